What follows belongs to an exercise in optimizing a design on an open flow for small area and a short achievable clock period; a production flow would make more cautious choices. Where RTL was checked, it was by simulation tests only, not by an equivalence proof against the original. The runs stand in the order in which they began. Some may have run side by side, so a run need not build on the results above it, and the first need not be the original design. Not every run is shown, and edits may drop behaviour that the tests do not exercise. Function not checked in runs 2 to 8, 10, 11, 13, 18, 21, 22, 25, 26 and 34: the RTL went through the layout flow alone. Power and IR drop assume default switching activity.

File: flow/run.sh
#!/bin/bash
# synth_recipe.tcl (not shown) runs the flow's synth.tcl, then flattens the netlist and writes it again
# the make line also repeats each setting of config.mk as NAME=value (left out here)
make -C /OpenROAD-flow-scripts/flow DESIGN_CONFIG=/design/flow/config.mk WORK_HOME=/design/flow/orfs CLKGATE_MAP_FILE= SYNTH_SCRIPT=/design/flow/synth_recipe.tcl finish
File: flow/config.mk
export PLATFORM = sky130hd
export DESIGN_NAME = mult32x32
export DESIGN_NICKNAME = mult32x32
export VERILOG_FILES = /design/flow/design.v
export SDC_FILE = /design/flow/constraint.sdc
export NUM_CORES = 4
export LEC_CHECK = 0
export CAP_MARGIN = 20
export CORE_MARGIN = 2
export CORE_UTILIZATION = 40
export SLEW_MARGIN = 20
File: flow/constraint.sdc
create_clock -name core_clock -period 4.0 [get_ports {i_clk}]
set_input_delay 0.8000 -clock core_clock [delete_from_list [all_inputs] [get_ports {i_clk}]]
set_output_delay 0.8000 -clock core_clock [all_outputs]
set_load 0.01 [all_outputs]
File: flow/design.v
`timescale 1ns/1ps
module full_adder(
	input   wire a,
	input   wire b,
	input   wire ci,
	output  wire s,
	output  wire co
);
assign s  = a ^ b ^ ci;
assign co = (a & b) | (a & ci) | (b & ci);
endmodule
`timescale 1ns/1ps
module half_adder(
	input   wire a,
	input   wire b,
	output  wire s,
	output  wire co
);
	assign s  = a ^ b;
	assign co = a & b;
endmodule
`timescale 1ns/1ps
module booth_r4_32x32 
(
	input  wire        i_multa_ns,  
	input  wire        i_multb_ns,  
	input  wire [31:0] i_multa   ,  
	input  wire [31:0] i_multb   ,  
	output wire [33:0] o_pp1     ,  
	output wire [33:0] o_pp2     ,
	output wire [33:0] o_pp3     ,
	output wire [33:0] o_pp4     ,
	output wire [33:0] o_pp5     ,
	output wire [33:0] o_pp6     ,
	output wire [33:0] o_pp7     ,
	output wire [33:0] o_pp8     ,
	output wire [33:0] o_pp9 	   ,
	output wire [33:0] o_pp10	   ,
	output wire [33:0] o_pp11	   ,
	output wire [33:0] o_pp12	   ,
	output wire [33:0] o_pp13	   ,
	output wire [33:0] o_pp14	   ,
	output wire [33:0] o_pp15	   ,
	output wire [33:0] o_pp16	   ,
	output wire [33:0] o_pp17	   
);
wire [1:0] sig_exta = ~i_multa_ns ? 2'b00 : {2{i_multa[31]}};
wire [1:0] sig_extb = ~i_multb_ns ? 2'b00 : {2{i_multb[31]}};
wire [33:0] x     =  {sig_exta, i_multa};
wire [33:0] x_c   = ~x + 1;     
wire [33:0] xm2   =  x << 1;    
wire [33:0] x_cm2 =  x_c << 1;  
wire [34:0] y     =  {sig_extb, i_multb, 1'b0};
wire [33:0] pp[16:0];
generate
  genvar i;
  for(i=0; i<34; i=i+2) begin : GEN_PP
    assign pp[i/2] = (y[i+2:i] == 3'b001 || y[i+2:i] == 3'b010) ? x     :
                     (y[i+2:i] == 3'b101 || y[i+2:i] == 3'b110) ? x_c   :
        	     	 (y[i+2:i] == 3'b011                      ) ? xm2   :
        	     	 (y[i+2:i] == 3'b100                      ) ? x_cm2 : 
					 34'b0;
  end
endgenerate
assign o_pp1   = pp[ 0];
assign o_pp2   = pp[ 1];
assign o_pp3   = pp[ 2];
assign o_pp4   = pp[ 3];
assign o_pp5   = pp[ 4];
assign o_pp6   = pp[ 5];
assign o_pp7   = pp[ 6];
assign o_pp8   = pp[ 7];
assign o_pp9   = pp[ 8];
assign o_pp10  = pp[ 9];
assign o_pp11  = pp[10];
assign o_pp12  = pp[11];
assign o_pp13  = pp[12];
assign o_pp14  = pp[13];
assign o_pp15  = pp[14];
assign o_pp16  = pp[15];
assign o_pp17  = pp[16];
endmodule
`timescale 1ns/1ps
module wtree_3to2_32x32(
	input    wire        clk    ,
	input    wire        rstn   ,
	input    wire [33:0] pp1    , 
	input    wire [33:0] pp2    , 
	input    wire [33:0] pp3    , 
	input    wire [33:0] pp4    , 
	input    wire [33:0] pp5    , 
	input    wire [33:0] pp6    , 
	input    wire [33:0] pp7    , 
	input    wire [33:0] pp8    , 
	input    wire [33:0] pp9    , 
	input    wire [33:0] pp10   , 
	input    wire [33:0] pp11   , 
	input    wire [33:0] pp12   , 
	input    wire [33:0] pp13   , 
	input    wire [33:0] pp14   , 
	input    wire [33:0] pp15   , 
	input    wire [33:0] pp16   , 
	input    wire [33:0] pp17   , 
	output   wire [63:0] final_p
);
wire [33:0] pp1_w;
wire [33:0] pp2_w;
wire [33:0] pp3_w;
wire [33:0] pp4_w;
wire [33:0] pp5_w;
wire [33:0] pp6_w;
wire [33:0] pp7_w;
wire [33:0] pp8_w;
wire [33:0] pp9_w; 
wire [33:0] pp10_w;
wire [33:0] pp11_w;
wire [33:0] pp12_w;
wire [33:0] pp13_w;
wire [33:0] pp14_w;
wire [33:0] pp15_w;
wire [33:0] pp16_w; 
wire [31:0] pp17_w;
reg  [33:0] pp1_ff;
reg  [33:0] pp2_ff;
reg  [33:0] pp3_ff;
reg  [33:0] pp4_ff;
reg  [33:0] pp5_ff;
reg  [33:0] pp6_ff;
reg  [33:0] pp7_ff;
reg  [33:0] pp8_ff;
reg  [33:0] pp9_ff; 
reg  [33:0] pp10_ff; 
reg  [33:0] pp11_ff;
reg  [33:0] pp12_ff;
reg  [33:0] pp13_ff;
reg  [33:0] pp14_ff;
reg  [33:0] pp15_ff;
reg  [33:0] pp16_ff; 
reg  [31:0] pp17_ff;
always @(posedge clk or negedge rstn) begin
  if(~rstn) begin
    pp1_ff  <= 34'b0;
    pp2_ff  <= 34'b0;
    pp3_ff  <= 34'b0;
    pp4_ff  <= 34'b0;
    pp5_ff  <= 34'b0;
    pp6_ff  <= 34'b0;
    pp7_ff  <= 34'b0;
    pp8_ff  <= 34'b0;
    pp9_ff  <= 34'b0;
    pp10_ff <= 34'b0;
    pp11_ff <= 34'b0;
    pp12_ff <= 34'b0;
    pp13_ff <= 34'b0;
    pp14_ff <= 34'b0;
    pp15_ff <= 34'b0;
    pp16_ff <= 34'b0;
    pp17_ff <= 32'b0;
  end
  else begin
    pp1_ff  <= pp1       ;
    pp2_ff  <= pp2       ;
    pp3_ff  <= pp3       ;
    pp4_ff  <= pp4       ;
    pp5_ff  <= pp5       ;
    pp6_ff  <= pp6       ;
    pp7_ff  <= pp7       ;
    pp8_ff  <= pp8       ;
    pp9_ff  <= pp9       ;
    pp10_ff <= pp10      ;
    pp11_ff <= pp11      ;
    pp12_ff <= pp12      ;
    pp13_ff <= pp13      ;
    pp14_ff <= pp14      ;
    pp15_ff <= pp15      ;
    pp16_ff <= pp16[33:0];
    pp17_ff <= pp17[31:0];
  end
end
assign pp1_w  = pp1_ff ;
assign pp2_w  = pp2_ff ;
assign pp3_w  = pp3_ff ;
assign pp4_w  = pp4_ff ;
assign pp5_w  = pp5_ff ;
assign pp6_w  = pp6_ff ;
assign pp7_w  = pp7_ff ;
assign pp8_w  = pp8_ff ;
assign pp9_w  = pp9_ff ;
assign pp10_w = pp10_ff;
assign pp11_w = pp11_ff;
assign pp12_w = pp12_ff;
assign pp13_w = pp13_ff;
assign pp14_w = pp14_ff;
assign pp15_w = pp15_ff;
assign pp16_w = pp16_ff;
assign pp17_w = pp17_ff;
wire [37:0] stg1_s1, stg1_c1;
wire [37:0] stg1_s2, stg1_c2;
wire [37:0] stg1_s3, stg1_c3;
wire [37:0] stg1_s4, stg1_c4;
wire [37:0] stg1_s5, stg1_c5;
assign stg1_s1[1:0]   = pp1_w[1:0];
assign stg1_c1[1:0]   = 2'b0;
half_adder u_a11_2 (.a(pp1_w[ 2]), .b(pp2_w[ 0]),                 .s(stg1_s1[ 2]), .co(stg1_c1[ 2]));
half_adder u_a11_3 (.a(pp1_w[ 3]), .b(pp2_w[ 1]),                 .s(stg1_s1[ 3]), .co(stg1_c1[ 3]));
full_adder u_a11_4 (.a(pp1_w[ 4]), .b(pp2_w[ 2]), .ci(pp3_w[ 0]), .s(stg1_s1[ 4]), .co(stg1_c1[ 4]));
full_adder u_a11_5 (.a(pp1_w[ 5]), .b(pp2_w[ 3]), .ci(pp3_w[ 1]), .s(stg1_s1[ 5]), .co(stg1_c1[ 5]));
full_adder u_a11_6 (.a(pp1_w[ 6]), .b(pp2_w[ 4]), .ci(pp3_w[ 2]), .s(stg1_s1[ 6]), .co(stg1_c1[ 6]));
full_adder u_a11_7 (.a(pp1_w[ 7]), .b(pp2_w[ 5]), .ci(pp3_w[ 3]), .s(stg1_s1[ 7]), .co(stg1_c1[ 7]));
full_adder u_a11_8 (.a(pp1_w[ 8]), .b(pp2_w[ 6]), .ci(pp3_w[ 4]), .s(stg1_s1[ 8]), .co(stg1_c1[ 8]));
full_adder u_a11_9 (.a(pp1_w[ 9]), .b(pp2_w[ 7]), .ci(pp3_w[ 5]), .s(stg1_s1[ 9]), .co(stg1_c1[ 9]));
full_adder u_a11_10(.a(pp1_w[10]), .b(pp2_w[ 8]), .ci(pp3_w[ 6]), .s(stg1_s1[10]), .co(stg1_c1[10]));
full_adder u_a11_11(.a(pp1_w[11]), .b(pp2_w[ 9]), .ci(pp3_w[ 7]), .s(stg1_s1[11]), .co(stg1_c1[11]));
full_adder u_a11_12(.a(pp1_w[12]), .b(pp2_w[10]), .ci(pp3_w[ 8]), .s(stg1_s1[12]), .co(stg1_c1[12]));
full_adder u_a11_13(.a(pp1_w[13]), .b(pp2_w[11]), .ci(pp3_w[ 9]), .s(stg1_s1[13]), .co(stg1_c1[13]));
full_adder u_a11_14(.a(pp1_w[14]), .b(pp2_w[12]), .ci(pp3_w[10]), .s(stg1_s1[14]), .co(stg1_c1[14]));
full_adder u_a11_15(.a(pp1_w[15]), .b(pp2_w[13]), .ci(pp3_w[11]), .s(stg1_s1[15]), .co(stg1_c1[15]));
full_adder u_a11_16(.a(pp1_w[16]), .b(pp2_w[14]), .ci(pp3_w[12]), .s(stg1_s1[16]), .co(stg1_c1[16]));
full_adder u_a11_17(.a(pp1_w[17]), .b(pp2_w[15]), .ci(pp3_w[13]), .s(stg1_s1[17]), .co(stg1_c1[17]));
full_adder u_a11_18(.a(pp1_w[18]), .b(pp2_w[16]), .ci(pp3_w[14]), .s(stg1_s1[18]), .co(stg1_c1[18]));
full_adder u_a11_19(.a(pp1_w[19]), .b(pp2_w[17]), .ci(pp3_w[15]), .s(stg1_s1[19]), .co(stg1_c1[19]));
full_adder u_a11_20(.a(pp1_w[20]), .b(pp2_w[18]), .ci(pp3_w[16]), .s(stg1_s1[20]), .co(stg1_c1[20]));
full_adder u_a11_21(.a(pp1_w[21]), .b(pp2_w[19]), .ci(pp3_w[17]), .s(stg1_s1[21]), .co(stg1_c1[21]));
full_adder u_a11_22(.a(pp1_w[22]), .b(pp2_w[20]), .ci(pp3_w[18]), .s(stg1_s1[22]), .co(stg1_c1[22]));
full_adder u_a11_23(.a(pp1_w[23]), .b(pp2_w[21]), .ci(pp3_w[19]), .s(stg1_s1[23]), .co(stg1_c1[23]));
full_adder u_a11_24(.a(pp1_w[24]), .b(pp2_w[22]), .ci(pp3_w[20]), .s(stg1_s1[24]), .co(stg1_c1[24]));
full_adder u_a11_25(.a(pp1_w[25]), .b(pp2_w[23]), .ci(pp3_w[21]), .s(stg1_s1[25]), .co(stg1_c1[25]));
full_adder u_a11_26(.a(pp1_w[26]), .b(pp2_w[24]), .ci(pp3_w[22]), .s(stg1_s1[26]), .co(stg1_c1[26]));
full_adder u_a11_27(.a(pp1_w[27]), .b(pp2_w[25]), .ci(pp3_w[23]), .s(stg1_s1[27]), .co(stg1_c1[27]));
full_adder u_a11_28(.a(pp1_w[28]), .b(pp2_w[26]), .ci(pp3_w[24]), .s(stg1_s1[28]), .co(stg1_c1[28]));
full_adder u_a11_29(.a(pp1_w[29]), .b(pp2_w[27]), .ci(pp3_w[25]), .s(stg1_s1[29]), .co(stg1_c1[29]));
full_adder u_a11_30(.a(pp1_w[30]), .b(pp2_w[28]), .ci(pp3_w[26]), .s(stg1_s1[30]), .co(stg1_c1[30]));
full_adder u_a11_31(.a(pp1_w[31]), .b(pp2_w[29]), .ci(pp3_w[27]), .s(stg1_s1[31]), .co(stg1_c1[31]));
full_adder u_a11_32(.a(pp1_w[32]), .b(pp2_w[30]), .ci(pp3_w[28]), .s(stg1_s1[32]), .co(stg1_c1[32]));
full_adder u_a11_33(.a(pp1_w[33]), .b(pp2_w[31]), .ci(pp3_w[29]), .s(stg1_s1[33]), .co(stg1_c1[33]));
full_adder u_a11_34(.a(pp1_w[33]), .b(pp2_w[32]), .ci(pp3_w[30]), .s(stg1_s1[34]), .co(stg1_c1[34]));
full_adder u_a11_35(.a(pp1_w[33]), .b(pp2_w[33]), .ci(pp3_w[31]), .s(stg1_s1[35]), .co(stg1_c1[35]));
full_adder u_a11_36(.a(pp1_w[33]), .b(pp2_w[33]), .ci(pp3_w[32]), .s(stg1_s1[36]), .co(stg1_c1[36]));
full_adder u_a11_37(.a(pp1_w[33]), .b(pp2_w[33]), .ci(pp3_w[33]), .s(stg1_s1[37]), .co(stg1_c1[37]));
assign stg1_s2[1:0]   = pp4_w[1:0];
assign stg1_c2[1:0]   = 2'b0;
half_adder u_a12_2 (.a(pp4_w[ 2]), .b(pp5_w[ 0]),                 .s(stg1_s2[ 2]), .co(stg1_c2[ 2]));
half_adder u_a12_3 (.a(pp4_w[ 3]), .b(pp5_w[ 1]),                 .s(stg1_s2[ 3]), .co(stg1_c2[ 3]));
full_adder u_a12_4 (.a(pp4_w[ 4]), .b(pp5_w[ 2]), .ci(pp6_w[ 0]), .s(stg1_s2[ 4]), .co(stg1_c2[ 4]));
full_adder u_a12_5 (.a(pp4_w[ 5]), .b(pp5_w[ 3]), .ci(pp6_w[ 1]), .s(stg1_s2[ 5]), .co(stg1_c2[ 5]));
full_adder u_a12_6 (.a(pp4_w[ 6]), .b(pp5_w[ 4]), .ci(pp6_w[ 2]), .s(stg1_s2[ 6]), .co(stg1_c2[ 6]));
full_adder u_a12_7 (.a(pp4_w[ 7]), .b(pp5_w[ 5]), .ci(pp6_w[ 3]), .s(stg1_s2[ 7]), .co(stg1_c2[ 7]));
full_adder u_a12_8 (.a(pp4_w[ 8]), .b(pp5_w[ 6]), .ci(pp6_w[ 4]), .s(stg1_s2[ 8]), .co(stg1_c2[ 8]));
full_adder u_a12_9 (.a(pp4_w[ 9]), .b(pp5_w[ 7]), .ci(pp6_w[ 5]), .s(stg1_s2[ 9]), .co(stg1_c2[ 9]));
full_adder u_a12_10(.a(pp4_w[10]), .b(pp5_w[ 8]), .ci(pp6_w[ 6]), .s(stg1_s2[10]), .co(stg1_c2[10]));
full_adder u_a12_11(.a(pp4_w[11]), .b(pp5_w[ 9]), .ci(pp6_w[ 7]), .s(stg1_s2[11]), .co(stg1_c2[11]));
full_adder u_a12_12(.a(pp4_w[12]), .b(pp5_w[10]), .ci(pp6_w[ 8]), .s(stg1_s2[12]), .co(stg1_c2[12]));
full_adder u_a12_13(.a(pp4_w[13]), .b(pp5_w[11]), .ci(pp6_w[ 9]), .s(stg1_s2[13]), .co(stg1_c2[13]));
full_adder u_a12_14(.a(pp4_w[14]), .b(pp5_w[12]), .ci(pp6_w[10]), .s(stg1_s2[14]), .co(stg1_c2[14]));
full_adder u_a12_15(.a(pp4_w[15]), .b(pp5_w[13]), .ci(pp6_w[11]), .s(stg1_s2[15]), .co(stg1_c2[15]));
full_adder u_a12_16(.a(pp4_w[16]), .b(pp5_w[14]), .ci(pp6_w[12]), .s(stg1_s2[16]), .co(stg1_c2[16]));
full_adder u_a12_17(.a(pp4_w[17]), .b(pp5_w[15]), .ci(pp6_w[13]), .s(stg1_s2[17]), .co(stg1_c2[17]));
full_adder u_a12_18(.a(pp4_w[18]), .b(pp5_w[16]), .ci(pp6_w[14]), .s(stg1_s2[18]), .co(stg1_c2[18]));
full_adder u_a12_19(.a(pp4_w[19]), .b(pp5_w[17]), .ci(pp6_w[15]), .s(stg1_s2[19]), .co(stg1_c2[19]));
full_adder u_a12_20(.a(pp4_w[20]), .b(pp5_w[18]), .ci(pp6_w[16]), .s(stg1_s2[20]), .co(stg1_c2[20]));
full_adder u_a12_21(.a(pp4_w[21]), .b(pp5_w[19]), .ci(pp6_w[17]), .s(stg1_s2[21]), .co(stg1_c2[21]));
full_adder u_a12_22(.a(pp4_w[22]), .b(pp5_w[20]), .ci(pp6_w[18]), .s(stg1_s2[22]), .co(stg1_c2[22]));
full_adder u_a12_23(.a(pp4_w[23]), .b(pp5_w[21]), .ci(pp6_w[19]), .s(stg1_s2[23]), .co(stg1_c2[23]));
full_adder u_a12_24(.a(pp4_w[24]), .b(pp5_w[22]), .ci(pp6_w[20]), .s(stg1_s2[24]), .co(stg1_c2[24]));
full_adder u_a12_25(.a(pp4_w[25]), .b(pp5_w[23]), .ci(pp6_w[21]), .s(stg1_s2[25]), .co(stg1_c2[25]));
full_adder u_a12_26(.a(pp4_w[26]), .b(pp5_w[24]), .ci(pp6_w[22]), .s(stg1_s2[26]), .co(stg1_c2[26]));
full_adder u_a12_27(.a(pp4_w[27]), .b(pp5_w[25]), .ci(pp6_w[23]), .s(stg1_s2[27]), .co(stg1_c2[27]));
full_adder u_a12_28(.a(pp4_w[28]), .b(pp5_w[26]), .ci(pp6_w[24]), .s(stg1_s2[28]), .co(stg1_c2[28]));
full_adder u_a12_29(.a(pp4_w[29]), .b(pp5_w[27]), .ci(pp6_w[25]), .s(stg1_s2[29]), .co(stg1_c2[29]));
full_adder u_a12_30(.a(pp4_w[30]), .b(pp5_w[28]), .ci(pp6_w[26]), .s(stg1_s2[30]), .co(stg1_c2[30]));
full_adder u_a12_31(.a(pp4_w[31]), .b(pp5_w[29]), .ci(pp6_w[27]), .s(stg1_s2[31]), .co(stg1_c2[31]));
full_adder u_a12_32(.a(pp4_w[32]), .b(pp5_w[30]), .ci(pp6_w[28]), .s(stg1_s2[32]), .co(stg1_c2[32]));
full_adder u_a12_33(.a(pp4_w[33]), .b(pp5_w[31]), .ci(pp6_w[29]), .s(stg1_s2[33]), .co(stg1_c2[33]));
full_adder u_a12_34(.a(pp4_w[33]), .b(pp5_w[32]), .ci(pp6_w[30]), .s(stg1_s2[34]), .co(stg1_c2[34]));
full_adder u_a12_35(.a(pp4_w[33]), .b(pp5_w[33]), .ci(pp6_w[31]), .s(stg1_s2[35]), .co(stg1_c2[35]));
full_adder u_a12_36(.a(pp4_w[33]), .b(pp5_w[33]), .ci(pp6_w[32]), .s(stg1_s2[36]), .co(stg1_c2[36]));
full_adder u_a12_37(.a(pp4_w[33]), .b(pp5_w[33]), .ci(pp6_w[33]), .s(stg1_s2[37]), .co(stg1_c2[37]));
assign stg1_s3[1:0]   = pp7_w[1:0];
assign stg1_c3[1:0]   = 2'b0;
half_adder u_a13_2 (.a(pp7_w[ 2]), .b(pp8_w[ 0]),                 .s(stg1_s3[ 2]), .co(stg1_c3[ 2]));
half_adder u_a13_3 (.a(pp7_w[ 3]), .b(pp8_w[ 1]),                 .s(stg1_s3[ 3]), .co(stg1_c3[ 3]));
full_adder u_a13_4 (.a(pp7_w[ 4]), .b(pp8_w[ 2]), .ci(pp9_w[ 0]), .s(stg1_s3[ 4]), .co(stg1_c3[ 4]));
full_adder u_a13_5 (.a(pp7_w[ 5]), .b(pp8_w[ 3]), .ci(pp9_w[ 1]), .s(stg1_s3[ 5]), .co(stg1_c3[ 5]));
full_adder u_a13_6 (.a(pp7_w[ 6]), .b(pp8_w[ 4]), .ci(pp9_w[ 2]), .s(stg1_s3[ 6]), .co(stg1_c3[ 6]));
full_adder u_a13_7 (.a(pp7_w[ 7]), .b(pp8_w[ 5]), .ci(pp9_w[ 3]), .s(stg1_s3[ 7]), .co(stg1_c3[ 7]));
full_adder u_a13_8 (.a(pp7_w[ 8]), .b(pp8_w[ 6]), .ci(pp9_w[ 4]), .s(stg1_s3[ 8]), .co(stg1_c3[ 8]));
full_adder u_a13_9 (.a(pp7_w[ 9]), .b(pp8_w[ 7]), .ci(pp9_w[ 5]), .s(stg1_s3[ 9]), .co(stg1_c3[ 9]));
full_adder u_a13_10(.a(pp7_w[10]), .b(pp8_w[ 8]), .ci(pp9_w[ 6]), .s(stg1_s3[10]), .co(stg1_c3[10]));
full_adder u_a13_11(.a(pp7_w[11]), .b(pp8_w[ 9]), .ci(pp9_w[ 7]), .s(stg1_s3[11]), .co(stg1_c3[11]));
full_adder u_a13_12(.a(pp7_w[12]), .b(pp8_w[10]), .ci(pp9_w[ 8]), .s(stg1_s3[12]), .co(stg1_c3[12]));
full_adder u_a13_13(.a(pp7_w[13]), .b(pp8_w[11]), .ci(pp9_w[ 9]), .s(stg1_s3[13]), .co(stg1_c3[13]));
full_adder u_a13_14(.a(pp7_w[14]), .b(pp8_w[12]), .ci(pp9_w[10]), .s(stg1_s3[14]), .co(stg1_c3[14]));
full_adder u_a13_15(.a(pp7_w[15]), .b(pp8_w[13]), .ci(pp9_w[11]), .s(stg1_s3[15]), .co(stg1_c3[15]));
full_adder u_a13_16(.a(pp7_w[16]), .b(pp8_w[14]), .ci(pp9_w[12]), .s(stg1_s3[16]), .co(stg1_c3[16]));
full_adder u_a13_17(.a(pp7_w[17]), .b(pp8_w[15]), .ci(pp9_w[13]), .s(stg1_s3[17]), .co(stg1_c3[17]));
full_adder u_a13_18(.a(pp7_w[18]), .b(pp8_w[16]), .ci(pp9_w[14]), .s(stg1_s3[18]), .co(stg1_c3[18]));
full_adder u_a13_19(.a(pp7_w[19]), .b(pp8_w[17]), .ci(pp9_w[15]), .s(stg1_s3[19]), .co(stg1_c3[19]));
full_adder u_a13_20(.a(pp7_w[20]), .b(pp8_w[18]), .ci(pp9_w[16]), .s(stg1_s3[20]), .co(stg1_c3[20]));
full_adder u_a13_21(.a(pp7_w[21]), .b(pp8_w[19]), .ci(pp9_w[17]), .s(stg1_s3[21]), .co(stg1_c3[21]));
full_adder u_a13_22(.a(pp7_w[22]), .b(pp8_w[20]), .ci(pp9_w[18]), .s(stg1_s3[22]), .co(stg1_c3[22]));
full_adder u_a13_23(.a(pp7_w[23]), .b(pp8_w[21]), .ci(pp9_w[19]), .s(stg1_s3[23]), .co(stg1_c3[23]));
full_adder u_a13_24(.a(pp7_w[24]), .b(pp8_w[22]), .ci(pp9_w[20]), .s(stg1_s3[24]), .co(stg1_c3[24]));
full_adder u_a13_25(.a(pp7_w[25]), .b(pp8_w[23]), .ci(pp9_w[21]), .s(stg1_s3[25]), .co(stg1_c3[25]));
full_adder u_a13_26(.a(pp7_w[26]), .b(pp8_w[24]), .ci(pp9_w[22]), .s(stg1_s3[26]), .co(stg1_c3[26]));
full_adder u_a13_27(.a(pp7_w[27]), .b(pp8_w[25]), .ci(pp9_w[23]), .s(stg1_s3[27]), .co(stg1_c3[27]));
full_adder u_a13_28(.a(pp7_w[28]), .b(pp8_w[26]), .ci(pp9_w[24]), .s(stg1_s3[28]), .co(stg1_c3[28]));
full_adder u_a13_29(.a(pp7_w[29]), .b(pp8_w[27]), .ci(pp9_w[25]), .s(stg1_s3[29]), .co(stg1_c3[29]));
full_adder u_a13_30(.a(pp7_w[30]), .b(pp8_w[28]), .ci(pp9_w[26]), .s(stg1_s3[30]), .co(stg1_c3[30]));
full_adder u_a13_31(.a(pp7_w[31]), .b(pp8_w[29]), .ci(pp9_w[27]), .s(stg1_s3[31]), .co(stg1_c3[31]));
full_adder u_a13_32(.a(pp7_w[32]), .b(pp8_w[30]), .ci(pp9_w[28]), .s(stg1_s3[32]), .co(stg1_c3[32]));
full_adder u_a13_33(.a(pp7_w[33]), .b(pp8_w[31]), .ci(pp9_w[29]), .s(stg1_s3[33]), .co(stg1_c3[33]));
full_adder u_a13_34(.a(pp7_w[33]), .b(pp8_w[32]), .ci(pp9_w[30]), .s(stg1_s3[34]), .co(stg1_c3[34]));
full_adder u_a13_35(.a(pp7_w[33]), .b(pp8_w[33]), .ci(pp9_w[31]), .s(stg1_s3[35]), .co(stg1_c3[35]));
full_adder u_a13_36(.a(pp7_w[33]), .b(pp8_w[33]), .ci(pp9_w[32]), .s(stg1_s3[36]), .co(stg1_c3[36]));
full_adder u_a13_37(.a(pp7_w[33]), .b(pp8_w[33]), .ci(pp9_w[33]), .s(stg1_s3[37]), .co(stg1_c3[37]));
assign stg1_s4[1:0]   = pp10_w[1:0];
assign stg1_c4[1:0]   = 2'b0;
half_adder u_a14_2  (.a(pp10_w[ 2]), .b(pp11_w[ 0]),                  .s(stg1_s4[ 2]), .co(stg1_c4[ 2]));
half_adder u_a14_3  (.a(pp10_w[ 3]), .b(pp11_w[ 1]),                  .s(stg1_s4[ 3]), .co(stg1_c4[ 3]));
full_adder u_a14_4  (.a(pp10_w[ 4]), .b(pp11_w[ 2]), .ci(pp12_w[ 0]), .s(stg1_s4[ 4]), .co(stg1_c4[ 4]));
full_adder u_a14_5  (.a(pp10_w[ 5]), .b(pp11_w[ 3]), .ci(pp12_w[ 1]), .s(stg1_s4[ 5]), .co(stg1_c4[ 5]));
full_adder u_a14_6  (.a(pp10_w[ 6]), .b(pp11_w[ 4]), .ci(pp12_w[ 2]), .s(stg1_s4[ 6]), .co(stg1_c4[ 6]));
full_adder u_a14_7  (.a(pp10_w[ 7]), .b(pp11_w[ 5]), .ci(pp12_w[ 3]), .s(stg1_s4[ 7]), .co(stg1_c4[ 7]));
full_adder u_a14_8  (.a(pp10_w[ 8]), .b(pp11_w[ 6]), .ci(pp12_w[ 4]), .s(stg1_s4[ 8]), .co(stg1_c4[ 8]));
full_adder u_a14_9  (.a(pp10_w[ 9]), .b(pp11_w[ 7]), .ci(pp12_w[ 5]), .s(stg1_s4[ 9]), .co(stg1_c4[ 9]));
full_adder u_a14_10 (.a(pp10_w[10]), .b(pp11_w[ 8]), .ci(pp12_w[ 6]), .s(stg1_s4[10]), .co(stg1_c4[10]));
full_adder u_a14_11 (.a(pp10_w[11]), .b(pp11_w[ 9]), .ci(pp12_w[ 7]), .s(stg1_s4[11]), .co(stg1_c4[11]));
full_adder u_a14_12 (.a(pp10_w[12]), .b(pp11_w[10]), .ci(pp12_w[ 8]), .s(stg1_s4[12]), .co(stg1_c4[12]));
full_adder u_a14_13 (.a(pp10_w[13]), .b(pp11_w[11]), .ci(pp12_w[ 9]), .s(stg1_s4[13]), .co(stg1_c4[13]));
full_adder u_a14_14 (.a(pp10_w[14]), .b(pp11_w[12]), .ci(pp12_w[10]), .s(stg1_s4[14]), .co(stg1_c4[14]));
full_adder u_a14_15 (.a(pp10_w[15]), .b(pp11_w[13]), .ci(pp12_w[11]), .s(stg1_s4[15]), .co(stg1_c4[15]));
full_adder u_a14_16 (.a(pp10_w[16]), .b(pp11_w[14]), .ci(pp12_w[12]), .s(stg1_s4[16]), .co(stg1_c4[16]));
full_adder u_a14_17 (.a(pp10_w[17]), .b(pp11_w[15]), .ci(pp12_w[13]), .s(stg1_s4[17]), .co(stg1_c4[17]));
full_adder u_a14_18 (.a(pp10_w[18]), .b(pp11_w[16]), .ci(pp12_w[14]), .s(stg1_s4[18]), .co(stg1_c4[18]));
full_adder u_a14_19 (.a(pp10_w[19]), .b(pp11_w[17]), .ci(pp12_w[15]), .s(stg1_s4[19]), .co(stg1_c4[19]));
full_adder u_a14_20 (.a(pp10_w[20]), .b(pp11_w[18]), .ci(pp12_w[16]), .s(stg1_s4[20]), .co(stg1_c4[20]));
full_adder u_a14_21 (.a(pp10_w[21]), .b(pp11_w[19]), .ci(pp12_w[17]), .s(stg1_s4[21]), .co(stg1_c4[21]));
full_adder u_a14_22 (.a(pp10_w[22]), .b(pp11_w[20]), .ci(pp12_w[18]), .s(stg1_s4[22]), .co(stg1_c4[22]));
full_adder u_a14_23 (.a(pp10_w[23]), .b(pp11_w[21]), .ci(pp12_w[19]), .s(stg1_s4[23]), .co(stg1_c4[23]));
full_adder u_a14_24 (.a(pp10_w[24]), .b(pp11_w[22]), .ci(pp12_w[20]), .s(stg1_s4[24]), .co(stg1_c4[24]));
full_adder u_a14_25 (.a(pp10_w[25]), .b(pp11_w[23]), .ci(pp12_w[21]), .s(stg1_s4[25]), .co(stg1_c4[25]));
full_adder u_a14_26 (.a(pp10_w[26]), .b(pp11_w[24]), .ci(pp12_w[22]), .s(stg1_s4[26]), .co(stg1_c4[26]));
full_adder u_a14_27 (.a(pp10_w[27]), .b(pp11_w[25]), .ci(pp12_w[23]), .s(stg1_s4[27]), .co(stg1_c4[27]));
full_adder u_a14_28 (.a(pp10_w[28]), .b(pp11_w[26]), .ci(pp12_w[24]), .s(stg1_s4[28]), .co(stg1_c4[28]));
full_adder u_a14_29 (.a(pp10_w[29]), .b(pp11_w[27]), .ci(pp12_w[25]), .s(stg1_s4[29]), .co(stg1_c4[29]));
full_adder u_a14_30 (.a(pp10_w[30]), .b(pp11_w[28]), .ci(pp12_w[26]), .s(stg1_s4[30]), .co(stg1_c4[30]));
full_adder u_a14_31 (.a(pp10_w[31]), .b(pp11_w[29]), .ci(pp12_w[27]), .s(stg1_s4[31]), .co(stg1_c4[31]));
full_adder u_a14_32 (.a(pp10_w[32]), .b(pp11_w[30]), .ci(pp12_w[28]), .s(stg1_s4[32]), .co(stg1_c4[32]));
full_adder u_a14_33 (.a(pp10_w[33]), .b(pp11_w[31]), .ci(pp12_w[29]), .s(stg1_s4[33]), .co(stg1_c4[33]));
full_adder u_a14_34 (.a(pp10_w[33]), .b(pp11_w[32]), .ci(pp12_w[30]), .s(stg1_s4[34]), .co(stg1_c4[34]));
full_adder u_a14_35 (.a(pp10_w[33]), .b(pp11_w[33]), .ci(pp12_w[31]), .s(stg1_s4[35]), .co(stg1_c4[35]));
full_adder u_a14_36 (.a(pp10_w[33]), .b(pp11_w[33]), .ci(pp12_w[32]), .s(stg1_s4[36]), .co(stg1_c4[36]));
full_adder u_a14_37 (.a(pp10_w[33]), .b(pp11_w[33]), .ci(pp12_w[33]), .s(stg1_s4[37]), .co(stg1_c4[37]));
assign stg1_s5[1:0]   = pp13_w[1:0];
assign stg1_c5[1:0]   = 2'b0;
half_adder u_a15_2  (.a(pp13_w[  2]), .b(pp14_w[  0]),                   .s(stg1_s5[  2]), .co(stg1_c5[  2]));
half_adder u_a15_3  (.a(pp13_w[  3]), .b(pp14_w[  1]),                   .s(stg1_s5[  3]), .co(stg1_c5[  3]));
full_adder u_a15_4  (.a(pp13_w[  4]), .b(pp14_w[  2]), .ci(pp15_w[  0]), .s(stg1_s5[  4]), .co(stg1_c5[  4]));
full_adder u_a15_5  (.a(pp13_w[  5]), .b(pp14_w[  3]), .ci(pp15_w[  1]), .s(stg1_s5[  5]), .co(stg1_c5[  5]));
full_adder u_a15_6  (.a(pp13_w[  6]), .b(pp14_w[  4]), .ci(pp15_w[  2]), .s(stg1_s5[  6]), .co(stg1_c5[  6]));
full_adder u_a15_7  (.a(pp13_w[  7]), .b(pp14_w[  5]), .ci(pp15_w[  3]), .s(stg1_s5[  7]), .co(stg1_c5[  7]));
full_adder u_a15_8  (.a(pp13_w[  8]), .b(pp14_w[  6]), .ci(pp15_w[  4]), .s(stg1_s5[  8]), .co(stg1_c5[  8]));
full_adder u_a15_9  (.a(pp13_w[  9]), .b(pp14_w[  7]), .ci(pp15_w[  5]), .s(stg1_s5[  9]), .co(stg1_c5[  9]));
full_adder u_a15_10 (.a(pp13_w[ 10]), .b(pp14_w[  8]), .ci(pp15_w[  6]), .s(stg1_s5[ 10]), .co(stg1_c5[ 10]));
full_adder u_a15_11 (.a(pp13_w[ 11]), .b(pp14_w[  9]), .ci(pp15_w[  7]), .s(stg1_s5[ 11]), .co(stg1_c5[ 11]));
full_adder u_a15_12 (.a(pp13_w[ 12]), .b(pp14_w[ 10]), .ci(pp15_w[  8]), .s(stg1_s5[ 12]), .co(stg1_c5[ 12]));
full_adder u_a15_13 (.a(pp13_w[ 13]), .b(pp14_w[ 11]), .ci(pp15_w[  9]), .s(stg1_s5[ 13]), .co(stg1_c5[ 13]));
full_adder u_a15_14 (.a(pp13_w[ 14]), .b(pp14_w[ 12]), .ci(pp15_w[ 10]), .s(stg1_s5[ 14]), .co(stg1_c5[ 14]));
full_adder u_a15_15 (.a(pp13_w[ 15]), .b(pp14_w[ 13]), .ci(pp15_w[ 11]), .s(stg1_s5[ 15]), .co(stg1_c5[ 15]));
full_adder u_a15_16 (.a(pp13_w[ 16]), .b(pp14_w[ 14]), .ci(pp15_w[ 12]), .s(stg1_s5[ 16]), .co(stg1_c5[ 16]));
full_adder u_a15_17 (.a(pp13_w[ 17]), .b(pp14_w[ 15]), .ci(pp15_w[ 13]), .s(stg1_s5[ 17]), .co(stg1_c5[ 17]));
full_adder u_a15_18 (.a(pp13_w[ 18]), .b(pp14_w[ 16]), .ci(pp15_w[ 14]), .s(stg1_s5[ 18]), .co(stg1_c5[ 18]));
full_adder u_a15_19 (.a(pp13_w[ 19]), .b(pp14_w[ 17]), .ci(pp15_w[ 15]), .s(stg1_s5[ 19]), .co(stg1_c5[ 19]));
full_adder u_a15_20 (.a(pp13_w[ 20]), .b(pp14_w[ 18]), .ci(pp15_w[ 16]), .s(stg1_s5[ 20]), .co(stg1_c5[ 20]));
full_adder u_a15_21 (.a(pp13_w[ 21]), .b(pp14_w[ 19]), .ci(pp15_w[ 17]), .s(stg1_s5[ 21]), .co(stg1_c5[ 21]));
full_adder u_a15_22 (.a(pp13_w[ 22]), .b(pp14_w[ 20]), .ci(pp15_w[ 18]), .s(stg1_s5[ 22]), .co(stg1_c5[ 22]));
full_adder u_a15_23 (.a(pp13_w[ 23]), .b(pp14_w[ 21]), .ci(pp15_w[ 19]), .s(stg1_s5[ 23]), .co(stg1_c5[ 23]));
full_adder u_a15_24 (.a(pp13_w[ 24]), .b(pp14_w[ 22]), .ci(pp15_w[ 20]), .s(stg1_s5[ 24]), .co(stg1_c5[ 24]));
full_adder u_a15_25 (.a(pp13_w[ 25]), .b(pp14_w[ 23]), .ci(pp15_w[ 21]), .s(stg1_s5[ 25]), .co(stg1_c5[ 25]));
full_adder u_a15_26 (.a(pp13_w[ 26]), .b(pp14_w[ 24]), .ci(pp15_w[ 22]), .s(stg1_s5[ 26]), .co(stg1_c5[ 26]));
full_adder u_a15_27 (.a(pp13_w[ 27]), .b(pp14_w[ 25]), .ci(pp15_w[ 23]), .s(stg1_s5[ 27]), .co(stg1_c5[ 27]));
full_adder u_a15_28 (.a(pp13_w[ 28]), .b(pp14_w[ 26]), .ci(pp15_w[ 24]), .s(stg1_s5[ 28]), .co(stg1_c5[ 28]));
full_adder u_a15_29 (.a(pp13_w[ 29]), .b(pp14_w[ 27]), .ci(pp15_w[ 25]), .s(stg1_s5[ 29]), .co(stg1_c5[ 29]));
full_adder u_a15_30 (.a(pp13_w[ 30]), .b(pp14_w[ 28]), .ci(pp15_w[ 26]), .s(stg1_s5[ 30]), .co(stg1_c5[ 30]));
full_adder u_a15_31 (.a(pp13_w[ 31]), .b(pp14_w[ 29]), .ci(pp15_w[ 27]), .s(stg1_s5[ 31]), .co(stg1_c5[ 31]));
full_adder u_a15_32 (.a(pp13_w[ 32]), .b(pp14_w[ 30]), .ci(pp15_w[ 28]), .s(stg1_s5[ 32]), .co(stg1_c5[ 32]));
full_adder u_a15_33 (.a(pp13_w[ 33]), .b(pp14_w[ 31]), .ci(pp15_w[ 29]), .s(stg1_s5[ 33]), .co(stg1_c5[ 33]));
full_adder u_a15_34 (.a(pp13_w[ 33]), .b(pp14_w[ 32]), .ci(pp15_w[ 30]), .s(stg1_s5[ 34]), .co(stg1_c5[ 34]));
full_adder u_a15_35 (.a(pp13_w[ 33]), .b(pp14_w[ 33]), .ci(pp15_w[ 31]), .s(stg1_s5[ 35]), .co(stg1_c5[ 35]));
full_adder u_a15_36 (.a(pp13_w[ 33]), .b(pp14_w[ 33]), .ci(pp15_w[ 32]), .s(stg1_s5[ 36]), .co(stg1_c5[ 36]));
full_adder u_a15_37 (.a(pp13_w[ 33]), .b(pp14_w[ 33]), .ci(pp15_w[ 33]), .s(stg1_s5[ 37]), .co(stg1_c5[ 37]));
wire [37:0] stg1_s1_w, stg1_c1_w;
wire [37:0] stg1_s2_w, stg1_c2_w;
wire [37:0] stg1_s3_w, stg1_c3_w;
wire [37:0] stg1_s4_w, stg1_c4_w;
wire [37:0] stg1_s5_w, stg1_c5_w;
wire [33:0] pp16_w2;
wire [31:0] pp17_w2;
reg [37:0] stg1_s1_ff, stg1_c1_ff;
reg [37:0] stg1_s2_ff, stg1_c2_ff;
reg [37:0] stg1_s3_ff, stg1_c3_ff;
reg [37:0] stg1_s4_ff, stg1_c4_ff;
reg [37:0] stg1_s5_ff, stg1_c5_ff;
reg [33:0] pp16_ff2;
reg [31:0] pp17_ff2;
always @(posedge clk or negedge rstn) begin
  if(~rstn) begin
    stg1_s1_ff <= 38'b0;
    stg1_c1_ff <= 38'b0;
    stg1_s2_ff <= 38'b0;
    stg1_c2_ff <= 38'b0;
    stg1_s3_ff <= 38'b0;
    stg1_c3_ff <= 38'b0;
    stg1_s4_ff <= 38'b0;
    stg1_c4_ff <= 38'b0;
    stg1_s5_ff <= 38'b0;
    stg1_c5_ff <= 38'b0;
    pp16_ff2 <= 34'b0;
    pp17_ff2 <= 32'b0;
  end
  else begin
    stg1_s1_ff <= stg1_s1;
    stg1_c1_ff <= stg1_c1;
    stg1_s2_ff <= stg1_s2;
    stg1_c2_ff <= stg1_c2;
    stg1_s3_ff <= stg1_s3;
    stg1_c3_ff <= stg1_c3;
    stg1_s4_ff <= stg1_s4;
    stg1_c4_ff <= stg1_c4;
    stg1_s5_ff <= stg1_s5;
    stg1_c5_ff <= stg1_c5;
    pp16_ff2   <= pp16_w[33:0];
    pp17_ff2   <= pp17_w[31:0];
  end
end
assign stg1_s1_w = stg1_s1_ff;
assign stg1_c1_w = stg1_c1_ff;
assign stg1_s2_w = stg1_s2_ff;
assign stg1_c2_w = stg1_c2_ff;
assign stg1_s3_w = stg1_s3_ff;
assign stg1_c3_w = stg1_c3_ff;
assign stg1_s4_w = stg1_s4_ff;
assign stg1_c4_w = stg1_c4_ff;
assign stg1_s5_w = stg1_s5_ff;
assign stg1_c5_w = stg1_c5_ff;
assign pp16_w2   = pp16_ff2;
assign pp17_w2   = pp17_ff2;
wire [43:0] stg2_s1, stg2_c1;
wire [43:0] stg2_s2, stg2_c2;
wire [43:0] stg2_s3, stg2_c3;
wire [38:0] stg2_s4, stg2_c4;
assign stg2_s1[0] = stg1_s1_w[0];
assign stg2_c1[0] = 1'b0; 
half_adder u_a21_1 (.a(stg1_s1_w[ 1]), .b(stg1_c1_w[ 0]),                     .s(stg2_s1[ 1]), .co(stg2_c1[ 1]));
half_adder u_a21_2 (.a(stg1_s1_w[ 2]), .b(stg1_c1_w[ 1]),                     .s(stg2_s1[ 2]), .co(stg2_c1[ 2]));
half_adder u_a21_3 (.a(stg1_s1_w[ 3]), .b(stg1_c1_w[ 2]),                     .s(stg2_s1[ 3]), .co(stg2_c1[ 3]));
half_adder u_a21_4 (.a(stg1_s1_w[ 4]), .b(stg1_c1_w[ 3]),                     .s(stg2_s1[ 4]), .co(stg2_c1[ 4]));
half_adder u_a21_5 (.a(stg1_s1_w[ 5]), .b(stg1_c1_w[ 4]),                     .s(stg2_s1[ 5]), .co(stg2_c1[ 5]));
full_adder u_a21_6 (.a(stg1_s1_w[ 6]), .b(stg1_c1_w[ 5]), .ci(stg1_s2_w[ 0]), .s(stg2_s1[ 6]), .co(stg2_c1[ 6]));
full_adder u_a21_7 (.a(stg1_s1_w[ 7]), .b(stg1_c1_w[ 6]), .ci(stg1_s2_w[ 1]), .s(stg2_s1[ 7]), .co(stg2_c1[ 7]));
full_adder u_a21_8 (.a(stg1_s1_w[ 8]), .b(stg1_c1_w[ 7]), .ci(stg1_s2_w[ 2]), .s(stg2_s1[ 8]), .co(stg2_c1[ 8]));
full_adder u_a21_9 (.a(stg1_s1_w[ 9]), .b(stg1_c1_w[ 8]), .ci(stg1_s2_w[ 3]), .s(stg2_s1[ 9]), .co(stg2_c1[ 9]));
full_adder u_a21_10(.a(stg1_s1_w[10]), .b(stg1_c1_w[ 9]), .ci(stg1_s2_w[ 4]), .s(stg2_s1[10]), .co(stg2_c1[10]));
full_adder u_a21_11(.a(stg1_s1_w[11]), .b(stg1_c1_w[10]), .ci(stg1_s2_w[ 5]), .s(stg2_s1[11]), .co(stg2_c1[11]));
full_adder u_a21_12(.a(stg1_s1_w[12]), .b(stg1_c1_w[11]), .ci(stg1_s2_w[ 6]), .s(stg2_s1[12]), .co(stg2_c1[12]));
full_adder u_a21_13(.a(stg1_s1_w[13]), .b(stg1_c1_w[12]), .ci(stg1_s2_w[ 7]), .s(stg2_s1[13]), .co(stg2_c1[13]));
full_adder u_a21_14(.a(stg1_s1_w[14]), .b(stg1_c1_w[13]), .ci(stg1_s2_w[ 8]), .s(stg2_s1[14]), .co(stg2_c1[14]));
full_adder u_a21_15(.a(stg1_s1_w[15]), .b(stg1_c1_w[14]), .ci(stg1_s2_w[ 9]), .s(stg2_s1[15]), .co(stg2_c1[15]));
full_adder u_a21_16(.a(stg1_s1_w[16]), .b(stg1_c1_w[15]), .ci(stg1_s2_w[10]), .s(stg2_s1[16]), .co(stg2_c1[16]));
full_adder u_a21_17(.a(stg1_s1_w[17]), .b(stg1_c1_w[16]), .ci(stg1_s2_w[11]), .s(stg2_s1[17]), .co(stg2_c1[17]));
full_adder u_a21_18(.a(stg1_s1_w[18]), .b(stg1_c1_w[17]), .ci(stg1_s2_w[12]), .s(stg2_s1[18]), .co(stg2_c1[18]));
full_adder u_a21_19(.a(stg1_s1_w[19]), .b(stg1_c1_w[18]), .ci(stg1_s2_w[13]), .s(stg2_s1[19]), .co(stg2_c1[19]));
full_adder u_a21_20(.a(stg1_s1_w[20]), .b(stg1_c1_w[19]), .ci(stg1_s2_w[14]), .s(stg2_s1[20]), .co(stg2_c1[20]));
full_adder u_a21_21(.a(stg1_s1_w[21]), .b(stg1_c1_w[20]), .ci(stg1_s2_w[15]), .s(stg2_s1[21]), .co(stg2_c1[21]));
full_adder u_a21_22(.a(stg1_s1_w[22]), .b(stg1_c1_w[21]), .ci(stg1_s2_w[16]), .s(stg2_s1[22]), .co(stg2_c1[22]));
full_adder u_a21_23(.a(stg1_s1_w[23]), .b(stg1_c1_w[22]), .ci(stg1_s2_w[17]), .s(stg2_s1[23]), .co(stg2_c1[23]));
full_adder u_a21_24(.a(stg1_s1_w[24]), .b(stg1_c1_w[23]), .ci(stg1_s2_w[18]), .s(stg2_s1[24]), .co(stg2_c1[24]));
full_adder u_a21_25(.a(stg1_s1_w[25]), .b(stg1_c1_w[24]), .ci(stg1_s2_w[19]), .s(stg2_s1[25]), .co(stg2_c1[25]));
full_adder u_a21_26(.a(stg1_s1_w[26]), .b(stg1_c1_w[25]), .ci(stg1_s2_w[20]), .s(stg2_s1[26]), .co(stg2_c1[26]));
full_adder u_a21_27(.a(stg1_s1_w[27]), .b(stg1_c1_w[26]), .ci(stg1_s2_w[21]), .s(stg2_s1[27]), .co(stg2_c1[27]));
full_adder u_a21_28(.a(stg1_s1_w[28]), .b(stg1_c1_w[27]), .ci(stg1_s2_w[22]), .s(stg2_s1[28]), .co(stg2_c1[28]));
full_adder u_a21_29(.a(stg1_s1_w[29]), .b(stg1_c1_w[28]), .ci(stg1_s2_w[23]), .s(stg2_s1[29]), .co(stg2_c1[29]));
full_adder u_a21_30(.a(stg1_s1_w[30]), .b(stg1_c1_w[29]), .ci(stg1_s2_w[24]), .s(stg2_s1[30]), .co(stg2_c1[30]));
full_adder u_a21_31(.a(stg1_s1_w[31]), .b(stg1_c1_w[30]), .ci(stg1_s2_w[25]), .s(stg2_s1[31]), .co(stg2_c1[31]));
full_adder u_a21_32(.a(stg1_s1_w[32]), .b(stg1_c1_w[31]), .ci(stg1_s2_w[26]), .s(stg2_s1[32]), .co(stg2_c1[32]));
full_adder u_a21_33(.a(stg1_s1_w[33]), .b(stg1_c1_w[32]), .ci(stg1_s2_w[27]), .s(stg2_s1[33]), .co(stg2_c1[33]));
full_adder u_a21_34(.a(stg1_s1_w[34]), .b(stg1_c1_w[33]), .ci(stg1_s2_w[28]), .s(stg2_s1[34]), .co(stg2_c1[34]));
full_adder u_a21_35(.a(stg1_s1_w[35]), .b(stg1_c1_w[34]), .ci(stg1_s2_w[29]), .s(stg2_s1[35]), .co(stg2_c1[35]));
full_adder u_a21_36(.a(stg1_s1_w[36]), .b(stg1_c1_w[35]), .ci(stg1_s2_w[30]), .s(stg2_s1[36]), .co(stg2_c1[36]));
full_adder u_a21_37(.a(stg1_s1_w[37]), .b(stg1_c1_w[36]), .ci(stg1_s2_w[31]), .s(stg2_s1[37]), .co(stg2_c1[37]));
full_adder u_a21_38(.a(stg1_s1_w[37]), .b(stg1_c1_w[37]), .ci(stg1_s2_w[32]), .s(stg2_s1[38]), .co(stg2_c1[38]));
full_adder u_a21_39(.a(stg1_s1_w[37]), .b(stg1_c1_w[37]), .ci(stg1_s2_w[33]), .s(stg2_s1[39]), .co(stg2_c1[39]));
full_adder u_a21_40(.a(stg1_s1_w[37]), .b(stg1_c1_w[37]), .ci(stg1_s2_w[34]), .s(stg2_s1[40]), .co(stg2_c1[40]));
full_adder u_a21_41(.a(stg1_s1_w[37]), .b(stg1_c1_w[37]), .ci(stg1_s2_w[35]), .s(stg2_s1[41]), .co(stg2_c1[41]));
full_adder u_a21_42(.a(stg1_s1_w[37]), .b(stg1_c1_w[37]), .ci(stg1_s2_w[36]), .s(stg2_s1[42]), .co(stg2_c1[42]));
full_adder u_a21_43(.a(stg1_s1_w[37]), .b(stg1_c1_w[37]), .ci(stg1_s2_w[37]), .s(stg2_s1[43]), .co(stg2_c1[43]));
assign stg2_s2[4:0] = stg1_c2_w[4:0];
assign stg2_c2[4:0] = 5'b0; 
half_adder u_a22_5 (.a(stg1_c2_w[ 5]), .b(stg1_s3_w[ 0]),                     .s(stg2_s2[ 5]), .co(stg2_c2[ 5]));
full_adder u_a22_6 (.a(stg1_c2_w[ 6]), .b(stg1_s3_w[ 1]), .ci(stg1_c3_w[ 0]), .s(stg2_s2[ 6]), .co(stg2_c2[ 6]));
full_adder u_a22_7 (.a(stg1_c2_w[ 7]), .b(stg1_s3_w[ 2]), .ci(stg1_c3_w[ 1]), .s(stg2_s2[ 7]), .co(stg2_c2[ 7]));
full_adder u_a22_8 (.a(stg1_c2_w[ 8]), .b(stg1_s3_w[ 3]), .ci(stg1_c3_w[ 2]), .s(stg2_s2[ 8]), .co(stg2_c2[ 8]));
full_adder u_a22_9 (.a(stg1_c2_w[ 9]), .b(stg1_s3_w[ 4]), .ci(stg1_c3_w[ 3]), .s(stg2_s2[ 9]), .co(stg2_c2[ 9]));
full_adder u_a22_10(.a(stg1_c2_w[10]), .b(stg1_s3_w[ 5]), .ci(stg1_c3_w[ 4]), .s(stg2_s2[10]), .co(stg2_c2[10]));
full_adder u_a22_11(.a(stg1_c2_w[11]), .b(stg1_s3_w[ 6]), .ci(stg1_c3_w[ 5]), .s(stg2_s2[11]), .co(stg2_c2[11]));
full_adder u_a22_12(.a(stg1_c2_w[12]), .b(stg1_s3_w[ 7]), .ci(stg1_c3_w[ 6]), .s(stg2_s2[12]), .co(stg2_c2[12]));
full_adder u_a22_13(.a(stg1_c2_w[13]), .b(stg1_s3_w[ 8]), .ci(stg1_c3_w[ 7]), .s(stg2_s2[13]), .co(stg2_c2[13]));
full_adder u_a22_14(.a(stg1_c2_w[14]), .b(stg1_s3_w[ 9]), .ci(stg1_c3_w[ 8]), .s(stg2_s2[14]), .co(stg2_c2[14]));
full_adder u_a22_15(.a(stg1_c2_w[15]), .b(stg1_s3_w[10]), .ci(stg1_c3_w[ 9]), .s(stg2_s2[15]), .co(stg2_c2[15]));
full_adder u_a22_16(.a(stg1_c2_w[16]), .b(stg1_s3_w[11]), .ci(stg1_c3_w[10]), .s(stg2_s2[16]), .co(stg2_c2[16]));
full_adder u_a22_17(.a(stg1_c2_w[17]), .b(stg1_s3_w[12]), .ci(stg1_c3_w[11]), .s(stg2_s2[17]), .co(stg2_c2[17]));
full_adder u_a22_18(.a(stg1_c2_w[18]), .b(stg1_s3_w[13]), .ci(stg1_c3_w[12]), .s(stg2_s2[18]), .co(stg2_c2[18]));
full_adder u_a22_19(.a(stg1_c2_w[19]), .b(stg1_s3_w[14]), .ci(stg1_c3_w[13]), .s(stg2_s2[19]), .co(stg2_c2[19]));
full_adder u_a22_20(.a(stg1_c2_w[20]), .b(stg1_s3_w[15]), .ci(stg1_c3_w[14]), .s(stg2_s2[20]), .co(stg2_c2[20]));
full_adder u_a22_21(.a(stg1_c2_w[21]), .b(stg1_s3_w[16]), .ci(stg1_c3_w[15]), .s(stg2_s2[21]), .co(stg2_c2[21]));
full_adder u_a22_22(.a(stg1_c2_w[22]), .b(stg1_s3_w[17]), .ci(stg1_c3_w[16]), .s(stg2_s2[22]), .co(stg2_c2[22]));
full_adder u_a22_23(.a(stg1_c2_w[23]), .b(stg1_s3_w[18]), .ci(stg1_c3_w[17]), .s(stg2_s2[23]), .co(stg2_c2[23]));
full_adder u_a22_24(.a(stg1_c2_w[24]), .b(stg1_s3_w[19]), .ci(stg1_c3_w[18]), .s(stg2_s2[24]), .co(stg2_c2[24]));
full_adder u_a22_25(.a(stg1_c2_w[25]), .b(stg1_s3_w[20]), .ci(stg1_c3_w[19]), .s(stg2_s2[25]), .co(stg2_c2[25]));
full_adder u_a22_26(.a(stg1_c2_w[26]), .b(stg1_s3_w[21]), .ci(stg1_c3_w[20]), .s(stg2_s2[26]), .co(stg2_c2[26]));
full_adder u_a22_27(.a(stg1_c2_w[27]), .b(stg1_s3_w[22]), .ci(stg1_c3_w[21]), .s(stg2_s2[27]), .co(stg2_c2[27]));
full_adder u_a22_28(.a(stg1_c2_w[28]), .b(stg1_s3_w[23]), .ci(stg1_c3_w[22]), .s(stg2_s2[28]), .co(stg2_c2[28]));
full_adder u_a22_29(.a(stg1_c2_w[29]), .b(stg1_s3_w[24]), .ci(stg1_c3_w[23]), .s(stg2_s2[29]), .co(stg2_c2[29]));
full_adder u_a22_30(.a(stg1_c2_w[30]), .b(stg1_s3_w[25]), .ci(stg1_c3_w[24]), .s(stg2_s2[30]), .co(stg2_c2[30]));
full_adder u_a22_31(.a(stg1_c2_w[31]), .b(stg1_s3_w[26]), .ci(stg1_c3_w[25]), .s(stg2_s2[31]), .co(stg2_c2[31]));
full_adder u_a22_32(.a(stg1_c2_w[32]), .b(stg1_s3_w[27]), .ci(stg1_c3_w[26]), .s(stg2_s2[32]), .co(stg2_c2[32]));
full_adder u_a22_33(.a(stg1_c2_w[33]), .b(stg1_s3_w[28]), .ci(stg1_c3_w[27]), .s(stg2_s2[33]), .co(stg2_c2[33]));
full_adder u_a22_34(.a(stg1_c2_w[34]), .b(stg1_s3_w[29]), .ci(stg1_c3_w[28]), .s(stg2_s2[34]), .co(stg2_c2[34]));
full_adder u_a22_35(.a(stg1_c2_w[35]), .b(stg1_s3_w[30]), .ci(stg1_c3_w[29]), .s(stg2_s2[35]), .co(stg2_c2[35]));
full_adder u_a22_36(.a(stg1_c2_w[36]), .b(stg1_s3_w[31]), .ci(stg1_c3_w[30]), .s(stg2_s2[36]), .co(stg2_c2[36]));
full_adder u_a22_37(.a(stg1_c2_w[37]), .b(stg1_s3_w[32]), .ci(stg1_c3_w[31]), .s(stg2_s2[37]), .co(stg2_c2[37]));
full_adder u_a22_38(.a(stg1_c2_w[37]), .b(stg1_s3_w[33]), .ci(stg1_c3_w[32]), .s(stg2_s2[38]), .co(stg2_c2[38]));
full_adder u_a22_39(.a(stg1_c2_w[37]), .b(stg1_s3_w[34]), .ci(stg1_c3_w[33]), .s(stg2_s2[39]), .co(stg2_c2[39]));
full_adder u_a22_40(.a(stg1_c2_w[37]), .b(stg1_s3_w[35]), .ci(stg1_c3_w[34]), .s(stg2_s2[40]), .co(stg2_c2[40]));
full_adder u_a22_41(.a(stg1_c2_w[37]), .b(stg1_s3_w[36]), .ci(stg1_c3_w[35]), .s(stg2_s2[41]), .co(stg2_c2[41]));
full_adder u_a22_42(.a(stg1_c2_w[37]), .b(stg1_s3_w[37]), .ci(stg1_c3_w[36]), .s(stg2_s2[42]), .co(stg2_c2[42]));
full_adder u_a22_43(.a(stg1_c2_w[37]), .b(stg1_s3_w[37]), .ci(stg1_c3_w[37]), .s(stg2_s2[43]), .co(stg2_c2[43]));
assign stg2_s3[0] = stg1_s4_w[0];
assign stg2_c3[0] = 1'b0; 
half_adder u_a23_1  (.a(stg1_s4_w[ 1]), .b(stg1_c4_w[ 0]),                     .s(stg2_s3[ 1]), .co(stg2_c3[ 1]));
half_adder u_a23_2  (.a(stg1_s4_w[ 2]), .b(stg1_c4_w[ 1]),                     .s(stg2_s3[ 2]), .co(stg2_c3[ 2]));
half_adder u_a23_3  (.a(stg1_s4_w[ 3]), .b(stg1_c4_w[ 2]),                     .s(stg2_s3[ 3]), .co(stg2_c3[ 3]));
half_adder u_a23_4  (.a(stg1_s4_w[ 4]), .b(stg1_c4_w[ 3]),                     .s(stg2_s3[ 4]), .co(stg2_c3[ 4]));
half_adder u_a23_5  (.a(stg1_s4_w[ 5]), .b(stg1_c4_w[ 4]),                     .s(stg2_s3[ 5]), .co(stg2_c3[ 5]));
full_adder u_a23_6  (.a(stg1_s4_w[ 6]), .b(stg1_c4_w[ 5]), .ci(stg1_s5_w[ 0]), .s(stg2_s3[ 6]), .co(stg2_c3[ 6]));
full_adder u_a23_7  (.a(stg1_s4_w[ 7]), .b(stg1_c4_w[ 6]), .ci(stg1_s5_w[ 1]), .s(stg2_s3[ 7]), .co(stg2_c3[ 7]));
full_adder u_a23_8  (.a(stg1_s4_w[ 8]), .b(stg1_c4_w[ 7]), .ci(stg1_s5_w[ 2]), .s(stg2_s3[ 8]), .co(stg2_c3[ 8]));
full_adder u_a23_9  (.a(stg1_s4_w[ 9]), .b(stg1_c4_w[ 8]), .ci(stg1_s5_w[ 3]), .s(stg2_s3[ 9]), .co(stg2_c3[ 9]));
full_adder u_a23_10 (.a(stg1_s4_w[10]), .b(stg1_c4_w[ 9]), .ci(stg1_s5_w[ 4]), .s(stg2_s3[10]), .co(stg2_c3[10]));
full_adder u_a23_11 (.a(stg1_s4_w[11]), .b(stg1_c4_w[10]), .ci(stg1_s5_w[ 5]), .s(stg2_s3[11]), .co(stg2_c3[11]));
full_adder u_a23_12 (.a(stg1_s4_w[12]), .b(stg1_c4_w[11]), .ci(stg1_s5_w[ 6]), .s(stg2_s3[12]), .co(stg2_c3[12]));
full_adder u_a23_13 (.a(stg1_s4_w[13]), .b(stg1_c4_w[12]), .ci(stg1_s5_w[ 7]), .s(stg2_s3[13]), .co(stg2_c3[13]));
full_adder u_a23_14 (.a(stg1_s4_w[14]), .b(stg1_c4_w[13]), .ci(stg1_s5_w[ 8]), .s(stg2_s3[14]), .co(stg2_c3[14]));
full_adder u_a23_15 (.a(stg1_s4_w[15]), .b(stg1_c4_w[14]), .ci(stg1_s5_w[ 9]), .s(stg2_s3[15]), .co(stg2_c3[15]));
full_adder u_a23_16 (.a(stg1_s4_w[16]), .b(stg1_c4_w[15]), .ci(stg1_s5_w[10]), .s(stg2_s3[16]), .co(stg2_c3[16]));
full_adder u_a23_17 (.a(stg1_s4_w[17]), .b(stg1_c4_w[16]), .ci(stg1_s5_w[11]), .s(stg2_s3[17]), .co(stg2_c3[17]));
full_adder u_a23_18 (.a(stg1_s4_w[18]), .b(stg1_c4_w[17]), .ci(stg1_s5_w[12]), .s(stg2_s3[18]), .co(stg2_c3[18]));
full_adder u_a23_19 (.a(stg1_s4_w[19]), .b(stg1_c4_w[18]), .ci(stg1_s5_w[13]), .s(stg2_s3[19]), .co(stg2_c3[19]));
full_adder u_a23_20 (.a(stg1_s4_w[20]), .b(stg1_c4_w[19]), .ci(stg1_s5_w[14]), .s(stg2_s3[20]), .co(stg2_c3[20]));
full_adder u_a23_21 (.a(stg1_s4_w[21]), .b(stg1_c4_w[20]), .ci(stg1_s5_w[15]), .s(stg2_s3[21]), .co(stg2_c3[21]));
full_adder u_a23_22 (.a(stg1_s4_w[22]), .b(stg1_c4_w[21]), .ci(stg1_s5_w[16]), .s(stg2_s3[22]), .co(stg2_c3[22]));
full_adder u_a23_23 (.a(stg1_s4_w[23]), .b(stg1_c4_w[22]), .ci(stg1_s5_w[17]), .s(stg2_s3[23]), .co(stg2_c3[23]));
full_adder u_a23_24 (.a(stg1_s4_w[24]), .b(stg1_c4_w[23]), .ci(stg1_s5_w[18]), .s(stg2_s3[24]), .co(stg2_c3[24]));
full_adder u_a23_25 (.a(stg1_s4_w[25]), .b(stg1_c4_w[24]), .ci(stg1_s5_w[19]), .s(stg2_s3[25]), .co(stg2_c3[25]));
full_adder u_a23_26 (.a(stg1_s4_w[26]), .b(stg1_c4_w[25]), .ci(stg1_s5_w[20]), .s(stg2_s3[26]), .co(stg2_c3[26]));
full_adder u_a23_27 (.a(stg1_s4_w[27]), .b(stg1_c4_w[26]), .ci(stg1_s5_w[21]), .s(stg2_s3[27]), .co(stg2_c3[27]));
full_adder u_a23_28 (.a(stg1_s4_w[28]), .b(stg1_c4_w[27]), .ci(stg1_s5_w[22]), .s(stg2_s3[28]), .co(stg2_c3[28]));
full_adder u_a23_29 (.a(stg1_s4_w[29]), .b(stg1_c4_w[28]), .ci(stg1_s5_w[23]), .s(stg2_s3[29]), .co(stg2_c3[29]));
full_adder u_a23_30 (.a(stg1_s4_w[30]), .b(stg1_c4_w[29]), .ci(stg1_s5_w[24]), .s(stg2_s3[30]), .co(stg2_c3[30]));
full_adder u_a23_31 (.a(stg1_s4_w[31]), .b(stg1_c4_w[30]), .ci(stg1_s5_w[25]), .s(stg2_s3[31]), .co(stg2_c3[31]));
full_adder u_a23_32 (.a(stg1_s4_w[32]), .b(stg1_c4_w[31]), .ci(stg1_s5_w[26]), .s(stg2_s3[32]), .co(stg2_c3[32]));
full_adder u_a23_33 (.a(stg1_s4_w[33]), .b(stg1_c4_w[32]), .ci(stg1_s5_w[27]), .s(stg2_s3[33]), .co(stg2_c3[33]));
full_adder u_a23_34 (.a(stg1_s4_w[34]), .b(stg1_c4_w[33]), .ci(stg1_s5_w[28]), .s(stg2_s3[34]), .co(stg2_c3[34]));
full_adder u_a23_35 (.a(stg1_s4_w[35]), .b(stg1_c4_w[34]), .ci(stg1_s5_w[29]), .s(stg2_s3[35]), .co(stg2_c3[35]));
full_adder u_a23_36 (.a(stg1_s4_w[36]), .b(stg1_c4_w[35]), .ci(stg1_s5_w[30]), .s(stg2_s3[36]), .co(stg2_c3[36]));
full_adder u_a23_37 (.a(stg1_s4_w[37]), .b(stg1_c4_w[36]), .ci(stg1_s5_w[31]), .s(stg2_s3[37]), .co(stg2_c3[37]));
full_adder u_a23_38 (.a(stg1_s4_w[37]), .b(stg1_c4_w[37]), .ci(stg1_s5_w[32]), .s(stg2_s3[38]), .co(stg2_c3[38]));
full_adder u_a23_39 (.a(stg1_s4_w[37]), .b(stg1_c4_w[37]), .ci(stg1_s5_w[33]), .s(stg2_s3[39]), .co(stg2_c3[39]));
full_adder u_a23_40 (.a(stg1_s4_w[37]), .b(stg1_c4_w[37]), .ci(stg1_s5_w[34]), .s(stg2_s3[40]), .co(stg2_c3[40]));
full_adder u_a23_41 (.a(stg1_s4_w[37]), .b(stg1_c4_w[37]), .ci(stg1_s5_w[35]), .s(stg2_s3[41]), .co(stg2_c3[41]));
full_adder u_a23_42 (.a(stg1_s4_w[37]), .b(stg1_c4_w[37]), .ci(stg1_s5_w[36]), .s(stg2_s3[42]), .co(stg2_c3[42]));
full_adder u_a23_43 (.a(stg1_s4_w[37]), .b(stg1_c4_w[37]), .ci(stg1_s5_w[37]), .s(stg2_s3[43]), .co(stg2_c3[43]));
assign stg2_s4[4:0] = stg1_c5_w[4:0];
assign stg2_c4[4:0] = 5'b0; 
half_adder u_a24_5  (.a(stg1_c5_w[ 5]), .b(pp16_w2[ 0]),                   .s(stg2_s4[ 5]), .co(stg2_c4[ 5]));
half_adder u_a24_6  (.a(stg1_c5_w[ 6]), .b(pp16_w2[ 1]),                   .s(stg2_s4[ 6]), .co(stg2_c4[ 6]));
full_adder u_a24_7  (.a(stg1_c5_w[ 7]), .b(pp16_w2[ 2]), .ci(pp17_w2[ 0]), .s(stg2_s4[ 7]), .co(stg2_c4[ 7]));
full_adder u_a24_8  (.a(stg1_c5_w[ 8]), .b(pp16_w2[ 3]), .ci(pp17_w2[ 1]), .s(stg2_s4[ 8]), .co(stg2_c4[ 8]));
full_adder u_a24_9  (.a(stg1_c5_w[ 9]), .b(pp16_w2[ 4]), .ci(pp17_w2[ 2]), .s(stg2_s4[ 9]), .co(stg2_c4[ 9]));
full_adder u_a24_10 (.a(stg1_c5_w[10]), .b(pp16_w2[ 5]), .ci(pp17_w2[ 3]), .s(stg2_s4[10]), .co(stg2_c4[10]));
full_adder u_a24_11 (.a(stg1_c5_w[11]), .b(pp16_w2[ 6]), .ci(pp17_w2[ 4]), .s(stg2_s4[11]), .co(stg2_c4[11]));
full_adder u_a24_12 (.a(stg1_c5_w[12]), .b(pp16_w2[ 7]), .ci(pp17_w2[ 5]), .s(stg2_s4[12]), .co(stg2_c4[12]));
full_adder u_a24_13 (.a(stg1_c5_w[13]), .b(pp16_w2[ 8]), .ci(pp17_w2[ 6]), .s(stg2_s4[13]), .co(stg2_c4[13]));
full_adder u_a24_14 (.a(stg1_c5_w[14]), .b(pp16_w2[ 9]), .ci(pp17_w2[ 7]), .s(stg2_s4[14]), .co(stg2_c4[14]));
full_adder u_a24_15 (.a(stg1_c5_w[15]), .b(pp16_w2[10]), .ci(pp17_w2[ 8]), .s(stg2_s4[15]), .co(stg2_c4[15]));
full_adder u_a24_16 (.a(stg1_c5_w[16]), .b(pp16_w2[11]), .ci(pp17_w2[ 9]), .s(stg2_s4[16]), .co(stg2_c4[16]));
full_adder u_a24_17 (.a(stg1_c5_w[17]), .b(pp16_w2[12]), .ci(pp17_w2[10]), .s(stg2_s4[17]), .co(stg2_c4[17]));
full_adder u_a24_18 (.a(stg1_c5_w[18]), .b(pp16_w2[13]), .ci(pp17_w2[11]), .s(stg2_s4[18]), .co(stg2_c4[18]));
full_adder u_a24_19 (.a(stg1_c5_w[19]), .b(pp16_w2[14]), .ci(pp17_w2[12]), .s(stg2_s4[19]), .co(stg2_c4[19]));
full_adder u_a24_20 (.a(stg1_c5_w[20]), .b(pp16_w2[15]), .ci(pp17_w2[13]), .s(stg2_s4[20]), .co(stg2_c4[20]));
full_adder u_a24_21 (.a(stg1_c5_w[21]), .b(pp16_w2[16]), .ci(pp17_w2[14]), .s(stg2_s4[21]), .co(stg2_c4[21]));
full_adder u_a24_22 (.a(stg1_c5_w[22]), .b(pp16_w2[17]), .ci(pp17_w2[15]), .s(stg2_s4[22]), .co(stg2_c4[22]));
full_adder u_a24_23 (.a(stg1_c5_w[23]), .b(pp16_w2[18]), .ci(pp17_w2[16]), .s(stg2_s4[23]), .co(stg2_c4[23]));
full_adder u_a24_24 (.a(stg1_c5_w[24]), .b(pp16_w2[19]), .ci(pp17_w2[17]), .s(stg2_s4[24]), .co(stg2_c4[24]));
full_adder u_a24_25 (.a(stg1_c5_w[25]), .b(pp16_w2[20]), .ci(pp17_w2[18]), .s(stg2_s4[25]), .co(stg2_c4[25]));
full_adder u_a24_26 (.a(stg1_c5_w[26]), .b(pp16_w2[21]), .ci(pp17_w2[19]), .s(stg2_s4[26]), .co(stg2_c4[26]));
full_adder u_a24_27 (.a(stg1_c5_w[27]), .b(pp16_w2[22]), .ci(pp17_w2[20]), .s(stg2_s4[27]), .co(stg2_c4[27]));
full_adder u_a24_28 (.a(stg1_c5_w[28]), .b(pp16_w2[23]), .ci(pp17_w2[21]), .s(stg2_s4[28]), .co(stg2_c4[28]));
full_adder u_a24_29 (.a(stg1_c5_w[29]), .b(pp16_w2[24]), .ci(pp17_w2[22]), .s(stg2_s4[29]), .co(stg2_c4[29]));
full_adder u_a24_30 (.a(stg1_c5_w[30]), .b(pp16_w2[25]), .ci(pp17_w2[23]), .s(stg2_s4[30]), .co(stg2_c4[30]));
full_adder u_a24_31 (.a(stg1_c5_w[31]), .b(pp16_w2[26]), .ci(pp17_w2[24]), .s(stg2_s4[31]), .co(stg2_c4[31]));
full_adder u_a24_32 (.a(stg1_c5_w[32]), .b(pp16_w2[27]), .ci(pp17_w2[25]), .s(stg2_s4[32]), .co(stg2_c4[32]));
full_adder u_a24_33 (.a(stg1_c5_w[33]), .b(pp16_w2[28]), .ci(pp17_w2[26]), .s(stg2_s4[33]), .co(stg2_c4[33]));
full_adder u_a24_34 (.a(stg1_c5_w[34]), .b(pp16_w2[29]), .ci(pp17_w2[27]), .s(stg2_s4[34]), .co(stg2_c4[34]));
full_adder u_a24_35 (.a(stg1_c5_w[35]), .b(pp16_w2[30]), .ci(pp17_w2[28]), .s(stg2_s4[35]), .co(stg2_c4[35]));
full_adder u_a24_36 (.a(stg1_c5_w[36]), .b(pp16_w2[31]), .ci(pp17_w2[29]), .s(stg2_s4[36]), .co(stg2_c4[36]));
full_adder u_a24_37 (.a(stg1_c5_w[37]), .b(pp16_w2[32]), .ci(pp17_w2[30]), .s(stg2_s4[37]), .co(stg2_c4[37]));
full_adder u_a24_38 (.a(stg1_c5_w[37]), .b(pp16_w2[33]), .ci(pp17_w2[31]), .s(stg2_s4[38]), .co(stg2_c4[38]));
wire [43:0] stg2_s1_w, stg2_c1_w;
wire [43:0] stg2_s2_w, stg2_c2_w;
wire [43:0] stg2_s3_w, stg2_c3_w;
wire [38:0] stg2_s4_w, stg2_c4_w;
reg [43:0] stg2_s1_ff, stg2_c1_ff;
reg [43:0] stg2_s2_ff, stg2_c2_ff;
reg [43:0] stg2_s3_ff, stg2_c3_ff;
reg [38:0] stg2_s4_ff, stg2_c4_ff;
always @(posedge clk or negedge rstn) begin
  if(~rstn) begin
    stg2_s1_ff <= 44'b0;
    stg2_c1_ff <= 44'b0;
    stg2_s2_ff <= 44'b0;
    stg2_c2_ff <= 44'b0;
    stg2_s3_ff <= 44'b0;
    stg2_c3_ff <= 44'b0;
    stg2_s4_ff <= 39'b0;
    stg2_c4_ff <= 39'b0;
  end
  else begin
    stg2_s1_ff <= stg2_s1;
    stg2_c1_ff <= stg2_c1;
    stg2_s2_ff <= stg2_s2;
    stg2_c2_ff <= stg2_c2;
    stg2_s3_ff <= stg2_s3;
    stg2_c3_ff <= stg2_c3;
    stg2_s4_ff <= stg2_s4;
    stg2_c4_ff <= stg2_c4;
  end
end
assign stg2_s1_w = stg2_s1_ff;
assign stg2_c1_w = stg2_c1_ff;
assign stg2_s2_w = stg2_s2_ff;
assign stg2_c2_w = stg2_c2_ff;
assign stg2_s3_w = stg2_s3_ff;
assign stg2_c3_w = stg2_c3_ff;
assign stg2_s4_w = stg2_s4_ff;
assign stg2_c4_w = stg2_c4_ff;
wire [50:0] stg3_s1, stg3_c1;
wire [54:0] stg3_s2, stg3_c2;
assign stg3_s1[0] = stg2_s1_w[0];
assign stg3_c1[0] = 1'b0;
half_adder u_a31_1 (.a(stg2_s1_w[ 1]), .b(stg2_c1_w[ 0]),                     .s(stg3_s1[ 1]), .co(stg3_c1[ 1]));
half_adder u_a31_2 (.a(stg2_s1_w[ 2]), .b(stg2_c1_w[ 1]),                     .s(stg3_s1[ 2]), .co(stg3_c1[ 2]));
half_adder u_a31_3 (.a(stg2_s1_w[ 3]), .b(stg2_c1_w[ 2]),                     .s(stg3_s1[ 3]), .co(stg3_c1[ 3]));
half_adder u_a31_4 (.a(stg2_s1_w[ 4]), .b(stg2_c1_w[ 3]),                     .s(stg3_s1[ 4]), .co(stg3_c1[ 4]));
half_adder u_a31_5 (.a(stg2_s1_w[ 5]), .b(stg2_c1_w[ 4]),                     .s(stg3_s1[ 5]), .co(stg3_c1[ 5]));
half_adder u_a31_6 (.a(stg2_s1_w[ 6]), .b(stg2_c1_w[ 5]),                     .s(stg3_s1[ 6]), .co(stg3_c1[ 6]));
full_adder u_a31_7 (.a(stg2_s1_w[ 7]), .b(stg2_c1_w[ 6]), .ci(stg2_s2_w[ 0]), .s(stg3_s1[ 7]), .co(stg3_c1[ 7]));
full_adder u_a31_8 (.a(stg2_s1_w[ 8]), .b(stg2_c1_w[ 7]), .ci(stg2_s2_w[ 1]), .s(stg3_s1[ 8]), .co(stg3_c1[ 8]));
full_adder u_a31_9 (.a(stg2_s1_w[ 9]), .b(stg2_c1_w[ 8]), .ci(stg2_s2_w[ 2]), .s(stg3_s1[ 9]), .co(stg3_c1[ 9]));
full_adder u_a31_10(.a(stg2_s1_w[10]), .b(stg2_c1_w[ 9]), .ci(stg2_s2_w[ 3]), .s(stg3_s1[10]), .co(stg3_c1[10]));
full_adder u_a31_11(.a(stg2_s1_w[11]), .b(stg2_c1_w[10]), .ci(stg2_s2_w[ 4]), .s(stg3_s1[11]), .co(stg3_c1[11]));
full_adder u_a31_12(.a(stg2_s1_w[12]), .b(stg2_c1_w[11]), .ci(stg2_s2_w[ 5]), .s(stg3_s1[12]), .co(stg3_c1[12]));
full_adder u_a31_13(.a(stg2_s1_w[13]), .b(stg2_c1_w[12]), .ci(stg2_s2_w[ 6]), .s(stg3_s1[13]), .co(stg3_c1[13]));
full_adder u_a31_14(.a(stg2_s1_w[14]), .b(stg2_c1_w[13]), .ci(stg2_s2_w[ 7]), .s(stg3_s1[14]), .co(stg3_c1[14]));
full_adder u_a31_15(.a(stg2_s1_w[15]), .b(stg2_c1_w[14]), .ci(stg2_s2_w[ 8]), .s(stg3_s1[15]), .co(stg3_c1[15]));
full_adder u_a31_16(.a(stg2_s1_w[16]), .b(stg2_c1_w[15]), .ci(stg2_s2_w[ 9]), .s(stg3_s1[16]), .co(stg3_c1[16]));
full_adder u_a31_17(.a(stg2_s1_w[17]), .b(stg2_c1_w[16]), .ci(stg2_s2_w[10]), .s(stg3_s1[17]), .co(stg3_c1[17]));
full_adder u_a31_18(.a(stg2_s1_w[18]), .b(stg2_c1_w[17]), .ci(stg2_s2_w[11]), .s(stg3_s1[18]), .co(stg3_c1[18]));
full_adder u_a31_19(.a(stg2_s1_w[19]), .b(stg2_c1_w[18]), .ci(stg2_s2_w[12]), .s(stg3_s1[19]), .co(stg3_c1[19]));
full_adder u_a31_20(.a(stg2_s1_w[20]), .b(stg2_c1_w[19]), .ci(stg2_s2_w[13]), .s(stg3_s1[20]), .co(stg3_c1[20]));
full_adder u_a31_21(.a(stg2_s1_w[21]), .b(stg2_c1_w[20]), .ci(stg2_s2_w[14]), .s(stg3_s1[21]), .co(stg3_c1[21]));
full_adder u_a31_22(.a(stg2_s1_w[22]), .b(stg2_c1_w[21]), .ci(stg2_s2_w[15]), .s(stg3_s1[22]), .co(stg3_c1[22]));
full_adder u_a31_23(.a(stg2_s1_w[23]), .b(stg2_c1_w[22]), .ci(stg2_s2_w[16]), .s(stg3_s1[23]), .co(stg3_c1[23]));
full_adder u_a31_24(.a(stg2_s1_w[24]), .b(stg2_c1_w[23]), .ci(stg2_s2_w[17]), .s(stg3_s1[24]), .co(stg3_c1[24]));
full_adder u_a31_25(.a(stg2_s1_w[25]), .b(stg2_c1_w[24]), .ci(stg2_s2_w[18]), .s(stg3_s1[25]), .co(stg3_c1[25]));
full_adder u_a31_26(.a(stg2_s1_w[26]), .b(stg2_c1_w[25]), .ci(stg2_s2_w[19]), .s(stg3_s1[26]), .co(stg3_c1[26]));
full_adder u_a31_27(.a(stg2_s1_w[27]), .b(stg2_c1_w[26]), .ci(stg2_s2_w[20]), .s(stg3_s1[27]), .co(stg3_c1[27]));
full_adder u_a31_28(.a(stg2_s1_w[28]), .b(stg2_c1_w[27]), .ci(stg2_s2_w[21]), .s(stg3_s1[28]), .co(stg3_c1[28]));
full_adder u_a31_29(.a(stg2_s1_w[29]), .b(stg2_c1_w[28]), .ci(stg2_s2_w[22]), .s(stg3_s1[29]), .co(stg3_c1[29]));
full_adder u_a31_30(.a(stg2_s1_w[30]), .b(stg2_c1_w[29]), .ci(stg2_s2_w[23]), .s(stg3_s1[30]), .co(stg3_c1[30]));
full_adder u_a31_31(.a(stg2_s1_w[31]), .b(stg2_c1_w[30]), .ci(stg2_s2_w[24]), .s(stg3_s1[31]), .co(stg3_c1[31]));
full_adder u_a31_32(.a(stg2_s1_w[32]), .b(stg2_c1_w[31]), .ci(stg2_s2_w[25]), .s(stg3_s1[32]), .co(stg3_c1[32]));
full_adder u_a31_33(.a(stg2_s1_w[33]), .b(stg2_c1_w[32]), .ci(stg2_s2_w[26]), .s(stg3_s1[33]), .co(stg3_c1[33]));
full_adder u_a31_34(.a(stg2_s1_w[34]), .b(stg2_c1_w[33]), .ci(stg2_s2_w[27]), .s(stg3_s1[34]), .co(stg3_c1[34]));
full_adder u_a31_35(.a(stg2_s1_w[35]), .b(stg2_c1_w[34]), .ci(stg2_s2_w[28]), .s(stg3_s1[35]), .co(stg3_c1[35]));
full_adder u_a31_36(.a(stg2_s1_w[36]), .b(stg2_c1_w[35]), .ci(stg2_s2_w[29]), .s(stg3_s1[36]), .co(stg3_c1[36]));
full_adder u_a31_37(.a(stg2_s1_w[37]), .b(stg2_c1_w[36]), .ci(stg2_s2_w[30]), .s(stg3_s1[37]), .co(stg3_c1[37]));
full_adder u_a31_38(.a(stg2_s1_w[38]), .b(stg2_c1_w[37]), .ci(stg2_s2_w[31]), .s(stg3_s1[38]), .co(stg3_c1[38]));
full_adder u_a31_39(.a(stg2_s1_w[39]), .b(stg2_c1_w[38]), .ci(stg2_s2_w[32]), .s(stg3_s1[39]), .co(stg3_c1[39]));
full_adder u_a31_40(.a(stg2_s1_w[40]), .b(stg2_c1_w[39]), .ci(stg2_s2_w[33]), .s(stg3_s1[40]), .co(stg3_c1[40]));
full_adder u_a31_41(.a(stg2_s1_w[41]), .b(stg2_c1_w[40]), .ci(stg2_s2_w[34]), .s(stg3_s1[41]), .co(stg3_c1[41]));
full_adder u_a31_42(.a(stg2_s1_w[42]), .b(stg2_c1_w[41]), .ci(stg2_s2_w[35]), .s(stg3_s1[42]), .co(stg3_c1[42]));
full_adder u_a31_43(.a(stg2_s1_w[43]), .b(stg2_c1_w[42]), .ci(stg2_s2_w[36]), .s(stg3_s1[43]), .co(stg3_c1[43]));
full_adder u_a31_44(.a(stg2_s1_w[43]), .b(stg2_c1_w[43]), .ci(stg2_s2_w[37]), .s(stg3_s1[44]), .co(stg3_c1[44]));
full_adder u_a31_45(.a(stg2_s1_w[43]), .b(stg2_c1_w[43]), .ci(stg2_s2_w[38]), .s(stg3_s1[45]), .co(stg3_c1[45]));
full_adder u_a31_46(.a(stg2_s1_w[43]), .b(stg2_c1_w[43]), .ci(stg2_s2_w[39]), .s(stg3_s1[46]), .co(stg3_c1[46]));
full_adder u_a31_47(.a(stg2_s1_w[43]), .b(stg2_c1_w[43]), .ci(stg2_s2_w[40]), .s(stg3_s1[47]), .co(stg3_c1[47]));
full_adder u_a31_48(.a(stg2_s1_w[43]), .b(stg2_c1_w[43]), .ci(stg2_s2_w[41]), .s(stg3_s1[48]), .co(stg3_c1[48]));
full_adder u_a31_49(.a(stg2_s1_w[43]), .b(stg2_c1_w[43]), .ci(stg2_s2_w[42]), .s(stg3_s1[49]), .co(stg3_c1[49]));
full_adder u_a31_50(.a(stg2_s1_w[43]), .b(stg2_c1_w[43]), .ci(stg2_s2_w[43]), .s(stg3_s1[50]), .co(stg3_c1[50]));
assign stg3_s2[9:0] = stg2_c2_w[9:0];
assign stg3_c2[9:0] = 10'b0;
half_adder u_a32_10 (.a(stg2_c2_w[10]), .b(stg2_s3_w[ 0]),                     .s(stg3_s2[10]), .co(stg3_c2[10]));
full_adder u_a32_11 (.a(stg2_c2_w[11]), .b(stg2_s3_w[ 1]), .ci(stg2_c3_w[ 0]), .s(stg3_s2[11]), .co(stg3_c2[11]));
full_adder u_a32_12 (.a(stg2_c2_w[12]), .b(stg2_s3_w[ 2]), .ci(stg2_c3_w[ 1]), .s(stg3_s2[12]), .co(stg3_c2[12]));
full_adder u_a32_13 (.a(stg2_c2_w[13]), .b(stg2_s3_w[ 3]), .ci(stg2_c3_w[ 2]), .s(stg3_s2[13]), .co(stg3_c2[13]));
full_adder u_a32_14 (.a(stg2_c2_w[14]), .b(stg2_s3_w[ 4]), .ci(stg2_c3_w[ 3]), .s(stg3_s2[14]), .co(stg3_c2[14]));
full_adder u_a32_15 (.a(stg2_c2_w[15]), .b(stg2_s3_w[ 5]), .ci(stg2_c3_w[ 4]), .s(stg3_s2[15]), .co(stg3_c2[15]));
full_adder u_a32_16 (.a(stg2_c2_w[16]), .b(stg2_s3_w[ 6]), .ci(stg2_c3_w[ 5]), .s(stg3_s2[16]), .co(stg3_c2[16]));
full_adder u_a32_17 (.a(stg2_c2_w[17]), .b(stg2_s3_w[ 7]), .ci(stg2_c3_w[ 6]), .s(stg3_s2[17]), .co(stg3_c2[17]));
full_adder u_a32_18 (.a(stg2_c2_w[18]), .b(stg2_s3_w[ 8]), .ci(stg2_c3_w[ 7]), .s(stg3_s2[18]), .co(stg3_c2[18]));
full_adder u_a32_19 (.a(stg2_c2_w[19]), .b(stg2_s3_w[ 9]), .ci(stg2_c3_w[ 8]), .s(stg3_s2[19]), .co(stg3_c2[19]));
full_adder u_a32_20 (.a(stg2_c2_w[20]), .b(stg2_s3_w[10]), .ci(stg2_c3_w[ 9]), .s(stg3_s2[20]), .co(stg3_c2[20]));
full_adder u_a32_21 (.a(stg2_c2_w[21]), .b(stg2_s3_w[11]), .ci(stg2_c3_w[10]), .s(stg3_s2[21]), .co(stg3_c2[21]));
full_adder u_a32_22 (.a(stg2_c2_w[22]), .b(stg2_s3_w[12]), .ci(stg2_c3_w[11]), .s(stg3_s2[22]), .co(stg3_c2[22]));
full_adder u_a32_23 (.a(stg2_c2_w[23]), .b(stg2_s3_w[13]), .ci(stg2_c3_w[12]), .s(stg3_s2[23]), .co(stg3_c2[23]));
full_adder u_a32_24 (.a(stg2_c2_w[24]), .b(stg2_s3_w[14]), .ci(stg2_c3_w[13]), .s(stg3_s2[24]), .co(stg3_c2[24]));
full_adder u_a32_25 (.a(stg2_c2_w[25]), .b(stg2_s3_w[15]), .ci(stg2_c3_w[14]), .s(stg3_s2[25]), .co(stg3_c2[25]));
full_adder u_a32_26 (.a(stg2_c2_w[26]), .b(stg2_s3_w[16]), .ci(stg2_c3_w[15]), .s(stg3_s2[26]), .co(stg3_c2[26]));
full_adder u_a32_27 (.a(stg2_c2_w[27]), .b(stg2_s3_w[17]), .ci(stg2_c3_w[16]), .s(stg3_s2[27]), .co(stg3_c2[27]));
full_adder u_a32_28 (.a(stg2_c2_w[28]), .b(stg2_s3_w[18]), .ci(stg2_c3_w[17]), .s(stg3_s2[28]), .co(stg3_c2[28]));
full_adder u_a32_29 (.a(stg2_c2_w[29]), .b(stg2_s3_w[19]), .ci(stg2_c3_w[18]), .s(stg3_s2[29]), .co(stg3_c2[29]));
full_adder u_a32_30 (.a(stg2_c2_w[30]), .b(stg2_s3_w[20]), .ci(stg2_c3_w[19]), .s(stg3_s2[30]), .co(stg3_c2[30]));
full_adder u_a32_31 (.a(stg2_c2_w[31]), .b(stg2_s3_w[21]), .ci(stg2_c3_w[20]), .s(stg3_s2[31]), .co(stg3_c2[31]));
full_adder u_a32_32 (.a(stg2_c2_w[32]), .b(stg2_s3_w[22]), .ci(stg2_c3_w[21]), .s(stg3_s2[32]), .co(stg3_c2[32]));
full_adder u_a32_33 (.a(stg2_c2_w[33]), .b(stg2_s3_w[23]), .ci(stg2_c3_w[22]), .s(stg3_s2[33]), .co(stg3_c2[33]));
full_adder u_a32_34 (.a(stg2_c2_w[34]), .b(stg2_s3_w[24]), .ci(stg2_c3_w[23]), .s(stg3_s2[34]), .co(stg3_c2[34]));
full_adder u_a32_35 (.a(stg2_c2_w[35]), .b(stg2_s3_w[25]), .ci(stg2_c3_w[24]), .s(stg3_s2[35]), .co(stg3_c2[35]));
full_adder u_a32_36 (.a(stg2_c2_w[36]), .b(stg2_s3_w[26]), .ci(stg2_c3_w[25]), .s(stg3_s2[36]), .co(stg3_c2[36]));
full_adder u_a32_37 (.a(stg2_c2_w[37]), .b(stg2_s3_w[27]), .ci(stg2_c3_w[26]), .s(stg3_s2[37]), .co(stg3_c2[37]));
full_adder u_a32_38 (.a(stg2_c2_w[38]), .b(stg2_s3_w[28]), .ci(stg2_c3_w[27]), .s(stg3_s2[38]), .co(stg3_c2[38]));
full_adder u_a32_39 (.a(stg2_c2_w[39]), .b(stg2_s3_w[29]), .ci(stg2_c3_w[28]), .s(stg3_s2[39]), .co(stg3_c2[39]));
full_adder u_a32_40 (.a(stg2_c2_w[40]), .b(stg2_s3_w[30]), .ci(stg2_c3_w[29]), .s(stg3_s2[40]), .co(stg3_c2[40]));
full_adder u_a32_41 (.a(stg2_c2_w[41]), .b(stg2_s3_w[31]), .ci(stg2_c3_w[30]), .s(stg3_s2[41]), .co(stg3_c2[41]));
full_adder u_a32_42 (.a(stg2_c2_w[42]), .b(stg2_s3_w[32]), .ci(stg2_c3_w[31]), .s(stg3_s2[42]), .co(stg3_c2[42]));
full_adder u_a32_43 (.a(stg2_c2_w[43]), .b(stg2_s3_w[33]), .ci(stg2_c3_w[32]), .s(stg3_s2[43]), .co(stg3_c2[43]));
full_adder u_a32_44 (.a(stg2_c2_w[43]), .b(stg2_s3_w[34]), .ci(stg2_c3_w[33]), .s(stg3_s2[44]), .co(stg3_c2[44]));
full_adder u_a32_45 (.a(stg2_c2_w[43]), .b(stg2_s3_w[35]), .ci(stg2_c3_w[34]), .s(stg3_s2[45]), .co(stg3_c2[45]));
full_adder u_a32_46 (.a(stg2_c2_w[43]), .b(stg2_s3_w[36]), .ci(stg2_c3_w[35]), .s(stg3_s2[46]), .co(stg3_c2[46]));
full_adder u_a32_47 (.a(stg2_c2_w[43]), .b(stg2_s3_w[37]), .ci(stg2_c3_w[36]), .s(stg3_s2[47]), .co(stg3_c2[47]));
full_adder u_a32_48 (.a(stg2_c2_w[43]), .b(stg2_s3_w[38]), .ci(stg2_c3_w[37]), .s(stg3_s2[48]), .co(stg3_c2[48]));
full_adder u_a32_49 (.a(stg2_c2_w[43]), .b(stg2_s3_w[39]), .ci(stg2_c3_w[38]), .s(stg3_s2[49]), .co(stg3_c2[49]));
full_adder u_a32_50 (.a(stg2_c2_w[43]), .b(stg2_s3_w[40]), .ci(stg2_c3_w[39]), .s(stg3_s2[50]), .co(stg3_c2[50]));
full_adder u_a32_51 (.a(stg2_c2_w[43]), .b(stg2_s3_w[41]), .ci(stg2_c3_w[40]), .s(stg3_s2[51]), .co(stg3_c2[51]));
full_adder u_a32_52 (.a(stg2_c2_w[43]), .b(stg2_s3_w[42]), .ci(stg2_c3_w[41]), .s(stg3_s2[52]), .co(stg3_c2[52]));
full_adder u_a32_53 (.a(stg2_c2_w[43]), .b(stg2_s3_w[43]), .ci(stg2_c3_w[42]), .s(stg3_s2[53]), .co(stg3_c2[53]));
full_adder u_a32_54 (.a(stg2_c2_w[43]), .b(stg2_s3_w[43]), .ci(stg2_c3_w[43]), .s(stg3_s2[54]), .co(stg3_c2[54]));
wire [50:0] stg3_s1_w, stg3_c1_w;
wire [54:0] stg3_s2_w, stg3_c2_w;
wire [38:0] stg2_s4_w2;
wire [37:0] stg2_c4_w2;
reg [50:0] stg3_s1_ff, stg3_c1_ff;
reg [54:0] stg3_s2_ff, stg3_c2_ff;
reg [38:0] stg2_s4_ff2;
reg [37:0] stg2_c4_ff2;
always @(posedge clk or negedge rstn) begin
  if(~rstn) begin
    stg3_s1_ff  <= 51'b0;
    stg3_c1_ff  <= 51'b0;
    stg3_s2_ff  <= 55'b0;
    stg3_c2_ff  <= 55'b0;
    stg2_s4_ff2 <= 39'b0;
    stg2_c4_ff2 <= 38'b0;
  end
  else begin
    stg3_s1_ff  <= stg3_s1         ;
    stg3_c1_ff  <= stg3_c1         ;
    stg3_s2_ff  <= stg3_s2         ;
    stg3_c2_ff  <= stg3_c2         ;
    stg2_s4_ff2 <= stg2_s4_w[38:0] ;
    stg2_c4_ff2 <= stg2_c4_w[37:0] ;
  end
end
assign stg3_s1_w  = stg3_s1_ff ;
assign stg3_c1_w  = stg3_c1_ff ;
assign stg3_s2_w  = stg3_s2_ff ;
assign stg3_c2_w  = stg3_c2_ff ;
assign stg2_s4_w2 = stg2_s4_ff2;
assign stg2_c4_w2 = stg2_c4_ff2;
wire [62:0] stg4_s1, stg4_c1;
wire [54:0] stg4_s2, stg4_c2;
assign stg4_s1[0] = stg3_s1_w[0];
assign stg4_c1[0] = 1'b0;
half_adder u_a41_1  (.a(stg3_s1_w[ 1]), .b(stg3_c1_w[ 0]),                     .s(stg4_s1[ 1]), .co(stg4_c1[ 1]));
half_adder u_a41_2  (.a(stg3_s1_w[ 2]), .b(stg3_c1_w[ 1]),                     .s(stg4_s1[ 2]), .co(stg4_c1[ 2]));
half_adder u_a41_3  (.a(stg3_s1_w[ 3]), .b(stg3_c1_w[ 2]),                     .s(stg4_s1[ 3]), .co(stg4_c1[ 3]));
half_adder u_a41_4  (.a(stg3_s1_w[ 4]), .b(stg3_c1_w[ 3]),                     .s(stg4_s1[ 4]), .co(stg4_c1[ 4]));
half_adder u_a41_5  (.a(stg3_s1_w[ 5]), .b(stg3_c1_w[ 4]),                     .s(stg4_s1[ 5]), .co(stg4_c1[ 5]));
half_adder u_a41_6  (.a(stg3_s1_w[ 6]), .b(stg3_c1_w[ 5]),                     .s(stg4_s1[ 6]), .co(stg4_c1[ 6]));
half_adder u_a41_7  (.a(stg3_s1_w[ 7]), .b(stg3_c1_w[ 6]),                     .s(stg4_s1[ 7]), .co(stg4_c1[ 7]));
full_adder u_a41_8  (.a(stg3_s1_w[ 8]), .b(stg3_c1_w[ 7]), .ci(stg3_s2_w[ 0]), .s(stg4_s1[ 8]), .co(stg4_c1[ 8]));
full_adder u_a41_9  (.a(stg3_s1_w[ 9]), .b(stg3_c1_w[ 8]), .ci(stg3_s2_w[ 1]), .s(stg4_s1[ 9]), .co(stg4_c1[ 9]));
full_adder u_a41_10 (.a(stg3_s1_w[10]), .b(stg3_c1_w[ 9]), .ci(stg3_s2_w[ 2]), .s(stg4_s1[10]), .co(stg4_c1[10]));
full_adder u_a41_11 (.a(stg3_s1_w[11]), .b(stg3_c1_w[10]), .ci(stg3_s2_w[ 3]), .s(stg4_s1[11]), .co(stg4_c1[11]));
full_adder u_a41_12 (.a(stg3_s1_w[12]), .b(stg3_c1_w[11]), .ci(stg3_s2_w[ 4]), .s(stg4_s1[12]), .co(stg4_c1[12]));
full_adder u_a41_13 (.a(stg3_s1_w[13]), .b(stg3_c1_w[12]), .ci(stg3_s2_w[ 5]), .s(stg4_s1[13]), .co(stg4_c1[13]));
full_adder u_a41_14 (.a(stg3_s1_w[14]), .b(stg3_c1_w[13]), .ci(stg3_s2_w[ 6]), .s(stg4_s1[14]), .co(stg4_c1[14]));
full_adder u_a41_15 (.a(stg3_s1_w[15]), .b(stg3_c1_w[14]), .ci(stg3_s2_w[ 7]), .s(stg4_s1[15]), .co(stg4_c1[15]));
full_adder u_a41_16 (.a(stg3_s1_w[16]), .b(stg3_c1_w[15]), .ci(stg3_s2_w[ 8]), .s(stg4_s1[16]), .co(stg4_c1[16]));
full_adder u_a41_17 (.a(stg3_s1_w[17]), .b(stg3_c1_w[16]), .ci(stg3_s2_w[9]), .s(stg4_s1[17]), .co(stg4_c1[17]));
full_adder u_a41_18 (.a(stg3_s1_w[18]), .b(stg3_c1_w[17]), .ci(stg3_s2_w[10]), .s(stg4_s1[18]), .co(stg4_c1[18]));
full_adder u_a41_19 (.a(stg3_s1_w[19]), .b(stg3_c1_w[18]), .ci(stg3_s2_w[11]), .s(stg4_s1[19]), .co(stg4_c1[19]));
full_adder u_a41_20 (.a(stg3_s1_w[20]), .b(stg3_c1_w[19]), .ci(stg3_s2_w[12]), .s(stg4_s1[20]), .co(stg4_c1[20]));
full_adder u_a41_21 (.a(stg3_s1_w[21]), .b(stg3_c1_w[20]), .ci(stg3_s2_w[13]), .s(stg4_s1[21]), .co(stg4_c1[21]));
full_adder u_a41_22 (.a(stg3_s1_w[22]), .b(stg3_c1_w[21]), .ci(stg3_s2_w[14]), .s(stg4_s1[22]), .co(stg4_c1[22]));
full_adder u_a41_23 (.a(stg3_s1_w[23]), .b(stg3_c1_w[22]), .ci(stg3_s2_w[15]), .s(stg4_s1[23]), .co(stg4_c1[23]));
full_adder u_a41_24 (.a(stg3_s1_w[24]), .b(stg3_c1_w[23]), .ci(stg3_s2_w[16]), .s(stg4_s1[24]), .co(stg4_c1[24]));
full_adder u_a41_25 (.a(stg3_s1_w[25]), .b(stg3_c1_w[24]), .ci(stg3_s2_w[17]), .s(stg4_s1[25]), .co(stg4_c1[25]));
full_adder u_a41_26 (.a(stg3_s1_w[26]), .b(stg3_c1_w[25]), .ci(stg3_s2_w[18]), .s(stg4_s1[26]), .co(stg4_c1[26]));
full_adder u_a41_27 (.a(stg3_s1_w[27]), .b(stg3_c1_w[26]), .ci(stg3_s2_w[19]), .s(stg4_s1[27]), .co(stg4_c1[27]));
full_adder u_a41_28 (.a(stg3_s1_w[28]), .b(stg3_c1_w[27]), .ci(stg3_s2_w[20]), .s(stg4_s1[28]), .co(stg4_c1[28]));
full_adder u_a41_29 (.a(stg3_s1_w[29]), .b(stg3_c1_w[28]), .ci(stg3_s2_w[21]), .s(stg4_s1[29]), .co(stg4_c1[29]));
full_adder u_a41_30 (.a(stg3_s1_w[30]), .b(stg3_c1_w[29]), .ci(stg3_s2_w[22]), .s(stg4_s1[30]), .co(stg4_c1[30]));
full_adder u_a41_31 (.a(stg3_s1_w[31]), .b(stg3_c1_w[30]), .ci(stg3_s2_w[23]), .s(stg4_s1[31]), .co(stg4_c1[31]));
full_adder u_a41_32 (.a(stg3_s1_w[32]), .b(stg3_c1_w[31]), .ci(stg3_s2_w[24]), .s(stg4_s1[32]), .co(stg4_c1[32]));
full_adder u_a41_33 (.a(stg3_s1_w[33]), .b(stg3_c1_w[32]), .ci(stg3_s2_w[25]), .s(stg4_s1[33]), .co(stg4_c1[33]));
full_adder u_a41_34 (.a(stg3_s1_w[34]), .b(stg3_c1_w[33]), .ci(stg3_s2_w[26]), .s(stg4_s1[34]), .co(stg4_c1[34]));
full_adder u_a41_35 (.a(stg3_s1_w[35]), .b(stg3_c1_w[34]), .ci(stg3_s2_w[27]), .s(stg4_s1[35]), .co(stg4_c1[35]));
full_adder u_a41_36 (.a(stg3_s1_w[36]), .b(stg3_c1_w[35]), .ci(stg3_s2_w[28]), .s(stg4_s1[36]), .co(stg4_c1[36]));
full_adder u_a41_37 (.a(stg3_s1_w[37]), .b(stg3_c1_w[36]), .ci(stg3_s2_w[29]), .s(stg4_s1[37]), .co(stg4_c1[37]));
full_adder u_a41_38 (.a(stg3_s1_w[38]), .b(stg3_c1_w[37]), .ci(stg3_s2_w[30]), .s(stg4_s1[38]), .co(stg4_c1[38]));
full_adder u_a41_39 (.a(stg3_s1_w[39]), .b(stg3_c1_w[38]), .ci(stg3_s2_w[31]), .s(stg4_s1[39]), .co(stg4_c1[39]));
full_adder u_a41_40 (.a(stg3_s1_w[40]), .b(stg3_c1_w[39]), .ci(stg3_s2_w[32]), .s(stg4_s1[40]), .co(stg4_c1[40]));
full_adder u_a41_41 (.a(stg3_s1_w[41]), .b(stg3_c1_w[40]), .ci(stg3_s2_w[33]), .s(stg4_s1[41]), .co(stg4_c1[41]));
full_adder u_a41_42 (.a(stg3_s1_w[42]), .b(stg3_c1_w[41]), .ci(stg3_s2_w[34]), .s(stg4_s1[42]), .co(stg4_c1[42]));
full_adder u_a41_43 (.a(stg3_s1_w[43]), .b(stg3_c1_w[42]), .ci(stg3_s2_w[35]), .s(stg4_s1[43]), .co(stg4_c1[43]));
full_adder u_a41_44 (.a(stg3_s1_w[44]), .b(stg3_c1_w[43]), .ci(stg3_s2_w[36]), .s(stg4_s1[44]), .co(stg4_c1[44]));
full_adder u_a41_45 (.a(stg3_s1_w[45]), .b(stg3_c1_w[44]), .ci(stg3_s2_w[37]), .s(stg4_s1[45]), .co(stg4_c1[45]));
full_adder u_a41_46 (.a(stg3_s1_w[46]), .b(stg3_c1_w[45]), .ci(stg3_s2_w[38]), .s(stg4_s1[46]), .co(stg4_c1[46]));
full_adder u_a41_47 (.a(stg3_s1_w[47]), .b(stg3_c1_w[46]), .ci(stg3_s2_w[39]), .s(stg4_s1[47]), .co(stg4_c1[47]));
full_adder u_a41_48 (.a(stg3_s1_w[48]), .b(stg3_c1_w[47]), .ci(stg3_s2_w[40]), .s(stg4_s1[48]), .co(stg4_c1[48]));
full_adder u_a41_49 (.a(stg3_s1_w[49]), .b(stg3_c1_w[48]), .ci(stg3_s2_w[41]), .s(stg4_s1[49]), .co(stg4_c1[49]));
full_adder u_a41_50 (.a(stg3_s1_w[50]), .b(stg3_c1_w[49]), .ci(stg3_s2_w[42]), .s(stg4_s1[50]), .co(stg4_c1[50]));
full_adder u_a41_51 (.a(stg3_s1_w[50]), .b(stg3_c1_w[50]), .ci(stg3_s2_w[43]), .s(stg4_s1[51]), .co(stg4_c1[51]));
full_adder u_a41_52 (.a(stg3_s1_w[50]), .b(stg3_c1_w[50]), .ci(stg3_s2_w[44]), .s(stg4_s1[52]), .co(stg4_c1[52]));
full_adder u_a41_53 (.a(stg3_s1_w[50]), .b(stg3_c1_w[50]), .ci(stg3_s2_w[45]), .s(stg4_s1[53]), .co(stg4_c1[53]));
full_adder u_a41_54 (.a(stg3_s1_w[50]), .b(stg3_c1_w[50]), .ci(stg3_s2_w[46]), .s(stg4_s1[54]), .co(stg4_c1[54]));
full_adder u_a41_55 (.a(stg3_s1_w[50]), .b(stg3_c1_w[50]), .ci(stg3_s2_w[47]), .s(stg4_s1[55]), .co(stg4_c1[55]));
full_adder u_a41_56 (.a(stg3_s1_w[50]), .b(stg3_c1_w[50]), .ci(stg3_s2_w[48]), .s(stg4_s1[56]), .co(stg4_c1[56]));
full_adder u_a41_57 (.a(stg3_s1_w[50]), .b(stg3_c1_w[50]), .ci(stg3_s2_w[49]), .s(stg4_s1[57]), .co(stg4_c1[57]));
full_adder u_a41_58 (.a(stg3_s1_w[50]), .b(stg3_c1_w[50]), .ci(stg3_s2_w[50]), .s(stg4_s1[58]), .co(stg4_c1[58]));
full_adder u_a41_59 (.a(stg3_s1_w[50]), .b(stg3_c1_w[50]), .ci(stg3_s2_w[51]), .s(stg4_s1[59]), .co(stg4_c1[59]));
full_adder u_a41_60 (.a(stg3_s1_w[50]), .b(stg3_c1_w[50]), .ci(stg3_s2_w[52]), .s(stg4_s1[60]), .co(stg4_c1[60]));
full_adder u_a41_61 (.a(stg3_s1_w[50]), .b(stg3_c1_w[50]), .ci(stg3_s2_w[53]), .s(stg4_s1[61]), .co(stg4_c1[61]));
full_adder u_a41_62 (.a(stg3_s1_w[50]), .b(stg3_c1_w[50]), .ci(stg3_s2_w[54]), .s(stg4_s1[62]), .co(stg4_c1[62]));
assign stg4_s2[15:0] = stg3_c2_w[15:0];
assign stg4_c2[15:0] = 16'b0;
half_adder u_a42_16 (.a(stg3_c2_w[16]), .b(stg2_s4_w2[ 0]),                      .s(stg4_s2[16]), .co(stg4_c2[16]));
full_adder u_a42_17 (.a(stg3_c2_w[17]), .b(stg2_s4_w2[ 1]), .ci(stg2_c4_w2[ 0]), .s(stg4_s2[17]), .co(stg4_c2[17]));
full_adder u_a42_18 (.a(stg3_c2_w[18]), .b(stg2_s4_w2[ 2]), .ci(stg2_c4_w2[ 1]), .s(stg4_s2[18]), .co(stg4_c2[18]));
full_adder u_a42_19 (.a(stg3_c2_w[19]), .b(stg2_s4_w2[ 3]), .ci(stg2_c4_w2[ 2]), .s(stg4_s2[19]), .co(stg4_c2[19]));
full_adder u_a42_20 (.a(stg3_c2_w[20]), .b(stg2_s4_w2[ 4]), .ci(stg2_c4_w2[ 3]), .s(stg4_s2[20]), .co(stg4_c2[20]));
full_adder u_a42_21 (.a(stg3_c2_w[21]), .b(stg2_s4_w2[ 5]), .ci(stg2_c4_w2[ 4]), .s(stg4_s2[21]), .co(stg4_c2[21]));
full_adder u_a42_22 (.a(stg3_c2_w[22]), .b(stg2_s4_w2[ 6]), .ci(stg2_c4_w2[ 5]), .s(stg4_s2[22]), .co(stg4_c2[22]));
full_adder u_a42_23 (.a(stg3_c2_w[23]), .b(stg2_s4_w2[ 7]), .ci(stg2_c4_w2[ 6]), .s(stg4_s2[23]), .co(stg4_c2[23]));
full_adder u_a42_24 (.a(stg3_c2_w[24]), .b(stg2_s4_w2[ 8]), .ci(stg2_c4_w2[ 7]), .s(stg4_s2[24]), .co(stg4_c2[24]));
full_adder u_a42_25 (.a(stg3_c2_w[25]), .b(stg2_s4_w2[ 9]), .ci(stg2_c4_w2[ 8]), .s(stg4_s2[25]), .co(stg4_c2[25]));
full_adder u_a42_26 (.a(stg3_c2_w[26]), .b(stg2_s4_w2[10]), .ci(stg2_c4_w2[ 9]), .s(stg4_s2[26]), .co(stg4_c2[26]));
full_adder u_a42_27 (.a(stg3_c2_w[27]), .b(stg2_s4_w2[11]), .ci(stg2_c4_w2[10]), .s(stg4_s2[27]), .co(stg4_c2[27]));
full_adder u_a42_28 (.a(stg3_c2_w[28]), .b(stg2_s4_w2[12]), .ci(stg2_c4_w2[11]), .s(stg4_s2[28]), .co(stg4_c2[28]));
full_adder u_a42_29 (.a(stg3_c2_w[29]), .b(stg2_s4_w2[13]), .ci(stg2_c4_w2[12]), .s(stg4_s2[29]), .co(stg4_c2[29]));
full_adder u_a42_30 (.a(stg3_c2_w[30]), .b(stg2_s4_w2[14]), .ci(stg2_c4_w2[13]), .s(stg4_s2[30]), .co(stg4_c2[30]));
full_adder u_a42_31 (.a(stg3_c2_w[31]), .b(stg2_s4_w2[15]), .ci(stg2_c4_w2[14]), .s(stg4_s2[31]), .co(stg4_c2[31]));
full_adder u_a42_32 (.a(stg3_c2_w[32]), .b(stg2_s4_w2[16]), .ci(stg2_c4_w2[15]), .s(stg4_s2[32]), .co(stg4_c2[32]));
full_adder u_a42_33 (.a(stg3_c2_w[33]), .b(stg2_s4_w2[17]), .ci(stg2_c4_w2[16]), .s(stg4_s2[33]), .co(stg4_c2[33]));
full_adder u_a42_34 (.a(stg3_c2_w[34]), .b(stg2_s4_w2[18]), .ci(stg2_c4_w2[17]), .s(stg4_s2[34]), .co(stg4_c2[34]));
full_adder u_a42_35 (.a(stg3_c2_w[35]), .b(stg2_s4_w2[19]), .ci(stg2_c4_w2[18]), .s(stg4_s2[35]), .co(stg4_c2[35]));
full_adder u_a42_36 (.a(stg3_c2_w[36]), .b(stg2_s4_w2[20]), .ci(stg2_c4_w2[19]), .s(stg4_s2[36]), .co(stg4_c2[36]));
full_adder u_a42_37 (.a(stg3_c2_w[37]), .b(stg2_s4_w2[21]), .ci(stg2_c4_w2[20]), .s(stg4_s2[37]), .co(stg4_c2[37]));
full_adder u_a42_38 (.a(stg3_c2_w[38]), .b(stg2_s4_w2[22]), .ci(stg2_c4_w2[21]), .s(stg4_s2[38]), .co(stg4_c2[38]));
full_adder u_a42_39 (.a(stg3_c2_w[39]), .b(stg2_s4_w2[23]), .ci(stg2_c4_w2[22]), .s(stg4_s2[39]), .co(stg4_c2[39]));
full_adder u_a42_40 (.a(stg3_c2_w[40]), .b(stg2_s4_w2[24]), .ci(stg2_c4_w2[23]), .s(stg4_s2[40]), .co(stg4_c2[40]));
full_adder u_a42_41 (.a(stg3_c2_w[41]), .b(stg2_s4_w2[25]), .ci(stg2_c4_w2[24]), .s(stg4_s2[41]), .co(stg4_c2[41]));
full_adder u_a42_42 (.a(stg3_c2_w[42]), .b(stg2_s4_w2[26]), .ci(stg2_c4_w2[25]), .s(stg4_s2[42]), .co(stg4_c2[42]));
full_adder u_a42_43 (.a(stg3_c2_w[43]), .b(stg2_s4_w2[27]), .ci(stg2_c4_w2[26]), .s(stg4_s2[43]), .co(stg4_c2[43]));
full_adder u_a42_44 (.a(stg3_c2_w[44]), .b(stg2_s4_w2[28]), .ci(stg2_c4_w2[27]), .s(stg4_s2[44]), .co(stg4_c2[44]));
full_adder u_a42_45 (.a(stg3_c2_w[45]), .b(stg2_s4_w2[29]), .ci(stg2_c4_w2[28]), .s(stg4_s2[45]), .co(stg4_c2[45]));
full_adder u_a42_46 (.a(stg3_c2_w[46]), .b(stg2_s4_w2[30]), .ci(stg2_c4_w2[29]), .s(stg4_s2[46]), .co(stg4_c2[46]));
full_adder u_a42_47 (.a(stg3_c2_w[47]), .b(stg2_s4_w2[31]), .ci(stg2_c4_w2[30]), .s(stg4_s2[47]), .co(stg4_c2[47]));
full_adder u_a42_48 (.a(stg3_c2_w[48]), .b(stg2_s4_w2[32]), .ci(stg2_c4_w2[31]), .s(stg4_s2[48]), .co(stg4_c2[48]));
full_adder u_a42_49 (.a(stg3_c2_w[49]), .b(stg2_s4_w2[33]), .ci(stg2_c4_w2[32]), .s(stg4_s2[49]), .co(stg4_c2[49]));
full_adder u_a42_50 (.a(stg3_c2_w[50]), .b(stg2_s4_w2[34]), .ci(stg2_c4_w2[33]), .s(stg4_s2[50]), .co(stg4_c2[50]));
full_adder u_a42_51 (.a(stg3_c2_w[51]), .b(stg2_s4_w2[35]), .ci(stg2_c4_w2[34]), .s(stg4_s2[51]), .co(stg4_c2[51]));
full_adder u_a42_52 (.a(stg3_c2_w[52]), .b(stg2_s4_w2[36]), .ci(stg2_c4_w2[35]), .s(stg4_s2[52]), .co(stg4_c2[52]));
full_adder u_a42_53 (.a(stg3_c2_w[53]), .b(stg2_s4_w2[37]), .ci(stg2_c4_w2[36]), .s(stg4_s2[53]), .co(stg4_c2[53]));
full_adder u_a42_54 (.a(stg3_c2_w[54]), .b(stg2_s4_w2[38]), .ci(stg2_c4_w2[37]), .s(stg4_s2[54]), .co(stg4_c2[54]));
wire [62:0] stg4_s1_w, stg4_c1_w;
wire [54:0] stg4_s2_w, stg4_c2_w;
reg [62:0] stg4_s1_ff, stg4_c1_ff;
reg [54:0] stg4_s2_ff, stg4_c2_ff;
always @(posedge clk or negedge rstn) begin
  if(~rstn) begin
    stg4_s1_ff <= 63'b0;
    stg4_c1_ff <= 63'b0;
	  stg4_s2_ff <= 55'b0;
    stg4_c2_ff <= 55'b0;
  end
  else begin
    stg4_s1_ff <= stg4_s1;
    stg4_c1_ff <= stg4_c1;
    stg4_s2_ff <= stg4_s2;
    stg4_c2_ff <= stg4_c2;
  end
end
assign stg4_s1_w = stg4_s1_ff;
assign stg4_c1_w = stg4_c1_ff;
assign stg4_s2_w = stg4_s2_ff;
assign stg4_c2_w = stg4_c2_ff;
wire [63:0] stg5_s1, stg5_c1;
assign stg5_s1[0] = stg4_s1_w[0];
assign stg5_c1[0] = 1'b0;
half_adder u_a51_1  (.a(stg4_s1_w[ 1]), .b(stg4_c1_w[ 0]),                     .s(stg5_s1[ 1]), .co(stg5_c1[ 1]));
half_adder u_a51_2  (.a(stg4_s1_w[ 2]), .b(stg4_c1_w[ 1]),                     .s(stg5_s1[ 2]), .co(stg5_c1[ 2]));
half_adder u_a51_3  (.a(stg4_s1_w[ 3]), .b(stg4_c1_w[ 2]),                     .s(stg5_s1[ 3]), .co(stg5_c1[ 3]));
half_adder u_a51_4  (.a(stg4_s1_w[ 4]), .b(stg4_c1_w[ 3]),                     .s(stg5_s1[ 4]), .co(stg5_c1[ 4]));
half_adder u_a51_5  (.a(stg4_s1_w[ 5]), .b(stg4_c1_w[ 4]),                     .s(stg5_s1[ 5]), .co(stg5_c1[ 5]));
half_adder u_a51_6  (.a(stg4_s1_w[ 6]), .b(stg4_c1_w[ 5]),                     .s(stg5_s1[ 6]), .co(stg5_c1[ 6]));
half_adder u_a51_7  (.a(stg4_s1_w[ 7]), .b(stg4_c1_w[ 6]),                     .s(stg5_s1[ 7]), .co(stg5_c1[ 7]));
half_adder u_a51_8  (.a(stg4_s1_w[ 8]), .b(stg4_c1_w[ 7]),                     .s(stg5_s1[ 8]), .co(stg5_c1[ 8]));
full_adder u_a51_9  (.a(stg4_s1_w[ 9]), .b(stg4_c1_w[ 8]), .ci(stg4_s2_w[ 0]), .s(stg5_s1[ 9]), .co(stg5_c1[ 9]));
full_adder u_a51_10 (.a(stg4_s1_w[10]), .b(stg4_c1_w[ 9]), .ci(stg4_s2_w[ 1]), .s(stg5_s1[10]), .co(stg5_c1[10]));
full_adder u_a51_11 (.a(stg4_s1_w[11]), .b(stg4_c1_w[10]), .ci(stg4_s2_w[ 2]), .s(stg5_s1[11]), .co(stg5_c1[11]));
full_adder u_a51_12 (.a(stg4_s1_w[12]), .b(stg4_c1_w[11]), .ci(stg4_s2_w[ 3]), .s(stg5_s1[12]), .co(stg5_c1[12]));
full_adder u_a51_13 (.a(stg4_s1_w[13]), .b(stg4_c1_w[12]), .ci(stg4_s2_w[ 4]), .s(stg5_s1[13]), .co(stg5_c1[13]));
full_adder u_a51_14 (.a(stg4_s1_w[14]), .b(stg4_c1_w[13]), .ci(stg4_s2_w[ 5]), .s(stg5_s1[14]), .co(stg5_c1[14]));
full_adder u_a51_15 (.a(stg4_s1_w[15]), .b(stg4_c1_w[14]), .ci(stg4_s2_w[ 6]), .s(stg5_s1[15]), .co(stg5_c1[15]));
full_adder u_a51_16 (.a(stg4_s1_w[16]), .b(stg4_c1_w[15]), .ci(stg4_s2_w[ 7]), .s(stg5_s1[16]), .co(stg5_c1[16]));
full_adder u_a51_17 (.a(stg4_s1_w[17]), .b(stg4_c1_w[16]), .ci(stg4_s2_w[ 8]), .s(stg5_s1[17]), .co(stg5_c1[17]));
full_adder u_a51_18 (.a(stg4_s1_w[18]), .b(stg4_c1_w[17]), .ci(stg4_s2_w[ 9]), .s(stg5_s1[18]), .co(stg5_c1[18]));
full_adder u_a51_19 (.a(stg4_s1_w[19]), .b(stg4_c1_w[18]), .ci(stg4_s2_w[10]), .s(stg5_s1[19]), .co(stg5_c1[19]));
full_adder u_a51_20 (.a(stg4_s1_w[20]), .b(stg4_c1_w[19]), .ci(stg4_s2_w[11]), .s(stg5_s1[20]), .co(stg5_c1[20]));
full_adder u_a51_21 (.a(stg4_s1_w[21]), .b(stg4_c1_w[20]), .ci(stg4_s2_w[12]), .s(stg5_s1[21]), .co(stg5_c1[21]));
full_adder u_a51_22 (.a(stg4_s1_w[22]), .b(stg4_c1_w[21]), .ci(stg4_s2_w[13]), .s(stg5_s1[22]), .co(stg5_c1[22]));
full_adder u_a51_23 (.a(stg4_s1_w[23]), .b(stg4_c1_w[22]), .ci(stg4_s2_w[14]), .s(stg5_s1[23]), .co(stg5_c1[23]));
full_adder u_a51_24 (.a(stg4_s1_w[24]), .b(stg4_c1_w[23]), .ci(stg4_s2_w[15]), .s(stg5_s1[24]), .co(stg5_c1[24]));
full_adder u_a51_25 (.a(stg4_s1_w[25]), .b(stg4_c1_w[24]), .ci(stg4_s2_w[16]), .s(stg5_s1[25]), .co(stg5_c1[25]));
full_adder u_a51_26 (.a(stg4_s1_w[26]), .b(stg4_c1_w[25]), .ci(stg4_s2_w[17]), .s(stg5_s1[26]), .co(stg5_c1[26]));
full_adder u_a51_27 (.a(stg4_s1_w[27]), .b(stg4_c1_w[26]), .ci(stg4_s2_w[18]), .s(stg5_s1[27]), .co(stg5_c1[27]));
full_adder u_a51_28 (.a(stg4_s1_w[28]), .b(stg4_c1_w[27]), .ci(stg4_s2_w[19]), .s(stg5_s1[28]), .co(stg5_c1[28]));
full_adder u_a51_29 (.a(stg4_s1_w[29]), .b(stg4_c1_w[28]), .ci(stg4_s2_w[20]), .s(stg5_s1[29]), .co(stg5_c1[29]));
full_adder u_a51_30 (.a(stg4_s1_w[30]), .b(stg4_c1_w[29]), .ci(stg4_s2_w[21]), .s(stg5_s1[30]), .co(stg5_c1[30]));
full_adder u_a51_31 (.a(stg4_s1_w[31]), .b(stg4_c1_w[30]), .ci(stg4_s2_w[22]), .s(stg5_s1[31]), .co(stg5_c1[31]));
full_adder u_a51_32 (.a(stg4_s1_w[32]), .b(stg4_c1_w[31]), .ci(stg4_s2_w[23]), .s(stg5_s1[32]), .co(stg5_c1[32]));
full_adder u_a51_33 (.a(stg4_s1_w[33]), .b(stg4_c1_w[32]), .ci(stg4_s2_w[24]), .s(stg5_s1[33]), .co(stg5_c1[33]));
full_adder u_a51_34 (.a(stg4_s1_w[34]), .b(stg4_c1_w[33]), .ci(stg4_s2_w[25]), .s(stg5_s1[34]), .co(stg5_c1[34]));
full_adder u_a51_35 (.a(stg4_s1_w[35]), .b(stg4_c1_w[34]), .ci(stg4_s2_w[26]), .s(stg5_s1[35]), .co(stg5_c1[35]));
full_adder u_a51_36 (.a(stg4_s1_w[36]), .b(stg4_c1_w[35]), .ci(stg4_s2_w[27]), .s(stg5_s1[36]), .co(stg5_c1[36]));
full_adder u_a51_37 (.a(stg4_s1_w[37]), .b(stg4_c1_w[36]), .ci(stg4_s2_w[28]), .s(stg5_s1[37]), .co(stg5_c1[37]));
full_adder u_a51_38 (.a(stg4_s1_w[38]), .b(stg4_c1_w[37]), .ci(stg4_s2_w[29]), .s(stg5_s1[38]), .co(stg5_c1[38]));
full_adder u_a51_39 (.a(stg4_s1_w[39]), .b(stg4_c1_w[38]), .ci(stg4_s2_w[30]), .s(stg5_s1[39]), .co(stg5_c1[39]));
full_adder u_a51_40 (.a(stg4_s1_w[40]), .b(stg4_c1_w[39]), .ci(stg4_s2_w[31]), .s(stg5_s1[40]), .co(stg5_c1[40]));
full_adder u_a51_41 (.a(stg4_s1_w[41]), .b(stg4_c1_w[40]), .ci(stg4_s2_w[32]), .s(stg5_s1[41]), .co(stg5_c1[41]));
full_adder u_a51_42 (.a(stg4_s1_w[42]), .b(stg4_c1_w[41]), .ci(stg4_s2_w[33]), .s(stg5_s1[42]), .co(stg5_c1[42]));
full_adder u_a51_43 (.a(stg4_s1_w[43]), .b(stg4_c1_w[42]), .ci(stg4_s2_w[34]), .s(stg5_s1[43]), .co(stg5_c1[43]));
full_adder u_a51_44 (.a(stg4_s1_w[44]), .b(stg4_c1_w[43]), .ci(stg4_s2_w[35]), .s(stg5_s1[44]), .co(stg5_c1[44]));
full_adder u_a51_45 (.a(stg4_s1_w[45]), .b(stg4_c1_w[44]), .ci(stg4_s2_w[36]), .s(stg5_s1[45]), .co(stg5_c1[45]));
full_adder u_a51_46 (.a(stg4_s1_w[46]), .b(stg4_c1_w[45]), .ci(stg4_s2_w[37]), .s(stg5_s1[46]), .co(stg5_c1[46]));
full_adder u_a51_47 (.a(stg4_s1_w[47]), .b(stg4_c1_w[46]), .ci(stg4_s2_w[38]), .s(stg5_s1[47]), .co(stg5_c1[47]));
full_adder u_a51_48 (.a(stg4_s1_w[48]), .b(stg4_c1_w[47]), .ci(stg4_s2_w[39]), .s(stg5_s1[48]), .co(stg5_c1[48]));
full_adder u_a51_49 (.a(stg4_s1_w[49]), .b(stg4_c1_w[48]), .ci(stg4_s2_w[40]), .s(stg5_s1[49]), .co(stg5_c1[49]));
full_adder u_a51_50 (.a(stg4_s1_w[50]), .b(stg4_c1_w[49]), .ci(stg4_s2_w[41]), .s(stg5_s1[50]), .co(stg5_c1[50]));
full_adder u_a51_51 (.a(stg4_s1_w[51]), .b(stg4_c1_w[50]), .ci(stg4_s2_w[42]), .s(stg5_s1[51]), .co(stg5_c1[51]));
full_adder u_a51_52 (.a(stg4_s1_w[52]), .b(stg4_c1_w[51]), .ci(stg4_s2_w[43]), .s(stg5_s1[52]), .co(stg5_c1[52]));
full_adder u_a51_53 (.a(stg4_s1_w[53]), .b(stg4_c1_w[52]), .ci(stg4_s2_w[44]), .s(stg5_s1[53]), .co(stg5_c1[53]));
full_adder u_a51_54 (.a(stg4_s1_w[54]), .b(stg4_c1_w[53]), .ci(stg4_s2_w[45]), .s(stg5_s1[54]), .co(stg5_c1[54]));
full_adder u_a51_55 (.a(stg4_s1_w[55]), .b(stg4_c1_w[54]), .ci(stg4_s2_w[46]), .s(stg5_s1[55]), .co(stg5_c1[55]));
full_adder u_a51_56 (.a(stg4_s1_w[56]), .b(stg4_c1_w[55]), .ci(stg4_s2_w[47]), .s(stg5_s1[56]), .co(stg5_c1[56]));
full_adder u_a51_57 (.a(stg4_s1_w[57]), .b(stg4_c1_w[56]), .ci(stg4_s2_w[48]), .s(stg5_s1[57]), .co(stg5_c1[57]));
full_adder u_a51_58 (.a(stg4_s1_w[58]), .b(stg4_c1_w[57]), .ci(stg4_s2_w[49]), .s(stg5_s1[58]), .co(stg5_c1[58]));
full_adder u_a51_59 (.a(stg4_s1_w[59]), .b(stg4_c1_w[58]), .ci(stg4_s2_w[50]), .s(stg5_s1[59]), .co(stg5_c1[59]));
full_adder u_a51_60 (.a(stg4_s1_w[60]), .b(stg4_c1_w[59]), .ci(stg4_s2_w[51]), .s(stg5_s1[60]), .co(stg5_c1[60]));
full_adder u_a51_61 (.a(stg4_s1_w[61]), .b(stg4_c1_w[60]), .ci(stg4_s2_w[52]), .s(stg5_s1[61]), .co(stg5_c1[61]));
full_adder u_a51_62 (.a(stg4_s1_w[62]), .b(stg4_c1_w[61]), .ci(stg4_s2_w[53]), .s(stg5_s1[62]), .co(stg5_c1[62]));
full_adder u_a51_63 (.a(stg4_s1_w[62]), .b(stg4_c1_w[62]), .ci(stg4_s2_w[54]), .s(stg5_s1[63]), .co(stg5_c1[63]));
wire [63:0] stg5_s1_w, stg5_c1_w;
wire [53:0] stg4_c2_w2;
reg [63:0] stg5_s1_ff, stg5_c1_ff;
reg [53:0] stg4_c2_ff2;
always @(posedge clk or negedge rstn) begin
  if(~rstn) begin
    stg5_s1_ff  <= 64'b0;
    stg5_c1_ff  <= 64'b0;
    stg4_c2_ff2 <= 54'b0;
  end
  else begin
    stg5_s1_ff  <= stg5_s1;
    stg5_c1_ff  <= stg5_c1;
    stg4_c2_ff2 <= stg4_c2_w[53:0] ;
  end
end
assign stg5_s1_w = stg5_s1_ff;
assign stg5_c1_w = stg5_c1_ff;
assign stg4_c2_w2 = stg4_c2_ff2;
wire [63:0] stg6_s1, stg6_c1;
assign stg6_s1[0] = stg5_s1_w[0];
assign stg6_c1[0] = 1'b0;
half_adder u_a61_1  (.a(stg5_s1_w[ 1]), .b(stg5_c1_w[ 0]),                      .s(stg6_s1[ 1]), .co(stg6_c1[ 1]));
half_adder u_a61_2  (.a(stg5_s1_w[ 2]), .b(stg5_c1_w[ 1]),                      .s(stg6_s1[ 2]), .co(stg6_c1[ 2]));
half_adder u_a61_3  (.a(stg5_s1_w[ 3]), .b(stg5_c1_w[ 2]),                      .s(stg6_s1[ 3]), .co(stg6_c1[ 3]));
half_adder u_a61_4  (.a(stg5_s1_w[ 4]), .b(stg5_c1_w[ 3]),                      .s(stg6_s1[ 4]), .co(stg6_c1[ 4]));
half_adder u_a61_5  (.a(stg5_s1_w[ 5]), .b(stg5_c1_w[ 4]),                      .s(stg6_s1[ 5]), .co(stg6_c1[ 5]));
half_adder u_a61_6  (.a(stg5_s1_w[ 6]), .b(stg5_c1_w[ 5]),                      .s(stg6_s1[ 6]), .co(stg6_c1[ 6]));
half_adder u_a61_7  (.a(stg5_s1_w[ 7]), .b(stg5_c1_w[ 6]),                      .s(stg6_s1[ 7]), .co(stg6_c1[ 7]));
half_adder u_a61_8  (.a(stg5_s1_w[ 8]), .b(stg5_c1_w[ 7]),                      .s(stg6_s1[ 8]), .co(stg6_c1[ 8]));
half_adder u_a61_9  (.a(stg5_s1_w[ 9]), .b(stg5_c1_w[ 8]),                      .s(stg6_s1[ 9]), .co(stg6_c1[ 9]));
full_adder u_a61_10 (.a(stg5_s1_w[10]), .b(stg5_c1_w[ 9]), .ci(stg4_c2_w2[ 0]), .s(stg6_s1[10]), .co(stg6_c1[10]));
full_adder u_a61_11 (.a(stg5_s1_w[11]), .b(stg5_c1_w[10]), .ci(stg4_c2_w2[ 1]), .s(stg6_s1[11]), .co(stg6_c1[11]));
full_adder u_a61_12 (.a(stg5_s1_w[12]), .b(stg5_c1_w[11]), .ci(stg4_c2_w2[ 2]), .s(stg6_s1[12]), .co(stg6_c1[12]));
full_adder u_a61_13 (.a(stg5_s1_w[13]), .b(stg5_c1_w[12]), .ci(stg4_c2_w2[ 3]), .s(stg6_s1[13]), .co(stg6_c1[13]));
full_adder u_a61_14 (.a(stg5_s1_w[14]), .b(stg5_c1_w[13]), .ci(stg4_c2_w2[ 4]), .s(stg6_s1[14]), .co(stg6_c1[14]));
full_adder u_a61_15 (.a(stg5_s1_w[15]), .b(stg5_c1_w[14]), .ci(stg4_c2_w2[ 5]), .s(stg6_s1[15]), .co(stg6_c1[15]));
full_adder u_a61_16 (.a(stg5_s1_w[16]), .b(stg5_c1_w[15]), .ci(stg4_c2_w2[ 6]), .s(stg6_s1[16]), .co(stg6_c1[16]));
full_adder u_a61_17 (.a(stg5_s1_w[17]), .b(stg5_c1_w[16]), .ci(stg4_c2_w2[ 7]), .s(stg6_s1[17]), .co(stg6_c1[17]));
full_adder u_a61_18 (.a(stg5_s1_w[18]), .b(stg5_c1_w[17]), .ci(stg4_c2_w2[ 8]), .s(stg6_s1[18]), .co(stg6_c1[18]));
full_adder u_a61_19 (.a(stg5_s1_w[19]), .b(stg5_c1_w[18]), .ci(stg4_c2_w2[ 9]), .s(stg6_s1[19]), .co(stg6_c1[19]));
full_adder u_a61_20 (.a(stg5_s1_w[20]), .b(stg5_c1_w[19]), .ci(stg4_c2_w2[10]), .s(stg6_s1[20]), .co(stg6_c1[20]));
full_adder u_a61_21 (.a(stg5_s1_w[21]), .b(stg5_c1_w[20]), .ci(stg4_c2_w2[11]), .s(stg6_s1[21]), .co(stg6_c1[21]));
full_adder u_a61_22 (.a(stg5_s1_w[22]), .b(stg5_c1_w[21]), .ci(stg4_c2_w2[12]), .s(stg6_s1[22]), .co(stg6_c1[22]));
full_adder u_a61_23 (.a(stg5_s1_w[23]), .b(stg5_c1_w[22]), .ci(stg4_c2_w2[13]), .s(stg6_s1[23]), .co(stg6_c1[23]));
full_adder u_a61_24 (.a(stg5_s1_w[24]), .b(stg5_c1_w[23]), .ci(stg4_c2_w2[14]), .s(stg6_s1[24]), .co(stg6_c1[24]));
full_adder u_a61_25 (.a(stg5_s1_w[25]), .b(stg5_c1_w[24]), .ci(stg4_c2_w2[15]), .s(stg6_s1[25]), .co(stg6_c1[25]));
full_adder u_a61_26 (.a(stg5_s1_w[26]), .b(stg5_c1_w[25]), .ci(stg4_c2_w2[16]), .s(stg6_s1[26]), .co(stg6_c1[26]));
full_adder u_a61_27 (.a(stg5_s1_w[27]), .b(stg5_c1_w[26]), .ci(stg4_c2_w2[17]), .s(stg6_s1[27]), .co(stg6_c1[27]));
full_adder u_a61_28 (.a(stg5_s1_w[28]), .b(stg5_c1_w[27]), .ci(stg4_c2_w2[18]), .s(stg6_s1[28]), .co(stg6_c1[28]));
full_adder u_a61_29 (.a(stg5_s1_w[29]), .b(stg5_c1_w[28]), .ci(stg4_c2_w2[19]), .s(stg6_s1[29]), .co(stg6_c1[29]));
full_adder u_a61_30 (.a(stg5_s1_w[30]), .b(stg5_c1_w[29]), .ci(stg4_c2_w2[20]), .s(stg6_s1[30]), .co(stg6_c1[30]));
full_adder u_a61_31 (.a(stg5_s1_w[31]), .b(stg5_c1_w[30]), .ci(stg4_c2_w2[21]), .s(stg6_s1[31]), .co(stg6_c1[31]));
full_adder u_a61_32 (.a(stg5_s1_w[32]), .b(stg5_c1_w[31]), .ci(stg4_c2_w2[22]), .s(stg6_s1[32]), .co(stg6_c1[32]));
full_adder u_a61_33 (.a(stg5_s1_w[33]), .b(stg5_c1_w[32]), .ci(stg4_c2_w2[23]), .s(stg6_s1[33]), .co(stg6_c1[33]));
full_adder u_a61_34 (.a(stg5_s1_w[34]), .b(stg5_c1_w[33]), .ci(stg4_c2_w2[24]), .s(stg6_s1[34]), .co(stg6_c1[34]));
full_adder u_a61_35 (.a(stg5_s1_w[35]), .b(stg5_c1_w[34]), .ci(stg4_c2_w2[25]), .s(stg6_s1[35]), .co(stg6_c1[35]));
full_adder u_a61_36 (.a(stg5_s1_w[36]), .b(stg5_c1_w[35]), .ci(stg4_c2_w2[26]), .s(stg6_s1[36]), .co(stg6_c1[36]));
full_adder u_a61_37 (.a(stg5_s1_w[37]), .b(stg5_c1_w[36]), .ci(stg4_c2_w2[27]), .s(stg6_s1[37]), .co(stg6_c1[37]));
full_adder u_a61_38 (.a(stg5_s1_w[38]), .b(stg5_c1_w[37]), .ci(stg4_c2_w2[28]), .s(stg6_s1[38]), .co(stg6_c1[38]));
full_adder u_a61_39 (.a(stg5_s1_w[39]), .b(stg5_c1_w[38]), .ci(stg4_c2_w2[29]), .s(stg6_s1[39]), .co(stg6_c1[39]));
full_adder u_a61_40 (.a(stg5_s1_w[40]), .b(stg5_c1_w[39]), .ci(stg4_c2_w2[30]), .s(stg6_s1[40]), .co(stg6_c1[40]));
full_adder u_a61_41 (.a(stg5_s1_w[41]), .b(stg5_c1_w[40]), .ci(stg4_c2_w2[31]), .s(stg6_s1[41]), .co(stg6_c1[41]));
full_adder u_a61_42 (.a(stg5_s1_w[42]), .b(stg5_c1_w[41]), .ci(stg4_c2_w2[32]), .s(stg6_s1[42]), .co(stg6_c1[42]));
full_adder u_a61_43 (.a(stg5_s1_w[43]), .b(stg5_c1_w[42]), .ci(stg4_c2_w2[33]), .s(stg6_s1[43]), .co(stg6_c1[43]));
full_adder u_a61_44 (.a(stg5_s1_w[44]), .b(stg5_c1_w[43]), .ci(stg4_c2_w2[34]), .s(stg6_s1[44]), .co(stg6_c1[44]));
full_adder u_a61_45 (.a(stg5_s1_w[45]), .b(stg5_c1_w[44]), .ci(stg4_c2_w2[35]), .s(stg6_s1[45]), .co(stg6_c1[45]));
full_adder u_a61_46 (.a(stg5_s1_w[46]), .b(stg5_c1_w[45]), .ci(stg4_c2_w2[36]), .s(stg6_s1[46]), .co(stg6_c1[46]));
full_adder u_a61_47 (.a(stg5_s1_w[47]), .b(stg5_c1_w[46]), .ci(stg4_c2_w2[37]), .s(stg6_s1[47]), .co(stg6_c1[47]));
full_adder u_a61_48 (.a(stg5_s1_w[48]), .b(stg5_c1_w[47]), .ci(stg4_c2_w2[38]), .s(stg6_s1[48]), .co(stg6_c1[48]));
full_adder u_a61_49 (.a(stg5_s1_w[49]), .b(stg5_c1_w[48]), .ci(stg4_c2_w2[39]), .s(stg6_s1[49]), .co(stg6_c1[49]));
full_adder u_a61_50 (.a(stg5_s1_w[50]), .b(stg5_c1_w[49]), .ci(stg4_c2_w2[40]), .s(stg6_s1[50]), .co(stg6_c1[50]));
full_adder u_a61_51 (.a(stg5_s1_w[51]), .b(stg5_c1_w[50]), .ci(stg4_c2_w2[41]), .s(stg6_s1[51]), .co(stg6_c1[51]));
full_adder u_a61_52 (.a(stg5_s1_w[52]), .b(stg5_c1_w[51]), .ci(stg4_c2_w2[42]), .s(stg6_s1[52]), .co(stg6_c1[52]));
full_adder u_a61_53 (.a(stg5_s1_w[53]), .b(stg5_c1_w[52]), .ci(stg4_c2_w2[43]), .s(stg6_s1[53]), .co(stg6_c1[53]));
full_adder u_a61_54 (.a(stg5_s1_w[54]), .b(stg5_c1_w[53]), .ci(stg4_c2_w2[44]), .s(stg6_s1[54]), .co(stg6_c1[54]));
full_adder u_a61_55 (.a(stg5_s1_w[55]), .b(stg5_c1_w[54]), .ci(stg4_c2_w2[45]), .s(stg6_s1[55]), .co(stg6_c1[55]));
full_adder u_a61_56 (.a(stg5_s1_w[56]), .b(stg5_c1_w[55]), .ci(stg4_c2_w2[46]), .s(stg6_s1[56]), .co(stg6_c1[56]));
full_adder u_a61_57 (.a(stg5_s1_w[57]), .b(stg5_c1_w[56]), .ci(stg4_c2_w2[47]), .s(stg6_s1[57]), .co(stg6_c1[57]));
full_adder u_a61_58 (.a(stg5_s1_w[58]), .b(stg5_c1_w[57]), .ci(stg4_c2_w2[48]), .s(stg6_s1[58]), .co(stg6_c1[58]));
full_adder u_a61_59 (.a(stg5_s1_w[59]), .b(stg5_c1_w[58]), .ci(stg4_c2_w2[49]), .s(stg6_s1[59]), .co(stg6_c1[59]));
full_adder u_a61_60 (.a(stg5_s1_w[60]), .b(stg5_c1_w[59]), .ci(stg4_c2_w2[50]), .s(stg6_s1[60]), .co(stg6_c1[60]));
full_adder u_a61_61 (.a(stg5_s1_w[61]), .b(stg5_c1_w[60]), .ci(stg4_c2_w2[51]), .s(stg6_s1[61]), .co(stg6_c1[61]));
full_adder u_a61_62 (.a(stg5_s1_w[62]), .b(stg5_c1_w[61]), .ci(stg4_c2_w2[52]), .s(stg6_s1[62]), .co(stg6_c1[62]));
full_adder u_a61_63 (.a(stg5_s1_w[63]), .b(stg5_c1_w[62]), .ci(stg4_c2_w2[53]), .s(stg6_s1[63]), .co(stg6_c1[63]));
wire [63:0] stg6_s1_w, stg6_c1_w;
reg [63:0] stg6_s1_ff, stg6_c1_ff;
always @(posedge clk or negedge rstn) begin
  if(~rstn) begin
    stg6_s1_ff <= 64'b0;
    stg6_c1_ff <= 64'b0;
  end
  else begin
    stg6_s1_ff <= stg6_s1;
    stg6_c1_ff <= stg6_c1;
  end
end
assign stg6_s1_w = stg6_s1_ff;
assign stg6_c1_w = stg6_c1_ff;
wire [63:0] stg7_s;
assign stg7_s = stg6_s1_w + {stg6_c1_w[62:0], 1'b0};  
reg [63:0] stg7_s_ff;
always @(posedge clk or negedge rstn) begin
  if(~rstn)
    stg7_s_ff <= 64'b0;
  else
    stg7_s_ff <= stg7_s;
end
assign final_p = stg7_s_ff;                    
endmodule
`timescale 1ns/1ps
module mult32x32 (
	input              i_clk     ,
	input              i_rstn    ,
	input  wire        i_multa_ns,      
	input  wire        i_multb_ns,      
	input  wire [31:0] i_multa   ,      
	input  wire [31:0] i_multb   ,      
	output wire [63:0] o_product
);
wire [33:0] pp1, pp2, pp3, pp4, pp5, pp6, pp7, pp8, pp9, pp10, pp11, pp12, pp13, pp14, pp15, pp16, pp17;
wire [63:0] final_p;
booth_r4_32x32 U_BOOTH_R4_32X32(
  .i_multa_ns  (i_multa_ns),
  .i_multb_ns  (i_multb_ns),
  .i_multa     (i_multa   ),
  .i_multb     (i_multb   ),
  .o_pp1       (pp1       ),
  .o_pp2       (pp2       ),
  .o_pp3       (pp3       ),
  .o_pp4       (pp4       ),
  .o_pp5       (pp5       ),
  .o_pp6       (pp6       ),
  .o_pp7       (pp7       ),
  .o_pp8       (pp8       ),
  .o_pp9       (pp9       ),
  .o_pp10      (pp10      ),
  .o_pp11      (pp11      ),
  .o_pp12      (pp12      ),
  .o_pp13      (pp13      ),
  .o_pp14      (pp14      ),
  .o_pp15      (pp15      ),
  .o_pp16      (pp16      ),
  .o_pp17      (pp17      )
);
wtree_3to2_32x32 U_WALLACE_TREE(
  .clk         (i_clk      ),
  .rstn        (i_rstn     ),
  .pp1         (pp1        ),
  .pp2         (pp2        ),
  .pp3         (pp3        ),
  .pp4         (pp4        ),
  .pp5         (pp5        ),
  .pp6         (pp6        ),
  .pp7         (pp7        ),
  .pp8         (pp8        ),
  .pp9         (pp9        ),
  .pp10        (pp10       ),
  .pp11        (pp11       ),
  .pp12        (pp12       ),
  .pp13        (pp13       ),
  .pp14        (pp14       ),
  .pp15        (pp15       ),
  .pp16        (pp16       ),
  .pp17        (pp17       ),
  .final_p     (final_p    )
);
assign o_product = final_p[63:0];
endmodule
==> results of run 1 <==
[power by group through the flow]
stage	combinational [mW]	sequential [mW]	clock [mW]
after CTS	17.9	32.1	22.5
after global placement	17.4	32.3	0
after global routing	19.7	32.7	23.4
after floorplan	8.42	31.5	0
final	17.9	32.0	22.1
after detailed placement	17.7	32.5	0
[worst max-delay path: cells and delay by family (launching register included)]
family	cells	cell delay [ns]
AND/OR/NAND/NOR	1	0.17
AO/OA/AOI/OAI	8	2.67
adder cells (fa/ha/maj)	1	0.37
flip-flops	1	0.37
[flip-flops by register name, indices dropped and copies added (netlist names), 38 cells and up]
register / count
U_WALLACE_TREE.stg1_s1_ff: 38
U_WALLACE_TREE.stg1_s2_ff: 38
U_WALLACE_TREE.stg1_s3_ff: 38
U_WALLACE_TREE.stg1_s4_ff: 38
U_WALLACE_TREE.stg1_s5_ff: 38
U_WALLACE_TREE.stg2_c1_ff: 41
U_WALLACE_TREE.stg2_c2_ff: 39
U_WALLACE_TREE.stg2_c3_ff: 41
U_WALLACE_TREE.stg2_s1_ff: 44
U_WALLACE_TREE.stg2_s2_ff: 42
U_WALLACE_TREE.stg2_s3_ff: 44
U_WALLACE_TREE.stg3_c1_ff: 47
U_WALLACE_TREE.stg3_c2_ff: 45
U_WALLACE_TREE.stg3_s1_ff: 51
U_WALLACE_TREE.stg3_s2_ff: 50
U_WALLACE_TREE.stg4_c1_ff: 58
U_WALLACE_TREE.stg4_s1_ff: 63
U_WALLACE_TREE.stg4_s2_ff: 45
U_WALLACE_TREE.stg5_c1_ff: 57
U_WALLACE_TREE.stg5_s1_ff: 64
U_WALLACE_TREE.stg6_c1_ff: 56
U_WALLACE_TREE.stg6_s1_ff: 64
U_WALLACE_TREE.stg7_s_ff: 64
[cells in the final DEF (no fill, tap or decap), types with 47 or more instances in the layout]
cell and count:
clkdlybuf4s50_1 90, nor2_1 439, a22oi_1 115, buf_12 77, fa_1 558, xor2_1 142, nand2b_1 68, inv_1 48
nand2_1 555, ha_1 132, dfrtp_1 2139, clkbuf_16 222, and2_1 47, xnor2_1 156, a31oi_1 59, a22o_1 53
a221oi_1 204, clkbuf_8 47, o21ai_0 599, o221ai_1 84, buf_4 605, a21oi_1 590, a21o_1 71
[per-layer routing]
layer,vias up,share of wire (%)
li1,25660,-
met1,33340,42
met2,4306,40
met3,1055,12
met4,70,5.8
met5,-,0.13
[path summary, 6_finish.rpt]
check | start | endpoint | slack, ns | cells past startpoint
worst max-delay path | U_WALLACE_TREE.stg6_c1_ff[11] | U_WALLACE_TREE.stg7_s_ff[61] | 0.30 | 10
worst min-delay path | i_multb[19] | U_WALLACE_TREE.pp11_ff[13] | 0.21 | 2
worst max register to register | U_WALLACE_TREE.stg6_c1_ff[11] | U_WALLACE_TREE.stg7_s_ff[61] | 0.30 | 10
worst min register to register | U_WALLACE_TREE.stg2_s4_ff[7] | U_WALLACE_TREE.stg2_s4_ff2[7] | 0.33 | 0
max in group asynchronous | i_rstn | U_WALLACE_TREE.stg2_s4_ff[37] | 2.18 | 4
min in group asynchronous | i_rstn | U_WALLACE_TREE.stg4_s1_ff[9] | 0.45 | 2
[repair_timing]
action	in CTS	in global routing
hold buffers	1	0
gates resized for setup	1	1
buffers inserted	0	0
endpoints found under the hold margin	21	0
cloned	0	0
endpoints found under the setup margin	3	2
[metrics by stage]
step	cell area [µm²]	instances	setup slack (ns)	hold slack [ns]	utilization [%]
2_1_floorplan	90390	7150	0.4242	0.3312	-
3_3_place_gp	99200	10370	-0.2038	0.3320	44.15
3_5_place_dp	99210	10370	-0.2051	0.3347	44.16
4_1_cts	107200	10780	0.09050	0.1541	47.72
5_1_grt	107200	10790	0.05721	0.2016	47.72
6_report	107300	10810	0.3043	0.2096	47.75
[kinds of logic after synthesis]
kind of cell               count (synthesis)
DFF                                     2139
AOI/OAI and AO/OA                       2049
and+or+nand+nor                         1289
adders and majority gates                690
buffers and inverters                    647
xor gates and xnor gates                 310
muxes                                     26
[layout make-up]
type / count / area [µm²]
diodes: 26 / 65.06
repair buffers: 813 / 7217
well taps: 2992 / 3744
fillers: 19670 / 117400
clock buffers: 302 / 6326
multi-input cells: 4364 / 34520
flip-flops and latches: 2139 / 53530
inverters: 58 / 217.7
clock inverters: 116 / 1662
==> impl_metrics.sql, run 1 <==
INSERT INTO impl_metrics (metric_group, metric, value, unit) VALUES
('status', 'run_status', 'finished clean', ''),
('placement', 'detailedPlacementHpwl', '272.5', 'mm'),
('synthesis', 'synthXorXnorAreaFrac', '3.004', '%'),
('global_route', 'global_route.usage.met3', '11.61', '%'),
('synthesis', 'post_synth_most_frequent_cells', 'dfrtp_1, o21ai_0, a21oi_1', ''),
('global_route', 'grt_pass1_wl', '519.9', 'mm'),
('critical_path', 'timing.critical_path.to_type', 'flip-flop', ''),
('layout', 'layout-drive-gt1-share', '15.00', '%'),
('job', 'cap_violations', '0', ''),
('die', 'dieArea', '229800', 'µm²'),
('synthesis', 'synth-edff-count', '0', ''),
('synthesis', 'synth_cell_type_count', '78', ''),
('sta', 'worst-slew-pin-transition', '1.314', 'ns'),
('synthesis', 'synth.yosys.warnings', '2', ''),
('sta', 'layout_min_cycle_time', '3.696', 'ns'),
('die', 'top_level_ports', '132', ''),
('global_route', 'vias_in_the_first_global_route', '63690', ''),
('global_route', 'track_usage', '32.64', '%'),
('critical_path', 'worst_ep_arrival_time', '4.47', 'ns'),
('detailed_routing', 'vias', '64430', ''),
('power', 'irDropWorstVdd', '0.4648', 'mV'),
('detailed_routing', 'vias_per_cell', '5.961', ''),
('cts', 'h-tree-depth', '4', ''),
('sta', 'totalNegativeSetupSlack', '0', 'ns'),
('synthesis', 'synth_area', '90390', 'µm²'),
('sta', 'clock.fmax', '270.6', 'MHz'),
('cts', 'root_buffer', 'clkbuf_16', ''),
('power', 'leakage_power_total', '48.15', 'nW'),
('placement', 'place.port_buffers', '131', ''),
('sta', 'timing_max_transition_violations_final', '0', ''),
('cts', 'cts_buffer_depth', '3', ''),
('cts', 'tritoncts_num_sinks', '2139', ''),
('synthesis', 'post-synth-top-area-cell', 'dfrtp_1', ''),
('worst_hold_path', 'worst_hold_path_type', 'in -> reg', ''),
('global_route', 'gr-usage-met1', '46.80', '%'),
('synthesis', 'synth_async_sr_flop_share', '100.0', '%'),
('power', 'power_density', '671.4', 'nW/µm²'),
('sta', 'clock-skew-final', '0.1100', 'ns'),
('critical_path', 'worst-endpoint-required', '4.78', 'ns'),
('synthesis', 'synth_sequential_area_ratio', '59.22', '%'),
('sta', 'finalHoldViolCount', '0', ''),
('synthesis', 'main_combinational_cell_family_by_area_after_synthesis', 'compound AO/OA/AOI/OAI gates', ''),
('die', 'floorplan.die.height', '479.4', 'µm'),
('layout', 'area_growth_syn_to_layout', '18.69', '%'),
('detailed_routing', 'detail_route.first_pass.iterations', '6', ''),
('detailed_routing', 'postRouteAntennaNets', '0', ''),
('cts', 'tritoncts', 'done', ''),
('detailed_routing', 'wl_per_cell', '34.64', 'µm'),
('critical_path', 'cp_cell_sequence', 'ha_1, a21o_1, a31o_2, o21ai_1, o31a_1, o21a_1, o31ai_2, a21oi_1, nor2_1, o311a_1', ''),
('synthesis', 'synthAdderAreaFrac', '14.19', '%'),
('power', 'seq_power_share', '44.4', '%'),
('critical_path', 'critical_path.slowest_cell', 'a21oi_1', ''),
('die', 'die_width', '479.4', 'µm'),
('synthesis', 'yosys.area_share.simple', '6.197', '%'),
('synthesis', 'dominantRegCellSynth', 'dfrtp_1', ''),
('synthesis', 'leading_cell_type_by_number_of_instances_after_synthesis', 'dfrtp_1', ''),
('synthesis', 'synthTopCellsByArea', 'dfrtp_1, fa_1, o21ai_0', ''),
('detailed_routing', 'overall_routed_net_length', '374.4', 'mm'),
('critical_path', 'worst-setup-path-type', 'reg -> reg', ''),
('detailed_routing', 'detail_route.iter0.violations', '9030', ''),
('layout', 'finalNetCount', '8354', ''),
('sta', 'final_min_period_over_clock_period', '92.39', '%'),
('global_route', 'largest_net_degree_at_the_start_of_global_routing', '149', ''),
('synthesis', 'avgSynthCellArea', '12.64', 'µm²'),
('critical_path', 'critical_path.startpoint_type', 'flip-flop', ''),
('critical_path', 'crit_path_max_fanout', '5', ''),
('sta', 'setup_viol_count_final', '0', ''),
('critical_path', 'critPathMaxStageDelay', '0.55', 'ns'),
('synthesis', 'compound_cell_area_share_of_the_yosys_netlist', '14.36', '%'),
('cts', 'cts_made_buffers', '220', ''),
('synthesis', 'post_synth_mux_area_share', '0.2879', '%');
--- run 2: outline of the changes from run 1 ---
flow/design.v: 1153 -> 3712 lines; modules unchanged: 0
  mult32x32: edited, 58 -> 3711 lines, shown in part
  removed: full_adder, half_adder, booth_r4_32x32, wtree_3to2_32x32
  code outside the modules changed too, not shown
==> module mult32x32, changes in run 2, first 57 of 3767 lines <==
@@ -1,58 +1,3711 @@
 module mult32x32 (
-	input              i_clk     ,
-	input              i_rstn    ,
-	input  wire        i_multa_ns,      
-	input  wire        i_multb_ns,      
-	input  wire [31:0] i_multa   ,      
-	input  wire [31:0] i_multb   ,      
-	output wire [63:0] o_product
+  input              i_clk     ,
+  input              i_rstn    ,
+  input  wire        i_multa_ns,
+  input  wire        i_multb_ns,
+  input  wire [31:0] i_multa   ,
+  input  wire [31:0] i_multb   ,
+  output wire [63:0] o_product
 );
-wire [33:0] pp1, pp2, pp3, pp4, pp5, pp6, pp7, pp8, pp9, pp10, pp11, pp12, pp13, pp14, pp15, pp16, pp17;
-wire [63:0] final_p;
-booth_r4_32x32 U_BOOTH_R4_32X32(
-  .i_multa_ns  (i_multa_ns),
-  .i_multb_ns  (i_multb_ns),
-  .i_multa     (i_multa   ),
-  .i_multb     (i_multb   ),
-  .o_pp1       (pp1       ),
-  .o_pp2       (pp2       ),
-  .o_pp3       (pp3       ),
-  .o_pp4       (pp4       ),
-  .o_pp5       (pp5       ),
-  .o_pp6       (pp6       ),
-  .o_pp7       (pp7       ),
-  .o_pp8       (pp8       ),
-  .o_pp9       (pp9       ),
-  .o_pp10      (pp10      ),
-  .o_pp11      (pp11      ),
-  .o_pp12      (pp12      ),
-  .o_pp13      (pp13      ),
-  .o_pp14      (pp14      ),
-  .o_pp15      (pp15      ),
-  .o_pp16      (pp16      ),
-  .o_pp17      (pp17      )
-);
-wtree_3to2_32x32 U_WALLACE_TREE(
-  .clk         (i_clk      ),
-  .rstn        (i_rstn     ),
-  .pp1         (pp1        ),
-  .pp2         (pp2        ),
-  .pp3         (pp3        ),
-  .pp4         (pp4        ),
-  .pp5         (pp5        ),
-  .pp6         (pp6        ),
-  .pp7         (pp7        ),
-  .pp8         (pp8        ),
-  .pp9         (pp9        ),
-  .pp10        (pp10       ),
-  .pp11        (pp11       ),
-  .pp12        (pp12       ),
==> run 2 against run 1 <==
Against the previous run: highest routed layer unchanged; die area is 47% lower; routed wire length fell by 66%; still clean; worst setup slack gained 0.70 ns; synthesized cell count shrank 42%; power shrank 38%; first-iteration DRC count decreased by 68%; maximum frequency is 23% higher; global-route usage fell by 12 points; critical path depth down 3; core utilization is 1.3 points lower; largest power group unchanged; sequential power shrank 46%; largest cell class is now multi-input gates; sequential cell count down 1086.
==> impl_metrics.sql, run 2 <==
INSERT INTO impl_metrics (metric_group, metric, value, unit) VALUES
('global_route', 'vias_in_the_first_global_route', '30710', ''),
('die', 'die_width', '349.2', 'µm'),
('worst_hold_path', 'worst_hold_path_type', 'in -> async', ''),
('layout', 'commonest_non_fill_non_tap_cells_in_the_layout', 'dfxtp_1, inv_1, xnor2_1, fa_1, a22oi_1', ''),
('critical_path', 'worst-endpoint-required', '4.58', 'ns'),
('sta', 'finalHoldViolCount', '0', ''),
('cts', 'root_buffer', 'clkbuf_16', ''),
('detailed_routing', 'wl_per_cell', '21.78', 'µm'),
('layout', 'layout-drive-gt1-share', '8.234', '%'),
('layout', 'area_used_by_multi_input_combinational_logic', '22960', 'µm²'),
('detailed_routing', 'postRouteAntennaNets', '0', ''),
('power', 'leakage_power_total', '23.14', 'nW'),
('global_route', 'track_usage', '20.88', '%'),
('placement', 'detailedPlace.worstSlack', '0.2911', 'ns'),
('critical_path', 'crit_path_max_fanout', '17', ''),
('job', 'cap_violations', '0', ''),
('critical_path', 'worst-setup-path-type', 'in -> reg', ''),
('placement', 'place.port_buffers', '131', ''),
('die', 'floorplan.die.height', '349.2', 'µm'),
('synthesis', 'synth.yosys.warnings', '1', ''),
('synthesis', 'synth-edff-count', '0', ''),
('layout', 'largestRegisters', 'prod_q (64), vld (7)', ''),
('power', 'irDropWorstVdd', '0.5775', 'mV'),
('sta', 'final_min_period_over_clock_period', '74.92', '%'),
('sta', 'clock.fmax', '333.7', 'MHz'),
('critical_path', 'timing.critical_path.to_type', 'flip-flop', ''),
('layout', 'post-route-util', '46.46', '%'),
('synthesis', 'main_combinational_cell_family_by_area_after_synthesis', 'adder cells', ''),
('synthesis', 'synth_async_sr_flop_share', '6.743', '%'),
('synthesis', 'synth_cell_type_count', '66', ''),
('synthesis', 'compound_cell_area_share_of_the_yosys_netlist', '10.27', '%'),
('detailed_routing', 'detail_route.first_pass.iterations', '6', ''),
('placement', 'placed_cells_incl_taps', '5612', ''),
('status', 'run_status', 'finished clean', '');
-- run 2: cell types whose count changed after synthesis, sizes merged, moves of 174 or more --
| cell | before | now |
|---|---|---|
| dfrtp | 2139 | 71 |
| dfxtp | 0 | 982 |
| a21oi | 595 | 23 |
| o21ai | 605 | 71 |
| inv | 50 | 533 |
| nand2 | 555 | 116 |
| nor2 | 443 | 44 |
| a22oi | 115 | 465 |
| xnor2 | 165 | 502 |
| a221oi | 204 | 2 |
| clkbuf | 495 | 321 |
-- run 2: cells by family after synthesis --
family	Yosys count
DFF	1053
buffers and inverters	878
AOI/OAI and AO/OA	673
xor gates and xnor gates	599
adders and majority gates	581
and+or+nand+nor	352
other	2
muxes	2
-- run 2: worst paths after layout --
kind | end | slack [ns] | cells after the start | start
setup / recovery | s1_1244 | 1.00 | 7 | i_multb[2]
hold / removal | prod_q[7] | 0.13 | 1 | i_rstn
setup reg to reg | s5_2547 | 1.11 | 7 | s4_2424
max in group asynchronous | prod_q[48] | 3.04 | 2 | i_rstn
hold reg to reg | s4_2426 | 0.31 | 0 | s3_2343
min in group core_clock | s4_2426 | 0.31 | 0 | s3_2343
-- run 2: layer usage --
layer  routed length [µm]  share of wire (%)  vias to the layer above  track usage, %
li1                     -                  -                    13210               -
met1                54020                 43                    14860           28.13
met2                58650                 46                     1247           33.73
met5                   13              0.010                        -               0
met4                 3833                3.0                        2           7.424
met3                10080                8.0                      245           3.726
-- run 2: cell type report --
type	count	area share [%]
clock buffer	148	5.583
sequential	1053	39.08
timing repair buffer	267	4.890
tap	1536	3.503
antenna	3	0.01368
clock inverter	51	1.337
inverter	547	3.743
multi-input combinational	2209	41.85
-- run 2: metrics by stage --
stage / power [mW] / cell area [µm²]
6_report: 44.95 / 54860
5_1_grt: 48.46 / 54860
4_1_cts: 45.41 / 54850
3_5_place_dp: 34.67 / 51060
3_3_place_gp: 34.14 / 51060
2_1_floorplan: 27.85 / 47660
-- run 2: worst max-delay path, cell delays in order --
cell and delay, ns:
clkdlybuf4s50_1 0.52, nand2b_1 0.21, o21ai_2 0.82, buf_4 0.29, o21ai_0 0.10, xnor2_1 0.35
fa_1 0.47
-- run 2: power breakdown --
group	switching (mW)	internal (mW)	total [mW]	leakage [nW]
Clock	4.32	6.29	10.6	1.86
Combinational	9.71	7.27	17.0	12.1
Sequential	1.91	15.5	17.4	9.18
==> run 3: too many edits to list; what changed since run 2 <==
flow/design.v: 3712 -> 4297 lines; modules unchanged: 0
  mult32x32: edited, 3711 -> 4296 lines, shown in part
==> module mult32x32, changes in run 3, first 8 of 1776 lines <==
@@ -1694,11 +1694,632 @@
 wire [63:0] row1 = {s3_2391, 1'b0, s3_2388, 1'b0, s3_2385, 1'b0, s3_2382, 1'b0, s3_2379, 1'b0, s3_2376, 1'b0, s3_2373, 1'b0, s3_2370, 1'b0, s3_2367, 1'b0, s3_2364, 1'b0, s3_2361, 1'b0, s3_2358, 1'b0, s3_2355, 1'b0, s3_2352, 1'b0, s3_2349, 1'b0, s3_2346, s3_2344, s3_2342, s3_2340, s3_2338, s3_2336, s3_2334, s3_2332, s3_2330, s3_2328, s3_2326, s3_2324, s3_2322, s3_2320, s3_2318, s3_2316, s3_2314, s3_2312, s3_2310, s3_2308, s3_2306, s3_2304, s3_2302, s3_2300, 1'b0, 1'b0, 1'b0, 1'b0, 1'b0, 1'b0, 1'b0, 1'b0, 1'b0, s3_2289};
 wire [63:0] rowa = row0;
 wire [63:0] rowb = row1;
-wire [33:0] plo = row0[31:0] + row1[31:0];
-wire [31:0] row0_hi = {s4_2457, s4_2456, s4_2455, s4_2454, s4_2453, s4_2452, s4_2451, s4_2450, s4_2449, s4_2448, s4_2447, s4_2446, s4_2445, s4_2444, s4_2443, s4_2442, s4_2441, s4_2440, s4_2439, s4_2438, s4_2437, s4_2436, s4_2435, s4_2434, s4_2433, s4_2432, s4_2431, s4_2430, s4_2429, s4_2428, s4_2427, s4_2426};
-wire [31:0] row1_hi = {s4_2489, s4_2488, s4_2487, s4_2486, s4_2485, s4_2484, s4_2483, s4_2482, s4_2481, s4_2480, s4_2479, s4_2478, s4_2477, s4_2476, s4_2475, s4_2474, s4_2473, s4_2472, s4_2471, s4_2470, s4_2469, s4_2468, s4_2467, s4_2466, s4_2465, s4_2464, s4_2463, s4_2462, s4_2461, s4_2460, s4_2459, s4_2458};
-wire [31:0] phi = row0_hi + row1_hi + s4_2424;
--- a/flow/config.mk
+++ b/flow/config.mk
@@ -8,4 +8,6 @@
 export CAP_MARGIN = 20
 export CORE_MARGIN = 2
 export CORE_UTILIZATION = 40
+export SETUP_SLACK_MARGIN = 1.9
 export SLEW_MARGIN = 20
+export TNS_END_PERCENT = 100
==> run 3 against run 2 <==
Against the previous run: global-route usage rose by 3.2 points; register-to-register slack improved by 0.41 ns; synthesized area fell by 0.78%; clock power barely moved; combinational power rose by 9%; critical path depth rose by 2; still clean on timing, DRC and antenna; sequential cell count fell by 2; non-clock buffer count rose by 113; highest routed layer unchanged.
==> impl_metrics.sql, run 3 <==
INSERT INTO impl_metrics (metric_group, metric, value, unit) VALUES
('status', 'run_status', 'finished clean', ''),
('synthesis', 'post-synth-top-area-cell', 'dfxtp_1', ''),
('critical_path', 'worst-endpoint-required', '4.60', 'ns'),
('global_route', 'grt_pass1_wl', '215.3', 'mm'),
('die', 'dieArea', '121000', 'µm²'),
('layout', 'largest_register', 'prod_q', ''),
('sta', 'totalNegativeSetupSlack', '0', 'ns'),
('layout', 'area_used_by_multi_input_combinational_logic', '26580', 'µm²'),
('detailed_routing', 'met2_length', '66.22', 'mm'),
('sta', 'setup_viol_count_final', '0', ''),
('detailed_routing', 'detail_route.iter0.violations', '2239', ''),
('placement', 'detailedPlacementHpwl', '92.54', 'mm'),
('synthesis', 'synth-edff-count', '0', ''),
('synthesis', 'synth.yosys.warnings', '1', ''),
('critical_path', 'cp_cell_sequence', 'ha_4, nand4_1, or4_4, a2111oi_4, buf_4, o211ai_4, o21ai_4, a41oi_2, xnor2_1', ''),
('layout', 'post_layout_nonfiller_instances', '5931', ''),
('sta', 'final_min_period_over_clock_period', '61.96', '%'),
('global_route', 'largest_net_degree_at_the_start_of_global_routing', '64', ''),
('layout', 'largestRegisters', 'prod_q (64), vld (7)', ''),
('layout', 'layout-drive-gt1-share', '30.62', '%'),
('placement', 'place.port_buffers', '131', ''),
('layout', 'flip_flop_count_of_the_largest_register_all_copies_and_words_added', '64', ''),
('synthesis', 'avgSynthCellArea', '11.48', 'µm²'),
('synthesis', 'synth_async_sr_flop_share', '6.755', '%'),
('layout', 'area_growth_syn_to_layout', '26.88', '%'),
('synthesis', 'leading_cell_type_by_number_of_instances_after_synthesis', 'dfxtp_1', ''),
('critical_path', 'crit_path_max_fanout', '4', ''),
('critical_path', 'critPathMaxStageDelay', '0.58', 'ns'),
('sta', 'finalHoldViolCount', '0', ''),
('layout', 'finalNetCount', '4940', ''),
('critical_path', 'critical_path.startpoint_type', 'flip-flop', ''),
('placement', 'placement.cell_area', '53590', 'µm²'),
('synthesis', 'synth_cell_type_count', '60', ''),
('layout', 'postLayoutCellArea', '60000', 'µm²');
run 3: cell types whose count changed after synthesis, moves of 8 or more:
cell / delta
nand3_1: +21
nand2b_1: -8
xnor2_1: +8
o31ai_1: -22
nand2_1: +20
o21ai_0: +21
xor2_1: -35
clkbuf_2: -16
buf_1: +18
a21oi_1: +9
run 3: cells by family (layout without fill, tap and decap cells):
| kind of cell | after synthesis | after routing | synth area share (%) |
|---|---|---|---|
| flip-flops | 1051 | 1051 | 45.25 |
| buffers and inverters | 870 | 1140 | 6.906 |
| AO/OA/AOI/OAI | 662 | 662 | 10.01 |
| XOR/XNOR | 572 | 572 | 10.59 |
| other | 2 | 8 | 0.01588 |
| AND/OR/NAND/NOR | 376 | 376 | 4.006 |
| adder cells (fa/ha/maj) | 582 | 582 | 23.13 |
| multiplexers | 4 | 4 | 0.08732 |
run 3: cell type report:
type	instances	share of cell area, %
flip-flops and latches	1051	35.69
clock inverters	58	1.055
repair buffers	380	6.821
multi-input cells	2198	44.30
inverters	548	3.514
clock buffers	154	5.387
well taps	1536	3.203
diodes	6	0.02502
run 3: report_power, final:
part	switching (mW)	leakage [nW]	internal (mW)
Clock	4.46	1.89	6.20
Combinational	10.4	13.7	8.23
Sequential	1.88	9.17	15.4
run 3: path summary, 6_finish.rpt:
| kind | cells past startpoint | to | from | slack, ns |
|---|---|---|---|---|
| hold reg to reg | 0 | s5_3098 | s4_2733 | 0.32 |
| min in group core_clock | 0 | s5_3098 | s4_2733 | 0.32 |
| setup reg to reg | 9 | s4_2765 | s3_2289 | 1.52 |
| setup / recovery | 9 | s4_2765 | s3_2289 | 1.52 |
| max in group asynchronous | 2 | prod_q[10] | i_rstn | 3.29 |
| hold / removal | 1 | prod_q[13] | i_rstn | 0.11 |
run 3: worst reg2reg max path, cell delays in order, from the launching register on:
cell	delay (ns)
dfxtp_2	0.35
ha_4	0.15
nand4_1	0.19
or4_4	0.58
a2111oi_4	0.30
buf_4	0.21
o211ai_4	0.12
o21ai_4	0.21
a41oi_2	0.13
xnor2_1	0.15
run 3: what timing repair did:
| action | 4_1_cts | 5_1_grt |
|---|---|---|
| endpoints found under the setup margin | 482 | 197 |
| gates cloned | 16 | 3 |
| setup buffers | 80 | 19 |
| endpoints found under the hold margin | 0 | 0 |
| pin swaps | 76 | 61 |
| gates resized for setup | 483 | 145 |
run 3: layer usage:
layer  up-vias  global-route usage, %
met4        10                  10.60
met2      1168                  38.39
met5         -                      0
met1     15850                  31.83
li1      13410                      -
met3       382                  4.702
==> run 4, diff against run 3 <==
--- a/flow/config.mk
+++ b/flow/config.mk
@@ -8,6 +8,6 @@
 export CAP_MARGIN = 20
 export CORE_MARGIN = 2
 export CORE_UTILIZATION = 40
-export SETUP_SLACK_MARGIN = 1.9
+export SETUP_SLACK_MARGIN = 1.6
 export SLEW_MARGIN = 20
 export TNS_END_PERCENT = 100
==> run 4 against run 3 <==
Against the previous run: largest cell class unchanged; sequential power is essentially flat; combinational power down 5%; clock skew is 0.027 ns higher; cell area decreased by 7.7%; synthesized area stayed put; sequential cell count unchanged; clock-buffer cell count fell by 6; global-route usage decreased by 3.0 points; sequential share of layout area grew 3.0 points; critical endpoint unchanged; critical path depth down 1.
==> impl_metrics.sql, run 4 <==
INSERT INTO impl_metrics (metric_group, metric, value, unit) VALUES
('status', 'run_status', 'finished clean', ''),
('synthesis', 'synthXorXnorAreaFrac', '10.59', '%'),
('layout', 'layout_commonest_cell', 'dfxtp_1', ''),
('critical_path', 'critPathLaunch', 's3_2300', ''),
('critical_path', 'worst-endpoint-required', '4.57', 'ns'),
('power', 'power_density', '813.2', 'nW/µm²'),
('placement', 'place.port_buffers', '131', ''),
('layout', 'finalNetCount', '4848', ''),
('synthesis', 'synth_area', '47290', 'µm²'),
('layout', 'layout-drive-gt1-share', '10.25', '%'),
('cts', 'cts_buffer_depth', '3', ''),
('synthesis', 'synthTopCellsByArea', 'dfxtp_1, fa_1, xnor2_1', ''),
('synthesis', 'post-synth-top-area-cell', 'dfxtp_1', ''),
('cts', 'tritoncts', 'done', ''),
('critical_path', 'timing.critical_path.to_type', 'flip-flop', ''),
('critical_path', 'worstRegToRegCells', '8', ''),
('placement', 'placement.cell_area', '50770', 'µm²'),
('synthesis', 'synthAdderAreaFrac', '23.13', '%'),
('critical_path', 'worst_ep_arrival_time', '3.09', 'ns'),
('sta', 'clock-skew-final', '0.05887', 'ns'),
('layout', 'largestRegisters', 'prod_q (64), vld (7)', ''),
('synthesis', 'synth_cell_type_count', '60', ''),
('synthesis', 'yosys.area_share.simple', '4.006', '%'),
('synthesis', 'synth_sequential_area_ratio', '45.25', '%'),
('detailed_routing', 'detail_route.iter0.violations', '2837', ''),
('synthesis', 'main_combinational_cell_family_by_area_after_synthesis', 'adder cells', ''),
('die', 'dieArea', '121000', 'µm²'),
('critical_path', 'critical_path.startpoint_type', 'flip-flop', ''),
('sta', 'clock.fmax', '397.5', 'MHz'),
('layout', 'postLayoutCellArea', '55350', 'µm²'),
('synthesis', 'dominantRegCellSynth', 'dfxtp_1', ''),
('sta', 'timing_max_transition_violations_final', '0', ''),
('cts', 'cts_made_buffers', '104', ''),
('synthesis', 'post_synth_mux_area_share', '0.08732', '%');
==> run 4: changes by cell type in the layout (fill, tap and decap cells not counted), sizes merged, moves of 7 or more <==
cell           previous run  this run
dlygate4sd2              11        37
clkdlybuf4s15             7         0
clkbuf                  166       149
dlymetal6s2s              2        18
clkinv                   49        39
clkinvlp                 13         6
buf                     337       164
bufbuf                    9         1
clkdlybuf4s50             2        74
==> run 4: kinds of logic (layout without fill, tap and decap cells) <==
group,Yosys count,after routing
compound gates,662,662
buf+inv,870,1033
mux,4,4
xor+xnor,572,572
simple gates,376,376
other cells,2,7
flops,1051,1051
fa+ha+maj,582,582
==> run 4: how the worst max path moves through the flow <==
stage / cells after the start / slack (ns) / to
final: 8 / 1.48 / s4_2765
after global routing: 8 / 1.40 / s4_2765
after CTS: 8 / 1.45 / s4_2765
after detailed placement: 7 / 0.57 / s1_1131
after global placement: 8 / 0.63 / s1_1409
after floorplan: 8 / 1.56 / s1_1237
==> run 4: final cells by class <==
| class | count | area, µm² |
|---|---|---|
| well taps | 1536 | 1922 |
| fillers | 10640 | 62260 |
| inverters | 548 | 2068 |
| diodes | 5 | 12.51 |
| clock inverters | 42 | 619.3 |
| clock buffers | 148 | 2989 |
| multi-input cells | 2198 | 23190 |
| flip-flops and latches | 1051 | 21400 |
| repair buffers | 295 | 3143 |
==> run 4: report_power, final <==
group,switching (mW),total (mW),internal (mW)
clock network,4.24,10.1,5.84
logic,10.1,17.6,7.47
registers,1.91,17.3,15.4
==> run 4: routing by layer <==
layer / global-route usage (%) / part of all wire [%]
met3: 4.435 / 9.3
met5: 0 / 0.027
met1: 30.02 / 44
met2: 31.66 / 44
met4: 7.554 / 2.9
==> run 4: timing repair <==
action | 4_1_cts | 5_1_grt
endpoints found under the setup margin | 344 | 157
gates resized for setup | 107 | 68
cloned | 1 | 1
pin swaps | 20 | 9
buffers inserted | 18 | 12
==> run 4: stage by stage <==
stage | cells | hold WS, ns | util [%] | power [mW]
floorplan | 4119 | 0.3096 | - | 27.56
global placement | 5596 | 0.3096 | 43.17 | 34.19
detailed placement | 5596 | 0.3121 | 43.17 | 34.67
CTS | 5805 | 0.03899 | 46.67 | 45.10
global route | 5821 | 0.06960 | 47.06 | 48.48
finish | 5823 | 0.06620 | 47.06 | 45.01
==> run 4: worst max-delay path: cells and delay by family (launching register included) <==
kind / cells / cell delay (ns)
compound gates: 4 / 0.95
xor+xnor: 1 / 0.15
fa+ha+maj: 1 / 0.26
flops: 1 / 0.33
simple gates: 2 / 0.70
## Run 5: large edit since run 4, in outline
flow/design.v: 4297 -> 4324 lines; modules unchanged: 0
  mult32x32: edited, 4296 -> 4323 lines, shown in part
==> module mult32x32 as of run 5, first 34 of 4323 lines <==
module mult32x32 (
  input              i_clk     ,
  input              i_rstn    ,
  input  wire        i_multa_ns,
  input  wire        i_multb_ns,
  input  wire [31:0] i_multa   ,
  input  wire [31:0] i_multb   ,
  output wire [63:0] o_product
);
wire n1 = i_multa_ns & i_multa[31];
wire n2 = i_multb_ns & i_multb[31];
wire one3 = i_multb[0] ^ 1'b0;
wire two4 = (i_multb[1] & ~i_multb[0] & ~1'b0) | (~i_multb[1] & i_multb[0] & 1'b0);
wire neg5 = i_multb[1] & ~(i_multb[0] & 1'b0);
wire pp6 = ((one3 & i_multa[0]) | (two4 & 1'b0)) ^ neg5;
wire pp7 = ((one3 & i_multa[1]) | (two4 & i_multa[0])) ^ neg5;
wire pp8 = ((one3 & i_multa[2]) | (two4 & i_multa[1])) ^ neg5;
wire pp9 = ((one3 & i_multa[3]) | (two4 & i_multa[2])) ^ neg5;
wire pp10 = ((one3 & i_multa[4]) | (two4 & i_multa[3])) ^ neg5;
wire pp11 = ((one3 & i_multa[5]) | (two4 & i_multa[4])) ^ neg5;
wire pp12 = ((one3 & i_multa[6]) | (two4 & i_multa[5])) ^ neg5;
wire pp13 = ((one3 & i_multa[7]) | (two4 & i_multa[6])) ^ neg5;
wire pp14 = ((one3 & i_multa[8]) | (two4 & i_multa[7])) ^ neg5;
wire pp15 = ((one3 & i_multa[9]) | (two4 & i_multa[8])) ^ neg5;
wire pp16 = ((one3 & i_multa[10]) | (two4 & i_multa[9])) ^ neg5;
wire pp17 = ((one3 & i_multa[11]) | (two4 & i_multa[10])) ^ neg5;
wire pp18 = ((one3 & i_multa[12]) | (two4 & i_multa[11])) ^ neg5;
wire pp19 = ((one3 & i_multa[13]) | (two4 & i_multa[12])) ^ neg5;
wire pp20 = ((one3 & i_multa[14]) | (two4 & i_multa[13])) ^ neg5;
wire pp21 = ((one3 & i_multa[15]) | (two4 & i_multa[14])) ^ neg5;
wire pp22 = ((one3 & i_multa[16]) | (two4 & i_multa[15])) ^ neg5;
wire pp23 = ((one3 & i_multa[17]) | (two4 & i_multa[16])) ^ neg5;
wire pp24 = ((one3 & i_multa[18]) | (two4 & i_multa[17])) ^ neg5;
wire pp25 = ((one3 & i_multa[19]) | (two4 & i_multa[18])) ^ neg5;
--- a/flow/config.mk
+++ b/flow/config.mk
@@ -7,7 +7,8 @@
 export LEC_CHECK = 0
 export CAP_MARGIN = 20
 export CORE_MARGIN = 2
-export CORE_UTILIZATION = 40
-export SETUP_SLACK_MARGIN = 1.6
+export CORE_UTILIZATION = 60
+export PLACE_DENSITY = 0.75
+export SETUP_SLACK_MARGIN = 1.9
 export SLEW_MARGIN = 20
 export TNS_END_PERCENT = 100
==> run 5 against run 4 <==
Against the previous run: first-iteration DRC count up 11%; largest cell class unchanged; die area down 32%; core utilization up 28 points; sequential power up 3%; clock skew down 0.030 ns; register-to-register slack better by 0.37 ns; clock-buffer cell count down 10; worst setup slack better by 0.37 ns.
==> impl_metrics.sql, run 5 <==
INSERT INTO impl_metrics (metric_group, metric, value, unit) VALUES
('layout', 'layout_commonest_cell', 'dfxtp_1', ''),
('detailed_routing', 'postRouteAntennaNets', '0', ''),
('placement', 'detailedPlacementHpwl', '81.96', 'mm'),
('synthesis', 'synth_area', '48330', 'µm²'),
('die', 'die_width', '287.8', 'µm'),
('critical_path', 'worstRegToRegCells', '8', ''),
('critical_path', 'crit_path_max_fanout', '5', ''),
('global_route', 'vias_in_the_first_global_route', '33670', ''),
('sta', 'final_min_period_over_clock_period', '53.65', '%'),
('critical_path', 'worst-endpoint-required', '4.60', 'ns'),
('layout', 'flip_flop_count_of_the_largest_register_all_copies_and_words_added', '64', ''),
('cts', 'cts_made_buffers', '107', ''),
('detailed_routing', 'detail_route.iter0.violations', '3139', ''),
('power', 'switchingPower', '16.41', 'mW'),
('die', 'dieArea', '82840', 'µm²'),
('power', 'leakage_power_total', '25.34', 'nW'),
('global_route', 'largest_net_degree_at_the_start_of_global_routing', '68', ''),
('sta', 'totalNegativeSetupSlack', '0', 'ns'),
('sta', 'setup_viol_count_final', '0', ''),
('job', 'cap_violations', '0', ''),
('detailed_routing', 'detail_route.first_pass.iterations', '6', ''),
('sta', 'clock.fmax', '466.0', 'MHz'),
('status', 'run_status', 'finished clean', ''),
('synthesis', 'synth.yosys.warnings', '1', ''),
('layout', 'area_growth_syn_to_layout', '25.29', '%'),
('die', 'floorplan.die.height', '287.8', 'µm'),
('sta', 'clock-skew-final', '0.02850', 'ns'),
('detailed_routing', 'vias_per_cell', '5.875', ''),
('power', 'seq_power_share', '38.1', '%'),
('critical_path', 'regToRegSetupSlack', '1.85', 'ns'),
('critical_path', 'r2r-end', 's5_2938', ''),
('synthesis', 'dominantRegCellSynth', 'dfxtp_1', ''),
('synthesis', 'post_synth_most_frequent_cells', 'dfxtp_1, inv_1, xnor2_1', ''),
('critical_path', 'worst-setup-path-type', 'reg -> reg', '');
==> run 5: cell count changes in the layout (fill, tap and decap cells not counted), sizes merged, moves of 12 or more <==
cell	before	now
dlymetal6s2s	18	1
buf	164	309
clkbuf	149	175
clkdlybuf4s50	74	9
inv	536	523
clkdlybuf4s15	0	27
dfxtp	980	1022
dlygate4sd2	37	9
ha	95	107
==> run 5: kinds of logic (layout without fill, tap and decap cells) <==
logic type,Yosys count,count (layout),synth area share (%)
simple gates,408,409,4.194
compound gates,671,671,9.946
fa+ha+maj,589,589,22.74
xor+xnor,566,566,10.26
flops,1093,1093,46.01
buf+inv,859,1133,6.801
mux,2,2,0.04142
other cells,2,6,0.01554
==> run 5: critical path, cell delays in order, from the launching register on <==
cell and delay [ns]:
dfxtp_1 0.30, ha_1 0.37, a21oi_1 0.14, o21ai_2 0.25, a2111oi_4 0.08, buf_4 0.18, o41ai_4 0.44, buf_4 0.18
xor2_1 0.13
==> run 5: how the worst max path moves through the flow <==
stage	end	slack [ns]
after floorplan	s1_1188	1.75
after global placement	s1_1277	0.07
final	s5_2938	1.85
after detailed placement	s1_1277	0.06
after global routing	s5_2938	1.79
after CTS	s1_1277	1.83
==> run 5: area by class of cell <==
class / count / area, µm²
Sequential cell: 1093 / 22250
Antenna cell: 4 / 10.01
Tap cell: 1060 / 1326
Multi-Input combinational cell: 2239 / 26390
Fill cell: 5044 / 19610
Inverter: 534 / 2063
Timing Repair inverter: 3 / 48.80
Clock inverter: 63 / 892.1
Clock buffer: 138 / 2987
Timing Repair Buffer: 395 / 4587
==> run 5: timing repair <==
item	4_1_cts	5_1_grt
setup buffers	97	22
cloned	19	7
setup endpoints to repair	467	227
pin swaps	75	40
hold buffers	0	0
resized for setup	362	166
==> run 5: through the flow <==
step | area, µm² | power, mW | utilization, % | hold slack, ns
floorplan | 52530 | 28.85 | - | 0.3096
CTS | 59840 | 46.35 | 74.66 | 0.1905
global route | 60550 | 49.98 | 75.54 | 0.2338
detailed placement | 53550 | 34.61 | 66.81 | 0.3121
global placement | 53550 | 33.99 | 66.81 | 0.3103
finish | 60550 | 46.75 | 75.54 | 0.1711
==> run 5: power by group through the flow <==
stage	Sequential (mW)	Combinational, mW	Clock [mW]
floorplan	17.5	11.4	0
finish	17.8	18.0	10.9
global placement	17.8	16.1	0
CTS	17.8	17.5	11.0
detailed placement	18.0	16.6	0
global route	18.2	20.3	11.5
==> run 5: metal layers <==
layer	part of all wire, %	routed length (µm)	vias to the layer above	global-route usage [%]
met4	5.7	7929	12	16.09
met3	12	16510	515	9.485
met2	46	64310	1972	53.82
li1	-	-	13670	-
met1	37	51120	16310	42.85
met5	0.090	126	-	0
==> run 6, diff against run 5 <==
--- a/flow/config.mk
+++ b/flow/config.mk
@@ -7,8 +7,7 @@
 export LEC_CHECK = 0
 export CAP_MARGIN = 20
 export CORE_MARGIN = 2
-export CORE_UTILIZATION = 60
-export PLACE_DENSITY = 0.75
+export CORE_UTILIZATION = 40
 export SETUP_SLACK_MARGIN = 1.9
 export SLEW_MARGIN = 20
 export TNS_END_PERCENT = 100
==> run 6 against run 5 <==
Against the previous run: still clean on timing, DRC and antenna; critical path depth decreased by 1; final cell count increased by 9.6%; combinational power decreased by 3%; die area increased by 49%; synthesized cell count unchanged; clock skew increased by 0.038 ns; critical path type unchanged; largest cell class unchanged.
==> impl_metrics.sql, run 6 <==
INSERT INTO impl_metrics (metric_group, metric, value, unit) VALUES
('cts', 'cts_buffer_depth', '3', ''),
('critical_path', 'cp_cell_sequence', 'ha_2, nand2_1, o21ai_1, a41oi_2, o41ai_4, a21oi_2, xnor2_1', ''),
('die', 'floorplan.die.height', '351.6', 'µm'),
('power', 'leakage_power_total', '25.26', 'nW'),
('placement', 'detailedPlacementHpwl', '89.82', 'mm'),
('synthesis', 'synth_async_sr_flop_share', '6.496', '%'),
('global_route', 'track_usage', '23.59', '%'),
('synthesis', 'synthTopCellsByArea', 'dfxtp_1, fa_1, xnor2_1', ''),
('die', 'dieArea', '123600', 'µm²'),
('detailed_routing', 'wl_per_cell', '23.62', 'µm'),
('placement', 'place.port_buffers', '131', ''),
('synthesis', 'compound_cell_area_share_of_the_yosys_netlist', '9.946', '%'),
('sta', 'timing_max_transition_violations_final', '0', ''),
('cts', 'cts_made_buffers', '115', ''),
('detailed_routing', 'detail_route.iter0.violations', '2346', ''),
('placement', 'placed_cells_incl_taps', '5736', ''),
('synthesis', 'synthAdderAreaFrac', '22.74', '%'),
('layout', 'area_growth_syn_to_layout', '26.19', '%'),
('die', 'top_level_ports', '132', ''),
('power', 'seq_power_share', '38.3', '%'),
('synthesis', 'yosys.area_share.simple', '4.194', '%'),
('power', 'irDropWorstVdd', '0.3912', 'mV'),
('power', 'p_sw_share', '35.09', '%'),
('power', 'intPower', '30.04', 'mW'),
('synthesis', 'synth.yosys.warnings', '1', ''),
('status', 'run_status', 'finished clean', ''),
('worst_hold_path', 'worst_hold_path_type', 'in -> async', ''),
('layout', 'layout_commonest_cell', 'dfxtp_1', ''),
('critical_path', 'worstRegToRegCells', '7', ''),
('layout', 'largest_register', 'prod_q', ''),
('layout', 'area_used_by_multi_input_combinational_logic', '26410', 'µm²'),
('synthesis', 'synth_cell_type_count', '66', ''),
('layout', 'layout-drive-gt1-share', '27.67', '%'),
('power', 'pwr-share-comb', '37.9', '%');
==> run 6: routing by layer <==
metal | routed length [µm] | track usage (%)
met4 | 6869 | 10.86
met2 | 66980 | 38.35
met5 | 73 | 0
met3 | 11440 | 4.668
met1 | 57740 | 30.32
==> run 6: logic make-up (layout without fill, tap and decap cells) <==
logic type | count (synthesis) | count (layout)
DFF | 1093 | 1093
buffers and inverters | 859 | 1113
AOI/OAI and AO/OA | 671 | 672
adders and majority gates | 589 | 589
xor gates and xnor gates | 566 | 566
and+or+nand+nor | 408 | 408
other | 2 | 4
muxes | 2 | 2
==> run 6: cell type report <==
class	instances	share of cell area [%]
inverters	534	3.383
flip-flops and latches	1093	36.49
repair buffers	361	6.990
clock inverters	43	0.9376
diodes	2	0.008206
well taps	1612	3.307
multi-input cells	2239	43.30
clock buffers	174	5.560
repair inverters	1	0.02667
==> run 6: what timing repair did <==
item,4_1_cts,5_1_grt
setup buffers,80,2
hold buffers,0,0
pin swaps,80,36
cloned,21,1
setup endpoints to repair,463,176
gates resized for setup,469,95
==> run 6: per-stage QoR <==
step / total power [mW] / setup slack [ns] / util, % / hold WS, ns / cell area, µm²
2_1_floorplan: 28.85 / 1.752 / - / 0.3096 / 52530
3_3_place_gp: 34.53 / 0.4415 / 45.41 / 0.3098 / 54470
3_5_place_dp: 34.94 / 0.4370 / 45.41 / 0.3121 / 54470
4_1_cts: 46.78 / 1.812 / 50.57 / 0.1093 / 60670
5_1_grt: 50.01 / 1.797 / 50.83 / 0.1561 / 60980
6_report: 46.28 / 1.873 / 50.83 / 0.09549 / 60990
==> run 6: worst paths after layout <==
path / from / end
min reg2reg: s4_2610 / s5_2919
min in group core_clock: s4_2610 / s5_2919
min: i_rstn / prod_q[4]
max reg2reg: s4_2667 / s5_2942
max: s4_2667 / s5_2942
max in group asynchronous: i_rstn / prod_q[60]
==> run 6: power by group through the flow <==
| stage | registers [mW] | logic, mW | clock network [mW] |
|---|---|---|---|
| 6_report | 17.7 | 17.5 | 11.0 |
| 5_1_grt | 18.2 | 20.1 | 11.7 |
| 4_1_cts | 17.8 | 17.7 | 11.3 |
| 3_5_place_dp | 18.0 | 17.0 | 0 |
| 3_3_place_gp | 17.9 | 16.6 | 0 |
| 2_1_floorplan | 17.5 | 11.4 | 0 |
==> run 6: critical path, delay by kind of cell (launching register included) <==
| family | cells | cell delay [ns] |
|---|---|---|
| DFF | 1 | 0.30 |
| AOI/OAI and AO/OA | 4 | 1.04 |
| xor gates and xnor gates | 1 | 0.14 |
| adders and majority gates | 1 | 0.44 |
| and+or+nand+nor | 1 | 0.08 |
==> run 7: too many edits to list; what changed since run 6 <==
flow/design.v: 4324 -> 3845 lines; modules unchanged: 0
  mult32x32: edited, 4323 -> 3844 lines, shown in part
==> module mult32x32 as of run 7, first 51 of 3844 lines <==
module mult32x32 (
  input              i_clk     ,
  input              i_rstn    ,
  input  wire        i_multa_ns,
  input  wire        i_multb_ns,
  input  wire [31:0] i_multa   ,
  input  wire [31:0] i_multb   ,
  output wire [63:0] o_product
);
wire n1 = i_multa_ns & i_multa[31];
wire n2 = i_multb_ns & i_multb[31];
wire g3 = i_multa[1] & i_multa[0];
wire p4 = i_multa[1] ^ i_multa[0];
wire g5 = i_multa[2] & i_multa[1];
wire p6 = i_multa[2] ^ i_multa[1];
wire g7 = i_multa[3] & i_multa[2];
wire p8 = i_multa[3] ^ i_multa[2];
wire g9 = i_multa[4] & i_multa[3];
wire p10 = i_multa[4] ^ i_multa[3];
wire g11 = i_multa[5] & i_multa[4];
wire p12 = i_multa[5] ^ i_multa[4];
wire g13 = i_multa[6] & i_multa[5];
wire p14 = i_multa[6] ^ i_multa[5];
wire g15 = i_multa[7] & i_multa[6];
wire p16 = i_multa[7] ^ i_multa[6];
wire g17 = i_multa[8] & i_multa[7];
wire p18 = i_multa[8] ^ i_multa[7];
wire g19 = i_multa[9] & i_multa[8];
wire p20 = i_multa[9] ^ i_multa[8];
wire g21 = i_multa[10] & i_multa[9];
wire p22 = i_multa[10] ^ i_multa[9];
wire g23 = i_multa[11] & i_multa[10];
wire p24 = i_multa[11] ^ i_multa[10];
wire g25 = i_multa[12] & i_multa[11];
wire p26 = i_multa[12] ^ i_multa[11];
wire g27 = i_multa[13] & i_multa[12];
wire p28 = i_multa[13] ^ i_multa[12];
wire g29 = i_multa[14] & i_multa[13];
wire p30 = i_multa[14] ^ i_multa[13];
wire g31 = i_multa[15] & i_multa[14];
wire p32 = i_multa[15] ^ i_multa[14];
wire g33 = i_multa[16] & i_multa[15];
wire p34 = i_multa[16] ^ i_multa[15];
wire g35 = i_multa[17] & i_multa[16];
wire p36 = i_multa[17] ^ i_multa[16];
wire g37 = i_multa[18] & i_multa[17];
wire p38 = i_multa[18] ^ i_multa[17];
wire g39 = i_multa[19] & i_multa[18];
wire p40 = i_multa[19] ^ i_multa[18];
wire g41 = i_multa[20] & i_multa[19];
wire p42 = i_multa[20] ^ i_multa[19];
==> run 7 against run 6 <==
Against the previous run: final cell count shrank 11%; sequential share of layout area grew 1.8 points; clock skew grew 0.0067 ns; die area shrank 9.9%; clock power shrank 11%; global-route usage shrank 1.3 points; sequential cell count shrank 141; largest cell class unchanged; highest routed layer unchanged.
==> impl_metrics.sql, run 7 <==
INSERT INTO impl_metrics (metric_group, metric, value, unit) VALUES
('critical_path', 'critical_path.startpoint_type', 'flip-flop', ''),
('layout', 'post_layout_nonfiller_instances', '5406', ''),
('cts', 'h-tree-depth', '3', ''),
('critical_path', 'critPathLaunch', 's1_451', ''),
('layout', 'area_growth_syn_to_layout', '18.16', '%'),
('power', 'power_density', '777.6', 'nW/µm²'),
('layout', 'largest_register', 'prod_q', ''),
('critical_path', 'r2r-end', 's2_1377', ''),
('power', 'leakage_power_total', '21.45', 'nW'),
('placement', 'detailedPlacementHpwl', '84.17', 'mm'),
('critical_path', 'crit_path_max_fanout', '11', ''),
('layout', 'finalNetCount', '4429', ''),
('power', 'seq_power_share', '40.8', '%'),
('synthesis', 'synth_cell_type_count', '61', ''),
('critical_path', 'worst-setup-path-type', 'reg -> reg', ''),
('global_route', 'busiest_layer_in_global_routing', 'met2', ''),
('detailed_routing', 'overall_routed_net_length', '126.4', 'mm'),
('power', 'p_sw_share', '34.73', '%'),
('power', 'pwr-share-comb', '34.7', '%'),
('synthesis', 'synth.yosys.warnings', '1', ''),
('status', 'run_status', 'finished clean', ''),
('detailed_routing', 'vias_per_cell', '5.602', ''),
('synthesis', 'avgSynthCellArea', '11.18', 'µm²'),
('worst_hold_path', 'worstHoldPathCells', '1', ''),
('cts', 'root_buffer', 'clkbuf_16', ''),
('sta', 'worst-slew-pin-transition', '0.9710', 'ns'),
('synthesis', 'synth_sequential_area_ratio', '44.63', '%'),
('detailed_routing', 'vias', '30290', ''),
('global_route', 'gr-usage-met2', '32.83', '%'),
('die', 'dieArea', '111400', 'µm²'),
('detailed_routing', 'detail_route.first_pass.iterations', '6', ''),
('cts', 'tritoncts_num_sinks', '952', ''),
('power', 'power', '39.96', 'mW'),
('power', 'intPower', '26.08', 'mW');
[run 7: cells by family after synthesis]
kind of cell	synth area share (%)
DFF	44.63
AOI/OAI and AO/OA	17.65
buffers and inverters	6.628
xor gates and xnor gates	9.665
adders and majority gates	17.77
and+or+nand+nor	3.596
muxes	0.04890
other	0.008621
[run 7: power groups by stage]
stage	Sequential [mW]	Clock [mW]	Combinational, mW
finish	16.3	9.77	13.9
CTS	16.2	10.1	13.5
global placement	16.3	0	13.1
detailed placement	16.4	0	13.2
floorplan	15.1	0	9.07
global route	16.7	10.4	15.9
[run 7: final cells by class]
type                       count  area [µm²]
timing repair buffer         307        2535
inverter                     389        1460
sequential                   952       19700
antenna                        1       2.502
clock inverter                55       809.5
multi-input combinational   2171       22370
clock buffer                 128        2759
fill                        9655       56110
tap                         1403        1755
[run 7: repair_timing]
item / 4_1_cts / 5_1_grt
resized for setup: 526 / 129
endpoints found under the setup margin: 332 / 117
cloned: 0 / 0
pin swaps: 48 / 41
endpoints found under the hold margin: 6 / 0
hold buffers: 1 / 0
setup buffers: 33 / 26
[run 7: worst max-delay path by stage]
stage | end | cells after the start | slack [ns]
after floorplan | s1_456 | 8 | 1.39
after global placement | s1_456 | 10 | 0.49
after detailed placement | s1_456 | 10 | 0.49
after CTS | s7_2932 | 9 | 1.82
after global routing | s1_456 | 10 | 1.75
final | s2_1377 | 4 | 1.80
[run 7: per-stage QoR]
step	hold slack [ns]	area (µm²)
after floorplan	0.3096	43800
final	0.2026	51390
after global placement	0.3099	46370
after global routing	0.1816	51390
after CTS	0.1561	50580
after detailed placement	0.3121	46370
[run 7: worst max-delay path, stage by stage, from the launching register on]
cell      delay [ns]
dfxtp_1         0.95
a22o_1          0.24
a221oi_1        0.06
xnor2_1         0.19
fa_1            0.55
[run 7: metal layers]
metal / part of all wire [%] / vias up
met4: 5.4 / 8
li1: - / 13450
met2: 42 / 1725
met5: 0.044 / -
met3: 12 / 419
met1: 41 / 14690
## Run 8: large edit since run 7, in outline
flow/design.v: 3845 -> 3866 lines; modules unchanged: 0
  full_adder: new, 10 lines
  half_adder: new, 9 lines
  mult32x32: edited, 3844 -> 3844 lines, shown in part
  code outside the modules changed too, not shown
==> module full_adder as of run 8 <==
module full_adder(
	input   wire a,
	input   wire b,
	input   wire ci,
	output  wire s,
	output  wire co
);
assign s  = a ^ b ^ ci;
assign co = (a & b) | (a & ci) | (b & ci);
endmodule
==> module half_adder as of run 8 <==
module half_adder(
	input   wire a,
	input   wire b,
	output  wire s,
	output  wire co
);
	assign s  = a ^ b;
	assign co = a & b;
endmodule
==> module mult32x32, changes in run 8, first 29 of 1325 lines <==
@@ -837,686 +837,686 @@
 wire pp951 = ((s1_915 & s1_423) | (s1_916 & s1_422) | (s1_917 & s1_456) | (s1_918 & s1_421)) ^ s1_919;
 wire pp952 = ((s1_915 & s1_424) | (s1_916 & s1_423) | (s1_917 & s1_457) | (s1_918 & s1_422)) ^ s1_919;
 wire pp953 = ((s1_915 & s1_424) | (s1_916 & s1_424) | (s1_917 & s1_458) | (s1_918 & s1_423)) ^ s1_919;
-wire s954 = s1_514 ^ pp473 ^ pp515;
-wire c955 = (s1_514 & pp473) | (s1_514 & pp515) | (pp473 & pp515);
-wire s956 = s1_559 ^ pp476 ^ pp518;
-wire c957 = (s1_559 & pp476) | (s1_559 & pp518) | (pp476 & pp518);
-wire s958 = pp477 ^ pp519 ^ pp561;
-wire c959 = (pp477 & pp519) | (pp477 & pp561) | (pp519 & pp561);
-wire s960 = pp478 ^ pp520 ^ pp562;
-wire c961 = (pp478 & pp520) | (pp478 & pp562) | (pp520 & pp562);
-wire s962 = s1_604 ^ pp479 ^ pp521;
-wire c963 = (s1_604 & pp479) | (s1_604 & pp521) | (pp479 & pp521);
-wire s964 = pp480 ^ pp522 ^ pp564;
-wire c965 = (pp480 & pp522) | (pp480 & pp564) | (pp522 & pp564);
-wire s966 = pp481 ^ pp523 ^ pp565;
-wire c967 = (pp481 & pp523) | (pp481 & pp565) | (pp523 & pp565);
-wire s968 = s1_649 ^ pp482 ^ pp524;
-wire c969 = (s1_649 & pp482) | (s1_649 & pp524) | (pp482 & pp524);
-wire s970 = pp566 ^ pp608 ^ pp650;
-wire c971 = (pp566 & pp608) | (pp566 & pp650) | (pp608 & pp650);
-wire s972 = pp483 ^ pp525 ^ pp567;
-wire c973 = (pp483 & pp525) | (pp483 & pp567) | (pp525 & pp567);
-wire s974 = pp484 ^ pp526 ^ pp568;
-wire c975 = (pp484 & pp526) | (pp484 & pp568) | (pp526 & pp568);
-wire s976 = s1_694 ^ pp485 ^ pp527;
-wire c977 = (s1_694 & pp485) | (s1_694 & pp527) | (pp485 & pp527);
-wire s978 = pp569 ^ pp611 ^ pp653;
--- a/flow/config.mk
+++ b/flow/config.mk
@@ -10,4 +10,5 @@
 export CORE_UTILIZATION = 40
 export SETUP_SLACK_MARGIN = 1.9
 export SLEW_MARGIN = 20
+export SYNTH_HIERARCHICAL = 1
 export TNS_END_PERCENT = 100
==> run 8 against run 7 <==
Against the previous run: still clean; power down 2.5%; routed wire length up 1.1%; combinational power down 8%; clock-buffer cell count up 11; worst hold slack worse by 0.021 ns; via count down 2.8%; maximum frequency down 6.4%; cell area down 2.4%; sequential cell count unchanged; final cell count down 6.2%; critical endpoint is now s1_458; largest cell class unchanged; largest power group unchanged; highest routed layer unchanged.
==> impl_metrics.sql, run 8 <==
INSERT INTO impl_metrics (metric_group, metric, value, unit) VALUES
('detailed_routing', 'postRouteAntennaNets', '0', ''),
('critical_path', 'r2r-end', 's2_1406', ''),
('detailed_routing', 'vias_per_cell', '5.803', ''),
('placement', 'placement.cell_area', '45090', 'µm²'),
('cts', 'root_buffer', 'clkbuf_16', ''),
('critical_path', 'critical_path.startpoint_type', 'primary input', ''),
('layout', 'layout-drive-gt1-share', '18.13', '%'),
('critical_path', 'critPathLaunch', 'i_multa[1]', ''),
('critical_path', 'cp_capture_point', 's1_458', ''),
('synthesis', 'synthTopCellsByArea', 'dfxtp_1, fa_1, xnor2_1', ''),
('critical_path', 'critPathMaxStageDelay', '0.39', 'ns'),
('synthesis', 'avgSynthCellArea', '11.85', 'µm²'),
('critical_path', 'crit_path_max_fanout', '3', ''),
('synthesis', 'leading_cell_type_by_number_of_instances_after_synthesis', 'dfxtp_1', ''),
('layout', 'post_layout_nonfiller_instances', '5070', ''),
('status', 'run_status', 'finished clean', ''),
('layout', 'commonest_non_fill_non_tap_cells_in_the_layout', 'dfxtp_1, xnor2_1, a22o_1, a221oi_1, fa_1', ''),
('critical_path', 'worst-setup-path-type', 'in -> reg', ''),
('sta', 'final_min_period_over_clock_period', '58.88', '%'),
('critical_path', 'regToRegSetupSlack', '1.78', 'ns'),
('die', 'floorplan.die.height', '330.0', 'µm'),
('critical_path', 'cp.buffers_inverters', '1', ''),
('sta', 'clock.fmax', '424.6', 'MHz'),
('critical_path', 'cpLargestDelayFamily', 'compound AO/OA/AOI/OAI gates', ''),
('layout', 'area_growth_syn_to_layout', '17.98', '%'),
('critical_path', 'worstRegToRegCells', '6', ''),
('placement', 'detailedPlacementHpwl', '82.27', 'mm'),
('critical_path', 'worst-endpoint-required', '4.58', 'ns'),
('synthesis', 'post_synth_most_frequent_cells', 'dfxtp_1, xnor2_1, a221oi_1, a22o_1, clkbuf_1', ''),
('global_route', 'grt_pass1_wl', '187.8', 'mm'),
('power', 'leakage_power_total', '19.68', 'nW'),
('cts', 'h-tree-depth', '3', ''),
('sta', 'worst-slew-pin-transition', '0.8619', 'ns'),
('detailed_routing', 'vias', '29420', '');
## run 8: Yosys stat by module, one instance, submodules excluded
module | cells | flip-flops and latches
mult32x32 | 3267 | 952
full_adder | 1 | 0
half_adder | 1 | 0
## run 8: timing repair
action,CTS,global route
hold buffers,0,0
setup endpoints to repair,311,119
resized for setup,484,137
buffers inserted,26,27
pin swaps,51,66
cloned,0,2
## run 8: metrics by stage
step,setup slack [ns],hold slack [ns]
CTS,1.632,0.1619
global placement,0.3712,0.3099
finish,1.645,0.1816
floorplan,1.264,0.3096
global route,1.648,0.1639
detailed placement,0.3192,0.3121
## run 8: power breakdown
group          switching, mW  internal [mW]
sequential              2.70           13.8
combinational           6.64           6.16
clock                   3.90           5.72
## run 8: metal layers
layer	up-vias	track usage, %	part of all wire (%)
met2	1789	32.85	41
met3	454	8.546	13
met1	14330	30.39	41
met5	-	0	0.087
li1	12830	-	-
met4	18	11.58	5.1
## run 8: worst min-delay path by stage
stage,start,end
after floorplan,s2_1210,s3_1782
after global placement,s5_2407,s6_2701
after detailed placement,s3_1920,s4_2161
after CTS,i_multa[0],s1_425
after global routing,i_multa[0],s1_425
final,i_rstn,prod_q[22]
## run 8: area by class of cell
type                            instances  area [µm²]
Clock inverter                         43       583.1
Sequential cell                       952       19690
Inverter                               68       255.2
Antenna cell                           11       27.53
Timing Repair Buffer                  273        2359
Clock buffer                          139        2914
Tap cell                             1391        1740
Multi-Input combinational cell       2193       22570
Fill cell                            9446       55130
## run 8: cell families after synthesis
family / Yosys count / share of synthesized area (%)
xor gates and xnor gates: 479 / 9.872
buffers and inverters: 441 / 4.007
and+or+nand+nor: 314 / 3.733
DFF: 952 / 45.68
adders and majority gates: 443 / 18.24
other: 1 / 0.008824
AOI/OAI and AO/OA: 955 / 18.44
muxes: 1 / 0.02355
==> run 9: too many edits to list; what changed since run 8 <==
flow/design.v: 3866 -> 3864 lines; modules unchanged: 2
  mult32x32: edited, 3844 -> 3842 lines, shown in part
==> module mult32x32, changes in run 9, first 35 of 1337 lines <==
@@ -837,686 +837,686 @@
 wire pp951 = ((s1_915 & s1_423) | (s1_916 & s1_422) | (s1_917 & s1_456) | (s1_918 & s1_421)) ^ s1_919;
 wire pp952 = ((s1_915 & s1_424) | (s1_916 & s1_423) | (s1_917 & s1_457) | (s1_918 & s1_422)) ^ s1_919;
 wire pp953 = ((s1_915 & s1_424) | (s1_916 & s1_424) | (s1_917 & s1_458) | (s1_918 & s1_423)) ^ s1_919;
-wire s954, c955;
-full_adder u_s954 (.a(s1_514), .b(pp473), .ci(pp515), .s(s954), .co(c955));
-wire s956, c957;
-full_adder u_s956 (.a(s1_559), .b(pp476), .ci(pp518), .s(s956), .co(c957));
-wire s958, c959;
-full_adder u_s958 (.a(pp477), .b(pp519), .ci(pp561), .s(s958), .co(c959));
-wire s960, c961;
-full_adder u_s960 (.a(pp478), .b(pp520), .ci(pp562), .s(s960), .co(c961));
-wire s962, c963;
-full_adder u_s962 (.a(s1_604), .b(pp479), .ci(pp521), .s(s962), .co(c963));
-wire s964, c965;
-full_adder u_s964 (.a(pp480), .b(pp522), .ci(pp564), .s(s964), .co(c965));
-wire s966, c967;
-full_adder u_s966 (.a(pp481), .b(pp523), .ci(pp565), .s(s966), .co(c967));
-wire s968, c969;
-full_adder u_s968 (.a(s1_649), .b(pp482), .ci(pp524), .s(s968), .co(c969));
-wire s970, c971;
-full_adder u_s970 (.a(pp566), .b(pp608), .ci(pp650), .s(s970), .co(c971));
-wire s972, c973;
-full_adder u_s972 (.a(pp483), .b(pp525), .ci(pp567), .s(s972), .co(c973));
-wire s974, c975;
-full_adder u_s974 (.a(pp484), .b(pp526), .ci(pp568), .s(s974), .co(c975));
-wire s976, c977;
-full_adder u_s976 (.a(s1_694), .b(pp485), .ci(pp527), .s(s976), .co(c977));
-wire s978, c979;
-full_adder u_s978 (.a(pp569), .b(pp611), .ci(pp653), .s(s978), .co(c979));
-wire s980, c981;
-full_adder u_s980 (.a(pp486), .b(pp528), .ci(pp570), .s(s980), .co(c981));
-wire s982, c983;
-full_adder u_s982 (.a(pp612), .b(pp654), .ci(pp696), .s(s982), .co(c983));
-wire s984, c985;
--- a/flow/config.mk
+++ b/flow/config.mk
@@ -10,5 +10,4 @@
 export CORE_UTILIZATION = 40
 export SETUP_SLACK_MARGIN = 1.9
 export SLEW_MARGIN = 20
-export SYNTH_HIERARCHICAL = 1
 export TNS_END_PERCENT = 100
==> run 9 against run 8 <==
Against the previous run: combinational power rose by 11%; clock skew fell by 0.017 ns; synthesized cell count rose by 9.3%; synthesized area rose by 1.9%; worst setup slack improved by 0.090 ns; sequential cell count did not move; cell area rose by 2.2%; routed wire length rose by 2.7%; critical path depth did not move; critical path type unchanged; highest routed layer unchanged.
==> impl_metrics.sql, run 9 <==
INSERT INTO impl_metrics (metric_group, metric, value, unit) VALUES
('placement', 'placed_cells_incl_taps', '5148', ''),
('job', 'cap_violations', '0', ''),
('layout', 'layout_commonest_cell', 'dfxtp_1', ''),
('cts', 'root_buffer', 'clkbuf_16', ''),
('layout', 'flip_flop_count_of_the_largest_register_all_copies_and_words_added', '64', ''),
('power', 'pwr-share-comb', '35.9', '%'),
('critical_path', 'timing.critical_path.to_type', 'flip-flop', ''),
('synthesis', 'synth_async_sr_flop_share', '0.7353', '%'),
('placement', 'detailedPlace.worstSlack', '0.2972', 'ns'),
('detailed_routing', 'wl_per_cell', '24.30', 'µm'),
('sta', 'finalHoldViolCount', '0', ''),
('die', 'top_level_ports', '132', ''),
('status', 'run_status', 'finished clean', ''),
('die', 'dieArea', '110900', 'µm²'),
('layout', 'layout-drive-gt1-share', '15.98', '%'),
('placement', 'placement.cell_area', '45840', 'µm²'),
('power', 'leakage_power_total', '21.22', 'nW'),
('layout', 'area_growth_syn_to_layout', '18.36', '%'),
('layout', 'post-route-util', '47.82', '%'),
('synthesis', 'leading_cell_type_by_number_of_instances_after_synthesis', 'dfxtp_1', ''),
('critical_path', 'crit_path_max_fanout', '4', ''),
('cts', 'tritoncts_num_sinks', '952', ''),
('synthesis', 'dominantRegCellSynth', 'dfxtp_1', ''),
('power', 'p_sw_share', '35.42', '%'),
('die', 'die_width', '333.1', 'µm'),
('synthesis', 'post-synth-top-area-cell', 'dfxtp_1', ''),
('critical_path', 'worst_ep_arrival_time', '2.84', 'ns'),
('synthesis', 'synthTopCellsByArea', 'dfxtp_1, fa_1, xnor2_1', ''),
('layout', 'largestRegisters', 'prod_q (64), vld (7)', ''),
('synthesis', 'synth.yosys.warnings', '1', ''),
('sta', 'timing.final.ws_setup', '1.735', 'ns'),
('power', 'power_density', '773.0', 'nW/µm²'),
('sta', 'whs', '0.2068', 'ns'),
('sta', 'setup_viol_count_final', '0', '');
==> run 9: cell types whose count changed after synthesis, moves of 8 or more <==
cell and delta:
dfxtp_1 +64, dfrtp_1 -64, clkbuf_1 +36, buf_1 -14, and2_1 -62, nand3_1 +11, xor2_1 -8, and3_1 +64
inv_1 +317
==> run 9: power by group through the flow <==
stage	clock (mW)	sequential (mW)	combinational [mW]
2_1_floorplan	0	15.0	9.06
3_3_place_gp	0	16.2	13.1
3_5_place_dp	0	16.3	13.3
4_1_cts	9.46	16.1	13.9
5_1_grt	9.85	16.6	16.1
6_report	9.20	16.2	14.2
==> run 9: worst paths after layout <==
| check | cells past startpoint | start | slack (ns) | endpoint |
|---|---|---|---|---|
| max | 10 | i_multa[1] | 1.74 | s1_458 |
| max reg2reg | 9 | s4_2065 | 1.74 | s5_2369 |
| min in group asynchronous | 2 | i_rstn | 0.59 | vld[0] |
| min reg2reg | 0 | s6_2647 | 0.30 | s7_2876 |
| min | 1 | i_multa[0] | 0.21 | s1_425 |
| max in group asynchronous | 2 | i_rstn | 3.25 | vld[6] |
==> run 9: what timing repair did <==
| item | 4_1_cts | 5_1_grt |
|---|---|---|
| buffers inserted | 28 | 40 |
| gates resized for setup | 385 | 147 |
| cloned | 0 | 3 |
| setup endpoints to repair | 327 | 142 |
| pin swaps | 58 | 58 |
| endpoints found under the hold margin | 0 | 0 |
==> run 9: kinds of logic after synthesis <==
| family | Yosys count | share of synthesized area [%] |
|---|---|---|
| buffers and inverters | 777 | 6.743 |
| flip-flops | 952 | 44.08 |
| AO/OA/AOI/OAI | 936 | 17.71 |
| multiplexers | 3 | 0.07222 |
| AND/OR/NAND/NOR | 331 | 3.874 |
| XOR/XNOR | 478 | 9.666 |
| adder cells (fa/ha/maj) | 442 | 17.85 |
| other | 1 | 0.008658 |
==> run 9: critical path: stages <==
cell	delay, ns
buf_12	0.11
ha_4	0.16
fa_2	0.36
a21oi_2	0.17
nor2_2	0.09
o2111ai_2	0.23
nand3_4	0.15
o311ai_4	0.36
a21oi_1	0.13
o31a_1	0.28
==> run 9: area by class of cell <==
type,instances,area [µm²]
tap,1403,1755
fill,9746,55940
multi-input combinational,2191,22500
clock inverter,41,486.7
clock buffer,135,2813
sequential,952,19380
inverter,385,1445
antenna,7,17.52
timing repair buffer,288,2863
==> run 9: routing by layer <==
| layer | wire [µm] | vias to the layer above | GRT usage, % |
|---|---|---|---|
| met1 | 53020 | 14900 | 29.61 |
| met3 | 15320 | 566 | 7.954 |
| met5 | 87 | - | 0.1737 |
| met4 | 8300 | 10 | 11.96 |
| met2 | 54550 | 1880 | 33.47 |
| li1 | - | 13530 | - |
==> run 10: too many edits to list; what changed since run 9 <==
flow/design.v: 3864 -> 4172 lines; modules unchanged: 2
  mult32x32: edited, 3842 -> 4147 lines, not shown
  mul_ao21: new, 3 lines
==> module mul_ao21 as of run 10 <==
module mul_ao21 (input wire a, input wire b, input wire c, output wire y);
assign y = (a & b) | c;
endmodule
--- a/flow/config.mk
+++ b/flow/config.mk
@@ -10,4 +10,5 @@
 export CORE_UTILIZATION = 40
 export SETUP_SLACK_MARGIN = 1.9
 export SLEW_MARGIN = 20
+export SYNTH_HIERARCHICAL = 1
 export TNS_END_PERCENT = 100
==> run 10 against run 9 <==
Against the previous run: largest power group unchanged; routed wire length grew 4.4%; clock power barely moved; synthesized cell count fell by 1.5%; synthesized area increased by 8.7%; first-iteration DRC count is 27% lower; die area is 8.6% higher; sequential cell count rose by 1; final cell count is 2.2% higher; global-route usage is 0.60 points lower.
==> impl_metrics.sql, run 10 <==
INSERT INTO impl_metrics (metric_group, metric, value, unit) VALUES
('sta', 'clock-skew-final', '0.05645', 'ns'),
('power', 'irDropWorstVdd', '0.3598', 'mV'),
('placement', 'placement.cell_area', '49470', 'µm²'),
('power', 'pwr-share-comb', '35.4', '%'),
('synthesis', 'post-synth-top-area-cell', 'dfxtp_1', ''),
('sta', 'timing_max_transition_violations_final', '0', ''),
('placement', 'placed_cells_incl_taps', '5300', ''),
('synthesis', 'post_synth_mux_area_share', '0', '%'),
('synthesis', 'avgSynthCellArea', '12.19', 'µm²'),
('synthesis', 'compound_cell_area_share_of_the_yosys_netlist', '22.99', '%'),
('placement', 'detailedPlace.worstSlack', '0.9444', 'ns'),
('status', 'run_status', 'finished clean', ''),
('synthesis', 'yosys.area_share.simple', '4.634', '%'),
('critical_path', 'crit_path_max_fanout', '33', ''),
('global_route', 'track_usage', '22.24', '%'),
('layout', 'post_layout_nonfiller_instances', '5519', ''),
('worst_hold_path', 'worst_hold_path_type', 'reg -> reg', ''),
('die', 'top_level_ports', '132', ''),
('layout', 'area_used_by_multi_input_combinational_logic', '25450', 'µm²'),
('placement', 'place.port_buffers', '131', ''),
('detailed_routing', 'overall_routed_net_length', '137.0', 'mm'),
('cts', 'tritoncts', 'done', ''),
('placement', 'detailedPlacementHpwl', '98.12', 'mm'),
('layout', 'flip_flop_count_of_the_largest_register_all_copies_and_words_added', '64', ''),
('synthesis', 'synthXorXnorAreaFrac', '9.062', '%'),
('global_route', 'grt_pass1_wl', '202.8', 'mm'),
('layout', 'layout-drive-gt1-share', '21.70', '%'),
('cts', 'cts_made_buffers', '101', ''),
('layout', 'largestRegisters', 'prod_q (64), vld (7)', ''),
('critical_path', 'critical_path.startpoint_type', 'flip-flop', ''),
('synthesis', 'main_combinational_cell_family_by_area_after_synthesis', 'compound AO/OA/AOI/OAI gates', ''),
('sta', 'timing.final.ws_setup', '1.839', 'ns'),
('layout', 'postLayoutCellArea', '53550', 'µm²'),
('die', 'floorplan.die.height', '347.0', 'µm');
## run 10: changes by cell type after synthesis, sizes merged, moves of 15 or more
cell    previous run  this run
a21o              20       296
and2              16        86
xnor2            414       358
xor2              64       129
a21oi             74        20
clkbuf           358        60
inv              385       142
nand4              8        23
o21ai             53        22
buf               34       309
## run 10: critical path: stages (launching register included)
cell and delay [ns]:
dfxtp_1 0.31, buf_8 0.17, a22o_1 0.22, a221oi_2 0.20
xor2_1 0.33, ha_2 0.26, inv_1 0.06, fa_1 0.42
## run 10: final timing paths
check                      startpoint  endpoint  slack, ns  cells after the start
setup reg to reg               s1_648   s2_1430       1.84                      7
max in group asynchronous      i_rstn    vld[6]       3.11                      2
min in group asynchronous      i_rstn    vld[5]       0.68                      2
hold reg to reg               s6_2666   s7_2895       0.32                      0
setup / recovery               s1_648   s2_1430       1.84                      7
hold / removal                s6_2666   s7_2895       0.32                      0
## run 10: Yosys stat by module, one instance, submodules excluded
module	area, µm²	flip-flops and latches	cells inside	times used
mult32x32	38670	953	3246	1
full_adder	20.02	0	1	291
half_adder	12.51	0	1	28
mul_ao21	7.507	0	1	296
## run 10: area by class of cell
class / count / area share, %
Sequential cell: 953 / 36.27
Inverter: 142 / 0.9954
Multi-Input combinational cell: 2402 / 47.53
Timing Repair Buffer: 315 / 5.452
Tap cell: 1524 / 3.561
Clock inverter: 46 / 0.8272
Clock buffer: 137 / 5.370
## run 10: cell families (layout without fill, tap and decap cells)
kind of cell	count (synthesis)	after routing
adder cells (fa/ha/maj)	440	440
flip-flops	953	953
buffers and inverters	511	640
other	2	7
AO/OA/AOI/OAI	1052	1052
AND/OR/NAND/NOR	416	416
XOR/XNOR	487	487
## run 10: routing by layer
layer,global-route usage (%),up-vias,wire [µm]
met4,7.578,6,4202
met1,31.32,15040,62920
met5,0,-,34
met2,33.27,1227,58770
met3,5.336,222,11070
li1,-,13880,-
## run 10: power by group through the flow
stage | sequential, mW | clock [mW] | combinational (mW)
2_1_floorplan | 15.2 | 0 | 9.77
3_3_place_gp | 16.7 | 0 | 13.9
5_1_grt | 17.0 | 9.89 | 15.9
3_5_place_dp | 16.8 | 0 | 14.1
6_report | 16.6 | 9.23 | 14.2
4_1_cts | 16.6 | 9.52 | 14.1
## run 10: what timing repair did
item | 4_1_cts | 5_1_grt
setup buffers | 13 | 22
endpoints found under the setup margin | 290 | 82
cloned | 0 | 1
pin swaps | 6 | 12
gates resized for setup | 229 | 53
==> run 11: too many edits to list; what changed since run 10 <==
flow/design.v: 4172 -> 3751 lines; modules unchanged: 3
  mult32x32: edited, 4147 -> 3726 lines, shown in part
==> module mult32x32, changes in run 11, first 53 of 7245 lines <==
@@ -79,2417 +79,2115 @@
 wire p70 = n1 ^ n1;
 wire pp_71 = p4 & i_multa[0];
 wire gg72;
-mul_ao21 u_gg72 (.a(p6), .b(g3), .c(g5), .y(gg72));
-wire pp_73 = p6 & p4;
+mul_ao21 u_gg72 (.a(p8), .b(g5), .c(g7), .y(gg72));
+wire pp_73 = p8 & p6;
 wire gg74;
-mul_ao21 u_gg74 (.a(p8), .b(g5), .c(g7), .y(gg74));
-wire pp_75 = p8 & p6;
+mul_ao21 u_gg74 (.a(p12), .b(g9), .c(g11), .y(gg74));
+wire pp_75 = p12 & p10;
 wire gg76;
-mul_ao21 u_gg76 (.a(p10), .b(g7), .c(g9), .y(gg76));
-wire pp_77 = p10 & p8;
+mul_ao21 u_gg76 (.a(p16), .b(g13), .c(g15), .y(gg76));
+wire pp_77 = p16 & p14;
 wire gg78;
-mul_ao21 u_gg78 (.a(p12), .b(g9), .c(g11), .y(gg78));
-wire pp_79 = p12 & p10;
+mul_ao21 u_gg78 (.a(p20), .b(g17), .c(g19), .y(gg78));
+wire pp_79 = p20 & p18;
 wire gg80;
-mul_ao21 u_gg80 (.a(p14), .b(g11), .c(g13), .y(gg80));
-wire pp_81 = p14 & p12;
+mul_ao21 u_gg80 (.a(p24), .b(g21), .c(g23), .y(gg80));
+wire pp_81 = p24 & p22;
 wire gg82;
-mul_ao21 u_gg82 (.a(p16), .b(g13), .c(g15), .y(gg82));
-wire pp_83 = p16 & p14;
+mul_ao21 u_gg82 (.a(p28), .b(g25), .c(g27), .y(gg82));
+wire pp_83 = p28 & p26;
 wire gg84;
-mul_ao21 u_gg84 (.a(p18), .b(g15), .c(g17), .y(gg84));
-wire pp_85 = p18 & p16;
+mul_ao21 u_gg84 (.a(p32), .b(g29), .c(g31), .y(gg84));
+wire pp_85 = p32 & p30;
 wire gg86;
-mul_ao21 u_gg86 (.a(p20), .b(g17), .c(g19), .y(gg86));
-wire pp_87 = p20 & p18;
+mul_ao21 u_gg86 (.a(p36), .b(g33), .c(g35), .y(gg86));
+wire pp_87 = p36 & p34;
 wire gg88;
-mul_ao21 u_gg88 (.a(p22), .b(g19), .c(g21), .y(gg88));
-wire pp_89 = p22 & p20;
+mul_ao21 u_gg88 (.a(p40), .b(g37), .c(g39), .y(gg88));
+wire pp_89 = p40 & p38;
 wire gg90;
-mul_ao21 u_gg90 (.a(p24), .b(g21), .c(g23), .y(gg90));
-wire pp_91 = p24 & p22;
+mul_ao21 u_gg90 (.a(p44), .b(g41), .c(g43), .y(gg90));
+wire pp_91 = p44 & p42;
==> run 11 against run 10 <==
Against the previous run: die area shrank 3.8%; largest power group unchanged; synthesized cell count shrank 8.6%; maximum frequency grew 1.4%; sequential share of layout area grew 1.0 points; final cell count shrank 6.4%; still clean on timing, DRC and antenna.
==> impl_metrics.sql, run 11 <==
INSERT INTO impl_metrics (metric_group, metric, value, unit) VALUES
('status', 'run_status', 'finished clean', ''),
('global_route', 'largest_net_degree_at_the_start_of_global_routing', '65', ''),
('global_route', 'track_usage', '20.74', '%'),
('layout', 'layout-drive-gt1-share', '23.38', '%'),
('sta', 'setup_viol_count_final', '0', ''),
('synthesis', 'synth_sequential_area_ratio', '42.24', '%'),
('sta', 'worst-slew-pin-transition', '0.9005', 'ns'),
('synthesis', 'synthTopCellsByArea', 'dfxtp_1, fa_1, a221oi_2', ''),
('synthesis', 'synth_cell_type_count', '31', ''),
('power', 'share_clk_of_total_power', '24.1', '%'),
('power', 'power_density', '730.2', 'nW/µm²'),
('synthesis', 'leading_cell_type_by_number_of_instances_after_synthesis', 'dfxtp_1', ''),
('power', 'irDropWorstVdd', '0.3763', 'mV'),
('cts', 'post_cts_buffers', '2', ''),
('synthesis', 'avgSynthCellArea', '12.82', 'µm²'),
('synthesis', 'synth.yosys.warnings', '7', ''),
('layout', 'largest_register', 'prod_q', ''),
('detailed_routing', 'postRouteAntennaNets', '0', ''),
('cts', 'tritoncts', 'done', ''),
('synthesis', 'synth_async_sr_flop_share', '0.7345', '%'),
('sta', 'layout_min_cycle_time', '2.132', 'ns'),
('detailed_routing', 'vias_per_cell', '5.486', ''),
('critical_path', 'crit_path_max_fanout', '8', ''),
('layout', 'largestRegisters', 'prod_q (64), vld (7)', ''),
('die', 'top_level_ports', '132', ''),
('synthesis', 'synth-edff-count', '0', ''),
('die', 'floorplan.die.height', '340.4', 'µm'),
('power', 'power', '37.92', 'mW'),
('layout', 'finalNetCount', '4093', ''),
('global_route', 'grt_pass1_wl', '184.2', 'mm'),
('die', 'die_width', '340.4', 'µm'),
('power', 'pwr-share-comb', '33.1', '%'),
('detailed_routing', 'overall_routed_net_length', '125.2', 'mm'),
('power', 'intPower', '25.15', 'mW');
==> run 11: area by class of cell <==
| class | count | area, µm² |
|---|---|---|
| Tap cell | 1500 | 1877 |
| Clock inverter | 47 | 569.3 |
| Fill cell | 10180 | 60410 |
| Multi-Input combinational cell | 2142 | 24010 |
| Inverter | 66 | 247.7 |
| Timing Repair Buffer | 321 | 3138 |
| Clock buffer | 136 | 2735 |
| Sequential cell | 953 | 19350 |
==> run 11: Yosys stat by module, one instance, submodules excluded <==
module	cells	copies in the design	area (µm²)
full_adder	1	291	20.02
mul_ao21	1	172	7.507
half_adder	1	28	12.51
mult32x32	3039	1	37790
==> run 11: through the flow <==
step / hold WS, ns / std cells / setup WS [ns] / instance area (µm²)
global placement: 0.3099 / 4915 / 0.7799 / 47090
floorplan: 0.3096 / 3531 / 1.616 / 45350
global route: 0.2838 / 5165 / 1.829 / 51930
finish: 0.3070 / 5165 / 1.868 / 51930
detailed placement: 0.3121 / 4915 / 0.7343 / 47090
CTS: 0.3184 / 5102 / 1.901 / 50940
==> run 11: power groups by stage <==
stage / Clock, mW / Combinational [mW] / Sequential (mW)
global placement: 0 / 12.2 / 16.3
finish: 9.13 / 12.5 / 16.2
detailed placement: 0 / 12.3 / 16.4
floorplan: 0 / 8.70 / 15.2
global route: 9.82 / 14.1 / 16.6
CTS: 9.43 / 12.4 / 16.2
==> run 11: cell families (layout without fill, tap and decap cells) <==
| kind of cell | after synthesis | count (layout) | synth area share, % |
|---|---|---|---|
| and+or+nand+nor | 281 | 281 | 3.520 |
| xor gates and xnor gates | 484 | 484 | 9.367 |
| other | 2 | 3 | 0.01659 |
| adders and majority gates | 444 | 444 | 17.10 |
| DFF | 953 | 953 | 42.24 |
| AOI/OAI and AO/OA | 928 | 930 | 21.77 |
| buffers and inverters | 438 | 570 | 5.991 |
==> run 11: layer usage <==
layer	part of all wire [%]	routed length [µm]	track usage (%)
met2	43	53720	30.79
met5	0.018	23	0
met3	8.8	11000	5.044
met1	45	56830	29.46
met4	2.9	3646	6.975
==> run 11: final timing paths <==
check,start,end,slack (ns),cells past startpoint
max reg2reg,s1_303,s2_1260,1.87,7
max,s1_303,s2_1260,1.87,7
min reg2reg,s3_1796,s4_2038,0.31,0
min,i_multa[11],s1_284,0.31,1
min in group asynchronous,i_rstn,vld[5],0.65,2
max in group asynchronous,i_rstn,vld[6],3.01,2
==> run 11: worst max-delay path, stage by stage (launching register included) <==
cell	delay (ns)
dfxtp_4	0.39
buf_8	0.15
buf_4	0.14
a221oi_2	0.27
xor2_1	0.22
ha_2	0.21
inv_2	0.05
fa_1	0.53
--- run 12: outline of the changes from run 11 ---
flow/design.v: 3751 -> 3759 lines; modules unchanged: 3
  mult32x32: edited, 3726 -> 3734 lines, shown in part
==> module mult32x32, changes in run 12, first 36 of 3211 lines <==
@@ -924,574 +924,570 @@
 full_adder u_s953 (.a(pp510), .b(pp552), .ci(pp594), .s(s953), .co(c954));
 wire s955, c956;
 full_adder u_s955 (.a(pp636), .b(pp678), .ci(pp720), .s(s955), .co(c956));
-wire s957 = ~(pp385 ^ pp427);
-wire c958 = pp385 | pp427;
+wire s957, c958;
+full_adder u_s957 (.a(pp385), .b(pp427), .ci(pp469), .s(s957), .co(c958));
 wire s959, c960;
-full_adder u_s959 (.a(pp469), .b(pp511), .ci(pp553), .s(s959), .co(c960));
+full_adder u_s959 (.a(pp511), .b(pp553), .ci(pp595), .s(s959), .co(c960));
 wire s961, c962;
-full_adder u_s961 (.a(pp595), .b(pp637), .ci(pp679), .s(s961), .co(c962));
+full_adder u_s961 (.a(pp637), .b(pp679), .ci(pp721), .s(s961), .co(c962));
 wire s963, c964;
-full_adder u_s963 (.a(pp721), .b(pp763), .ci(pp805), .s(s963), .co(c964));
-wire s965 = ~(pp428 ^ pp470);
-wire c966 = pp428 | pp470;
+full_adder u_s963 (.a(pp428), .b(pp470), .ci(pp512), .s(s963), .co(c964));
+wire s965, c966;
+full_adder u_s965 (.a(pp554), .b(pp596), .ci(pp638), .s(s965), .co(c966));
 wire s967, c968;
-full_adder u_s967 (.a(pp512), .b(pp554), .ci(pp596), .s(s967), .co(c968));
+full_adder u_s967 (.a(pp680), .b(pp722), .ci(pp764), .s(s967), .co(c968));
 wire s969, c970;
-full_adder u_s969 (.a(pp638), .b(pp680), .ci(pp722), .s(s969), .co(c970));
+full_adder u_s969 (.a(pp429), .b(pp471), .ci(pp513), .s(s969), .co(c970));
 wire s971, c972;
-full_adder u_s971 (.a(pp764), .b(pp806), .ci(c958), .s(s971), .co(c972));
-wire s973 = ~(pp429 ^ pp471);
-wire c974 = pp429 | pp471;
+full_adder u_s971 (.a(pp555), .b(pp597), .ci(pp639), .s(s971), .co(c972));
+wire s973, c974;
+full_adder u_s973 (.a(pp681), .b(pp723), .ci(pp765), .s(s973), .co(c974));
 wire s975, c976;
-full_adder u_s975 (.a(pp513), .b(pp555), .ci(pp597), .s(s975), .co(c976));
==> run 12 against run 11 <==
Against the previous run: still clean; maximum frequency is 1.3% higher; routed wire length rose by 2.5%; register-to-register slack better by 0.03 ns; synthesized cell count is 1.1% higher; sequential cell count up 4; combinational power barely moved; sequential share of layout area increased by 0.35 points; global-route usage up 0.69 points; first-iteration DRC count increased by 30%; synthesized area increased by 0.33%.
==> impl_metrics.sql, run 12 <==
INSERT INTO impl_metrics (metric_group, metric, value, unit) VALUES
('sta', 'timing_max_transition_violations_final', '0', ''),
('synthesis', 'synth_sequential_area_ratio', '42.27', '%'),
('die', 'top_level_ports', '132', ''),
('placement', 'detailedPlacementHpwl', '83.94', 'mm'),
('layout', 'post-route-util', '45.95', '%'),
('detailed_routing', 'detail_route.iter0.violations', '2752', ''),
('global_route', 'largest_net_degree_at_the_start_of_global_routing', '47', ''),
('critical_path', 'worst-endpoint-required', '4.55', 'ns'),
('layout', 'layout-drive-gt1-share', '22.59', '%'),
('synthesis', 'avgSynthCellArea', '12.72', 'µm²'),
('cts', 'cts_made_buffers', '97', ''),
('layout', 'postLayoutCellArea', '51700', 'µm²'),
('detailed_routing', 'postRouteAntennaNets', '0', ''),
('synthesis', 'post_synth_most_frequent_cells', 'dfxtp_1, xnor2_1, a221oi_2, a22o_1, fa_1', ''),
('global_route', 'global_route.usage.met3', '6.350', '%'),
('placement', 'place.port_buffers', '131', ''),
('synthesis', 'post_synth_mux_area_share', '0', '%'),
('critical_path', 'crit_path_max_fanout', '16', ''),
('status', 'run_status', 'finished clean', ''),
('detailed_routing', 'wl_per_cell', '24.90', 'µm'),
('sta', 'layout_min_cycle_time', '2.104', 'ns'),
('critical_path', 'critical_path.startpoint_type', 'flip-flop', ''),
('synthesis', 'post-synth-top-area-cell', 'dfxtp_1', ''),
('synthesis', 'synthTopCellsByArea', 'dfxtp_1, fa_1, a221oi_2', ''),
('cts', 'tritoncts_num_sinks', '957', ''),
('die', 'die_width', '340.9', 'µm'),
('placement', 'placement.cell_area', '47350', 'µm²'),
('synthesis', 'synthAdderAreaFrac', '17.05', '%'),
('worst_hold_path', 'worst_hold_path_type', 'in -> reg', ''),
('global_route', 'gr-usage-met2', '30.28', '%'),
('layout', 'finalNetCount', '4083', ''),
('power', 'power_density', '744.9', 'nW/µm²'),
('power', 'irDropWorstVdd', '0.4558', 'mV'),
('sta', 'totalNegativeSetupSlack', '0', 'ns');
==> run 12: changes by cell type in the layout (fill, tap and decap cells not counted), moves of 18 or more <==
| cell | previous run | this run |
|---|---|---|
| clkbuf_1 | 24 | 6 |
| o21ai_1 | 0 | 22 |
| inv_1 | 62 | 102 |
| clkdlybuf4s15_1 | 47 | 22 |
| o21ai_0 | 22 | 0 |
| xnor2_1 | 352 | 374 |
| dlygate4sd2_1 | 27 | 47 |
| buf_4 | 137 | 102 |
==> run 12: power by group <==
group	internal, mW	total [mW]	switching, mW
Clock	5.73	9.67	3.94
Sequential	13.8	16.4	2.60
Combinational	6.00	12.5	6.45
==> run 12: cells by family (layout without fill, tap and decap cells) <==
family                     Yosys count  in the layout
other                                2              5
and+or+nand+nor                    282            282
adders and majority gates          444            444
buffers and inverters              473            552
AOI/OAI and AO/OA                  928            930
DFF                                957            957
xor gates and xnor gates           484            484
==> run 12: through the flow <==
| stage | power, mW | setup WS, ns | hold WS [ns] |
|---|---|---|---|
| global route | 41.32 | 1.887 | 0.3016 |
| finish | 38.51 | 1.896 | 0.2987 |
| floorplan | 23.99 | 1.616 | 0.3096 |
| CTS | 38.75 | 1.900 | 0.3083 |
| global placement | 28.66 | 0.6021 | 0.3100 |
| detailed placement | 28.92 | 0.5811 | 0.3121 |
==> run 12: worst max-delay path, cell delays in order (launching register included) <==
cell and delay [ns]:
dfxtp_2 0.54, buf_4 0.39, a221oi_2 0.14, xnor2_1 0.17, fa_1 0.69
==> run 12: worst paths after layout <==
kind	from	endpoint	depth (start not counted)
min in group asynchronous	i_rstn	vld[0]	2
max reg2reg	s1_571	s2_1273	4
max in group asynchronous	i_rstn	vld[6]	2
max	s1_571	s2_1273	4
min reg2reg	s4_1993	s5_2250	0
min	i_multa[11]	s1_284	1
==> run 12: area by class of cell <==
type	count	area [µm²]	share of cell area [%]
multi-input combinational	2143	23930	46.28
sequential	957	19450	37.62
timing repair buffer	268	2557	4.947
clock inverter	58	773.2	1.496
inverter	104	390.4	0.7551
clock buffer	122	2723	5.266
tap	1500	1877	3.630
antenna	2	5.005	0.009681
==> run 12: per-layer routing <==
metal  part of all wire (%)  up-vias
met5                  0.037        -
met4                    4.1        8
met3                     11      348
met2                     40     1418
met1                     45    14190
li1                       -    12730
==> run 12: what timing repair did <==
item                       4_1_cts  5_1_grt
setup endpoints to repair      305       84
resized for setup              270       62
pin swaps                        5        8
hold buffers                     0        0
buffers inserted                 3       16
gates cloned                     1        1
==> run 13, diff against run 12 <==
==> flow/design.v: back to that of run 11 <==
--- a/flow/config.mk
+++ b/flow/config.mk
@@ -7,7 +7,8 @@
 export LEC_CHECK = 0
 export CAP_MARGIN = 20
 export CORE_MARGIN = 2
-export CORE_UTILIZATION = 40
+export CORE_UTILIZATION = 50
+export CTS_CLUSTER_SIZE = 30
 export SETUP_SLACK_MARGIN = 1.9
 export SLEW_MARGIN = 20
 export SYNTH_HIERARCHICAL = 1
==> run 13 against run 12 <==
Against the previous run: core utilization is 11 points higher; routed wire length is 4.8% higher; die area is 20% lower; critical path type unchanged.
==> impl_metrics.sql, run 13 <==
INSERT INTO impl_metrics (metric_group, metric, value, unit) VALUES
('critical_path', 'critical_path.startpoint_type', 'flip-flop', ''),
('sta', 'clock-skew-final', '0.03588', 'ns'),
('synthesis', 'post_synth_most_frequent_cells', 'dfxtp_1, xnor2_1, a22o_1', ''),
('detailed_routing', 'vias', '29450', ''),
('critical_path', 'r2r_start', 's1_349', ''),
('worst_hold_path', 'worstHoldPathCells', '1', ''),
('detailed_routing', 'postRouteAntennaNets', '0', ''),
('sta', 'totalNegativeSetupSlack', '0', 'ns'),
('synthesis', 'synthAdderAreaFrac', '17.10', '%'),
('placement', 'detailedPlacementHpwl', '87.87', 'mm'),
('critical_path', 'critPathLaunch', 's1_349', ''),
('detailed_routing', 'wl_per_cell', '27.83', 'µm'),
('sta', 'finalHoldViolCount', '0', ''),
('sta', 'timing.final.ws_setup', '1.800', 'ns'),
('synthesis', 'synthTopCellsByArea', 'dfxtp_1, fa_1, a221oi_2', ''),
('worst_hold_path', 'worst_hold_path_type', 'in -> reg', ''),
('cts', 'h-tree-depth', '3', ''),
('layout', 'finalNetCount', '4089', ''),
('synthesis', 'post-synth-top-area-cell', 'dfxtp_1', ''),
('sta', 'final_min_period_over_clock_period', '55.01', '%'),
('die', 'die_width', '304.8', 'µm'),
('synthesis', 'leading_cell_type_by_number_of_instances_after_synthesis', 'dfxtp_1', ''),
('detailed_routing', 'detail_route.iter0.violations', '3175', ''),
('placement', 'detailedPlace.worstSlack', '0.8345', 'ns'),
('synthesis', 'main_combinational_cell_family_by_area_after_synthesis', 'compound AO/OA/AOI/OAI gates', ''),
('synthesis', 'synth_cell_type_count', '31', ''),
('critical_path', 'worst_ep_arrival_time', '2.72', 'ns'),
('power', 'irDropWorstVdd', '0.4469', 'mV'),
('critical_path', 'worst-endpoint-required', '4.52', 'ns'),
('sta', 'worst-slew-pin-transition', '0.8878', 'ns'),
('critical_path', 'cp_capture_point', 's2_1178', ''),
('global_route', 'largest_net_degree_at_the_start_of_global_routing', '66', ''),
('power', 'power_density', '744.7', 'nW/µm²'),
('status', 'run_status', 'finished clean', '');
-- run 13: worst min-delay path by stage --
stage	startpoint	slack (ns)	to
floorplan	s2_1091	0.31	s3_1663
global placement	s6_2431	0.31	s7_2610
detailed placement	s2_1110	0.31	s3_1676
CTS	s6_2420	0.32	s7_2599
global route	i_multa[10]	0.30	s1_283
finish	i_multa[9]	0.31	s1_282
-- run 13: metal layers --
metal | vias to the layer above | global-route usage (%) | wire length (µm)
li1 | 12740 | - | -
met1 | 14700 | 40.46 | 60110
met2 | 1663 | 40.28 | 54990
met3 | 347 | 7.385 | 14310
met4 | 6 | 9.222 | 5019
met5 | - | 0 | 31
-- run 13: where the power goes --
group	switching (mW)	internal, mW
Combinational	6.72	6.08
Clock	3.70	5.45
Sequential	2.63	13.8
Total	13.0	25.3
-- run 13: logic make-up (layout without fill, tap and decap cells) --
family | Yosys count | after routing
flops | 953 | 953
buf+inv | 438 | 558
simple gates | 281 | 281
xor+xnor | 484 | 484
fa+ha+maj | 444 | 444
compound gates | 928 | 929
other cells | 2 | 6
-- run 13: worst register-to-register path: stages, from the launching register on --
cell	delay [ns]
dfxtp_2	0.62
a22o_1	0.25
a221oi_2	0.04
xnor2_1	0.55
fa_1	0.58
-- run 13: repair_timing --
item                       in CTS  in global routing
gates resized for setup       264                 82
cloned                          2                  1
pin swaps                       8                 15
buffers inserted               15                 44
setup endpoints to repair     316                 92
-- run 13: layout make-up --
type / instances / area (µm²) / area share, %
Antenna cell: 3 / 7.507 / 0.01458
Multi-Input combinational cell: 2141 / 23970 / 46.53
Timing Repair Buffer: 321 / 3162 / 6.139
Tap cell: 1176 / 1471 / 2.857
Clock buffer: 133 / 2740 / 5.320
Clock inverter: 38 / 536.8 / 1.042
Inverter: 66 / 247.7 / 0.4810
Sequential cell: 953 / 19370 / 37.61
-- run 13: modules after synthesis (local to each module, per instance) --
module / cell area (µm²) / flip-flops and latches
half_adder: 12.51 / 0
full_adder: 20.02 / 0
mul_ao21: 7.507 / 0
mult32x32: 37790 / 953
-- run 13: stage by stage --
stage / util [%] / cell area, µm² / power, mW / hold slack (ns) / std cells
after floorplan: - / 45350 / 23.91 / 0.3096 / 3531
after global placement: 52.05 / 46780 / 28.72 / 0.3099 / 4595
after detailed placement: 52.06 / 46780 / 29.06 / 0.3121 / 4595
after CTS: 56.50 / 50780 / 38.42 / 0.3215 / 4783
after global routing: 57.30 / 51500 / 40.90 / 0.3032 / 4828
final: 57.31 / 51510 / 38.36 / 0.3110 / 4831
==> run 14, diff against run 13 <==
==> flow/design.v: back to that of run 12 <==
--- a/flow/config.mk
+++ b/flow/config.mk
@@ -7,9 +7,8 @@
 export LEC_CHECK = 0
 export CAP_MARGIN = 20
 export CORE_MARGIN = 2
-export CORE_UTILIZATION = 50
-export CTS_CLUSTER_SIZE = 30
-export SETUP_SLACK_MARGIN = 1.9
+export CORE_UTILIZATION = 40
+export SETUP_SLACK_MARGIN = 1.8
 export SLEW_MARGIN = 20
 export SYNTH_HIERARCHICAL = 1
 export TNS_END_PERCENT = 100
==> run 14 against run 13 <==
Against the previous run: register-to-register slack worse by 0.095 ns; core utilization shrank 12 points; final cell count rose by 6.0%; critical endpoint is now s2_1135; largest power group unchanged; highest routed layer unchanged.
==> impl_metrics.sql, run 14 <==
INSERT INTO impl_metrics (metric_group, metric, value, unit) VALUES
('critical_path', 'worstRegToRegCells', '4', ''),
('power', 'intPower', '25.14', 'mW'),
('detailed_routing', 'detail_route.iter0.violations', '2730', ''),
('job', 'cap_violations', '0', ''),
('power', 'pwr-share-comb', '32.4', '%'),
('layout', 'post_layout_nonfiller_instances', '5121', ''),
('die', 'die_width', '340.9', 'µm'),
('critical_path', 'worst-endpoint-required', '4.55', 'ns'),
('critical_path', 'critical_path.slowest_cell', 'dfxtp_1', ''),
('critical_path', 'crit_path_max_fanout', '11', ''),
('power', 'share_clk_of_total_power', '24.5', '%'),
('critical_path', 'timing.critical_path.to_type', 'flip-flop', ''),
('placement', 'place.port_buffers', '131', ''),
('detailed_routing', 'route.layer.met1.wl', '56.36', 'mm'),
('sta', 'finalHoldViolCount', '0', ''),
('layout', 'fillers', '10060', ''),
('global_route', 'gr-usage-met1', '29.85', '%'),
('layout', 'finalNetCount', '4050', ''),
('placement', 'placed_cells_incl_taps', '4937', ''),
('sta', 'clock-skew-final', '0.04586', 'ns'),
('status', 'run_status', 'finished clean', ''),
('synthesis', 'post_synth_most_frequent_cells', 'dfxtp_1, xnor2_1, a221oi_2, a22o_1, fa_1', ''),
('layout', 'area_growth_syn_to_layout', '12.50', '%'),
('synthesis', 'synth_cell_type_count', '31', ''),
('detailed_routing', 'met2_length', '51.34', 'mm'),
('synthesis', 'compound_cell_area_share_of_the_yosys_netlist', '21.78', '%'),
('detailed_routing', 'topRoutingLayerUsed', 'met5', ''),
('critical_path', 'worst-setup-path-type', 'reg -> reg', ''),
('power', 'seq_power_share', '43.1', '%'),
('cts', 'cts_made_buffers', '98', ''),
('cts', 'cts_hold_buffers', '0', ''),
('critical_path', 'cp.buffers_inverters', '0', ''),
('global_route', 'global_route.usage.met3', '7.002', '%'),
('synthesis', 'synth.yosys.warnings', '7', '');
==> run 14: cell count changes in the layout (fill, tap and decap cells not counted), sizes merged, moves of 2 or more <==
| cell | previous run | this run |
|---|---|---|
| buf | 187 | 105 |
| inv | 72 | 110 |
| diode | 3 | 1 |
| dlygate4sd2 | 65 | 86 |
| xor2 | 126 | 108 |
| clkdlybuf4s15 | 18 | 2 |
| xnor2 | 358 | 376 |
| clkdlybuf4s50 | 36 | 38 |
| bufinv | 10 | 8 |
| clkbuf | 143 | 127 |
| clkinvlp | 2 | 9 |
| dfxtp | 946 | 950 |
| clkinv | 20 | 32 |
==> run 14: final cells by class <==
cell class | count | area, µm² | share of cell area [%]
Inverter | 104 | 390.4 | 0.7643
Tap cell | 1500 | 1877 | 3.674
Clock buffer | 127 | 2753 | 5.389
Timing Repair Buffer | 235 | 2155 | 4.218
Clock inverter | 55 | 639.4 | 1.252
Multi-Input combinational cell | 2142 | 23860 | 46.72
Sequential cell | 957 | 19400 | 37.98
Antenna cell | 1 | 2.502 | 0.004899
==> run 14: per-stage QoR <==
step / utilization, % / power (mW) / hold slack [ns]
after global placement: 42.05 / 28.67 / 0.3105
after CTS: 45.25 / 38.40 / 0.3196
after floorplan: - / 23.99 / 0.3096
after global routing: 45.40 / 40.86 / 0.3210
final: 45.40 / 38.08 / 0.3169
after detailed placement: 42.05 / 28.92 / 0.3121
==> run 14: power by group through the flow <==
stage	Combinational [mW]	Clock, mW	Sequential, mW
finish	12.3	9.34	16.4
detailed placement	12.3	0	16.6
CTS	12.4	9.63	16.4
global route	14.1	10.0	16.8
floorplan	8.80	0	15.2
global placement	12.2	0	16.5
==> run 14: worst paths after layout <==
check,start,end
max,s1_323,s2_1135
min,s4_1994,s5_2209
max reg2reg,s1_323,s2_1135
min reg2reg,s4_1994,s5_2209
max in group asynchronous,i_rstn,vld[6]
min in group asynchronous,i_rstn,vld[6]
==> run 14: modules after synthesis (local to each module, per instance) <==
module / cells / flip-flops and latches
mult32x32: 3079 / 957
full_adder: 1 / 0
half_adder: 1 / 0
mul_ao21: 1 / 0
==> run 14: cells by family (layout without fill, tap and decap cells) <==
kind of cell,count (synthesis),in the layout
other cells,2,4
flops,957,957
simple gates,282,282
fa+ha+maj,444,444
buf+inv,473,521
compound gates,928,929
xor+xnor,484,484
==> run 14: repair_timing <==
| item | in CTS | in global routing |
|---|---|---|
| pin swaps | 3 | 1 |
| endpoints found under the setup margin | 263 | 79 |
| cloned | 0 | 1 |
| gates resized for setup | 164 | 45 |
==> run 15, diff against run 14 <==
--- a/flow/config.mk
+++ b/flow/config.mk
@@ -8,7 +8,7 @@
 export CAP_MARGIN = 20
 export CORE_MARGIN = 2
 export CORE_UTILIZATION = 40
-export SETUP_SLACK_MARGIN = 1.8
+export SETUP_SLACK_MARGIN = 2.0
 export SLEW_MARGIN = 20
 export SYNTH_HIERARCHICAL = 1
 export TNS_END_PERCENT = 100
==> run 15 against run 14 <==
Against the previous run: critical path depth is the same; sequential cell count unchanged; sequential share of layout area is 0.32 points lower; clock skew is 0.0063 ns higher; global-route usage fell by 0.10 points; synthesized area unchanged; register-to-register slack improved by 0.26 ns.
==> impl_metrics.sql, run 15 <==
INSERT INTO impl_metrics (metric_group, metric, value, unit) VALUES
('layout', 'commonest_non_fill_non_tap_cells_in_the_layout', 'dfxtp_1, xnor2_1, a22o_1, a221oi_2, fa_1', ''),
('critical_path', 'worst-setup-path-type', 'reg -> reg', ''),
('sta', 'timing_max_transition_violations_final', '0', ''),
('placement', 'placement.cell_area', '47340', 'µm²'),
('layout', 'area_growth_syn_to_layout', '13.96', '%'),
('synthesis', 'synth_sequential_area_ratio', '42.27', '%'),
('critical_path', 'crit_path_max_fanout', '11', ''),
('layout', 'layout_commonest_cell', 'dfxtp_1', ''),
('detailed_routing', 'vias_per_cell', '5.549', ''),
('synthesis', 'synth-edff-count', '0', ''),
('critical_path', 'cp_capture_point', 's2_1160', ''),
('die', 'floorplan.die.height', '340.9', 'µm'),
('detailed_routing', 'overall_routed_net_length', '128.8', 'mm'),
('status', 'run_status', 'finished clean', ''),
('job', 'cap_violations', '0', ''),
('power', 'leakage_power_total', '21.69', 'nW'),
('critical_path', 'r2r_start', 's1_333', ''),
('critical_path', 'timing.critical_path.to_type', 'flip-flop', ''),
('sta', 'whs', '0.2888', 'ns'),
('layout', 'finalNetCount', '4109', ''),
('critical_path', 'critical_path.startpoint_type', 'flip-flop', ''),
('global_route', 'track_usage', '21.36', '%'),
('cts', 'tritoncts', 'done', ''),
('synthesis', 'synthTopCellsByArea', 'dfxtp_1, fa_1, a221oi_2', ''),
('critical_path', 'regToRegSetupSlack', '1.97', 'ns'),
('synthesis', 'post_synth_most_frequent_cells', 'dfxtp_1, xnor2_1, a221oi_2, a22o_1, fa_1', ''),
('critical_path', 'worstRegToRegCells', '4', ''),
('sta', 'setup_viol_count_final', '0', ''),
('synthesis', 'dominantRegCellSynth', 'dfxtp_1', ''),
('sta', 'layout_min_cycle_time', '2.031', 'ns'),
('detailed_routing', 'detail_route.first_pass.iterations', '8', ''),
('synthesis', 'avgSynthCellArea', '12.72', 'µm²'),
('global_route', 'grt_pass1_wl', '188.9', 'mm'),
('power', 'power', '38.32', 'mW');
-- run 15: cell counts after synthesis --
Identical to the previous run, type by type.
-- run 15: how the worst min path moves through the flow --
stage	from	endpoint	slack, ns	cells past startpoint
5_1_grt	i_multa[1]	s1_274	0.27	1
4_1_cts	i_multa[8]	s1_281	0.29	1
3_5_place_dp	s2_1054	s3_1656	0.31	0
2_1_floorplan	s2_1053	s3_1655	0.31	0
6_report	i_multa[1]	s1_274	0.29	1
3_3_place_gp	s4_2049	s5_2271	0.31	0
-- run 15: layer usage --
layer | GRT usage [%] | vias to the layer above | wire [µm]
met5 | 0 | - | 76
met4 | 8.746 | 12 | 5592
met3 | 6.256 | 337 | 13680
met2 | 30.01 | 1428 | 52100
met1 | 30.50 | 14170 | 57370
li1 | - | 12780 | -
-- run 15: critical path: stages (launching register included) --
cell and delay, ns:
dfxtp_1 0.63, a22o_1 0.22, a221oi_2 0.05, xnor2_1 0.52
fa_1 0.53
-- run 15: what timing repair did --
action                                  CTS  global route
cloned                                    2             1
pin swaps                                15            23
gates resized for setup                 469            97
setup buffers                            13            35
endpoints found under the setup margin  322           101
-- run 15: Yosys stat by module (local to each module, per instance) --
module	copies in the design	area, µm²	flip-flops and latches	cells inside
full_adder	291	20.02	0	1
mul_ao21	172	7.507	0	1
half_adder	28	12.51	0	1
mult32x32	1	37940	957	3079
-- run 15: kinds of logic (layout without fill, tap and decap cells) --
| logic type | after synthesis | after routing | synth area share (%) |
|---|---|---|---|
| and+or+nand+nor | 282 | 282 | 3.519 |
| xor gates and xnor gates | 484 | 484 | 9.336 |
| buffers and inverters | 473 | 574 | 6.032 |
| other | 2 | 4 | 0.01654 |
| adders and majority gates | 444 | 444 | 17.05 |
| AOI/OAI and AO/OA | 928 | 931 | 21.78 |
| DFF | 957 | 957 | 42.27 |
-- run 15: power breakdown --
group          internal, mW  leakage, nW  switching, mW  total, mW
Clock                  5.35         1.62           3.83       9.18
Sequential             13.8         8.11           2.60       16.4
Combinational          6.17         12.0           6.58       12.7
Total                  25.3         21.7           13.0       38.3
-- run 15: final cells by class --
type | instances | area, µm²
timing repair buffer | 291 | 2572
sequential | 957 | 19490
multi-input combinational | 2144 | 24090
clock buffer | 142 | 2870
fill | 10100 | 60760
tap | 1500 | 1877
clock inverter | 37 | 454.2
antenna | 1 | 2.502
inverter | 104 | 390.4
-- run 15: stage by stage --
| stage | setup slack [ns] | cells |
|---|---|---|
| global placement | 0.6411 | 4945 |
| detailed placement | 0.6298 | 4945 |
| global route | 1.919 | 5175 |
| floorplan | 1.617 | 3571 |
| CTS | 1.954 | 5139 |
| finish | 1.969 | 5176 |
==> run 16, diff against run 15 <==
--- a/flow/config.mk
+++ b/flow/config.mk
@@ -8,7 +8,7 @@
 export CAP_MARGIN = 20
 export CORE_MARGIN = 2
 export CORE_UTILIZATION = 40
-export SETUP_SLACK_MARGIN = 2.0
+export SETUP_SLACK_MARGIN = 2.2
 export SLEW_MARGIN = 20
 export SYNTH_HIERARCHICAL = 1
 export TNS_END_PERCENT = 100
==> run 16 against run 15 <==
Against the previous run: sequential power about the same; non-clock buffer count is 314 higher; synthesized area unchanged; combinational power rose by 17%; global-route usage grew 4.5 points; via count grew 13%; worst hold slack lost 0.071 ns; largest power group unchanged; highest routed layer unchanged.
==> impl_metrics.sql, run 16 <==
INSERT INTO impl_metrics (metric_group, metric, value, unit) VALUES
('die', 'dieArea', '116200', 'µm²'),
('sta', 'totalNegativeSetupSlack', '0', 'ns'),
('cts', 'tritoncts', 'done', ''),
('sta', 'timing.final.ws_setup', '1.953', 'ns'),
('global_route', 'vias_in_the_first_global_route', '31530', ''),
('die', 'top_level_ports', '132', ''),
('placement', 'place.port_buffers', '131', ''),
('layout', 'layout_commonest_cell', 'dfxtp_1', ''),
('layout', 'area_growth_syn_to_layout', '28.48', '%'),
('sta', 'clock.fmax', '488.6', 'MHz'),
('placement', 'detailedPlace.worstSlack', '0.5650', 'ns'),
('worst_hold_path', 'worstHoldPathCells', '1', ''),
('job', 'cap_violations', '0', ''),
('placement', 'placement.cell_area', '47230', 'µm²'),
('layout', 'area_used_by_multi_input_combinational_logic', '25320', 'µm²'),
('detailed_routing', 'detail_route.first_pass.iterations', '13', ''),
('cts', 'tritoncts_num_sinks', '957', ''),
('layout', 'fillers', '9314', ''),
('critical_path', 'crit_path_max_fanout', '7', ''),
('synthesis', 'synth_area', '45400', 'µm²'),
('cts', 'root_buffer', 'clkbuf_16', ''),
('cts', 'cts_buffer_depth', '3', ''),
('power', 'leakage_power_total', '24.52', 'nW'),
('cts', 'cts_made_buffers', '98', ''),
('worst_hold_path', 'worst_hold_path_type', 'in -> reg', ''),
('status', 'run_status', 'finished clean', ''),
('synthesis', 'dominantRegCellSynth', 'dfxtp_1', ''),
('detailed_routing', 'overall_routed_net_length', '157.3', 'mm'),
('synthesis', 'synth_async_sr_flop_share', '0.7315', '%'),
('placement', 'detailedPlacementHpwl', '83.02', 'mm'),
('die', 'die_width', '340.9', 'µm'),
('sta', 'setup_viol_count_final', '0', ''),
('layout', 'postLayoutCellArea', '58340', 'µm²'),
('layout', 'post_layout_nonfiller_instances', '5497', '');
## run 16: cell counts after synthesis
No cell type changed its count.
## run 16: timing repair
item / 4_1_cts / 5_1_grt
pin swaps: 294 / 282
hold endpoints to repair: 0 / 0
endpoints found under the setup margin: 372 / 304
buffers inserted: 243 / 81
hold buffers: 0 / 0
resized for setup: 903 / 246
cloned: 39 / 11
## run 16: critical path, delay by kind of cell (launching register included)
kind                       cells  cell delay [ns]
buffers and inverters          2             0.30
adders and majority gates      1             0.56
DFF                            1             0.37
xor gates and xnor gates       1             0.19
AOI/OAI and AO/OA              2             0.44
## run 16: area by class of cell
class	instances	share of cell area, %
Antenna cell	6	0.02574
Clock buffer	124	4.560
Clock inverter	57	1.362
Inverter	104	0.6692
Multi-Input combinational cell	2144	43.40
Sequential cell	957	33.62
Tap cell	1500	3.217
Timing Repair Buffer	605	13.14
## run 16: cell families after synthesis
group	share of synthesized area, %
fa+ha+maj	17.05
simple gates	3.519
other cells	0.01654
buf+inv	6.032
flops	42.27
xor+xnor	9.336
compound gates	21.78
## run 16: worst max-delay path by stage
stage / from / to / slack, ns
after global placement: i_multa[3] / s1_339 / 0.60
final: s1_438 / s2_1214 / 1.95
after detailed placement: i_multa[3] / s1_339 / 0.57
after floorplan: i_multa[2] / s1_339 / 1.62
after CTS: s6_2469 / s7_2646 / 1.95
after global routing: s1_438 / s2_1214 / 1.95
## run 16: layer usage
metal	vias up	wire length (µm)	GRT usage [%]
met5	-	393	0.5310
met4	40	11800	15.04
met3	837	23570	12.57
met2	2365	60750	35.39
met1	15660	60810	32.80
li1	13450	-	-
## run 16: where the power goes
group / internal, mW / total (mW) / leakage (nW) / switching, mW
Sequential: 13.8 / 16.3 / 8.13 / 2.50
Combinational: 7.34 / 14.8 / 14.7 / 7.51
Clock: 5.57 / 9.55 / 1.66 / 3.97
## run 16: per-module statistics from Yosys (local to each module, per instance)
module | flip-flops and latches | copies in the design | cells inside
mult32x32 | 957 | 1 | 3079
full_adder | 0 | 291 | 1
half_adder | 0 | 28 | 1
mul_ao21 | 0 | 172 | 1
==> run 17, diff against run 16 <==
--- a/flow/config.mk
+++ b/flow/config.mk
@@ -8,7 +8,8 @@
 export CAP_MARGIN = 20
 export CORE_MARGIN = 2
 export CORE_UTILIZATION = 40
-export SETUP_SLACK_MARGIN = 2.2
+export CTS_BUF_LIST = sky130_fd_sc_hd__clkbuf_8
+export SETUP_SLACK_MARGIN = 2.0
 export SLEW_MARGIN = 20
 export SYNTH_HIERARCHICAL = 1
 export TNS_END_PERCENT = 100
==> run 17 against run 16 <==
Against the previous run: still clean; sequential power barely moved; first-iteration DRC count fell by 35%; register-to-register slack got worse by 0.05 ns; synthesized cell count did not move; worst hold slack got worse by 0.054 ns; clock power fell by 6.9%; sequential cell count did not move; combinational power fell by 13%; cell area fell by 10%; routed wire length fell by 17%; largest cell class unchanged.
==> impl_metrics.sql, run 17 <==
INSERT INTO impl_metrics (metric_group, metric, value, unit) VALUES
('synthesis', 'synthTopCellsByArea', 'dfxtp_1, fa_1, a221oi_2', ''),
('global_route', 'busiest_layer_in_global_routing', 'met1', ''),
('critical_path', 'cp_cell_sequence', 'buf_12, a221oi_2, xnor2_1, fa_1', ''),
('layout', 'finalNetCount', '4188', ''),
('sta', 'whs', '0.1644', 'ns'),
('critical_path', 'critPathMaxStageDelay', '0.63', 'ns'),
('sta', 'totalNegativeSetupSlack', '0', 'ns'),
('synthesis', 'synth_sequential_area_ratio', '42.27', '%'),
('critical_path', 'critical_path.slowest_cell', 'dfxtp_2', ''),
('synthesis', 'synth_area', '45400', 'µm²'),
('status', 'run_status', 'finished clean', ''),
('sta', 'finalHoldViolCount', '0', ''),
('cts', 'cts_hold_buffers', '0', ''),
('sta', 'layout_min_cycle_time', '2.100', 'ns'),
('detailed_routing', 'postRouteAntennaNets', '0', ''),
('detailed_routing', 'overall_routed_net_length', '131.2', 'mm'),
('sta', 'clock-skew-final', '0.05373', 'ns'),
('placement', 'place.port_buffers', '131', ''),
('synthesis', 'leading_cell_type_by_number_of_instances_after_synthesis', 'dfxtp_1', ''),
('synthesis', 'synth_cell_type_count', '31', ''),
('synthesis', 'post-synth-top-area-cell', 'dfxtp_1', ''),
('layout', 'postLayoutCellArea', '52300', 'µm²'),
('detailed_routing', 'vias', '29240', ''),
('die', 'die_width', '340.9', 'µm'),
('critical_path', 'worst-endpoint-required', '4.69', 'ns'),
('layout', 'layout_commonest_cell', 'dfxtp_1', ''),
('power', 'irDropWorstVdd', '0.3200', 'mV'),
('cts', 'h-tree-depth', '4', ''),
('sta', 'timing_max_transition_violations_final', '0', ''),
('placement', 'placed_cells_incl_taps', '4945', ''),
('global_route', 'global_route.usage.met3', '6.601', '%'),
('critical_path', 'critical_path.startpoint_type', 'flip-flop', ''),
('power', 'leakage_power_total', '22.14', 'nW'),
('critical_path', 'cp.buffers_inverters', '1', '');
-- run 17: cell count changes in the layout (fill, tap and decap cells not counted), sizes merged, moves of 4 or more --
cell / before / now
inv: 114 / 151
clkdlybuf4s50: 34 / 38
dlygate4sd2: 3 / 20
clkbuf: 135 / 195
buf: 540 / 247
diode: 6 / 2
clkinv: 25 / 17
bufbuf: 13 / 0
-- run 17: power by group --
group	total, mW	internal, mW	leakage, nW	switching [mW]
combinational	12.9	6.28	12.2	6.63
sequential	16.4	13.8	8.12	2.61
clock	8.89	5.07	1.85	3.83
total	38.2	25.2	22.1	13.1
-- run 17: final timing paths --
check | startpoint | slack (ns) | cells after the start | to
worst max-delay path | s1_296 | 1.90 | 4 | s2_1140
worst min-delay path | i_multa[8] | 0.16 | 1 | s1_281
worst max register to register | s1_296 | 1.90 | 4 | s2_1140
worst min register to register | s2_1067 | 0.31 | 0 | s3_1666
max in group asynchronous | i_rstn | 3.18 | 2 | vld[6]
min in group asynchronous | i_rstn | 0.47 | 2 | vld[5]
-- run 17: metal layers --
metal  vias to the layer above  share of wire, %
met5                         -             0.020
met4                         4               4.7
met3                       372                11
met2                      1568                40
met1                     14340                44
li1                      12960                 -
-- run 17: what timing repair did --
| item | 4_1_cts | 5_1_grt |
|---|---|---|
| cloned | 1 | 1 |
| pin swaps | 10 | 19 |
| gates resized for setup | 477 | 105 |
| buffers inserted | 13 | 58 |
| setup endpoints to repair | 321 | 179 |
-- run 17: cell families (layout without fill, tap and decap cells) --
| family | count (synthesis) | in the layout | share of synthesized area (%) |
|---|---|---|---|
| fa+ha+maj | 444 | 444 | 17.05 |
| compound gates | 928 | 929 | 21.78 |
| xor+xnor | 484 | 484 | 9.336 |
| flops | 957 | 957 | 42.27 |
| buf+inv | 473 | 692 | 6.032 |
| simple gates | 282 | 282 | 3.519 |
| other cells | 2 | 5 | 0.01654 |
-- run 17: per-module statistics from Yosys (local to each module, per instance) --
| module | copies in the design | flops+latches |
|---|---|---|
| mult32x32 | 1 | 957 |
| mul_ao21 | 172 | 0 |
| half_adder | 28 | 0 |
| full_adder | 291 | 0 |
-- run 17: through the flow --
stage	power (mW)	util, %	setup slack [ns]
after floorplan	23.99	-	1.617
after global placement	28.67	42.08	0.6411
after detailed placement	28.96	42.08	0.6298
after CTS	38.18	45.51	1.834
after global routing	41.07	46.49	1.867
final	38.23	46.49	1.900
-- run 17: area by class of cell --
type	instances	area [µm²]
fillers	10060	60200
multi-input cells	2142	24030
flip-flops and latches	957	19530
repair buffers	315	3129
clock buffers	189	2601
well taps	1500	1877
clock inverters	84	737.0
inverters	104	390.4
diodes	2	5.005
--- run 18: outline of the changes from run 17 ---
flow/design.v: 3759 -> 3761 lines; modules unchanged: 3
  mult32x32: edited, 3734 -> 3736 lines, shown in part
==> module mult32x32, changes in run 18, first 50 of 1273 lines <==
@@ -1512,440 +1512,448 @@
 wire p2075 = s4_1980 ^ s4_1981;
 wire g2076 = s4_1982 & s4_1983;
 wire p2077 = s4_1982 ^ s4_1983;
-wire gg2078 = s4_1951 & g2052;
-wire pp_2079 = s4_1951 & p2053;
-wire pp_2080 = s4_1953 & s4_1952;
-wire pp_2081 = s4_1955 & s4_1954;
-wire pp_2082 = s4_1957 & s4_1956;
-wire pp_2083 = s4_1959 & s4_1958;
-wire gg2084;
-mul_ao21 u_gg2084 (.a(p2057), .b(g2054), .c(g2056), .y(gg2084));
-wire pp_2085 = p2057 & p2055;
-wire gg2086;
-mul_ao21 u_gg2086 (.a(p2061), .b(g2058), .c(g2060), .y(gg2086));
-wire pp_2087 = p2061 & p2059;
-wire gg2088;
-mul_ao21 u_gg2088 (.a(p2065), .b(g2062), .c(g2064), .y(gg2088));
-wire pp_2089 = p2065 & p2063;
+wire g2078 = s4_1984 & s4_1985;
+wire p2079 = s4_1984 ^ s4_1985;
+wire g2080 = s4_1986 & s4_1987;
+wire p2081 = s4_1986 ^ s4_1987;
+wire g2082 = s4_1988 & s4_1989;
+wire p2083 = s4_1988 ^ s4_1989;
+wire gg2084 = s4_1951 & g2052;
+wire pp_2085 = s4_1951 & p2053;
+wire pp_2086 = s4_1953 & s4_1952;
+wire pp_2087 = s4_1955 & s4_1954;
+wire pp_2088 = s4_1957 & s4_1956;
+wire pp_2089 = s4_1959 & s4_1958;
 wire gg2090;
-mul_ao21 u_gg2090 (.a(p2069), .b(g2066), .c(g2068), .y(gg2090));
-wire pp_2091 = p2069 & p2067;
+mul_ao21 u_gg2090 (.a(p2057), .b(g2054), .c(g2056), .y(gg2090));
+wire pp_2091 = p2057 & p2055;
 wire gg2092;
-mul_ao21 u_gg2092 (.a(p2073), .b(g2070), .c(g2072), .y(gg2092));
-wire pp_2093 = p2073 & p2071;
+mul_ao21 u_gg2092 (.a(p2061), .b(g2058), .c(g2060), .y(gg2092));
+wire pp_2093 = p2061 & p2059;
 wire gg2094;
-mul_ao21 u_gg2094 (.a(p2077), .b(g2074), .c(g2076), .y(gg2094));
-wire pp_2095 = p2077 & p2075;
-wire gg2096 = s4_1952 & gg2078;
-wire pp_2097 = s4_1952 & pp_2079;
-wire gg2098 = pp_2080 & gg2078;
-wire pp_2099 = pp_2080 & pp_2079;
-wire pp_2100 = s4_1956 & pp_2081;
-wire pp_2101 = pp_2082 & pp_2081;
--- a/flow/config.mk
+++ b/flow/config.mk
@@ -8,7 +8,6 @@
 export CAP_MARGIN = 20
 export CORE_MARGIN = 2
 export CORE_UTILIZATION = 40
-export CTS_BUF_LIST = sky130_fd_sc_hd__clkbuf_8
 export SETUP_SLACK_MARGIN = 2.0
 export SLEW_MARGIN = 20
 export SYNTH_HIERARCHICAL = 1
==> run 18 against run 17 <==
Against the previous run: still clean; non-clock buffer count fell by 9; sequential power about the same; synthesized area is 0.12% higher; die area increased by 0.12%; clock-buffer cell count is 63 lower; sequential cell count shrank 3; final cell count decreased by 1.9%; clock power grew 12%; first-iteration DRC count increased by 5.6%; register-to-register slack improved by 0.05 ns; critical path depth grew 3; sequential share of layout area is 0.34 points lower; largest cell class unchanged.
==> impl_metrics.sql, run 18 <==
INSERT INTO impl_metrics (metric_group, metric, value, unit) VALUES
('detailed_routing', 'vias_per_cell', '5.639', ''),
('die', 'top_level_ports', '132', ''),
('synthesis', 'synth_async_sr_flop_share', '0.7338', '%'),
('global_route', 'vias_in_the_first_global_route', '29220', ''),
('critical_path', 'critPathMostFrequentCell', 'a21o_4', ''),
('sta', 'layout_min_cycle_time', '2.046', 'ns'),
('status', 'run_status', 'finished clean', ''),
('detailed_routing', 'overall_routed_net_length', '133.6', 'mm'),
('synthesis', 'synth_cell_type_count', '33', ''),
('critical_path', 'timing.critical_path.to_type', 'flip-flop', ''),
('global_route', 'grt_pass1_wl', '192.8', 'mm'),
('worst_hold_path', 'worst_hold_path_type', 'in -> reg', ''),
('detailed_routing', 'detail_route.iter0.violations', '2660', ''),
('sta', 'finalHoldViolCount', '0', ''),
('synthesis', 'synth_sequential_area_ratio', '42.09', '%'),
('layout', 'post-route-util', '46.61', '%'),
('critical_path', 'worst_ep_arrival_time', '2.61', 'ns'),
('cts', 'cts_hold_buffers', '0', ''),
('power', 'share_clk_of_total_power', '25.1', '%'),
('layout', 'layout-drive-gt1-share', '26.39', '%'),
('sta', 'clock-skew-final', '0.03989', 'ns'),
('power', 'power_density', '753.1', 'nW/µm²'),
('sta', 'final_min_period_over_clock_period', '51.15', '%'),
('layout', 'largestRegisters', 'prod_q (64), vld (7)', ''),
('synthesis', 'leading_cell_type_by_number_of_instances_after_synthesis', 'dfxtp_1', ''),
('power', 'p_sw_share', '33.84', '%'),
('layout', 'flip_flop_count_of_the_largest_register_all_copies_and_words_added', '64', ''),
('power', 'pwr-share-comb', '33.5', '%'),
('power', 'leakage_power_total', '22.01', 'nW'),
('power', 'switchingPower', '13.38', 'mW'),
('detailed_routing', 'detail_route.first_pass.iterations', '5', ''),
('power', 'irDropWorstVdd', '0.3925', 'mV'),
('global_route', 'gr-usage-met2', '30.79', '%'),
('placement', 'detailedPlacementHpwl', '84.31', 'mm');
-- run 18: changes by cell type after synthesis, sizes merged --
cell / change
dfxtp: -3
and3: -3
nand3: -1
and4: +1
a21o: +2
buf: +2
clkbuf: -2
and2: +3
-- run 18: worst paths after layout --
path                                  start      end  slack (ns)  cells past startpoint
max in group asynchronous            i_rstn   vld[6]        3.01                      2
worst max-delay path                s6_2472  s7_2649        1.95                      7
min in group asynchronous            i_rstn   vld[6]        0.69                      2
worst max register to register      s6_2472  s7_2649        1.95                      7
worst min register to register      s6_2436  s7_2615        0.32                      0
worst min-delay path            i_multa[10]   s1_283        0.28                      1
-- run 18: through the flow --
step / total power [mW] / worst slack (ns) / std cells / area, µm²
floorplan: 23.99 / 1.617 / 3570 / 45570
global placement: 28.82 / 0.7941 / 4935 / 47250
detailed placement: 29.04 / 0.7507 / 4935 / 47250
CTS: 39.32 / 1.946 / 5142 / 51510
global route: 42.26 / 1.904 / 5194 / 52510
finish: 39.54 / 1.954 / 5194 / 52510
-- run 18: cells by family after synthesis --
family,after synthesis,share of synthesized area [%]
buffers and inverters,473,6.237
XOR/XNOR,484,9.325
flip-flops,954,42.09
AO/OA/AOI/OAI,930,21.78
other,2,0.01652
AND/OR/NAND/NOR,282,3.523
adder cells (fa/ha/maj),444,17.03
-- run 18: final cells by class --
class,instances,area share (%)
Clock buffer,126,5.257
Inverter,104,0.7435
Timing Repair Buffer,306,5.469
Multi-Input combinational cell,2147,46.34
Sequential cell,954,37.01
Tap cell,1500,3.574
Clock inverter,57,1.606
-- run 18: power groups by stage --
stage | sequential (mW) | clock [mW] | combinational, mW
after floorplan | 15.1 | 0 | 8.85
after global placement | 16.5 | 0 | 12.4
after detailed placement | 16.6 | 0 | 12.5
after CTS | 16.3 | 10.2 | 12.8
after global routing | 16.7 | 10.6 | 14.9
final | 16.3 | 9.93 | 13.3
-- run 18: what timing repair did --
action,in CTS,in global routing
setup endpoints to repair,325,103
pin swaps,17,43
buffers inserted,22,50
gates cloned,2,2
resized for setup,466,120
-- run 18: Yosys stat by module (local to each module, per instance) --
module      flip-flops and latches  copies in the design  cell area (µm²)  cells inside
half_adder                       0                    28            12.51             1
mul_ao21                         0                   174            7.507             1
mult32x32                      954                     1            37980          3076
full_adder                       0                   291            20.02             1
-- run 18: metal layers --
| layer | up-vias | share of wire [%] |
|---|---|---|
| li1 | 12820 | - |
| met4 | 10 | 3.9 |
| met1 | 14520 | 44 |
| met3 | 348 | 11 |
| met2 | 1586 | 41 |
| met5 | - | 0.055 |
==> run 19, diff against run 18 <==
==> flow/design.v: back to that of run 12 <==
--- a/flow/config.mk
+++ b/flow/config.mk
@@ -8,6 +8,8 @@
 export CAP_MARGIN = 20
 export CORE_MARGIN = 2
 export CORE_UTILIZATION = 40
+export CTS_CLUSTER_DIAMETER = 40
+export CTS_CLUSTER_SIZE = 10
 export SETUP_SLACK_MARGIN = 2.0
 export SLEW_MARGIN = 20
 export SYNTH_HIERARCHICAL = 1
==> run 19 against run 18 <==
Against the previous run: global-route usage decreased by 0.33 points; critical path depth decreased by 3; clock-buffer cell count increased by 41; clock skew decreased by 0.0086 ns; critical path type unchanged; largest cell class unchanged.
==> impl_metrics.sql, run 19 <==
INSERT INTO impl_metrics (metric_group, metric, value, unit) VALUES
('die', 'floorplan.die.height', '340.9', 'µm'),
('status', 'run_status', 'finished clean', ''),
('layout', 'flip_flop_count_of_the_largest_register_all_copies_and_words_added', '64', ''),
('critical_path', 'timing.critical_path.to_type', 'flip-flop', ''),
('placement', 'placement.cell_area', '47340', 'µm²'),
('power', 'seq_power_share', '40.0', '%'),
('critical_path', 'r2r_start', 's1_333', ''),
('layout', 'fillers', '9913', ''),
('job', 'cap_violations', '0', ''),
('detailed_routing', 'detail_route.first_pass.iterations', '7', ''),
('layout', 'antenna_cells_inserted', '0', ''),
('cts', 'cts_made_buffers', '143', ''),
('synthesis', 'leading_cell_type_by_number_of_instances_after_synthesis', 'dfxtp_1', ''),
('die', 'die_width', '340.9', 'µm'),
('worst_hold_path', 'worst_hold_path_type', 'in -> reg', ''),
('critical_path', 'cp.buffers_inverters', '0', ''),
('synthesis', 'synth-edff-count', '0', ''),
('critical_path', 'critPathMaxStageDelay', '0.64', 'ns'),
('critical_path', 'worst_ep_arrival_time', '2.66', 'ns'),
('synthesis', 'post-synth-top-area-cell', 'dfxtp_1', ''),
('die', 'top_level_ports', '132', ''),
('power', 'power_density', '772.2', 'nW/µm²'),
('critical_path', 'cp_cell_sequence', 'a22o_1, a221oi_2, xnor2_1, fa_1', ''),
('cts', 'tritoncts', 'done', ''),
('layout', 'layout-drive-gt1-share', '26.84', '%'),
('worst_hold_path', 'holdCritStartpoint', 'i_multa[1]', ''),
('cts', 'cts_hold_buffers', '0', ''),
('layout', 'ff_latch_area', '19530', 'µm²'),
('sta', 'finalHoldViolCount', '0', ''),
('detailed_routing', 'overall_routed_net_length', '130.6', 'mm'),
('sta', 'final_min_period_over_clock_period', '51.85', '%'),
('power', 'intPower', '27.56', 'mW'),
('detailed_routing', 'vias', '29210', ''),
('sta', 'clock.fmax', '482.2', 'MHz');
## run 19: logic make-up (layout without fill, tap and decap cells)
family | after synthesis | after routing | share of synthesized area, %
AND/OR/NAND/NOR | 282 | 282 | 3.519
XOR/XNOR | 484 | 484 | 9.336
other | 2 | 3 | 0.01654
buffers and inverters | 473 | 618 | 6.032
AO/OA/AOI/OAI | 928 | 931 | 21.78
adder cells (fa/ha/maj) | 444 | 444 | 17.05
flip-flops | 957 | 957 | 42.27
## run 19: final timing paths
check / cells after the start / endpoint
max in group asynchronous: 2 / vld[6]
min reg2reg: 0 / s5_2238
min: 1 / s1_274
max reg2reg: 4 / s2_1160
max: 4 / s2_1160
min in group asynchronous: 2 / vld[0]
## run 19: repair_timing
item,in CTS,in global routing
cloned,2,2
pin swaps,11,23
setup endpoints to repair,320,163
setup buffers,9,33
gates resized for setup,492,122
## run 19: through the flow
stage / setup WS (ns) / cells / total power [mW] / util (%)
2_1_floorplan: 1.617 / 3571 / 23.99 / -
3_3_place_gp: 0.6411 / 4945 / 28.67 / 42.08
3_5_place_dp: 0.6298 / 4945 / 28.96 / 42.08
4_1_cts: 1.953 / 5184 / 41.18 / 46.60
5_1_grt: 1.927 / 5219 / 44.00 / 47.40
6_report: 1.926 / 5219 / 41.18 / 47.40
## run 19: Yosys stat by module (local to each module, per instance)
module      cells inside  times used
full_adder             1         291
half_adder             1          28
mul_ao21               1         172
mult32x32           3079           1
## run 19: power by group through the flow
stage	combinational [mW]	clock (mW)	sequential, mW
floorplan	8.81	0	15.2
global placement	12.2	0	16.5
detailed placement	12.3	0	16.6
CTS	12.5	12.2	16.4
global route	14.6	12.6	16.8
finish	12.8	11.9	16.5
## run 19: cell type report
class	instances	area share (%)
tap	1500	3.519
inverter	104	0.7320
sequential	957	36.62
clock buffer	167	7.189
timing repair buffer	286	5.284
clock inverter	61	1.441
multi-input combinational	2144	45.22
## run 19: worst reg2reg max path, cell delays in order (launching register included)
cell and delay, ns:
dfxtp_1 0.64, a22o_1 0.23, a221oi_2 0.05, xnor2_1 0.51, fa_1 0.53
## run 19: per-layer routing
metal,vias up,share of wire [%],track usage (%)
li1,12880,-,-
met1,14400,44,30.29
met2,1558,41,30.47
met3,359,11,6.835
met4,8,4.4,9.068
met5,-,0.041,0
==> run 20, diff against run 19 <==
--- a/flow/config.mk
+++ b/flow/config.mk
@@ -8,8 +8,8 @@
 export CAP_MARGIN = 20
 export CORE_MARGIN = 2
 export CORE_UTILIZATION = 40
-export CTS_CLUSTER_DIAMETER = 40
-export CTS_CLUSTER_SIZE = 10
+export CTS_CLUSTER_DIAMETER = 60
+export CTS_CLUSTER_SIZE = 25
 export SETUP_SLACK_MARGIN = 2.0
 export SLEW_MARGIN = 20
 export SYNTH_HIERARCHICAL = 1
==> run 20 against run 19 <==
Against the previous run: synthesized cell count unchanged; non-clock buffer count increased by 17; worst setup slack improved by 0.0029 ns; maximum frequency increased by 0.14%; critical path type unchanged; largest power group unchanged.
==> impl_metrics.sql, run 20 <==
INSERT INTO impl_metrics (metric_group, metric, value, unit) VALUES
('status', 'run_status', 'finished clean', ''),
('power', 'power_density', '728.2', 'nW/µm²'),
('synthesis', 'synth_cell_type_count', '31', ''),
('cts', 'root_buffer', 'clkbuf_16', ''),
('critical_path', 'critPathMaxStageDelay', '0.63', 'ns'),
('synthesis', 'post_synth_most_frequent_cells', 'dfxtp_1, xnor2_1, a221oi_2, a22o_1, fa_1', ''),
('die', 'die_width', '340.9', 'µm'),
('placement', 'place.port_buffers', '131', ''),
('die', 'dieArea', '116200', 'µm²'),
('detailed_routing', 'route.layer.met1.wl', '56.87', 'mm'),
('layout', 'flip_flop_count_of_the_largest_register_all_copies_and_words_added', '64', ''),
('detailed_routing', 'postRouteAntennaNets', '0', ''),
('cts', 'cts_hold_buffers', '0', ''),
('critical_path', 'worst-setup-path-type', 'reg -> reg', ''),
('detailed_routing', 'wl_per_cell', '25.03', 'µm'),
('critical_path', 'worst_ep_arrival_time', '2.63', 'ns'),
('die', 'top_level_ports', '132', ''),
('synthesis', 'post-synth-top-area-cell', 'dfxtp_1', ''),
('synthesis', 'avgSynthCellArea', '12.72', 'µm²'),
('die', 'floorplan.die.height', '340.9', 'µm'),
('detailed_routing', 'routed-wl-met3', '14.13', 'mm'),
('synthesis', 'dominantRegCellSynth', 'dfxtp_1', ''),
('global_route', 'grt_pass1_wl', '188.2', 'mm'),
('critical_path', 'timing.critical_path.to_type', 'flip-flop', ''),
('synthesis', 'synth_area', '45400', 'µm²'),
('layout', 'post_layout_nonfiller_instances', '5153', ''),
('detailed_routing', 'vias', '28670', ''),
('critical_path', 'cp.buffers_inverters', '1', ''),
('layout', 'largestRegisters', 'prod_q (64), vld (7)', ''),
('synthesis', 'synthTopCellsByArea', 'dfxtp_1, fa_1, a221oi_2', ''),
('layout', 'finalNetCount', '4100', ''),
('layout', 'fillers', '10100', ''),
('critical_path', 'worstRegToRegCells', '4', ''),
('placement', 'placed_cells_incl_taps', '4945', '');
-- run 20: changes by cell type in the layout (fill, tap and decap cells not counted), moves of 8 or more --
cell / previous run / this run
buf_2: 36 / 67
buf_4: 103 / 118
buf_6: 50 / 26
bufinv_16: 10 / 1
clkbuf_1: 12 / 2
clkbuf_16: 150 / 80
clkbuf_2: 5 / 13
clkinv_2: 10 / 1
clkinv_8: 3 / 12
dfxtp_1: 817 / 845
dfxtp_2: 68 / 41
inv_12: 0 / 13
-- run 20: logic make-up (layout without fill, tap and decap cells) --
group / after synthesis / count (layout) / share of synthesized area (%)
AND/OR/NAND/NOR: 282 / 282 / 3.519
XOR/XNOR: 484 / 484 / 9.336
flip-flops: 957 / 957 / 42.27
other: 2 / 5 / 0.01654
buffers and inverters: 473 / 550 / 6.032
AO/OA/AOI/OAI: 928 / 931 / 21.78
adder cells (fa/ha/maj): 444 / 444 / 17.05
-- run 20: worst min path at each step --
stage,from,endpoint,slack (ns),depth (start not counted)
floorplan,s2_1053,s3_1655,0.31,0
global placement,s4_2049,s5_2271,0.31,0
detailed placement,s2_1054,s3_1656,0.31,0
CTS,i_multa[8],s1_281,0.27,1
global route,i_multa[1],s1_274,0.24,1
finish,i_multa[1],s1_274,0.26,1
-- run 20: through the flow --
stage | util, % | power (mW) | setup WS, ns | area, µm² | hold WS (ns)
floorplan | - | 23.99 | 1.617 | 45510 | 0.3096
global placement | 42.08 | 28.67 | 0.6411 | 47340 | 0.3102
detailed placement | 42.08 | 28.96 | 0.6298 | 47340 | 0.3121
CTS | 45.04 | 37.50 | 1.954 | 50670 | 0.2746
global route | 45.76 | 40.24 | 1.933 | 51480 | 0.2387
finish | 45.77 | 37.49 | 1.929 | 51490 | 0.2606
-- run 20: power by group --
part / internal (mW) / leakage [nW] / switching (mW)
logic: 6.17 / 12.1 / 6.61
registers: 13.8 / 8.11 / 2.57
clock network: 4.09 / 1.37 / 4.27
total: 24.0 / 21.5 / 13.5
-- run 20: cell type report --
class	instances	area, µm²	share of cell area [%]
well taps	1500	1877	3.645
clock buffers	81	1973	3.832
inverters	104	390.4	0.7582
clock inverters	62	927.1	1.801
repair buffers	303	2714	5.271
flip-flops and latches	957	19490	37.85
multi-input cells	2144	24110	46.83
diodes	2	5.005	0.009721
-- run 20: metal layers --
layer	global-route usage (%)	up-vias
li1	-	12770
met1	30.68	14060
met2	29.99	1504
met3	6.094	327
met4	8.315	6
met5	0	-
-- run 20: modules after synthesis (local to each module, per instance) --
module	cells	copies in the design	flops+latches	cell area, µm²
mul_ao21	1	172	0	7.507
half_adder	1	28	0	12.51
mult32x32	3079	1	957	37940
full_adder	1	291	0	20.02
==> run 21: too many edits to list; what changed since run 20 <==
flow/design.v: 3759 -> 4920 lines; modules unchanged: 3
  mult32x32: edited, 3734 -> 4886 lines, shown in part
  mul_aoi22: new, 3 lines
  mul_aoi21: new, 3 lines
  mul_oai21: new, 3 lines
==> module mult32x32 as of run 21, first 43 of 4886 lines <==
module mult32x32 (
  input              i_clk     ,
  input              i_rstn    ,
  input  wire        i_multa_ns,
  input  wire        i_multb_ns,
  input  wire [31:0] i_multa   ,
  input  wire [31:0] i_multb   ,
  output wire [63:0] o_product
);
wire n1 = i_multa_ns & i_multa[31];
wire n2 = i_multb_ns & i_multb[31];
wire g3 = i_multa[1] & i_multa[0];
wire p4 = i_multa[1] ^ i_multa[0];
wire g5 = i_multa[2] & i_multa[1];
wire p6 = i_multa[2] ^ i_multa[1];
wire g7 = i_multa[3] & i_multa[2];
wire p8 = i_multa[3] ^ i_multa[2];
wire g9 = i_multa[4] & i_multa[3];
wire p10 = i_multa[4] ^ i_multa[3];
wire g11 = i_multa[5] & i_multa[4];
wire p12 = i_multa[5] ^ i_multa[4];
wire g13 = i_multa[6] & i_multa[5];
wire p14 = i_multa[6] ^ i_multa[5];
wire g15 = i_multa[7] & i_multa[6];
wire p16 = i_multa[7] ^ i_multa[6];
wire g17 = i_multa[8] & i_multa[7];
wire p18 = i_multa[8] ^ i_multa[7];
wire g19 = i_multa[9] & i_multa[8];
wire p20 = i_multa[9] ^ i_multa[8];
wire g21 = i_multa[10] & i_multa[9];
wire p22 = i_multa[10] ^ i_multa[9];
wire g23 = i_multa[11] & i_multa[10];
wire p24 = i_multa[11] ^ i_multa[10];
wire g25 = i_multa[12] & i_multa[11];
wire p26 = i_multa[12] ^ i_multa[11];
wire g27 = i_multa[13] & i_multa[12];
wire p28 = i_multa[13] ^ i_multa[12];
wire g29 = i_multa[14] & i_multa[13];
wire p30 = i_multa[14] ^ i_multa[13];
wire g31 = i_multa[15] & i_multa[14];
wire p32 = i_multa[15] ^ i_multa[14];
wire g33 = i_multa[16] & i_multa[15];
wire p34 = i_multa[16] ^ i_multa[15];
==> module mul_aoi22 as of run 21 <==
module mul_aoi22 (input wire a, input wire b, input wire c, input wire d, output wire y);
assign y = ~((a & b) | (c & d));
endmodule
==> module mul_aoi21 as of run 21 <==
module mul_aoi21 (input wire a, input wire b, input wire c, output wire y);
assign y = ~((a & b) | c);
endmodule
==> module mul_oai21 as of run 21 <==
module mul_oai21 (input wire a, input wire b, input wire c, output wire y);
assign y = ~((a | b) & c);
endmodule
--- a/flow/config.mk
+++ b/flow/config.mk
@@ -8,8 +8,6 @@
 export CAP_MARGIN = 20
 export CORE_MARGIN = 2
 export CORE_UTILIZATION = 40
-export CTS_CLUSTER_DIAMETER = 60
-export CTS_CLUSTER_SIZE = 25
 export SETUP_SLACK_MARGIN = 2.0
 export SLEW_MARGIN = 20
 export SYNTH_HIERARCHICAL = 1
==> run 21 against run 20 <==
Against the previous run: core utilization increased by 3.3 points; highest routed layer unchanged; maximum frequency up 1.6%; first-iteration DRC count fell by 3.4%; clock-buffer cell count is 66 higher; sequential share of layout area shrank 3.0 points; routed wire length up 15%; still clean; worst hold slack worse by 0.22 ns; clock power increased by 19%; largest power group unchanged; cell area grew 8.9%; die area rose by 1.2%.
==> impl_metrics.sql, run 21 <==
INSERT INTO impl_metrics (metric_group, metric, value, unit) VALUES
('critical_path', 'worst_ep_arrival_time', '2.58', 'ns'),
('status', 'run_status', 'finished clean', ''),
('synthesis', 'leading_cell_type_by_number_of_instances_after_synthesis', 'dfxtp_1', ''),
('detailed_routing', 'vias', '31570', ''),
('sta', 'whs', '0.04174', 'ns'),
('placement', 'detailedPlacementHpwl', '93.24', 'mm'),
('power', 'seq_power_share', '41.0', '%'),
('critical_path', 'critical_path.startpoint_type', 'flip-flop', ''),
('global_route', 'vias_in_the_first_global_route', '31990', ''),
('detailed_routing', 'wl_per_cell', '25.73', 'µm'),
('synthesis', 'synth.yosys.warnings', '7', ''),
('synthesis', 'post-synth-top-area-cell', 'dfxtp_1', ''),
('critical_path', 'crit_path_max_fanout', '11', ''),
('die', 'floorplan.die.height', '342.9', 'µm'),
('critical_path', 'critPathLaunch', 's1_809', ''),
('detailed_routing', 'topRoutingLayerUsed', 'met5', ''),
('sta', 'finalHoldViolCount', '0', ''),
('power', 'power', '40.41', 'mW'),
('power', 'switchingPower', '14.18', 'mW'),
('critical_path', 'cpLargestDelayFamily', 'flip-flops', ''),
('cts', 'cts_made_buffers', '103', ''),
('power', 'p_sw_share', '35.09', '%'),
('power', 'power_density', '721.1', 'nW/µm²'),
('die', 'top_level_ports', '132', ''),
('layout', 'post_layout_nonfiller_instances', '5750', ''),
('critical_path', 'timing.critical_path.to_type', 'flip-flop', ''),
('global_route', 'largest_net_degree_at_the_start_of_global_routing', '65', ''),
('worst_hold_path', 'worst_hold_path_type', 'in -> async', ''),
('cts', 'root_buffer', 'clkbuf_16', ''),
('sta', 'clock-skew-final', '0.05411', 'ns'),
('layout', 'flip_flop_count_of_the_largest_register_all_copies_and_words_added', '64', ''),
('detailed_routing', 'routed-wl-met3', '14.51', 'mm'),
('layout', 'largest_register', 'prod_q', ''),
('job', 'cap_violations', '0', '');
[run 21: cell count changes after synthesis, sizes merged, moves of 11 or more]
cell    change
a22o      -341
nand2     +373
a22oi     +757
xnor2     -351
a221oi    -341
o21ai      -22
clkbuf     -41
buf       -271
xor2      +351
a222oi     -11
[run 21: final cells by class]
class                           count  area [µm²]  share of cell area, %
Antenna cell                        2       5.005               0.008930
Clock buffer                      147        2964                  5.289
Clock inverter                     42       664.4                  1.186
Inverter                          106       405.4                 0.7234
Multi-Input combinational cell   2570       26710                  47.67
Sequential cell                   957       19560                  34.90
Tap cell                         1512        1892                  3.376
Timing Repair Buffer              414        3840                  6.852
[run 21: through the flow]
stage	worst slack [ns]	utilization, %	instance area (µm²)
after floorplan	1.617	-	46280
after global placement	0.8528	43.97	50210
after detailed placement	0.8385	43.97	50210
after CTS	1.976	48.18	55020
after global routing	1.986	49.07	56040
final	1.961	49.08	56040
[run 21: repair_timing]
item                                    4_1_cts  5_1_grt
gates cloned                                  2        0
setup buffers                                64       81
endpoints found under the setup margin      321       81
resized for setup                           484       63
pin swaps                                    15       24
[run 21: modules after synthesis, one instance, submodules excluded]
module,copies in the design,area [µm²]
full_adder,291,20.02
mul_aoi22,768,12.51
mul_ao21,172,7.507
half_adder,28,12.51
mult32x32,1,28870
[run 21: power by group through the flow]
stage               Clock [mW]  Combinational (mW)  Sequential [mW]
global placement             0                12.9             16.8
floorplan                    0                7.79             16.1
global route              10.6                15.6             16.9
detailed placement           0                13.0             16.9
finish                    9.94                13.9             16.6
CTS                       10.2                13.5             16.6
[run 21: worst register-to-register path, cell delays in order, from the launching register on]
cell	delay [ns]
dfxtp_4	0.57
buf_4	0.32
a22oi_2	0.09
nand2_1	0.14
xor2_1	0.20
fa_1	0.55
[run 21: final timing paths]
kind	endpoint	slack, ns	depth (start not counted)
setup reg to reg	s2_1921	1.96	5
setup / recovery	s2_1921	1.96	5
min in group core_clock	s1_283	0.27	1
max in group asynchronous	vld[6]	3.62	1
hold reg to reg	s5_3027	0.30	0
hold / removal	vld[6]	0.04	1
[run 21: metal layers]
layer | GRT usage [%] | up-vias
met5 | 0 | -
met3 | 6.815 | 484
met2 | 35.96 | 1538
li1 | - | 13900
met4 | 11.14 | 12
met1 | 33.57 | 15640
[run 21: logic make-up (layout without fill, tap and decap cells)]
group	Yosys count	count (layout)	share of synthesized area [%]
and+or+nand+nor	654	654	6.601
xor gates and xnor gates	484	484	9.226
buffers and inverters	163	709	1.705
other	2	38	0.01635
AOI/OAI and AO/OA	950	952	23.83
DFF	957	957	41.77
adders and majority gates	444	444	16.85
--- run 22: outline of the changes from run 21 ---
flow/design.v: 4920 -> 4020 lines; modules unchanged: 5
  mult32x32: edited, 4886 -> 3989 lines, shown in part
  removed: mul_aoi22
==> module mult32x32 as of run 22, first 51 of 3989 lines <==
module mult32x32 (
  input              i_clk     ,
  input              i_rstn    ,
  input  wire        i_multa_ns,
  input  wire        i_multb_ns,
  input  wire [31:0] i_multa   ,
  input  wire [31:0] i_multb   ,
  output wire [63:0] o_product
);
wire n1 = i_multa_ns & i_multa[31];
wire n2 = i_multb_ns & i_multb[31];
wire g3 = i_multa[1] & i_multa[0];
wire p4 = i_multa[1] ^ i_multa[0];
wire g5 = i_multa[2] & i_multa[1];
wire p6 = i_multa[2] ^ i_multa[1];
wire g7 = i_multa[3] & i_multa[2];
wire p8 = i_multa[3] ^ i_multa[2];
wire g9 = i_multa[4] & i_multa[3];
wire p10 = i_multa[4] ^ i_multa[3];
wire g11 = i_multa[5] & i_multa[4];
wire p12 = i_multa[5] ^ i_multa[4];
wire g13 = i_multa[6] & i_multa[5];
wire p14 = i_multa[6] ^ i_multa[5];
wire g15 = i_multa[7] & i_multa[6];
wire p16 = i_multa[7] ^ i_multa[6];
wire g17 = i_multa[8] & i_multa[7];
wire p18 = i_multa[8] ^ i_multa[7];
wire g19 = i_multa[9] & i_multa[8];
wire p20 = i_multa[9] ^ i_multa[8];
wire g21 = i_multa[10] & i_multa[9];
wire p22 = i_multa[10] ^ i_multa[9];
wire g23 = i_multa[11] & i_multa[10];
wire p24 = i_multa[11] ^ i_multa[10];
wire g25 = i_multa[12] & i_multa[11];
wire p26 = i_multa[12] ^ i_multa[11];
wire g27 = i_multa[13] & i_multa[12];
wire p28 = i_multa[13] ^ i_multa[12];
wire g29 = i_multa[14] & i_multa[13];
wire p30 = i_multa[14] ^ i_multa[13];
wire g31 = i_multa[15] & i_multa[14];
wire p32 = i_multa[15] ^ i_multa[14];
wire g33 = i_multa[16] & i_multa[15];
wire p34 = i_multa[16] ^ i_multa[15];
wire g35 = i_multa[17] & i_multa[16];
wire p36 = i_multa[17] ^ i_multa[16];
wire g37 = i_multa[18] & i_multa[17];
wire p38 = i_multa[18] ^ i_multa[17];
wire g39 = i_multa[19] & i_multa[18];
wire p40 = i_multa[19] ^ i_multa[18];
wire g41 = i_multa[20] & i_multa[19];
wire p42 = i_multa[20] ^ i_multa[19];
==> run 22 against run 21 <==
Against the previous run: via count is 6.7% lower; sequential cell count stayed put; die area is 0.97% lower; final cell count is 7.6% lower; clock skew is 0.0020 ns lower; combinational power hardly changed; first-iteration DRC count is 17% higher; critical path depth is 1 lower; clock power is 3.6% lower; critical endpoint is now s2_1215; largest power group unchanged.
==> impl_metrics.sql, run 22 <==
INSERT INTO impl_metrics (metric_group, metric, value, unit) VALUES
('status', 'run_status', 'finished clean', ''),
('cts', 'h-tree-depth', '3', ''),
('synthesis', 'synth_cell_type_count', '31', ''),
('layout', 'final-nonclk-buf-share', '5.349', '%'),
('layout', 'count_of_sequential_standard_cells', '957', ''),
('layout', 'n_all_inverters', '160', ''),
('sta', 'final_min_period_over_clock_period', '50.77', '%'),
('power', 'power_density', '756.7', 'nW/µm²'),
('detailed_routing', 'detail_route.first_pass.iterations', '7', ''),
('synthesis', 'synthTopCellsByArea', 'dfxtp_1, fa_1, a221oi_2', ''),
('synthesis', 'dominantRegCellSynth', 'dfxtp_1', ''),
('critical_path', 'worst-endpoint-required', '4.54', 'ns'),
('sta', 'setup_viol_count_final', '0', ''),
('cts', 'tritoncts_num_sinks', '957', ''),
('die', 'floorplan.die.height', '341.2', 'µm'),
('placement', 'place.port_buffers', '131', ''),
('worst_hold_path', 'worst_hold_path_type', 'in -> reg', ''),
('sta', 'totalNegativeSetupSlack', '0', 'ns'),
('cts', 'root_buffer', 'clkbuf_16', ''),
('synthesis', 'synth-edff-count', '0', ''),
('cts', 'tritoncts', 'done', ''),
('synthesis', 'leading_cell_type_by_number_of_instances_after_synthesis', 'dfxtp_1', ''),
('layout', 'commonest_non_fill_non_tap_cells_in_the_layout', 'dfxtp_1, xnor2_1, a22o_1, a221oi_2, fa_1', ''),
('die', 'dieArea', '116400', 'µm²'),
('layout', 'ff_latch_area', '19510', 'µm²'),
('die', 'top_level_ports', '132', ''),
('sta', 'timing_max_transition_violations_final', '0', ''),
('sta', 'clock.fmax', '492.4', 'MHz'),
('sta', 'finalHoldViolCount', '0', ''),
('layout', 'area_growth_syn_to_layout', '15.49', '%'),
('layout', 'antenna_cells_inserted', '2', ''),
('die', 'die_width', '341.2', 'µm'),
('global_route', 'vias_in_the_first_global_route', '29210', ''),
('detailed_routing', 'detail_route.iter0.violations', '2890', '');
## run 22: changes by cell type after synthesis, moves of 178 or more
cell	previous run	this run
nand2_1	408	99
a22oi_2	768	0
a22o_1	0	341
a221oi_2	0	341
xor2_1	459	59
xnor2_1	25	429
buf_2	2	180
## run 22: repair_timing
action	in CTS	in global routing
cloned	0	0
pin swaps	8	35
gates resized for setup	443	107
setup endpoints to repair	328	110
setup buffers	18	59
## run 22: cells by family (layout without fill, tap and decap cells)
logic type | after synthesis | count (layout) | synth area share, %
compound gates | 959 | 959 | 22.18
xor+xnor | 488 | 488 | 9.395
fa+ha+maj | 439 | 439 | 16.88
buf+inv | 526 | 651 | 6.389
flops | 957 | 957 | 42.19
other cells | 2 | 40 | 0.01651
simple gates | 279 | 279 | 2.951
## run 22: modules after synthesis (local to each module, per instance)
module / cell area, µm² / times used / flops+latches / cells inside
full_adder: 20.02 / 291 / 0 / 1
mul_oai21: 5.005 / 82 / 0 / 1
mul_aoi21: 8.758 / 131 / 0 / 1
mult32x32: 37760 / 1 / 957 / 3118
half_adder: 12.51 / 28 / 0 / 1
## run 22: metrics by stage
step           cells  setup slack, ns  area (µm²)  total power, mW  util (%)
4_1_cts         5252            1.986       51520            39.61     45.73
3_5_place_dp    5055           0.7142       47670            29.77     42.32
5_1_grt         5312            1.919       52540            42.54     46.64
6_report        5313            1.969       52540            39.76     46.64
3_3_place_gp    5054           0.7128       47650            29.47     42.30
2_1_floorplan   3686            1.734       45890            24.61         -
## run 22: critical path: stages, from the launching register on
cell      delay, ns
dfxtp_1        0.85
a22o_1         0.25
a221oi_2       0.05
xnor2_1        0.19
fa_1           0.56
## run 22: metal layers
metal	track usage (%)	vias to the layer above	wire, µm
met1	30.72	14360	58130
met4	7.489	8	4783
met5	0	-	51
met2	29.77	1669	52760
met3	6.400	352	15360
li1	-	13070	-
## run 22: path summary, 6_finish.rpt
kind                                 start  slack, ns      end
worst max-delay path                s1_400       1.97  s2_1215
worst min-delay path            i_multa[1]       0.28   s1_343
worst max register to register      s1_400       1.97  s2_1215
worst min register to register     s6_2603       0.31  s7_2821
max in group asynchronous           i_rstn       3.06   vld[6]
min in group asynchronous           i_rstn       0.29   vld[6]
## run 22: where the power goes
part	internal (mW)	switching [mW]
Combinational	6.40	7.28
Clock	5.71	3.87
Sequential	13.8	2.70
Total	25.9	13.8
==> run 23, diff against run 22 <==
==> flow/design.v: back to that of run 12 <==
==> flow/flow/run.sh (new file) <==
#!/bin/bash
set -euo pipefail
export CTS_ARGS="-sink_clustering_enable -repair_clock_nets -dont_use_dummy_load"
bash standard.sh > standard.log 2>&1
==> flow/standard.sh (new file) <==
#!/bin/bash
# synth_recipe.tcl (not shown) runs the flow's synth.tcl, then flattens the netlist and writes it again
# the make line also repeats each setting of config.mk as NAME=value (left out here)
make -C /OpenROAD-flow-scripts/flow DESIGN_CONFIG=/design/flow/config.mk WORK_HOME=/design/flow/orfs CLKGATE_MAP_FILE= SYNTH_SCRIPT=/design/flow/synth_recipe.tcl "${@:-finish}"
removed: flow/run.sh
==> run 23 against run 22 <==
Against the previous run: register-to-register slack got worse by 0.04 ns; clock-buffer cell count decreased by 29; worst hold slack improved by 0.0036 ns; sequential power about the same; clock skew increased by 0.046 ns; critical path type unchanged.
==> impl_metrics.sql, run 23 <==
INSERT INTO impl_metrics (metric_group, metric, value, unit) VALUES
('status', 'run_status', 'finished clean', ''),
('sta', 'clock-skew-final', '0.09843', 'ns'),
('detailed_routing', 'vias', '28570', ''),
('critical_path', 'crit_path_max_fanout', '18', ''),
('critical_path', 'cpLargestDelayFamily', 'adder cells', ''),
('layout', 'postLayoutCellArea', '50740', 'µm²'),
('detailed_routing', 'detail_route.iter0.violations', '2378', ''),
('critical_path', 'critPathMaxStageDelay', '0.54', 'ns'),
('detailed_routing', 'wl_per_cell', '25.10', 'µm'),
('synthesis', 'avgSynthCellArea', '12.72', 'µm²'),
('cts', 'cts_made_buffers', '99', ''),
('power', 'power', '36.79', 'mW'),
('synthesis', 'post_synth_most_frequent_cells', 'dfxtp_1, xnor2_1, a221oi_2, a22o_1, fa_1', ''),
('detailed_routing', 'postRouteAntennaNets', '0', ''),
('critical_path', 'cp_cell_sequence', 'buf_12, o31a_1, a21oi_1, xor2_1, fa_1', ''),
('layout', 'layout-drive-gt1-share', '23.75', '%'),
('synthesis', 'synth_sequential_area_ratio', '42.27', '%'),
('cts', 'root_buffer', 'clkbuf_16', ''),
('critical_path', 'timing.critical_path.to_type', 'flip-flop', ''),
('synthesis', 'dominantRegCellSynth', 'dfxtp_1', ''),
('synthesis', 'synth_cell_type_count', '31', ''),
('sta', 'layout_min_cycle_time', '2.072', 'ns'),
('global_route', 'track_usage', '21.25', '%'),
('layout', 'post_layout_nonfiller_instances', '5091', ''),
('detailed_routing', 'detail_route.first_pass.iterations', '6', ''),
('sta', 'worst-slew-pin-transition', '0.8153', 'ns'),
('global_route', 'largest_net_degree_at_the_start_of_global_routing', '65', ''),
('layout', 'largestRegisters', 'prod_q (64), vld (7)', ''),
('detailed_routing', 'overall_routed_net_length', '127.8', 'mm'),
('worst_hold_path', 'worst_hold_path_type', 'reg -> reg', ''),
('job', 'cap_violations', '0', ''),
('layout', 'largest_register', 'prod_q', ''),
('placement', 'placement.cell_area', '47340', 'µm²'),
('cts', 'tritoncts', 'done', '');
-- run 23: cell families (layout without fill, tap and decap cells) --
family	after synthesis	count (layout)	synth area share, %
adder cells (fa/ha/maj)	444	444	17.05
other	2	7	0.01654
XOR/XNOR	484	484	9.336
flip-flops	957	957	42.27
buffers and inverters	473	486	6.032
AO/OA/AOI/OAI	928	931	21.78
AND/OR/NAND/NOR	282	282	3.519
-- run 23: power by group --
group          leakage (nW)  internal, mW  switching [mW]  total [mW]
clock network          1.22          4.31            3.33        7.64
registers              8.10          13.8            2.63        16.4
logic                  11.9          6.18            6.54        12.7
-- run 23: path summary, 6_finish.rpt --
kind,start,endpoint,slack [ns],depth (start not counted)
max,s1_484,s2_1273,1.93,5
min,s4_1987,s5_2247,0.28,0
max reg2reg,s1_484,s2_1273,1.93,5
min reg2reg,s4_1987,s5_2247,0.28,0
max in group asynchronous,i_rstn,vld[6],3.02,2
min in group asynchronous,i_rstn,vld[2],0.62,2
-- run 23: metal layers --
metal | global-route usage, % | share of wire [%] | vias to the layer above | wire length (µm)
met3 | 6.239 | 11 | 344 | 13580
li1 | - | - | 12690 | -
met5 | 0 | 0.038 | - | 48
met2 | 30.00 | 41 | 1416 | 51760
met4 | 8.599 | 4.1 | 8 | 5254
met1 | 30.25 | 45 | 14110 | 57150
-- run 23: what timing repair did --
item | 4_1_cts | 5_1_grt
setup buffers | 11 | 29
gates cloned | 3 | 0
pin swaps | 17 | 19
gates resized for setup | 474 | 92
endpoints found under the setup margin | 324 | 108
-- run 23: cell type report --
cell class              instances  area, µm²  area share [%]
multi-input cells            2144      24120           47.54
flip-flops and latches        957      19460           38.36
inverters                     104      390.4          0.7694
clock buffers                  99       2477           4.883
diodes                          4      10.01         0.01973
repair buffers                283       2399           4.727
well taps                    1500       1877           3.699
-- run 23: modules after synthesis (local to each module, per instance) --
module      cells  flops+latches  cell area (µm²)  copies in the design
mul_ao21        1              0            7.507                   172
mult32x32    3079            957            37940                     1
full_adder      1              0            20.02                   291
half_adder      1              0            12.51                    28
==> run 24, diff against run 23 <==
--- a/flow/config.mk
+++ b/flow/config.mk
@@ -8,6 +8,7 @@
 export CAP_MARGIN = 20
 export CORE_MARGIN = 2
 export CORE_UTILIZATION = 40
+export PLACE_DENSITY = 0.75
 export SETUP_SLACK_MARGIN = 2.0
 export SLEW_MARGIN = 20
 export SYNTH_HIERARCHICAL = 1
==> run 24 against run 23 <==
Against the previous run: clock-buffer cell count fell by 8; cell area decreased by 0.36%; via count shrank 0.15%; clock skew fell by 0.054 ns; synthesized area did not move; routed wire length decreased by 4.9%; register-to-register slack better by 0.04 ns; global-route usage decreased by 0.94 points; final cell count fell by 0.53%; power rose by 0.32%; clock power down 5.2%; largest cell class unchanged.
==> impl_metrics.sql, run 24 <==
INSERT INTO impl_metrics (metric_group, metric, value, unit) VALUES
('layout', 'fillers', '9867', ''),
('critical_path', 'worstRegToRegCells', '4', ''),
('synthesis', 'synth_cell_type_count', '31', ''),
('layout', 'flip_flop_count_of_the_largest_register_all_copies_and_words_added', '64', ''),
('detailed_routing', 'detail_route.iter0.violations', '2901', ''),
('sta', 'final_min_period_over_clock_period', '50.91', '%'),
('critical_path', 'cp_capture_point', 's2_1130', ''),
('layout', 'largest_register', 'prod_q', ''),
('cts', 'tritoncts', 'done', ''),
('cts', 'cts_buffer_depth', '3', ''),
('global_route', 'vias_in_the_first_global_route', '28880', ''),
('synthesis', 'synthTopCellsByArea', 'dfxtp_1, fa_1, a221oi_2', ''),
('sta', 'worst-slew-pin-transition', '0.7981', 'ns'),
('synthesis', 'leading_cell_type_by_number_of_instances_after_synthesis', 'dfxtp_1', ''),
('layout', 'post_layout_nonfiller_instances', '5064', ''),
('critical_path', 'crit_path_max_fanout', '11', ''),
('critical_path', 'cpLargestDelayFamily', 'flip-flops', ''),
('worst_hold_path', 'worst_hold_path_type', 'in -> async', ''),
('sta', 'finalHoldViolCount', '0', ''),
('job', 'cap_violations', '0', ''),
('global_route', 'gr-usage-met2', '29.73', '%'),
('cts', 'tritoncts_num_sinks', '957', ''),
('status', 'run_status', 'finished clean', ''),
('global_route', 'gr-usage-met1', '28.02', '%'),
('critical_path', 'critical_path.slowest_cell', 'dfxtp_1', ''),
('detailed_routing', 'wl_per_cell', '24.00', 'µm'),
('synthesis', 'synth.yosys.warnings', '7', ''),
('synthesis', 'avgSynthCellArea', '12.72', 'µm²'),
('sta', 'layout_min_cycle_time', '2.036', 'ns'),
('synthesis', 'dominantRegCellSynth', 'dfxtp_1', ''),
('sta', 'clock.fmax', '491.0', 'MHz'),
('critical_path', 'worst-endpoint-required', '4.48', 'ns'),
('detailed_routing', 'postRouteAntennaNets', '0', ''),
('detailed_routing', 'detail_route.first_pass.iterations', '7', '');
[run 24: cell counts after synthesis]
No cell type changed its count.
[run 24: modules after synthesis, one instance, submodules excluded]
module      cell area, µm²  flops+latches  times used  cells
full_adder           20.02              0         291      1
half_adder           12.51              0          28      1
mul_ao21             7.507              0         172      1
mult32x32            37940            957           1   3079
[run 24: what timing repair did]
action	CTS	global route
gates resized for setup	471	104
pin swaps	20	28
setup buffers	15	18
cloned	3	1
endpoints found under the setup margin	322	108
[run 24: layer usage]
metal	share of wire [%]	routed length (µm)
met5	0.030	37
met4	3.6	4417
met3	12	14180
met2	42	51060
met1	43	51860
[run 24: report_power, final]
| group | switching (mW) | leakage, nW | internal, mW | total (mW) |
|---|---|---|---|---|
| clock network | 3.27 | 1.12 | 3.97 | 7.24 |
| logic | 6.91 | 11.8 | 6.38 | 13.3 |
| registers | 2.57 | 8.11 | 13.8 | 16.4 |
[run 24: kinds of logic (layout without fill, tap and decap cells)]
family | after synthesis | after routing | synth area share, %
compound gates | 928 | 931 | 21.78
xor+xnor | 484 | 484 | 9.336
fa+ha+maj | 444 | 444 | 17.05
buf+inv | 473 | 460 | 6.032
flops | 957 | 957 | 42.27
other cells | 2 | 6 | 0.01654
simple gates | 282 | 282 | 3.519
[run 24: layout make-up]
cell class	count	share of cell area, %
inverter	104	0.7722
sequential	957	38.50
clock buffer	91	4.505
multi-input combinational	2144	48.03
tap	1500	3.713
antenna	3	0.01485
timing repair buffer	265	4.468
[run 24: worst min path at each step]
stage | start | end | slack, ns | depth (start not counted)
2_1_floorplan | s2_1053 | s3_1655 | 0.31 | 0
3_3_place_gp | s4_2047 | s5_2242 | 0.31 | 0
3_5_place_dp | s4_1992 | s5_2208 | 0.31 | 0
4_1_cts | i_rstn | vld[4] | 0.21 | 1
5_1_grt | i_rstn | vld[4] | 0.26 | 1
6_report | i_rstn | vld[4] | 0.23 | 1
[run 24: through the flow]
step           power [mW]  cell area, µm²  setup WS (ns)  util (%)  hold WS, ns
6_report            36.90           50550          1.964     44.94       0.2292
5_1_grt             39.36           50550          1.959     44.93       0.2602
4_1_cts             36.70           50000          1.979     44.45       0.2064
3_5_place_dp        29.10           47210         0.7062     41.96       0.3121
3_3_place_gp        28.44           47210         0.6959     41.96       0.3103
2_1_floorplan       23.99           45510          1.617         -       0.3096
--- run 25: outline of the changes from run 24 ---
flow/design.v: 3759 -> 4041 lines; modules unchanged: 3
  mult32x32: edited, 3734 -> 4010 lines, shown in part
  mul_aoi21: new, 3 lines
  mul_oai21: new, 3 lines
==> module mult32x32 as of run 25, first 48 of 4010 lines <==
module mult32x32 (
  input              i_clk     ,
  input              i_rstn    ,
  input  wire        i_multa_ns,
  input  wire        i_multb_ns,
  input  wire [31:0] i_multa   ,
  input  wire [31:0] i_multb   ,
  output wire [63:0] o_product
);
wire n1 = i_multa_ns & i_multa[31];
wire n2 = i_multb_ns & i_multb[31];
wire g3 = i_multa[1] & i_multa[0];
wire p4 = i_multa[1] ^ i_multa[0];
wire g5 = i_multa[2] & i_multa[1];
wire p6 = i_multa[2] ^ i_multa[1];
wire g7 = i_multa[3] & i_multa[2];
wire p8 = i_multa[3] ^ i_multa[2];
wire g9 = i_multa[4] & i_multa[3];
wire p10 = i_multa[4] ^ i_multa[3];
wire g11 = i_multa[5] & i_multa[4];
wire p12 = i_multa[5] ^ i_multa[4];
wire g13 = i_multa[6] & i_multa[5];
wire p14 = i_multa[6] ^ i_multa[5];
wire g15 = i_multa[7] & i_multa[6];
wire p16 = i_multa[7] ^ i_multa[6];
wire g17 = i_multa[8] & i_multa[7];
wire p18 = i_multa[8] ^ i_multa[7];
wire g19 = i_multa[9] & i_multa[8];
wire p20 = i_multa[9] ^ i_multa[8];
wire g21 = i_multa[10] & i_multa[9];
wire p22 = i_multa[10] ^ i_multa[9];
wire g23 = i_multa[11] & i_multa[10];
wire p24 = i_multa[11] ^ i_multa[10];
wire g25 = i_multa[12] & i_multa[11];
wire p26 = i_multa[12] ^ i_multa[11];
wire g27 = i_multa[13] & i_multa[12];
wire p28 = i_multa[13] ^ i_multa[12];
wire g29 = i_multa[14] & i_multa[13];
wire p30 = i_multa[14] ^ i_multa[13];
wire g31 = i_multa[15] & i_multa[14];
wire p32 = i_multa[15] ^ i_multa[14];
wire g33 = i_multa[16] & i_multa[15];
wire p34 = i_multa[16] ^ i_multa[15];
wire g35 = i_multa[17] & i_multa[16];
wire p36 = i_multa[17] ^ i_multa[16];
wire g37 = i_multa[18] & i_multa[17];
wire p38 = i_multa[18] ^ i_multa[17];
wire g39 = i_multa[19] & i_multa[18];
==> module mul_aoi21 as of run 25 <==
module mul_aoi21 (input wire a, input wire b, input wire c, output wire y);
assign y = ~((a & b) | c);
endmodule
==> module mul_oai21 as of run 25 <==
module mul_oai21 (input wire a, input wire b, input wire c, output wire y);
assign y = ~((a | b) & c);
endmodule
--- a/flow/config.mk
+++ b/flow/config.mk
@@ -8,7 +8,6 @@
 export CAP_MARGIN = 20
 export CORE_MARGIN = 2
 export CORE_UTILIZATION = 40
-export PLACE_DENSITY = 0.75
 export SETUP_SLACK_MARGIN = 2.0
 export SLEW_MARGIN = 20
 export SYNTH_HIERARCHICAL = 1
==> run 25 against run 24 <==
Against the previous run: still clean on timing, DRC and antenna; die area is 0.54% lower; non-clock buffer count increased by 95; first-iteration DRC count shrank 2.4%; clock skew grew 0.031 ns; worst setup slack got worse by 0.036 ns; power up 4.5%; maximum frequency is 1.7% lower; combinational power up 12%; core utilization up 1.6 points; register-to-register slack got worse by 0.04 ns; final cell count increased by 4.6%; critical path type unchanged; critical endpoint is now s5_2583; highest routed layer unchanged.
==> impl_metrics.sql, run 25 <==
INSERT INTO impl_metrics (metric_group, metric, value, unit) VALUES
('critical_path', 'r2r_start', 's4_2018', ''),
('layout', 'commonest_non_fill_non_tap_cells_in_the_layout', 'dfxtp_1, xnor2_1, a22o_1, a221oi_2, fa_1', ''),
('cts', 'cts_buffer_depth', '3', ''),
('critical_path', 'cpLargestDelayFamily', 'compound AO/OA/AOI/OAI gates', ''),
('detailed_routing', 'detail_route.first_pass.iterations', '6', ''),
('synthesis', 'synth_area', '45150', 'µm²'),
('global_route', 'grt_pass1_wl', '199.8', 'mm'),
('critical_path', 'worstRegToRegCells', '11', ''),
('critical_path', 'worst-endpoint-required', '4.53', 'ns'),
('critical_path', 'critPathMostFrequentCell', 'a21oi_4', ''),
('cts', 'root_buffer', 'clkbuf_16', ''),
('die', 'top_level_ports', '132', ''),
('sta', 'timing_max_transition_violations_final', '0', ''),
('worst_hold_path', 'worst_hold_path_type', 'in -> reg', ''),
('cts', 'tritoncts', 'done', ''),
('critical_path', 'timing.critical_path.to_type', 'flip-flop', ''),
('critical_path', 'crit_path_max_fanout', '7', ''),
('critical_path', 'worst-setup-path-type', 'reg -> reg', ''),
('critical_path', 'number_of_gates_on_the_worst_path_with_buffers_counted', '11', ''),
('synthesis', 'synth_cell_type_count', '34', ''),
('sta', 'worst-slew-pin-transition', '0.8151', 'ns'),
('global_route', 'largest_net_degree_at_the_start_of_global_routing', '65', ''),
('status', 'run_status', 'finished clean', ''),
('detailed_routing', 'vias_per_cell', '5.718', ''),
('synthesis', 'synth_async_sr_flop_share', '0.7527', '%'),
('detailed_routing', 'postRouteAntennaNets', '0', ''),
('synthesis', 'leading_cell_type_by_number_of_instances_after_synthesis', 'dfxtp_1', ''),
('placement', 'placement.cell_area', '47340', 'µm²'),
('layout', 'flip_flop_count_of_the_largest_register_all_copies_and_words_added', '64', ''),
('critical_path', 'critical_path.slowest_cell', 'dfxtp_2', ''),
('layout', 'area_growth_syn_to_layout', '15.60', '%'),
('sta', 'totalNegativeSetupSlack', '0', 'ns'),
('synthesis', 'avgSynthCellArea', '12.32', 'µm²'),
('critical_path', 'cp_cell_sequence', 'ha_4, a21oi_4, o21ai_4, a21oi_4, o21ai_4, buf_12, a21oi_4, buf_12, buf_6, o21ai_2, xor2_1', '');
[run 25: cell count changes in the layout (fill, tap and decap cells not counted), sizes merged, moves of 57 or more]
| cell | before | now |
|---|---|---|
| and2 | 73 | 12 |
| buf | 199 | 285 |
| a21oi | 20 | 150 |
| o21ai | 22 | 114 |
| a21o | 175 | 0 |
| inv | 104 | 161 |
| nand2 | 37 | 104 |
[run 25: timing repair]
action	in CTS	in global routing
endpoints found under the setup margin	347	113
cloned	0	4
setup buffers	44	75
pin swaps	26	55
resized for setup	462	173
hold endpoints to repair	0	0
hold buffers	0	0
[run 25: final cells by class]
class | count | area, µm²
inverter | 162 | 619.3
clock buffer | 98 | 2452
antenna | 5 | 12.51
fill | 10050 | 59990
tap | 1500 | 1877
timing repair buffer | 360 | 3477
multi-input combinational | 2241 | 24830
sequential | 930 | 18940
[run 25: cell families after synthesis]
kind of cell               Yosys count  synth area share (%)
buffers and inverters              528                 6.470
AOI/OAI and AO/OA                  978                 22.54
xor gates and xnor gates           488                 9.465
other                                2               0.01663
DFF                                930                 41.31
adders and majority gates          439                 17.00
and+or+nand+nor                    299                 3.192
[run 25: metrics by stage]
stage | utilization [%] | cells | total power, mW | worst slack (ns) | hold WS (ns)
2_1_floorplan | - | 3699 | 24.45 | 1.734 | 0.3096
3_3_place_gp | 42.20 | 5070 | 29.49 | 0.6047 | 0.3097
3_5_place_dp | 42.20 | 5070 | 29.80 | 0.6181 | 0.3121
4_1_cts | 45.17 | 5212 | 37.99 | 1.816 | 0.3130
5_1_grt | 46.53 | 5296 | 41.35 | 1.882 | 0.2672
6_report | 46.53 | 5296 | 38.55 | 1.927 | 0.2921
[run 25: per-module statistics from Yosys (local to each module, per instance)]
| module | flops+latches | copies in the design | cells inside |
|---|---|---|---|
| mult32x32 | 930 | 1 | 3113 |
| mul_oai21 | 0 | 92 | 1 |
| mul_aoi21 | 0 | 140 | 1 |
| half_adder | 0 | 28 | 1 |
| full_adder | 0 | 291 | 1 |
[run 25: where the power goes]
group / leakage, nW / internal (mW) / total, mW / switching [mW]
Clock: 1.21 / 4.26 / 7.58 / 3.32
Sequential: 7.88 / 13.4 / 16.1 / 2.65
Combinational: 11.5 / 6.98 / 14.9 / 7.91
[run 25: per-layer routing]
metal	track usage [%]	part of all wire [%]	vias up
met5	0	0.027	-
met4	9.827	4.8	4
met3	7.440	12	430
met2	32.61	40	1773
met1	31.57	43	14900
li1	-	-	13180
## Run 26: large edit since run 25, in outline
flow/design.v: 4041 -> 3792 lines; modules unchanged: 5
  mult32x32: edited, 4010 -> 3761 lines, shown in part
==> module mult32x32 as of run 26, first 51 of 3761 lines <==
module mult32x32 (
  input              i_clk     ,
  input              i_rstn    ,
  input  wire        i_multa_ns,
  input  wire        i_multb_ns,
  input  wire [31:0] i_multa   ,
  input  wire [31:0] i_multb   ,
  output wire [63:0] o_product
);
wire n1 = i_multa_ns & i_multa[31];
wire n2 = i_multb_ns & i_multb[31];
wire g3 = i_multa[1] & i_multa[0];
wire p4 = i_multa[1] ^ i_multa[0];
wire g5 = i_multa[2] & i_multa[1];
wire p6 = i_multa[2] ^ i_multa[1];
wire g7 = i_multa[3] & i_multa[2];
wire p8 = i_multa[3] ^ i_multa[2];
wire g9 = i_multa[4] & i_multa[3];
wire p10 = i_multa[4] ^ i_multa[3];
wire g11 = i_multa[5] & i_multa[4];
wire p12 = i_multa[5] ^ i_multa[4];
wire g13 = i_multa[6] & i_multa[5];
wire p14 = i_multa[6] ^ i_multa[5];
wire g15 = i_multa[7] & i_multa[6];
wire p16 = i_multa[7] ^ i_multa[6];
wire g17 = i_multa[8] & i_multa[7];
wire p18 = i_multa[8] ^ i_multa[7];
wire g19 = i_multa[9] & i_multa[8];
wire p20 = i_multa[9] ^ i_multa[8];
wire g21 = i_multa[10] & i_multa[9];
wire p22 = i_multa[10] ^ i_multa[9];
wire g23 = i_multa[11] & i_multa[10];
wire p24 = i_multa[11] ^ i_multa[10];
wire g25 = i_multa[12] & i_multa[11];
wire p26 = i_multa[12] ^ i_multa[11];
wire g27 = i_multa[13] & i_multa[12];
wire p28 = i_multa[13] ^ i_multa[12];
wire g29 = i_multa[14] & i_multa[13];
wire p30 = i_multa[14] ^ i_multa[13];
wire g31 = i_multa[15] & i_multa[14];
wire p32 = i_multa[15] ^ i_multa[14];
wire g33 = i_multa[16] & i_multa[15];
wire p34 = i_multa[16] ^ i_multa[15];
wire g35 = i_multa[17] & i_multa[16];
wire p36 = i_multa[17] ^ i_multa[16];
wire g37 = i_multa[18] & i_multa[17];
wire p38 = i_multa[18] ^ i_multa[17];
wire g39 = i_multa[19] & i_multa[18];
wire p40 = i_multa[19] ^ i_multa[18];
wire g41 = i_multa[20] & i_multa[19];
wire p42 = i_multa[20] ^ i_multa[19];
==> run 26 against run 25 <==
Against the previous run: sequential share of layout area rose by 0.85 points; worst hold slack improved by 0.0053 ns; cell area fell by 2.2%; power fell by 3.7%; critical path depth fell by 3; highest routed layer unchanged.
==> impl_metrics.sql, run 26 <==
INSERT INTO impl_metrics (metric_group, metric, value, unit) VALUES
('synthesis', 'synth_async_sr_flop_share', '0.7527', '%'),
('sta', 'timing.final.ws_setup', '1.925', 'ns'),
('layout', 'finalNetCount', '4140', ''),
('sta', 'clock-skew-final', '0.05727', 'ns'),
('sta', 'final_min_period_over_clock_period', '51.88', '%'),
('synthesis', 'avgSynthCellArea', '12.60', 'µm²'),
('placement', 'detailedPlace.worstSlack', '0.6030', 'ns'),
('sta', 'timing_max_transition_violations_final', '0', ''),
('sta', 'setup_viol_count_final', '0', ''),
('critical_path', 'worst-setup-path-type', 'reg -> reg', ''),
('synthesis', 'post_synth_mux_area_share', '0', '%'),
('critical_path', 'regToRegSetupSlack', '1.92', 'ns'),
('detailed_routing', 'vias_per_cell', '5.677', ''),
('die', 'top_level_ports', '132', ''),
('synthesis', 'post-synth-top-area-cell', 'dfxtp_1', ''),
('synthesis', 'synth_cell_type_count', '33', ''),
('placement', 'detailedPlacementHpwl', '85.18', 'mm'),
('status', 'run_status', 'finished clean', ''),
('synthesis', 'leading_cell_type_by_number_of_instances_after_synthesis', 'dfxtp_1', ''),
('layout', 'largestRegisters', 'prod_q (64), vld (7)', ''),
('detailed_routing', 'overall_routed_net_length', '133.4', 'mm'),
('layout', 'postLayoutCellArea', '51040', 'µm²'),
('synthesis', 'synth-edff-count', '0', ''),
('cts', 'tritoncts_num_sinks', '930', ''),
('cts', 'tritoncts', 'done', ''),
('sta', 'layout_min_cycle_time', '2.075', 'ns'),
('critical_path', 'crit_path_max_fanout', '7', ''),
('synthesis', 'synth_area', '45180', 'µm²'),
('power', 'irDropWorstVdd', '0.3776', 'mV'),
('detailed_routing', 'postRouteAntennaNets', '0', ''),
('worst_hold_path', 'worst_hold_path_type', 'in -> reg', ''),
('layout', 'commonest_non_fill_non_tap_cells_in_the_layout', 'dfxtp_1, xnor2_1, a22o_1, a221oi_2, fa_1', ''),
('synthesis', 'synthTopCellsByArea', 'dfxtp_1, fa_1, a221oi_2', ''),
('synthesis', 'synthAdderAreaFrac', '17.13', '%');
==> run 26: cell types whose count changed after synthesis, moves of 35 or more <==
cell,delta
a21oi_2,-140
xnor2_1,-51
and2_1,+69
xor2_1,+47
o21ai_1,-90
a21o_1,+192
inv_1,-54
nand2_1,-62
and3_1,+35
==> run 26: worst paths after layout <==
kind | cells after the start | from | endpoint
hold reg to reg | 0 | s6_2581 | s7_2645
min in group asynchronous | 2 | i_rstn | vld[6]
max in group asynchronous | 2 | i_rstn | vld[6]
setup reg to reg | 8 | s4_1974 | s5_2415
setup / recovery | 8 | s4_1974 | s5_2415
hold / removal | 1 | i_multa[3] | s1_276
==> run 26: cell families (layout without fill, tap and decap cells) <==
group,count (synthesis),in the layout
AOI/OAI and AO/OA,948,952
xor gates and xnor gates,484,484
adders and majority gates,444,444
buffers and inverters,479,514
DFF,930,930
other,2,4
and+or+nand+nor,299,299
==> run 26: critical path, cell delays in order, from the launching register on <==
cell and delay, ns:
dfxtp_2 0.32, ha_4 0.24, a21o_1 0.18, a21o_1 0.20, a21o_4 0.23, a21o_4 0.22
a21o_4 0.22, a21o_1 0.19, xor2_1 0.14
==> run 26: power by group <==
part	switching, mW	internal [mW]
registers	2.59	13.4
clock network	3.24	4.01
logic	7.15	6.70
total	13.0	24.1
==> run 26: final cells by class <==
cell class	instances	area, µm²
Multi-Input combinational cell	2182	24530
Timing Repair Buffer	310	2954
Sequential cell	930	18950
Inverter	112	422.9
Tap cell	1500	1877
Antenna cell	1	2.502
Fill cell	10090	61150
Clock buffer	92	2302
==> run 26: metal layers <==
layer	GRT usage (%)	wire length, µm	vias up
li1	-	-	12790
met1	31.21	58660	14270
met2	30.91	53590	1645
met3	5.920	14980	392
met4	8.214	6082	14
met5	0	90	-
==> run 26: through the flow <==
step / std cells / util, % / total power, mW
finish: 5127 / 45.49 / 37.12
floorplan: 3587 / - / 23.87
global placement: 4948 / 41.85 / 28.87
global route: 5126 / 45.49 / 39.73
CTS: 5076 / 44.73 / 36.87
detailed placement: 4948 / 41.85 / 29.06
==> run 26: what timing repair did <==
| item | 4_1_cts | 5_1_grt |
|---|---|---|
| resized for setup | 487 | 109 |
| pin swaps | 34 | 38 |
| setup endpoints to repair | 343 | 123 |
| endpoints found under the hold margin | 0 | 0 |
| setup buffers | 32 | 50 |
| cloned | 4 | 0 |
==> run 26: per-module statistics from Yosys, one instance, submodules excluded <==
module | copies in the design | cell area (µm²) | flip-flops and latches | cells
full_adder | 291 | 20.02 | 0 | 1
mul_ao21 | 192 | 7.507 | 0 | 1
half_adder | 28 | 12.51 | 0 | 1
mult32x32 | 1 | 37570 | 930 | 3075
==> run 27, diff against run 26 <==
==> flow/design.v: back to that of run 12 <==
--- a/flow/config.mk
+++ b/flow/config.mk
@@ -8,6 +8,8 @@
 export CAP_MARGIN = 20
 export CORE_MARGIN = 2
 export CORE_UTILIZATION = 40
+export GPL_ROUTABILITY_DRIVEN = 0
+export PLACE_DENSITY = 0.75
 export SETUP_SLACK_MARGIN = 2.0
 export SLEW_MARGIN = 20
 export SYNTH_HIERARCHICAL = 1
==> run 27 against run 26 <==
Against the previous run: still clean; synthesized cell count shrank 0.45%; clock-buffer cell count fell by 2; global-route usage is 2.0 points lower; worst hold slack got worse by 0.0077 ns; final cell count shrank 0.98%; sequential cell count increased by 27; cell area fell by 0.93%; clock skew rose by 0.023 ns; synthesized area up 0.49%; sequential share of layout area increased by 1.3 points; worst setup slack improved by 0.031 ns; non-clock buffer count down 30; critical path type unchanged; largest power group unchanged.
==> impl_metrics.sql, run 27 <==
INSERT INTO impl_metrics (metric_group, metric, value, unit) VALUES
('layout', 'postLayoutCellArea', '50560', 'µm²'),
('global_route', 'grt_pass1_wl', '177.8', 'mm'),
('cts', 'cts_buffer_depth', '3', ''),
('cts', 'tritoncts', 'done', ''),
('synthesis', 'compound_cell_area_share_of_the_yosys_netlist', '21.78', '%'),
('power', 'leakage_power_total', '21.05', 'nW'),
('sta', 'clock-skew-final', '0.08013', 'ns'),
('synthesis', 'synth.yosys.warnings', '7', ''),
('critical_path', 'worst-setup-path-type', 'reg -> reg', ''),
('die', 'dieArea', '116200', 'µm²'),
('status', 'run_status', 'finished clean', ''),
('worst_hold_path', 'worstHoldPathCells', '0', ''),
('layout', 'commonest_non_fill_non_tap_cells_in_the_layout', 'dfxtp_1, xnor2_1, a22o_1, a221oi_2, fa_1', ''),
('synthesis', 'leading_cell_type_by_number_of_instances_after_synthesis', 'dfxtp_1', ''),
('critical_path', 'worstRegToRegCells', '4', ''),
('job', 'cap_violations', '0', ''),
('sta', 'timing_max_transition_violations_final', '0', ''),
('sta', 'layout_min_cycle_time', '2.044', 'ns'),
('critical_path', 'worst-endpoint-required', '4.52', 'ns'),
('cts', 'cts_made_buffers', '90', ''),
('synthesis', 'synthAdderAreaFrac', '17.05', '%'),
('die', 'floorplan.die.height', '340.9', 'µm'),
('layout', 'finalNetCount', '4089', ''),
('critical_path', 'cp_cell_sequence', 'a22o_1, a221oi_2, xnor2_1, fa_1', ''),
('synthesis', 'synth_async_sr_flop_share', '0.7315', '%'),
('synthesis', 'main_combinational_cell_family_by_area_after_synthesis', 'compound AO/OA/AOI/OAI gates', ''),
('detailed_routing', 'overall_routed_net_length', '119.4', 'mm'),
('synthesis', 'avgSynthCellArea', '12.72', 'µm²'),
('die', 'die_width', '340.9', 'µm'),
('synthesis', 'synth_sequential_area_ratio', '42.27', '%'),
('critical_path', 'critPathMaxStageDelay', '0.82', 'ns'),
('power', 'irDropWorstVdd', '0.4680', 'mV'),
('detailed_routing', 'detail_route.iter0.violations', '2812', ''),
('detailed_routing', 'postRouteAntennaNets', '0', '');
==> run 27: changes by cell type after synthesis, moves of 6 or more <==
cell      delta
dfxtp_1     +27
a21o_1      -20
o21ai_0     -20
o21ai_1     +20
buf_2       +17
clkbuf_2    -10
and2_1       -8
inv_1        -6
==> run 27: Yosys stat by module (local to each module, per instance) <==
module	cell area, µm²	flip-flops and latches
mul_ao21	7.507	0
half_adder	12.51	0
mult32x32	37940	957
full_adder	20.02	0
==> run 27: cell type report <==
type                       count  area (µm²)  area share [%]
inverter                     104       390.4          0.7721
sequential                   957       19440           38.45
clock buffer                  90        2252           4.454
multi-input combinational   2144       24240           47.95
tap                         1500        1877           3.712
antenna                        2       5.005        0.009899
timing repair buffer         280        2351           4.650
==> run 27: report_power, final <==
part / internal [mW] / total [mW] / switching, mW / leakage [nW]
Combinational: 6.44 / 13.4 / 6.92 / 11.8
Sequential: 13.8 / 16.4 / 2.56 / 8.11
Clock: 3.93 / 7.15 / 3.22 / 1.11
==> run 27: worst reg2reg max path: cells and delay by family, from the launching register on <==
family | cells | cell delay, ns
flops | 1 | 0.82
fa+ha+maj | 1 | 0.50
xor+xnor | 1 | 0.32
compound gates | 2 | 0.31
==> run 27: cell families (layout without fill, tap and decap cells) <==
group,Yosys count,after routing
AOI/OAI and AO/OA,928,931
buffers and inverters,473,474
and+or+nand+nor,282,282
DFF,957,957
other,2,5
adders and majority gates,444,444
xor gates and xnor gates,484,484
==> run 27: worst paths after layout <==
kind,startpoint,endpoint,slack (ns)
worst min register to register,s6_2445,s7_2624,0.29
worst min-delay path,s6_2445,s7_2624,0.29
max in group asynchronous,i_rstn,vld[6],3.02
worst max register to register,s1_330,s2_1140,1.96
min in group asynchronous,i_rstn,vld[6],0.72
worst max-delay path,s1_330,s2_1140,1.96
==> run 27: metrics by stage <==
stage          utilization [%]  power [mW]  hold slack (ns)  setup slack (ns)
3_5_place_dp             41.95       29.14           0.3121            0.6829
4_1_cts                  44.32       36.60           0.2873             1.941
2_1_floorplan                -       23.99           0.3096             1.617
3_3_place_gp             41.95       28.33           0.3100            0.7235
6_report                 44.94       36.88           0.2897             1.956
5_1_grt                  44.94       39.28           0.2779             1.977
==> run 27: per-layer routing <==
layer	up-vias	track usage (%)	share of wire, %
li1	12660	-	-
met1	14140	26.73	42
met2	1657	29.35	43
met3	358	6.350	12
met4	20	7.333	3.6
met5	-	0	0.11
==> run 27: timing repair <==
| action | in CTS | in global routing |
|---|---|---|
| pin swaps | 24 | 34 |
| cloned | 3 | 0 |
| setup buffers | 15 | 31 |
| resized for setup | 422 | 130 |
| setup endpoints to repair | 314 | 126 |
==> run 28, diff against run 27 <==
--- a/flow/config.mk
+++ b/flow/config.mk
@@ -8,8 +8,7 @@
 export CAP_MARGIN = 20
 export CORE_MARGIN = 2
 export CORE_UTILIZATION = 40
-export GPL_ROUTABILITY_DRIVEN = 0
-export PLACE_DENSITY = 0.75
+export PLACE_DENSITY = 0.95
 export SETUP_SLACK_MARGIN = 2.0
 export SLEW_MARGIN = 20
 export SYNTH_HIERARCHICAL = 1
==> run 28 against run 27 <==
Against the previous run: critical endpoint is now s2_1148; largest cell class unchanged; routed wire length rose by 11%; synthesized cell count did not move; critical path type unchanged; power increased by 3.3%; still clean.
==> impl_metrics.sql, run 28 <==
INSERT INTO impl_metrics (metric_group, metric, value, unit) VALUES
('status', 'run_status', 'finished clean', ''),
('critical_path', 'worstRegToRegCells', '5', ''),
('synthesis', 'synth_area', '45400', 'µm²'),
('critical_path', 'worst-setup-path-type', 'reg -> reg', ''),
('power', 'irDropWorstVdd', '0.3646', 'mV'),
('critical_path', 'cp_capture_point', 's2_1148', ''),
('power', 'leakage_power_total', '21.08', 'nW'),
('critical_path', 'r2r-end', 's2_1148', ''),
('cts', 'root_buffer', 'clkbuf_16', ''),
('detailed_routing', 'detail_route.iter0.violations', '3381', ''),
('sta', 'worst-slew-pin-transition', '1.002', 'ns'),
('synthesis', 'yosys.area_share.simple', '3.519', '%'),
('global_route', 'grt_pass1_wl', '195.0', 'mm'),
('cts', 'tritoncts_num_sinks', '957', ''),
('die', 'die_width', '340.9', 'µm'),
('sta', 'totalNegativeSetupSlack', '0', 'ns'),
('detailed_routing', 'vias_per_cell', '5.916', ''),
('critical_path', 'r2r_start', 's1_278', ''),
('layout', 'largestRegisters', 'prod_q (64), vld (7)', ''),
('sta', 'clock-skew-final', '0.08736', 'ns'),
('layout', 'commonest_non_fill_non_tap_cells_in_the_layout', 'dfxtp_1, xnor2_1, a22o_1, a221oi_2, fa_1', ''),
('detailed_routing', 'postRouteAntennaNets', '0', ''),
('sta', 'final_min_period_over_clock_period', '52.17', '%'),
('layout', 'area_used_by_multi_input_combinational_logic', '24350', 'µm²'),
('placement', 'placed_cells_incl_taps', '4935', ''),
('synthesis', 'synth_sequential_area_ratio', '42.27', '%'),
('synthesis', 'synthAdderAreaFrac', '17.05', '%'),
('detailed_routing', 'overall_routed_net_length', '132.8', 'mm'),
('synthesis', 'post_synth_mux_area_share', '0', '%'),
('synthesis', 'avgSynthCellArea', '12.72', 'µm²'),
('critical_path', 'crit_path_max_fanout', '33', ''),
('cts', 'cts_hold_buffers', '0', ''),
('synthesis', 'synth_async_sr_flop_share', '0.7315', '%'),
('layout', 'ff_latch_area', '19460', 'µm²');
run 28: cell count changes in the layout (fill, tap and decap cells not counted), moves of 6 or more:
cell,change
xnor2_1,-6
buf_4,-9
xnor2_2,+6
dfxtp_1,-13
clkdlybuf4s15_2,+11
clkbuf_2,-9
dfxtp_2,+12
run 28: power by group:
part           internal, mW  total (mW)  switching, mW
clock                  3.81        7.14           3.33
sequential             13.8        16.6           2.75
combinational          6.76        14.4           7.64
run 28: how the worst min path moves through the flow:
stage               startpoint      end  slack [ns]  cells after the start
floorplan              s2_1053  s3_1655        0.31                      0
CTS                    s6_2413  s7_2592        0.27                      0
finish                  i_rstn   vld[3]        0.23                      1
global route            i_rstn   vld[2]        0.27                      1
global placement       s5_2269  s6_2473        0.31                      0
detailed placement     s3_1801  s4_2050        0.31                      0
run 28: cells by family after synthesis:
family                     Yosys count
DFF                                957
and+or+nand+nor                    282
AOI/OAI and AO/OA                  928
adders and majority gates          444
other                                2
buffers and inverters              473
xor gates and xnor gates           484
run 28: layout make-up:
class	instances	share of cell area, %
repair buffers	280	4.873
inverters	104	0.7694
diodes	5	0.02466
clock buffers	87	4.291
flip-flops and latches	957	38.35
well taps	1500	3.699
multi-input cells	2144	48.00
run 28: Yosys stat by module, one instance, submodules excluded:
module | times used | cells
mult32x32 | 1 | 3079
full_adder | 291 | 1
half_adder | 28 | 1
mul_ao21 | 172 | 1
run 28: critical path, delay by kind of cell, from the launching register on:
family                     cells  cell delay [ns]
buffers and inverters          1             0.22
DFF                            1             0.30
xor gates and xnor gates       1             0.19
adders and majority gates      1             0.55
AOI/OAI and AO/OA              2             0.63
run 28: what timing repair did:
action | 4_1_cts | 5_1_grt
pin swaps | 18 | 36
buffers inserted | 12 | 35
cloned | 3 | 0
resized for setup | 477 | 121
endpoints found under the setup margin | 330 | 130
run 28: metal layers:
metal / track usage [%] / share of wire [%] / vias to the layer above
met5: 0 / 0.077 / -
met4: 8.976 / 5.3 / 16
met3: 6.378 / 12 / 587
met2: 35.02 / 45 / 2015
met1: 27.39 / 38 / 14790
li1: - / - / 12630
run 28: stage by stage:
| stage | hold slack (ns) | power (mW) | area, µm² | util [%] | setup WS (ns) |
|---|---|---|---|---|---|
| global placement | 0.3100 | 27.98 | 47160 | 41.92 | 0.6778 |
| CTS | 0.2705 | 37.47 | 49930 | 44.38 | 1.999 |
| detailed placement | 0.3121 | 29.61 | 47160 | 41.92 | 0.6654 |
| finish | 0.2268 | 38.11 | 50740 | 45.10 | 1.913 |
| floorplan | 0.3096 | 23.99 | 45510 | - | 1.617 |
| global route | 0.2693 | 40.03 | 50730 | 45.09 | 1.916 |
==> run 29, diff against run 28 <==
--- a/flow/config.mk
+++ b/flow/config.mk
@@ -7,8 +7,8 @@
 export LEC_CHECK = 0
 export CAP_MARGIN = 20
 export CORE_MARGIN = 2
-export CORE_UTILIZATION = 40
-export PLACE_DENSITY = 0.95
+export CORE_UTILIZATION = 60
+export PLACE_DENSITY = 0.85
 export SETUP_SLACK_MARGIN = 2.0
 export SLEW_MARGIN = 20
 export SYNTH_HIERARCHICAL = 1
==> run 29 against run 28 <==
Against the previous run: still clean; clock skew decreased by 0.014 ns; power is 0.99% lower; via count shrank 2.1%; sequential share of layout area rose by 0.63 points; sequential cell count stayed put; worst hold slack gained 0.022 ns; critical path type unchanged; largest power group unchanged.
==> impl_metrics.sql, run 29 <==
INSERT INTO impl_metrics (metric_group, metric, value, unit) VALUES
('layout', 'largestRegisters', 'prod_q (64), vld (7)', ''),
('cts', 'root_buffer', 'clkbuf_16', ''),
('cts', 'cts_hold_buffers', '0', ''),
('die', 'top_level_ports', '132', ''),
('die', 'die_width', '279.1', 'µm'),
('die', 'floorplan.die.height', '279.1', 'µm'),
('critical_path', 'crit_path_max_fanout', '11', ''),
('synthesis', 'synth_sequential_area_ratio', '42.27', '%'),
('sta', 'layout_min_cycle_time', '2.022', 'ns'),
('critical_path', 'critical_path.startpoint_type', 'flip-flop', ''),
('layout', 'layout_commonest_cell', 'dfxtp_1', ''),
('critical_path', 'worst_ep_arrival_time', '2.55', 'ns'),
('detailed_routing', 'wl_per_cell', '26.37', 'µm'),
('synthesis', 'leading_cell_type_by_number_of_instances_after_synthesis', 'dfxtp_1', ''),
('detailed_routing', 'postRouteAntennaNets', '0', ''),
('power', 'leakage_power_total', '20.96', 'nW'),
('sta', 'clock-skew-final', '0.07374', 'ns'),
('sta', 'clock.fmax', '494.5', 'MHz'),
('worst_hold_path', 'worst_hold_path_type', 'in -> async', ''),
('layout', 'layout-drive-gt1-share', '22.70', '%'),
('synthesis', 'dominantRegCellSynth', 'dfxtp_1', ''),
('layout', 'flip_flop_count_of_the_largest_register_all_copies_and_words_added', '64', ''),
('cts', 'cts_made_buffers', '92', ''),
('layout', 'area_growth_syn_to_layout', '9.785', '%'),
('critical_path', 'critPathMaxStageDelay', '0.88', 'ns'),
('global_route', 'vias_in_the_first_global_route', '29520', ''),
('sta', 'worst-slew-pin-transition', '0.8696', 'ns'),
('critical_path', 'cp_cell_sequence', 'a22o_1, a221oi_2, xnor2_1, fa_1', ''),
('status', 'run_status', 'finished clean', ''),
('detailed_routing', 'vias_per_cell', '6.477', ''),
('critical_path', 'worst-setup-path-type', 'reg -> reg', ''),
('cts', 'tritoncts', 'done', ''),
('synthesis', 'post_synth_most_frequent_cells', 'dfxtp_1, xnor2_1, a221oi_2, a22o_1, fa_1', ''),
('placement', 'detailedPlacementHpwl', '77.89', 'mm');
run 29: where the power goes:
group / switching [mW] / internal, mW / leakage, nW
Sequential: 2.82 / 13.8 / 8.10
Combinational: 7.23 / 6.59 / 11.7
Clock: 3.26 / 4.02 / 1.13
run 29: cell families after synthesis:
kind of cell               share of synthesized area (%)
xor gates and xnor gates                           9.336
DFF                                                42.27
buffers and inverters                              6.032
adders and majority gates                          17.05
and+or+nand+nor                                    3.519
other                                            0.01654
AOI/OAI and AO/OA                                  21.78
run 29: final timing paths:
| kind | startpoint | end | slack [ns] | depth (start not counted) |
|---|---|---|---|---|
| worst max-delay path | s1_312 | s2_1183 | 1.98 | 4 |
| worst min-delay path | i_rstn | vld[1] | 0.25 | 1 |
| worst max register to register | s1_312 | s2_1183 | 1.98 | 4 |
| worst min register to register | s6_2440 | s7_2619 | 0.31 | 0 |
| max in group asynchronous | i_rstn | vld[3] | 3.32 | 1 |
| min in group core_clock | s6_2440 | s7_2619 | 0.31 | 0 |
run 29: routing by layer:
layer  global-route usage [%]  vias to the layer above  wire length (µm)
li1                         -                    12660                 -
met1                    37.85                    14360             45220
met2                    46.28                     1926             53700
met3                    11.10                      429             16210
met4                    11.07                       16              4424
met5                        0                        -                99
run 29: what timing repair did:
item / 4_1_cts / 5_1_grt
setup buffers: 9 / 29
cloned: 3 / 0
endpoints found under the setup margin: 323 / 130
pin swaps: 17 / 31
resized for setup: 365 / 124
run 29: critical path, delay by kind of cell, from the launching register on:
family | cells | cell delay [ns]
compound gates | 2 | 0.29
xor+xnor | 1 | 0.28
flops | 1 | 0.88
fa+ha+maj | 1 | 0.47
run 29: through the flow:
step | hold slack (ns) | instance area, µm² | utilization (%) | setup WS, ns
after CTS | 0.3102 | 49340 | 66.06 | 1.978
after detailed placement | 0.3121 | 46520 | 62.27 | 0.8397
after global routing | 0.2733 | 49850 | 66.73 | 1.955
after floorplan | 0.3096 | 45510 | - | 1.617
final | 0.2492 | 49850 | 66.73 | 1.978
after global placement | 0.3108 | 46520 | 62.27 | 0.8828
run 29: final cells by class:
cell class | instances | area (µm²)
tap | 969 | 1212
clock buffer | 92 | 2302
timing repair buffer | 271 | 2328
sequential | 957 | 19430
fill | 5089 | 24850
inverter | 104 | 390.4
multi-input combinational | 2144 | 24180
antenna | 1 | 2.502
run 29: Yosys stat by module (local to each module, per instance):
module / cell area [µm²] / flops+latches
mul_ao21: 7.507 / 0
mult32x32: 37940 / 957
full_adder: 20.02 / 0
half_adder: 12.51 / 0
==> run 30, diff against run 29 <==
--- a/flow/config.mk
+++ b/flow/config.mk
@@ -7,7 +7,7 @@
 export LEC_CHECK = 0
 export CAP_MARGIN = 20
 export CORE_MARGIN = 2
-export CORE_UTILIZATION = 60
+export CORE_UTILIZATION = 40
 export PLACE_DENSITY = 0.85
 export SETUP_SLACK_MARGIN = 2.0
 export SLEW_MARGIN = 20
==> run 30 against run 29 <==
Against the previous run: still clean; cell area increased by 0.92%; maximum frequency up 0.90%; worst setup slack better by 0.018 ns; power fell by 0.98%; sequential power is essentially flat; synthesized cell count is the same; clock-buffer cell count decreased by 3; routed wire length up 4.9%; clock power shrank 2%; worst hold slack better by 0.017 ns; critical path depth did not move; critical path type unchanged; critical endpoint is now s2_1288; largest cell class unchanged.
==> impl_metrics.sql, run 30 <==
INSERT INTO impl_metrics (metric_group, metric, value, unit) VALUES
('status', 'run_status', 'finished clean', ''),
('critical_path', 'cp.buffers_inverters', '0', ''),
('power', 'switchingPower', '13.17', 'mW'),
('cts', 'tritoncts_num_sinks', '957', ''),
('cts', 'root_buffer', 'clkbuf_16', ''),
('die', 'die_width', '340.9', 'µm'),
('power', 'seq_power_share', '44.2', '%'),
('detailed_routing', 'wl_per_cell', '24.85', 'µm'),
('power', 'intPower', '24.19', 'mW'),
('detailed_routing', 'detail_route.first_pass.iterations', '6', ''),
('critical_path', 'regToRegSetupSlack', '2.00', 'ns'),
('power', 'power_density', '742.7', 'nW/µm²'),
('detailed_routing', 'vias_per_cell', '5.773', ''),
('layout', 'flip_flop_count_of_the_largest_register_all_copies_and_words_added', '64', ''),
('job', 'cap_violations', '0', ''),
('cts', 'cts_hold_buffers', '0', ''),
('layout', 'layout-drive-gt1-share', '23.06', '%'),
('global_route', 'vias_in_the_first_global_route', '30040', ''),
('detailed_routing', 'postRouteAntennaNets', '0', ''),
('synthesis', 'synth_cell_type_count', '31', ''),
('critical_path', 'r2r_start', 's1_527', ''),
('detailed_routing', 'overall_routed_net_length', '125.6', 'mm'),
('critical_path', 'r2r-end', 's2_1288', ''),
('sta', 'layout_min_cycle_time', '2.004', 'ns'),
('layout', 'fillers', '9730', ''),
('layout', 'ff_latch_area', '19440', 'µm²'),
('power', 'leakage_power_total', '20.95', 'nW'),
('critical_path', 'crit_path_max_fanout', '34', ''),
('die', 'floorplan.die.height', '340.9', 'µm'),
('sta', 'clock.fmax', '499.0', 'MHz'),
('synthesis', 'synth_area', '45400', 'µm²'),
('synthesis', 'post_synth_most_frequent_cells', 'dfxtp_1, xnor2_1, a221oi_2, a22o_1, fa_1', ''),
('critical_path', 'timing.critical_path.to_type', 'flip-flop', ''),
('critical_path', 'critPathMaxStageDelay', '0.77', 'ns');
==> run 30: cell counts after synthesis <==
Identical to the previous run, type by type.
==> run 30: stage by stage <==
step	util, %	hold slack [ns]	worst slack (ns)	power (mW)
detailed placement	41.93	0.3121	0.6371	29.34
global placement	41.91	0.3095	0.6717	28.19
finish	44.72	0.2663	1.996	37.36
global route	44.72	0.2577	1.986	39.45
CTS	44.34	0.2679	1.987	37.13
floorplan	-	0.3096	1.617	23.99
==> run 30: worst max-delay path by stage <==
stage	to	slack, ns
6_report	s2_1288	2.00
5_1_grt	s2_1237	1.99
4_1_cts	s1_338	1.99
3_5_place_dp	s1_338	0.64
3_3_place_gp	s1_339	0.67
2_1_floorplan	s1_339	1.62
==> run 30: worst register-to-register path, cell delays in order, from the launching register on <==
cell and delay (ns):
dfxtp_4 0.77, o31a_1 0.25, a21oi_1 0.05, xor2_1 0.30, fa_1 0.50
==> run 30: Yosys stat by module, one instance, submodules excluded <==
module | cells inside | flip-flops and latches | times used | area, µm²
mult32x32 | 3079 | 957 | 1 | 37940
half_adder | 1 | 0 | 28 | 12.51
mul_ao21 | 1 | 0 | 172 | 7.507
full_adder | 1 | 0 | 291 | 20.02
==> run 30: area by class of cell <==
type                       count  area share (%)
multi-input combinational   2144           47.95
antenna                        1        0.004974
clock buffer                  89           4.427
tap                         1500           3.731
inverter                     104          0.7760
timing repair buffer         258           4.464
sequential                   957           38.64
==> run 30: kinds of logic after synthesis <==
logic type	Yosys count	share of synthesized area (%)
fa+ha+maj	444	17.05
buf+inv	473	6.032
xor+xnor	484	9.336
compound gates	928	21.78
flops	957	42.27
other cells	2	0.01654
simple gates	282	3.519
==> run 30: power groups by stage <==
stage	clock [mW]	combinational, mW	sequential [mW]
after floorplan	0	8.81	15.2
after global placement	0	11.8	16.3
after detailed placement	0	12.8	16.6
after CTS	7.28	13.4	16.5
after global routing	7.64	15.0	16.8
final	7.17	13.7	16.5
==> run 30: timing repair <==
action                                  CTS  global route
pin swaps                                20            26
gates cloned                              3             0
resized for setup                       462           119
endpoints found under the setup margin  322           107
setup buffers                            15            14
==> run 30: layer usage <==
metal	wire length [µm]	vias up	track usage, %
li1	-	12600	-
met5	193	-	0
met4	4851	22	8.012
met3	14390	432	5.777
met2	56280	1709	32.81
met1	49840	14410	27.13
==> run 31, diff against run 30 <==
--- a/flow/config.mk
+++ b/flow/config.mk
@@ -9,7 +9,7 @@
 export CORE_MARGIN = 2
 export CORE_UTILIZATION = 40
 export PLACE_DENSITY = 0.85
-export SETUP_SLACK_MARGIN = 2.0
+export SETUP_SLACK_MARGIN = 2.05
 export SLEW_MARGIN = 20
 export SYNTH_HIERARCHICAL = 1
 export TNS_END_PERCENT = 100
==> run 31 against run 30 <==
Against the previous run: routed wire length rose by 2.1%; power is 1.2% higher; register-to-register slack better by 0.02 ns; sequential cell count is the same; first-iteration DRC count shrank 0.60%; die area unchanged; global-route usage grew 0.14 points; critical path type unchanged; largest power group unchanged.
==> impl_metrics.sql, run 31 <==
INSERT INTO impl_metrics (metric_group, metric, value, unit) VALUES
('sta', 'worst-slew-pin-transition', '1.003', 'ns'),
('power', 'pwr-share-comb', '37.3', '%'),
('sta', 'timing_max_transition_violations_final', '0', ''),
('sta', 'setup_viol_count_final', '0', ''),
('global_route', 'track_usage', '20.96', '%'),
('critical_path', 'timing.critical_path.to_type', 'flip-flop', ''),
('critical_path', 'critPathLaunch', 's1_334', ''),
('sta', 'clock.fmax', '504.4', 'MHz'),
('layout', 'layout-drive-gt1-share', '24.72', '%'),
('sta', 'whs', '0.2666', 'ns'),
('detailed_routing', 'vias_per_cell', '5.820', ''),
('layout', 'flip_flop_count_of_the_largest_register_all_copies_and_words_added', '64', ''),
('synthesis', 'synth_sequential_area_ratio', '42.27', '%'),
('critical_path', 'r2r_start', 's1_334', ''),
('global_route', 'largest_net_degree_at_the_start_of_global_routing', '65', ''),
('sta', 'finalHoldViolCount', '0', ''),
('synthesis', 'leading_cell_type_by_number_of_instances_after_synthesis', 'dfxtp_1', ''),
('detailed_routing', 'met2_length', '57.51', 'mm'),
('sta', 'timing.final.ws_setup', '2.017', 'ns'),
('critical_path', 'cp_capture_point', 's2_1329', ''),
('synthesis', 'synth_async_sr_flop_share', '0.7315', '%'),
('sta', 'clock-skew-final', '0.07061', 'ns'),
('detailed_routing', 'detail_route.iter0.violations', '3001', ''),
('critical_path', 'r2r-end', 's2_1329', ''),
('cts', 'cts_hold_buffers', '0', ''),
('cts', 'root_buffer', 'clkbuf_16', ''),
('synthesis', 'post-synth-top-area-cell', 'dfxtp_1', ''),
('worst_hold_path', 'worst_hold_path_type', 'in -> reg', ''),
('placement', 'detailedPlace.worstSlack', '0.6371', 'ns'),
('status', 'run_status', 'finished clean', ''),
('cts', 'tritoncts', 'done', ''),
('cts', 'cts_made_buffers', '89', ''),
('layout', 'largest_register', 'prod_q', ''),
('synthesis', 'synth-edff-count', '0', '');
## run 31: cell types whose count changed in the layout (fill, tap and decap cells not counted), moves of 10 or more
cell | before | now
buf_12 | 6 | 16
buf_6 | 26 | 51
dfxtp_1 | 856 | 842
dfxtp_4 | 51 | 62
ha_1 | 117 | 104
ha_4 | 35 | 47
## run 31: worst min-delay path by stage
stage / start / slack, ns / end
2_1_floorplan: s2_1053 / 0.31 / s3_1655
3_3_place_gp: s6_2439 / 0.31 / s7_2618
3_5_place_dp: s3_1802 / 0.31 / s4_2051
4_1_cts: s4_1994 / 0.27 / s5_2209
5_1_grt: i_multa[3] / 0.26 / s1_276
6_report: i_multa[3] / 0.27 / s1_276
## run 31: cell families after synthesis
logic type / count (synthesis) / share of synthesized area, %
adders and majority gates: 444 / 17.05
and+or+nand+nor: 282 / 3.519
DFF: 957 / 42.27
other: 2 / 0.01654
buffers and inverters: 473 / 6.032
AOI/OAI and AO/OA: 928 / 21.78
xor gates and xnor gates: 484 / 9.336
## run 31: final cells by class
class / instances / share of cell area [%]
Sequential cell: 957 / 38.15
Timing Repair Buffer: 282 / 5.384
Inverter: 104 / 0.7643
Tap cell: 1500 / 3.674
Multi-Input combinational cell: 2144 / 47.67
Clock buffer: 89 / 4.360
## run 31: critical path: stages, from the launching register on
cell and delay (ns):
dfxtp_1 0.82, a22o_1 0.28, a221oi_2 0.04, xnor2_1 0.22
fa_1 0.49
## run 31: repair_timing
item | in CTS | in global routing
setup endpoints to repair | 326 | 136
gates cloned | 3 | 3
setup buffers | 22 | 28
pin swaps | 27 | 58
resized for setup | 571 | 135
## run 31: metrics by stage
step | power (mW) | instance area [µm²] | utilization, %
after floorplan | 23.99 | 45510 | -
after global placement | 28.19 | 47150 | 41.91
after detailed placement | 29.34 | 47170 | 41.93
after CTS | 37.35 | 50170 | 44.59
after global routing | 39.89 | 51080 | 45.40
final | 37.83 | 51080 | 45.40
## run 31: power groups by stage
stage	Sequential (mW)	Combinational (mW)	Clock (mW)
2_1_floorplan	15.2	8.81	0
3_3_place_gp	16.3	11.8	0
3_5_place_dp	16.6	12.8	0
4_1_cts	16.5	13.6	7.28
5_1_grt	16.9	15.4	7.64
6_report	16.6	14.1	7.17
## run 31: per-module statistics from Yosys, one instance, submodules excluded
| module | area (µm²) | flops+latches | cells inside | copies in the design |
|---|---|---|---|---|
| half_adder | 12.51 | 0 | 1 | 28 |
| mult32x32 | 37940 | 957 | 3079 | 1 |
| full_adder | 20.02 | 0 | 1 | 291 |
| mul_ao21 | 7.507 | 0 | 1 | 172 |
==> run 32, diff against run 31 <==
==> flow/flow/run.sh (replaced) <==
#!/bin/bash
set -euo pipefail
export CTS_ARGS="-sink_clustering_enable -repair_clock_nets -dont_use_dummy_load -sink_clustering_size 20 -sink_clustering_max_diameter 100"
bash standard.sh > standard.log 2>&1
--- a/flow/config.mk
+++ b/flow/config.mk
@@ -9,7 +9,7 @@
 export CORE_MARGIN = 2
 export CORE_UTILIZATION = 40
 export PLACE_DENSITY = 0.85
-export SETUP_SLACK_MARGIN = 2.05
+export SETUP_SLACK_MARGIN = 2.0
 export SLEW_MARGIN = 20
 export SYNTH_HIERARCHICAL = 1
 export TNS_END_PERCENT = 100
==> run 32 against run 31 <==
Against the previous run: worst setup slack got worse by 0.049 ns; sequential share of layout area increased by 1.0 points; clock-buffer cell count decreased by 32; synthesized area unchanged; sequential cell count unchanged; first-iteration DRC count increased by 2.0%; cell area decreased by 2.8%; synthesized cell count unchanged; routed wire length decreased by 3.6%; die area unchanged; non-clock buffer count decreased by 13; sequential power about the same; critical endpoint is now s2_1216; largest power group unchanged.
==> impl_metrics.sql, run 32 <==
INSERT INTO impl_metrics (metric_group, metric, value, unit) VALUES
('critical_path', 'timing.critical_path.to_type', 'flip-flop', ''),
('sta', 'worst-slew-pin-transition', '1.015', 'ns'),
('power', 'power_density', '714.2', 'nW/µm²'),
('detailed_routing', 'detail_route.iter0.violations', '3061', ''),
('worst_hold_path', 'holdCritStartpoint', 'i_multa[5]', ''),
('worst_hold_path', 'worst_hold_path_type', 'in -> reg', ''),
('cts', 'h-tree-depth', '2', ''),
('die', 'floorplan.die.height', '340.9', 'µm'),
('synthesis', 'synth_cell_type_count', '31', ''),
('global_route', 'vias_in_the_first_global_route', '29390', ''),
('critical_path', 'r2r_start', 's1_322', ''),
('cts', 'cts_buffer_depth', '3', ''),
('power', 'leakage_power_total', '20.65', 'nW'),
('synthesis', 'synth.yosys.warnings', '7', ''),
('status', 'run_status', 'finished clean', ''),
('layout', 'largest_register', 'prod_q', ''),
('critical_path', 'r2r-end', 's2_1216', ''),
('synthesis', 'post-synth-top-area-cell', 'dfxtp_1', ''),
('critical_path', 'worst-setup-path-type', 'reg -> reg', ''),
('detailed_routing', 'overall_routed_net_length', '123.6', 'mm'),
('layout', 'post-route-util', '44.14', '%'),
('sta', 'totalNegativeSetupSlack', '0', 'ns'),
('critical_path', 'worst-endpoint-required', '4.53', 'ns'),
('layout', 'area_growth_syn_to_layout', '9.358', '%'),
('die', 'die_width', '340.9', 'µm'),
('layout', 'post_layout_nonfiller_instances', '5034', ''),
('cts', 'tritoncts', 'done', ''),
('critical_path', 'regToRegSetupSlack', '1.97', 'ns'),
('layout', 'flip_flop_count_of_the_largest_register_all_copies_and_words_added', '64', ''),
('power', 'irDropWorstVdd', '0.4168', 'mV'),
('cts', 'tritoncts_num_sinks', '957', ''),
('detailed_routing', 'postRouteAntennaNets', '0', ''),
('synthesis', 'dominantRegCellSynth', 'dfxtp_1', ''),
('global_route', 'track_usage', '20.28', '%');
==> run 32: worst max-delay path by stage <==
stage / startpoint / end / depth (start not counted)
after global routing: s4_1960 / s5_2202 / 8
after CTS: i_multa[16] / s1_338 / 7
after global placement: i_multa[7] / s1_339 / 8
after floorplan: i_multa[2] / s1_339 / 7
after detailed placement: i_multa[7] / s1_338 / 8
final: s1_322 / s2_1216 / 4
==> run 32: final cells by class <==
cell class,count,area (µm²)
fill,9797,62850
multi-input combinational,2144,24140
sequential,957,19450
timing repair buffer,269,2361
tap,1500,1877
clock buffer,57,1426
inverter,104,390.4
antenna,3,7.507
==> run 32: worst max-delay path, cell delays in order, from the launching register on <==
cell and delay [ns]:
dfxtp_1 0.77, a22o_1 0.24, a221oi_2 0.04, xnor2_1 0.16
fa_1 0.72
==> run 32: kinds of logic (layout without fill, tap and decap cells) <==
group / Yosys count / after routing / share of synthesized area (%)
fa+ha+maj: 444 / 444 / 17.05
other cells: 2 / 6 / 0.01654
simple gates: 282 / 282 / 3.519
buf+inv: 473 / 430 / 6.032
compound gates: 928 / 931 / 21.78
xor+xnor: 484 / 484 / 9.336
flops: 957 / 957 / 42.27
==> run 32: where the power goes <==
part           switching (mW)  internal, mW  leakage, nW  total, mW
registers                2.61          13.8         8.11       16.4
clock network            3.00          2.51        0.702       5.52
logic                    7.10          6.46         11.8       13.6
==> run 32: layer usage <==
metal,GRT usage [%],up-vias,routed length (µm)
met5,0,-,126
met4,7.021,20,4809
met3,5.582,412,14730
met2,31.52,1754,54310
met1,27.15,14310,49630
li1,-,12560,-
==> run 32: through the flow <==
stage,setup slack [ns],instance area [µm²],total power [mW],hold slack (ns)
2_1_floorplan,1.617,45510,23.99,0.3096
3_3_place_gp,0.6717,47150,28.19,0.3095
3_5_place_dp,0.6371,47170,29.34,0.3121
4_1_cts,1.996,49050,35.19,0.2949
5_1_grt,1.974,49650,37.64,0.2639
6_report,1.968,49650,35.46,0.2655
==> run 32: per-module statistics from Yosys (local to each module, per instance) <==
module | times used | area, µm²
mult32x32 | 1 | 37940
full_adder | 291 | 20.02
half_adder | 28 | 12.51
mul_ao21 | 172 | 7.507
==> run 32: timing repair <==
action,CTS,global route
endpoints found under the setup margin,325,104
resized for setup,489,121
gates cloned,3,1
hold buffers,0,0
buffers inserted,16,23
pin swaps,20,33
--- run 33: outline of the changes from run 32 ---
flow/design.v: 3759 -> 3732 lines; modules unchanged: 3
  mult32x32: edited, 3734 -> 3701 lines, shown in part
  mul_aoi21: new, 3 lines
  mul_oai21: new, 3 lines
==> module mult32x32, changes in run 33, first 33 of 3514 lines <==
@@ -930,1022 +930,1019 @@
 full_adder u_s959 (.a(pp511), .b(pp553), .ci(pp595), .s(s959), .co(c960));
 wire s961, c962;
 full_adder u_s961 (.a(pp637), .b(pp679), .ci(pp721), .s(s961), .co(c962));
-wire s963, c964;
-full_adder u_s963 (.a(pp428), .b(pp470), .ci(pp512), .s(s963), .co(c964));
+wire s963 = ~(pp763 ^ pp805);
+wire c964 = pp763 | pp805;
 wire s965, c966;
-full_adder u_s965 (.a(pp554), .b(pp596), .ci(pp638), .s(s965), .co(c966));
+full_adder u_s965 (.a(pp428), .b(pp470), .ci(pp512), .s(s965), .co(c966));
 wire s967, c968;
-full_adder u_s967 (.a(pp680), .b(pp722), .ci(pp764), .s(s967), .co(c968));
+full_adder u_s967 (.a(pp554), .b(pp596), .ci(pp638), .s(s967), .co(c968));
 wire s969, c970;
-full_adder u_s969 (.a(pp429), .b(pp471), .ci(pp513), .s(s969), .co(c970));
+full_adder u_s969 (.a(pp680), .b(pp722), .ci(pp764), .s(s969), .co(c970));
 wire s971, c972;
-full_adder u_s971 (.a(pp555), .b(pp597), .ci(pp639), .s(s971), .co(c972));
+full_adder u_s971 (.a(pp429), .b(pp471), .ci(pp513), .s(s971), .co(c972));
 wire s973, c974;
-full_adder u_s973 (.a(pp681), .b(pp723), .ci(pp765), .s(s973), .co(c974));
+full_adder u_s973 (.a(pp555), .b(pp597), .ci(pp639), .s(s973), .co(c974));
 wire s975, c976;
-full_adder u_s975 (.a(pp430), .b(pp472), .ci(pp514), .s(s975), .co(c976));
+full_adder u_s975 (.a(pp681), .b(pp723), .ci(pp765), .s(s975), .co(c976));
 wire s977, c978;
-full_adder u_s977 (.a(pp556), .b(pp598), .ci(pp640), .s(s977), .co(c978));
+full_adder u_s977 (.a(pp430), .b(pp472), .ci(pp514), .s(s977), .co(c978));
 wire s979, c980;
-full_adder u_s979 (.a(pp682), .b(pp724), .ci(pp766), .s(s979), .co(c980));
+full_adder u_s979 (.a(pp556), .b(pp598), .ci(pp640), .s(s979), .co(c980));
 wire s981, c982;
==> module mul_aoi21 as of run 33 <==
module mul_aoi21 (input wire a, input wire b, input wire c, output wire y);
assign y = ~((a & b) | c);
endmodule
==> module mul_oai21 as of run 33 <==
module mul_oai21 (input wire a, input wire b, input wire c, output wire y);
assign y = ~((a | b) & c);
endmodule
==> flow/flow/run.sh (replaced) <==
#!/bin/bash
set -euo pipefail
export CTS_ARGS="-sink_clustering_enable -repair_clock_nets -dont_use_dummy_load"
bash standard.sh > standard.log 2>&1
==> run 33 against run 32 <==
Against the previous run: power grew 6.8%; final cell count shrank 0.50%; largest cell class unchanged; first-iteration DRC count grew 4.4%; die area shrank 0.27%; largest power group unchanged; cell area grew 0.49%; synthesized area shrank 0.27%.
==> impl_metrics.sql, run 33 <==
INSERT INTO impl_metrics (metric_group, metric, value, unit) VALUES
('detailed_routing', 'detail_route.first_pass.iterations', '7', ''),
('synthesis', 'synth_area', '45280', 'µm²'),
('detailed_routing', 'wl_per_cell', '25.94', 'µm'),
('critical_path', 'crit_path_max_fanout', '11', ''),
('sta', 'clock-skew-final', '0.07614', 'ns'),
('critical_path', 'critPathMaxStageDelay', '0.82', 'ns'),
('detailed_routing', 'vias', '29540', ''),
('synthesis', 'synthTopCellsByArea', 'dfxtp_1, fa_1, a221oi_2', ''),
('critical_path', 'cp_cell_sequence', 'a22o_1, a221oi_2, xnor2_1, fa_1', ''),
('synthesis', 'synth.yosys.warnings', '7', ''),
('layout', 'largestRegisters', 'prod_q (64), vld (7)', ''),
('cts', 'h-tree-depth', '3', ''),
('critical_path', 'cpLargestDelayFamily', 'flip-flops', ''),
('die', 'floorplan.die.height', '340.5', 'µm'),
('layout', 'area_growth_syn_to_layout', '10.19', '%'),
('placement', 'detailedPlacementHpwl', '82.27', 'mm'),
('layout', 'largest_register', 'prod_q', ''),
('sta', 'worst-slew-pin-transition', '0.8226', 'ns'),
('sta', 'whs', '0.1646', 'ns'),
('power', 'irDropWorstVdd', '0.3738', 'mV'),
('critical_path', 'cp.buffers_inverters', '0', ''),
('sta', 'timing_max_transition_violations_final', '0', ''),
('synthesis', 'post_synth_most_frequent_cells', 'dfxtp_1, xnor2_1, a221oi_2, a22o_1, fa_1', ''),
('die', 'top_level_ports', '132', ''),
('critical_path', 'critical_path.startpoint_type', 'flip-flop', ''),
('layout', 'finalNetCount', '4017', ''),
('cts', 'tritoncts_num_sinks', '942', ''),
('status', 'run_status', 'finished clean', ''),
('sta', 'finalHoldViolCount', '0', ''),
('sta', 'setup_viol_count_final', '0', ''),
('power', 'share_clk_of_total_power', '18.5', '%'),
('critical_path', 'timing.critical_path.to_type', 'flip-flop', ''),
('layout', 'flip_flop_count_of_the_largest_register_all_copies_and_words_added', '64', ''),
('global_route', 'track_usage', '21.56', '%');
-- run 33: cell count changes after synthesis, moves of 4 or more --
cell and delta:
xor2_1 +11, buf_4 -4, and3_1 -4, inv_1 -12, o21ai_0 +22, o21ai_1 -22
clkbuf_2 +9, buf_6 +26, buf_2 -15, and2_1 +5, xnor2_1 -12, dfxtp_1 -15
-- run 33: metal layers --
layer	global-route usage [%]	vias up	wire length (µm)
met5	0	-	156
met4	9.297	16	6345
met3	8.065	547	16380
met2	33.91	1970	57910
met1	26.44	14510	49160
li1	-	12500	-
-- run 33: repair_timing --
| item | 4_1_cts | 5_1_grt |
|---|---|---|
| gates resized for setup | 443 | 110 |
| setup buffers | 10 | 14 |
| hold endpoints to repair | 0 | 0 |
| cloned | 3 | 0 |
| pin swaps | 16 | 23 |
| endpoints found under the setup margin | 331 | 123 |
-- run 33: area by class of cell --
cell class                      count  area, µm²  share of cell area, %
Multi-Input combinational cell   2142      24170                  48.43
Sequential cell                   942      19160                  38.41
Clock buffer                       87       2177                  4.363
Timing Repair Buffer              242       2161                  4.330
Tap cell                         1500       1877                  3.761
Inverter                           90      337.8                 0.6770
Antenna cell                        6      15.01                0.03009
-- run 33: stage by stage --
stage,instance area [µm²],cells
after floorplan,45390,3558
after global placement,46710,4888
after detailed placement,46710,4888
after CTS,49440,4988
after global routing,49880,5003
final,49900,5009
-- run 33: cell families after synthesis --
kind of cell	synth area share, %
other	0.01658
XOR/XNOR	9.342
AO/OA/AOI/OAI	21.82
AND/OR/NAND/NOR	3.526
buffers and inverters	6.463
adder cells (fa/ha/maj)	17.11
flip-flops	41.72
-- run 33: path summary, 6_finish.rpt --
check | from | endpoint | depth (start not counted)
worst max-delay path | s1_335 | s2_1188 | 4
worst min-delay path | i_rstn | vld[0] | 1
worst max register to register | s1_335 | s2_1188 | 4
worst min register to register | s5_2214 | s6_2436 | 0
max in group asynchronous | i_rstn | vld[6] | 1
min in group core_clock | s5_2214 | s6_2436 | 0
-- run 33: modules after synthesis (local to each module, per instance) --
module      cells inside  area (µm²)  flops+latches
full_adder             1       20.02              0
half_adder             1       12.51              0
mul_ao21               1       7.507              0
mult32x32           3067       37820            942
-- run 33: power by group through the flow --
stage | Sequential (mW) | Combinational [mW] | Clock [mW]
finish | 16.5 | 14.4 | 7.02
detailed placement | 16.5 | 13.2 | 0
global placement | 16.2 | 12.0 | 0
CTS | 16.4 | 13.8 | 7.14
floorplan | 15.0 | 9.13 | 0
global route | 16.8 | 15.6 | 7.50
## Run 34: large edit since run 33, in outline
flow/design.v: 3732 -> 3726 lines; modules unchanged: 5
  mult32x32: edited, 3701 -> 3695 lines, shown in part
==> module mult32x32, changes in run 34, first 34 of 2145 lines <==
@@ -1232,717 +1232,717 @@
 full_adder u_s1547 (.a(s2_1251), .b(c1534), .ci(c1536), .s(s1547), .co(c1548));
 wire s1549, c1550;
 full_adder u_s1549 (.a(s1543), .b(s1545), .ci(c1538), .s(s1549), .co(c1550));
-wire s1551 = ~(s2_1252 ^ s2_1253);
-wire c1552 = s2_1252 | s2_1253;
-wire s1553, c1554;
-full_adder u_s1553 (.a(s2_1254), .b(s2_1255), .ci(s2_1256), .s(s1553), .co(c1554));
+wire s1551, c1552;
+full_adder u_s1551 (.a(c1540), .b(s1547), .ci(s1549), .s(s1551), .co(c1552));
+wire s1553 = ~(s2_1252 ^ s2_1253);
+wire c1554 = s2_1252 | s2_1253;
 wire s1555, c1556;
-full_adder u_s1555 (.a(s2_1257), .b(s1551), .ci(c1544), .s(s1555), .co(c1556));
+full_adder u_s1555 (.a(s2_1254), .b(s2_1255), .ci(s2_1256), .s(s1555), .co(c1556));
 wire s1557, c1558;
-full_adder u_s1557 (.a(c1546), .b(s1553), .ci(c1548), .s(s1557), .co(c1558));
-wire s1559 = ~(s2_1258 ^ s2_1259);
-wire c1560 = s2_1258 | s2_1259;
-wire s1561, c1562;
-full_adder u_s1561 (.a(s2_1260), .b(s2_1261), .ci(s2_1262), .s(s1561), .co(c1562));
+full_adder u_s1557 (.a(s2_1257), .b(s1553), .ci(c1544), .s(s1557), .co(c1558));
+wire s1559, c1560;
+full_adder u_s1559 (.a(c1546), .b(s1555), .ci(c1548), .s(s1559), .co(c1560));
+wire s1561 = ~(s2_1258 ^ s2_1259);
+wire c1562 = s2_1258 | s2_1259;
 wire s1563, c1564;
-full_adder u_s1563 (.a(s2_1263), .b(c1552), .ci(s1559), .s(s1563), .co(c1564));
+full_adder u_s1563 (.a(s2_1260), .b(s2_1261), .ci(s2_1262), .s(s1563), .co(c1564));
 wire s1565, c1566;
-full_adder u_s1565 (.a(c1554), .b(s1561), .ci(s1563), .s(s1565), .co(c1566));
+full_adder u_s1565 (.a(s2_1263), .b(c1554), .ci(s1561), .s(s1565), .co(c1566));
 wire s1567, c1568;
-full_adder u_s1567 (.a(s2_1264), .b(s2_1265), .ci(s2_1266), .s(s1567), .co(c1568));
==> run 34 against run 33 <==
Against the previous run: still clean; die area shrank 0.13%; clock-buffer cell count is the same; first-iteration DRC count fell by 5.5%; sequential share of layout area down 0.079 points; synthesized area fell by 0.13%; cell area shrank 0.19%; largest cell class unchanged.
==> impl_metrics.sql, run 34 <==
INSERT INTO impl_metrics (metric_group, metric, value, unit) VALUES
('critical_path', 'cp_cell_sequence', 'buf_4, a221oi_2, xnor2_1, fa_1', ''),
('sta', 'final_min_period_over_clock_period', '51.79', '%'),
('sta', 'whs', '0.2147', 'ns'),
('power', 'p_sw_share', '35.84', '%'),
('cts', 'tritoncts', 'done', ''),
('synthesis', 'synth_area', '45220', 'µm²'),
('synthesis', 'synth_sequential_area_ratio', '41.65', '%'),
('die', 'top_level_ports', '132', ''),
('global_route', 'largest_net_degree_at_the_start_of_global_routing', '72', ''),
('synthesis', 'post_synth_most_frequent_cells', 'dfxtp_1, xnor2_1, a221oi_2, a22o_1, fa_1', ''),
('critical_path', 'critPathMaxStageDelay', '0.76', 'ns'),
('synthesis', 'avgSynthCellArea', '12.72', 'µm²'),
('layout', 'layout_commonest_cell', 'dfxtp_1', ''),
('layout', 'fillers', '9760', ''),
('layout', 'flip_flop_count_of_the_largest_register_all_copies_and_words_added', '64', ''),
('critical_path', 'worst_ep_arrival_time', '2.60', 'ns'),
('critical_path', 'crit_path_max_fanout', '22', ''),
('placement', 'detailedPlacementHpwl', '81.01', 'mm'),
('critical_path', 'r2r-end', 's2_1195', ''),
('layout', 'largestRegisters', 'prod_q (64), vld (7)', ''),
('critical_path', 'worstRegToRegCells', '4', ''),
('synthesis', 'synth_cell_type_count', '30', ''),
('job', 'cap_violations', '0', ''),
('worst_hold_path', 'worst_hold_path_type', 'in -> async', ''),
('sta', 'layout_min_cycle_time', '2.072', 'ns'),
('status', 'run_status', 'finished clean', ''),
('synthesis', 'synth-edff-count', '0', ''),
('cts', 'cts_hold_buffers', '0', ''),
('layout', 'finalNetCount', '4029', ''),
('sta', 'finalHoldViolCount', '0', ''),
('sta', 'clock.fmax', '482.7', 'MHz'),
('cts', 'cts_buffer_depth', '3', ''),
('critical_path', 'timing.critical_path.to_type', 'flip-flop', ''),
('sta', 'clock-skew-final', '0.05618', 'ns');
[run 34: worst max path at each step]
stage	start	to	slack, ns
2_1_floorplan	i_multa[2]	s1_339	1.62
3_3_place_gp	i_multa[3]	s1_339	0.56
3_5_place_dp	i_multa[3]	s1_339	0.56
4_1_cts	i_multa[24]	s1_339	1.98
5_1_grt	s6_2443	s7_2625	1.95
6_report	s1_437	s2_1195	1.93
[run 34: logic make-up after synthesis]
group,after synthesis,synth area share [%]
compound gates,927,21.85
xor+xnor,483,9.355
fa+ha+maj,444,17.13
buf+inv,477,6.472
flops,939,41.65
other cells,2,0.01661
simple gates,282,3.530
[run 34: modules after synthesis (local to each module, per instance)]
| module | copies in the design | area, µm² | cells inside | flops+latches |
|---|---|---|---|---|
| mult32x32 | 1 | 37750 | 3064 | 939 |
| half_adder | 27 | 12.51 | 1 | 0 |
| mul_ao21 | 171 | 7.507 | 1 | 0 |
| full_adder | 292 | 20.02 | 1 | 0 |
[run 34: final cells by class]
cell class	count	area, µm²	share of cell area (%)
flip-flops and latches	939	19090	38.33
well taps	1500	1877	3.769
multi-input cells	2142	24200	48.60
repair buffers	257	2108	4.233
diodes	4	10.01	0.02010
clock buffers	87	2177	4.372
inverters	90	337.8	0.6783
[run 34: power by group through the flow]
stage                     clock [mW]  sequential (mW)  combinational (mW)
after floorplan                    0             14.9                9.20
after global placement             0             16.1                12.1
after detailed placement           0             16.4                13.1
after CTS                       7.15             16.3                13.9
after global routing            7.50             16.7                15.7
final                           7.00             16.4                14.3
[run 34: routing by layer]
layer | up-vias | share of wire, % | GRT usage [%]
li1 | 12510 | - | -
met1 | 14420 | 39 | 26.83
met2 | 1924 | 44 | 32.94
met3 | 506 | 13 | 7.328
met4 | 18 | 4.2 | 7.507
met5 | - | 0.12 | 0
[run 34: timing repair]
action	4_1_cts	5_1_grt
cloned	3	0
resized for setup	437	115
endpoints found under the setup margin	336	129
setup buffers	11	19
endpoints found under the hold margin	0	0
pin swaps	20	23
[run 34: stage by stage]
step	instances	area [µm²]	setup slack [ns]	power, mW	util [%]
finish	5019	49800	1.928	37.69	44.33
global route	5015	49790	1.946	39.84	44.32
floorplan	3555	45330	1.617	24.11	-
global placement	4895	46710	0.5606	28.27	41.57
CTS	4996	49430	1.975	37.33	44.00
detailed placement	4895	46710	0.5618	29.49	41.57
==> run 35, diff against run 34 <==
==> flow/design.v: back to that of run 33 <==
==> flow/flow/run.sh (replaced) <==
#!/bin/bash
set -euo pipefail
export CTS_ARGS="-sink_clustering_enable -repair_clock_nets -dont_use_dummy_load -sink_clustering_size 20 -sink_clustering_max_diameter 100"
bash standard.sh > standard.log 2>&1
==> run 35 against run 34 <==
Against the previous run: still clean; power down 4.8%; combinational power about the same; routed wire length up 0.38%; critical path type unchanged; critical endpoint is now s2_1236; largest power group unchanged.
==> impl_metrics.sql, run 35 <==
INSERT INTO impl_metrics (metric_group, metric, value, unit) VALUES
('synthesis', 'synthTopCellsByArea', 'dfxtp_1, fa_1, a221oi_2', ''),
('cts', 'cts_buffer_depth', '3', ''),
('layout', 'layout-drive-gt1-share', '22.77', '%'),
('critical_path', 'cpLargestDelayFamily', 'adder cells', ''),
('layout', 'ff_latch_area', '19170', 'µm²'),
('sta', 'final_min_period_over_clock_period', '50.39', '%'),
('synthesis', 'synth-edff-count', '0', ''),
('layout', 'largest_register', 'prod_q', ''),
('synthesis', 'post_synth_most_frequent_cells', 'dfxtp_1, xnor2_1, a221oi_2, a22o_1, fa_1', ''),
('placement', 'detailedPlacementHpwl', '82.27', 'mm'),
('layout', 'flip_flop_count_of_the_largest_register_all_copies_and_words_added', '64', ''),
('layout', 'commonest_non_fill_non_tap_cells_in_the_layout', 'dfxtp_1, xnor2_1, a22o_1, a221oi_2, fa_1', ''),
('placement', 'placed_cells_incl_taps', '4888', ''),
('layout', 'largestRegisters', 'prod_q (64), vld (7)', ''),
('detailed_routing', 'routed-wl-met3', '16.35', 'mm'),
('synthesis', 'synth_cell_type_count', '30', ''),
('status', 'run_status', 'finished clean', ''),
('sta', 'layout_min_cycle_time', '2.016', 'ns'),
('sta', 'whs', '0.1858', 'ns'),
('die', 'top_level_ports', '132', ''),
('sta', 'timing_max_transition_violations_final', '0', ''),
('critical_path', 'crit_path_max_fanout', '35', ''),
('power', 'irDropWorstVdd', '0.4421', 'mV'),
('detailed_routing', 'met2_length', '55.83', 'mm'),
('sta', 'finalHoldViolCount', '0', ''),
('die', 'dieArea', '115900', 'µm²'),
('layout', 'area_used_by_multi_input_combinational_logic', '24170', 'µm²'),
('die', 'die_width', '340.5', 'µm'),
('placement', 'detailedPlace.worstSlack', '0.4717', 'ns'),
('critical_path', 'number_of_gates_on_the_worst_path_with_buffers_counted', '4', ''),
('sta', 'setup_viol_count_final', '0', ''),
('sta', 'clock-skew-final', '0.08047', 'ns'),
('detailed_routing', 'detail_route.first_pass.iterations', '8', ''),
('die', 'floorplan.die.height', '340.5', 'µm');
-- run 35: changes by cell type in the layout (fill, tap and decap cells not counted), moves of 6 or more --
cell	change
dfxtp_4	+6
buf_2	+16
clkdlybuf4s15_2	-9
clkbuf_16	-33
clkbuf_2	-9
buf_4	-15
dfxtp_1	-7
-- run 35: logic make-up (layout without fill, tap and decap cells) --
logic type      count (synthesis)  in the layout  share of synthesized area (%)
xor+xnor                      483            483                          9.342
buf+inv                       477            390                          6.463
flops                         942            942                          41.72
compound gates                927            930                          21.82
simple gates                  282            282                          3.526
other cells                     2              6                        0.01658
fa+ha+maj                     444            444                          17.11
-- run 35: final cells by class --
type,count,share of cell area (%)
clock buffer,56,2.858
multi-input combinational,2142,49.30
tap,1500,3.828
inverter,90,0.6890
timing repair buffer,244,4.208
antenna,3,0.01531
sequential,942,39.11
-- run 35: timing repair --
action | CTS | global route
setup endpoints to repair | 334 | 108
setup buffers | 14 | 13
cloned | 3 | 0
gates resized for setup | 493 | 118
hold buffers | 0 | 0
pin swaps | 21 | 29
-- run 35: where the power goes --
part / switching, mW / total (mW) / internal, mW / leakage, nW
clock network: 2.93 / 5.40 / 2.47 / 0.690
logic: 7.33 / 14.1 / 6.73 / 11.6
registers: 2.79 / 16.4 / 13.6 / 7.99
total: 13.1 / 35.9 / 22.8 / 20.2
-- run 35: path summary, 6_finish.rpt --
kind	from	to	slack, ns
max in group asynchronous	i_rstn	vld[6]	3.36
worst max register to register	s1_573	s2_1236	1.98
worst min-delay path	i_rstn	vld[5]	0.19
worst min register to register	s4_2028	s5_2255	0.28
min in group core_clock	s4_2028	s5_2255	0.28
worst max-delay path	s1_573	s2_1236	1.98
-- run 35: modules after synthesis (local to each module, per instance) --
module      copies in the design  cells inside  flops+latches
mult32x32                      1          3067            942
full_adder                   292             1              0
half_adder                    27             1              0
mul_ao21                     171             1              0
-- run 35: metal layers --
| metal | GRT usage (%) | up-vias |
|---|---|---|
| met3 | 7.881 | 535 |
| met4 | 8.517 | 16 |
| met2 | 32.64 | 1868 |
| met5 | 0 | - |
| met1 | 26.14 | 14250 |
| li1 | - | 12440 |
==> run 36, diff against run 35 <==
--- a/flow/config.mk
+++ b/flow/config.mk
@@ -8,7 +8,7 @@
 export CAP_MARGIN = 20
 export CORE_MARGIN = 2
 export CORE_UTILIZATION = 40
-export PLACE_DENSITY = 0.85
+export PLACE_DENSITY = 0.8
 export SETUP_SLACK_MARGIN = 2.0
 export SLEW_MARGIN = 20
 export SYNTH_HIERARCHICAL = 1
==> run 36 against run 35 <==
Against the previous run: largest power group unchanged; cell area is 0.82% higher; sequential power hardly changed; critical path type unchanged; largest cell class unchanged; global-route usage is 0.73 points lower; register-to-register slack lost 0.03 ns; synthesized cell count is the same; routed wire length down 2.3%.
==> impl_metrics.sql, run 36 <==
INSERT INTO impl_metrics (metric_group, metric, value, unit) VALUES
('layout', 'commonest_non_fill_non_tap_cells_in_the_layout', 'dfxtp_1, xnor2_1, a22o_1, a221oi_2, fa_1', ''),
('synthesis', 'synth_cell_type_count', '30', ''),
('worst_hold_path', 'worst_hold_path_type', 'in -> async', ''),
('detailed_routing', 'postRouteAntennaNets', '0', ''),
('critical_path', 'worst-setup-path-type', 'reg -> reg', ''),
('sta', 'clock-skew-final', '0.03564', 'ns'),
('detailed_routing', 'overall_routed_net_length', '123.8', 'mm'),
('global_route', 'largest_net_degree_at_the_start_of_global_routing', '72', ''),
('cts', 'tritoncts_num_sinks', '942', ''),
('detailed_routing', 'wl_per_cell', '24.66', 'µm'),
('critical_path', 'worst-endpoint-required', '4.49', 'ns'),
('synthesis', 'synth_sequential_area_ratio', '41.72', '%'),
('cts', 'cts_hold_buffers', '0', ''),
('placement', 'detailedPlacementHpwl', '80.59', 'mm'),
('synthesis', 'avgSynthCellArea', '12.73', 'µm²'),
('power', 'irDropWorstVdd', '0.3933', 'mV'),
('critical_path', 'cp_capture_point', 's3_1727', ''),
('placement', 'place.port_buffers', '131', ''),
('critical_path', 'worst_ep_arrival_time', '2.53', 'ns'),
('job', 'cap_violations', '0', ''),
('sta', 'worst-slew-pin-transition', '0.9751', 'ns'),
('die', 'die_width', '340.5', 'µm'),
('critical_path', 'critPathLaunch', 's2_1164', ''),
('critical_path', 'crit_path_max_fanout', '1', ''),
('detailed_routing', 'detail_route.iter0.violations', '3173', ''),
('sta', 'totalNegativeSetupSlack', '0', 'ns'),
('global_route', 'grt_pass1_wl', '182.3', 'mm'),
('power', 'pwr-share-comb', '38.8', '%'),
('synthesis', 'post-synth-top-area-cell', 'dfxtp_1', ''),
('global_route', 'track_usage', '20.22', '%'),
('sta', 'whs', '0.2045', 'ns'),
('synthesis', 'synth-edff-count', '0', ''),
('synthesis', 'synth_area', '45280', 'µm²'),
('status', 'run_status', 'finished clean', '');
run 36: cell counts after synthesis:
No cell type changed its count.
run 36: per-layer routing:
| layer | track usage, % | vias up |
|---|---|---|
| li1 | - | 12510 |
| met2 | 30.93 | 1884 |
| met3 | 6.976 | 441 |
| met1 | 26.46 | 14250 |
| met4 | 7.296 | 0 |
| met5 | 0 | - |
run 36: power groups by stage:
stage,Clock (mW),Sequential (mW),Combinational [mW]
4_1_cts,5.42,16.3,13.1
2_1_floorplan,0,15.0,9.13
6_report,5.27,16.3,13.6
3_5_place_dp,0,16.5,12.8
3_3_place_gp,0,16.2,12.1
5_1_grt,5.74,16.6,15.1
run 36: logic make-up after synthesis:
kind of cell / Yosys count / share of synthesized area (%)
DFF: 942 / 41.72
and+or+nand+nor: 282 / 3.526
AOI/OAI and AO/OA: 927 / 21.82
xor gates and xnor gates: 483 / 9.342
buffers and inverters: 477 / 6.463
adders and majority gates: 444 / 17.11
other: 2 / 0.01658
run 36: modules after synthesis (local to each module, per instance):
| module | flops+latches | cell area, µm² |
|---|---|---|
| full_adder | 0 | 20.02 |
| half_adder | 0 | 12.51 |
| mul_ao21 | 0 | 7.507 |
| mult32x32 | 942 | 37820 |
run 36: cell type report:
type	count	area, µm²	area share, %
clock buffers	54	1351	2.734
repair buffers	288	2551	5.161
inverters	90	337.8	0.6834
flip-flops and latches	942	19190	38.82
diodes	2	5.005	0.01012
well taps	1500	1877	3.797
multi-input cells	2142	24120	48.80
run 36: worst min path at each step:
stage	from	endpoint	slack [ns]	cells past startpoint
after global routing	i_rstn	vld[4]	0.21	1
after floorplan	s2_1067	s3_1679	0.31	0
after global placement	s2_1068	s3_1680	0.31	0
final	i_rstn	vld[4]	0.20	1
after CTS	s4_2028	s5_2255	0.29	0
after detailed placement	s2_1070	s3_1682	0.31	0
run 36: what timing repair did:
item	CTS	global route
setup buffers	12	49
cloned	3	0
pin swaps	17	26
gates resized for setup	469	108
endpoints found under the setup margin	333	153
run 36: critical path: stages, from the launching register on:
cell and delay (ns):
dfxtp_1 0.39, fa_1 0.47, fa_1 0.59, fa_1 0.45
run 36: through the flow:
stage	util [%]	instance area [µm²]	worst slack, ns	instances
final	44.00	49430	1.957	5018
after global routing	44.00	49430	1.980	5016
after floorplan	-	45390	1.617	3558
after detailed placement	41.66	46800	0.4747	4898
after global placement	41.66	46800	0.4899	4898
after CTS	43.34	48690	1.994	4967
==> run 37, diff against run 36 <==
--- a/flow/config.mk
+++ b/flow/config.mk
@@ -8,8 +8,8 @@
 export CAP_MARGIN = 20
 export CORE_MARGIN = 2
 export CORE_UTILIZATION = 40
-export PLACE_DENSITY = 0.8
-export SETUP_SLACK_MARGIN = 2.0
+export PLACE_DENSITY = 0.85
+export SETUP_SLACK_MARGIN = 1.95
 export SLEW_MARGIN = 20
 export SYNTH_HIERARCHICAL = 1
 export TNS_END_PERCENT = 100
==> run 37 against run 36 <==
Against the previous run: power is 1.0% higher; sequential cell count stayed put; synthesized cell count unchanged; non-clock buffer count down 39; sequential power about the same; critical path depth grew 1; critical path type unchanged; largest power group unchanged.
==> impl_metrics.sql, run 37 <==
INSERT INTO impl_metrics (metric_group, metric, value, unit) VALUES
('cts', 'h-tree-depth', '2', ''),
('detailed_routing', 'detail_route.first_pass.iterations', '7', ''),
('critical_path', 'worst-endpoint-required', '4.53', 'ns'),
('layout', 'area_used_by_multi_input_combinational_logic', '24050', 'µm²'),
('die', 'die_width', '340.5', 'µm'),
('layout', 'layout-drive-gt1-share', '21.13', '%'),
('detailed_routing', 'overall_routed_net_length', '121.5', 'mm'),
('detailed_routing', 'vias_per_cell', '5.795', ''),
('layout', 'post_layout_nonfiller_instances', '4984', ''),
('global_route', 'vias_in_the_first_global_route', '29160', ''),
('power', 'irDropWorstVdd', '0.4403', 'mV'),
('synthesis', 'dominantRegCellSynth', 'dfxtp_1', ''),
('critical_path', 'cp_cell_sequence', 'a22o_1, a221oi_2, xnor2_1, fa_1', ''),
('sta', 'finalHoldViolCount', '0', ''),
('sta', 'clock.fmax', '471.9', 'MHz'),
('sta', 'setup_viol_count_final', '0', ''),
('critical_path', 'critPathMaxStageDelay', '0.81', 'ns'),
('synthesis', 'synth.yosys.warnings', '7', ''),
('layout', 'finalNetCount', '3993', ''),
('cts', 'cts_hold_buffers', '0', ''),
('sta', 'layout_min_cycle_time', '2.119', 'ns'),
('critical_path', 'crit_path_max_fanout', '11', ''),
('critical_path', 'worst_ep_arrival_time', '2.65', 'ns'),
('synthesis', 'post_synth_most_frequent_cells', 'dfxtp_1, xnor2_1, a221oi_2, a22o_1, fa_1', ''),
('placement', 'detailedPlacementHpwl', '81.78', 'mm'),
('status', 'run_status', 'finished clean', ''),
('job', 'cap_violations', '0', ''),
('layout', 'fillers', '9845', ''),
('layout', 'ff_latch_area', '19140', 'µm²'),
('sta', 'timing.final.ws_setup', '1.881', 'ns'),
('sta', 'totalNegativeSetupSlack', '0', 'ns'),
('cts', 'cts_made_buffers', '56', ''),
('synthesis', 'avgSynthCellArea', '12.73', 'µm²'),
('layout', 'largest_register', 'prod_q', '');
-- run 37: report_power, final --
group,leakage (nW),internal (mW),switching [mW]
logic,11.5,6.55,7.27
clock network,0.690,2.47,2.92
registers,7.98,13.6,2.67
-- run 37: worst paths after layout --
| kind | slack [ns] | to | depth (start not counted) | startpoint |
|---|---|---|---|---|
| worst min-delay path | 0.22 | vld[3] | 1 | i_rstn |
| worst min register to register | 0.30 | s6_2395 | 0 | s5_2173 |
| max in group asynchronous | 3.33 | vld[6] | 1 | i_rstn |
| worst max-delay path | 1.88 | s2_1182 | 4 | s1_325 |
| worst max register to register | 1.88 | s2_1182 | 4 | s1_325 |
| min in group core_clock | 0.30 | s6_2395 | 0 | s5_2173 |
-- run 37: modules after synthesis (local to each module, per instance) --
module | cell area (µm²) | times used | cells | flops+latches
full_adder | 20.02 | 292 | 1 | 0
half_adder | 12.51 | 27 | 1 | 0
mul_ao21 | 7.507 | 171 | 1 | 0
mult32x32 | 37820 | 1 | 3067 | 942
-- run 37: cell families (layout without fill, tap and decap cells) --
logic type / after synthesis / after routing / synth area share (%)
DFF: 942 / 942 / 41.72
buffers and inverters: 477 / 395 / 6.463
AOI/OAI and AO/OA: 927 / 930 / 21.82
xor gates and xnor gates: 483 / 483 / 9.342
and+or+nand+nor: 282 / 282 / 3.526
other: 2 / 8 / 0.01658
adders and majority gates: 444 / 444 / 17.11
-- run 37: cell type report --
cell class | instances | share of cell area (%)
sequential | 942 | 39.12
timing repair buffer | 249 | 4.290
clock buffer | 56 | 2.865
multi-input combinational | 2142 | 49.17
tap | 1500 | 3.837
inverter | 90 | 0.6906
antenna | 5 | 0.02558
-- run 37: per-layer routing --
metal | GRT usage [%] | wire, µm | share of wire, %
met5 | 0 | 130 | 0.11
met4 | 6.691 | 4862 | 4.0
met3 | 6.099 | 14420 | 12
met2 | 31.62 | 53430 | 44
met1 | 26.43 | 48630 | 40
-- run 37: worst reg2reg max path, cell delays in order, from the launching register on --
cell and delay [ns]:
dfxtp_1 0.81, a22o_1 0.26, a221oi_2 0.05, xnor2_1 0.18, fa_1 0.73
-- run 37: repair_timing --
action,4_1_cts,5_1_grt
gates cloned,2,1
setup buffers,7,24
setup endpoints to repair,312,133
resized for setup,350,106
pin swaps,13,16
-- run 37: metrics by stage --
step	hold slack (ns)	power, mW	instance area, µm²	util, %
after floorplan	0.3096	24.10	45390	-
after global routing	0.2534	37.63	48910	43.53
final	0.2238	35.50	48920	43.54
after CTS	0.2854	35.29	48510	43.18
after detailed placement	0.3121	29.57	46710	41.57
after global placement	0.3098	28.25	46710	41.57

port drivers added, routing unchanged:
The flow's constraints put no driver on any port. The routed layouts listed below were extracted and timed again, unchanged, in two steps. Step 1, drivers: a clkbuf_16 drives i_clk and a buf_2 each remaining input, both assumed. Step 2, shift: input delay + t, output delay - t, t = (earliest + latest rising clock arrival at the registers) / 2. This alone moves slack from input paths to output paths. Three values: ideal, step 1, step 2; two values: the first two.
| run | t, ns | setup WS [ns] | hold WS [ns] | worst setup path after step 2 | clock arrival spread, ns | worst register clock-pin slew, ns |
|---|---|---|---|---|---|---|
| run 1 | 0.954 | 0.304 / 0.304 / -0.344 | 0.210 / 0.156 / 0.333 | input to register | 0.123 / 0.122 | 0.07 / 0.07 |
| run 2 | 0.764 | 1.003 / 1.057 / 0.293 | 0.127 / 0.076 / 0.315 | input to register | 0.038 / 0.038 | 0.07 / 0.07 |
| run 3 | 0.780 | 1.522 / 1.522 / 1.069 | 0.110 / 0.071 / 0.319 | input to register | 0.035 / 0.035 | 0.07 / 0.07 |
| run 4 | 0.744 | 1.484 / 1.484 / 0.741 | 0.066 / 0.049 / 0.292 | input to register | 0.069 / 0.068 | 0.07 / 0.07 |
| run 5 | 0.746 | 1.854 / 1.828 / 1.081 | 0.171 / 0.127 / 0.308 | input to register | 0.030 / 0.031 | 0.07 / 0.07 |
| run 6 | 0.792 | 1.873 / 1.873 / 1.140 | 0.095 / 0.039 / 0.281 | input to register | 0.075 / 0.075 | 0.07 / 0.07 |
| run 7 | 0.766 | 1.796 / 1.796 / 1.116 | 0.203 / 0.175 / 0.279 | input to register | 0.081 / 0.080 | 0.07 / 0.07 |
| run 8 | 0.758 | 1.645 / 1.673 / 0.915 | 0.182 / 0.136 / 0.321 | input to register | 0.059 / 0.059 | 0.07 / 0.07 |
| run 9 | 0.760 | 1.735 / 1.744 / 1.002 | 0.207 / 0.174 / 0.304 | input to register | 0.040 / 0.039 | 0.07 / 0.07 |
| run 10 | 0.758 | 1.839 / 1.839 / 1.254 | 0.317 / 0.278 / 0.317 | input to register | 0.060 / 0.061 | 0.07 / 0.07 |
| run 11 | 0.744 | 1.868 / 1.868 / 1.247 | 0.307 / 0.260 / 0.311 | input to register | 0.039 / 0.039 | 0.07 / 0.07 |
| run 12 | 0.746 | 1.896 / 1.886 / 1.236 | 0.299 / 0.253 / 0.308 | input to register | 0.057 / 0.057 | 0.08 / 0.08 |
| run 13 | 0.741 | 1.800 / 1.800 / 1.221 | 0.311 / 0.259 / 0.320 | input to register | 0.042 / 0.042 | 0.07 / 0.07 |
| run 14 | 0.746 | 1.704 / 1.704 / 1.115 | 0.317 / 0.306 / 0.317 | input to register | 0.051 / 0.051 | 0.07 / 0.07 |
| run 15 | 0.736 | 1.969 / 1.969 / 1.343 | 0.289 / 0.258 / 0.305 | input to register | 0.052 / 0.053 | 0.08 / 0.08 |
| run 16 | 0.774 | 1.953 / 1.953 / 1.423 | 0.218 / 0.176 / 0.312 | input to register | 0.058 / 0.057 | 0.07 / 0.07 |
| run 17 | 0.888 | 1.900 / 1.880 / 1.117 | 0.164 / 0.121 / 0.308 | input to register | 0.060 / 0.060 | 0.07 / 0.07 |
| run 18 | 0.748 | 1.954 / 1.954 / 1.303 | 0.283 / 0.241 / 0.317 | input to register | 0.044 / 0.044 | 0.07 / 0.07 |
| run 19 | 0.788 | 1.926 / 1.926 / 1.251 | 0.251 / 0.215 / 0.320 | input to register | 0.036 / 0.036 | 0.05 / 0.05 |
| run 20 | 0.750 | 1.929 / 1.929 / 1.316 | 0.261 / 0.232 / 0.322 | input to register | 0.062 / 0.062 | 0.09 / 0.09 |
| run 21 | 0.764 | 1.961 / 1.961 / 1.235 | 0.042 / -0.006 / 0.301 | input to register | 0.056 / 0.055 | 0.07 / 0.07 |
| run 22 | 0.750 | 1.969 / 1.969 / 1.359 | 0.279 / 0.235 / 0.310 | input to register | 0.052 / 0.052 | 0.07 / 0.07 |
| run 23 | 0.712 | 1.928 / 1.928 / 1.342 | 0.283 / 0.280 / 0.283 | input to register | 0.099 / 0.098 | 0.06 / 0.06 |
| run 24 | 0.706 | 1.964 / 1.964 / 1.371 | 0.229 / 0.216 / 0.307 | input to register | 0.049 / 0.049 | 0.06 / 0.06 |
| run 25 | 0.712 | 1.927 / 1.927 / 1.429 | 0.292 / 0.238 / 0.312 | input to register | 0.076 / 0.076 | 0.07 / 0.07 |
| run 26 | 0.711 | 1.925 / 1.925 / 1.336 | 0.297 / 0.261 / 0.317 | input to register | 0.060 / 0.060 | 0.06 / 0.06 |
| run 27 | 0.688 | 1.956 / 1.956 / 1.341 | 0.290 / 0.288 / 0.290 | input to register | 0.083 / 0.083 | 0.07 / 0.07 |
| run 28 | 0.716 | 1.913 / 1.913 / 1.301 | 0.227 / 0.201 / 0.255 | input to register | 0.095 / 0.095 | 0.07 / 0.07 |
| run 29 | 0.686 | 1.978 / 1.978 / 1.358 | 0.249 / 0.215 / 0.308 | input to register | 0.074 / 0.074 | 0.06 / 0.06 |
| run 30 | 0.699 | 1.996 / 1.973 / 1.341 | 0.266 / 0.241 / 0.266 | input to register | 0.076 / 0.077 | 0.07 / 0.07 |
| run 31 | 0.699 | 2.017 / 2.004 / 1.372 | 0.267 / 0.244 / 0.268 | input to register | 0.071 / 0.071 | 0.07 / 0.07 |
| run 32 | 0.691 | 1.968 / 1.960 / 1.362 | 0.265 / 0.245 / 0.305 | input to register | 0.075 / 0.074 | 0.09 / 0.09 |
| run 33 | 0.707 | 1.981 / 1.967 / 1.355 | 0.165 / 0.172 / 0.314 | input to register | 0.082 / 0.082 | 0.07 / 0.07 |
| run 34 | 0.689 | 1.928 / 1.928 / 1.368 | 0.215 / 0.223 / 0.306 | input to register | 0.057 / 0.057 | 0.07 / 0.07 |
| run 35 | 0.676 | 1.984 / 1.965 / 1.376 | 0.186 / 0.196 / 0.281 | input to register | 0.092 / 0.092 | 0.09 / 0.09 |
| run 36 | 0.678 | 1.957 / 1.957 / 1.384 | 0.205 / 0.214 / 0.308 | input to register | 0.044 / 0.045 | 0.10 / 0.10 |
| run 37 | 0.686 | 1.881 / 1.881 / 1.350 | 0.224 / 0.233 / 0.304 | input to register | 0.066 / 0.066 | 0.09 / 0.09 |
With both steps, setup timing fails in run 1, where it was met with ideal ports. The setup slack of run 17, which loses most, moves by -0.020 ns with the drivers and by -0.783 ns with both steps.
